Source: an optimization exercise on an open RTL-to-GDS flow (aim: small area). Production flows keep margins and buffers that such runs may drop. At most, simulation tests tie the RTL to the original design; equivalence was not proved. Runs are listed by start time; runs that overlapped did not see each other's results, and the first one shown may already differ from the original design. Some runs may be left out. An edit can pass the tests and still lose a function that they never use. Function not checked in runs 1, 3 and 6: the RTL went through the layout flow alone.

### design/flow/config.mk
export PLATFORM = sky130hd
export DESIGN_NAME = jpeg_dctq
export DESIGN_NICKNAME = jpeg_dctq
export VERILOG_FILES = /design/flow/design.v
export SDC_FILE = /design/flow/constraint.sdc
export NUM_CORES = 4
export LEC_CHECK = 0
export CAP_MARGIN = 20
export CORE_MARGIN = 2
export CORE_UTILIZATION = 40
export PLACE_DENSITY = 0.6
export SLEW_MARGIN = 20
### design/flow/constraint.sdc
create_clock -name core_clock -period 11.0 [get_ports {clk}]
set_input_delay 2.2000 -clock core_clock [delete_from_list [all_inputs] [get_ports {clk}]]
set_output_delay 2.2000 -clock core_clock [all_outputs]
set_load 0.01 [all_outputs]
### design/flow/run.sh
#!/bin/bash
# synth_recipe.tcl (not shown) runs the flow's synth.tcl, then flattens the netlist and writes it again
# the make line also repeats each setting of config.mk as NAME=value (left out here)
make -C /OpenROAD-flow-scripts/flow DESIGN_CONFIG=/design/flow/config.mk WORK_HOME=/design/flow/orfs CLKGATE_MAP_FILE= SYNTH_SCRIPT=/design/flow/synth_recipe.tcl finish
### design/flow/design.v
module D_ff_64b(in,out,clk,reset);
  input clk, reset;
  input [63:0]in;
  output reg[63:0]out;
  always@(posedge clk)
  begin
    if(~reset)
      out <= 64'b0;
    else
      out <= in;
  end
endmodule
module DCT_first(in,out);
  input [63:0]in;
  output wire [71:0]out;
  wire signed [7:0] in_temp [7:0];
  wire signed [17:0] out_temp [7:0];
  wire signed [9:0] a1,a2,a3,a4,a5,a6,a7,a8;
  wire signed [11:0] b1,b2,b3,b4,b5,b6,b7,a62,a72,a82;
  wire signed [12:0] b31,a63,a73,a83;
  wire signed [13:0] a54,a64,a84,b52,b62,b72;
  wire signed [14:0] c1,c2,b33,b43,a55;
  wire signed [15:0] b34,b44,a56,a66,a76;
  wire signed [16:0] c12,c22,b55,b65,b75;
  wire signed [17:0] c13,b36,b46,c23;
  wire signed [19:0] c15,c25;
  assign in_temp[7] = in[7:0];
  assign in_temp[6] = in[15:8];
  assign in_temp[5] = in[23:16];
  assign in_temp[4] = in[31:24];
  assign in_temp[3] = in[39:32];
  assign in_temp[2] = in[47:40];
  assign in_temp[1] = in[55:48];
  assign in_temp[0] = in[63:56];
  assign a1 = $signed(in_temp[0]) + $signed(in_temp[7]);
  assign a2 = $signed(in_temp[1]) + $signed(in_temp[6]);
  assign a3 = $signed(in_temp[2]) + $signed(in_temp[5]);
  assign a4 = $signed(in_temp[3]) + $signed(in_temp[4]);
  assign a5 = $signed(in_temp[0]) - $signed(in_temp[7]);
  assign a6 = $signed(in_temp[1]) - $signed(in_temp[6]);
  assign a7 = $signed(in_temp[2]) - $signed(in_temp[5]);
  assign a8 = $signed(in_temp[3]) - $signed(in_temp[4]);
  assign b1 = a1 + a4;
  assign b2 = a2 + a3;
  assign b3 = a1 - a4;
  assign b4 = a2 - a3;
  assign b5 = a6 + a7;
  assign b6 = a5 - a8;
  assign b7 = a5 + a8;
  assign c1 = b1 + b2; 
  assign c2 = b1 - b2;
  assign b31 = {b3,1'b0};
  assign b33 = {b3,3'b0};
  assign b34 = {b3,4'b0};
  assign b36 = {b3,6'b0};
  assign b44 = {b4,4'b0};
  assign b43 = {b4,3'b0};
  assign b46 = {b4,6'b0};
  assign b52 = {b5,2'b0};
  assign b55 = {b5,5'b0};
  assign b62 = {b6,2'b0};
  assign b65 = {b6,5'b0};
  assign b72 = {b7,2'b0};
  assign b75 = {b7,5'b0};
  assign a54 = {a5,4'b0};
  assign a56 = {a5,6'b0};
  assign a62 = {a6,2'b0};
  assign a63 = {a6,3'b0};
  assign a64 = {a6,4'b0};
  assign a66 = {a6,6'b0};
  assign a72 = {a7,2'b0};
  assign a73 = {a7,3'b0};
  assign a76 = {a7,6'b0};
  assign a82 = {a8,2'b0};
  assign a83 = {a8,3'b0};
  assign a84 = {a8,4'b0};
  assign c12 = {c1,2'b0};
  assign c13 = {c1,3'b0};
  assign c15 = {c1,5'b0};
  assign c22 = {c2,2'b0};
  assign c23 = {c2,3'b0};
  assign c25 = {c2,5'b0};
  assign out_temp[0]= c1 + c12 + c13 + c15; 
  assign out_temp[2]= b3 + b31 - b33 + b36 + b43 + b44;
  assign out_temp[4]= c2 + c22 + c23 + c25;
  assign out_temp[6]= -b4 -b43 - b46 + b33 + b34;
  assign out_temp[1]= b52 + b55 -a5 + a56 +a6 + a64 + a82 + a83;
  assign out_temp[3]= b62 + b65 +a7 - a76 +a5 + a54 - a62 - a63;
  assign out_temp[5]= b72 + b75 +a6 - a66 +a8 + a84 + a72 + a73;
  assign out_temp[7]= 20'd0;
  round1  rnd1(out_temp[0],out[71:63]),
          rnd2(out_temp[1],out[62:54]),
          rnd3(out_temp[2],out[53:45]),
          rnd4(out_temp[3],out[44:36]),
          rnd5(out_temp[4],out[35:27]),
          rnd6(out_temp[5],out[26:18]),
          rnd7(out_temp[6],out[17:9]),
          rnd8(out_temp[7],out[8:0]);
endmodule
module round1(out_temp,out);
  input [17:0]out_temp;
  output reg[8:0]out;
  always @(out_temp)
  begin
    if(out_temp[17])
      begin
        if(out_temp[8:0] > 9'b100000000)
          out  = out_temp[17:9] + 1'b1;
        else
          out = out_temp[17:9];
      end
    else
      begin
        if(out_temp[8])
          out = out_temp[17:9] + 1'b1;
        else
          out = out_temp[17:9];
      end
  end
endmodule
module TPmem1
#( parameter BW = 9 )
(  input [8*BW-1:0]  i_data,
   input	   i_enable,
   input 	   i_clk,
   input	   i_Reset,
   output reg [8*BW-1:0] o_data
);
reg [4-1:0]  counter ;
reg [8*BW-1:0] array [8-1:0];
reg [8*BW-1:0] data_out;
wire [8*BW-1:0] col [8-1:0];
wire [3-1:0] index = counter[3-1:0] ;
wire [8*BW-1:0] w_data;
always@(posedge i_clk) begin
    if(~i_Reset) begin
    counter <= 4'b0;
    o_data <= {BW{8'b0}};
    end
    else    begin
	o_data <= w_data ;
        if(i_enable) 
        counter <= counter + 4'b1;
        else begin    
            if(counter[3]==1'b1)
	    counter <= counter + 4'b1;
    	    else    
    	    counter <= counter ;
    	    end
    end
end
always@(posedge i_clk) begin
    if(~i_Reset) begin
	array[7] <= {BW{8'b0}};
	array[6] <= {BW{8'b0}};
	array[5] <= {BW{8'b0}};
	array[4] <= {BW{8'b0}};
	array[3] <= {BW{8'b0}};
	array[2] <= {BW{8'b0}};
	array[1] <= {BW{8'b0}};
	array[0] <= {BW{8'b0}};
    end
    else    begin
	if(i_enable) begin
	array[index] <= i_data ;
	end
    end
end
assign col[0] = {{array[0][8*BW-1:7*BW]},{array[1][8*BW-1:7*BW]},{array[2][8*BW-1:7*BW]},{array[3][8*BW-1:7*BW]},{array[4][8*BW-1:7*BW]},{array[5][8*BW-1:7*BW]},{array[6][8*BW-1:7*BW]},{array[7][8*BW-1:7*BW]}} ; 
assign col[1] = {{array[0][7*BW-1:6*BW]},{array[1][7*BW-1:6*BW]},{array[2][7*BW-1:6*BW]},{array[3][7*BW-1:6*BW]},{array[4][7*BW-1:6*BW]},{array[5][7*BW-1:6*BW]},{array[6][7*BW-1:6*BW]},{array[7][7*BW-1:6*BW]}} ; 
assign col[2] = {{array[0][6*BW-1:5*BW]},{array[1][6*BW-1:5*BW]},{array[2][6*BW-1:5*BW]},{array[3][6*BW-1:5*BW]},{array[4][6*BW-1:5*BW]},{array[5][6*BW-1:5*BW]},{array[6][6*BW-1:5*BW]},{array[7][6*BW-1:5*BW]}} ; 
assign col[3] = {{array[0][5*BW-1:4*BW]},{array[1][5*BW-1:4*BW]},{array[2][5*BW-1:4*BW]},{array[3][5*BW-1:4*BW]},{array[4][5*BW-1:4*BW]},{array[5][5*BW-1:4*BW]},{array[6][5*BW-1:4*BW]},{array[7][5*BW-1:4*BW]}} ; 
assign col[4] = {{array[0][4*BW-1:3*BW]},{array[1][4*BW-1:3*BW]},{array[2][4*BW-1:3*BW]},{array[3][4*BW-1:3*BW]},{array[4][4*BW-1:3*BW]},{array[5][4*BW-1:3*BW]},{array[6][4*BW-1:3*BW]},{array[7][4*BW-1:3*BW]}} ; 
assign col[5] = {{array[0][3*BW-1:2*BW]},{array[1][3*BW-1:2*BW]},{array[2][3*BW-1:2*BW]},{array[3][3*BW-1:2*BW]},{array[4][3*BW-1:2*BW]},{array[5][3*BW-1:2*BW]},{array[6][3*BW-1:2*BW]},{array[7][3*BW-1:2*BW]}} ; 
assign col[6] = {{array[0][2*BW-1:1*BW]},{array[1][2*BW-1:1*BW]},{array[2][2*BW-1:1*BW]},{array[3][2*BW-1:1*BW]},{array[4][2*BW-1:1*BW]},{array[5][2*BW-1:1*BW]},{array[6][2*BW-1:1*BW]},{array[7][2*BW-1:1*BW]}} ; 
assign col[7] = 72'b0; 
always@(*) begin
    if(counter[3]==1'b1) begin
    data_out = col[index] ;
    end
    else    begin
    data_out = {BW{8'b0}}; 
    end
end
assign w_data = data_out ; 
endmodule
module DCT_second(in,out,count1);
  input [72-1:0]in;
  input wire [2:0] count1;
  output [80-1:0]out;
  wire signed [9-1:0] in_temp [7:0];
  wire signed [16:0] out_temp [7:0];
  wire signed [9:0] a1,a2,a3,a4,a5,a6,a7,a8;
  wire signed [11:0] b1,b2,b3,b4,b5,b6;
  wire signed [14:0] c1;
	wire signed [9:0]out_temp2,out_temp3,out_temp4;
  assign in_temp[7] = in[8:0];
  assign in_temp[6] = in[17:9];
  assign in_temp[5] = in[26:18];
  assign in_temp[4] = in[35:27];
  assign in_temp[3] = in[44:36];
  assign in_temp[2] = in[53:45];
  assign in_temp[1] = in[62:54];
  assign in_temp[0] = in[71:63];
  assign a1 = $signed(in_temp[0]) + $signed(in_temp[7]);
  assign a2 = $signed(in_temp[1]) + $signed(in_temp[6]);
  assign a3 = $signed(in_temp[2]) + $signed(in_temp[5]);
  assign a4 = $signed(in_temp[3]) + $signed(in_temp[4]);
  assign a5 = $signed(in_temp[0]) - $signed(in_temp[7]);
  assign a6 = $signed(in_temp[1]) - $signed(in_temp[6]);
  assign a7 = $signed(in_temp[2]) - $signed(in_temp[5]);
  assign a8 = $signed(in_temp[3]) - $signed(in_temp[4]);
  assign b1 = a1 + a4;
  assign b2 = a2 + a3;
  assign b3 = a1 - a4;
  assign b4 = a2 - a3;
  assign b5 = a6 + a7;
  assign b6 = a5 - a8;
  assign c1 = b1 + b2; 
  assign out_temp[0] = ({c1,5'b0} + {c1,3'b0} + {c1,2'b0} + c1);
  assign out_temp[2] = {-b3,3'b0} - {-b3,6'b0} + {b4,3'b0} + {b4,4'b0}; 
  assign out_temp[1] =  {b5,5'b0} + {a5,6'b0};
  assign out_temp[3] =  {b6,5'b0} - {a7,6'b0};
  assign out_temp[4] =  20'b0;
  assign out_temp[5] =  20'b0;
  assign out_temp[6] =  20'b0;
  assign out_temp[7] =  20'b0;
  round2  rnd2(out_temp[1],out_temp2),
          rnd3(out_temp[2],out_temp3),
					rnd4(out_temp[3],out_temp4);
  assign out = (count1==3'b010) ? {out_temp[0][16:7],out_temp2,out_temp3,out_temp4,40'b0}:
                                  {out_temp[0][14:5],out_temp2,out_temp3,out_temp4,40'b0};
endmodule
module round2(out_temp,out);
  input [16:0]out_temp;
  output reg[9:0]out;
  always @(out_temp)
  begin
    if(out_temp[16])
      begin
        if(out_temp[4:0] > 5'b10000)
          out  = out_temp[14:5] + 1'b1;
        else
          out = out_temp[14:5];
      end
    else
      begin
        if(out_temp[4])
          out = out_temp[14:5] + 1'b1;
        else
          out = out_temp[14:5];
      end
  end
endmodule
module D_ff_80b(in,out,clk,reset);
  input clk, reset;
  input [79:0]in;
  output reg[79:0]out;
  always@(posedge clk)
  begin
    if(~reset)
      out <= 80'b0;
    else
      out <= in;
  end
endmodule
module Quantization_re(in,out,count,clk,reset);
  input [79:0]in;
  input clk,reset;
  input [2:0]count;
  output wire [63:0]out;
  wire signed [9:0] in_temp [7:0];
  reg signed [17:0] out_temp [7:0];
  assign in_temp[7] = in[9:0];
  assign in_temp[6] = in[19:10];
  assign in_temp[5] = in[29:20];
  assign in_temp[4] = in[39:30];
  assign in_temp[3] = in[49:40];
  assign in_temp[2] = in[59:50];
  assign in_temp[1] = in[69:60];
  assign in_temp[0] = in[79:70];
  parameter signed q11 = 7'h20;
  parameter signed q12 = 7'h0B;
  parameter signed q13 = 7'h0C; 
  parameter signed q14 = 7'h08; 
  parameter signed q15 = 7'h05; 
  parameter signed q16 = 7'h03; 
  parameter signed q17 = 7'h02; 
  parameter signed q18 = 7'h02;
  parameter signed q21 = 7'h0A;
  parameter signed q22 = 7'h0A;
  parameter signed q23 = 7'h09;
  parameter signed q24 = 7'h06;
  parameter signed q25 = 7'h04;
  parameter signed q26 = 7'h02;
  parameter signed q27 = 7'h02;
  parameter signed q28 = 7'h02;
  parameter signed q31 = 7'h09;
  parameter signed q32 = 7'h09;
  parameter signed q33 = 7'h08;
  parameter signed q34 = 7'h05;
  parameter signed q35 = 7'h03;
  parameter signed q36 = 7'h02;
  parameter signed q37 = 7'h01;
  parameter signed q38 = 7'h02;
  parameter signed q41 = 7'h09;
  parameter signed q42 = 7'h07;
  parameter signed q43 = 7'h05;
  parameter signed q44 = 7'h04;
  parameter signed q45 = 7'h02;
  parameter signed q46 = 7'h01;
  parameter signed q47 = 7'h01;
  parameter signed q48 = 7'h02;
  parameter signed q51 = 7'h07;
  parameter signed q52 = 7'h05;
  parameter signed q53 = 7'h03;
  parameter signed q54 = 7'h02;
  parameter signed q55 = 7'h01;
  parameter signed q56 = 7'h01;
  parameter signed q57 = 7'h01;
  parameter signed q58 = 7'h01;
  parameter signed q61 = 7'h05;
  parameter signed q62 = 7'h03;
  parameter signed q63 = 7'h02;
  parameter signed q64 = 7'h02 ;
  parameter signed q65 = 7'h01 ;
  parameter signed q66 = 7'h01 ;
  parameter signed q67 = 7'h01 ;
  parameter signed q68 = 7'h01 ;
  parameter signed q71 = 7'h02;
  parameter signed q72 = 7'h02;
  parameter signed q73 = 7'h01;
  parameter signed q74 = 7'h01;
  parameter signed q75 = 7'h01;
  parameter signed q76 = 7'h01;
  parameter signed q77 = 7'h01;
  parameter signed q78 = 7'h01;
  parameter signed q81 = 7'h01;
  parameter signed q82 = 7'h01;
  parameter signed q83 = 7'h01;
  parameter signed q84 = 7'h01;
  parameter signed q85 = 7'h01;
  parameter signed q86 = 7'h01;
  parameter signed q87 = 7'h01;
  parameter signed q88 = 7'h01;
  round rnd1(out_temp[0],out[63:56]),
        rnd2(out_temp[1],out[55:48]),
        rnd3(out_temp[2],out[47:40]),
        rnd4(out_temp[3],out[39:32]),
        rnd5(out_temp[4],out[31:24]),
        rnd6(out_temp[5],out[23:16]),
        rnd7(out_temp[6],out[15:8]),
        rnd8(out_temp[7],out[7:0]);
  always @(*)
  case(count)
    3'b000: begin out_temp[0] = $signed(in_temp[0]) * $signed(q11);out_temp[1] = $signed(in_temp[1]) * $signed(q21);out_temp[2] = $signed(in_temp[2]) * $signed(q31);out_temp[3] = $signed(in_temp[3]) * $signed(q41);out_temp[4] = $signed(in_temp[4]) * $signed(q51);out_temp[5] = $signed(in_temp[5]) * $signed(q61);out_temp[6] = $signed(in_temp[6]) * $signed(q71);out_temp[7] = $signed(in_temp[7]) * $signed(q81); end
    3'b001: begin out_temp[0] = $signed(in_temp[0]) * $signed(q12);out_temp[1] = $signed(in_temp[1]) * $signed(q22);out_temp[2] = $signed(in_temp[2]) * $signed(q32);out_temp[3] = $signed(in_temp[3]) * $signed(q42);out_temp[4] = $signed(in_temp[4]) * $signed(q52);out_temp[5] = $signed(in_temp[5]) * $signed(q62);out_temp[6] = $signed(in_temp[6]) * $signed(q72);out_temp[7] = $signed(in_temp[7]) * $signed(q82); end
    3'b010: begin out_temp[0] = $signed(in_temp[0]) * $signed(q13);out_temp[1] = $signed(in_temp[1]) * $signed(q23);out_temp[2] = $signed(in_temp[2]) * $signed(q33);out_temp[3] = $signed(in_temp[3]) * $signed(q43);out_temp[4] = $signed(in_temp[4]) * $signed(q53);out_temp[5] = $signed(in_temp[5]) * $signed(q63);out_temp[6] = $signed(in_temp[6]) * $signed(q73);out_temp[7] = $signed(in_temp[7]) * $signed(q83); end
    3'b011: begin out_temp[0] = $signed(in_temp[0]) * $signed(q14);out_temp[1] = $signed(in_temp[1]) * $signed(q24);out_temp[2] = $signed(in_temp[2]) * $signed(q34);out_temp[3] = $signed(in_temp[3]) * $signed(q44);out_temp[4] = $signed(in_temp[4]) * $signed(q54);out_temp[5] = $signed(in_temp[5]) * $signed(q64);out_temp[6] = $signed(in_temp[6]) * $signed(q74);out_temp[7] = $signed(in_temp[7]) * $signed(q84); end
    3'b100: begin out_temp[0] = $signed(in_temp[0]) * $signed(q15);out_temp[1] = $signed(in_temp[1]) * $signed(q25);out_temp[2] = $signed(in_temp[2]) * $signed(q35);out_temp[3] = $signed(in_temp[3]) * $signed(q45);out_temp[4] = $signed(in_temp[4]) * $signed(q55);out_temp[5] = $signed(in_temp[5]) * $signed(q65);out_temp[6] = $signed(in_temp[6]) * $signed(q75);out_temp[7] = $signed(in_temp[7]) * $signed(q85); end
    3'b101: begin out_temp[0] = $signed(in_temp[0]) * $signed(q16);out_temp[1] = $signed(in_temp[1]) * $signed(q26);out_temp[2] = $signed(in_temp[2]) * $signed(q36);out_temp[3] = $signed(in_temp[3]) * $signed(q46);out_temp[4] = $signed(in_temp[4]) * $signed(q56);out_temp[5] = $signed(in_temp[5]) * $signed(q66);out_temp[6] = $signed(in_temp[6]) * $signed(q76);out_temp[7] = $signed(in_temp[7]) * $signed(q86); end
    3'b110: begin out_temp[0] = $signed(in_temp[0]) * $signed(q17);out_temp[1] = $signed(in_temp[1]) * $signed(q27);out_temp[2] = $signed(in_temp[2]) * $signed(q37);out_temp[3] = $signed(in_temp[3]) * $signed(q47);out_temp[4] = $signed(in_temp[4]) * $signed(q57);out_temp[5] = $signed(in_temp[5]) * $signed(q67);out_temp[6] = $signed(in_temp[6]) * $signed(q77);out_temp[7] = $signed(in_temp[7]) * $signed(q87); end
    3'b111: begin out_temp[0] = $signed(in_temp[0]) * $signed(q18);out_temp[1] = $signed(in_temp[1]) * $signed(q28);out_temp[2] = $signed(in_temp[2]) * $signed(q38);out_temp[3] = $signed(in_temp[3]) * $signed(q48);out_temp[4] = $signed(in_temp[4]) * $signed(q58);out_temp[5] = $signed(in_temp[5]) * $signed(q68);out_temp[6] = $signed(in_temp[6]) * $signed(q78);out_temp[7] = $signed(in_temp[7]) * $signed(q88); end
  endcase
endmodule
module round(out_temp,out);
  input [17:0]out_temp;
  output reg[7:0]out;
  always @(out_temp)
  begin
    if(out_temp[17])
      begin
        if(out_temp[6:0] > 7'b1000000)
          out  = out_temp[14:7] + 1'b1;
        else
          out = out_temp[14:7];
      end
    else
      begin
        if(out_temp[6])
          out = out_temp[14:7] + 1'b1;
        else
          out = out_temp[14:7];
      end
  end
endmodule
module ZigZag_TP
#( parameter BW = 8 )
(  input [8*BW-1:0]  i_data,
   input	   i_enable,
   input 	   i_clk,
   input	   i_Reset,
   output reg [8*BW-1:0] o_data
);
  reg [4-1:0]  counter ;
  reg [8*BW-1:0] array [8-1:0];
  reg [8*BW-1:0] data_out;
  wire [8*BW-1:0] col [8-1:0];
  wire [3-1:0] index = counter[3-1:0] ;
  wire [8*BW-1:0] w_data;
  always@(posedge i_clk) 
  begin
      if(~i_Reset) 
      begin
        counter <= 4'b1111;
        o_data <= {BW{8'b0}}; 
      end
      else    
      begin
        o_data <= w_data ;
        if(i_enable) 
          counter <= counter + 4'b1;
        else 
        begin
        if(counter[3]==1'b1)
          counter <= counter + 4'b1;
   	    else    
     	    counter <= counter ;
   	    end
      end
  end
  always@(posedge i_clk) 
  begin
      if(~i_Reset) 
      begin
        array[7] <= {BW{8'b0}};
        array[6] <= {BW{8'b0}};
        array[5] <= {BW{8'b0}};
        array[4] <= {BW{8'b0}};
        array[3] <= {BW{8'b0}};
        array[2] <= {BW{8'b0}};
        array[1] <= {BW{8'b0}};
        array[0] <= {BW{8'b0}};
      end
      else    
      begin
        if(i_enable)
        begin
          array[index] <= i_data ;
        end
      end
  end
	assign col[0] = {{array[0][8*BW-1:7*BW]},{array[1][8*BW-1:7*BW]},{array[0][7*BW-1:6*BW]},{array[0][6*BW-1:5*BW]},{array[1][7*BW-1:6*BW]},{array[2][8*BW-1:7*BW]},{array[3][8*BW-1:7*BW]},{array[2][7*BW-1:6*BW]}} ; 
  assign col[1] = {{array[1][6*BW-1:5*BW]},{array[0][5*BW-1:4*BW]},8'b0,{array[1][5*BW-1:4*BW]},{array[2][6*BW-1:5*BW]},{array[3][7*BW-1:6*BW]},{array[4][8*BW-1:7*BW]},{array[5][8*BW-1:7*BW]}} ; 
  assign col[2] = {{array[4][7*BW-1:6*BW]},{array[3][6*BW-1:5*BW]},{array[2][5*BW-1:4*BW]},40'b0} ; 
  assign col[3] = {{array[3][5*BW-1:4*BW]},{array[4][6*BW-1:5*BW]},{array[5][7*BW-1:6*BW]},{array[6][8*BW-1:7*BW]},{array[7][8*BW-1:7*BW]},{array[6][7*BW-1:6*BW]},{array[5][6*BW-1:5*BW]},{array[4][5*BW-1:4*BW]}} ; 
  assign col[4] = 64'b0;
  assign col[5] = {{array[5][5*BW-1:4*BW]},{array[6][6*BW-1:5*BW]},{array[7][7*BW-1:6*BW]},{array[7][6*BW-1:5*BW]},{array[6][5*BW-1:4*BW]},24'b0} ; 
  assign col[6] = 64'b0; 
  assign col[7] = 64'b0;
  always@(*) 
  begin
    if(counter[3]==1'b1)
    begin
      data_out = col[index] ;
    end
    else
    begin
      data_out = {BW{8'b0}}; 
    end
  end
  assign w_data = data_out ; 
endmodule
module jpeg_dctq (clk, reset, pix_in, coef_out);
  input clk, reset;
  input [63:0] pix_in;
  output [63:0] coef_out;
  wire [3:0]count1;
  wire [71:0]DCT_out1,tp_out1,tp_out2;
  wire [79:0]DCT_out2,DCT_out2_ff;
  wire [63:0]DIN1;
  wire [71:0]DIN2;
  wire [63:0]qt_out,tp_out4,tp_out3,out;
  wire en1,en2;
  D_ff_64b      din(pix_in,DIN1,clk,reset);
  DCT_first     d1(DIN1,DCT_out1);
  TPmem1 TP1(DCT_out1, en1,clk,reset,tp_out1);
  TPmem1 TP2(DCT_out1,~en1,clk,reset,tp_out2);
  DCT_second    d2(DIN2,DCT_out2,count1[2:0]);
  D_ff_80b      df1(DCT_out2,DCT_out2_ff,clk,reset);
  Quantization_re qt2(DCT_out2_ff,qt_out,(count1[2:0]-3'b011),clk,reset);
  ZigZag_TP Zg3(qt_out, en2,clk,reset,tp_out3),
            Zg4(qt_out,~en2,clk,reset,tp_out4);
  counter  cnt1(count1,       clk,reset);
  TPcontrol tp1(count1,en1,en2,clk,reset);
  assign DIN2 = en1 ? tp_out2 : tp_out1;
  assign out = en2 ? tp_out4 : tp_out3;
  assign coef_out = out;
endmodule
module counter(count,clk,reset);
  input clk,reset;
  output reg [3:0]count;
  always @(posedge clk)
  begin
    if(~reset)
      count <= 4'b0;
    else
      count <= count + 1'b1;
  end
endmodule
module TPcontrol(count,en1,en2,clk,reset);
input [3:0]count;
input clk,reset;
output reg en1,en2;
  always @(posedge clk)
  begin
    if(~reset)
      en1 <= 1'b1;
    else if(count[3:0] == 4'b0000)
      en1 <= 1'b1;
    else
      begin
        if(count[2:0] == 3'b000)
          en1 <= ~en1;
      end
  end
  always @(posedge clk)
    if(~reset)
      en2 <= 1'b1;
    else if(count[3:0]==4'b1010)
      en2<=1'b1;
    else if(count[2:0] == 3'b010)
      en2<=(~en2);
endmodule
==> impl_metrics.py, run 1 <==
metrics = {
    "critical_path": {
        "arrival_ns": 10.04,
        "path_max_fanout": 16,
        "crit_end": "TP1.array[0][48]$_SDFFCE_PN0P_",
        "cp-end-kind": "flip-flop",
        "ff2ff_setup_slack_ns": 1.52,
        "cp_slowest_cell": "a31oi_2",
        "required_ns": 11.56,
        "r2r_cells": 32,
        "start_kind": "flip-flop",
        "reg2reg_to": "TP1.array[0][48]$_SDFFCE_PN0P_",
        "crit_type": "reg -> reg",
        "r2r-start": "din.out[25]$_SDFF_PN0_",
        "critPathLaunch": "din.out[25]$_SDFF_PN0_",
        "slowest_delay_ns": 0.91,
    },
    "cells_and_area": {
        "layout_common_cells": "nor2_1, edfxtp_1, ha_1",
        "stdcell_area_um2": 124000,
        "area_growth_pct": 11.9,
        "num-nets-final": 11400,
        "nFillCells": 25400,
        "fin_util_pct": 45.0,
        "final_common_cell": "nor2_1",
        "final_layout_size_suffix_gt1_share_pct": 10.9,
    },
    "logic_synthesis": {
        "synth_cell_types": 117,
        "syn_area_per_cell_um2": 10.9,
        "synth-edff-count": 1504,
        "synth_seq_cells": 1902,
        "synth_area_um2": 111000,
        "synth_ff_type": "edfxtp_1",
        "synth_xor_area_share_pct": 3.82,
        "synth_top_family_by_area": "adder cells",
        "muxShareOfSynthArea_pct": 4.87,
        "syn_inst": 10200,
        "synth_warnings": 14,
        "seq_area_frac_synth_pct": 47.8,
        "async_reset_ff_share_pct": 0,
        "synth_compound_area_share_pct": 11.6,
        "yosys.area_share.simple_pct": 11.8,
        "synth-adder-area-share_pct": 15.5,
    },
    "grt": {
        "grt_start_max_net_pins": 109,
        "grt_use_total_pct": 24.6,
        "grt_pass1_wl_um": 523000,
        "antenna_found_initial": 7,
        "grt_pass1_vias": 80600,
        "gr-total-overflow": 0,
    },
    "sta": {
        "finalHoldViolations": 0,
        "worst_slew_pin_slew_ns": 1.20,
        "fin_skew_ns": 0.109,
        "min_period_ns": 9.48,
        "drv_slew": 0,
        "setup_tns_ns": 0,
        "max_freq_ghz": 0.106,
        "setup_viol": 0,
        "slew_headroom_pct": 18.0,
        "rsz0062_at_grt": "no",
        "fin_crit_sh_pct": 86.1,
    },
    "placed_design": {
        "portBuffers": 129,
        "gp_congestion": 0.919,
        "dp_hpwl_um": 232000,
        "dpl_cell_area_um2": 117000,
    },
    "floorplanning": {
        "initial_core_util_pct": 40.2,
        "rows": 193,
        "die_h_um": 531,
        "dieWidth_um": 531,
        "fp.dieArea_um2": 282000,
        "core_area_um2": 276000,
        "io_pins": 130,
    },
    "routing": {
        "drc": 0,
        "routed_via_density": 5.76,
        "ant_nets": 0,
        "drt-total-wl_um": 352000,
        "drt-initial-drc-count": 9259,
        "wl_per_cell_um": 25.1,
        "via_count": 80700,
        "firstDrtPassIters": 10,
    },
    "clock_network": {
        "cts_setup_buffers": 0,
        "cts_made_buffers": 203,
        "insertion_delay_ns": 0.95,
        "cts-resized-gates": 0,
        "cts_buffer_depth": 4,
        "cts.clk_slew.worst_paths_ns": 0.06,
        "clock-sinks": 1902,
        "hold_buffers": 0,
        "clock-root-buffer": "clkbuf_16",
        "cts_tree": "built",
        "htree_levels": 4,
    },
    "flow_run": {
        "maxCapViolations": 0,
    },
    "min_path": {
        "holdCritPathClass": "reg -> reg",
    },
    "status": {
        "status": "finished clean",
    },
}
[flip-flops by register name (all words and copies together), names as in the netlist, 72 cells and up]
signal,flops
TP2.array,504
Zg3.array,248
TP1.array,504
TP1.o_data,72
Zg4.array,248
TP2.o_data,72
[metal layers]
layer  vias up  track usage, %  share of wire [%]
met5         -               0                  0
met4         0            7.34                3.3
met3       552            3.89                8.9
met2      3819            40.5                 46
met1     40300            33.4                 41
li1      36100               -                  -
[how the worst min path moves through the flow]
| stage | from | endpoint | slack (ns) | cells past startpoint |
|---|---|---|---|---|
| after global routing | TP1.array[0][70]$_SDFFCE_PN0P_ | TP1.o_data[70]$_SDFF_PN0_ | 0.51 | 2 |
| after CTS | Zg4.array[7][55]$_SDFFCE_PN0P_ | Zg4.o_data[47]$_SDFF_PN0_ | 0.49 | 2 |
| after global placement | Zg4.array[4][63]$_SDFFCE_PN0P_ | Zg4.o_data[15]$_SDFF_PN0_ | 0.48 | 2 |
| after floorplan | TP1.array[0][70]$_SDFFCE_PN0P_ | TP1.o_data[70]$_SDFF_PN0_ | 0.45 | 2 |
| final | TP1.array[0][70]$_SDFFCE_PN0P_ | TP1.o_data[70]$_SDFF_PN0_ | 0.49 | 2 |
| after detailed placement | Zg4.array[5][62]$_SDFFCE_PN0P_ | Zg4.o_data[6]$_SDFF_PN0_ | 0.48 | 2 |
[kinds of logic (layout without fill, tap and decap cells)]
| family | Yosys count | count (layout) |
|---|---|---|
| and+or+nand+nor | 3038 | 3038 |
| DFF | 1902 | 1902 |
| AOI/OAI and AO/OA | 1824 | 1824 |
| buffers and inverters | 1331 | 1451 |
| adders and majority gates | 1144 | 1144 |
| muxes | 487 | 487 |
| xor gates and xnor gates | 471 | 471 |
| other | 0 | 2 |
[worst max-delay path, delay by kind of cell (launching register included)]
kind / cells / cell delay [ns]
AO/OA/AOI/OAI: 13 / 3.85
XOR/XNOR: 3 / 1.07
adder cells (fa/ha/maj): 7 / 2.83
buffers and inverters: 5 / 0.37
flip-flops: 1 / 0.39
AND/OR/NAND/NOR: 4 / 0.65
[synthesized netlist by cell type (17+ instances only)]
library cell | count | share of area (%)
buf_1 | 23 | 0.078
nand2_1 | 303 | 1.0
inv_1 | 738 | 2.5
a221oi_1 | 86 | 0.68
mux2_2 | 401 | 4.1
edfxtp_1 | 1504 | 41
o21ai_1 | 17 | 0.077
a222oi_1 | 221 | 2.0
nor2b_1 | 56 | 0.32
o22ai_1 | 20 | 0.11
fa_1 | 394 | 7.1
clkbuf_1 | 509 | 1.7
or3_1 | 35 | 0.20
o21ai_0 | 180 | 0.81
xor2_1 | 163 | 1.3
a21oi_1 | 548 | 2.5
nand2b_1 | 48 | 0.27
nor3_1 | 229 | 1.0
dfxtp_1 | 398 | 7.2
and3_1 | 20 | 0.11
o31ai_1 | 20 | 0.14
nor2_1 | 1999 | 6.8
and2_1 | 91 | 0.51
buf_2 | 49 | 0.22
a31oi_1 | 27 | 0.15
a21o_1 | 95 | 0.64
o21bai_1 | 115 | 0.78
nand3_1 | 90 | 0.41
nor4_1 | 26 | 0.15
ha_1 | 750 | 8.4
nand4_1 | 21 | 0.12
o211ai_1 | 31 | 0.21
xnor2_1 | 296 | 2.3
mux2i_1 | 66 | 0.59
o21a_1 | 60 | 0.41
nor3b_1 | 31 | 0.21
or2_2 | 18 | 0.10
a211oi_1 | 204 | 1.4
[through the flow]
stage / cells / hold WS (ns) / setup WS [ns]
after CTS: 14000 / 0.490 / 1.34
final: 14000 / 0.489 / 1.52
after detailed placement: 13600 / 0.479 / 1.38
after global placement: 13600 / 0.484 / 1.52
after global routing: 14000 / 0.514 / 0.786
after floorplan: 10200 / 0.447 / 2.18
[final cells by class]
| type | count | area [um2] | share of cell area [%] |
|---|---|---|---|
| multi-input cells | 6964 | 54200 | 43.6 |
| flip-flops and latches | 1902 | 53100 | 42.8 |
| clock buffers | 287 | 5710 | 4.60 |
| well taps | 3705 | 4640 | 3.73 |
| repair buffers | 328 | 2900 | 2.33 |
| inverters | 743 | 2790 | 2.24 |
| clock inverters | 93 | 953 | 0.767 |
| diodes | 2 | 5.00 | 0.00403 |
Power of run 1 is left out: the tool's default activity adds up to more than one toggle a clock period on the data nets, which glitch-free logic cannot reach.
==> run 2: changes to the inputs <==
==> design/flow/design.v (replaced) <==
module jpeg_dctq (clk, reset, pix_in, coef_out);
  input clk, reset;
  input [63:0] pix_in;
  output [63:0] coef_out;
  reg [2:0] ph;
  reg [2:0] bc;
  always @(posedge clk)
    if (~reset) begin ph <= 3'd0; bc <= 3'd0; end
    else begin
      ph <= ph + 3'd1;
      if (ph == 3'd7 && bc != 3'd4) bc <= bc + 3'd1;
    end
  wire [55:0] d1;
  dct_row row (.in(pix_in), .out(d1));
  reg [63:0] ln0;
  reg [71:0] ln1;
  reg [79:0] ln2;
  reg [87:0] ln3;
  reg [95:0] ln4;
  reg [103:0] ln5;
  reg [111:0] ln6;
  always @(posedge clk) begin
    ln0 <= {ln0[55:0], d1[55:48]};
    ln1 <= {ln1[63:0], d1[47:40]};
    ln2 <= {ln2[71:0], d1[39:32]};
    ln3 <= {ln3[79:0], d1[31:24]};
    ln4 <= {ln4[87:0], d1[23:16]};
    ln5 <= {ln5[95:0], d1[15:8]};
    ln6 <= {ln6[103:0], d1[7:0]};
  end
  wire b0 = (bc == 3'd1);           
  wire [3:0] lsel = b0 ? {1'b0, ph} + 4'd1 : {1'b0, ph};
  reg [63:0] col;
  always @(*) begin
    case (lsel)
      4'd0: col = {(b0 ? 8'd0 : ln0[63:56]), ln0[55:48], ln0[47:40], ln0[39:32], ln0[31:24], ln0[23:16], ln0[15:8], ln0[7:0]};
      4'd1: col = {(b0 ? ln1[7:0] : ln1[71:64]), ln1[63:56], ln1[55:48], ln1[47:40], ln1[39:32], ln1[31:24], ln1[23:16], ln1[15:8]};
      4'd2: col = {(b0 ? ln2[15:8] : ln2[79:72]), ln2[71:64], ln2[63:56], ln2[55:48], ln2[47:40], ln2[39:32], ln2[31:24], ln2[23:16]};
      4'd3: col = {(b0 ? ln3[23:16] : ln3[87:80]), ln3[79:72], ln3[71:64], ln3[63:56], ln3[55:48], ln3[47:40], ln3[39:32], ln3[31:24]};
      4'd4: col = {(b0 ? ln4[31:24] : ln4[95:88]), ln4[87:80], ln4[79:72], ln4[71:64], ln4[63:56], ln4[55:48], ln4[47:40], ln4[39:32]};
      4'd5: col = {(b0 ? ln5[39:32] : ln5[103:96]), ln5[95:88], ln5[87:80], ln5[79:72], ln5[71:64], ln5[63:56], ln5[55:48], ln5[47:40]};
      4'd6: col = {(b0 ? ln6[47:40] : ln6[111:104]), ln6[103:96], ln6[95:88], ln6[87:80], ln6[79:72], ln6[71:64], ln6[63:56], ln6[55:48]};
      default: col = 64'd0;
    endcase
  end
  wire [39:0] d2;
  dct_col cdct (.in(col), .dc(ph == 3'd0), .out(d2));
  reg [39:0] d2r;
  always @(posedge clk) d2r <= d2;
  wire [2:0] uq = ph - 3'd1;
  reg [5:0] q0;
  reg [5:0] q1;
  reg [5:0] q2;
  reg [5:0] q3;
  always @(*) begin
    case (uq)
      3'd0: begin q0 = 6'd32; q1 = 6'd10; q2 = 6'd9; q3 = 6'd9; end
      3'd1: begin q0 = 6'd11; q1 = 6'd10; q2 = 6'd9; q3 = 6'd7; end
      3'd2: begin q0 = 6'd12; q1 = 6'd9; q2 = 6'd8; q3 = 6'd5; end
      3'd3: begin q0 = 6'd8; q1 = 6'd6; q2 = 6'd5; q3 = 6'd4; end
      3'd4: begin q0 = 6'd5; q1 = 6'd4; q2 = 6'd3; q3 = 6'd2; end
      3'd5: begin q0 = 6'd3; q1 = 6'd2; q2 = 6'd2; q3 = 6'd1; end
      3'd6: begin q0 = 6'd2; q1 = 6'd2; q2 = 6'd1; q3 = 6'd1; end
      default: begin q0 = 6'd0; q1 = 6'd0; q2 = 6'd0; q3 = 6'd0; end
    endcase
  end
  wire [7:0] qo0;
  quant qu0 (.in(d2r[39:30]), .q(q0), .out(qo0));
  wire [7:0] qo1;
  quant qu1 (.in(d2r[29:20]), .q(q1), .out(qo1));
  wire [7:0] qo2;
  quant qu2 (.in(d2r[19:10]), .q(q2), .out(qo2));
  wire [7:0] qo3;
  quant qu3 (.in(d2r[9:0]), .q(q3), .out(qo3));
  reg [87:0] zz0;
  reg [87:0] zz1;
  reg [87:0] zz2;
  reg [95:0] zz3;
  always @(posedge clk) begin
    zz0 <= {zz0[79:0], qo0};
    zz1 <= {zz1[79:0], qo1};
    zz2 <= {zz2[79:0], qo2};
    zz3 <= {zz3[87:0], qo3};
  end
  wire [2:0] r = {~ph[2], ph[1:0]};
  wire ob0 = (bc == 3'd3 && !ph[2]) || (bc == 3'd2 && ph[2]);
  wire obn = !ob0;
  wire e0 = obn && r == 3'd0;
  wire e1 = obn && r == 3'd1;
  wire e2 = (obn && r == 3'd2) || (ob0 && r == 3'd0);
  wire e3 = (obn && r == 3'd3) || (ob0 && r == 3'd1);
  wire e5 = (obn && r == 3'd5) || (ob0 && r == 3'd3);
  assign coef_out[63:56] = ({8{e0}} & zz0[87:80]) | ({8{e1}} & zz2[87:80]) | ({8{e2}} & zz1[71:64]) | ({8{e3}} & zz3[87:80]) | ({8{e5}} & zz3[87:80]);
  assign coef_out[55:48] = ({8{e0}} & zz0[79:72]) | ({8{e1}} & zz3[95:88]) | ({8{e2}} & zz2[79:72]) | ({8{e3}} & zz2[79:72]) | ({8{e5}} & zz2[79:72]);
  assign coef_out[47:40] = ({8{e0}} & zz1[87:80]) | ({8{e2}} & zz3[87:80]) | ({8{e3}} & zz1[71:64]) | ({8{e5}} & zz1[71:64]);
  assign coef_out[39:32] = ({8{e0}} & zz2[87:80]) | ({8{e1}} & zz3[87:80]) | ({8{e3}} & zz0[63:56]) | ({8{e5}} & zz2[71:64]);
  assign coef_out[31:24] = ({8{e0}} & zz1[79:72]) | ({8{e1}} & zz2[79:72]) | ({8{e3}} & zz0[55:48]) | ({8{e5}} & zz3[79:72]);
  assign coef_out[23:16] = ({8{e0}} & zz0[71:64]) | ({8{e1}} & zz1[71:64]) | ({8{e3}} & zz1[63:56]);
  assign coef_out[15:8] = ({8{e0}} & zz0[63:56]) | ({8{e1}} & zz0[63:56]) | ({8{e3}} & zz2[71:64]);
  assign coef_out[7:0] = ({8{e0}} & zz1[71:64]) | ({8{e1}} & zz0[55:48]) | ({8{e3}} & zz3[79:72]);
endmodule
module dct_row (in, out);
  input [63:0] in;
  output [55:0] out;
  wire signed [7:0] p0 = in[63:56], p1 = in[55:48], p2 = in[47:40], p3 = in[39:32],
                    p4 = in[31:24], p5 = in[23:16], p6 = in[15:8],  p7 = in[7:0];
  wire signed [8:0] a1 = p0 + p7, a2 = p1 + p6, a3 = p2 + p5, a4 = p3 + p4;
  wire signed [8:0] a5 = p0 - p7, a6 = p1 - p6, a7 = p2 - p5, a8 = p3 - p4;
  wire signed [9:0] b1 = a1 + a4, b2 = a2 + a3, b3 = a1 - a4, b4 = a2 - a3;
  wire signed [10:0] c1 = b1 + b2, c2 = b1 - b2;
  wire signed [17:0] s0 = 45 * c1;
  wire signed [17:0] s4 = 45 * c2;
  wire signed [17:0] s2 = 59 * b3 + 24 * b4;
  wire signed [17:0] s6 = 24 * b3 - 73 * b4;
  wire signed [17:0] s1 = 63 * a5 + 53 * a6 + 36 * a7 + 12 * a8;
  wire signed [17:0] s3 = 53 * a5 - 12 * a6 - 63 * a7 - 36 * a8;
  wire signed [17:0] s5 = 36 * a5 - 63 * a6 + 12 * a7 + 53 * a8;
  rnd9 r0 (s0, out[55:48]);
  rnd9 r1 (s1, out[47:40]);
  rnd9 r2 (s2, out[39:32]);
  rnd9 r3 (s3, out[31:24]);
  rnd9 r4 (s4, out[23:16]);
  rnd9 r5 (s5, out[15:8]);
  rnd9 r6 (s6, out[7:0]);
endmodule
module rnd9 (s, o);
  input [17:0] s;
  output [7:0] o;
  wire up = s[8] & ((|s[7:0]) | ~s[17]);
  assign o = s[16:9] + {7'd0, up};
endmodule
module dct_col (in, dc, out);
  input [63:0] in;
  input dc;
  output [39:0] out;
  wire signed [7:0] x0 = in[63:56], x1 = in[55:48], x2 = in[47:40], x3 = in[39:32],
                    x4 = in[31:24], x5 = in[23:16], x6 = in[15:8],  x7 = in[7:0];
  wire signed [8:0] a1 = x0 + x7, a2 = x1 + x6, a3 = x2 + x5, a4 = x3 + x4;
  wire signed [8:0] a5 = x0 - x7, a6 = x1 - x6, a7 = x2 - x5, a8 = x3 - x4;
  wire signed [9:0] b1 = a1 + a4, b2 = a2 + a3, b3 = a1 - a4, b4 = a2 - a3;
  wire signed [9:0] b5 = a6 + a7, b6 = a5 - a8;
  wire signed [10:0] c1 = b1 + b2;
  wire signed [16:0] m = 45 * c1;
  wire [16:0] md = m + {c1[10], 15'd0};
  wire [9:0] v0 = dc ? md[16:7] : m[14:5];
  wire [9:0] v1 = b5 + {a5, 1'b0};
  wire [9:0] v3 = b6 - {a7, 1'b0};
  wire signed [16:0] t = 56 * b3 + 24 * b4;
  wire f1 = (b3 > 0);
  wire f2 = b4[9];
  wire [16:0] wv = t + {f1, 15'd0} + {f2, 15'd0} + {f2, 16'd0};
  wire inc2 = wv[16] ? (t[4:3] == 2'b11) : t[4];
  wire [9:0] v2 = t[14:5] + {9'd0, inc2};
  assign out = {v0, v1, v2, v3};
endmodule
module quant (in, q, out);
  input [9:0] in;
  input [5:0] q;
  output [7:0] out;
  wire signed [15:0] p = $signed(in) * $signed({1'b0, q});
  wire [14:0] pr = p[14:0] + 15'd63 + {14'd0, ~in[9]};
  assign out = pr[14:7];
endmodule
==> run 2 against run 1 <==
  * Synthesized area is 41% lower
  * Routed wire length is 53% lower
  * Sequential share of layout area is 17 points lower
  * Register-to-register slack worse by 0.88 ns
  * Critical path type is now in -> reg
  * Largest cell class unchanged
==> impl_metrics.py, run 2 <==
metrics = {
    "status": {
        "status": "finished clean",
    },
    "flow_run": {
        "maxCapViolations": 0,
    },
    "sta": {
        "max_freq_ghz": 0.0950,
        "fin_crit_sh_pct": 95.7,
        "worst_slew_pin_slew_ns": 1.10,
        "fin_skew_ns": 0.0615,
        "rsz0062_at_grt": "yes",
        "slew_headroom_pct": 26.4,
        "setup_viol": 0,
        "finalHoldViolations": 0,
        "setup_tns_ns": 0,
        "min_period_ns": 10.52,
        "drv_slew": 0,
    },
    "critical_path": {
        "path_max_fanout": 5,
        "cp_num_buf_inv": 7,
        "start_kind": "input port",
        "required_ns": 11.51,
        "arrival_ns": 11.03,
        "crit_type": "in -> reg",
        "crit_top_cell": "fa_1",
        "cp_slowest_cell": "fa_1",
        "slowest_delay_ns": 0.54,
        "cp_top_family": "adder cells",
        "cp-end-kind": "flip-flop",
    },
    "clock_network": {
        "cts.clk_slew.worst_paths_ns": 0.06,
        "cts_made_buffers": 94,
        "hold_buffers": 0,
        "clock-sinks": 1022,
        "cts_tree": "built",
        "cts_buffer_depth": 3,
        "insertion_delay_ns": 0.69,
        "clock-root-buffer": "clkbuf_16",
        "htree_levels": 3,
    },
    "placed_design": {
        "gp_congestion": 0.923,
        "dp_cells": 9425,
        "portBuffers": 129,
        "dp_hpwl_um": 139000,
    },
    "grt": {
        "gr-total-overflow": 0,
        "grt_start_max_net_pins": 58,
        "antenna_found_initial": 4,
        "grt_use_total_pct": 19.3,
        "grt_pass1_wl_um": 256000,
        "grt_pass1_vias": 47800,
    },
    "logic_synthesis": {
        "synth_cell_types": 105,
        "seq_area_frac_synth_pct": 31.0,
        "syn_area_per_cell_um2": 10.0,
        "post-synth-top-count-cell": "inv_1",
        "synth_area_um2": 66100,
        "synth_ff_type": "dfxtp_1",
        "synth_common_cells": "inv_1, dfxtp_1, ha_1",
        "syn_inst": 6589,
        "synth-edff-count": 0,
        "async_reset_ff_share_pct": 0,
        "synth_warnings": 1,
        "yosysTopAreaCell": "dfxtp_1",
        "synthTopCellsByArea": "dfxtp_1, ha_1, fa_1",
        "synth_seq_cells": 1022,
        "synth_top_area_share_pct": 31.0,
    },
    "routing": {
        "ant_nets": 0,
        "firstDrtPassIters": 12,
        "via_count": 47200,
        "routed_via_density": 4.90,
        "drt-total-wl_um": 164000,
        "drc": 0,
        "drt-initial-drc-count": 2560,
        "wl_per_cell_um": 17.1,
    },
    "floorplanning": {
        "io_pins": 130,
        "initial_core_util_pct": 40.2,
        "dieWidth_um": 410,
        "rows": 149,
        "die_h_um": 410,
        "fp.dieArea_um2": 168000,
        "core_area_um2": 164000,
    },
    "cells_and_area": {
        "regMostFlops": "ln6",
        "layout_common_cells": "inv_1, dfxtp_1, ha_1",
        "area_growth_pct": 18.6,
        "final_layout_size_suffix_gt1_share_pct": 12.7,
        "fin_util_pct": 47.7,
        "final_common_cell": "inv_1",
        "final_cells": 9621,
        "num-nets-final": 8878,
        "largest_reg_flops": 112,
        "nFillCells": 15300,
        "reg.largest.list": "ln6: 112 flops, ln5: 104 flops",
    },
    "min_path": {
        "holdCritPathClass": "reg -> reg",
    },
}
-- run 2: per-stage QoR --
step	area [um2]	hold slack (ns)	worst slack (ns)
6_report	78400	0.294	0.478
5_1_grt	78400	0.300	-0.0613
4_1_cts	77900	0.290	0.111
3_5_place_dp	74600	0.312	-0.418
3_3_place_gp	74600	0.310	-0.313
2_1_floorplan	66100	0.310	0.150
-- run 2: final timing paths --
check	start	end	slack, ns	cells past startpoint
min reg2reg	zz3[24]$_DFF_P_	zz3[32]$_DFF_P_	0.29	0
max	pix_in[16]	ln3[4]$_DFF_P_	0.48	40
max reg2reg	ph[1]$_SDFF_PN0_	d2r[18]$_DFF_P_	0.64	50
min	zz3[24]$_DFF_P_	zz3[32]$_DFF_P_	0.29	0
-- run 2: area by class of cell --
| type | count | area [um2] | share of cell area (%) |
|---|---|---|---|
| multi-input cells | 4358 | 41500 | 52.9 |
| flip-flops and latches | 1022 | 20500 | 26.1 |
| repair buffers | 788 | 6350 | 8.10 |
| inverters | 1089 | 4090 | 5.22 |
| well taps | 2189 | 2740 | 3.49 |
| clock buffers | 137 | 2720 | 3.47 |
| clock inverters | 35 | 561 | 0.715 |
| diodes | 3 | 7.51 | 0.00958 |
-- run 2: cell families after synthesis --
group                      after synthesis  share of synthesized area (%)
adders and majority gates             1462                           33.5
buffers and inverters                 1209                           6.88
AOI/OAI and AO/OA                     1168                           12.2
and+or+nand+nor                       1124                           8.24
DFF                                   1022                           31.0
xor gates and xnor gates               568                           7.64
muxes                                   35                          0.543
other                                    1                        0.00568
-- run 2: metal layers --
layer	up-vias	track usage, %	share of wire (%)
met2	892	36.3	51
li1	23500	-	-
met4	2	7.49	4.1
met3	220	1.75	3.1
met1	22600	22.4	41
met5	-	0	0.0067
-- run 2: worst register-to-register path, delay by kind of cell, from the launching register on --
family                   cells  cell delay [ns]
buffers and inverters        7             0.79
AO/OA/AOI/OAI               12             2.48
flip-flops                   1             0.36
AND/OR/NAND/NOR             13             1.74
adder cells (fa/ha/maj)     12             3.80
XOR/XNOR                     6             1.19
-- run 2: timing repair --
action                                 CTS  global route
endpoints found under the hold margin    0             0
setup endpoints to repair                0            37
gates resized for setup                  0            70
buffers inserted                         0            21
Power of run 2 is left out for the same reason.
==> run 3: too many edits to list; what changed since run 2 <==
design/flow/design.v: 163 -> 1937 lines; modules unchanged: 1
  dct_row: edited, 24 -> 1222 lines, shown in part
  dct_col: edited, 24 -> 449 lines
  quant: edited, 8 -> 165 lines
  removed: rnd9
==> module dct_row, changes in run 3, first 38 of 1242 lines <==
@@ -2,23 +2,1221 @@
   input [63:0] in;
   output [55:0] out;
-  wire signed [7:0] p0 = in[63:56], p1 = in[55:48], p2 = in[47:40], p3 = in[39:32],
-                    p4 = in[31:24], p5 = in[23:16], p6 = in[15:8],  p7 = in[7:0];
-  wire signed [8:0] a1 = p0 + p7, a2 = p1 + p6, a3 = p2 + p5, a4 = p3 + p4;
-  wire signed [8:0] a5 = p0 - p7, a6 = p1 - p6, a7 = p2 - p5, a8 = p3 - p4;
-  wire signed [9:0] b1 = a1 + a4, b2 = a2 + a3, b3 = a1 - a4, b4 = a2 - a3;
-  wire signed [10:0] c1 = b1 + b2, c2 = b1 - b2;
-  wire signed [17:0] s0 = 45 * c1;
-  wire signed [17:0] s4 = 45 * c2;
-  wire signed [17:0] s2 = 59 * b3 + 24 * b4;
-  wire signed [17:0] s6 = 24 * b3 - 73 * b4;
-  wire signed [17:0] s1 = 63 * a5 + 53 * a6 + 36 * a7 + 12 * a8;
-  wire signed [17:0] s3 = 53 * a5 - 12 * a6 - 63 * a7 - 36 * a8;
-  wire signed [17:0] s5 = 36 * a5 - 63 * a6 + 12 * a7 + 53 * a8;
-  rnd9 r0 (s0, out[55:48]);
-  rnd9 r1 (s1, out[47:40]);
-  rnd9 r2 (s2, out[39:32]);
-  rnd9 r3 (s3, out[31:24]);
-  rnd9 r4 (s4, out[23:16]);
-  rnd9 r5 (s5, out[15:8]);
-  rnd9 r6 (s6, out[7:0]);
+  wire r1 = in[56] ^ in[0];
+  wire r2 = in[56] & in[0];
+  wire r3 = in[57] ^ in[1] ^ r2;
+  wire r4 = (in[57] & in[1]) | (in[57] & r2) | (in[1] & r2);
+  wire r5 = in[58] ^ in[2] ^ r4;
+  wire r6 = (in[58] & in[2]) | (in[58] & r4) | (in[2] & r4);
+  wire r7 = in[59] ^ in[3] ^ r6;
+  wire r8 = (in[59] & in[3]) | (in[59] & r6) | (in[3] & r6);
+  wire r9 = in[60] ^ in[4] ^ r8;
+  wire r10 = (in[60] & in[4]) | (in[60] & r8) | (in[4] & r8);
+  wire r11 = in[61] ^ in[5] ^ r10;
+  wire r12 = (in[61] & in[5]) | (in[61] & r10) | (in[5] & r10);
+  wire r13 = in[62] ^ in[6] ^ r12;
+  wire r14 = (in[62] & in[6]) | (in[62] & r12) | (in[6] & r12);
+  wire r15 = ~in[63] ^ ~in[7] ^ r14;
==> module dct_col as of run 3 <==
module dct_col (in, dc, out);
  input [63:0] in;
  input dc;
  output [39:0] out;
  wire c1 = in[56] ^ in[0];
  wire c2 = in[56] & in[0];
  wire c3 = in[57] ^ in[1] ^ c2;
  wire c4 = (in[57] & in[1]) | (in[57] & c2) | (in[1] & c2);
  wire c5 = in[58] ^ in[2] ^ c4;
  wire c6 = (in[58] & in[2]) | (in[58] & c4) | (in[2] & c4);
  wire c7 = in[59] ^ in[3] ^ c6;
  wire c8 = (in[59] & in[3]) | (in[59] & c6) | (in[3] & c6);
  wire c9 = in[60] ^ in[4] ^ c8;
  wire c10 = (in[60] & in[4]) | (in[60] & c8) | (in[4] & c8);
  wire c11 = in[61] ^ in[5] ^ c10;
  wire c12 = (in[61] & in[5]) | (in[61] & c10) | (in[5] & c10);
  wire c13 = in[62] ^ in[6] ^ c12;
  wire c14 = (in[62] & in[6]) | (in[62] & c12) | (in[6] & c12);
  wire c15 = ~in[63] ^ ~in[7] ^ c14;
  wire c16 = (~in[63] & ~in[7]) | (~in[63] & c14) | (~in[7] & c14);
  wire c17 = in[48] ^ in[8];
  wire c18 = in[48] & in[8];
  wire c19 = in[49] ^ in[9] ^ c18;
  wire c20 = (in[49] & in[9]) | (in[49] & c18) | (in[9] & c18);
  wire c21 = in[50] ^ in[10] ^ c20;
  wire c22 = (in[50] & in[10]) | (in[50] & c20) | (in[10] & c20);
  wire c23 = in[51] ^ in[11] ^ c22;
  wire c24 = (in[51] & in[11]) | (in[51] & c22) | (in[11] & c22);
  wire c25 = in[52] ^ in[12] ^ c24;
  wire c26 = (in[52] & in[12]) | (in[52] & c24) | (in[12] & c24);
  wire c27 = in[53] ^ in[13] ^ c26;
  wire c28 = (in[53] & in[13]) | (in[53] & c26) | (in[13] & c26);
  wire c29 = in[54] ^ in[14] ^ c28;
  wire c30 = (in[54] & in[14]) | (in[54] & c28) | (in[14] & c28);
  wire c31 = ~in[55] ^ ~in[15] ^ c30;
  wire c32 = (~in[55] & ~in[15]) | (~in[55] & c30) | (~in[15] & c30);
  wire c33 = in[40] ^ in[16];
  wire c34 = in[40] & in[16];
  wire c35 = in[41] ^ in[17] ^ c34;
  wire c36 = (in[41] & in[17]) | (in[41] & c34) | (in[17] & c34);
  wire c37 = in[42] ^ in[18] ^ c36;
  wire c38 = (in[42] & in[18]) | (in[42] & c36) | (in[18] & c36);
  wire c39 = in[43] ^ in[19] ^ c38;
  wire c40 = (in[43] & in[19]) | (in[43] & c38) | (in[19] & c38);
  wire c41 = in[44] ^ in[20] ^ c40;
  wire c42 = (in[44] & in[20]) | (in[44] & c40) | (in[20] & c40);
  wire c43 = in[45] ^ in[21] ^ c42;
  wire c44 = (in[45] & in[21]) | (in[45] & c42) | (in[21] & c42);
  wire c45 = in[46] ^ in[22] ^ c44;
  wire c46 = (in[46] & in[22]) | (in[46] & c44) | (in[22] & c44);
  wire c47 = ~in[47] ^ ~in[23] ^ c46;
  wire c48 = (~in[47] & ~in[23]) | (~in[47] & c46) | (~in[23] & c46);
  wire c49 = in[32] ^ in[24];
  wire c50 = in[32] & in[24];
  wire c51 = in[33] ^ in[25] ^ c50;
  wire c52 = (in[33] & in[25]) | (in[33] & c50) | (in[25] & c50);
  wire c53 = in[34] ^ in[26] ^ c52;
  wire c54 = (in[34] & in[26]) | (in[34] & c52) | (in[26] & c52);
  wire c55 = in[35] ^ in[27] ^ c54;
  wire c56 = (in[35] & in[27]) | (in[35] & c54) | (in[27] & c54);
  wire c57 = in[36] ^ in[28] ^ c56;
  wire c58 = (in[36] & in[28]) | (in[36] & c56) | (in[28] & c56);
  wire c59 = in[37] ^ in[29] ^ c58;
  wire c60 = (in[37] & in[29]) | (in[37] & c58) | (in[29] & c58);
  wire c61 = in[38] ^ in[30] ^ c60;
  wire c62 = (in[38] & in[30]) | (in[38] & c60) | (in[30] & c60);
  wire c63 = ~in[39] ^ ~in[31] ^ c62;
  wire c64 = (~in[39] & ~in[31]) | (~in[39] & c62) | (~in[31] & c62);
  wire c65 = ~(in[56] ^ ~in[0]);
  wire c66 = in[56] | ~in[0];
  wire c67 = in[57] ^ ~in[1] ^ c66;
  wire c68 = (in[57] & ~in[1]) | (in[57] & c66) | (~in[1] & c66);
  wire c69 = in[58] ^ ~in[2] ^ c68;
  wire c70 = (in[58] & ~in[2]) | (in[58] & c68) | (~in[2] & c68);
  wire c71 = in[59] ^ ~in[3] ^ c70;
  wire c72 = (in[59] & ~in[3]) | (in[59] & c70) | (~in[3] & c70);
  wire c73 = in[60] ^ ~in[4] ^ c72;
  wire c74 = (in[60] & ~in[4]) | (in[60] & c72) | (~in[4] & c72);
  wire c75 = in[61] ^ ~in[5] ^ c74;
  wire c76 = (in[61] & ~in[5]) | (in[61] & c74) | (~in[5] & c74);
  wire c77 = in[62] ^ ~in[6] ^ c76;
  wire c78 = (in[62] & ~in[6]) | (in[62] & c76) | (~in[6] & c76);
  wire c79 = ~in[63] ^ in[7] ^ c78;
  wire c80 = (~in[63] & in[7]) | (~in[63] & c78) | (in[7] & c78);
  wire c81 = ~(in[48] ^ ~in[8]);
  wire c82 = in[48] | ~in[8];
  wire c83 = in[49] ^ ~in[9] ^ c82;
  wire c84 = (in[49] & ~in[9]) | (in[49] & c82) | (~in[9] & c82);
  wire c85 = in[50] ^ ~in[10] ^ c84;
  wire c86 = (in[50] & ~in[10]) | (in[50] & c84) | (~in[10] & c84);
  wire c87 = in[51] ^ ~in[11] ^ c86;
  wire c88 = (in[51] & ~in[11]) | (in[51] & c86) | (~in[11] & c86);
  wire c89 = in[52] ^ ~in[12] ^ c88;
  wire c90 = (in[52] & ~in[12]) | (in[52] & c88) | (~in[12] & c88);
  wire c91 = in[53] ^ ~in[13] ^ c90;
  wire c92 = (in[53] & ~in[13]) | (in[53] & c90) | (~in[13] & c90);
  wire c93 = in[54] ^ ~in[14] ^ c92;
  wire c94 = (in[54] & ~in[14]) | (in[54] & c92) | (~in[14] & c92);
  wire c95 = ~in[55] ^ in[15] ^ c94;
  wire c96 = (~in[55] & in[15]) | (~in[55] & c94) | (in[15] & c94);
  wire c97 = ~(in[40] ^ ~in[16]);
  wire c98 = in[40] | ~in[16];
  wire c99 = in[41] ^ ~in[17] ^ c98;
  wire c100 = (in[41] & ~in[17]) | (in[41] & c98) | (~in[17] & c98);
  wire c101 = in[42] ^ ~in[18] ^ c100;
  wire c102 = (in[42] & ~in[18]) | (in[42] & c100) | (~in[18] & c100);
  wire c103 = in[43] ^ ~in[19] ^ c102;
  wire c104 = (in[43] & ~in[19]) | (in[43] & c102) | (~in[19] & c102);
  wire c105 = in[44] ^ ~in[20] ^ c104;
  wire c106 = (in[44] & ~in[20]) | (in[44] & c104) | (~in[20] & c104);
  wire c107 = in[45] ^ ~in[21] ^ c106;
  wire c108 = (in[45] & ~in[21]) | (in[45] & c106) | (~in[21] & c106);
  wire c109 = in[46] ^ ~in[22] ^ c108;
  wire c110 = (in[46] & ~in[22]) | (in[46] & c108) | (~in[22] & c108);
  wire c111 = ~in[47] ^ in[23] ^ c110;
  wire c112 = (~in[47] & in[23]) | (~in[47] & c110) | (in[23] & c110);
  wire c113 = ~(in[32] ^ ~in[24]);
  wire c114 = in[32] | ~in[24];
  wire c115 = in[33] ^ ~in[25] ^ c114;
  wire c116 = (in[33] & ~in[25]) | (in[33] & c114) | (~in[25] & c114);
  wire c117 = in[34] ^ ~in[26] ^ c116;
  wire c118 = (in[34] & ~in[26]) | (in[34] & c116) | (~in[26] & c116);
  wire c119 = in[35] ^ ~in[27] ^ c118;
  wire c120 = (in[35] & ~in[27]) | (in[35] & c118) | (~in[27] & c118);
  wire c121 = in[36] ^ ~in[28] ^ c120;
  wire c122 = (in[36] & ~in[28]) | (in[36] & c120) | (~in[28] & c120);
  wire c123 = in[37] ^ ~in[29] ^ c122;
  wire c124 = (in[37] & ~in[29]) | (in[37] & c122) | (~in[29] & c122);
  wire c125 = in[38] ^ ~in[30] ^ c124;
  wire c126 = (in[38] & ~in[30]) | (in[38] & c124) | (~in[30] & c124);
  wire c127 = ~in[39] ^ in[31] ^ c126;
  wire c128 = (~in[39] & in[31]) | (~in[39] & c126) | (in[31] & c126);
  wire c129 = c1 ^ c49;
  wire c130 = c1 & c49;
  wire c131 = c130 ^ c3 ^ c51;
  wire c132 = (c130 & c3) | (c130 & c51) | (c3 & c51);
  wire c133 = c5 ^ c53 ^ c132;
  wire c134 = (c5 & c53) | (c5 & c132) | (c53 & c132);
  wire c135 = c7 ^ c55 ^ c134;
  wire c136 = (c7 & c55) | (c7 & c134) | (c55 & c134);
  wire c137 = c9 ^ c57 ^ c136;
  wire c138 = (c9 & c57) | (c9 & c136) | (c57 & c136);
  wire c139 = c11 ^ c59 ^ c138;
  wire c140 = (c11 & c59) | (c11 & c138) | (c59 & c138);
  wire c141 = c13 ^ c61 ^ c140;
  wire c142 = (c13 & c61) | (c13 & c140) | (c61 & c140);
  wire c143 = c15 ^ c63 ^ c142;
  wire c144 = (c15 & c63) | (c15 & c142) | (c63 & c142);
  wire c145 = c16 ^ c64 ^ c144;
  wire c146 = (c16 & c64) | (c16 & c144) | (c64 & c144);
  wire c147 = c17 ^ c33;
  wire c148 = c17 & c33;
  wire c149 = c148 ^ c19 ^ c35;
  wire c150 = (c148 & c19) | (c148 & c35) | (c19 & c35);
  wire c151 = c21 ^ c37 ^ c150;
  wire c152 = (c21 & c37) | (c21 & c150) | (c37 & c150);
  wire c153 = c23 ^ c39 ^ c152;
  wire c154 = (c23 & c39) | (c23 & c152) | (c39 & c152);
  wire c155 = c25 ^ c41 ^ c154;
  wire c156 = (c25 & c41) | (c25 & c154) | (c41 & c154);
  wire c157 = c27 ^ c43 ^ c156;
  wire c158 = (c27 & c43) | (c27 & c156) | (c43 & c156);
  wire c159 = c29 ^ c45 ^ c158;
  wire c160 = (c29 & c45) | (c29 & c158) | (c45 & c158);
  wire c161 = c31 ^ c47 ^ c160;
  wire c162 = (c31 & c47) | (c31 & c160) | (c47 & c160);
  wire c163 = c32 ^ c48 ^ c162;
  wire c164 = (c32 & c48) | (c32 & c162) | (c48 & c162);
  wire c165 = ~(c1 ^ ~c49);
  wire c166 = c1 | ~c49;
  wire c167 = c166 ^ c3 ^ ~c51;
  wire c168 = (c166 & c3) | (c166 & ~c51) | (c3 & ~c51);
  wire c169 = c5 ^ ~c53 ^ c168;
  wire c170 = (c5 & ~c53) | (c5 & c168) | (~c53 & c168);
  wire c171 = c7 ^ ~c55 ^ c170;
  wire c172 = (c7 & ~c55) | (c7 & c170) | (~c55 & c170);
  wire c173 = c9 ^ ~c57 ^ c172;
  wire c174 = (c9 & ~c57) | (c9 & c172) | (~c57 & c172);
  wire c175 = c11 ^ ~c59 ^ c174;
  wire c176 = (c11 & ~c59) | (c11 & c174) | (~c59 & c174);
  wire c177 = c13 ^ ~c61 ^ c176;
  wire c178 = (c13 & ~c61) | (c13 & c176) | (~c61 & c176);
  wire c179 = c15 ^ ~c63 ^ c178;
  wire c180 = (c15 & ~c63) | (c15 & c178) | (~c63 & c178);
  wire c181 = c16 ^ ~c64 ^ c180;
  wire c182 = (c16 & ~c64) | (c16 & c180) | (~c64 & c180);
  wire c183 = ~(c17 ^ ~c33);
  wire c184 = c17 | ~c33;
  wire c185 = c184 ^ c19 ^ ~c35;
  wire c186 = (c184 & c19) | (c184 & ~c35) | (c19 & ~c35);
  wire c187 = c21 ^ ~c37 ^ c186;
  wire c188 = (c21 & ~c37) | (c21 & c186) | (~c37 & c186);
  wire c189 = c23 ^ ~c39 ^ c188;
  wire c190 = (c23 & ~c39) | (c23 & c188) | (~c39 & c188);
  wire c191 = c25 ^ ~c41 ^ c190;
  wire c192 = (c25 & ~c41) | (c25 & c190) | (~c41 & c190);
  wire c193 = c27 ^ ~c43 ^ c192;
  wire c194 = (c27 & ~c43) | (c27 & c192) | (~c43 & c192);
  wire c195 = c29 ^ ~c45 ^ c194;
  wire c196 = (c29 & ~c45) | (c29 & c194) | (~c45 & c194);
  wire c197 = c31 ^ ~c47 ^ c196;
  wire c198 = (c31 & ~c47) | (c31 & c196) | (~c47 & c196);
  wire c199 = c32 ^ ~c48 ^ c198;
  wire c200 = (c32 & ~c48) | (c32 & c198) | (~c48 & c198);
  wire c201 = c129 ^ c147;
  wire c202 = c129 & c147;
  wire c203 = c202 ^ c131 ^ c149;
  wire c204 = (c202 & c131) | (c202 & c149) | (c131 & c149);
  wire c205 = c133 ^ c151 ^ c204;
  wire c206 = (c133 & c151) | (c133 & c204) | (c151 & c204);
  wire c207 = c135 ^ c153 ^ c206;
  wire c208 = (c135 & c153) | (c135 & c206) | (c153 & c206);
  wire c209 = c137 ^ c155 ^ c208;
  wire c210 = (c137 & c155) | (c137 & c208) | (c155 & c208);
  wire c211 = c139 ^ c157 ^ c210;
  wire c212 = (c139 & c157) | (c139 & c210) | (c157 & c210);
  wire c213 = c141 ^ c159 ^ c212;
  wire c214 = (c141 & c159) | (c141 & c212) | (c159 & c212);
  wire c215 = c143 ^ c161 ^ c214;
  wire c216 = (c143 & c161) | (c143 & c214) | (c161 & c214);
  wire c217 = c145 ^ c163 ^ c216;
  wire c218 = (c145 & c163) | (c145 & c216) | (c163 & c216);
  wire c219 = c146 ^ c164 ^ c218;
  wire c220 = (c146 & c164) | (c146 & c218) | (c164 & c218);
  wire c221 = dc & ~c220;
  wire c222 = c201 ^ c205;
  wire c223 = c201 & c205;
  wire c224 = c201 ^ c203 ^ c223;
  wire c225 = (c201 & c203) | (c201 & c223) | (c203 & c223);
  wire c226 = c207 ^ c224;
  wire c227 = c207 & c224;
  wire c228 = c203 ^ c205 ^ c225;
  wire c229 = (c203 & c205) | (c203 & c225) | (c205 & c225);
  wire c230 = c209 ^ c227 ^ c228;
  wire c231 = (c209 & c227) | (c209 & c228) | (c227 & c228);
  wire c232 = c201 ^ c205 ^ c207;
  wire c233 = (c201 & c205) | (c201 & c207) | (c205 & c207);
  wire c234 = c232 ^ c229 ^ c211;
  wire c235 = (c232 & c229) | (c232 & c211) | (c229 & c211);
  wire c236 = c231 ^ c234;
  wire c237 = c231 & c234;
  wire c238 = c203 ^ c207 ^ c209;
  wire c239 = (c203 & c207) | (c203 & c209) | (c207 & c209);
  wire c240 = c233 ^ c238 ^ c213;
  wire c241 = (c233 & c238) | (c233 & c213) | (c238 & c213);
  wire c242 = c235 ^ c237 ^ c240;
  wire c243 = (c235 & c237) | (c235 & c240) | (c237 & c240);
  wire c244 = c205 ^ c209 ^ c211;
  wire c245 = (c205 & c209) | (c205 & c211) | (c209 & c211);
  wire c246 = c239 ^ c244 ^ c215;
  wire c247 = (c239 & c244) | (c239 & c215) | (c244 & c215);
  wire c248 = c241 ^ c243 ^ c246;
  wire c249 = (c241 & c243) | (c241 & c246) | (c243 & c246);
  wire c250 = c207 ^ c211 ^ c213;
  wire c251 = (c207 & c211) | (c207 & c213) | (c211 & c213);
  wire c252 = c245 ^ c250 ^ c217;
  wire c253 = (c245 & c250) | (c245 & c217) | (c250 & c217);
  wire c254 = c247 ^ c249 ^ c252;
  wire c255 = (c247 & c249) | (c247 & c252) | (c249 & c252);
  wire c256 = c209 ^ c213 ^ c215;
  wire c257 = (c209 & c213) | (c209 & c215) | (c213 & c215);
  wire c258 = c251 ^ c256 ^ c219;
  wire c259 = (c251 & c256) | (c251 & c219) | (c256 & c219);
  wire c260 = c253 ^ c258 ^ c255;
  wire c261 = (c253 & c258) | (c253 & c255) | (c258 & c255);
  wire c262 = ~(c211 ^ c215);
  wire c263 = c211 | c215;
  wire c264 = c262 ^ c217 ^ c257;
  wire c265 = (c262 & c217) | (c262 & c257) | (c217 & c257);
  wire c266 = c220 ^ c264 ^ c259;
  wire c267 = (c220 & c264) | (c220 & c259) | (c264 & c259);
  wire c268 = c266 ^ c261;
  wire c269 = c266 & c261;
  wire c270 = ~(c213 ^ c263);
  wire c271 = c213 | c263;
  wire c272 = c217 ^ c270 ^ c219;
  wire c273 = (c217 & c270) | (c217 & c219) | (c270 & c219);
  wire c274 = c265 ^ c272 ^ c267;
  wire c275 = (c265 & c272) | (c265 & c267) | (c272 & c267);
  wire c276 = c269 ^ c274;
  wire c277 = c269 & c274;
  wire c278 = c215 ^ c271 ^ c220;
  wire c279 = (c215 & c271) | (c215 & c220) | (c271 & c220);
  wire c280 = c219 ^ c273 ^ c278;
  wire c281 = (c219 & c273) | (c219 & c278) | (c273 & c278);
  wire c282 = c280 ^ c275 ^ c277;
  wire c283 = (c280 & c275) | (c280 & c277) | (c275 & c277);
  wire c284 = c217 ^ c220 ^ c279;
  wire c285 = (c217 & c220) | (c217 & c279) | (c220 & c279);
  wire c286 = c281 ^ c284 ^ c283;
  wire c287 = (c281 & c284) | (c281 & c283) | (c284 & c283);
  wire c288 = ~(c219 ^ c285);
  wire c289 = c219 | c285;
  wire c290 = c288 ^ c287;
  wire c291 = c288 & c287;
  wire c292 = c221 ^ c220 ^ c289;
  wire c293 = (c221 & c220) | (c221 & c289) | (c220 & c289);
  wire c294 = c292 ^ c291;
  wire c295 = c292 & c291;
  wire c296 = ~(c293 ^ c295);
  wire c297 = c293 | c295;
  wire c298 = c81 ^ c97;
  wire c299 = c81 & c97;
  wire c300 = c65 ^ c299 ^ c83;
  wire c301 = (c65 & c299) | (c65 & c83) | (c299 & c83);
  wire c302 = c99 ^ c300;
  wire c303 = c99 & c300;
  wire c304 = c67 ^ c85 ^ c101;
  wire c305 = (c67 & c85) | (c67 & c101) | (c85 & c101);
  wire c306 = c301 ^ c303 ^ c304;
  wire c307 = (c301 & c303) | (c301 & c304) | (c303 & c304);
  wire c308 = c69 ^ c87 ^ c103;
  wire c309 = (c69 & c87) | (c69 & c103) | (c87 & c103);
  wire c310 = c305 ^ c307 ^ c308;
  wire c311 = (c305 & c307) | (c305 & c308) | (c307 & c308);
  wire c312 = c71 ^ c89 ^ c105;
  wire c313 = (c71 & c89) | (c71 & c105) | (c89 & c105);
  wire c314 = c309 ^ c311 ^ c312;
  wire c315 = (c309 & c311) | (c309 & c312) | (c311 & c312);
  wire c316 = c73 ^ c91 ^ c107;
  wire c317 = (c73 & c91) | (c73 & c107) | (c91 & c107);
  wire c318 = c313 ^ c315 ^ c316;
  wire c319 = (c313 & c315) | (c313 & c316) | (c315 & c316);
  wire c320 = c75 ^ c93 ^ c109;
  wire c321 = (c75 & c93) | (c75 & c109) | (c93 & c109);
  wire c322 = c317 ^ c319 ^ c320;
  wire c323 = (c317 & c319) | (c317 & c320) | (c319 & c320);
  wire c324 = c77 ^ c95 ^ c111;
  wire c325 = (c77 & c95) | (c77 & c111) | (c95 & c111);
  wire c326 = c321 ^ c323 ^ c324;
  wire c327 = (c321 & c323) | (c321 & c324) | (c323 & c324);
  wire c328 = c96 ^ c112 ^ c79;
  wire c329 = (c96 & c112) | (c96 & c79) | (c112 & c79);
  wire c330 = c325 ^ c328 ^ c327;
  wire c331 = (c325 & c328) | (c325 & c327) | (c328 & c327);
  wire c332 = c80 ^ c329 ^ c331;
  wire c333 = (c80 & c329) | (c80 & c331) | (c329 & c331);
  wire c334 = ~(c65 ^ ~c113);
  wire c335 = c65 | ~c113;
  wire c336 = ~(~c97 ^ c335);
  wire c337 = ~c97 | c335;
  wire c338 = c67 ^ ~c115 ^ c336;
  wire c339 = (c67 & ~c115) | (c67 & c336) | (~c115 & c336);
  wire c340 = ~c99 ^ c337 ^ c69;
  wire c341 = (~c99 & c337) | (~c99 & c69) | (c337 & c69);
  wire c342 = ~c117 ^ c339 ^ c340;
  wire c343 = (~c117 & c339) | (~c117 & c340) | (c339 & c340);
  wire c344 = ~c101 ^ c71 ^ ~c119;
  wire c345 = (~c101 & c71) | (~c101 & ~c119) | (c71 & ~c119);
  wire c346 = c341 ^ c343 ^ c344;
  wire c347 = (c341 & c343) | (c341 & c344) | (c343 & c344);
  wire c348 = ~c103 ^ c73 ^ ~c121;
  wire c349 = (~c103 & c73) | (~c103 & ~c121) | (c73 & ~c121);
  wire c350 = c345 ^ c347 ^ c348;
  wire c351 = (c345 & c347) | (c345 & c348) | (c347 & c348);
  wire c352 = ~c105 ^ c75 ^ ~c123;
  wire c353 = (~c105 & c75) | (~c105 & ~c123) | (c75 & ~c123);
  wire c354 = c349 ^ c351 ^ c352;
  wire c355 = (c349 & c351) | (c349 & c352) | (c351 & c352);
  wire c356 = ~c107 ^ c77 ^ ~c125;
  wire c357 = (~c107 & c77) | (~c107 & ~c125) | (c77 & ~c125);
  wire c358 = c353 ^ c355 ^ c356;
  wire c359 = (c353 & c355) | (c353 & c356) | (c355 & c356);
  wire c360 = ~c109 ^ c79 ^ ~c127;
  wire c361 = (~c109 & c79) | (~c109 & ~c127) | (c79 & ~c127);
  wire c362 = c357 ^ c359 ^ c360;
  wire c363 = (c357 & c359) | (c357 & c360) | (c359 & c360);
  wire c364 = c80 ^ ~c128 ^ ~c111;
  wire c365 = (c80 & ~c128) | (c80 & ~c111) | (~c128 & ~c111);
  wire c366 = c361 ^ c364 ^ c363;
  wire c367 = (c361 & c364) | (c361 & c363) | (c364 & c363);
  wire c368 = ~c112 ^ c365 ^ c367;
  wire c369 = (~c112 & c365) | (~c112 & c367) | (c365 & c367);
  wire c370 = ~(~c165 ^ c183);
  wire c371 = ~c165 | c183;
  wire c372 = c183 ^ c371 ^ ~c167;
  wire c373 = (c183 & c371) | (c183 & ~c167) | (c371 & ~c167);
  wire c374 = c185 ^ c372;
  wire c375 = c185 & c372;
  wire c376 = c185 ^ ~c169 ^ c187;
  wire c377 = (c185 & ~c169) | (c185 & c187) | (~c169 & c187);
  wire c378 = c373 ^ c375 ^ c376;
  wire c379 = (c373 & c375) | (c373 & c376) | (c375 & c376);
  wire c380 = c165 ^ c187 ^ ~c171;
  wire c381 = (c165 & c187) | (c165 & ~c171) | (c187 & ~c171);
  wire c382 = c189 ^ c377 ^ c379;
  wire c383 = (c189 & c377) | (c189 & c379) | (c377 & c379);
  wire c384 = c380 ^ c382;
  wire c385 = c380 & c382;
  wire c386 = c167 ^ c189 ^ ~c173;
  wire c387 = (c167 & c189) | (c167 & ~c173) | (c189 & ~c173);
  wire c388 = c191 ^ c381 ^ c383;
  wire c389 = (c191 & c381) | (c191 & c383) | (c381 & c383);
  wire c390 = c386 ^ c385 ^ c388;
  wire c391 = (c386 & c385) | (c386 & c388) | (c385 & c388);
  wire c392 = c169 ^ c191 ^ ~c175;
  wire c393 = (c169 & c191) | (c169 & ~c175) | (c191 & ~c175);
  wire c394 = c193 ^ c387 ^ c389;
  wire c395 = (c193 & c387) | (c193 & c389) | (c387 & c389);
  wire c396 = c392 ^ c391 ^ c394;
  wire c397 = (c392 & c391) | (c392 & c394) | (c391 & c394);
  wire c398 = c171 ^ c193 ^ ~c177;
  wire c399 = (c171 & c193) | (c171 & ~c177) | (c193 & ~c177);
  wire c400 = c195 ^ c393 ^ c395;
  wire c401 = (c195 & c393) | (c195 & c395) | (c393 & c395);
  wire c402 = c398 ^ c400 ^ c397;
  wire c403 = (c398 & c400) | (c398 & c397) | (c400 & c397);
  wire c404 = c173 ^ c195 ^ ~c179;
  wire c405 = (c173 & c195) | (c173 & ~c179) | (c195 & ~c179);
  wire c406 = c197 ^ c399 ^ c401;
  wire c407 = (c197 & c399) | (c197 & c401) | (c399 & c401);
  wire c408 = c404 ^ c406 ^ c403;
  wire c409 = (c404 & c406) | (c404 & c403) | (c406 & c403);
  wire c410 = c175 ^ c197 ^ ~c181;
  wire c411 = (c175 & c197) | (c175 & ~c181) | (c197 & ~c181);
  wire c412 = c199 ^ c405 ^ c407;
  wire c413 = (c199 & c405) | (c199 & c407) | (c405 & c407);
  wire c414 = c410 ^ c412 ^ c409;
  wire c415 = (c410 & c412) | (c410 & c409) | (c412 & c409);
  wire c416 = c177 ^ ~c182 ^ c200;
  wire c417 = (c177 & ~c182) | (c177 & c200) | (~c182 & c200);
  wire c418 = c199 ^ c411 ^ c416;
  wire c419 = (c199 & c411) | (c199 & c416) | (c411 & c416);
  wire c420 = c418 ^ c413 ^ c415;
  wire c421 = (c418 & c413) | (c418 & c415) | (c413 & c415);
  wire c422 = c179 ^ c200 ^ c417;
  wire c423 = (c179 & c200) | (c179 & c417) | (c200 & c417);
  wire c424 = c419 ^ c422 ^ c421;
  wire c425 = (c419 & c422) | (c419 & c421) | (c422 & c421);
  wire c426 = ~(c181 ^ c423);
  wire c427 = c181 | c423;
  wire c428 = c426 ^ c425;
  wire c429 = c426 & c425;
  wire c430 = c182 ^ c427 ^ c429;
  wire c431 = (c182 & c427) | (c182 & c429) | (c427 & c429);
  wire [16:0] m = {c296, c294, c290, c286, c282, c276, c268, c260, c254, c248, c242, c236, c230, c226, c222, c203, c201};
  wire [9:0] v1 = {c332, c330, c326, c322, c318, c314, c310, c306, c302, c298};
  wire [9:0] v3 = {c368, c366, c362, c358, c354, c350, c346, c342, c338, c334};
  wire [16:0] t = {~c431, c430, c428, c424, c420, c414, c408, c402, c396, c390, c384, c378, c374, c370, 1'b0, 1'b0, 1'b0};
  wire [9:0] b3 = {~c182, c181, c179, c177, c175, c173, c171, c169, c167, c165};
  wire [9:0] b4 = {~c200, c199, c197, c195, c193, c191, c189, c187, c185, c183};
  wire [9:0] v0 = dc ? m[16:7] : m[14:5];
  wire f1 = ~b3[9] & (|b3[8:0]);
  wire f2 = b4[9];
  wire [1:0] hs = t[16:15] + {1'b0, f1} + {f2, f2};
  wire inc2 = hs[1] ? (t[4:3] == 2'b11) : t[4];
  wire [9:0] v2 = t[14:5] + {9'd0, inc2};
  assign out = {v0, v1, v2, v3};
endmodule
==> module quant as of run 3 <==
module quant (in, q, out);
  input [9:0] in;
  input [5:0] q;
  output [7:0] out;
  wire q1 = q[0] & in[0];
  wire q2 = q[0] & in[1];
  wire q3 = q[0] & in[2];
  wire q4 = q[0] & in[3];
  wire q5 = q[0] & in[4];
  wire q6 = q[0] & in[5];
  wire q7 = q[0] & in[6];
  wire q8 = q[0] & in[7];
  wire q9 = q[0] & in[8];
  wire q10 = q[0] & in[9];
  wire q11 = q[1] & in[0];
  wire q12 = q[1] & in[1];
  wire q13 = q[1] & in[2];
  wire q14 = q[1] & in[3];
  wire q15 = q[1] & in[4];
  wire q16 = q[1] & in[5];
  wire q17 = q[1] & in[6];
  wire q18 = q[1] & in[7];
  wire q19 = q[1] & in[8];
  wire q20 = q[1] & in[9];
  wire q21 = q[2] & in[0];
  wire q22 = q[2] & in[1];
  wire q23 = q[2] & in[2];
  wire q24 = q[2] & in[3];
  wire q25 = q[2] & in[4];
  wire q26 = q[2] & in[5];
  wire q27 = q[2] & in[6];
  wire q28 = q[2] & in[7];
  wire q29 = q[2] & in[8];
  wire q30 = q[2] & in[9];
  wire q31 = q[3] & in[0];
  wire q32 = q[3] & in[1];
  wire q33 = q[3] & in[2];
  wire q34 = q[3] & in[3];
  wire q35 = q[3] & in[4];
  wire q36 = q[3] & in[5];
  wire q37 = q[3] & in[6];
  wire q38 = q[3] & in[7];
  wire q39 = q[3] & in[8];
  wire q40 = q[3] & in[9];
  wire q41 = q[5] & in[0];
  wire q42 = q[5] & in[1];
  wire q43 = q[5] & in[2];
  wire q44 = q[5] & in[3];
  wire q45 = q[5] & in[4];
  wire q46 = q[5] & in[5];
  wire q47 = q[5] & in[6];
  wire q48 = q[5] & in[7];
  wire q49 = q[5] & in[8];
  wire q50 = q[5] & in[9];
  wire q51 = ~(~in[9] ^ q1);
  wire q52 = ~in[9] | q1;
  wire q53 = ~(q2 ^ q11);
  wire q54 = q2 | q11;
  wire q55 = q52 ^ q53;
  wire q56 = q52 & q53;
  wire q57 = ~(q3 ^ q12);
  wire q58 = q3 | q12;
  wire q59 = q21 ^ q54 ^ q57;
  wire q60 = (q21 & q54) | (q21 & q57) | (q54 & q57);
  wire q61 = q56 ^ q59;
  wire q62 = q56 & q59;
  wire q63 = ~(q4 ^ q13);
  wire q64 = q4 | q13;
  wire q65 = q22 ^ q31 ^ q58;
  wire q66 = (q22 & q31) | (q22 & q58) | (q31 & q58);
  wire q67 = q63 ^ q60 ^ q65;
  wire q68 = (q63 & q60) | (q63 & q65) | (q60 & q65);
  wire q69 = q62 ^ q67;
  wire q70 = q62 & q67;
  wire q71 = ~(q5 ^ q14);
  wire q72 = q5 | q14;
  wire q73 = q23 ^ q32 ^ q64;
  wire q74 = (q23 & q32) | (q23 & q64) | (q32 & q64);
  wire q75 = q71 ^ q66 ^ q73;
  wire q76 = (q71 & q66) | (q71 & q73) | (q66 & q73);
  wire q77 = q68 ^ q75 ^ q70;
  wire q78 = (q68 & q75) | (q68 & q70) | (q75 & q70);
  wire q79 = ~(q6 ^ q15);
  wire q80 = q6 | q15;
  wire q81 = q24 ^ q33 ^ q41;
  wire q82 = (q24 & q33) | (q24 & q41) | (q33 & q41);
  wire q83 = q72 ^ q79 ^ q81;
  wire q84 = (q72 & q79) | (q72 & q81) | (q79 & q81);
  wire q85 = q74 ^ q83 ^ q76;
  wire q86 = (q74 & q83) | (q74 & q76) | (q83 & q76);
  wire q87 = q85 ^ q78;
  wire q88 = q85 & q78;
  wire q89 = q7 ^ q16 ^ q25;
  wire q90 = (q7 & q16) | (q7 & q25) | (q16 & q25);
  wire q91 = q34 ^ q42 ^ q80;
  wire q92 = (q34 & q42) | (q34 & q80) | (q42 & q80);
  wire q93 = q82 ^ q89 ^ q91;
  wire q94 = (q82 & q89) | (q82 & q91) | (q89 & q91);
  wire q95 = q84 ^ q93 ^ q86;
  wire q96 = (q84 & q93) | (q84 & q86) | (q93 & q86);
  wire q97 = q95 ^ q88;
  wire q98 = q95 & q88;
  wire q99 = q8 ^ q17 ^ q26;
  wire q100 = (q8 & q17) | (q8 & q26) | (q17 & q26);
  wire q101 = q35 ^ q43 ^ q90;
  wire q102 = (q35 & q43) | (q35 & q90) | (q43 & q90);
  wire q103 = q99 ^ q92 ^ q101;
  wire q104 = (q99 & q92) | (q99 & q101) | (q92 & q101);
  wire q105 = q94 ^ q103 ^ q96;
  wire q106 = (q94 & q103) | (q94 & q96) | (q103 & q96);
  wire q107 = q98 ^ q105;
  wire q108 = q98 & q105;
  wire q109 = q9 ^ q18 ^ q27;
  wire q110 = (q9 & q18) | (q9 & q27) | (q18 & q27);
  wire q111 = q36 ^ q44 ^ q100;
  wire q112 = (q36 & q44) | (q36 & q100) | (q44 & q100);
  wire q113 = q109 ^ q102 ^ q111;
  wire q114 = (q109 & q102) | (q109 & q111) | (q102 & q111);
  wire q115 = q104 ^ q113 ^ q106;
  wire q116 = (q104 & q113) | (q104 & q106) | (q113 & q106);
  wire q117 = q108 ^ q115;
  wire q118 = q108 & q115;
  wire q119 = ~(~q10 ^ q19);
  wire q120 = ~q10 | q19;
  wire q121 = q28 ^ q37 ^ q45;
  wire q122 = (q28 & q37) | (q28 & q45) | (q37 & q45);
  wire q123 = q119 ^ q110 ^ q121;
  wire q124 = (q119 & q110) | (q119 & q121) | (q110 & q121);
  wire q125 = q112 ^ q123 ^ q114;
  wire q126 = (q112 & q123) | (q112 & q114) | (q123 & q114);
  wire q127 = q125 ^ q116 ^ q118;
  wire q128 = (q125 & q116) | (q125 & q118) | (q116 & q118);
  wire q129 = ~q20 ^ q29 ^ q38;
  wire q130 = (~q20 & q29) | (~q20 & q38) | (q29 & q38);
  wire q131 = q46 ^ q120 ^ q122;
  wire q132 = (q46 & q120) | (q46 & q122) | (q120 & q122);
  wire q133 = q129 ^ q124 ^ q131;
  wire q134 = (q129 & q124) | (q129 & q131) | (q124 & q131);
  wire q135 = q133 ^ q126 ^ q128;
  wire q136 = (q133 & q126) | (q133 & q128) | (q126 & q128);
  wire q137 = ~q30 ^ q39 ^ q47;
  wire q138 = (~q30 & q39) | (~q30 & q47) | (q39 & q47);
  wire q139 = q130 ^ q137 ^ q132;
  wire q140 = (q130 & q137) | (q130 & q132) | (q137 & q132);
  wire q141 = q134 ^ q139 ^ q136;
  wire q142 = (q134 & q139) | (q134 & q136) | (q139 & q136);
  wire q143 = ~q40 ^ q48 ^ q138;
  wire q144 = (~q40 & q48) | (~q40 & q138) | (q48 & q138);
  wire q145 = q143 ^ q140 ^ q142;
  wire q146 = (q143 & q140) | (q143 & q142) | (q140 & q142);
  wire q147 = ~(q49 ^ q144);
  wire q148 = q49 | q144;
  wire q149 = q147 ^ q146;
  wire q150 = q147 & q146;
  wire q151 = ~q50 ^ q148 ^ q150;
  wire q152 = (~q50 & q148) | (~q50 & q150) | (q148 & q150);
  assign out[0] = q107;
  assign out[1] = q117;
  assign out[2] = q127;
  assign out[3] = q135;
  assign out[4] = q141;
  assign out[5] = q145;
  assign out[6] = q149;
  assign out[7] = q151;
endmodule
==> run 3 against run 2 <==
  * Die area decreased by 26%
  * Still clean on timing, DRC and antenna
  * Non-clock buffer count down 319
  * Cell area is 26% lower
  * Routed wire length shrank 27%
  * Fmax shrank 1.9%
==> impl_metrics.py, run 3 <==
metrics = {
    "status": {
        "status": "finished clean",
    },
    "sta": {
        "setup_viol": 0,
        "min_period_ns": 10.73,
        "slew_headroom_pct": 31.8,
        "finalHoldViolations": 0,
        "fin_crit_sh_pct": 97.5,
        "max_freq_ghz": 0.0932,
        "fin_skew_ns": 0.0396,
        "worst_slew_pin_slew_ns": 1.02,
        "drv_slew": 0,
        "finalWorstSetupSlack_ns": 0.272,
    },
    "routing": {
        "routed_via_density": 4.74,
        "drt-total-wl_um": 121000,
        "firstDrtPassIters": 10,
        "wl_per_cell_um": 19.1,
        "via_count": 29900,
        "drt-initial-drc-count": 2261,
        "ant_nets": 0,
        "drc": 0,
    },
    "logic_synthesis": {
        "synth_warnings": 1,
        "synth_cell_types": 77,
        "synth_seq_cells": 1022,
        "post-synth-top-count-cell": "dfxtp_1",
        "synth_ff_type": "dfxtp_1",
        "synthTopCellsByArea": "dfxtp_1, fa_1, inv_1",
        "synth-edff-count": 0,
        "synth_top_area_share_pct": 42.1,
        "synth_area_um2": 48600,
        "yosysTopAreaCell": "dfxtp_1",
        "async_reset_ff_share_pct": 0,
        "syn_area_per_cell_um2": 11.7,
        "synth_common_cells": "dfxtp_1, inv_1, fa_1",
        "syn_inst": 4159,
        "seq_area_frac_synth_pct": 42.1,
    },
    "clock_network": {
        "cts.clk_slew.worst_paths_ns": 0.06,
        "clock-root-buffer": "clkbuf_16",
        "htree_levels": 3,
        "insertion_delay_ns": 0.68,
        "cts_made_buffers": 98,
        "cts_buffer_depth": 3,
        "clock-sinks": 1022,
        "hold_buffers": 0,
        "cts_tree": "built",
    },
    "critical_path": {
        "start_kind": "input port",
        "arrival_ns": 11.28,
        "cp-end-kind": "flip-flop",
        "reg2reg_to": "d2r[18]$_DFF_P_",
        "r2r_cells": 39,
        "crit_type": "in -> reg",
        "required_ns": 11.55,
        "slowest_delay_ns": 0.56,
        "path_max_fanout": 3,
        "r2r-start": "bc[1]$_SDFFE_PN0P_",
        "crit_top_cell": "fa_2",
        "ff2ff_setup_slack_ns": 0.40,
        "cp_slowest_cell": "fa_2",
    },
    "floorplanning": {
        "fp.dieArea_um2": 124000,
        "core_area_um2": 120000,
        "die_h_um": 352,
        "io_pins": 130,
        "initial_core_util_pct": 40.4,
        "dieWidth_um": 352,
        "rows": 127,
    },
    "min_path": {
        "hold_depth": 0,
        "min_from": "zz2[25]$_DFF_P_",
        "holdCritPathClass": "reg -> reg",
        "holdPathEnd": "zz2[33]$_DFF_P_",
    },
    "cells_and_area": {
        "num-nets-final": 5615,
        "final_layout_size_suffix_gt1_share_pct": 15.0,
        "final_common_cell": "dfxtp_1",
        "layout_common_cells": "dfxtp_1, inv_1, fa_1",
        "regMostFlops": "ln6",
        "reg.largest.list": "ln6: 112 flops, ln5: 104 flops",
        "area_growth_pct": 19.5,
        "largest_reg_flops": 112,
        "n_antenna_cell": 0,
    },
    "grt": {
        "antenna_found_initial": 0,
        "grt_pass1_vias": 32200,
        "grt_start_max_net_pins": 58,
        "gr-total-overflow": 0,
        "grt_use_total_pct": 19.6,
        "grt_pass1_wl_um": 187000,
    },
    "flow_run": {
        "maxCapViolations": 0,
    },
    "placed_design": {
        "gp_congestion": 0.957,
        "pre_cts_slack_ns": -0.955,
        "dp_hpwl_um": 96900,
        "portBuffers": 129,
    },
}
run 3: repair_timing:
action	4_1_cts	5_1_grt
pin swaps	28	70
setup endpoints to repair	11	27
gates cloned	0	1
resized for setup	34	122
buffers inserted	6	19
run 3: critical path: cells and delay by family:
| kind | cells | cell delay [ns] |
|---|---|---|
| and+or+nand+nor | 2 | 0.66 |
| adders and majority gates | 24 | 7.22 |
| xor gates and xnor gates | 1 | 0.13 |
| buffers and inverters | 8 | 0.93 |
| AOI/OAI and AO/OA | 1 | 0.14 |
run 3: per-layer routing:
metal | GRT usage (%) | part of all wire, % | vias to the layer above
met2 | 34.5 | 50 | 898
met1 | 24.6 | 42 | 14900
met5 | 0 | 0 | -
li1 | - | - | 13800
met3 | 2.24 | 4.8 | 227
met4 | 7.28 | 3.8 | 0
run 3: cell families (layout without fill, tap and decap cells):
| group | Yosys count | in the layout | share of synthesized area, % |
|---|---|---|---|
| compound gates | 409 | 409 | 6.25 |
| xor+xnor | 56 | 56 | 1.14 |
| fa+ha+maj | 947 | 947 | 34.9 |
| buf+inv | 1015 | 1543 | 8.08 |
| flops | 1022 | 1022 | 42.1 |
| mux | 64 | 65 | 1.44 |
| simple gates | 646 | 646 | 6.00 |
run 3: cell type report:
class / count / area [um2]
tap: 1612 / 2020
sequential: 1022 / 20500
clock buffer: 131 / 2750
multi-input combinational: 2123 / 24700
timing repair buffer: 469 / 4010
fill: 10900 / 62100
clock inverter: 49 / 754
inverter: 894 / 3370
run 3: stage by stage:
step                instance area (um2)  setup TNS (ns)  hold WS (ns)  util, %  instances
floorplan                         48600               0         0.310        -       4159
CTS                               57500               0         0.288     47.9       6280
detailed placement                53900          -16.30         0.312     44.9       6094
finish                            58000               0         0.295     48.3       6300
global placement                  53900          -11.60         0.309     44.9       6094
global route                      58000         -0.0882         0.300     48.3       6300
run 3: how the worst max path moves through the flow:
stage / startpoint / endpoint / slack, ns / depth (start not counted)
6_report: pix_in[25] / ln5[7]$_DFF_P_ / 0.27 / 36
5_1_grt: bc[1]$_SDFFE_PN0P_ / d2r[16]$_DFF_P_ / -0.03 / 46
4_1_cts: pix_in[32] / ln5[7]$_DFF_P_ / 0.003 / 38
3_5_place_dp: pix_in[24] / ln2[7]$_DFF_P_ / -0.96 / 38
3_3_place_gp: pix_in[24] / ln2[7]$_DFF_P_ / -0.85 / 38
2_1_floorplan: pix_in[16] / ln2[7]$_DFF_P_ / 0.004 / 37
Power of run 3 is left out for the same reason.
## Run 4: large edit since run 3, in outline
design/flow/design.v: 1937 -> 2008 lines; modules unchanged: 0
  jpeg_dctq: edited, 101 -> 163 lines, not shown
  dct_row: edited, 1222 -> 1220 lines, shown in part
  dct_col: edited, 449 -> 448 lines
  quant: edited, 165 -> 165 lines
  fa: new, 6 lines
  ha: new, 6 lines
==> module dct_row as of run 4, first 58 of 1220 lines <==
module dct_row (in, out);
  input [63:0] in;
  output [55:0] out;
  wire r1s, r1c;
  ha r1u (in[56], in[0], r1s, r1c);
  wire r2s, r2c;
  fa r2u (in[57], in[1], r1c, r2s, r2c);
  wire r3s, r3c;
  fa r3u (in[58], in[2], r2c, r3s, r3c);
  wire r4s, r4c;
  fa r4u (in[59], in[3], r3c, r4s, r4c);
  wire r5s, r5c;
  fa r5u (in[60], in[4], r4c, r5s, r5c);
  wire r6s, r6c;
  fa r6u (in[61], in[5], r5c, r6s, r6c);
  wire r7s, r7c;
  fa r7u (in[62], in[6], r6c, r7s, r7c);
  wire r8s, r8c;
  fa r8u (in[63], in[7], ~r7c, r8s, r8c);
  wire r9s, r9c;
  ha r9u (in[48], in[8], r9s, r9c);
  wire r10s, r10c;
  fa r10u (in[49], in[9], r9c, r10s, r10c);
  wire r11s, r11c;
  fa r11u (in[50], in[10], r10c, r11s, r11c);
  wire r12s, r12c;
  fa r12u (in[51], in[11], r11c, r12s, r12c);
  wire r13s, r13c;
  fa r13u (in[52], in[12], r12c, r13s, r13c);
  wire r14s, r14c;
  fa r14u (in[53], in[13], r13c, r14s, r14c);
  wire r15s, r15c;
  fa r15u (in[54], in[14], r14c, r15s, r15c);
  wire r16s, r16c;
  fa r16u (in[55], in[15], ~r15c, r16s, r16c);
  wire r17s, r17c;
  ha r17u (in[40], in[16], r17s, r17c);
  wire r18s, r18c;
  fa r18u (in[41], in[17], r17c, r18s, r18c);
  wire r19s, r19c;
  fa r19u (in[42], in[18], r18c, r19s, r19c);
  wire r20s, r20c;
  fa r20u (in[43], in[19], r19c, r20s, r20c);
  wire r21s, r21c;
  fa r21u (in[44], in[20], r20c, r21s, r21c);
  wire r22s, r22c;
  fa r22u (in[45], in[21], r21c, r22s, r22c);
  wire r23s, r23c;
  fa r23u (in[46], in[22], r22c, r23s, r23c);
  wire r24s, r24c;
  fa r24u (in[47], in[23], ~r23c, r24s, r24c);
  wire r25s, r25c;
  ha r25u (in[32], in[24], r25s, r25c);
  wire r26s, r26c;
  fa r26u (in[33], in[25], r25c, r26s, r26c);
  wire r27s, r27c;
  fa r27u (in[34], in[26], r26c, r27s, r27c);
  wire r28s, r28c;
==> module dct_col as of run 4 <==
module dct_col (in, dc, out);
  input [63:0] in;
  input dc;
  output [39:0] out;
  wire c1s, c1c;
  ha c1u (in[56], in[0], c1s, c1c);
  wire c2s, c2c;
  fa c2u (in[57], in[1], c1c, c2s, c2c);
  wire c3s, c3c;
  fa c3u (in[58], in[2], c2c, c3s, c3c);
  wire c4s, c4c;
  fa c4u (in[59], in[3], c3c, c4s, c4c);
  wire c5s, c5c;
  fa c5u (in[60], in[4], c4c, c5s, c5c);
  wire c6s, c6c;
  fa c6u (in[61], in[5], c5c, c6s, c6c);
  wire c7s, c7c;
  fa c7u (in[62], in[6], c6c, c7s, c7c);
  wire c8s, c8c;
  fa c8u (in[63], in[7], ~c7c, c8s, c8c);
  wire c9s, c9c;
  ha c9u (in[48], in[8], c9s, c9c);
  wire c10s, c10c;
  fa c10u (in[49], in[9], c9c, c10s, c10c);
  wire c11s, c11c;
  fa c11u (in[50], in[10], c10c, c11s, c11c);
  wire c12s, c12c;
  fa c12u (in[51], in[11], c11c, c12s, c12c);
  wire c13s, c13c;
  fa c13u (in[52], in[12], c12c, c13s, c13c);
  wire c14s, c14c;
  fa c14u (in[53], in[13], c13c, c14s, c14c);
  wire c15s, c15c;
  fa c15u (in[54], in[14], c14c, c15s, c15c);
  wire c16s, c16c;
  fa c16u (in[55], in[15], ~c15c, c16s, c16c);
  wire c17s, c17c;
  ha c17u (in[40], in[16], c17s, c17c);
  wire c18s, c18c;
  fa c18u (in[41], in[17], c17c, c18s, c18c);
  wire c19s, c19c;
  fa c19u (in[42], in[18], c18c, c19s, c19c);
  wire c20s, c20c;
  fa c20u (in[43], in[19], c19c, c20s, c20c);
  wire c21s, c21c;
  fa c21u (in[44], in[20], c20c, c21s, c21c);
  wire c22s, c22c;
  fa c22u (in[45], in[21], c21c, c22s, c22c);
  wire c23s, c23c;
  fa c23u (in[46], in[22], c22c, c23s, c23c);
  wire c24s, c24c;
  fa c24u (in[47], in[23], ~c23c, c24s, c24c);
  wire c25s, c25c;
  ha c25u (in[32], in[24], c25s, c25c);
  wire c26s, c26c;
  fa c26u (in[33], in[25], c25c, c26s, c26c);
  wire c27s, c27c;
  fa c27u (in[34], in[26], c26c, c27s, c27c);
  wire c28s, c28c;
  fa c28u (in[35], in[27], c27c, c28s, c28c);
  wire c29s, c29c;
  fa c29u (in[36], in[28], c28c, c29s, c29c);
  wire c30s, c30c;
  fa c30u (in[37], in[29], c29c, c30s, c30c);
  wire c31s, c31c;
  fa c31u (in[38], in[30], c30c, c31s, c31c);
  wire c32s, c32c;
  fa c32u (in[39], in[31], ~c31c, c32s, c32c);
  wire c33 = in[56] ^ in[0];
  wire c34 = in[56] | ~in[0];
  wire c35s, c35c;
  fa c35u (in[57], ~in[1], c34, c35s, c35c);
  wire c36s, c36c;
  fa c36u (in[58], ~in[2], c35c, c36s, c36c);
  wire c37s, c37c;
  fa c37u (in[59], ~in[3], c36c, c37s, c37c);
  wire c38s, c38c;
  fa c38u (in[60], ~in[4], c37c, c38s, c38c);
  wire c39s, c39c;
  fa c39u (in[61], ~in[5], c38c, c39s, c39c);
  wire c40s, c40c;
  fa c40u (in[62], ~in[6], c39c, c40s, c40c);
  wire c41s, c41c;
  fa c41u (~in[63], in[7], c40c, c41s, c41c);
  wire c42 = in[48] ^ in[8];
  wire c43 = in[48] | ~in[8];
  wire c44s, c44c;
  fa c44u (in[49], ~in[9], c43, c44s, c44c);
  wire c45s, c45c;
  fa c45u (in[50], ~in[10], c44c, c45s, c45c);
  wire c46s, c46c;
  fa c46u (in[51], ~in[11], c45c, c46s, c46c);
  wire c47s, c47c;
  fa c47u (in[52], ~in[12], c46c, c47s, c47c);
  wire c48s, c48c;
  fa c48u (in[53], ~in[13], c47c, c48s, c48c);
  wire c49s, c49c;
  fa c49u (in[54], ~in[14], c48c, c49s, c49c);
  wire c50s, c50c;
  fa c50u (~in[55], in[15], c49c, c50s, c50c);
  wire c51 = in[40] ^ in[16];
  wire c52 = in[40] | ~in[16];
  wire c53s, c53c;
  fa c53u (in[41], ~in[17], c52, c53s, c53c);
  wire c54s, c54c;
  fa c54u (in[42], ~in[18], c53c, c54s, c54c);
  wire c55s, c55c;
  fa c55u (in[43], ~in[19], c54c, c55s, c55c);
  wire c56s, c56c;
  fa c56u (in[44], ~in[20], c55c, c56s, c56c);
  wire c57s, c57c;
  fa c57u (in[45], ~in[21], c56c, c57s, c57c);
  wire c58s, c58c;
  fa c58u (in[46], ~in[22], c57c, c58s, c58c);
  wire c59s, c59c;
  fa c59u (~in[47], in[23], c58c, c59s, c59c);
  wire c60 = in[32] ^ in[24];
  wire c61 = in[32] | ~in[24];
  wire c62s, c62c;
  fa c62u (in[33], ~in[25], c61, c62s, c62c);
  wire c63s, c63c;
  fa c63u (in[34], ~in[26], c62c, c63s, c63c);
  wire c64s, c64c;
  fa c64u (in[35], ~in[27], c63c, c64s, c64c);
  wire c65s, c65c;
  fa c65u (in[36], ~in[28], c64c, c65s, c65c);
  wire c66s, c66c;
  fa c66u (in[37], ~in[29], c65c, c66s, c66c);
  wire c67s, c67c;
  fa c67u (in[38], ~in[30], c66c, c67s, c67c);
  wire c68s, c68c;
  fa c68u (~in[39], in[31], c67c, c68s, c68c);
  wire c69s, c69c;
  ha c69u (c1s, c25s, c69s, c69c);
  wire c70s, c70c;
  fa c70u (c69c, c2s, c26s, c70s, c70c);
  wire c71s, c71c;
  fa c71u (c3s, c27s, c70c, c71s, c71c);
  wire c72s, c72c;
  fa c72u (c4s, c28s, c71c, c72s, c72c);
  wire c73s, c73c;
  fa c73u (c5s, c29s, c72c, c73s, c73c);
  wire c74s, c74c;
  fa c74u (c6s, c30s, c73c, c74s, c74c);
  wire c75s, c75c;
  fa c75u (c7s, c31s, c74c, c75s, c75c);
  wire c76s, c76c;
  fa c76u (c8s, c32s, ~c75c, c76s, c76c);
  wire c77s, c77c;
  fa c77u (c8c, c32c, c76c, c77s, c77c);
  wire c78s, c78c;
  ha c78u (c9s, c17s, c78s, c78c);
  wire c79s, c79c;
  fa c79u (c78c, c10s, c18s, c79s, c79c);
  wire c80s, c80c;
  fa c80u (c11s, c19s, c79c, c80s, c80c);
  wire c81s, c81c;
  fa c81u (c12s, c20s, c80c, c81s, c81c);
  wire c82s, c82c;
  fa c82u (c13s, c21s, c81c, c82s, c82c);
  wire c83s, c83c;
  fa c83u (c14s, c22s, c82c, c83s, c83c);
  wire c84s, c84c;
  fa c84u (c15s, c23s, c83c, c84s, c84c);
  wire c85s, c85c;
  fa c85u (c16s, c24s, ~c84c, c85s, c85c);
  wire c86s, c86c;
  fa c86u (c16c, c24c, c85c, c86s, c86c);
  wire c87 = c1s ^ c25s;
  wire c88 = c1s | ~c25s;
  wire c89s, c89c;
  fa c89u (c88, c2s, ~c26s, c89s, c89c);
  wire c90s, c90c;
  fa c90u (c3s, ~c27s, c89c, c90s, c90c);
  wire c91s, c91c;
  fa c91u (c4s, ~c28s, c90c, c91s, c91c);
  wire c92s, c92c;
  fa c92u (c5s, ~c29s, c91c, c92s, c92c);
  wire c93s, c93c;
  fa c93u (c6s, ~c30s, c92c, c93s, c93c);
  wire c94s, c94c;
  fa c94u (c7s, ~c31s, c93c, c94s, c94c);
  wire c95s, c95c;
  fa c95u (~c8s, c32s, c94c, c95s, c95c);
  wire c96s, c96c;
  fa c96u (~c8c, c32c, c95c, c96s, c96c);
  wire c97 = c9s ^ c17s;
  wire c98 = c9s | ~c17s;
  wire c99s, c99c;
  fa c99u (c98, c10s, ~c18s, c99s, c99c);
  wire c100s, c100c;
  fa c100u (c11s, ~c19s, c99c, c100s, c100c);
  wire c101s, c101c;
  fa c101u (c12s, ~c20s, c100c, c101s, c101c);
  wire c102s, c102c;
  fa c102u (c13s, ~c21s, c101c, c102s, c102c);
  wire c103s, c103c;
  fa c103u (c14s, ~c22s, c102c, c103s, c103c);
  wire c104s, c104c;
  fa c104u (c15s, ~c23s, c103c, c104s, c104c);
  wire c105s, c105c;
  fa c105u (~c16s, c24s, c104c, c105s, c105c);
  wire c106s, c106c;
  fa c106u (~c16c, c24c, c105c, c106s, c106c);
  wire c107s, c107c;
  ha c107u (c69s, c78s, c107s, c107c);
  wire c108s, c108c;
  fa c108u (c107c, c70s, c79s, c108s, c108c);
  wire c109s, c109c;
  fa c109u (c71s, c80s, c108c, c109s, c109c);
  wire c110s, c110c;
  fa c110u (c72s, c81s, c109c, c110s, c110c);
  wire c111s, c111c;
  fa c111u (c73s, c82s, c110c, c111s, c111c);
  wire c112s, c112c;
  fa c112u (c74s, c83s, c111c, c112s, c112c);
  wire c113s, c113c;
  fa c113u (c75s, c84s, c112c, c113s, c113c);
  wire c114s, c114c;
  fa c114u (c76s, c85s, ~c113c, c114s, c114c);
  wire c115s, c115c;
  fa c115u (c77s, c86s, c114c, c115s, c115c);
  wire c116s, c116c;
  fa c116u (c77c, c86c, c115c, c116s, c116c);
  wire c117 = dc & c116c;
  wire c118s, c118c;
  ha c118u (c107s, c109s, c118s, c118c);
  wire c119s, c119c;
  fa c119u (c107s, c108s, c118c, c119s, c119c);
  wire c120s, c120c;
  ha c120u (c110s, c119s, c120s, c120c);
  wire c121s, c121c;
  fa c121u (c108s, c109s, c119c, c121s, c121c);
  wire c122s, c122c;
  fa c122u (c111s, c120c, c121s, c122s, c122c);
  wire c123s, c123c;
  fa c123u (c107s, c109s, c110s, c123s, c123c);
  wire c124s, c124c;
  fa c124u (c123s, c121c, c112s, c124s, c124c);
  wire c125s, c125c;
  ha c125u (c122c, c124s, c125s, c125c);
  wire c126s, c126c;
  fa c126u (c108s, c110s, c111s, c126s, c126c);
  wire c127s, c127c;
  fa c127u (c123c, c126s, c113s, c127s, c127c);
  wire c128s, c128c;
  fa c128u (c124c, c125c, c127s, c128s, c128c);
  wire c129s, c129c;
  fa c129u (c109s, c111s, c112s, c129s, c129c);
  wire c130s, c130c;
  fa c130u (c126c, c129s, c127c, c130s, c130c);
  wire c131s, c131c;
  fa c131u (~c114s, c128c, c130s, c131s, c131c);
  wire c132s, c132c;
  fa c132u (c110s, c112s, c113s, c132s, c132c);
  wire c133s, c133c;
  fa c133u (c129c, c132s, c130c, c133s, c133c);
  wire c134s, c134c;
  fa c134u (~c115s, c131c, c133s, c134s, c134c);
  wire c135s, c135c;
  fa c135u (c111s, c113s, c132c, c135s, c135c);
  wire c136s, c136c;
  fa c136u (c114s, ~c135s, c116s, c136s, c136c);
  wire c137s, c137c;
  fa c137u (c133c, ~c136s, c134c, c137s, c137c);
  wire c138 = c112s ^ c114s;
  wire c139 = c112s | ~c114s;
  wire c140s, c140c;
  fa c140u (c138, ~c115s, c135c, c140s, c140c);
  wire c141s, c141c;
  fa c141u (c116c, ~c140s, c136c, c141s, c141c);
  wire c142 = c141s ^ c137c;
  wire c143 = ~c141s & c137c;
  wire c144 = c113s ^ c139;
  wire c145 = c113s | c139;
  wire c146s, c146c;
  fa c146u (c115s, c144, c116s, c146s, c146c);
  wire c147s, c147c;
  fa c147u (~c140c, c146s, c141c, c147s, c147c);
  wire c148 = c143 ^ c147s;
  wire c149 = c143 & ~c147s;
  wire c150s, c150c;
  fa c150u (c114s, c116c, c116s, c150s, c150c);
  wire c151s, c151c;
  fa c151u (~c145, c146c, c150s, c151s, c151c);
  wire c152s, c152c;
  fa c152u (c151s, c147c, ~c149, c152s, c152c);
  wire c153s, c153c;
  fa c153u (c115s, c116c, c150c, c153s, c153c);
  wire c154s, c154c;
  fa c154u (c151c, c153s, c152c, c154s, c154c);
  wire c155s, c155c;
  ha c155u (c116s, c153c, c155s, c155c);
  wire c156 = c155s ^ c154c;
  wire c157 = c155s | c154c;
  wire c158s, c158c;
  fa c158u (~c117, c116c, c155c, c158s, c158c);
  wire c159 = c158s ^ c157;
  wire c160 = c158s | c157;
  wire c161 = c158c ^ c160;
  wire c162s, c162c;
  ha c162u (c42, c51, c162s, c162c);
  wire c163s, c163c;
  fa c163u (c33, c162c, c44s, c163s, c163c);
  wire c164s, c164c;
  ha c164u (c53s, c163s, c164s, c164c);
  wire c165s, c165c;
  fa c165u (c35s, c45s, c54s, c165s, c165c);
  wire c166s, c166c;
  fa c166u (c163c, c164c, c165s, c166s, c166c);
  wire c167s, c167c;
  fa c167u (c36s, c46s, c55s, c167s, c167c);
  wire c168s, c168c;
  fa c168u (c165c, c166c, c167s, c168s, c168c);
  wire c169s, c169c;
  fa c169u (c37s, c47s, c56s, c169s, c169c);
  wire c170s, c170c;
  fa c170u (c167c, c168c, c169s, c170s, c170c);
  wire c171s, c171c;
  fa c171u (c38s, c48s, c57s, c171s, c171c);
  wire c172s, c172c;
  fa c172u (c169c, c170c, c171s, c172s, c172c);
  wire c173s, c173c;
  fa c173u (c39s, c49s, c58s, c173s, c173c);
  wire c174s, c174c;
  fa c174u (c171c, c172c, c173s, c174s, c174c);
  wire c175s, c175c;
  fa c175u (c40s, c50s, c59s, c175s, c175c);
  wire c176s, c176c;
  fa c176u (c173c, c174c, c175s, c176s, c176c);
  wire c177s, c177c;
  fa c177u (c50c, c59c, c41s, c177s, c177c);
  wire c178s, c178c;
  fa c178u (c175c, c177s, c176c, c178s, c178c);
  wire c179 = c41c ^ c177c;
  wire c180 = c179 ^ c178c;
  wire c181 = c33 ^ c60;
  wire c182 = c33 | ~c60;
  wire c183 = c51 ^ c182;
  wire c184 = ~c51 | c182;
  wire c185s, c185c;
  fa c185u (c35s, ~c62s, c183, c185s, c185c);
  wire c186s, c186c;
  fa c186u (~c53s, c184, c36s, c186s, c186c);
  wire c187s, c187c;
  fa c187u (~c63s, c185c, c186s, c187s, c187c);
  wire c188s, c188c;
  fa c188u (c54s, ~c37s, c64s, c188s, c188c);
  wire c189s, c189c;
  fa c189u (c186c, c187c, ~c188s, c189s, c189c);
  wire c190s, c190c;
  fa c190u (c55s, c65s, c188c, c190s, c190c);
  wire c191s, c191c;
  fa c191u (c38s, c189c, ~c190s, c191s, c191c);
  wire c192s, c192c;
  fa c192u (c56s, c66s, c190c, c192s, c192c);
  wire c193s, c193c;
  fa c193u (c39s, c191c, ~c192s, c193s, c193c);
  wire c194s, c194c;
  fa c194u (c57s, c67s, c192c, c194s, c194c);
  wire c195s, c195c;
  fa c195u (c40s, c193c, ~c194s, c195s, c195c);
  wire c196s, c196c;
  fa c196u (c58s, c68s, c194c, c196s, c196c);
  wire c197s, c197c;
  fa c197u (c41s, c195c, ~c196s, c197s, c197c);
  wire c198s, c198c;
  fa c198u (~c41c, c68c, c59s, c198s, c198c);
  wire c199s, c199c;
  fa c199u (c196c, c198s, ~c197c, c199s, c199c);
  wire c200 = c59c ^ c198c;
  wire c201 = c200 ^ c199c;
  wire c202 = c87 ^ c97;
  wire c203 = ~c87 | c97;
  wire c204s, c204c;
  fa c204u (c97, c203, c99s, c204s, c204c);
  wire c205 = c89s ^ c204s;
  wire c206 = ~c89s & c204s;
  wire c207s, c207c;
  fa c207u (c99s, c100s, c204c, c207s, c207c);
  wire c208s, c208c;
  fa c208u (~c90s, c206, c207s, c208s, c208c);
  wire c209s, c209c;
  fa c209u (c87, c100s, c101s, c209s, c209c);
  wire c210s, c210c;
  fa c210u (c207c, c208c, c209s, c210s, c210c);
  wire c211 = c91s ^ c210s;
  wire c212 = ~c91s & c210s;
  wire c213s, c213c;
  fa c213u (c89s, c101s, c102s, c213s, c213c);
  wire c214s, c214c;
  fa c214u (c209c, c210c, c213s, c214s, c214c);
  wire c215s, c215c;
  fa c215u (~c92s, c212, c214s, c215s, c215c);
  wire c216s, c216c;
  fa c216u (c90s, c102s, c103s, c216s, c216c);
  wire c217s, c217c;
  fa c217u (c213c, c214c, c216s, c217s, c217c);
  wire c218s, c218c;
  fa c218u (~c93s, c215c, c217s, c218s, c218c);
  wire c219s, c219c;
  fa c219u (c91s, c103s, c104s, c219s, c219c);
  wire c220s, c220c;
  fa c220u (c216c, c217c, c219s, c220s, c220c);
  wire c221s, c221c;
  fa c221u (~c94s, c220s, c218c, c221s, c221c);
  wire c222s, c222c;
  fa c222u (c92s, c104s, c105s, c222s, c222c);
  wire c223s, c223c;
  fa c223u (c219c, c220c, c222s, c223s, c223c);
  wire c224s, c224c;
  fa c224u (~c95s, c223s, c221c, c224s, c224c);
  wire c225s, c225c;
  fa c225u (c93s, c105s, c106s, c225s, c225c);
  wire c226s, c226c;
  fa c226u (c222c, c223c, c225s, c226s, c226c);
  wire c227s, c227c;
  fa c227u (~c96s, c226s, c224c, c227s, c227c);
  wire c228s, c228c;
  fa c228u (c94s, c106c, c106s, c228s, c228c);
  wire c229s, c229c;
  fa c229u (~c96c, c225c, c228s, c229s, c229c);
  wire c230s, c230c;
  fa c230u (c226c, c229s, c227c, c230s, c230c);
  wire c231s, c231c;
  fa c231u (c95s, c106c, c228c, c231s, c231c);
  wire c232s, c232c;
  fa c232u (c231s, c229c, c230c, c232s, c232c);
  wire c233 = c96s ^ c231c;
  wire c234 = c96s | c231c;
  wire c235 = c233 ^ c232c;
  wire c236 = ~c233 & c232c;
  wire c237s, c237c;
  fa c237u (c96c, c234, c236, c237s, c237c);
  wire [16:0] m = {~c161, c159, c156, ~c154s, ~c152s, ~c148, ~c142, c137s, c134s, c131s, c128s, c125s, c122s, c120s, c118s, c108s, c107s};
  wire [9:0] v1 = {c180, c178s, c176s, c174s, c172s, c170s, c168s, c166s, c164s, c162s};
  wire [9:0] v3 = {~c201, ~c199s, c197s, c195s, c193s, c191s, c189s, c187s, c185s, c181};
  wire [16:0] t = {~c237c, c237s, ~c235, c232s, c230s, c227s, c224s, c221s, c218s, c215s, ~c211, c208s, ~c205, c202, 1'b0, 1'b0, 1'b0};
  wire [9:0] b3 = {~c96c, c96s, c95s, c94s, c93s, c92s, c91s, c90s, c89s, c87};
  wire [9:0] b4 = {~c106c, c106s, c105s, c104s, c103s, c102s, c101s, c100s, c99s, c97};
  wire [9:0] v0 = dc ? m[16:7] : m[14:5];
  wire f1 = ~b3[9] & (|b3[8:0]);
  wire f2 = b4[9];
  wire [1:0] hs = t[16:15] + {1'b0, f1} + {f2, f2};
  wire inc2 = hs[1] ? (t[4:3] == 2'b11) : t[4];
  wire [9:0] v2 = t[14:5] + {9'd0, inc2};
  assign out = {v0, v1, v2, v3};
endmodule
==> module quant as of run 4 <==
module quant (in, q, out);
  input [9:0] in;
  input [5:0] q;
  output [7:0] out;
  wire q1 = q[0] & in[0];
  wire q2 = q[0] & in[1];
  wire q3 = q[0] & in[2];
  wire q4 = q[0] & in[3];
  wire q5 = q[0] & in[4];
  wire q6 = q[0] & in[5];
  wire q7 = q[0] & in[6];
  wire q8 = q[0] & in[7];
  wire q9 = q[0] & in[8];
  wire q10 = q[0] & in[9];
  wire q11 = q[1] & in[0];
  wire q12 = q[1] & in[1];
  wire q13 = q[1] & in[2];
  wire q14 = q[1] & in[3];
  wire q15 = q[1] & in[4];
  wire q16 = q[1] & in[5];
  wire q17 = q[1] & in[6];
  wire q18 = q[1] & in[7];
  wire q19 = q[1] & in[8];
  wire q20 = q[1] & in[9];
  wire q21 = q[2] & in[0];
  wire q22 = q[2] & in[1];
  wire q23 = q[2] & in[2];
  wire q24 = q[2] & in[3];
  wire q25 = q[2] & in[4];
  wire q26 = q[2] & in[5];
  wire q27 = q[2] & in[6];
  wire q28 = q[2] & in[7];
  wire q29 = q[2] & in[8];
  wire q30 = q[2] & in[9];
  wire q31 = q[3] & in[0];
  wire q32 = q[3] & in[1];
  wire q33 = q[3] & in[2];
  wire q34 = q[3] & in[3];
  wire q35 = q[3] & in[4];
  wire q36 = q[3] & in[5];
  wire q37 = q[3] & in[6];
  wire q38 = q[3] & in[7];
  wire q39 = q[3] & in[8];
  wire q40 = q[3] & in[9];
  wire q41 = q[5] & in[0];
  wire q42 = q[5] & in[1];
  wire q43 = q[5] & in[2];
  wire q44 = q[5] & in[3];
  wire q45 = q[5] & in[4];
  wire q46 = q[5] & in[5];
  wire q47 = q[5] & in[6];
  wire q48 = q[5] & in[7];
  wire q49 = q[5] & in[8];
  wire q50 = q[5] & in[9];
  wire q51 = in[9] ^ q1;
  wire q52 = ~in[9] | q1;
  wire q53 = q2 ^ q11;
  wire q54 = q2 | q11;
  wire q55 = q52 ^ q53;
  wire q56 = q52 & ~q53;
  wire q57 = q3 ^ q12;
  wire q58 = q3 | q12;
  wire q59s, q59c;
  fa q59u (q21, q54, ~q57, q59s, q59c);
  wire q60s, q60c;
  ha q60u (q56, q59s, q60s, q60c);
  wire q61 = q4 ^ q13;
  wire q62 = q4 | q13;
  wire q63s, q63c;
  fa q63u (q22, q31, q58, q63s, q63c);
  wire q64s, q64c;
  fa q64u (~q61, q59c, q63s, q64s, q64c);
  wire q65s, q65c;
  ha q65u (q60c, q64s, q65s, q65c);
  wire q66 = q5 ^ q14;
  wire q67 = q5 | q14;
  wire q68s, q68c;
  fa q68u (q23, q32, q62, q68s, q68c);
  wire q69s, q69c;
  fa q69u (~q66, q63c, q68s, q69s, q69c);
  wire q70s, q70c;
  fa q70u (q64c, q69s, q65c, q70s, q70c);
  wire q71 = q6 ^ q15;
  wire q72 = q6 | q15;
  wire q73s, q73c;
  fa q73u (q24, q33, q41, q73s, q73c);
  wire q74s, q74c;
  fa q74u (q67, q73s, q68c, q74s, q74c);
  wire q75s, q75c;
  fa q75u (~q71, q69c, q74s, q75s, q75c);
  wire q76s, q76c;
  ha q76u (q75s, q70c, q76s, q76c);
  wire q77s, q77c;
  fa q77u (q7, q16, q25, q77s, q77c);
  wire q78s, q78c;
  fa q78u (q34, q42, q72, q78s, q78c);
  wire q79s, q79c;
  fa q79u (q73c, q77s, q78s, q79s, q79c);
  wire q80s, q80c;
  fa q80u (q74c, q79s, q75c, q80s, q80c);
  wire q81s, q81c;
  ha q81u (q80s, q76c, q81s, q81c);
  wire q82s, q82c;
  fa q82u (q8, q17, q26, q82s, q82c);
  wire q83s, q83c;
  fa q83u (q35, q43, q77c, q83s, q83c);
  wire q84s, q84c;
  fa q84u (q82s, q78c, q83s, q84s, q84c);
  wire q85s, q85c;
  fa q85u (q79c, q84s, q80c, q85s, q85c);
  wire q86s, q86c;
  ha q86u (q81c, q85s, q86s, q86c);
  wire q87s, q87c;
  fa q87u (q9, q18, q27, q87s, q87c);
  wire q88s, q88c;
  fa q88u (q36, q44, q82c, q88s, q88c);
  wire q89s, q89c;
  fa q89u (q87s, q83c, q88s, q89s, q89c);
  wire q90s, q90c;
  fa q90u (q84c, q89s, q85c, q90s, q90c);
  wire q91s, q91c;
  ha q91u (q86c, q90s, q91s, q91c);
  wire q92 = q19 ^ q28;
  wire q93 = q19 | q28;
  wire q94s, q94c;
  fa q94u (~q10, q37, q45, q94s, q94c);
  wire q95s, q95c;
  fa q95u (~q92, q87c, q94s, q95s, q95c);
  wire q96s, q96c;
  fa q96u (q88c, q95s, q89c, q96s, q96c);
  wire q97s, q97c;
  fa q97u (q96s, q90c, q91c, q97s, q97c);
  wire q98s, q98c;
  fa q98u (q29, q38, q46, q98s, q98c);
  wire q99s, q99c;
  fa q99u (q93, q94c, q98s, q99s, q99c);
  wire q100s, q100c;
  fa q100u (~q20, q95c, q99s, q100s, q100c);
  wire q101s, q101c;
  fa q101u (q100s, q96c, q97c, q101s, q101c);
  wire q102s, q102c;
  fa q102u (~q30, q39, q47, q102s, q102c);
  wire q103s, q103c;
  fa q103u (q98c, q102s, q99c, q103s, q103c);
  wire q104s, q104c;
  fa q104u (q100c, q103s, q101c, q104s, q104c);
  wire q105s, q105c;
  fa q105u (~q40, q48, q102c, q105s, q105c);
  wire q106s, q106c;
  fa q106u (q105s, q103c, q104c, q106s, q106c);
  wire q107 = q49 ^ q105c;
  wire q108 = q49 | q105c;
  wire q109 = q107 ^ q106c;
  wire q110 = ~q107 & q106c;
  wire q111 = q50 ^ q108;
  wire q112 = q111 ^ q110;
  assign out[0] = q86s;
  assign out[1] = q91s;
  assign out[2] = q97s;
  assign out[3] = q101s;
  assign out[4] = q104s;
  assign out[5] = q106s;
  assign out[6] = ~q109;
  assign out[7] = ~q112;
endmodule
==> module fa as of run 4 <==
module fa (a, b, c, s, co);
  input a, b, c;
  output s, co;
  assign s = a ^ b ^ c;
  assign co = (a & b) | (a & c) | (b & c);
endmodule
==> module ha as of run 4 <==
module ha (a, b, s, co);
  input a, b;
  output s, co;
  assign s = a ^ b;
  assign co = a & b;
endmodule
--- a/design/flow/config.mk
+++ b/design/flow/config.mk
@@ -9,4 +9,7 @@
 export CORE_MARGIN = 2
 export CORE_UTILIZATION = 40
+export GPL_TIMING_DRIVEN = 0
 export PLACE_DENSITY = 0.6
 export SLEW_MARGIN = 20
+export SYNTH_HIERARCHICAL = 1
+export SYNTH_MINIMUM_KEEP_SIZE = 0
==> run 4 against run 3 <==
  * Non-clock buffer count is 174 lower
  * Highest routed layer unchanged
  * Cell area is 7.5% lower
  * Worst hold slack better by 0.024 ns
  * Clock skew is 0.0055 ns higher
  * Routed wire length is 13% lower
  * Register-to-register slack worse by 0.04 ns
  * Largest cell class unchanged
  * Via count is 15% lower
  * Final cell count is 15% lower
==> impl_metrics.py, run 4 <==
metrics = {
    "status": {
        "status": "finished clean",
    },
    "critical_path": {
        "crit_top_cell": "fa_1",
        "cp-end-kind": "flip-flop",
        "crit_type": "reg -> reg",
        "path_max_fanout": 10,
        "cp_slowest_cell": "fa_2",
        "critPathLaunch": "sel[2]$_SDFF_PN0_",
        "reg2reg_to": "d2r[18]$_DFF_P_",
        "ff2ff_setup_slack_ns": 0.36,
        "arrival_ns": 11.22,
        "slowest_delay_ns": 0.59,
        "required_ns": 11.58,
        "start_kind": "flip-flop",
        "r2r-start": "sel[2]$_SDFF_PN0_",
        "r2r_cells": 32,
    },
    "cells_and_area": {
        "regMostFlops": "ln6",
        "reg.largest.list": "ln6: 112 flops, ln5: 104 flops, ln4: 96 flops",
        "area_growth_pct": 14.8,
        "final_common_cell": "dfxtp_1",
        "final_cells": 5329,
        "final_layout_size_suffix_gt1_share_pct": 10.2,
        "layout_common_cells": "dfxtp_1, fa_1, inv_1",
        "num-nets-final": 4771,
        "largest_reg_flops": 112,
    },
    "floorplanning": {
        "die_h_um": 346,
        "rows": 125,
        "core_area_um2": 116000,
        "io_pins": 130,
        "initial_core_util_pct": 40.3,
        "dieWidth_um": 346,
        "fp.dieArea_um2": 120000,
    },
    "clock_network": {
        "cts_made_buffers": 98,
        "cts_buffer_depth": 3,
        "cts_tree": "built",
        "htree_levels": 3,
        "hold_buffers": 0,
        "insertion_delay_ns": 0.73,
        "clock-root-buffer": "clkbuf_16",
        "cts.clk_slew.worst_paths_ns": 0.06,
        "clock-sinks": 1032,
    },
    "sta": {
        "worst_slew_pin_slew_ns": 1.02,
        "min_period_ns": 10.64,
        "drv_slew": 0,
        "hold-worst-slack_ns": 0.319,
        "setup_viol": 0,
        "max_freq_ghz": 0.0940,
        "setup_tns_ns": 0,
        "slew_headroom_pct": 31.9,
        "fin_skew_ns": 0.0451,
        "fin_crit_sh_pct": 96.7,
        "finalHoldViolations": 0,
    },
    "placed_design": {
        "gp_congestion": 0.867,
        "portBuffers": 129,
        "dp_cells": 5147,
        "dp_hpwl_um": 84700,
    },
    "grt": {
        "grt_start_max_net_pins": 22,
        "grt_pass1_vias": 27800,
        "antenna_found_initial": 4,
        "grt_pass1_wl_um": 163000,
        "gr-total-overflow": 0,
        "grt_use_total_pct": 18.1,
    },
    "routing": {
        "ant_nets": 0,
        "wl_per_cell_um": 19.7,
        "firstDrtPassIters": 8,
        "drc": 0,
        "routed_via_density": 4.75,
        "drt-total-wl_um": 105000,
        "drt-initial-drc-count": 1799,
        "via_count": 25300,
    },
    "min_path": {
        "holdCritPathClass": "reg -> reg",
        "min_from": "ln5[43]$_DFF_P_",
        "holdPathEnd": "ln5[51]$_DFF_P_",
        "hold_depth": 0,
    },
    "logic_synthesis": {
        "syn_inst": 3468,
        "syn_area_per_cell_um2": 13.5,
        "synth_area_um2": 46800,
        "synth_warnings": 7,
    },
    "flow_run": {
        "maxCapViolations": 0,
    },
}
==> run 4: cell types whose count changed in the layout (fill, tap and decap cells not counted), sizes merged, moves of 67 or more <==
cell	change
inv	-423
nand2	-225
buf	-213
a22oi	+100
a21oi	-84
and2	+67
==> run 4: final cells by class <==
type	instances	area (um2)
sequential	1032	20700
antenna	1	2.50
inverter	472	1770
tap	1524	1910
timing repair buffer	136	1340
buffer	159	1060
multi-input combinational	1823	23600
clock buffer	133	2770
fill	10400	62300
clock inverter	49	617
==> run 4: critical path: cells and delay by family (launching register included) <==
family / cells / cell delay (ns)
flip-flops: 1 / 0.50
AND/OR/NAND/NOR: 5 / 0.71
multiplexers: 1 / 0.30
XOR/XNOR: 1 / 0.13
adder cells (fa/ha/maj): 20 / 7.76
buffers and inverters: 2 / 0.69
AO/OA/AOI/OAI: 3 / 0.37
==> run 4: repair_timing <==
item / CTS / global route
resized for setup: 75 / 71
setup endpoints to repair: 14 / 5
pin swaps: 0 / 10
setup buffers: 0 / 7
==> run 4: worst max-delay path by stage <==
stage                           end
floorplan           d2r[18]$_DFF_P_
global placement    d2r[18]$_DFF_P_
detailed placement  d2r[18]$_DFF_P_
CTS                 d2r[18]$_DFF_P_
global route        d2r[18]$_DFF_P_
finish              d2r[18]$_DFF_P_
==> run 4: per-stage QoR <==
| step | utilization (%) | instance area [um2] | setup slack, ns |
|---|---|---|---|
| floorplan | - | 46900 | 0.969 |
| global placement | 43.2 | 50100 | -1.18 |
| detailed placement | 43.2 | 50100 | -1.28 |
| CTS | 46.2 | 53600 | 0.0158 |
| global route | 46.3 | 53700 | -0.0251 |
| finish | 46.3 | 53700 | 0.359 |
==> run 4: layer usage <==
layer | GRT usage [%] | up-vias | wire [um] | share of wire, %
li1 | - | 11600 | - | -
met1 | 21.6 | 12800 | 42200 | 40
met2 | 32.8 | 703 | 54500 | 52
met3 | 2.71 | 156 | 4890 | 4.7
met4 | 6.65 | 0 | 3560 | 3.4
met5 | 0 | - | 0 | 0
Power of run 4 is left out for the same reason.
==> run 5: changes to the inputs <==
--- a/design/flow/config.mk
+++ b/design/flow/config.mk
@@ -9,5 +9,4 @@
 export CORE_MARGIN = 2
 export CORE_UTILIZATION = 40
-export GPL_TIMING_DRIVEN = 0
 export PLACE_DENSITY = 0.6
 export SLEW_MARGIN = 20
==> run 5 against run 4 <==
  * Final cell count is 3.0% lower
  * First-iteration DRC count is 14% lower
  * Clock skew is 0.013 ns lower
  * Worst hold slack worse by 0.0094 ns
  * Register-to-register slack better by 0.27 ns
==> impl_metrics.py, run 5 <==
metrics = {
    "routing": {
        "drc": 0,
        "ant_nets": 0,
        "wl_per_cell_um": 18.8,
        "drt-initial-drc-count": 1556,
        "routed_via_density": 4.74,
        "firstDrtPassIters": 8,
        "via_count": 24500,
        "drt-total-wl_um": 97200,
    },
    "clock_network": {
        "cts_setup_buffers": 0,
        "clock-sinks": 1032,
        "hold_buffers": 0,
        "cts_tree": "built",
        "cts.clk_slew.worst_paths_ns": 0.06,
        "htree_levels": 3,
        "insertion_delay_ns": 0.68,
        "clock-root-buffer": "clkbuf_16",
        "cts-resized-gates": 0,
        "cts_made_buffers": 96,
        "cts_buffer_depth": 3,
    },
    "critical_path": {
        "required_ns": 11.57,
        "crit_type": "reg -> reg",
        "slowest_delay_ns": 0.90,
        "ff2ff_setup_slack_ns": 0.63,
        "start_kind": "flip-flop",
        "cp_slowest_cell": "dfxtp_2",
        "crit_top_cell": "fa_1",
        "r2r_cells": 31,
        "cp.depth": 31,
        "cp_top_family": "adder cells",
        "path_max_fanout": 36,
        "arrival_ns": 10.94,
        "cp-end-kind": "flip-flop",
        "cp_num_buf_inv": 1,
        "reg2reg_to": "d2r[18]$_DFF_P_",
        "r2r-start": "sel[1]$_SDFF_PN0_",
    },
    "grt": {
        "grt_use_total_pct": 16.7,
        "gr-total-overflow": 0,
        "grt_pass1_wl_um": 155000,
        "grt_start_max_net_pins": 47,
        "antenna_found_initial": 1,
        "grt_pass1_vias": 27200,
    },
    "cells_and_area": {
        "final_common_cell": "dfxtp_1",
        "layout_common_cells": "dfxtp_1, fa_1, inv_1",
        "num-nets-final": 4623,
        "regMostFlops": "ln6",
        "area_growth_pct": 12.4,
        "stdcell_area_um2": 52600,
        "reg.largest.list": "ln6: 112 flops, ln5: 104 flops, ln4: 96 flops",
        "final_layout_size_suffix_gt1_share_pct": 6.31,
        "n_antenna_cell": 0,
        "largest_reg_flops": 112,
    },
    "logic_synthesis": {
        "synth_area_um2": 46800,
        "synth_warnings": 7,
        "syn_area_per_cell_um2": 13.5,
        "syn_inst": 3468,
    },
    "floorplanning": {
        "initial_core_util_pct": 40.3,
        "rows": 125,
        "core_area_um2": 116000,
        "io_pins": 130,
        "die_h_um": 346,
        "fp.dieArea_um2": 120000,
        "dieWidth_um": 346,
    },
    "min_path": {
        "holdPathEnd": "zz0[13]$_DFF_P_",
        "min_from": "zz0[5]$_DFF_P_",
        "hold_depth": 0,
        "holdCritPathClass": "reg -> reg",
    },
    "sta": {
        "setup_viol": 0,
        "slew_headroom_pct": 32.3,
        "finalHoldViolations": 0,
        "min_period_ns": 10.37,
        "setup_tns_ns": 0,
        "fin_crit_sh_pct": 94.3,
        "rsz0062_at_grt": "no",
        "max_freq_ghz": 0.0964,
        "fin_skew_ns": 0.0325,
        "worst_slew_pin_slew_ns": 1.02,
        "drv_slew": 0,
    },
    "placed_design": {
        "dpl_cell_area_um2": 49300,
        "gp_congestion": 0.878,
        "portBuffers": 129,
        "dp_hpwl_um": 76200,
    },
    "flow_run": {
        "maxCapViolations": 0,
    },
    "status": {
        "status": "finished clean",
    },
}
[run 5: layout make-up]
| type | instances | area, um2 |
|---|---|---|
| Clock buffer | 133 | 2690 |
| Fill cell | 10500 | 63400 |
| Multi-Input combinational cell | 1823 | 23500 |
| Inverter | 472 | 1770 |
| Clock inverter | 38 | 594 |
| Sequential cell | 1032 | 20700 |
| Timing Repair Buffer | 149 | 1460 |
| Tap cell | 1524 | 1910 |
[run 5: stage by stage]
stage	worst slack [ns]	instances	hold slack (ns)	util, %
finish	0.629	5171	0.309	45.3
global route	0.175	5171	0.309	45.3
CTS	0.621	5170	0.305	45.3
detailed placement	0.669	4999	0.312	42.5
global placement	0.812	4999	0.310	42.5
floorplan	0.969	3494	0.310	-
[run 5: how the worst max path moves through the flow]
stage                     slack [ns]         startpoint               to
after CTS                       0.62  sel[1]$_SDFF_PN0_  d2r[18]$_DFF_P_
after floorplan                 0.97  sel[4]$_SDFF_PN0_  d2r[18]$_DFF_P_
after global routing            0.18  sel[1]$_SDFF_PN0_  d2r[18]$_DFF_P_
after global placement          0.81  sel[3]$_SDFF_PN0_  d2r[18]$_DFF_P_
final                           0.63  sel[1]$_SDFF_PN0_  d2r[18]$_DFF_P_
after detailed placement        0.67  sel[3]$_SDFF_PN0_  d2r[18]$_DFF_P_
[run 5: layer usage]
metal / wire length, um / vias to the layer above / GRT usage [%]
met5: 0 / - / 0
met4: 2820 / 0 / 5.00
met3: 4000 / 135 / 2.73
met2: 49000 / 512 / 29.5
met1: 41400 / 12600 / 21.0
li1: - / 11300 / -
Power of run 5 is left out for the same reason.
==> run 6: changes to the inputs <==
--- a/design/flow/design.v
+++ b/design/flow/design.v
@@ -111,34 +111,48 @@
   always @(posedge clk) d2r <= d2;
   wire [2:0] uq = ph - 3'd1;
-  reg [5:0] q0;
-  reg [5:0] q1;
-  reg [5:0] q2;
-  reg [5:0] q3;
-  always @(*) begin
-    case (uq)
-      3'd0: begin q0 = 6'd32; q1 = 6'd10; q2 = 6'd9; q3 = 6'd9; end
-      3'd1: begin q0 = 6'd11; q1 = 6'd10; q2 = 6'd9; q3 = 6'd7; end
-      3'd2: begin q0 = 6'd12; q1 = 6'd9; q2 = 6'd8; q3 = 6'd5; end
-      3'd3: begin q0 = 6'd8; q1 = 6'd6; q2 = 6'd5; q3 = 6'd4; end
-      3'd4: begin q0 = 6'd5; q1 = 6'd4; q2 = 6'd3; q3 = 6'd2; end
-      3'd5: begin q0 = 6'd3; q1 = 6'd2; q2 = 6'd2; q3 = 6'd1; end
-      3'd6: begin q0 = 6'd2; q1 = 6'd2; q2 = 6'd1; q3 = 6'd1; end
-      default: begin q0 = 6'd0; q1 = 6'd0; q2 = 6'd0; q3 = 6'd0; end
-    endcase
-  end
+  wire dcq = (uq == 3'd0);    
+  wire [7:0] qs0;
+  assign qs0[0] = uq == 3'd5 || uq == 3'd6;
+  assign qs0[1] = uq == 3'd4;
+  assign qs0[2] = uq == 3'd1 || uq == 3'd2 || uq == 3'd3;
+  assign qs0[3] = uq == 3'd0;
+  assign qs0[4] = uq == 3'd4 || uq == 3'd5;
+  assign qs0[5] = uq == 3'd1;
+  assign qs0[6] = uq == 3'd2;
+  assign qs0[7] = uq == 3'd1;
   wire [7:0] qo0;
-  quant qu0 (.in(d2r[39:30]), .q(q0), .out(qo0));
+  quant0 qu0 (.in(d2r[39:30]), .sel(qs0), .off(dcq), .out(qo0));
+  wire [4:0] qs1;
+  assign qs1[0] = uq == 3'd5 || uq == 3'd6;
+  assign qs1[1] = uq == 3'd3 || uq == 3'd4;
+  assign qs1[2] = uq == 3'd0 || uq == 3'd1 || uq == 3'd2;
+  assign qs1[3] = uq == 3'd2;
+  assign qs1[4] = uq == 3'd0 || uq == 3'd1 || uq == 3'd3;
   wire [7:0] qo1;
-  quant qu1 (.in(d2r[29:20]), .q(q1), .out(qo1));
+  quant1 qu1 (.in(d2r[29:20]), .sel(qs1), .off(1'b0), .out(qo1));
+  wire [4:0] qs2;
+  assign qs2[0] = uq == 3'd6;
+  assign qs2[1] = uq == 3'd4 || uq == 3'd5;
+  assign qs2[2] = uq == 3'd3;
+  assign qs2[3] = uq == 3'd0 || uq == 3'd1 || uq == 3'd2;
+  assign qs2[4] = uq == 3'd0 || uq == 3'd1 || uq == 3'd3 || uq == 3'd4;
   wire [7:0] qo2;
-  quant qu2 (.in(d2r[19:10]), .q(q2), .out(qo2));
+  quant2 qu2 (.in(d2r[19:10]), .sel(qs2), .off(1'b0), .out(qo2));
+  wire [6:0] qs3;
+  assign qs3[0] = uq == 3'd5 || uq == 3'd6;
+  assign qs3[1] = uq == 3'd4;
+  assign qs3[2] = uq == 3'd1 || uq == 3'd2 || uq == 3'd3;
+  assign qs3[3] = uq == 3'd0;
+  assign qs3[4] = uq == 3'd0 || uq == 3'd2;
+  assign qs3[5] = uq == 3'd1;
+  assign qs3[6] = uq == 3'd1;
   wire [7:0] qo3;
-  quant qu3 (.in(d2r[9:0]), .q(q3), .out(qo3));
-  reg [79:0] zz0;
+  quant3 qu3 (.in(d2r[9:0]), .sel(qs3), .off(1'b0), .out(qo3));
+  reg [69:0] zz0;
   reg [69:0] zz1;
   reg [69:0] zz2;
   reg [76:0] zz3;
   always @(posedge clk) begin
-    zz0 <= {zz0[71:0], qo0[7:0]};
+    zz0 <= {zz0[62:0], qo0[6:0]};
     zz1 <= {zz1[62:0], qo1[6:0]};
     zz2 <= {zz2[62:0], qo2[6:0]};
@@ -146,4 +160,5 @@
   end
   wire [2:0] r = ph - 3'd3;
+  wire [7:0] dcv = {{1'b0, zz0[69:68]} - 3'd1, zz0[67:63]};
   wire ob0 = (bc == 3'd4 && ph < 3'd3) || (bc == 3'd3 && ph >= 3'd3);
   wire obn = !ob0;
@@ -153,12 +168,12 @@
   wire e3 = (obn && r == 3'd3) || (ob0 && r == 3'd1);
   wire e5 = (obn && r == 3'd5) || (ob0 && r == 3'd3);
-  assign coef_out[63:56] = ({8{e0}} & zz0[79:72]) | ({8{e1}} & {zz2[69], zz2[69:63]}) | ({8{e2}} & {zz1[55], zz1[55:49]}) | ({8{e3}} & {zz3[69], zz3[69:63]}) | ({8{e5}} & {zz3[69], zz3[69:63]});
-  assign coef_out[55:48] = ({8{e0}} & zz0[71:64]) | ({8{e1}} & {zz3[76], zz3[76:70]}) | ({8{e2}} & {zz2[62], zz2[62:56]}) | ({8{e3}} & {zz2[62], zz2[62:56]}) | ({8{e5}} & {zz2[62], zz2[62:56]});
+  assign coef_out[63:56] = ({8{e0}} & dcv) | ({8{e1}} & {zz2[69], zz2[69:63]}) | ({8{e2}} & {zz1[55], zz1[55:49]}) | ({8{e3}} & {zz3[69], zz3[69:63]}) | ({8{e5}} & {zz3[69], zz3[69:63]});
+  assign coef_out[55:48] = ({8{e0}} & {zz0[62], zz0[62:56]}) | ({8{e1}} & {zz3[76], zz3[76:70]}) | ({8{e2}} & {zz2[62], zz2[62:56]}) | ({8{e3}} & {zz2[62], zz2[62:56]}) | ({8{e5}} & {zz2[62], zz2[62:56]});
   assign coef_out[47:40] = ({8{e0}} & {zz1[69], zz1[69:63]}) | ({8{e2}} & {zz3[69], zz3[69:63]}) | ({8{e3}} & {zz1[55], zz1[55:49]}) | ({8{e5}} & {zz1[55], zz1[55:49]});
-  assign coef_out[39:32] = ({8{e0}} & {zz2[69], zz2[69:63]}) | ({8{e1}} & {zz3[69], zz3[69:63]}) | ({8{e3}} & zz0[55:48]) | ({8{e5}} & {zz2[55], zz2[55:49]});
-  assign coef_out[31:24] = ({8{e0}} & {zz1[62], zz1[62:56]}) | ({8{e1}} & {zz2[62], zz2[62:56]}) | ({8{e3}} & zz0[47:40]) | ({8{e5}} & {zz3[62], zz3[62:56]});
-  assign coef_out[23:16] = ({8{e0}} & zz0[63:56]) | ({8{e1}} & {zz1[55], zz1[55:49]}) | ({8{e3}} & {zz1[48], zz1[48:42]});
-  assign coef_out[15:8] = ({8{e0}} & zz0[55:48]) | ({8{e1}} & zz0[55:48]) | ({8{e3}} & {zz2[55], zz2[55:49]});
-  assign coef_out[7:0] = ({8{e0}} & {zz1[55], zz1[55:49]}) | ({8{e1}} & zz0[47:40]) | ({8{e3}} & {zz3[62], zz3[62:56]});
+  assign coef_out[39:32] = ({8{e0}} & {zz2[69], zz2[69:63]}) | ({8{e1}} & {zz3[69], zz3[69:63]}) | ({8{e3}} & {zz0[48], zz0[48:42]}) | ({8{e5}} & {zz2[55], zz2[55:49]});
+  assign coef_out[31:24] = ({8{e0}} & {zz1[62], zz1[62:56]}) | ({8{e1}} & {zz2[62], zz2[62:56]}) | ({8{e3}} & {zz0[41], zz0[41:35]}) | ({8{e5}} & {zz3[62], zz3[62:56]});
+  assign coef_out[23:16] = ({8{e0}} & {zz0[55], zz0[55:49]}) | ({8{e1}} & {zz1[55], zz1[55:49]}) | ({8{e3}} & {zz1[48], zz1[48:42]});
+  assign coef_out[15:8] = ({8{e0}} & {zz0[48], zz0[48:42]}) | ({8{e1}} & {zz0[48], zz0[48:42]}) | ({8{e3}} & {zz2[55], zz2[55:49]});
+  assign coef_out[7:0] = ({8{e0}} & {zz1[55], zz1[55:49]}) | ({8{e1}} & {zz0[41], zz0[41:35]}) | ({8{e3}} & {zz3[62], zz3[62:56]});
 endmodule
 module dct_row (in, out);
@@ -1830,168 +1845,460 @@
   assign out = {v0, v1, v2, v3};
 endmodule
-module quant (in, q, out);
+module quant0 (in, sel, off, out);
+  input [9:0] in;
+  input [7:0] sel;
+  input off;
+  output [7:0] out;
+  wire q0_1 = (sel[0] & in[0]);
+  wire q0_2 = (sel[0] & in[1]) | (sel[1] & in[0]);
+  wire q0_3 = (sel[0] & in[2]) | (sel[1] & in[1]) | (sel[2] & in[0]);
+  wire q0_4 = (sel[0] & in[3]) | (sel[1] & in[2]) | (sel[2] & in[1]);
+  wire q0_5 = (sel[0] & in[4]) | (sel[1] & in[3]) | (sel[2] & in[2]) | (sel[3] & in[0]);
+  wire q0_6 = (sel[0] & in[5]) | (sel[1] & in[4]) | (sel[2] & in[3]) | (sel[3] & in[1]);
+  wire q0_7 = (sel[0] & in[6]) | (sel[1] & in[5]) | (sel[2] & in[4]) | (sel[3] & in[2]);
+  wire q0_8 = (sel[0] & in[7]) | (sel[1] & in[6]) | (sel[2] & in[5]) | (sel[3] & in[3]);
+  wire q0_9 = (sel[0] & in[8]) | (sel[1] & in[7]) | (sel[2] & in[6]) | (sel[3] & in[4]);
+  wire q0_10 = (sel[1] & in[8]) | (sel[2] & in[7]) | (sel[3] & in[5]);
+  wire q0_11 = (sel[2] & in[8]) | (sel[3] & in[6]);
+  wire q0_12 = (sel[3] & in[7]);
+  wire q0_13 = (sel[3] & in[8]);
+  wire q0_14 = sel[0] & in[9];
+  wire q0_15 = sel[1] & in[9];
+  wire q0_16 = sel[2] & in[9];
+  wire q0_17 = sel[3] & in[9];
+  wire q0_18 = (sel[4] & in[0]);
+  wire q0_19 = (sel[4] & in[1]) | (sel[5] & in[0]);
+  wire q0_20 = (sel[4] & in[2]) | (sel[5] & in[1]) | (sel[6] & in[0]);
+  wire q0_21 = (sel[4] & in[3]) | (sel[5] & in[2]) | (sel[6] & in[1]);
+  wire q0_22 = (sel[4] & in[4]) | (sel[5] & in[3]) | (sel[6] & in[2]);
+  wire q0_23 = (sel[4] & in[5]) | (sel[5] & in[4]) | (sel[6] & in[3]);
+  wire q0_24 = (sel[4] & in[6]) | (sel[5] & in[5]) | (sel[6] & in[4]);
+  wire q0_25 = (sel[4] & in[7]) | (sel[5] & in[6]) | (sel[6] & in[5]);
+  wire q0_26 = (sel[4] & in[8]) | (sel[5] & in[7]) | (sel[6] & in[6]);
+  wire q0_27 = (sel[5] & in[8]) | (sel[6] & in[7]);
+  wire q0_28 = (sel[6] & in[8]);
+  wire q0_29 = sel[4] & in[9];
+  wire q0_30 = sel[5] & in[9];
+  wire q0_31 = sel[6] & in[9];
+  wire q0_32 = (sel[7] & in[0]);
+  wire q0_33 = (sel[7] & in[1]);
+  wire q0_34 = (sel[7] & in[2]);
+  wire q0_35 = (sel[7] & in[3]);
+  wire q0_36 = (sel[7] & in[4]);
+  wire q0_37 = (sel[7] & in[5]);
+  wire q0_38 = (sel[7] & in[6]);
+  wire q0_39 = (sel[7] & in[7]);
+  wire q0_40 = (sel[7] & in[8]);
+  wire q0_41 = sel[7] & in[9];
+  wire q0_42 = q0_18 ^ q0_32;
+  wire q0_43 = q0_18 | q0_32;
+  wire q0_44 = in[9] ^ q0_42;
+  wire q0_45 = in[9] | q0_42;
+  wire q0_46 = q0_1 ^ q0_19;
+  wire q0_47 = q0_1 | q0_19;
+  wire q0_48s, q0_48c;
+  fa q0_48u (q0_33, q0_43, ~q0_46, q0_48s, q0_48c);
+  wire q0_49 = q0_45 ^ q0_48s;
+  wire q0_50 = ~q0_45 & q0_48s;
+  wire q0_51 = q0_2 ^ q0_20;
+  wire q0_52 = q0_2 | q0_20;
+  wire q0_53s, q0_53c;
+  fa q0_53u (q0_34, q0_47, ~q0_51, q0_53s, q0_53c);
+  wire q0_54s, q0_54c;
+  fa q0_54u (q0_48c, q0_53s, q0_50, q0_54s, q0_54c);
+  wire q0_55 = q0_3 ^ q0_21;
+  wire q0_56 = q0_3 | q0_21;
+  wire q0_57s, q0_57c;
+  fa q0_57u (q0_35, q0_52, ~q0_55, q0_57s, q0_57c);
+  wire q0_58s, q0_58c;
+  fa q0_58u (q0_53c, q0_57s, q0_54c, q0_58s, q0_58c);
+  wire q0_59 = q0_4 ^ q0_22;
+  wire q0_60 = q0_4 | q0_22;
+  wire q0_61s, q0_61c;
+  fa q0_61u (q0_36, q0_56, ~q0_59, q0_61s, q0_61c);
+  wire q0_62s, q0_62c;
+  fa q0_62u (q0_57c, q0_61s, q0_58c, q0_62s, q0_62c);
+  wire q0_63 = q0_5 ^ q0_23;
+  wire q0_64 = q0_5 | q0_23;
+  wire q0_65s, q0_65c;
+  fa q0_65u (q0_37, q0_60, ~q0_63, q0_65s, q0_65c);
+  wire q0_66s, q0_66c;
+  fa q0_66u (q0_61c, q0_65s, q0_62c, q0_66s, q0_66c);
+  wire q0_67s, q0_67c;
+  fa q0_67u (q0_6, q0_24, q0_38, q0_67s, q0_67c);
+  wire q0_68s, q0_68c;
+  fa q0_68u (q0_64, q0_67s, q0_65c, q0_68s, q0_68c);
+  wire q0_69s, q0_69c;
+  ha q0_69u (q0_68s, q0_66c, q0_69s, q0_69c);
+  wire q0_70s, q0_70c;
+  fa q0_70u (q0_7, q0_25, q0_39, q0_70s, q0_70c);
+  wire q0_71s, q0_71c;
+  fa q0_71u (q0_67c, q0_70s, q0_68c, q0_71s, q0_71c);
+  wire q0_72s, q0_72c;
+  ha q0_72u (q0_71s, q0_69c, q0_72s, q0_72c);
+  wire q0_73s, q0_73c;
+  fa q0_73u (q0_8, q0_26, q0_40, q0_73s, q0_73c);
+  wire q0_74s, q0_74c;
+  fa q0_74u (q0_70c, q0_73s, q0_71c, q0_74s, q0_74c);
+  wire q0_75s, q0_75c;
+  ha q0_75u (q0_74s, q0_72c, q0_75s, q0_75c);
+  wire q0_76s, q0_76c;
+  fa q0_76u (q0_29, q0_41, ~q0_9, q0_76s, q0_76c);
+  wire q0_77s, q0_77c;
+  fa q0_77u (q0_27, q0_73c, ~q0_76s, q0_77s, q0_77c);
+  wire q0_78s, q0_78c;
+  fa q0_78u (q0_77s, q0_74c, q0_75c, q0_78s, q0_78c);
+  wire q0_79s, q0_79c;
+  ha q0_79u (q0_14, q0_30, q0_79s, q0_79c);
+  wire q0_80s, q0_80c;
+  fa q0_80u (q0_10, q0_28, ~q0_79s, q0_80s, q0_80c);
+  wire q0_81s, q0_81c;
+  fa q0_81u (~q0_76c, q0_80s, q0_77c, q0_81s, q0_81c);
+  wire q0_82s, q0_82c;
+  ha q0_82u (q0_81s, q0_78c, q0_82s, q0_82c);
+  wire q0_83s, q0_83c;
+  fa q0_83u (q0_15, q0_31, q0_79c, q0_83s, q0_83c);
+  wire q0_84s, q0_84c;
+  fa q0_84u (q0_11, q0_80c, ~q0_83s, q0_84s, q0_84c);
+  wire q0_85s, q0_85c;
+  fa q0_85u (q0_84s, q0_81c, q0_82c, q0_85s, q0_85c);
+  wire q0_86 = off ^ q0_12;
+  wire q0_87 = off | q0_12;
+  wire q0_88s, q0_88c;
+  fa q0_88u (q0_16, q0_86, q0_83c, q0_88s, q0_88c);
+  wire q0_89s, q0_89c;
+  fa q0_89u (q0_84c, ~q0_88s, q0_85c, q0_89s, q0_89c);
+  wire q0_90s, q0_90c;
+  fa q0_90u (q0_13, q0_87, ~q0_88c, q0_90s, q0_90c);
+  wire q0_91s, q0_91c;
+  ha q0_91u (q0_90s, q0_89c, q0_91s, q0_91c);
+  wire q0_92 = q0_17 ^ q0_90c;
+  wire q0_93 = q0_92 ^ q0_91c;
+  assign out[0] = q0_72s;
+  assign out[1] = q0_75s;
+  assign out[2] = q0_78s;
+  assign out[3] = q0_82s;
+  assign out[4] = q0_85s;
+  assign out[5] = q0_89s;
+  assign out[6] = q0_91s;
+  assign out[7] = ~q0_93;
+endmodule
+module quant1 (in, sel, off, out);
+  input [9:0] in;
+  input [4:0] sel;
+  input off;
+  output [7:0] out;
+  wire q1_1 = (sel[0] & in[0]);
+  wire q1_2 = (sel[0] & in[1]) | (sel[1] & in[0]);
+  wire q1_3 = (sel[0] & in[2]) | (sel[1] & in[1]) | (sel[2] & in[0]);
+  wire q1_4 = (sel[0] & in[3]) | (sel[1] & in[2]) | (sel[2] & in[1]);
+  wire q1_5 = (sel[0] & in[4]) | (sel[1] & in[3]) | (sel[2] & in[2]);
+  wire q1_6 = (sel[0] & in[5]) | (sel[1] & in[4]) | (sel[2] & in[3]);
+  wire q1_7 = (sel[0] & in[6]) | (sel[1] & in[5]) | (sel[2] & in[4]);
+  wire q1_8 = (sel[0] & in[7]) | (sel[1] & in[6]) | (sel[2] & in[5]);
+  wire q1_9 = (sel[0] & in[8]) | (sel[1] & in[7]) | (sel[2] & in[6]);
+  wire q1_10 = (sel[1] & in[8]) | (sel[2] & in[7]);
+  wire q1_11 = (sel[2] & in[8]);
+  wire q1_12 = sel[0] & in[9];
+  wire q1_13 = sel[1] & in[9];
+  wire q1_14 = sel[2] & in[9];
+  wire q1_15 = (sel[3] & in[0]);
+  wire q1_16 = (sel[3] & in[1]) | (sel[4] & in[0]);
+  wire q1_17 = (sel[3] & in[2]) | (sel[4] & in[1]);
+  wire q1_18 = (sel[3] & in[3]) | (sel[4] & in[2]);
+  wire q1_19 = (sel[3] & in[4]) | (sel[4] & in[3]);
+  wire q1_20 = (sel[3] & in[5]) | (sel[4] & in[4]);
+  wire q1_21 = (sel[3] & in[6]) | (sel[4] & in[5]);
+  wire q1_22 = (sel[3] & in[7]) | (sel[4] & in[6]);
+  wire q1_23 = (sel[3] & in[8]) | (sel[4] & in[7]);
+  wire q1_24 = (sel[4] & in[8]);
+  wire q1_25 = sel[3] & in[9];
+  wire q1_26 = sel[4] & in[9];
+  wire q1_27 = in[9] ^ q1_15;
+  wire q1_28 = ~in[9] | q1_15;
+  wire q1_29 = q1_1 ^ q1_16;
+  wire q1_30 = q1_1 | q1_16;
+  wire q1_31 = q1_28 ^ q1_29;
+  wire q1_32 = q1_28 & ~q1_29;
+  wire q1_33 = q1_2 ^ q1_17;
+  wire q1_34 = q1_2 | q1_17;
+  wire q1_35s, q1_35c;
+  fa q1_35u (q1_30, ~q1_33, q1_32, q1_35s, q1_35c);
+  wire q1_36 = q1_3 ^ q1_18;
+  wire q1_37 = q1_3 | q1_18;
+  wire q1_38s, q1_38c;
+  fa q1_38u (q1_34, ~q1_36, q1_35c, q1_38s, q1_38c);
+  wire q1_39 = q1_4 ^ q1_19;
+  wire q1_40 = q1_4 | q1_19;
+  wire q1_41s, q1_41c;
+  fa q1_41u (q1_37, ~q1_39, q1_38c, q1_41s, q1_41c);
+  wire q1_42 = q1_5 ^ q1_20;
+  wire q1_43 = q1_5 | q1_20;
+  wire q1_44s, q1_44c;
+  fa q1_44u (q1_40, ~q1_42, q1_41c, q1_44s, q1_44c);
+  wire q1_45s, q1_45c;
+  fa q1_45u (q1_6, q1_21, q1_43, q1_45s, q1_45c);
+  wire q1_46s, q1_46c;
+  ha q1_46u (q1_45s, q1_44c, q1_46s, q1_46c);
+  wire q1_47s, q1_47c;
+  fa q1_47u (q1_7, q1_22, q1_45c, q1_47s, q1_47c);
+  wire q1_48s, q1_48c;
+  ha q1_48u (q1_47s, q1_46c, q1_48s, q1_48c);
+  wire q1_49s, q1_49c;
+  fa q1_49u (q1_8, q1_23, q1_47c, q1_49s, q1_49c);
+  wire q1_50s, q1_50c;
+  ha q1_50u (q1_49s, q1_48c, q1_50s, q1_50c);
+  wire q1_51 = q1_9 ^ q1_24;
+  wire q1_52 = q1_9 | q1_24;
+  wire q1_53s, q1_53c;
+  fa q1_53u (q1_25, q1_51, ~q1_49c, q1_53s, q1_53c);
+  wire q1_54 = q1_53s ^ q1_50c;
+  wire q1_55 = ~q1_53s & q1_50c;
+  wire q1_56s, q1_56c;
+  ha q1_56u (q1_12, q1_26, q1_56s, q1_56c);
+  wire q1_57s, q1_57c;
+  fa q1_57u (q1_10, ~q1_56s, q1_52, q1_57s, q1_57c);
+  wire q1_58s, q1_58c;
+  fa q1_58u (q1_57s, ~q1_53c, q1_55, q1_58s, q1_58c);
+  wire q1_59s, q1_59c;
+  ha q1_59u (q1_13, q1_56c, q1_59s, q1_59c);
+  wire q1_60s, q1_60c;
+  fa q1_60u (q1_11, ~q1_59s, q1_57c, q1_60s, q1_60c);
+  wire q1_61s, q1_61c;
+  ha q1_61u (q1_60s, q1_58c, q1_61s, q1_61c);
+  wire q1_62s, q1_62c;
+  ha q1_62u (q1_14, q1_59c, q1_62s, q1_62c);
+  wire q1_63s, q1_63c;
+  fa q1_63u (~q1_62s, q1_60c, q1_61c, q1_63s, q1_63c);
+  wire q1_64 = q1_62c ^ q1_63c;
+  wire q1_65 = ~q1_62c & q1_63c;
+  assign out[0] = q1_48s;
+  assign out[1] = q1_50s;
+  assign out[2] = ~q1_54;
+  assign out[3] = q1_58s;
+  assign out[4] = q1_61s;
+  assign out[5] = q1_63s;
+  assign out[6] = ~q1_64;
+  assign out[7] = ~q1_65;
+endmodule
+module quant2 (in, sel, off, out);
+  input [9:0] in;
+  input [4:0] sel;
+  input off;
+  output [7:0] out;
+  wire q2_1 = (sel[0] & in[0]);
+  wire q2_2 = (sel[0] & in[1]) | (sel[1] & in[0]);
+  wire q2_3 = (sel[0] & in[2]) | (sel[1] & in[1]) | (sel[2] & in[0]);
+  wire q2_4 = (sel[0] & in[3]) | (sel[1] & in[2]) | (sel[2] & in[1]) | (sel[3] & in[0]);
+  wire q2_5 = (sel[0] & in[4]) | (sel[1] & in[3]) | (sel[2] & in[2]) | (sel[3] & in[1]);
+  wire q2_6 = (sel[0] & in[5]) | (sel[1] & in[4]) | (sel[2] & in[3]) | (sel[3] & in[2]);
+  wire q2_7 = (sel[0] & in[6]) | (sel[1] & in[5]) | (sel[2] & in[4]) | (sel[3] & in[3]);
+  wire q2_8 = (sel[0] & in[7]) | (sel[1] & in[6]) | (sel[2] & in[5]) | (sel[3] & in[4]);
+  wire q2_9 = (sel[0] & in[8]) | (sel[1] & in[7]) | (sel[2] & in[6]) | (sel[3] & in[5]);
+  wire q2_10 = (sel[1] & in[8]) | (sel[2] & in[7]) | (sel[3] & in[6]);
+  wire q2_11 = (sel[2] & in[8]) | (sel[3] & in[7]);
+  wire q2_12 = (sel[3] & in[8]);
+  wire q2_13 = sel[0] & in[9];
+  wire q2_14 = sel[1] & in[9];
+  wire q2_15 = sel[2] & in[9];
+  wire q2_16 = sel[3] & in[9];
+  wire q2_17 = (sel[4] & in[0]);
+  wire q2_18 = (sel[4] & in[1]);
+  wire q2_19 = (sel[4] & in[2]);
+  wire q2_20 = (sel[4] & in[3]);
+  wire q2_21 = (sel[4] & in[4]);
+  wire q2_22 = (sel[4] & in[5]);
+  wire q2_23 = (sel[4] & in[6]);
+  wire q2_24 = (sel[4] & in[7]);
+  wire q2_25 = (sel[4] & in[8]);
+  wire q2_26 = sel[4] & in[9];
+  wire q2_27 = q2_1 ^ q2_17;
+  wire q2_28 = q2_1 | q2_17;
+  wire q2_29 = in[9] ^ q2_27;
+  wire q2_30 = in[9] | q2_27;
+  wire q2_31 = q2_2 ^ q2_18;
+  wire q2_32 = q2_2 | q2_18;
+  wire q2_33s, q2_33c;
+  fa q2_33u (~q2_28, q2_31, q2_30, q2_33s, q2_33c);
+  wire q2_34 = q2_3 ^ q2_19;
+  wire q2_35 = q2_3 | q2_19;
+  wire q2_36s, q2_36c;
+  fa q2_36u (~q2_32, q2_34, q2_33c, q2_36s, q2_36c);
+  wire q2_37 = q2_4 ^ q2_20;
+  wire q2_38 = q2_4 | q2_20;
+  wire q2_39s, q2_39c;
+  fa q2_39u (~q2_35, q2_37, q2_36c, q2_39s, q2_39c);
+  wire q2_40 = q2_5 ^ q2_21;
+  wire q2_41 = q2_5 | q2_21;
+  wire q2_42s, q2_42c;
+  fa q2_42u (~q2_38, q2_40, q2_39c, q2_42s, q2_42c);
+  wire q2_43 = q2_6 ^ q2_22;
+  wire q2_44 = q2_6 | q2_22;
+  wire q2_45s, q2_45c;
+  fa q2_45u (~q2_41, q2_43, q2_42c, q2_45s, q2_45c);
+  wire q2_46s, q2_46c;
+  fa q2_46u (q2_7, q2_23, q2_44, q2_46s, q2_46c);
+  wire q2_47 = q2_46s ^ q2_45c;
+  wire q2_48 = q2_46s & ~q2_45c;
+  wire q2_49s, q2_49c;
+  fa q2_49u (q2_8, q2_24, q2_46c, q2_49s, q2_49c);
+  wire q2_50s, q2_50c;
+  ha q2_50u (q2_49s, q2_48, q2_50s, q2_50c);
+  wire q2_51s, q2_51c;
+  fa q2_51u (q2_9, q2_25, q2_49c, q2_51s, q2_51c);
+  wire q2_52s, q2_52c;
+  ha q2_52u (q2_51s, q2_50c, q2_52s, q2_52c);
+  wire q2_53s, q2_53c;
+  fa q2_53u (q2_13, q2_26, ~q2_10, q2_53s, q2_53c);
+  wire q2_54s, q2_54c;
+  fa q2_54u (~q2_53s, q2_51c, q2_52c, q2_54s, q2_54c);
+  wire q2_55s, q2_55c;
+  fa q2_55u (q2_14, ~q2_11, q2_53c, q2_55s, q2_55c);
+  wire q2_56 = q2_55s ^ q2_54c;
+  wire q2_57 = ~q2_55s & q2_54c;
+  wire q2_58s, q2_58c;
+  fa q2_58u (q2_15, ~q2_12, q2_55c, q2_58s, q2_58c);
+  wire q2_59 = q2_58s ^ q2_57;
+  wire q2_60 = ~q2_58s & q2_57;
+  wire q2_61s, q2_61c;
+  fa q2_61u (q2_16, q2_58c, ~q2_60, q2_61s, q2_61c);
+  assign out[0] = q2_50s;
+  assign out[1] = q2_52s;
+  assign out[2] = q2_54s;
+  assign out[3] = ~q2_56;
+  assign out[4] = ~q2_59;
+  assign out[5] = ~q2_61s;
+  assign out[6] = q2_61c;
+  assign out[7] = q2_61c;
+endmodule
+module quant3 (in, sel, off, out);
   input [9:0] in;
-  input [5:0] q;
+  input [6:0] sel;
+  input off;
   output [7:0] out;
-  wire q1 = q[0] & in[0];
-  wire q2 = q[0] & in[1];
-  wire q3 = q[0] & in[2];
-  wire q4 = q[0] & in[3];
-  wire q5 = q[0] & in[4];
-  wire q6 = q[0] & in[5];
-  wire q7 = q[0] & in[6];
-  wire q8 = q[0] & in[7];
-  wire q9 = q[0] & in[8];
-  wire q10 = q[0] & in[9];
-  wire q11 = q[1] & in[0];
-  wire q12 = q[1] & in[1];
-  wire q13 = q[1] & in[2];
-  wire q14 = q[1] & in[3];
-  wire q15 = q[1] & in[4];
-  wire q16 = q[1] & in[5];
-  wire q17 = q[1] & in[6];
-  wire q18 = q[1] & in[7];
-  wire q19 = q[1] & in[8];
-  wire q20 = q[1] & in[9];
-  wire q21 = q[2] & in[0];
-  wire q22 = q[2] & in[1];
-  wire q23 = q[2] & in[2];
-  wire q24 = q[2] & in[3];
-  wire q25 = q[2] & in[4];
-  wire q26 = q[2] & in[5];
-  wire q27 = q[2] & in[6];
-  wire q28 = q[2] & in[7];
-  wire q29 = q[2] & in[8];
-  wire q30 = q[2] & in[9];
-  wire q31 = q[3] & in[0];
-  wire q32 = q[3] & in[1];
-  wire q33 = q[3] & in[2];
-  wire q34 = q[3] & in[3];
-  wire q35 = q[3] & in[4];
-  wire q36 = q[3] & in[5];
-  wire q37 = q[3] & in[6];
-  wire q38 = q[3] & in[7];
-  wire q39 = q[3] & in[8];
-  wire q40 = q[3] & in[9];
-  wire q41 = q[5] & in[0];
-  wire q42 = q[5] & in[1];
-  wire q43 = q[5] & in[2];
-  wire q44 = q[5] & in[3];
-  wire q45 = q[5] & in[4];
-  wire q46 = q[5] & in[5];
-  wire q47 = q[5] & in[6];
-  wire q48 = q[5] & in[7];
-  wire q49 = q[5] & in[8];
-  wire q50 = q[5] & in[9];
-  wire q51 = in[9] ^ q1;
-  wire q52 = ~in[9] | q1;
-  wire q53 = q2 ^ q11;
-  wire q54 = q2 | q11;
-  wire q55 = q52 ^ q53;
-  wire q56 = q52 & ~q53;
-  wire q57 = q3 ^ q12;
-  wire q58 = q3 | q12;
-  wire q59s, q59c;
-  fa q59u (q21, q54, ~q57, q59s, q59c);
-  wire q60s, q60c;
-  ha q60u (q56, q59s, q60s, q60c);
-  wire q61 = q4 ^ q13;
-  wire q62 = q4 | q13;
-  wire q63s, q63c;
-  fa q63u (q22, q31, q58, q63s, q63c);
-  wire q64s, q64c;
-  fa q64u (~q61, q59c, q63s, q64s, q64c);
-  wire q65s, q65c;
-  ha q65u (q60c, q64s, q65s, q65c);
-  wire q66 = q5 ^ q14;
-  wire q67 = q5 | q14;
-  wire q68s, q68c;
-  fa q68u (q23, q32, q62, q68s, q68c);
-  wire q69s, q69c;
-  fa q69u (~q66, q63c, q68s, q69s, q69c);
-  wire q70s, q70c;
-  fa q70u (q64c, q69s, q65c, q70s, q70c);
-  wire q71 = q6 ^ q15;
-  wire q72 = q6 | q15;
-  wire q73s, q73c;
-  fa q73u (q24, q33, q41, q73s, q73c);
-  wire q74s, q74c;
-  fa q74u (q67, q73s, q68c, q74s, q74c);
-  wire q75s, q75c;
-  fa q75u (~q71, q69c, q74s, q75s, q75c);
-  wire q76s, q76c;
-  ha q76u (q75s, q70c, q76s, q76c);
-  wire q77s, q77c;
-  fa q77u (q7, q16, q25, q77s, q77c);
-  wire q78s, q78c;
-  fa q78u (q34, q42, q72, q78s, q78c);
-  wire q79s, q79c;
-  fa q79u (q73c, q77s, q78s, q79s, q79c);
-  wire q80s, q80c;
-  fa q80u (q74c, q79s, q75c, q80s, q80c);
-  wire q81s, q81c;
-  ha q81u (q80s, q76c, q81s, q81c);
-  wire q82s, q82c;
-  fa q82u (q8, q17, q26, q82s, q82c);
-  wire q83s, q83c;
-  fa q83u (q35, q43, q77c, q83s, q83c);
-  wire q84s, q84c;
-  fa q84u (q82s, q78c, q83s, q84s, q84c);
-  wire q85s, q85c;
-  fa q85u (q79c, q84s, q80c, q85s, q85c);
-  wire q86s, q86c;
-  ha q86u (q81c, q85s, q86s, q86c);
-  wire q87s, q87c;
-  fa q87u (q9, q18, q27, q87s, q87c);
-  wire q88s, q88c;
-  fa q88u (q36, q44, q82c, q88s, q88c);
-  wire q89s, q89c;
-  fa q89u (q87s, q83c, q88s, q89s, q89c);
-  wire q90s, q90c;
-  fa q90u (q84c, q89s, q85c, q90s, q90c);
-  wire q91s, q91c;
-  ha q91u (q86c, q90s, q91s, q91c);
-  wire q92 = q19 ^ q28;
-  wire q93 = q19 | q28;
-  wire q94s, q94c;
-  fa q94u (~q10, q37, q45, q94s, q94c);
-  wire q95s, q95c;
-  fa q95u (~q92, q87c, q94s, q95s, q95c);
-  wire q96s, q96c;
-  fa q96u (q88c, q95s, q89c, q96s, q96c);
-  wire q97s, q97c;
-  fa q97u (q96s, q90c, q91c, q97s, q97c);
-  wire q98s, q98c;
-  fa q98u (q29, q38, q46, q98s, q98c);
-  wire q99s, q99c;
-  fa q99u (q93, q94c, q98s, q99s, q99c);
-  wire q100s, q100c;
-  fa q100u (~q20, q95c, q99s, q100s, q100c);
-  wire q101s, q101c;
-  fa q101u (q100s, q96c, q97c, q101s, q101c);
-  wire q102s, q102c;
-  fa q102u (~q30, q39, q47, q102s, q102c);
-  wire q103s, q103c;
-  fa q103u (q98c, q102s, q99c, q103s, q103c);
-  wire q104s, q104c;
-  fa q104u (q100c, q103s, q101c, q104s, q104c);
-  wire q105s, q105c;
-  fa q105u (~q40, q48, q102c, q105s, q105c);
-  wire q106s, q106c;
-  fa q106u (q105s, q103c, q104c, q106s, q106c);
-  wire q107 = q49 ^ q105c;
-  wire q108 = q49 | q105c;
-  wire q109 = q107 ^ q106c;
-  wire q110 = ~q107 & q106c;
-  wire q111 = q50 ^ q108;
-  wire q112 = q111 ^ q110;
-  assign out[0] = q86s;
-  assign out[1] = q91s;
-  assign out[2] = q97s;
-  assign out[3] = q101s;
-  assign out[4] = q104s;
-  assign out[5] = q106s;
-  assign out[6] = ~q109;
-  assign out[7] = ~q112;
+  wire q3_1 = (sel[0] & in[0]);
+  wire q3_2 = (sel[0] & in[1]) | (sel[1] & in[0]);
+  wire q3_3 = (sel[0] & in[2]) | (sel[1] & in[1]) | (sel[2] & in[0]);
+  wire q3_4 = (sel[0] & in[3]) | (sel[1] & in[2]) | (sel[2] & in[1]) | (sel[3] & in[0]);
+  wire q3_5 = (sel[0] & in[4]) | (sel[1] & in[3]) | (sel[2] & in[2]) | (sel[3] & in[1]);
+  wire q3_6 = (sel[0] & in[5]) | (sel[1] & in[4]) | (sel[2] & in[3]) | (sel[3] & in[2]);
+  wire q3_7 = (sel[0] & in[6]) | (sel[1] & in[5]) | (sel[2] & in[4]) | (sel[3] & in[3]);
+  wire q3_8 = (sel[0] & in[7]) | (sel[1] & in[6]) | (sel[2] & in[5]) | (sel[3] & in[4]);
+  wire q3_9 = (sel[0] & in[8]) | (sel[1] & in[7]) | (sel[2] & in[6]) | (sel[3] & in[5]);
+  wire q3_10 = (sel[1] & in[8]) | (sel[2] & in[7]) | (sel[3] & in[6]);
+  wire q3_11 = (sel[2] & in[8]) | (sel[3] & in[7]);
+  wire q3_12 = (sel[3] & in[8]);
+  wire q3_13 = sel[0] & in[9];
+  wire q3_14 = sel[1] & in[9];
+  wire q3_15 = sel[2] & in[9];
+  wire q3_16 = sel[3] & in[9];
+  wire q3_17 = (sel[4] & in[0]);
+  wire q3_18 = (sel[4] & in[1]) | (sel[5] & in[0]);
+  wire q3_19 = (sel[4] & in[2]) | (sel[5] & in[1]);
+  wire q3_20 = (sel[4] & in[3]) | (sel[5] & in[2]);
+  wire q3_21 = (sel[4] & in[4]) | (sel[5] & in[3]);
+  wire q3_22 = (sel[4] & in[5]) | (sel[5] & in[4]);
+  wire q3_23 = (sel[4] & in[6]) | (sel[5] & in[5]);
+  wire q3_24 = (sel[4] & in[7]) | (sel[5] & in[6]);
+  wire q3_25 = (sel[4] & in[8]) | (sel[5] & in[7]);
+  wire q3_26 = (sel[5] & in[8]);
+  wire q3_27 = sel[4] & in[9];
+  wire q3_28 = sel[5] & in[9];
+  wire q3_29 = (sel[6] & in[0]);
+  wire q3_30 = (sel[6] & in[1]);
+  wire q3_31 = (sel[6] & in[2]);
+  wire q3_32 = (sel[6] & in[3]);
+  wire q3_33 = (sel[6] & in[4]);
+  wire q3_34 = (sel[6] & in[5]);
+  wire q3_35 = (sel[6] & in[6]);
+  wire q3_36 = (sel[6] & in[7]);
+  wire q3_37 = (sel[6] & in[8]);
+  wire q3_38 = sel[6] & in[9];
+  wire q3_39 = q3_1 ^ q3_17;
+  wire q3_40 = q3_1 | q3_17;
+  wire q3_41s, q3_41c;
+  fa q3_41u (in[9], ~q3_29, q3_39, q3_41s, q3_41c);
+  wire q3_42 = q3_2 ^ q3_18;
+  wire q3_43 = q3_2 | q3_18;
+  wire q3_44s, q3_44c;
+  fa q3_44u (q3_30, q3_40, ~q3_42, q3_44s, q3_44c);
+  wire q3_45 = q3_41c ^ q3_44s;
+  wire q3_46 = ~q3_41c & q3_44s;
+  wire q3_47 = q3_3 ^ q3_19;
+  wire q3_48 = q3_3 | q3_19;
+  wire q3_49s, q3_49c;
+  fa q3_49u (q3_31, q3_43, ~q3_47, q3_49s, q3_49c);
+  wire q3_50s, q3_50c;
+  fa q3_50u (q3_44c, q3_49s, q3_46, q3_50s, q3_50c);
+  wire q3_51 = q3_4 ^ q3_20;
+  wire q3_52 = q3_4 | q3_20;
+  wire q3_53s, q3_53c;
+  fa q3_53u (q3_32, q3_48, ~q3_51, q3_53s, q3_53c);
+  wire q3_54s, q3_54c;
+  fa q3_54u (q3_49c, q3_53s, q3_50c, q3_54s, q3_54c);
+  wire q3_55 = q3_5 ^ q3_21;
+  wire q3_56 = q3_5 | q3_21;
+  wire q3_57s, q3_57c;
+  fa q3_57u (q3_33, q3_52, ~q3_55, q3_57s, q3_57c);
+  wire q3_58s, q3_58c;
+  fa q3_58u (q3_53c, q3_57s, q3_54c, q3_58s, q3_58c);
+  wire q3_59 = q3_6 ^ q3_22;
+  wire q3_60 = q3_6 | q3_22;
+  wire q3_61s, q3_61c;
+  fa q3_61u (q3_34, q3_56, ~q3_59, q3_61s, q3_61c);
+  wire q3_62s, q3_62c;
+  fa q3_62u (q3_57c, q3_61s, q3_58c, q3_62s, q3_62c);
+  wire q3_63s, q3_63c;
+  fa q3_63u (q3_7, q3_23, q3_35, q3_63s, q3_63c);
+  wire q3_64s, q3_64c;
+  fa q3_64u (q3_60, q3_63s, q3_61c, q3_64s, q3_64c);
+  wire q3_65s, q3_65c;
+  ha q3_65u (q3_64s, q3_62c, q3_65s, q3_65c);
+  wire q3_66s, q3_66c;
+  fa q3_66u (q3_8, q3_24, q3_36, q3_66s, q3_66c);
+  wire q3_67s, q3_67c;
+  fa q3_67u (q3_63c, q3_66s, q3_64c, q3_67s, q3_67c);
+  wire q3_68s, q3_68c;
+  ha q3_68u (q3_67s, q3_65c, q3_68s, q3_68c);
+  wire q3_69s, q3_69c;
+  fa q3_69u (q3_9, q3_25, q3_37, q3_69s, q3_69c);
+  wire q3_70s, q3_70c;
+  fa q3_70u (q3_66c, q3_69s, q3_67c, q3_70s, q3_70c);
+  wire q3_71s, q3_71c;
+  ha q3_71u (q3_70s, q3_68c, q3_71s, q3_71c);
+  wire q3_72s, q3_72c;
+  ha q3_72u (q3_13, q3_27, q3_72s, q3_72c);
+  wire q3_73s, q3_73c;
+  fa q3_73u (~q3_38, q3_10, q3_26, q3_73s, q3_73c);
+  wire q3_74s, q3_74c;
+  fa q3_74u (~q3_72s, q3_69c, q3_73s, q3_74s, q3_74c);
+  wire q3_75s, q3_75c;
+  fa q3_75u (q3_74s, q3_70c, q3_71c, q3_75s, q3_75c);
+  wire q3_76s, q3_76c;
+  fa q3_76u (q3_14, q3_28, q3_72c, q3_76s, q3_76c);
+  wire q3_77s, q3_77c;
+  fa q3_77u (q3_11, q3_73c, ~q3_76s, q3_77s, q3_77c);
+  wire q3_78s, q3_78c;
+  fa q3_78u (q3_74c, q3_77s, q3_75c, q3_78s, q3_78c);
+  wire q3_79 = q3_15 ^ q3_12;
+  wire q3_80 = ~q3_15 | q3_12;
+  wire q3_81s, q3_81c;
+  fa q3_81u (q3_79, ~q3_76c, q3_77c, q3_81s, q3_81c);
+  wire q3_82s, q3_82c;
+  ha q3_82u (q3_81s, q3_78c, q3_82s, q3_82c);
+  wire q3_83 = q3_16 ^ q3_80;
+  wire q3_84 = ~q3_16 | q3_80;
+  wire q3_85s, q3_85c;
+  fa q3_85u (q3_83, q3_81c, q3_82c, q3_85s, q3_85c);
+  wire q3_86s, q3_86c;
+  ha q3_86u (q3_84, q3_85c, q3_86s, q3_86c);
+  assign out[0] = q3_68s;
+  assign out[1] = q3_71s;
+  assign out[2] = q3_75s;
+  assign out[3] = q3_78s;
+  assign out[4] = q3_82s;
+  assign out[5] = q3_85s;
+  assign out[6] = q3_86s;
+  assign out[7] = ~q3_86c;
 endmodule
 module fa (a, b, c, s, co);
--- a/design/flow/config.mk
+++ b/design/flow/config.mk
@@ -9,4 +9,6 @@
 export CORE_MARGIN = 2
 export CORE_UTILIZATION = 40
+export CTS_BUF_LIST = sky130_fd_sc_hd__clkbuf_8
+export CTS_CLUSTER_SIZE = 24
 export PLACE_DENSITY = 0.6
 export SLEW_MARGIN = 20
==> run 6 against run 5 <==
  * Still clean on timing, DRC and antenna
  * Cell area decreased by 2.9%
  * Clock skew increased by 0.011 ns
  * Register-to-register slack improved by 0.09 ns
  * Clock-buffer cell count increased by 41
  * Flip-flop and latch count decreased by 10
  * Synthesized area decreased by 2.3%
  * Fmax increased by 0.83%
  * Critical path type unchanged
==> impl_metrics.py, run 6 <==
metrics = {
    "grt": {
        "grt_pass1_vias": 27500,
        "gr-total-overflow": 0,
        "grt_start_max_net_pins": 64,
        "antenna_found_initial": 2,
        "grt_pass1_wl_um": 152000,
        "grt_use_total_pct": 16.8,
    },
    "sta": {
        "fin_crit_sh_pct": 93.5,
        "worst_slew_pin_slew_ns": 1.05,
        "min_period_ns": 10.28,
        "max_freq_ghz": 0.0972,
        "drv_slew": 0,
        "setup_tns_ns": 0,
        "finalHoldViolations": 0,
        "slew_headroom_pct": 29.8,
        "fin_skew_ns": 0.0432,
        "rsz0062_at_grt": "no",
        "setup_viol": 0,
    },
    "floorplanning": {
        "dieWidth_um": 342,
        "fp.dieArea_um2": 117000,
        "core_area_um2": 114000,
        "rows": 124,
        "initial_core_util_pct": 40.2,
        "io_pins": 130,
        "die_h_um": 342,
    },
    "cells_and_area": {
        "final_common_cell": "dfxtp_1",
        "largest_reg_flops": 112,
        "area_growth_pct": 11.8,
        "final_layout_size_suffix_gt1_share_pct": 8.04,
        "num-nets-final": 4513,
        "regMostFlops": "ln6",
        "layout_common_cells": "dfxtp_1, fa_1, inv_1",
        "reg.largest.list": "ln6: 112 flops, ln5: 104 flops, ln4: 96 flops",
    },
    "logic_synthesis": {
        "syn_area_per_cell_um2": 13.4,
        "synth_warnings": 7,
        "syn_inst": 3414,
        "synth_area_um2": 45700,
    },
    "routing": {
        "ant_nets": 0,
        "drt-initial-drc-count": 1863,
        "via_count": 24900,
        "drt-total-wl_um": 95900,
        "drc": 0,
        "firstDrtPassIters": 6,
        "routed_via_density": 4.85,
        "wl_per_cell_um": 18.6,
    },
    "clock_network": {
        "htree_levels": 4,
        "insertion_delay_ns": 0.83,
        "cts.clk_slew.worst_paths_ns": 0.06,
        "cts_made_buffers": 153,
        "cts_tree": "built",
        "clock-root-buffer": "clkbuf_8",
        "cts-resized-gates": 0,
        "cts_setup_buffers": 0,
        "cts_buffer_depth": 3,
        "clock-sinks": 1022,
        "hold_buffers": 0,
    },
    "status": {
        "status": "finished clean",
    },
    "critical_path": {
        "crit_top_cell": "fa_1",
        "path_max_fanout": 27,
        "r2r_cells": 31,
        "slowest_delay_ns": 0.59,
        "start_kind": "flip-flop",
        "required_ns": 11.69,
        "cp-end-kind": "flip-flop",
        "crit_type": "reg -> reg",
        "arrival_ns": 10.98,
        "cp_slowest_cell": "fa_1",
    },
    "placed_design": {
        "dp_hpwl_um": 73900,
        "gp_congestion": 0.857,
        "portBuffers": 129,
    },
    "min_path": {
        "hold_depth": 0,
        "holdCritPathClass": "reg -> reg",
    },
    "flow_run": {
        "maxCapViolations": 0,
    },
}
## run 6: critical path: cells and delay by family (launching register included)
kind	cells	cell delay [ns]
fa+ha+maj	20	7.87
simple gates	5	0.66
compound gates	3	0.62
flops	1	0.50
mux	1	0.30
xor+xnor	1	0.13
buf+inv	1	0.07
## run 6: area by class of cell
cell class,count,area (um2)
multi-input cells,1711,22300
repair buffers,152,1460
flip-flops and latches,1022,20500
clock inverters,90,788
well taps,1512,1890
clock buffers,174,2390
fillers,10400,62800
inverters,485,1820
diodes,2,5.00
## run 6: final timing paths
path                          start  slack [ns]               to
setup / recovery  sel[5]$_SDFF_PN0_        0.72  d2r[18]$_DFF_P_
hold / removal      zz0[24]$_DFF_P_        0.31  zz0[31]$_DFF_P_
setup reg to reg  sel[5]$_SDFF_PN0_        0.72  d2r[18]$_DFF_P_
hold reg to reg     zz0[24]$_DFF_P_        0.31  zz0[31]$_DFF_P_
## run 6: routing by layer
layer  global-route usage [%]  wire [um]  up-vias
li1                         -          -    11400
met1                     20.8      40400    12700
met2                     29.7      48500      702
met3                     2.96       4610      155
met4                     5.54       2390        0
met5                        0          0        -
## run 6: per-stage QoR
| step | area (um2) | cells | util [%] | hold WS (ns) | worst slack (ns) |
|---|---|---|---|---|---|
| 2_1_floorplan | 45700 | 3414 | - | 0.310 | 0.999 |
| 3_3_place_gp | 47900 | 4882 | 42.1 | 0.310 | 0.855 |
| 3_5_place_dp | 47900 | 4882 | 42.1 | 0.312 | 0.729 |
| 4_1_cts | 51100 | 5146 | 44.9 | 0.312 | 0.699 |
| 5_1_grt | 51100 | 5147 | 44.9 | 0.308 | 0.224 |
| 6_report | 51100 | 5148 | 44.9 | 0.310 | 0.715 |
Power of run 6 is left out for the same reason.
==> run 7: changes to the inputs <==
--- a/design/flow/design.v
+++ b/design/flow/design.v
@@ -474,926 +474,890 @@
   wire r155s, r155c;
   fa r155u (r41c, r68c, r154c, r155s, r155c);
-  wire r156 = r107s ^ r116c;
-  wire r157 = r107s | ~r116c;
-  wire r158 = r108s ^ r157;
-  wire r159 = r108s | r157;
-  wire r160 = r107s ^ r109s;
-  wire r161 = r107s | r109s;
-  wire r162 = r160 ^ r159;
-  wire r163 = ~r160 & r159;
-  wire r164 = r107s ^ r108s;
-  wire r165 = r107s | r108s;
-  wire r166s, r166c;
-  fa r166u (~r164, r161, r110s, r166s, r166c);
-  wire r167s, r167c;
-  ha r167u (r166s, r163, r167s, r167c);
-  wire r168 = r108s ^ r165;
-  wire r169 = r108s | r165;
-  wire r170s, r170c;
-  fa r170u (r109s, r111s, r166c, r170s, r170c);
-  wire r171s, r171c;
-  fa r171u (~r168, r170s, r167c, r171s, r171c);
-  wire r172 = r107s ^ r109s;
-  wire r173 = r107s | r109s;
-  wire r174s, r174c;
-  fa r174u (r169, ~r172, r110s, r174s, r174c);
-  wire r175s, r175c;
-  fa r175u (r174s, r112s, r170c, r175s, r175c);
-  wire r176s, r176c;
-  ha r176u (r175s, r171c, r176s, r176c);
-  wire r177 = r108s ^ r173;
-  wire r178 = r108s | r173;
+  wire r156s, r156c;
+  ha r156u (r107s, r108s, r156s, r156c);
+  wire r157s, r157c;
+  fa r157u (r108s, r156c, r109s, r157s, r157c);
+  wire r158s, r158c;
+  fa r158u (r109s, r110s, r157c, r158s, r158c);
+  wire r159s, r159c;
+  fa r159u (r110s, r111s, r158c, r159s, r159c);
+  wire r160s, r160c;
+  fa r160u (r111s, r112s, r159c, r160s, r160c);
+  wire r161s, r161c;
+  fa r161u (r112s, r113s, r160c, r161s, r161c);
+  wire r162s, r162c;
+  fa r162u (r113s, ~r114s, r161c, r162s, r162c);
+  wire r163s, r163c;
+  fa r163u (r114s, r115s, ~r162c, r163s, r163c);
+  wire r164s, r164c;
+  fa r164u (r115s, r116s, r163c, r164s, r164c);
+  wire r165s, r165c;
+  ha r165u (r116c, r116s, r165s, r165c);
+  wire r166 = r165s ^ r164c;
+  wire r167 = r165s | r164c;
+  wire r168s, r168c;
+  fa r168u (r116c, r165c, r167, r168s, r168c);
+  wire r169 = r107s ^ r116c;
+  wire r170 = r107s | r116c;
+  wire r171 = r156s ^ r170;
+  wire r172 = r156s | r170;
+  wire r173 = r157s ^ r172;
+  wire r174 = r157s | r172;
+  wire r175 = r158s ^ r174;
+  wire r176 = r158s | r174;
+  wire r177s, r177c;
+  fa r177u (~r107s, r159s, r176, r177s, r177c);
+  wire r178s, r178c;
+  fa r178u (~r156s, r160s, r177c, r178s, r178c);
   wire r179s, r179c;
-  fa r179u (r110s, r111s, r174c, r179s, r179c);
+  fa r179u (~r157s, r161s, r178c, r179s, r179c);
   wire r180s, r180c;
-  fa r180u (r179s, r113s, r175c, r180s, r180c);
-  wire r181s, r181c;
-  fa r181u (~r177, r180s, r176c, r181s, r181c);
-  wire r182 = r109s ^ r178;
-  wire r183 = r109s | r178;
-  wire r184s, r184c;
-  fa r184u (r111s, r112s, r179c, r184s, r184c);
+  fa r180u (~r158s, r162s, r179c, r180s, r180c);
+  wire r181 = r159s ^ r163s;
+  wire r182 = r159s | r163s;
+  wire r183 = r181 ^ r180c;
+  wire r184 = r181 | r180c;
   wire r185s, r185c;
-  fa r185u (r182, ~r184s, r114s, r185s, r185c);
-  wire r186s, r186c;
-  fa r186u (r180c, ~r185s, r181c, r186s, r186c);
-  wire r187s, r187c;
-  fa r187u (r110s, r183, r112s, r187s, r187c);
+  fa r185u (r160s, r182, r164s, r185s, r185c);
+  wire r186 = r185s ^ r184;
+  wire r187 = r185s & ~r184;
   wire r188s, r188c;
-  fa r188u (r113s, r184c, r187s, r188s, r188c);
+  fa r188u (r161s, ~r166, r185c, r188s, r188c);
   wire r189s, r189c;
-  fa r189u (~r188s, r115s, r185c, r189s, r189c);
-  wire r190 = r189s ^ r186c;
-  wire r191 = ~r189s & r186c;
-  wire r192s, r192c;
-  fa r192u (r111s, r113s, r187c, r192s, r192c);
-  wire r193s, r193c;
-  fa r193u (~r114s, r192s, r188c, r193s, r193c);
+  ha r189u (r188s, r187, r189s, r189c);
+  wire r190s, r190c;
+  fa r190u (r162s, r168s, r188c, r190s, r190c);
+  wire r191s, r191c;
+  ha r191u (r190s, r189c, r191s, r191c);
+  wire r192 = r163s ^ r168c;
+  wire r193 = ~r163s | r168c;
   wire r194s, r194c;
-  fa r194u (~r193s, r116s, r189c, r194s, r194c);
-  wire r195 = r194s ^ r191;
-  wire r196 = ~r194s & r191;
-  wire r197 = r112s ^ r192c;
-  wire r198 = r112s | r192c;
-  wire r199s, r199c;
-  fa r199u (r114s, r197, r115s, r199s, r199c);
-  wire r200s, r200c;
-  fa r200u (~r193c, r116c, r199s, r200s, r200c);
-  wire r201s, r201c;
-  fa r201u (r194c, r200s, ~r196, r201s, r201c);
-  wire r202 = r113s ^ r198;
-  wire r203 = r113s | r198;
+  fa r194u (r192, r190c, r191c, r194s, r194c);
+  wire r195 = r164s ^ r193;
+  wire r196 = ~r164s | r193;
+  wire r197s, r197c;
+  ha r197u (r195, r194c, r197s, r197c);
+  wire r198 = r166 ^ r196;
+  wire r199 = r166 | r196;
+  wire r200 = r198 ^ r197c;
+  wire r201 = ~r198 & r197c;
+  wire r202 = r168s ^ r199;
+  wire r203 = ~r168s | r199;
   wire r204s, r204c;
-  fa r204u (r115s, r202, r116s, r204s, r204c);
-  wire r205s, r205c;
-  fa r205u (r199c, r204s, r200c, r205s, r205c);
-  wire r206 = r205s ^ r201c;
-  wire r207 = r205s | r201c;
+  ha r204u (r202, r201, r204s, r204c);
+  wire r205 = r168c ^ r203;
+  wire r206 = r205 ^ r204c;
+  wire r207s, r207c;
+  ha r207u (r117, r119s, r207s, r207c);
   wire r208s, r208c;
-  fa r208u (r114s, r116c, r116s, r208s, r208c);
+  fa r208u (r119s, r207c, r120s, r208s, r208c);
   wire r209s, r209c;
-  fa r209u (~r203, r204c, r208s, r209s, r209c);
+  fa r209u (r120s, r121s, r208c, r209s, r209c);
   wire r210s, r210c;
-  fa r210u (r205c, r209s, r207, r210s, r210c);
+  fa r210u (r121s, r122s, r209c, r210s, r210c);
   wire r211s, r211c;
-  fa r211u (r115s, r116c, r208c, r211s, r211c);
+  fa r211u (r122s, r123s, r210c, r211s, r211c);
   wire r212s, r212c;
-  fa r212u (r209c, r211s, r210c, r212s, r212c);
+  fa r212u (r123s, r124s, r211c, r212s, r212c);
   wire r213s, r213c;
-  ha r213u (r116s, r211c, r213s, r213c);
-  wire r214 = r213s ^ r212c;
-  wire r215 = r213s | r212c;
-  wire r216s, r216c;
-  fa r216u (r116c, r213c, r215, r216s, r216c);
-  wire r217 = r117 ^ r127c;
-  wire r218 = r117 | r127c;
-  wire r219 = r119s ^ r218;
-  wire r220 = r119s | r218;
-  wire r221 = r117 ^ r120s;
-  wire r222 = r117 | r120s;
-  wire r223 = r221 ^ r220;
-  wire r224 = ~r221 & r220;
-  wire r225 = r117 ^ r119s;
-  wire r226 = r117 | r119s;
-  wire r227s, r227c;
-  fa r227u (~r225, r222, r121s, r227s, r227c);
-  wire r228s, r228c;
-  ha r228u (r227s, r224, r228s, r228c);
-  wire r229 = r119s ^ r226;
-  wire r230 = r119s | r226;
+  fa r213u (r124s, r125s, r212c, r213s, r213c);
+  wire r214s, r214c;
+  fa r214u (r125s, r126s, r213c, r214s, r214c);
+  wire r215s, r215c;
+  fa r215u (r126s, r127s, r214c, r215s, r215c);
+  wire r216 = r127c ^ r127s;
+  wire r217 = r127c | r127s;
+  wire r218 = r216 ^ r215c;
+  wire r219 = ~r216 & r215c;
+  wire r220s, r220c;
+  fa r220u (r127c, r217, r219, r220s, r220c);
+  wire r221 = r117 ^ r127c;
+  wire r222 = ~r117 & r127c;
+  wire r223 = r207s ^ r222;
+  wire r224 = ~r207s & r222;
+  wire r225 = r208s ^ r224;
+  wire r226 = ~r208s & r224;
+  wire r227 = r209s ^ r226;
+  wire r228 = ~r209s & r226;
+  wire r229s, r229c;
+  fa r229u (r117, ~r210s, r228, r229s, r229c);
+  wire r230s, r230c;
+  fa r230u (r207s, ~r211s, r229c, r230s, r230c);
   wire r231s, r231c;
-  fa r231u (r120s, r122s, r227c, r231s, r231c);
+  fa r231u (r208s, ~r212s, r230c, r231s, r231c);
   wire r232s, r232c;
-  fa r232u (~r229, r231s, r228c, r232s, r232c);
-  wire r233 = r117 ^ r120s;
-  wire r234 = r117 | r120s;
+  fa r232u (r209s, ~r213s, r231c, r232s, r232c);
+  wire r233 = r210s ^ r214s;
+  wire r234 = r210s | ~r214s;
   wire r235s, r235c;
-  fa r235u (r230, ~r233, r121s, r235s, r235c);
+  ha r235u (r233, r232c, r235s, r235c);
   wire r236s, r236c;
-  fa r236u (r235s, r123s, r231c, r236s, r236c);
+  fa r236u (r211s, r234, ~r215s, r236s, r236c);
   wire r237s, r237c;
-  ha r237u (r236s, r232c, r237s, r237c);
-  wire r238 = r119s ^ r234;
-  wire r239 = r119s | r234;
+  ha r237u (r236s, r235c, r237s, r237c);
+  wire r238s, r238c;
+  fa r238u (r212s, r218, r236c, r238s, r238c);
+  wire r239s, r239c;
+  ha r239u (r238s, r237c, r239s, r239c);
   wire r240s, r240c;
-  fa r240u (r121s, r122s, r235c, r240s, r240c);
+  fa r240u (r213s, ~r220s, r238c, r240s, r240c);
   wire r241s, r241c;
-  fa r241u (r240s, r124s, r236c, r241s, r241c);
-  wire r242s, r242c;
-  fa r242u (~r238, r241s, r237c, r242s, r242c);
-  wire r243 = r120s ^ r239;
-  wire r244 = r120s | r239;
-  wire r245s, r245c;
-  fa r245u (r122s, r123s, r240c, r245s, r245c);
-  wire r246s, r246c;
-  fa r246u (r245s, r125s, r241c, r246s, r246c);
-  wire r247s, r247c;
-  fa r247u (~r243, r246s, r242c, r247s, r247c);
-  wire r248s, r248c;
-  fa r248u (r121s, r244, r123s, r248s, r248c);
-  wire r249s, r249c;
-  fa r249u (r124s, r245c, r248s, r249s, r249c);
-  wire r250s, r250c;
-  fa r250u (r249s, r126s, r246c, r250s, r250c);
+  ha r241u (r240s, r239c, r241s, r241c);
+  wire r242 = r214s ^ r220c;
+  wire r243 = r214s | ~r220c;
+  wire r244s, r244c;
+  fa r244u (r242, r240c, r241c, r244s, r244c);
+  wire r245 = r215s ^ r243;
+  wire r246 = r215s | r243;
+  wire r247 = r245 ^ r244c;
+  wire r248 = ~r245 & r244c;
+  wire r249 = r218 ^ r246;
+  wire r250 = ~r218 | r246;
   wire r251s, r251c;
-  ha r251u (r250s, r247c, r251s, r251c);
-  wire r252s, r252c;
-  fa r252u (r122s, r124s, r248c, r252s, r252c);
-  wire r253s, r253c;
-  fa r253u (r125s, r252s, r249c, r253s, r253c);
-  wire r254s, r254c;
-  fa r254u (r253s, r127s, r250c, r254s, r254c);
-  wire r255s, r255c;
-  ha r255u (r254s, r251c, r255s, r255c);
-  wire r256 = r123s ^ r125s;
-  wire r257 = r123s | r125s;
-  wire r258s, r258c;
-  fa r258u (r252c, r126s, r253c, r258s, r258c);
-  wire r259s, r259c;
-  fa r259u (~r256, r127c, r258s, r259s, r259c);
+  ha r251u (r249, r248, r251s, r251c);
+  wire r252 = r220s ^ r250;
+  wire r253 = r220s | r250;
+  wire r254 = r252 ^ r251c;
+  wire r255 = ~r252 & r251c;
+  wire r256 = r220c ^ r253;
+  wire r257 = r256 ^ r255;
+  wire r258 = r87 ^ r89s;
+  wire r259 = r87 | r89s;
   wire r260s, r260c;
-  fa r260u (r254c, r259s, r255c, r260s, r260c);
-  wire r261 = r124s ^ r257;
-  wire r262 = r124s | r257;
+  ha r260u (r87, r259, r260s, r260c);
+  wire r261 = r90s ^ r260s;
+  wire r262 = r90s | r260s;
   wire r263s, r263c;
-  fa r263u (r126s, r127s, r258c, r263s, r263c);
+  fa r263u (~r97, r89s, r260c, r263s, r263c);
   wire r264s, r264c;
-  fa r264u (~r261, r259c, r263s, r264s, r264c);
+  fa r264u (r262, r91s, r263s, r264s, r264c);
   wire r265s, r265c;
-  ha r265u (r264s, r260c, r265s, r265c);
+  fa r265u (r97, r99s, ~r90s, r265s, r265c);
   wire r266s, r266c;
-  fa r266u (r125s, r262, r127c, r266s, r266c);
-  wire r267s, r267c;
-  fa r267u (r127s, r266s, r263c, r267s, r267c);
-  wire r268s, r268c;
-  fa r268u (r264c, r267s, r265c, r268s, r268c);
+  fa r266u (r263c, r92s, r264c, r266s, r266c);
+  wire r267 = r265s ^ r266s;
+  wire r268 = r265s & ~r266s;
   wire r269s, r269c;
-  fa r269u (r126s, r127c, r266c, r269s, r269c);
+  fa r269u (r99s, r100s, r265c, r269s, r269c);
   wire r270s, r270c;
-  fa r270u (r269s, r267c, r268c, r270s, r270c);
-  wire r271 = r127s ^ r269c;
-  wire r272 = r127s | r269c;
-  wire r273 = r271 ^ r270c;
-  wire r274 = ~r271 & r270c;
-  wire r275s, r275c;
-  fa r275u (r127c, r272, r274, r275s, r275c);
-  wire r276 = r87 ^ r89s;
-  wire r277 = r87 | r89s;
+  fa r270u (r91s, r93s, r266c, r270s, r270c);
+  wire r271s, r271c;
+  fa r271u (r269s, r268, ~r270s, r271s, r271c);
+  wire r272s, r272c;
+  fa r272u (r87, r100s, r101s, r272s, r272c);
+  wire r273s, r273c;
+  fa r273u (~r92s, r269c, r272s, r273s, r273c);
+  wire r274s, r274c;
+  fa r274u (~r273s, r94s, r270c, r274s, r274c);
+  wire r275 = r271c ^ r274s;
+  wire r276 = r271c & ~r274s;
+  wire r277s, r277c;
+  fa r277u (r89s, r101s, r102s, r277s, r277c);
   wire r278s, r278c;
-  ha r278u (r87, r277, r278s, r278c);
-  wire r279 = r90s ^ r278s;
-  wire r280 = r90s | r278s;
+  fa r278u (r272c, r273c, r277s, r278s, r278c);
+  wire r279s, r279c;
+  fa r279u (r93s, r95s, r274c, r279s, r279c);
+  wire r280s, r280c;
+  fa r280u (r278s, r276, ~r279s, r280s, r280c);
   wire r281s, r281c;
-  fa r281u (~r97, r89s, r278c, r281s, r281c);
+  fa r281u (r90s, r102s, r103s, r281s, r281c);
   wire r282s, r282c;
-  fa r282u (r280, r91s, r281s, r282s, r282c);
+  fa r282u (r277c, r278c, r281s, r282s, r282c);
   wire r283s, r283c;
-  fa r283u (r97, r99s, ~r90s, r283s, r283c);
+  fa r283u (r94s, r96s, r279c, r283s, r283c);
   wire r284s, r284c;
-  fa r284u (r281c, r92s, r282c, r284s, r284c);
-  wire r285 = r283s ^ r284s;
-  wire r286 = r283s & ~r284s;
+  fa r284u (r282s, r280c, ~r283s, r284s, r284c);
+  wire r285 = r91s ^ r103s;
+  wire r286 = r91s | r103s;
   wire r287s, r287c;
-  fa r287u (r99s, r100s, r283c, r287s, r287c);
+  fa r287u (~r285, r104s, r281c, r287s, r287c);
   wire r288s, r288c;
-  fa r288u (r91s, r93s, r284c, r288s, r288c);
+  fa r288u (~r95s, r282c, r287s, r288s, r288c);
   wire r289s, r289c;
-  fa r289u (r287s, r286, ~r288s, r289s, r289c);
-  wire r290s, r290c;
-  fa r290u (r87, r100s, r101s, r290s, r290c);
-  wire r291s, r291c;
-  fa r291u (~r92s, r287c, r290s, r291s, r291c);
-  wire r292s, r292c;
-  fa r292u (~r291s, r94s, r288c, r292s, r292c);
-  wire r293 = r289c ^ r292s;
-  wire r294 = r289c & ~r292s;
+  fa r289u (r96c, ~r288s, r283c, r289s, r289c);
+  wire r290 = r284c ^ r289s;
+  wire r291 = r284c & ~r289s;
+  wire r292 = r92s ^ r286;
+  wire r293 = r92s | r286;
+  wire r294s, r294c;
+  fa r294u (r104s, r105s, r287c, r294s, r294c);
   wire r295s, r295c;
-  fa r295u (r89s, r101s, r102s, r295s, r295c);
+  fa r295u (r292, r96s, ~r288c, r295s, r295c);
   wire r296s, r296c;
-  fa r296u (r290c, r291c, r295s, r296s, r296c);
-  wire r297s, r297c;
-  fa r297u (r93s, r95s, r292c, r297s, r297c);
-  wire r298s, r298c;
-  fa r298u (r296s, r294, ~r297s, r298s, r298c);
+  fa r296u (~r294s, r295s, r289c, r296s, r296c);
+  wire r297 = r291 ^ r296s;
+  wire r298 = r291 & ~r296s;
   wire r299s, r299c;
-  fa r299u (r90s, r102s, r103s, r299s, r299c);
+  fa r299u (r93s, r293, r105s, r299s, r299c);
   wire r300s, r300c;
-  fa r300u (r295c, r296c, r299s, r300s, r300c);
+  fa r300u (r106s, r294c, r299s, r300s, r300c);
   wire r301s, r301c;
-  fa r301u (r94s, r96s, r297c, r301s, r301c);
+  fa r301u (r96c, r295c, ~r300s, r301s, r301c);
   wire r302s, r302c;
-  fa r302u (r300s, r298c, ~r301s, r302s, r302c);
-  wire r303 = r91s ^ r103s;
-  wire r304 = r91s | r103s;
+  fa r302u (r301s, r296c, ~r298, r302s, r302c);
+  wire r303s, r303c;
+  fa r303u (r94s, r106c, r106s, r303s, r303c);
+  wire r304s, r304c;
+  fa r304u (r299c, r300c, r303s, r304s, r304c);
   wire r305s, r305c;
-  fa r305u (~r303, r104s, r299c, r305s, r305c);
+  fa r305u (r301c, ~r304s, r302c, r305s, r305c);
   wire r306s, r306c;
-  fa r306u (~r95s, r300c, r305s, r306s, r306c);
+  fa r306u (r95s, r106c, r303c, r306s, r306c);
   wire r307s, r307c;
-  fa r307u (r96c, ~r306s, r301c, r307s, r307c);
-  wire r308 = r302c ^ r307s;
-  wire r309 = r302c & ~r307s;
-  wire r310 = r92s ^ r304;
-  wire r311 = r92s | r304;
+  fa r307u (r306s, r304c, ~r305c, r307s, r307c);
+  wire r308 = r96s ^ r306c;
+  wire r309 = r96s | r306c;
+  wire r310 = r308 ^ r307c;
+  wire r311 = ~r308 & r307c;
   wire r312s, r312c;
-  fa r312u (r104s, r105s, r305c, r312s, r312c);
-  wire r313s, r313c;
-  fa r313u (r310, r96s, ~r306c, r313s, r313c);
-  wire r314s, r314c;
-  fa r314u (~r312s, r313s, r307c, r314s, r314c);
-  wire r315 = r309 ^ r314s;
-  wire r316 = r309 & ~r314s;
-  wire r317s, r317c;
-  fa r317u (r93s, r311, r105s, r317s, r317c);
-  wire r318s, r318c;
-  fa r318u (r106s, r312c, r317s, r318s, r318c);
-  wire r319s, r319c;
-  fa r319u (r96c, r313c, ~r318s, r319s, r319c);
-  wire r320s, r320c;
-  fa r320u (r319s, r314c, ~r316, r320s, r320c);
-  wire r321s, r321c;
-  fa r321u (r94s, r106c, r106s, r321s, r321c);
+  fa r312u (r96c, r309, r311, r312s, r312c);
+  wire r313 = r284s & ((|{r87, r258, r261, ~r264s, ~r267, r271s, ~r275, r280s}) | r312c);
+  wire r314 = r313 ^ r290;
+  wire r315 = r313 & ~r290;
+  wire r316 = r315 ^ r297;
+  wire r317 = r315 & ~r297;
+  wire r318 = r317 ^ r302s;
+  wire r319 = r317 & ~r302s;
+  wire r320 = r319 ^ r305s;
+  wire r321 = r319 & ~r305s;
   wire r322s, r322c;
-  fa r322u (r317c, r318c, r321s, r322s, r322c);
-  wire r323s, r323c;
-  fa r323u (r319c, ~r322s, r320c, r323s, r323c);
-  wire r324s, r324c;
-  fa r324u (r95s, r106c, r321c, r324s, r324c);
+  ha r322u (r321, r307s, r322s, r322c);
+  wire r323 = r310 ^ r322c;
+  wire r324 = ~r310 & r322c;
   wire r325s, r325c;
-  fa r325u (r324s, r322c, ~r323c, r325s, r325c);
-  wire r326 = r96s ^ r324c;
-  wire r327 = r96s | r324c;
-  wire r328 = r326 ^ r325c;
-  wire r329 = ~r326 & r325c;
-  wire r330s, r330c;
-  fa r330u (r96c, r327, r329, r330s, r330c);
-  wire r331 = r302s & ((|{r87, r276, r279, ~r282s, ~r285, r289s, ~r293, r298s}) | r330c);
-  wire r332 = r331 ^ r308;
-  wire r333 = r331 & ~r308;
-  wire r334 = r333 ^ r315;
-  wire r335 = r333 & ~r315;
-  wire r336 = r335 ^ r320s;
-  wire r337 = r335 & ~r320s;
-  wire r338 = r337 ^ r323s;
-  wire r339 = r337 & ~r323s;
+  ha r325u (r324, r312s, r325s, r325c);
+  wire r326 = r312c ^ r325c;
+  wire r327 = r97 ^ r99s;
+  wire r328 = r97 | r99s;
+  wire r329 = r328 ^ r100s;
+  wire r330 = r328 | r100s;
+  wire r331 = r87 ^ r97;
+  wire r332 = r87 | ~r97;
+  wire r333s, r333c;
+  fa r333u (~r331, r330, r101s, r333s, r333c);
+  wire r334s, r334c;
+  fa r334u (r87, r332, r89s, r334s, r334c);
+  wire r335s, r335c;
+  fa r335u (r99s, r102s, r333c, r335s, r335c);
+  wire r336 = r334s ^ r335s;
+  wire r337 = r334s & ~r335s;
+  wire r338s, r338c;
+  fa r338u (r89s, r90s, r334c, r338s, r338c);
+  wire r339s, r339c;
+  fa r339u (r100s, r103s, r335c, r339s, r339c);
   wire r340s, r340c;
-  ha r340u (r339, r325s, r340s, r340c);
-  wire r341 = r328 ^ r340c;
-  wire r342 = ~r328 & r340c;
+  fa r340u (r338s, r337, ~r339s, r340s, r340c);
+  wire r341 = r97 ^ r90s;
+  wire r342 = ~r97 | r90s;
   wire r343s, r343c;
-  ha r343u (r342, r330s, r343s, r343c);
-  wire r344 = r330c ^ r343c;
-  wire r345 = r97 ^ r99s;
-  wire r346 = r97 | r99s;
-  wire r347 = r346 ^ r100s;
-  wire r348 = r346 | r100s;
-  wire r349 = r87 ^ r97;
-  wire r350 = r87 | ~r97;
+  fa r343u (r341, r91s, r338c, r343s, r343c);
+  wire r344s, r344c;
+  fa r344u (r101s, r104s, r339c, r344s, r344c);
+  wire r345s, r345c;
+  fa r345u (r343s, r340c, ~r344s, r345s, r345c);
+  wire r346s, r346c;
+  fa r346u (~r99s, r342, r91s, r346s, r346c);
+  wire r347s, r347c;
+  fa r347u (r92s, r343c, r346s, r347s, r347c);
+  wire r348s, r348c;
+  fa r348u (r102s, r105s, r344c, r348s, r348c);
+  wire r349s, r349c;
+  fa r349u (r347s, r345c, ~r348s, r349s, r349c);
+  wire r350s, r350c;
+  fa r350u (~r100s, r92s, r346c, r350s, r350c);
   wire r351s, r351c;
-  fa r351u (~r349, r348, r101s, r351s, r351c);
+  fa r351u (r93s, r347c, r350s, r351s, r351c);
   wire r352s, r352c;
-  fa r352u (r87, r350, r89s, r352s, r352c);
+  fa r352u (r103s, r106s, r348c, r352s, r352c);
   wire r353s, r353c;
-  fa r353u (r99s, r102s, r351c, r353s, r353c);
-  wire r354 = r352s ^ r353s;
-  wire r355 = r352s & ~r353s;
+  fa r353u (r351s, r349c, ~r352s, r353s, r353c);
+  wire r354 = r93s ^ r350c;
+  wire r355 = r93s | r350c;
   wire r356s, r356c;
-  fa r356u (r89s, r90s, r352c, r356s, r356c);
+  fa r356u (r101s, r354, r104s, r356s, r356c);
   wire r357s, r357c;
-  fa r357u (r100s, r103s, r353c, r357s, r357c);
+  fa r357u (r94s, r351c, ~r356s, r357s, r357c);
   wire r358s, r358c;
-  fa r358u (r356s, r355, ~r357s, r358s, r358c);
-  wire r359 = r97 ^ r90s;
-  wire r360 = ~r97 | r90s;
-  wire r361s, r361c;
-  fa r361u (r359, r91s, r356c, r361s, r361c);
-  wire r362s, r362c;
-  fa r362u (r101s, r104s, r357c, r362s, r362c);
+  fa r358u (r106c, ~r357s, r352c, r358s, r358c);
+  wire r359 = r358s ^ r353c;
+  wire r360 = ~r358s & r353c;
+  wire r361 = r102s ^ r355;
+  wire r362 = ~r102s | r355;
   wire r363s, r363c;
-  fa r363u (r361s, r358c, ~r362s, r363s, r363c);
+  fa r363u (r94s, r361, r95s, r363s, r363c);
   wire r364s, r364c;
-  fa r364u (~r99s, r360, r91s, r364s, r364c);
+  fa r364u (r105s, r356c, ~r357c, r364s, r364c);
   wire r365s, r365c;
-  fa r365u (r92s, r361c, r364s, r365s, r365c);
-  wire r366s, r366c;
-  fa r366u (r102s, r105s, r362c, r366s, r366c);
-  wire r367s, r367c;
-  fa r367u (r365s, r363c, ~r366s, r367s, r367c);
-  wire r368s, r368c;
-  fa r368u (~r100s, r92s, r364c, r368s, r368c);
-  wire r369s, r369c;
-  fa r369u (r93s, r365c, r368s, r369s, r369c);
+  fa r365u (~r363s, r364s, r358c, r365s, r365c);
+  wire r366 = r360 ^ r365s;
+  wire r367 = r360 & ~r365s;
+  wire r368 = r103s ^ r362;
+  wire r369 = ~r103s | r362;
   wire r370s, r370c;
-  fa r370u (r103s, r106s, r366c, r370s, r370c);
+  fa r370u (r368, r95s, r96s, r370s, r370c);
   wire r371s, r371c;
-  fa r371u (r369s, r367c, ~r370s, r371s, r371c);
-  wire r372 = r93s ^ r368c;
-  wire r373 = r93s | r368c;
-  wire r374s, r374c;
-  fa r374u (r101s, r372, r104s, r374s, r374c);
-  wire r375s, r375c;
-  fa r375u (r94s, r369c, ~r374s, r375s, r375c);
-  wire r376s, r376c;
-  fa r376u (r106c, ~r375s, r370c, r376s, r376c);
-  wire r377 = r376s ^ r371c;
-  wire r378 = ~r376s & r371c;
-  wire r379 = r102s ^ r373;
-  wire r380 = ~r102s | r373;
-  wire r381s, r381c;
-  fa r381u (r94s, r379, r95s, r381s, r381c);
-  wire r382s, r382c;
-  fa r382u (r105s, r374c, ~r375c, r382s, r382c);
-  wire r383s, r383c;
-  fa r383u (~r381s, r382s, r376c, r383s, r383c);
-  wire r384 = r378 ^ r383s;
-  wire r385 = r378 & ~r383s;
-  wire r386 = r103s ^ r380;
-  wire r387 = ~r103s | r380;
+  fa r371u (r106s, ~r363c, r364c, r371s, r371c);
+  wire r372s, r372c;
+  fa r372u (~r370s, r371s, r365c, r372s, r372c);
+  wire r373 = r367 ^ r372s;
+  wire r374 = r367 & ~r372s;
+  wire r375 = r104s ^ r369;
+  wire r376 = ~r104s | r369;
+  wire r377s, r377c;
+  fa r377u (r375, r96c, r96s, r377s, r377c);
+  wire r378s, r378c;
+  fa r378u (~r106c, r370c, r377s, r378s, r378c);
+  wire r379s, r379c;
+  fa r379u (r371c, ~r378s, r372c, r379s, r379c);
+  wire r380 = r374 ^ r379s;
+  wire r381 = r374 & ~r379s;
+  wire r382 = r105s ^ r376;
+  wire r383 = ~r105s | r376;
+  wire r384s, r384c;
+  fa r384u (r96c, r382, r377c, r384s, r384c);
+  wire r385s, r385c;
+  fa r385u (r384s, r378c, ~r379c, r385s, r385c);
+  wire r386s, r386c;
+  ha r386u (r381, r385s, r386s, r386c);
+  wire r387s, r387c;
+  fa r387u (r383, ~r106s, r384c, r387s, r387c);
   wire r388s, r388c;
-  fa r388u (r386, r95s, r96s, r388s, r388c);
+  fa r388u (r387s, r385c, r386c, r388s, r388c);
   wire r389s, r389c;
-  fa r389u (r106s, ~r381c, r382c, r389s, r389c);
-  wire r390s, r390c;
-  fa r390u (~r388s, r389s, r383c, r390s, r390c);
-  wire r391 = r385 ^ r390s;
-  wire r392 = r385 & ~r390s;
-  wire r393 = r104s ^ r387;
-  wire r394 = ~r104s | r387;
-  wire r395s, r395c;
-  fa r395u (r393, r96c, r96s, r395s, r395c);
-  wire r396s, r396c;
-  fa r396u (~r106c, r388c, r395s, r396s, r396c);
-  wire r397s, r397c;
-  fa r397u (r389c, ~r396s, r390c, r397s, r397c);
-  wire r398 = r392 ^ r397s;
-  wire r399 = r392 & ~r397s;
-  wire r400 = r105s ^ r394;
-  wire r401 = ~r105s | r394;
-  wire r402s, r402c;
-  fa r402u (r96c, r400, r395c, r402s, r402c);
-  wire r403s, r403c;
-  fa r403u (r402s, r396c, ~r397c, r403s, r403c);
-  wire r404s, r404c;
-  ha r404u (r399, r403s, r404s, r404c);
+  fa r389u (~r106c, r387c, r388c, r389s, r389c);
+  wire r390 = r353s & ((|{r97, r327, r329, ~r333s, ~r336, r340s, r345s, r349s}) | r389c);
+  wire r391 = r390 ^ r359;
+  wire r392 = r390 & ~r359;
+  wire r393 = r392 ^ r366;
+  wire r394 = r392 & ~r366;
+  wire r395 = r394 ^ r373;
+  wire r396 = r394 & ~r373;
+  wire r397 = r396 ^ r380;
+  wire r398 = r396 & ~r380;
+  wire r399s, r399c;
+  ha r399u (r398, r386s, r399s, r399c);
+  wire r400s, r400c;
+  ha r400u (r399c, r388s, r400s, r400c);
+  wire r401s, r401c;
+  ha r401u (r400c, r389s, r401s, r401c);
+  wire r402 = r389c ^ r401c;
+  wire r403 = r33 ^ r42;
+  wire r404 = ~r33 | r42;
   wire r405s, r405c;
-  fa r405u (r401, ~r106s, r402c, r405s, r405c);
+  fa r405u (r404, ~r35s, r44s, r405s, r405c);
   wire r406s, r406c;
-  fa r406u (r405s, r403c, r404c, r406s, r406c);
+  fa r406u (r60, r128s, r45s, r406s, r406c);
   wire r407s, r407c;
-  fa r407u (~r106c, r405c, r406c, r407s, r407c);
-  wire r408 = r371s & ((|{r97, r345, r347, ~r351s, ~r354, r358s, r363s, r367s}) | r407c);
-  wire r409 = r408 ^ r377;
-  wire r410 = r408 & ~r377;
-  wire r411 = r410 ^ r384;
-  wire r412 = r410 & ~r384;
-  wire r413 = r412 ^ r391;
-  wire r414 = r412 & ~r391;
-  wire r415 = r414 ^ r398;
-  wire r416 = r414 & ~r398;
+  fa r407u (~r36s, r405c, r406s, r407s, r407c);
+  wire r408s, r408c;
+  fa r408u (r60, r62s, r129s, r408s, r408c);
+  wire r409s, r409c;
+  fa r409u (~r37s, r46s, r406c, r409s, r409c);
+  wire r410s, r410c;
+  fa r410u (r408s, r407c, r409s, r410s, r410c);
+  wire r411s, r411c;
+  fa r411u (r42, r62s, r63s, r411s, r411c);
+  wire r412s, r412c;
+  fa r412u (r130s, r408c, r411s, r412s, r412c);
+  wire r413s, r413c;
+  fa r413u (~r38s, r47s, r409c, r413s, r413c);
+  wire r414s, r414c;
+  fa r414u (r412s, r410c, r413s, r414s, r414c);
+  wire r415s, r415c;
+  fa r415u (r128s, r44s, r63s, r415s, r415c);
+  wire r416s, r416c;
+  fa r416u (r64s, r411c, r415s, r416s, r416c);
   wire r417s, r417c;
-  ha r417u (r416, r404s, r417s, r417c);
+  fa r417u (r131s, r412c, r416s, r417s, r417c);
   wire r418s, r418c;
-  ha r418u (r417c, r406s, r418s, r418c);
+  fa r418u (~r39s, r48s, r413c, r418s, r418c);
   wire r419s, r419c;
-  ha r419u (r418c, r407s, r419s, r419c);
-  wire r420 = r407c ^ r419c;
-  wire r421 = r33 ^ r42;
-  wire r422 = ~r33 | r42;
+  fa r419u (r417s, r414c, r418s, r419s, r419c);
+  wire r420s, r420c;
+  fa r420u (r33, r45s, r129s, r420s, r420c);
+  wire r421s, r421c;
+  fa r421u (r64s, r415c, r420s, r421s, r421c);
+  wire r422s, r422c;
+  fa r422u (r65s, r416c, r421s, r422s, r422c);
   wire r423s, r423c;
-  fa r423u (r422, ~r35s, r44s, r423s, r423c);
+  fa r423u (r132s, r417c, r49s, r423s, r423c);
   wire r424s, r424c;
-  fa r424u (r60, r128s, r45s, r424s, r424c);
+  fa r424u (~r40s, r418c, r422s, r424s, r424c);
   wire r425s, r425c;
-  fa r425u (~r36s, r423c, r424s, r425s, r425c);
+  fa r425u (r419c, r423s, r424s, r425s, r425c);
   wire r426s, r426c;
-  fa r426u (r60, r62s, r129s, r426s, r426c);
+  fa r426u (r35s, r46s, r130s, r426s, r426c);
   wire r427s, r427c;
-  fa r427u (~r37s, r46s, r424c, r427s, r427c);
+  fa r427u (r420c, r65s, r421c, r427s, r427c);
   wire r428s, r428c;
-  fa r428u (r426s, r425c, r427s, r428s, r428c);
+  fa r428u (r426s, r66s, r422c, r428s, r428c);
   wire r429s, r429c;
-  fa r429u (r42, r62s, r63s, r429s, r429c);
+  fa r429u (r427s, r133s, r50s, r429s, r429c);
   wire r430s, r430c;
-  fa r430u (r130s, r426c, r429s, r430s, r430c);
+  fa r430u (r423c, r424c, r428s, r430s, r430c);
   wire r431s, r431c;
-  fa r431u (~r38s, r47s, r427c, r431s, r431c);
-  wire r432s, r432c;
-  fa r432u (r430s, r428c, r431s, r432s, r432c);
-  wire r433s, r433c;
-  fa r433u (r128s, r44s, r63s, r433s, r433c);
+  fa r431u (r429s, r425c, r430s, r431s, r431c);
+  wire r432 = r41s ^ r431s;
+  wire r433 = ~r41s & r431s;
   wire r434s, r434c;
-  fa r434u (r64s, r429c, r433s, r434s, r434c);
+  fa r434u (r36s, r47s, r131s, r434s, r434c);
   wire r435s, r435c;
-  fa r435u (r131s, r430c, r434s, r435s, r435c);
+  fa r435u (r426c, r66s, r427c, r435s, r435c);
   wire r436s, r436c;
-  fa r436u (~r39s, r48s, r431c, r436s, r436c);
+  fa r436u (r434s, r67s, r50c, r436s, r436c);
   wire r437s, r437c;
-  fa r437u (r435s, r432c, r436s, r437s, r437c);
+  fa r437u (~r41c, r428c, r435s, r437s, r437c);
   wire r438s, r438c;
-  fa r438u (r33, r45s, r129s, r438s, r438c);
+  fa r438u (r134s, r429c, r436s, r438s, r438c);
   wire r439s, r439c;
-  fa r439u (r64s, r433c, r438s, r439s, r439c);
+  fa r439u (r430c, r437s, r438s, r439s, r439c);
   wire r440s, r440c;
-  fa r440u (r65s, r434c, r439s, r440s, r440c);
-  wire r441s, r441c;
-  fa r441u (r132s, r435c, r49s, r441s, r441c);
-  wire r442s, r442c;
-  fa r442u (~r40s, r436c, r440s, r442s, r442c);
+  fa r440u (r431c, r433, r439s, r440s, r440c);
+  wire r441 = r37s ^ r48s;
+  wire r442 = r37s | r48s;
   wire r443s, r443c;
-  fa r443u (r437c, r441s, r442s, r443s, r443c);
+  fa r443u (r132s, r434c, r67s, r443s, r443c);
   wire r444s, r444c;
-  fa r444u (r35s, r46s, r130s, r444s, r444c);
+  fa r444u (r435c, r68s, r443s, r444s, r444c);
   wire r445s, r445c;
-  fa r445u (r438c, r65s, r439c, r445s, r445c);
+  fa r445u (~r441, r436c, r437c, r445s, r445c);
   wire r446s, r446c;
-  fa r446u (r444s, r66s, r440c, r446s, r446c);
+  fa r446u (r135s, r444s, r438c, r446s, r446c);
   wire r447s, r447c;
-  fa r447u (r445s, r133s, r50s, r447s, r447c);
+  fa r447u (r445s, r439c, r446s, r447s, r447c);
   wire r448s, r448c;
-  fa r448u (r441c, r442c, r446s, r448s, r448c);
+  ha r448u (r447s, r440c, r448s, r448c);
   wire r449s, r449c;
-  fa r449u (r447s, r443c, r448s, r449s, r449c);
-  wire r450 = r41s ^ r449s;
-  wire r451 = ~r41s & r449s;
+  fa r449u (r38s, r442, r49s, r449s, r449c);
+  wire r450s, r450c;
+  fa r450u (r133s, r68c, r68s, r450s, r450c);
+  wire r451s, r451c;
+  fa r451u (r443c, r449s, r444c, r451s, r451c);
   wire r452s, r452c;
-  fa r452u (r36s, r47s, r131s, r452s, r452c);
+  fa r452u (r450s, r445c, r136s, r452s, r452c);
   wire r453s, r453c;
-  fa r453u (r444c, r66s, r445c, r453s, r453c);
+  fa r453u (r451s, r446c, r452s, r453s, r453c);
   wire r454s, r454c;
-  fa r454u (r452s, r67s, r50c, r454s, r454c);
-  wire r455s, r455c;
-  fa r455u (~r41c, r446c, r453s, r455s, r455c);
-  wire r456s, r456c;
-  fa r456u (r134s, r447c, r454s, r456s, r456c);
+  fa r454u (r447c, r453s, r448c, r454s, r454c);
+  wire r455 = r39s ^ r68c;
+  wire r456 = r39s | r68c;
   wire r457s, r457c;
-  fa r457u (r448c, r455s, r456s, r457s, r457c);
+  fa r457u (r50s, r449c, r134s, r457s, r457c);
   wire r458s, r458c;
-  fa r458u (r449c, r451, r457s, r458s, r458c);
-  wire r459 = r37s ^ r48s;
-  wire r460 = r37s | r48s;
+  fa r458u (~r455, r450c, r457s, r458s, r458c);
+  wire r459s, r459c;
+  fa r459u (r136c, r451c, r458s, r459s, r459c);
+  wire r460s, r460c;
+  fa r460u (r452c, r459s, r453c, r460s, r460c);
   wire r461s, r461c;
-  fa r461u (r132s, r452c, r67s, r461s, r461c);
-  wire r462s, r462c;
-  fa r462u (r453c, r68s, r461s, r462s, r462c);
-  wire r463s, r463c;
-  fa r463u (~r459, r454c, r455c, r463s, r463c);
+  ha r461u (r460s, r454c, r461s, r461c);
+  wire r462 = r40s ^ r50c;
+  wire r463 = r40s | r50c;
   wire r464s, r464c;
-  fa r464u (r135s, r462s, r456c, r464s, r464c);
+  fa r464u (r456, r135s, r457c, r464s, r464c);
   wire r465s, r465c;
-  fa r465u (r463s, r457c, r464s, r465s, r465c);
+  fa r465u (~r462, r458c, r464s, r465s, r465c);
   wire r466s, r466c;
-  ha r466u (r465s, r458c, r466s, r466c);
+  fa r466u (r459c, r465s, r460c, r466s, r466c);
   wire r467s, r467c;
-  fa r467u (r38s, r460, r49s, r467s, r467c);
+  ha r467u (r461c, r466s, r467s, r467c);
   wire r468s, r468c;
-  fa r468u (r133s, r68c, r68s, r468s, r468c);
+  fa r468u (r41s, r463, r136s, r468s, r468c);
   wire r469s, r469c;
-  fa r469u (r461c, r467s, r462c, r469s, r469c);
+  fa r469u (r464c, r465c, r468s, r469s, r469c);
   wire r470s, r470c;
-  fa r470u (r468s, r463c, r136s, r470s, r470c);
-  wire r471s, r471c;
-  fa r471u (r469s, r464c, r470s, r471s, r471c);
-  wire r472s, r472c;
-  fa r472u (r465c, r471s, r466c, r472s, r472c);
-  wire r473 = r39s ^ r68c;
-  wire r474 = r39s | r68c;
+  fa r470u (r469s, r466c, r467c, r470s, r470c);
+  wire r471 = r41c ^ r136c;
+  wire r472 = r41c | r136c;
+  wire r473s, r473c;
+  fa r473u (~r471, r468c, r469c, r473s, r473c);
+  wire r474s, r474c;
+  ha r474u (r473s, r470c, r474s, r474c);
   wire r475s, r475c;
-  fa r475u (r50s, r467c, r134s, r475s, r475c);
-  wire r476s, r476c;
-  fa r476u (~r473, r468c, r475s, r476s, r476c);
+  fa r475u (r472, r473c, r474c, r475s, r475c);
+  wire r476 = r440s & ((|{r403, r405s, r407s, r410s, r414s, r419s, r425s, ~r432}) | r475c);
   wire r477s, r477c;
-  fa r477u (r136c, r469c, r476s, r477s, r477c);
+  ha r477u (r476, r448s, r477s, r477c);
   wire r478s, r478c;
-  fa r478u (r470c, r477s, r471c, r478s, r478c);
+  ha r478u (r477c, r454s, r478s, r478c);
   wire r479s, r479c;
-  ha r479u (r478s, r472c, r479s, r479c);
-  wire r480 = r40s ^ r50c;
-  wire r481 = r40s | r50c;
+  ha r479u (r461s, r478c, r479s, r479c);
+  wire r480s, r480c;
+  ha r480u (r479c, r467s, r480s, r480c);
+  wire r481s, r481c;
+  ha r481u (r480c, r470s, r481s, r481c);
   wire r482s, r482c;
-  fa r482u (r474, r135s, r475c, r482s, r482c);
+  ha r482u (r474s, r481c, r482s, r482c);
   wire r483s, r483c;
-  fa r483u (~r480, r476c, r482s, r483s, r483c);
-  wire r484s, r484c;
-  fa r484u (r477c, r483s, r478c, r484s, r484c);
+  ha r483u (r482c, r475s, r483s, r483c);
+  wire r484 = r475c ^ r483c;
   wire r485s, r485c;
-  ha r485u (r479c, r484s, r485s, r485c);
+  ha r485u (r51, r33, r485s, r485c);
   wire r486s, r486c;
-  fa r486u (r41s, r481, r136s, r486s, r486c);
-  wire r487s, r487c;
-  fa r487u (r482c, r483c, r486s, r487s, r487c);
-  wire r488s, r488c;
-  fa r488u (r487s, r484c, r485c, r488s, r488c);
-  wire r489 = r41c ^ r136c;
-  wire r490 = r41c | r136c;
+  fa r486u (r485c, r53s, r35s, r486s, r486c);
+  wire r487 = r42 ^ r137;
+  wire r488 = ~r42 | r137;
+  wire r489s, r489c;
+  fa r489u (r487, r54s, r36s, r489s, r489c);
+  wire r490s, r490c;
+  ha r490u (r486c, r489s, r490s, r490c);
   wire r491s, r491c;
-  fa r491u (~r489, r486c, r487c, r491s, r491c);
+  ha r491u (r42, r44s, r491s, r491c);
   wire r492s, r492c;
-  ha r492u (r491s, r488c, r492s, r492c);
+  fa r492u (r488, ~r491s, r139s, r492s, r492c);
   wire r493s, r493c;
-  fa r493u (r490, r491c, r492c, r493s, r493c);
-  wire r494 = r458s & ((|{r421, r423s, r425s, r428s, r432s, r437s, r443s, ~r450}) | r493c);
+  fa r493u (r55s, r37s, r489c, r493s, r493c);
+  wire r494s, r494c;
+  fa r494u (r492s, r490c, r493s, r494s, r494c);
   wire r495s, r495c;
-  ha r495u (r494, r466s, r495s, r495c);
+  fa r495u (~r33, r44s, r491c, r495s, r495c);
   wire r496s, r496c;
-  ha r496u (r495c, r472s, r496s, r496c);
+  fa r496u (r45s, r495s, ~r140s, r496s, r496c);
   wire r497s, r497c;
-  ha r497u (r479s, r496c, r497s, r497c);
+  fa r497u (r492c, r56s, r38s, r497s, r497c);
   wire r498s, r498c;
-  ha r498u (r497c, r485s, r498s, r498c);
-  wire r499s, r499c;
-  ha r499u (r498c, r488s, r499s, r499c);
-  wire r500s, r500c;
-  ha r500u (r492s, r499c, r500s, r500c);
+  fa r498u (r493c, r494c, r497s, r498s, r498c);
+  wire r499 = r496s ^ r498s;
+  wire r500 = ~r496s & r498s;
   wire r501s, r501c;
-  ha r501u (r500c, r493s, r501s, r501c);
-  wire r502 = r493c ^ r501c;
+  fa r501u (r137, r35s, ~r45s, r501s, r501c);
+  wire r502s, r502c;
+  fa r502u (r495c, r46s, ~r501s, r502s, r502c);
   wire r503s, r503c;
-  ha r503u (r51, r33, r503s, r503c);
+  fa r503u (~r141s, r496c, r502s, r503s, r503c);
   wire r504s, r504c;
-  fa r504u (r503c, r53s, r35s, r504s, r504c);
-  wire r505 = r42 ^ r137;
-  wire r506 = ~r42 | r137;
-  wire r507s, r507c;
-  fa r507u (r505, r54s, r36s, r507s, r507c);
-  wire r508s, r508c;
-  ha r508u (r504c, r507s, r508s, r508c);
+  fa r504u (r57s, r39s, r497c, r504s, r504c);
+  wire r505s, r505c;
+  fa r505u (~r503s, r498c, r504s, r505s, r505c);
+  wire r506s, r506c;
+  ha r506u (r500, r505s, r506s, r506c);
+  wire r507 = r36s ^ r139s;
+  wire r508 = r36s | r139s;
   wire r509s, r509c;
-  ha r509u (r42, r44s, r509s, r509c);
+  fa r509u (r51, r46s, r507, r509s, r509c);
   wire r510s, r510c;
-  fa r510u (r506, ~r509s, r139s, r510s, r510c);
+  fa r510u (r47s, r502c, r509s, r510s, r510c);
   wire r511s, r511c;
-  fa r511u (r55s, r37s, r507c, r511s, r511c);
+  fa r511u (r501c, r142s, ~r503c, r511s, r511c);
   wire r512s, r512c;
-  fa r512u (r510s, r508c, r511s, r512s, r512c);
+  fa r512u (r58s, r40s, r504c, r512s, r512c);
   wire r513s, r513c;
-  fa r513u (~r33, r44s, r509c, r513s, r513c);
+  fa r513u (r511s, r505c, r512s, r513s, r513c);
   wire r514s, r514c;
-  fa r514u (r45s, r513s, ~r140s, r514s, r514c);
+  fa r514u (~r510s, r506c, r513s, r514s, r514c);
   wire r515s, r515c;
-  fa r515u (r510c, r56s, r38s, r515s, r515c);
+  fa r515u (r508, r37s, r140s, r515s, r515c);
   wire r516s, r516c;
-  fa r516u (r511c, r512c, r515s, r516s, r516c);
-  wire r517 = r514s ^ r516s;
-  wire r518 = ~r514s & r516s;
+  fa r516u (r53s, r47s, r509c, r516s, r516c);
+  wire r517s, r517c;
+  fa r517u (r48s, r510c, r516s, r517s, r517c);
+  wire r518s, r518c;
+  fa r518u (r515s, r143s, r511c, r518s, r518c);
   wire r519s, r519c;
-  fa r519u (r137, r35s, ~r45s, r519s, r519c);
+  fa r519u (r59s, r41s, r512c, r519s, r519c);
   wire r520s, r520c;
-  fa r520u (r513c, r46s, ~r519s, r520s, r520c);
+  fa r520u (r518s, r513c, r519s, r520s, r520c);
   wire r521s, r521c;
-  fa r521u (~r141s, r514c, r520s, r521s, r521c);
+  fa r521u (~r517s, r514c, r520s, r521s, r521c);
   wire r522s, r522c;
-  fa r522u (r57s, r39s, r515c, r522s, r522c);
+  fa r522u (r38s, r141s, r515c, r522s, r522c);
   wire r523s, r523c;
-  fa r523u (~r521s, r516c, r522s, r523s, r523c);
+  fa r523u (r54s, r48s, r516c, r523s, r523c);
   wire r524s, r524c;
-  ha r524u (r518, r523s, r524s, r524c);
-  wire r525 = r36s ^ r139s;
-  wire r526 = r36s | r139s;
+  fa r524u (r49s, r517c, r523s, r524s, r524c);
+  wire r525s, r525c;
+  fa r525u (r522s, r59c, r41c, r525s, r525c);
+  wire r526s, r526c;
+  fa r526u (r144s, r518c, ~r524s, r526s, r526c);
   wire r527s, r527c;
-  fa r527u (r51, r46s, r525, r527s, r527c);
+  fa r527u (r519c, r525s, r526s, r527s, r527c);
   wire r528s, r528c;
-  fa r528u (r47s, r520c, r527s, r528s, r528c);
-  wire r529s, r529c;
-  fa r529u (r519c, r142s, ~r521c, r529s, r529c);
-  wire r530s, r530c;
-  fa r530u (r58s, r40s, r522c, r530s, r530c);
+  fa r528u (r520c, r527s, r521c, r528s, r528c);
+  wire r529 = r39s ^ r142s;
+  wire r530 = r39s | r142s;
   wire r531s, r531c;
-  fa r531u (r529s, r523c, r530s, r531s, r531c);
+  fa r531u (r55s, r49s, r523c, r531s, r531c);
   wire r532s, r532c;
-  fa r532u (~r528s, r524c, r531s, r532s, r532c);
+  fa r532u (r529, r50s, r524c, r532s, r532c);
   wire r533s, r533c;
-  fa r533u (r526, r37s, r140s, r533s, r533c);
+  fa r533u (r522c, ~r531s, r525c, r533s, r533c);
   wire r534s, r534c;
-  fa r534u (r53s, r47s, r527c, r534s, r534c);
+  fa r534u (r145s, r526c, ~r532s, r534s, r534c);
   wire r535s, r535c;
-  fa r535u (r48s, r528c, r534s, r535s, r535c);
+  fa r535u (r533s, r534s, r527c, r535s, r535c);
   wire r536s, r536c;
-  fa r536u (r533s, r143s, r529c, r536s, r536c);
+  ha r536u (r535s, r528c, r536s, r536c);
   wire r537s, r537c;
-  fa r537u (r59s, r41s, r530c, r537s, r537c);
+  fa r537u (r530, r40s, r143s, r537s, r537c);
   wire r538s, r538c;
-  fa r538u (r536s, r531c, r537s, r538s, r538c);
+  fa r538u (r56s, r50c, r50s, r538s, r538c);
   wire r539s, r539c;
-  fa r539u (~r535s, r532c, r538s, r539s, r539c);
+  fa r539u (r531c, r532c, r538s, r539s, r539c);
   wire r540s, r540c;
-  fa r540u (r38s, r141s, r533c, r540s, r540c);
+  fa r540u (r537s, r533c, r146s, r540s, r540c);
   wire r541s, r541c;
-  fa r541u (r54s, r48s, r534c, r541s, r541c);
+  fa r541u (r534c, r540s, r535c, r541s, r541c);
   wire r542s, r542c;
-  fa r542u (r49s, r535c, r541s, r542s, r542c);
+  fa r542u (~r539s, r536c, r541s, r542s, r542c);
   wire r543s, r543c;
-  fa r543u (r540s, r59c, r41c, r543s, r543c);
+  ha r543u (r57s, r50c, r543s, r543c);
   wire r544s, r544c;
-  fa r544u (r144s, r536c, ~r542s, r544s, r544c);
+  fa r544u (r41s, r144s, r537c, r544s, r544c);
   wire r545s, r545c;
-  fa r545u (r537c, r543s, r544s, r545s, r545c);
+  fa r545u (r543s, r538c, ~r544s, r545s, r545c);
   wire r546s, r546c;
-  fa r546u (r538c, r545s, r539c, r546s, r546c);
-  wire r547 = r39s ^ r142s;
-  wire r548 = r39s | r142s;
-  wire r549s, r549c;
-  fa r549u (r55s, r49s, r541c, r549s, r549c);
-  wire r550s, r550c;
-  fa r550u (r547, r50s, r542c, r550s, r550c);
+  fa r546u (~r146c, r539c, r545s, r546s, r546c);
+  wire r547s, r547c;
+  fa r547u (r540c, ~r546s, r541c, r547s, r547c);
+  wire r548s, r548c;
+  ha r548u (r542c, r547s, r548s, r548c);
+  wire r549 = r58s ^ r41c;
+  wire r550 = ~r58s | r41c;
   wire r551s, r551c;
-  fa r551u (r540c, ~r549s, r543c, r551s, r551c);
+  fa r551u (r549, r145s, r544c, r551s, r551c);
   wire r552s, r552c;
-  fa r552u (r145s, r544c, ~r550s, r552s, r552c);
+  fa r552u (r543c, r545c, ~r551s, r552s, r552c);
   wire r553s, r553c;
-  fa r553u (r551s, r552s, r545c, r553s, r553c);
-  wire r554s, r554c;
-  ha r554u (r553s, r546c, r554s, r554c);
-  wire r555s, r555c;
-  fa r555u (r548, r40s, r143s, r555s, r555c);
+  fa r553u (r546c, r552s, ~r547c, r553s, r553c);
+  wire r554 = r548c ^ r553s;
+  wire r555 = r548c & ~r553s;
   wire r556s, r556c;
-  fa r556u (r56s, r50c, r50s, r556s, r556c);
+  fa r556u (r550, r146s, r551c, r556s, r556c);
   wire r557s, r557c;
-  fa r557u (r549c, r550c, r556s, r557s, r557c);
+  fa r557u (r59s, r552c, ~r556s, r557s, r557c);
   wire r558s, r558c;
-  fa r558u (r555s, r551c, r146s, r558s, r558c);
-  wire r559s, r559c;
-  fa r559u (r552c, r558s, r553c, r559s, r559c);
-  wire r560s, r560c;
-  fa r560u (~r557s, r554c, r559s, r560s, r560c);
+  fa r558u (r557s, r553c, ~r555, r558s, r558c);
+  wire r559 = r59c ^ r146c;
+  wire r560 = ~r59c | r146c;
   wire r561s, r561c;
-  ha r561u (r57s, r50c, r561s, r561c);
-  wire r562s, r562c;
-  fa r562u (r41s, r144s, r555c, r562s, r562c);
-  wire r563s, r563c;
-  fa r563u (r561s, r556c, ~r562s, r563s, r563c);
+  fa r561u (r559, r556c, ~r557c, r561s, r561c);
+  wire r562 = r561s ^ r558c;
+  wire r563 = r561s & ~r558c;
   wire r564s, r564c;
-  fa r564u (~r146c, r557c, r563s, r564s, r564c);
-  wire r565s, r565c;
-  fa r565u (r558c, ~r564s, r559c, r565s, r565c);
+  fa r564u (r560, r561c, r563, r564s, r564c);
+  wire r565 = r528s & ((|{r485s, r486s, r490s, r494s, ~r499, r506s, r514s, r521s}) | r564c);
   wire r566s, r566c;
-  ha r566u (r560c, r565s, r566s, r566c);
-  wire r567 = r58s ^ r41c;
-  wire r568 = ~r58s | r41c;
-  wire r569s, r569c;
-  fa r569u (r567, r145s, r562c, r569s, r569c);
-  wire r570s, r570c;
-  fa r570u (r561c, r563c, ~r569s, r570s, r570c);
-  wire r571s, r571c;
-  fa r571u (r564c, r570s, ~r565c, r571s, r571c);
-  wire r572 = r566c ^ r571s;
-  wire r573 = r566c & ~r571s;
-  wire r574s, r574c;
-  fa r574u (r568, r146s, r569c, r574s, r574c);
+  ha r566u (r565, r536s, r566s, r566c);
+  wire r567s, r567c;
+  ha r567u (r566c, r542s, r567s, r567c);
+  wire r568s, r568c;
+  ha r568u (r548s, r567c, r568s, r568c);
+  wire r569 = r568c ^ r554;
+  wire r570 = r568c & ~r554;
+  wire r571 = r570 ^ r558s;
+  wire r572 = r570 & ~r558s;
+  wire r573 = r562 ^ r572;
+  wire r574 = ~r562 & r572;
   wire r575s, r575c;
-  fa r575u (r59s, r570c, ~r574s, r575s, r575c);
-  wire r576s, r576c;
-  fa r576u (r575s, r571c, ~r573, r576s, r576c);
-  wire r577 = r59c ^ r146c;
-  wire r578 = ~r59c | r146c;
+  ha r575u (r574, r564s, r575s, r575c);
+  wire r576 = r564c ^ r575c;
+  wire r577s, r577c;
+  ha r577u (r42, r60, r577s, r577c);
+  wire r578s, r578c;
+  fa r578u (r577c, r44s, r62s, r578s, r578c);
   wire r579s, r579c;
-  fa r579u (r577, r574c, ~r575c, r579s, r579c);
-  wire r580 = r579s ^ r576c;
-  wire r581 = r579s & ~r576c;
+  fa r579u (r51, r147s, r45s, r579s, r579c);
+  wire r580s, r580c;
+  fa r580u (r63s, r578c, r579s, r580s, r580c);
+  wire r581s, r581c;
+  fa r581u (r51, r53s, r148s, r581s, r581c);
   wire r582s, r582c;
-  fa r582u (r578, r579c, r581, r582s, r582c);
-  wire r583 = r546s & ((|{r503s, r504s, r508s, r512s, ~r517, r524s, r532s, r539s}) | r582c);
+  fa r582u (r46s, r64s, r579c, r582s, r582c);
+  wire r583s, r583c;
+  fa r583u (r581s, r580c, r582s, r583s, r583c);
   wire r584s, r584c;
-  ha r584u (r583, r554s, r584s, r584c);
+  fa r584u (r60, r53s, r54s, r584s, r584c);
   wire r585s, r585c;
-  ha r585u (r584c, r560s, r585s, r585c);
+  fa r585u (r149s, r581c, r584s, r585s, r585c);
   wire r586s, r586c;
-  ha r586u (r566s, r585c, r586s, r586c);
-  wire r587 = r586c ^ r572;
-  wire r588 = r586c & ~r572;
-  wire r589 = r588 ^ r576s;
-  wire r590 = r588 & ~r576s;
-  wire r591 = r580 ^ r590;
-  wire r592 = ~r580 & r590;
-  wire r593s, r593c;
-  ha r593u (r592, r582s, r593s, r593c);
-  wire r594 = r582c ^ r593c;
+  fa r586u (r47s, r65s, r582c, r586s, r586c);
+  wire r587s, r587c;
+  fa r587u (r585s, r583c, r586s, r587s, r587c);
+  wire r588s, r588c;
+  fa r588u (r147s, r62s, r54s, r588s, r588c);
+  wire r589s, r589c;
+  fa r589u (r55s, r584c, r588s, r589s, r589c);
+  wire r590s, r590c;
+  fa r590u (r150s, r585c, r589s, r590s, r590c);
+  wire r591s, r591c;
+  fa r591u (r48s, r66s, r586c, r591s, r591c);
+  wire r592s, r592c;
+  fa r592u (r590s, r587c, r591s, r592s, r592c);
+  wire r593 = r63s ^ r148s;
+  wire r594 = r63s | r148s;
   wire r595s, r595c;
-  ha r595u (r42, r60, r595s, r595c);
+  fa r595u (~r42, r55s, r588c, r595s, r595c);
   wire r596s, r596c;
-  fa r596u (r595c, r44s, r62s, r596s, r596c);
+  fa r596u (r56s, r589c, r595s, r596s, r596c);
   wire r597s, r597c;
-  fa r597u (r51, r147s, r45s, r597s, r597c);
+  fa r597u (r151s, r590c, r596s, r597s, r597c);
   wire r598s, r598c;
-  fa r598u (r63s, r596c, r597s, r598s, r598c);
+  fa r598u (r49s, r67s, r591c, r598s, r598c);
   wire r599s, r599c;
-  fa r599u (r51, r53s, r148s, r599s, r599c);
-  wire r600s, r600c;
-  fa r600u (r46s, r64s, r597c, r600s, r600c);
-  wire r601s, r601c;
-  fa r601u (r599s, r598c, r600s, r601s, r601c);
+  fa r599u (r597s, r592c, r598s, r599s, r599c);
+  wire r600 = r593 ^ r599s;
+  wire r601 = ~r593 & r599s;
   wire r602s, r602c;
-  fa r602u (r60, r53s, r54s, r602s, r602c);
+  fa r602u (r594, r64s, r149s, r602s, r602c);
   wire r603s, r603c;
-  fa r603u (r149s, r599c, r602s, r603s, r603c);
+  fa r603u (~r44s, r56s, r595c, r603s, r603c);
   wire r604s, r604c;
-  fa r604u (r47s, r65s, r600c, r604s, r604c);
+  fa r604u (r602s, r57s, r596c, r604s, r604c);
   wire r605s, r605c;
-  fa r605u (r603s, r601c, r604s, r605s, r605c);
+  fa r605u (r603s, r152s, r597c, r605s, r605c);
   wire r606s, r606c;
-  fa r606u (r147s, r62s, r54s, r606s, r606c);
+  fa r606u (r604s, r50s, r68s, r606s, r606c);
   wire r607s, r607c;
-  fa r607u (r55s, r602c, r606s, r607s, r607c);
+  fa r607u (r598c, r605s, r599c, r607s, r607c);
   wire r608s, r608c;
-  fa r608u (r150s, r603c, r607s, r608s, r608c);
+  fa r608u (r606s, r601, r607s, r608s, r608c);
   wire r609s, r609c;
-  fa r609u (r48s, r66s, r604c, r609s, r609c);
+  fa r609u (r65s, r150s, r602c, r609s, r609c);
   wire r610s, r610c;
-  fa r610u (r608s, r605c, r609s, r610s, r610c);
-  wire r611 = r63s ^ r148s;
-  wire r612 = r63s | r148s;
+  fa r610u (~r45s, r57s, r603c, r610s, r610c);
+  wire r611s, r611c;
+  fa r611u (r609s, r58s, r604c, r611s, r611c);
+  wire r612s, r612c;
+  fa r612u (r610s, r50c, r68c, r612s, r612c);
   wire r613s, r613c;
-  fa r613u (~r42, r55s, r606c, r613s, r613c);
+  fa r613u (r153s, r605c, r611s, r613s, r613c);
   wire r614s, r614c;
-  fa r614u (r56s, r607c, r613s, r614s, r614c);
+  fa r614u (r606c, r612s, r613s, r614s, r614c);
   wire r615s, r615c;
-  fa r615u (r151s, r608c, r614s, r615s, r615c);
-  wire r616s, r616c;
-  fa r616u (r49s, r67s, r609c, r616s, r616c);
-  wire r617s, r617c;
-  fa r617u (r615s, r610c, r616s, r617s, r617c);
-  wire r618 = r611 ^ r617s;
-  wire r619 = ~r611 & r617s;
+  fa r615u (r607c, r614s, r608c, r615s, r615c);
+  wire r616 = r66s ^ r151s;
+  wire r617 = r66s | r151s;
+  wire r618s, r618c;
+  fa r618u (r609c, r58s, r610c, r618s, r618c);
+  wire r619s, r619c;
+  fa r619u (r46s, r616, ~r59s, r619s, r619c);
   wire r620s, r620c;
-  fa r620u (r612, r64s, r149s, r620s, r620c);
+  fa r620u (r611c, r618s, r612c, r620s, r620c);
   wire r621s, r621c;
-  fa r621u (~r44s, r56s, r613c, r621s, r621c);
+  fa r621u (r154s, ~r619s, r613c, r621s, r621c);
   wire r622s, r622c;
-  fa r622u (r620s, r57s, r614c, r622s, r622c);
+  fa r622u (r620s, r621s, r614c, r622s, r622c);
   wire r623s, r623c;
-  fa r623u (r621s, r152s, r615c, r623s, r623c);
+  ha r623u (r622s, r615c, r623s, r623c);
   wire r624s, r624c;
-  fa r624u (r622s, r50s, r68s, r624s, r624c);
+  fa r624u (r617, r67s, r152s, r624s, r624c);
   wire r625s, r625c;
-  fa r625u (r616c, r623s, r617c, r625s, r625c);
+  fa r625u (r59c, r59s, r618c, r625s, r625c);
   wire r626s, r626c;
-  fa r626u (r624s, r619, r625s, r626s, r626c);
+  fa r626u (r47s, ~r624s, r619c, r626s, r626c);
   wire r627s, r627c;
-  fa r627u (r65s, r150s, r620c, r627s, r627c);
+  fa r627u (r625s, r620c, r155s, r627s, r627c);
   wire r628s, r628c;
-  fa r628u (~r45s, r57s, r621c, r628s, r628c);
+  fa r628u (r621c, r627s, r622c, r628s, r628c);
   wire r629s, r629c;
-  fa r629u (r627s, r58s, r622c, r629s, r629c);
-  wire r630s, r630c;
-  fa r630u (r628s, r50c, r68c, r630s, r630c);
-  wire r631s, r631c;
-  fa r631u (r153s, r623c, r629s, r631s, r631c);
+  fa r629u (~r626s, r623c, r628s, r629s, r629c);
+  wire r630 = r59c ^ r68s;
+  wire r631 = r59c | r68s;
   wire r632s, r632c;
-  fa r632u (r624c, r630s, r631s, r632s, r632c);
+  fa r632u (~r48s, r153s, r624c, r632s, r632c);
   wire r633s, r633c;
-  fa r633u (r625c, r632s, r626c, r633s, r633c);
-  wire r634 = r66s ^ r151s;
-  wire r635 = r66s | r151s;
+  fa r633u (~r630, r625c, r632s, r633s, r633c);
+  wire r634s, r634c;
+  fa r634u (r155c, ~r626c, r633s, r634s, r634c);
+  wire r635s, r635c;
+  fa r635u (r627c, r634s, r628c, r635s, r635c);
   wire r636s, r636c;
-  fa r636u (r627c, r58s, r628c, r636s, r636c);
-  wire r637s, r637c;
-  fa r637u (r46s, r634, ~r59s, r637s, r637c);
-  wire r638s, r638c;
-  fa r638u (r629c, r636s, r630c, r638s, r638c);
+  ha r636u (r629c, r635s, r636s, r636c);
+  wire r637 = r49s ^ r68c;
+  wire r638 = ~r49s | r68c;
   wire r639s, r639c;
-  fa r639u (r154s, ~r637s, r631c, r639s, r639c);
+  fa r639u (r637, r631, r154s, r639s, r639c);
   wire r640s, r640c;
-  fa r640u (r638s, r639s, r632c, r640s, r640c);
+  fa r640u (r632c, r633c, r639s, r640s, r640c);
   wire r641s, r641c;
-  ha r641u (r640s, r633c, r641s, r641c);
+  fa r641u (r634c, r640s, r635c, r641s, r641c);
   wire r642s, r642c;
-  fa r642u (r635, r67s, r152s, r642s, r642c);
+  ha r642u (r636c, r641s, r642s, r642c);
   wire r643s, r643c;
-  fa r643u (r59c, r59s, r636c, r643s, r643c);
+  fa r643u (r638, r155s, r639c, r643s, r643c);
   wire r644s, r644c;
-  fa r644u (r47s, ~r642s, r637c, r644s, r644c);
+  fa r644u (~r50s, r640c, r643s, r644s, r644c);
   wire r645s, r645c;
-  fa r645u (r643s, r638c, r155s, r645s, r645c);
-  wire r646s, r646c;
-  fa r646u (r639c, r645s, r640c, r646s, r646c);
-  wire r647s, r647c;
-  fa r647u (~r644s, r641c, r646s, r647s, r647c);
-  wire r648 = r59c ^ r68s;
-  wire r649 = r59c | r68s;
+  fa r645u (r644s, r641c, r642c, r645s, r645c);
+  wire r646 = r50c ^ r155c;
+  wire r647 = ~r50c | r155c;
+  wire r648s, r648c;
+  fa r648u (r646, r643c, r644c, r648s, r648c);
+  wire r649s, r649c;
+  ha r649u (r648s, r645c, r649s, r649c);
   wire r650s, r650c;
-  fa r650u (~r48s, r153s, r642c, r650s, r650c);
-  wire r651s, r651c;
-  fa r651u (~r648, r643c, r650s, r651s, r651c);
+  fa r650u (r647, r648c, r649c, r650s, r650c);
+  wire r651 = r615s & ((|{r577s, r578s, r580s, r583s, r587s, r592s, ~r600, r608s}) | r650c);
   wire r652s, r652c;
-  fa r652u (r155c, ~r644c, r651s, r652s, r652c);
+  ha r652u (r651, r623s, r652s, r652c);
   wire r653s, r653c;
-  fa r653u (r645c, r652s, r646c, r653s, r653c);
+  ha r653u (r652c, r629s, r653s, r653c);
   wire r654s, r654c;
-  ha r654u (r647c, r653s, r654s, r654c);
-  wire r655 = r49s ^ r68c;
-  wire r656 = ~r49s | r68c;
+  ha r654u (r636s, r653c, r654s, r654c);
+  wire r655s, r655c;
+  ha r655u (r654c, r642s, r655s, r655c);
+  wire r656s, r656c;
+  ha r656u (r655c, r645s, r656s, r656c);
   wire r657s, r657c;
-  fa r657u (r655, r649, r154s, r657s, r657c);
+  ha r657u (r649s, r656c, r657s, r657c);
   wire r658s, r658c;
-  fa r658u (r650c, r651c, r657s, r658s, r658c);
-  wire r659s, r659c;
-  fa r659u (r652c, r658s, r653c, r659s, r659c);
-  wire r660s, r660c;
-  ha r660u (r654c, r659s, r660s, r660c);
-  wire r661s, r661c;
-  fa r661u (r656, r155s, r657c, r661s, r661c);
-  wire r662s, r662c;
-  fa r662u (~r50s, r658c, r661s, r662s, r662c);
-  wire r663s, r663c;
-  fa r663u (r662s, r659c, r660c, r663s, r663c);
-  wire r664 = r50c ^ r155c;
-  wire r665 = ~r50c | r155c;
-  wire r666s, r666c;
-  fa r666u (r664, r661c, r662c, r666s, r666c);
-  wire r667s, r667c;
-  ha r667u (r666s, r663c, r667s, r667c);
-  wire r668s, r668c;
-  fa r668u (r665, r666c, r667c, r668s, r668c);
-  wire r669 = r633s & ((|{r595s, r596s, r598s, r601s, r605s, r610s, ~r618, r626s}) | r668c);
-  wire r670s, r670c;
-  ha r670u (r669, r641s, r670s, r670c);
-  wire r671s, r671c;
-  ha r671u (r670c, r647s, r671s, r671c);
-  wire r672s, r672c;
-  ha r672u (r654s, r671c, r672s, r672c);
-  wire r673s, r673c;
-  ha r673u (r672c, r660s, r673s, r673c);
-  wire r674s, r674c;
-  ha r674u (r673c, r663s, r674s, r674c);
-  wire r675s, r675c;
-  ha r675u (r667s, r674c, r675s, r675c);
-  wire r676s, r676c;
-  ha r676u (r675c, r668s, r676s, r676c);
-  wire r677 = r668c ^ r676c;
-  assign out[48] = ~r195;
-  assign out[49] = ~r201s;
-  assign out[50] = r206;
-  assign out[51] = ~r210s;
-  assign out[52] = ~r212s;
-  assign out[53] = r214;
-  assign out[54] = ~r216s;
-  assign out[55] = r216c;
-  assign out[40] = r495s;
-  assign out[41] = r496s;
-  assign out[42] = r497s;
-  assign out[43] = r498s;
-  assign out[44] = r499s;
-  assign out[45] = r500s;
-  assign out[46] = r501s;
-  assign out[47] = ~r502;
-  assign out[32] = ~r332;
-  assign out[33] = ~r334;
-  assign out[34] = ~r336;
-  assign out[35] = ~r338;
-  assign out[36] = r340s;
-  assign out[37] = ~r341;
-  assign out[38] = r343s;
-  assign out[39] = ~r344;
-  assign out[24] = r584s;
-  assign out[25] = r585s;
-  assign out[26] = r586s;
-  assign out[27] = ~r587;
-  assign out[28] = ~r589;
-  assign out[29] = ~r591;
-  assign out[30] = r593s;
-  assign out[31] = ~r594;
-  assign out[16] = r255s;
-  assign out[17] = r260s;
-  assign out[18] = r265s;
-  assign out[19] = r268s;
-  assign out[20] = r270s;
-  assign out[21] = ~r273;
-  assign out[22] = r275s;
-  assign out[23] = ~r275c;
-  assign out[8] = r670s;
-  assign out[9] = r671s;
-  assign out[10] = r672s;
-  assign out[11] = r673s;
-  assign out[12] = r674s;
-  assign out[13] = r675s;
-  assign out[14] = r676s;
-  assign out[15] = ~r677;
-  assign out[0] = ~r409;
-  assign out[1] = ~r411;
-  assign out[2] = ~r413;
-  assign out[3] = ~r415;
-  assign out[4] = r417s;
-  assign out[5] = r418s;
-  assign out[6] = r419s;
-  assign out[7] = ~r420;
+  ha r658u (r657c, r650s, r658s, r658c);
+  wire r659 = r650c ^ r658c;
+  assign out[48] = ~r186;
+  assign out[49] = r189s;
+  assign out[50] = r191s;
+  assign out[51] = r194s;
+  assign out[52] = r197s;
+  assign out[53] = ~r200;
+  assign out[54] = r204s;
+  assign out[55] = ~r206;
+  assign out[40] = r477s;
+  assign out[41] = r478s;
+  assign out[42] = r479s;
+  assign out[43] = r480s;
+  assign out[44] = r481s;
+  assign out[45] = r482s;
+  assign out[46] = r483s;
+  assign out[47] = ~r484;
+  assign out[32] = ~r314;
+  assign out[33] = ~r316;
+  assign out[34] = ~r318;
+  assign out[35] = ~r320;
+  assign out[36] = r322s;
+  assign out[37] = ~r323;
+  assign out[38] = r325s;
+  assign out[39] = ~r326;
+  assign out[24] = r566s;
+  assign out[25] = r567s;
+  assign out[26] = r568s;
+  assign out[27] = ~r569;
+  assign out[28] = ~r571;
+  assign out[29] = ~r573;
+  assign out[30] = r575s;
+  assign out[31] = ~r576;
+  assign out[16] = r237s;
+  assign out[17] = r239s;
+  assign out[18] = r241s;
+  assign out[19] = r244s;
+  assign out[20] = ~r247;
+  assign out[21] = r251s;
+  assign out[22] = ~r254;
+  assign out[23] = r257;
+  assign out[8] = r652s;
+  assign out[9] = r653s;
+  assign out[10] = r654s;
+  assign out[11] = r655s;
+  assign out[12] = r656s;
+  assign out[13] = r657s;
+  assign out[14] = r658s;
+  assign out[15] = ~r659;
+  assign out[0] = ~r391;
+  assign out[1] = ~r393;
+  assign out[2] = ~r395;
+  assign out[3] = ~r397;
+  assign out[4] = r399s;
+  assign out[5] = r400s;
+  assign out[6] = r401s;
+  assign out[7] = ~r402;
 endmodule
 module dct_col (in, dc, out);
@@ -1623,216 +1587,205 @@
   wire c117 = dc & c116c;
   wire c118s, c118c;
-  ha c118u (c107s, c109s, c118s, c118c);
+  ha c118u (c107s, c108s, c118s, c118c);
   wire c119s, c119c;
-  fa c119u (c107s, c108s, c118c, c119s, c119c);
+  fa c119u (c108s, c118c, c109s, c119s, c119c);
   wire c120s, c120c;
-  ha c120u (c110s, c119s, c120s, c120c);
+  fa c120u (c109s, c110s, c119c, c120s, c120c);
   wire c121s, c121c;
-  fa c121u (c108s, c109s, c119c, c121s, c121c);
+  fa c121u (c110s, c111s, c120c, c121s, c121c);
   wire c122s, c122c;
-  fa c122u (c111s, c120c, c121s, c122s, c122c);
+  fa c122u (c111s, c112s, c121c, c122s, c122c);
   wire c123s, c123c;
-  fa c123u (c107s, c109s, c110s, c123s, c123c);
+  fa c123u (c112s, c113s, c122c, c123s, c123c);
   wire c124s, c124c;
-  fa c124u (c123s, c121c, c112s, c124s, c124c);
+  fa c124u (c113s, ~c114s, c123c, c124s, c124c);
   wire c125s, c125c;
-  ha c125u (c122c, c124s, c125s, c125c);
+  fa c125u (c114s, c115s, ~c124c, c125s, c125c);
   wire c126s, c126c;
-  fa c126u (c108s, c110s, c111s, c126s, c126c);
+  fa c126u (c115s, c116s, c125c, c126s, c126c);
   wire c127s, c127c;
-  fa c127u (c123c, c126s, c113s, c127s, c127c);
-  wire c128s, c128c;
-  fa c128u (c124c, c125c, c127s, c128s, c128c);
-  wire c129s, c129c;
-  fa c129u (c109s, c111s, c112s, c129s, c129c);
+  ha c127u (c116c, c116s, c127s, c127c);
+  wire c128 = c127s ^ c126c;
+  wire c129 = c127s | c126c;
   wire c130s, c130c;
-  fa c130u (c126c, c129s, c127c, c130s, c130c);
-  wire c131s, c131c;
-  fa c131u (~c114s, c128c, c130s, c131s, c131c);
-  wire c132s, c132c;
-  fa c132u (c110s, c112s, c113s, c132s, c132c);
-  wire c133s, c133c;
-  fa c133u (c129c, c132s, c130c, c133s, c133c);
-  wire c134s, c134c;
-  fa c134u (~c115s, c131c, c133s, c134s, c134c);
-  wire c135s, c135c;
-  fa c135u (c111s, c113s, c132c, c135s, c135c);
-  wire c136s, c136c;
-  fa c136u (c114s, ~c135s, c116s, c136s, c136c);
+  fa c130u (c116c, c127c, c129, c130s, c130c);
+  wire c131 = c107s ^ c118s;
+  wire c132 = c107s | c118s;
+  wire c133 = c132 ^ c119s;
+  wire c134 = c132 | c119s;
+  wire c135 = c134 ^ c120s;
+  wire c136 = c134 | c120s;
   wire c137s, c137c;
-  fa c137u (c133c, ~c136s, c134c, c137s, c137c);
-  wire c138 = c112s ^ c114s;
-  wire c139 = c112s | ~c114s;
+  fa c137u (~c107s, c136, c121s, c137s, c137c);
+  wire c138s, c138c;
+  fa c138u (~c118s, c122s, c137c, c138s, c138c);
+  wire c139s, c139c;
+  fa c139u (~c119s, c123s, c138c, c139s, c139c);
   wire c140s, c140c;
-  fa c140u (c138, ~c115s, c135c, c140s, c140c);
+  fa c140u (~c120s, c124s, c139c, c140s, c140c);
   wire c141s, c141c;
-  fa c141u (c116c, ~c140s, c136c, c141s, c141c);
-  wire c142 = c141s ^ c137c;
-  wire c143 = ~c141s & c137c;
-  wire c144 = c113s ^ c139;
-  wire c145 = c113s | c139;
-  wire c146s, c146c;
-  fa c146u (c115s, c144, c116s, c146s, c146c);
+  fa c141u (c121s, c125s, ~c140c, c141s, c141c);
+  wire c142s, c142c;
+  fa c142u (c122s, c126s, c141c, c142s, c142c);
+  wire c143s, c143c;
+  fa c143u (c123s, ~c128, c142c, c143s, c143c);
+  wire c144s, c144c;
+  fa c144u (c124s, c130s, c143c, c144s, c144c);
+  wire c145 = c125s ^ c130c;
+  wire c146 = ~c125s | c130c;
   wire c147s, c147c;
-  fa c147u (~c140c, c146s, c141c, c147s, c147c);
-  wire c148 = c143 ^ c147s;
-  wire c149 = c143 & ~c147s;
+  ha c147u (c145, c144c, c147s, c147c);
+  wire c148 = c126s ^ c146;
+  wire c149 = ~c126s | c146;
   wire c150s, c150c;
-  fa c150u (c114s, c116c, c116s, c150s, c150c);
-  wire c151s, c151c;
-  fa c151u (~c145, c146c, c150s, c151s, c151c);
-  wire c152s, c152c;
-  fa c152u (c151s, c147c, ~c149, c152s, c152c);
-  wire c153s, c153c;
-  fa c153u (c115s, c116c, c150c, c153s, c153c);
-  wire c154s, c154c;
-  fa c154u (c151c, c153s, c152c, c154s, c154c);
-  wire c155s, c155c;
-  ha c155u (c116s, c153c, c155s, c155c);
-  wire c156 = c155s ^ c154c;
-  wire c157 = c155s | c154c;
-  wire c158s, c158c;
-  fa c158u (~c117, c116c, c155c, c158s, c158c);
-  wire c159 = c158s ^ c157;
-  wire c160 = c158s | c157;
-  wire c161 = c158c ^ c160;
+  ha c150u (c148, c147c, c150s, c150c);
+  wire c151 = c128 ^ c149;
+  wire c152 = c128 | c149;
+  wire c153 = c151 ^ c150c;
+  wire c154 = ~c151 & c150c;
+  wire c155 = c117 ^ c130s;
+  wire c156 = c117 | ~c130s;
+  wire c157s, c157c;
+  fa c157u (c155, c152, c154, c157s, c157c);
+  wire c158 = c130c ^ c156;
+  wire c159 = c158 ^ c157c;
+  wire c160s, c160c;
+  ha c160u (c42, c51, c160s, c160c);
+  wire c161s, c161c;
+  fa c161u (c33, c160c, c44s, c161s, c161c);
   wire c162s, c162c;
-  ha c162u (c42, c51, c162s, c162c);
+  ha c162u (c53s, c161s, c162s, c162c);
   wire c163s, c163c;
-  fa c163u (c33, c162c, c44s, c163s, c163c);
+  fa c163u (c35s, c45s, c54s, c163s, c163c);
   wire c164s, c164c;
-  ha c164u (c53s, c163s, c164s, c164c);
+  fa c164u (c161c, c162c, c163s, c164s, c164c);
   wire c165s, c165c;
-  fa c165u (c35s, c45s, c54s, c165s, c165c);
+  fa c165u (c36s, c46s, c55s, c165s, c165c);
   wire c166s, c166c;
   fa c166u (c163c, c164c, c165s, c166s, c166c);
   wire c167s, c167c;
-  fa c167u (c36s, c46s, c55s, c167s, c167c);
+  fa c167u (c37s, c47s, c56s, c167s, c167c);
   wire c168s, c168c;
   fa c168u (c165c, c166c, c167s, c168s, c168c);
   wire c169s, c169c;
-  fa c169u (c37s, c47s, c56s, c169s, c169c);
+  fa c169u (c38s, c48s, c57s, c169s, c169c);
   wire c170s, c170c;
   fa c170u (c167c, c168c, c169s, c170s, c170c);
   wire c171s, c171c;
-  fa c171u (c38s, c48s, c57s, c171s, c171c);
+  fa c171u (c39s, c49s, c58s, c171s, c171c);
   wire c172s, c172c;
   fa c172u (c169c, c170c, c171s, c172s, c172c);
   wire c173s, c173c;
-  fa c173u (c39s, c49s, c58s, c173s, c173c);
+  fa c173u (c40s, c50s, c59s, c173s, c173c);
   wire c174s, c174c;
   fa c174u (c171c, c172c, c173s, c174s, c174c);
   wire c175s, c175c;
-  fa c175u (c40s, c50s, c59s, c175s, c175c);
+  fa c175u (c50c, c59c, c41s, c175s, c175c);
   wire c176s, c176c;
-  fa c176u (c173c, c174c, c175s, c176s, c176c);
-  wire c177s, c177c;
-  fa c177u (c50c, c59c, c41s, c177s, c177c);
-  wire c178s, c178c;
-  fa c178u (c175c, c177s, c176c, c178s, c178c);
-  wire c179 = c41c ^ c177c;
-  wire c180 = c179 ^ c178c;
-  wire c181 = c33 ^ c60;
-  wire c182 = c33 | ~c60;
-  wire c183 = c51 ^ c182;
-  wire c184 = ~c51 | c182;
+  fa c176u (c173c, c175s, c174c, c176s, c176c);
+  wire c177 = c41c ^ c175c;
+  wire c178 = c177 ^ c176c;
+  wire c179 = c33 ^ c60;
+  wire c180 = c33 | ~c60;
+  wire c181 = c51 ^ c180;
+  wire c182 = ~c51 | c180;
+  wire c183s, c183c;
+  fa c183u (c35s, ~c62s, c181, c183s, c183c);
+  wire c184s, c184c;
+  fa c184u (~c53s, c182, c36s, c184s, c184c);
   wire c185s, c185c;
-  fa c185u (c35s, ~c62s, c183, c185s, c185c);
+  fa c185u (~c63s, c183c, c184s, c185s, c185c);
   wire c186s, c186c;
-  fa c186u (~c53s, c184, c36s, c186s, c186c);
+  fa c186u (c54s, ~c37s, c64s, c186s, c186c);
   wire c187s, c187c;
-  fa c187u (~c63s, c185c, c186s, c187s, c187c);
+  fa c187u (c184c, c185c, ~c186s, c187s, c187c);
   wire c188s, c188c;
-  fa c188u (c54s, ~c37s, c64s, c188s, c188c);
+  fa c188u (c55s, c65s, c186c, c188s, c188c);
   wire c189s, c189c;
-  fa c189u (c186c, c187c, ~c188s, c189s, c189c);
+  fa c189u (c38s, c187c, ~c188s, c189s, c189c);
   wire c190s, c190c;
-  fa c190u (c55s, c65s, c188c, c190s, c190c);
+  fa c190u (c56s, c66s, c188c, c190s, c190c);
   wire c191s, c191c;
-  fa c191u (c38s, c189c, ~c190s, c191s, c191c);
+  fa c191u (c39s, c189c, ~c190s, c191s, c191c);
   wire c192s, c192c;
-  fa c192u (c56s, c66s, c190c, c192s, c192c);
+  fa c192u (c57s, c67s, c190c, c192s, c192c);
   wire c193s, c193c;
-  fa c193u (c39s, c191c, ~c192s, c193s, c193c);
+  fa c193u (c40s, c191c, ~c192s, c193s, c193c);
   wire c194s, c194c;
-  fa c194u (c57s, c67s, c192c, c194s, c194c);
+  fa c194u (c58s, c68s, c192c, c194s, c194c);
   wire c195s, c195c;
-  fa c195u (c40s, c193c, ~c194s, c195s, c195c);
+  fa c195u (c41s, c193c, ~c194s, c195s, c195c);
   wire c196s, c196c;
-  fa c196u (c58s, c68s, c194c, c196s, c196c);
+  fa c196u (~c41c, c68c, c59s, c196s, c196c);
   wire c197s, c197c;
-  fa c197u (c41s, c195c, ~c196s, c197s, c197c);
-  wire c198s, c198c;
-  fa c198u (~c41c, c68c, c59s, c198s, c198c);
-  wire c199s, c199c;
-  fa c199u (c196c, c198s, ~c197c, c199s, c199c);
-  wire c200 = c59c ^ c198c;
-  wire c201 = c200 ^ c199c;
-  wire c202 = c87 ^ c97;
-  wire c203 = ~c87 | c97;
-  wire c204s, c204c;
-  fa c204u (c97, c203, c99s, c204s, c204c);
-  wire c205 = c89s ^ c204s;
-  wire c206 = ~c89s & c204s;
+  fa c197u (c194c, c196s, ~c195c, c197s, c197c);
+  wire c198 = c59c ^ c196c;
+  wire c199 = c198 ^ c197c;
+  wire c200 = c87 ^ c97;
+  wire c201 = ~c87 | c97;
+  wire c202s, c202c;
+  fa c202u (c97, c201, c99s, c202s, c202c);
+  wire c203 = c89s ^ c202s;
+  wire c204 = ~c89s & c202s;
+  wire c205s, c205c;
+  fa c205u (c99s, c100s, c202c, c205s, c205c);
+  wire c206s, c206c;
+  fa c206u (~c90s, c204, c205s, c206s, c206c);
   wire c207s, c207c;
-  fa c207u (c99s, c100s, c204c, c207s, c207c);
+  fa c207u (c87, c100s, c101s, c207s, c207c);
   wire c208s, c208c;
-  fa c208u (~c90s, c206, c207s, c208s, c208c);
-  wire c209s, c209c;
-  fa c209u (c87, c100s, c101s, c209s, c209c);
-  wire c210s, c210c;
-  fa c210u (c207c, c208c, c209s, c210s, c210c);
-  wire c211 = c91s ^ c210s;
-  wire c212 = ~c91s & c210s;
+  fa c208u (c205c, c206c, c207s, c208s, c208c);
+  wire c209 = c91s ^ c208s;
+  wire c210 = ~c91s & c208s;
+  wire c211s, c211c;
+  fa c211u (c89s, c101s, c102s, c211s, c211c);
+  wire c212s, c212c;
+  fa c212u (c207c, c208c, c211s, c212s, c212c);
   wire c213s, c213c;
-  fa c213u (c89s, c101s, c102s, c213s, c213c);
+  fa c213u (~c92s, c210, c212s, c213s, c213c);
   wire c214s, c214c;
-  fa c214u (c209c, c210c, c213s, c214s, c214c);
+  fa c214u (c90s, c102s, c103s, c214s, c214c);
   wire c215s, c215c;
-  fa c215u (~c92s, c212, c214s, c215s, c215c);
+  fa c215u (c211c, c212c, c214s, c215s, c215c);
   wire c216s, c216c;
-  fa c216u (c90s, c102s, c103s, c216s, c216c);
+  fa c216u (~c93s, c213c, c215s, c216s, c216c);
   wire c217s, c217c;
-  fa c217u (c213c, c214c, c216s, c217s, c217c);
+  fa c217u (c91s, c103s, c104s, c217s, c217c);
   wire c218s, c218c;
-  fa c218u (~c93s, c215c, c217s, c218s, c218c);
+  fa c218u (c214c, c215c, c217s, c218s, c218c);
   wire c219s, c219c;
-  fa c219u (c91s, c103s, c104s, c219s, c219c);
+  fa c219u (~c94s, c218s, c216c, c219s, c219c);
   wire c220s, c220c;
-  fa c220u (c216c, c217c, c219s, c220s, c220c);
+  fa c220u (c92s, c104s, c105s, c220s, c220c);
   wire c221s, c221c;
-  fa c221u (~c94s, c220s, c218c, c221s, c221c);
+  fa c221u (c217c, c218c, c220s, c221s, c221c);
   wire c222s, c222c;
-  fa c222u (c92s, c104s, c105s, c222s, c222c);
+  fa c222u (~c95s, c221s, c219c, c222s, c222c);
   wire c223s, c223c;
-  fa c223u (c219c, c220c, c222s, c223s, c223c);
+  fa c223u (c93s, c105s, c106s, c223s, c223c);
   wire c224s, c224c;
-  fa c224u (~c95s, c223s, c221c, c224s, c224c);
+  fa c224u (c220c, c221c, c223s, c224s, c224c);
   wire c225s, c225c;
-  fa c225u (c93s, c105s, c106s, c225s, c225c);
+  fa c225u (~c96s, c224s, c222c, c225s, c225c);
   wire c226s, c226c;
-  fa c226u (c222c, c223c, c225s, c226s, c226c);
+  fa c226u (c94s, c106c, c106s, c226s, c226c);
   wire c227s, c227c;
-  fa c227u (~c96s, c226s, c224c, c227s, c227c);
+  fa c227u (~c96c, c223c, c226s, c227s, c227c);
   wire c228s, c228c;
-  fa c228u (c94s, c106c, c106s, c228s, c228c);
+  fa c228u (c224c, c227s, c225c, c228s, c228c);
   wire c229s, c229c;
-  fa c229u (~c96c, c225c, c228s, c229s, c229c);
+  fa c229u (c95s, c106c, c226c, c229s, c229c);
   wire c230s, c230c;
-  fa c230u (c226c, c229s, c227c, c230s, c230c);
-  wire c231s, c231c;
-  fa c231u (c95s, c106c, c228c, c231s, c231c);
-  wire c232s, c232c;
-  fa c232u (c231s, c229c, c230c, c232s, c232c);
-  wire c233 = c96s ^ c231c;
-  wire c234 = c96s | c231c;
-  wire c235 = c233 ^ c232c;
-  wire c236 = ~c233 & c232c;
-  wire c237s, c237c;
-  fa c237u (c96c, c234, c236, c237s, c237c);
-  wire [16:0] m = {~c161, c159, c156, ~c154s, ~c152s, ~c148, ~c142, c137s, c134s, c131s, c128s, c125s, c122s, c120s, c118s, c108s, c107s};
-  wire [9:0] v1 = {c180, c178s, c176s, c174s, c172s, c170s, c168s, c166s, c164s, c162s};
-  wire [9:0] v3 = {~c201, ~c199s, c197s, c195s, c193s, c191s, c189s, c187s, c185s, c181};
-  wire [16:0] t = {~c237c, c237s, ~c235, c232s, c230s, c227s, c224s, c221s, c218s, c215s, ~c211, c208s, ~c205, c202, 1'b0, 1'b0, 1'b0};
+  fa c230u (c229s, c227c, c228c, c230s, c230c);
+  wire c231 = c96s ^ c229c;
+  wire c232 = c96s | c229c;
+  wire c233 = c231 ^ c230c;
+  wire c234 = ~c231 & c230c;
+  wire c235s, c235c;
+  fa c235u (c96c, c232, c234, c235s, c235c);
+  wire [16:0] m = {~c159, c157s, ~c153, c150s, c147s, c144s, c143s, c142s, c141s, ~c140s, ~c139s, ~c138s, ~c137s, c135, c133, c131, c107s};
+  wire [9:0] v1 = {c178, c176s, c174s, c172s, c170s, c168s, c166s, c164s, c162s, c160s};
+  wire [9:0] v3 = {~c199, ~c197s, c195s, c193s, c191s, c189s, c187s, c185s, c183s, c179};
+  wire [16:0] t = {~c235c, c235s, ~c233, c230s, c228s, c225s, c222s, c219s, c216s, c213s, ~c209, c206s, ~c203, c200, 1'b0, 1'b0, 1'b0};
   wire [9:0] b3 = {~c96c, c96s, c95s, c94s, c93s, c92s, c91s, c90s, c89s, c87};
   wire [9:0] b4 = {~c106c, c106s, c105s, c104s, c103s, c102s, c101s, c100s, c99s, c97};
--- a/design/flow/config.mk
+++ b/design/flow/config.mk
@@ -9,6 +9,7 @@
 export CORE_MARGIN = 2
 export CORE_UTILIZATION = 40
-export CTS_BUF_LIST = sky130_fd_sc_hd__clkbuf_8
-export CTS_CLUSTER_SIZE = 24
+export CTS_BUF_LIST = sky130_fd_sc_hd__clkbuf_16
+export CTS_CLUSTER_DIAMETER = 120
+export CTS_CLUSTER_SIZE = 32
 export PLACE_DENSITY = 0.6
 export SLEW_MARGIN = 20
==> run 7 against run 6 <==
  * Synthesized cell count down 0.97%
  * Fmax grew 0.81%
  * Critical endpoint is now ln6[7]$_DFF_P_
  * Worst setup slack improved by 0.082 ns
  * Flip-flop and latch count stayed put
  * Core utilization decreased by 1.6 points
  * Worst hold slack better by 0.0058 ns
==> impl_metrics.py, run 7 <==
metrics = {
    "critical_path": {
        "arrival_ns": 10.71,
        "crit_type": "reg -> reg",
        "cp-end-kind": "flip-flop",
        "crit_top_cell": "fa_1",
        "path_max_fanout": 5,
        "slowest_delay_ns": 0.62,
        "cp_slowest_cell": "fa_1",
        "required_ns": 11.51,
        "start_kind": "flip-flop",
    },
    "cells_and_area": {
        "final_common_cell": "dfxtp_1",
        "fin_util_pct": 43.3,
        "final_layout_size_suffix_gt1_share_pct": 3.75,
        "reg.largest.list": "ln6: 112 flops, ln5: 104 flops, ln4: 96 flops",
        "num-nets-final": 4341,
        "stdcell_area_um2": 48600,
        "regMostFlops": "ln6",
        "layout_common_cells": "dfxtp_1, fa_1, inv_1",
        "area_growth_pct": 7.50,
        "largest_reg_flops": 112,
    },
    "routing": {
        "drt-initial-drc-count": 1944,
        "wl_per_cell_um": 18.8,
        "ant_nets": 0,
        "drt-total-wl_um": 91800,
        "via_count": 23600,
        "routed_via_density": 4.83,
        "firstDrtPassIters": 9,
        "drc": 0,
    },
    "sta": {
        "drv_slew": 0,
        "fin_crit_sh_pct": 92.8,
        "min_period_ns": 10.20,
        "setup_viol": 0,
        "worst_slew_pin_slew_ns": 1.05,
        "max_freq_ghz": 0.0980,
        "slew_headroom_pct": 30.1,
        "finalWorstSetupSlack_ns": 0.797,
        "finalHoldViolations": 0,
        "rsz0062_at_grt": "no",
        "fin_skew_ns": 0.0346,
        "setup_tns_ns": 0,
    },
    "status": {
        "status": "finished clean",
    },
    "placed_design": {
        "portBuffers": 129,
        "gp_congestion": 0.879,
        "dpl_cell_area_um2": 47400,
        "dp_hpwl_um": 72200,
        "pre_cts_slack_ns": 0.776,
    },
    "floorplanning": {
        "initial_core_util_pct": 40.3,
        "fp.dieArea_um2": 116000,
        "core_area_um2": 112000,
        "die_h_um": 340,
        "rows": 123,
        "dieWidth_um": 340,
        "io_pins": 130,
    },
    "grt": {
        "gr-total-overflow": 0,
        "grt_pass1_vias": 25700,
        "antenna_found_initial": 1,
        "grt_start_max_net_pins": 65,
        "grt_use_total_pct": 16.3,
        "grt_pass1_wl_um": 147000,
    },
    "clock_network": {
        "cts.clk_slew.worst_paths_ns": 0.11,
        "cts-resized-gates": 0,
        "clock-sinks": 1022,
        "clock-root-buffer": "clkbuf_16",
        "htree_levels": 2,
        "hold_buffers": 0,
        "insertion_delay_ns": 0.63,
        "cts_made_buffers": 40,
        "cts_setup_buffers": 0,
        "cts_tree": "built",
        "cts_buffer_depth": 3,
    },
    "logic_synthesis": {
        "syn_area_per_cell_um2": 13.4,
        "syn_inst": 3381,
        "synth_warnings": 7,
        "synth_area_um2": 45200,
    },
    "min_path": {
        "holdCritPathClass": "reg -> reg",
    },
    "flow_run": {
        "maxCapViolations": 0,
    },
}
==> run 7: final timing paths <==
kind                   startpoint              end  slack, ns  cells after the start
setup reg to reg  din[48]$_DFF_P_   ln6[7]$_DFF_P_       0.80                     30
hold / removal    ln6[25]$_DFF_P_  ln6[33]$_DFF_P_       0.32                      0
setup / recovery  din[48]$_DFF_P_   ln6[7]$_DFF_P_       0.80                     30
hold reg to reg   ln6[25]$_DFF_P_  ln6[33]$_DFF_P_       0.32                      0
==> run 7: cell type report <==
type	count	area, um2
sequential	1022	20500
tap	1500	1880
clock buffer	41	1030
clock inverter	10	159
inverter	472	1770
antenna	2	5.00
fill	10200	63600
timing repair buffer	157	1500
multi-input combinational	1689	21700
==> run 7: metrics by stage <==
stage                     cells  hold slack [ns]
after detailed placement   4840            0.312
after floorplan            3381            0.310
after global placement     4840            0.310
after global routing       4891            0.318
final                      4893            0.316
after CTS                  4891            0.319
==> run 7: metal layers <==
metal	part of all wire (%)	GRT usage [%]	vias up	routed length, um
met5	0	0	-	0
met4	2.9	4.66	0	2630
met3	4.1	1.89	101	3790
met2	51	29.0	529	46600
met1	42	20.8	12000	38800
li1	-	-	11000	-
==> run 7: critical path, delay by kind of cell (launching register included) <==
kind,cells,cell delay [ns]
adders and majority gates,26,9.09
DFF,1,0.34
buffers and inverters,1,0.07
and+or+nand+nor,1,0.35
xor gates and xnor gates,1,0.12
AOI/OAI and AO/OA,1,0.14
Power of run 7 is left out for the same reason.
==> run 8: changes to the inputs <==
--- a/design/flow/design.v
+++ b/design/flow/design.v
@@ -6,9 +6,9 @@
   reg [2:0] bc;
   wire [2:0] nph = ph + 3'd1;
-  wire [2:0] nbc = (ph == 3'd7 && bc != 3'd5) ? bc + 3'd1 : bc;
+  wire [2:0] nbc = (ph == 3'd7 && bc != 3'd4) ? bc + 3'd1 : bc;
   always @(posedge clk)
-    if (~reset) begin ph <= 3'd7; bc <= 3'd0; end
+    if (~reset) begin ph <= 3'd0; bc <= 3'd0; end
     else begin ph <= nph; bc <= nbc; end
-  wire nb0 = (nbc == 3'd2);
+  wire nb0 = (nbc == 3'd1);
   wire [3:0] nl = nb0 ? {1'b0, nph} + 4'd1 : {1'b0, nph};
   reg [6:0] sel;
@@ -21,8 +21,6 @@
       dc <= (nph == 3'd0);
     end
-  reg [63:0] din;
-  always @(posedge clk) din <= pix_in;
   wire [55:0] d1;
-  dct_row row (.in(din), .out(d1));
+  dct_row row (.in(pix_in), .out(d1));
   reg [63:0] ln0;
   reg [71:0] ln1;
@@ -149,17 +147,17 @@
   wire [7:0] qo3;
   quant3 qu3 (.in(d2r[9:0]), .sel(qs3), .off(1'b0), .out(qo3));
-  reg [69:0] zz0;
-  reg [69:0] zz1;
-  reg [69:0] zz2;
-  reg [76:0] zz3;
+  reg [76:0] zz0;
+  reg [76:0] zz1;
+  reg [76:0] zz2;
+  reg [83:0] zz3;
   always @(posedge clk) begin
-    zz0 <= {zz0[62:0], qo0[6:0]};
-    zz1 <= {zz1[62:0], qo1[6:0]};
-    zz2 <= {zz2[62:0], qo2[6:0]};
-    zz3 <= {zz3[69:0], qo3[6:0]};
+    zz0 <= {zz0[69:0], qo0[6:0]};
+    zz1 <= {zz1[69:0], qo1[6:0]};
+    zz2 <= {zz2[69:0], qo2[6:0]};
+    zz3 <= {zz3[76:0], qo3[6:0]};
   end
-  wire [2:0] r = ph - 3'd3;
-  wire [7:0] dcv = {{1'b0, zz0[69:68]} - 3'd1, zz0[67:63]};
-  wire ob0 = (bc == 3'd4 && ph < 3'd3) || (bc == 3'd3 && ph >= 3'd3);
+  wire [2:0] r = ph - 3'd4;
+  wire [7:0] dcv = {{1'b0, zz0[76:75]} - 3'd1, zz0[74:70]};
+  wire ob0 = (bc == 3'd3 && ph < 3'd4) || (bc == 3'd2 && ph >= 3'd4);
   wire obn = !ob0;
   wire e0 = obn && r == 3'd0;
@@ -168,12 +166,12 @@
   wire e3 = (obn && r == 3'd3) || (ob0 && r == 3'd1);
   wire e5 = (obn && r == 3'd5) || (ob0 && r == 3'd3);
-  assign coef_out[63:56] = ({8{e0}} & dcv) | ({8{e1}} & {zz2[69], zz2[69:63]}) | ({8{e2}} & {zz1[55], zz1[55:49]}) | ({8{e3}} & {zz3[69], zz3[69:63]}) | ({8{e5}} & {zz3[69], zz3[69:63]});
-  assign coef_out[55:48] = ({8{e0}} & {zz0[62], zz0[62:56]}) | ({8{e1}} & {zz3[76], zz3[76:70]}) | ({8{e2}} & {zz2[62], zz2[62:56]}) | ({8{e3}} & {zz2[62], zz2[62:56]}) | ({8{e5}} & {zz2[62], zz2[62:56]});
-  assign coef_out[47:40] = ({8{e0}} & {zz1[69], zz1[69:63]}) | ({8{e2}} & {zz3[69], zz3[69:63]}) | ({8{e3}} & {zz1[55], zz1[55:49]}) | ({8{e5}} & {zz1[55], zz1[55:49]});
-  assign coef_out[39:32] = ({8{e0}} & {zz2[69], zz2[69:63]}) | ({8{e1}} & {zz3[69], zz3[69:63]}) | ({8{e3}} & {zz0[48], zz0[48:42]}) | ({8{e5}} & {zz2[55], zz2[55:49]});
-  assign coef_out[31:24] = ({8{e0}} & {zz1[62], zz1[62:56]}) | ({8{e1}} & {zz2[62], zz2[62:56]}) | ({8{e3}} & {zz0[41], zz0[41:35]}) | ({8{e5}} & {zz3[62], zz3[62:56]});
-  assign coef_out[23:16] = ({8{e0}} & {zz0[55], zz0[55:49]}) | ({8{e1}} & {zz1[55], zz1[55:49]}) | ({8{e3}} & {zz1[48], zz1[48:42]});
-  assign coef_out[15:8] = ({8{e0}} & {zz0[48], zz0[48:42]}) | ({8{e1}} & {zz0[48], zz0[48:42]}) | ({8{e3}} & {zz2[55], zz2[55:49]});
-  assign coef_out[7:0] = ({8{e0}} & {zz1[55], zz1[55:49]}) | ({8{e1}} & {zz0[41], zz0[41:35]}) | ({8{e3}} & {zz3[62], zz3[62:56]});
+  assign coef_out[63:56] = ({8{e0}} & dcv) | ({8{e1}} & {zz2[76], zz2[76:70]}) | ({8{e2}} & {zz1[62], zz1[62:56]}) | ({8{e3}} & {zz3[76], zz3[76:70]}) | ({8{e5}} & {zz3[76], zz3[76:70]});
+  assign coef_out[55:48] = ({8{e0}} & {zz0[69], zz0[69:63]}) | ({8{e1}} & {zz3[83], zz3[83:77]}) | ({8{e2}} & {zz2[69], zz2[69:63]}) | ({8{e3}} & {zz2[69], zz2[69:63]}) | ({8{e5}} & {zz2[69], zz2[69:63]});
+  assign coef_out[47:40] = ({8{e0}} & {zz1[76], zz1[76:70]}) | ({8{e2}} & {zz3[76], zz3[76:70]}) | ({8{e3}} & {zz1[62], zz1[62:56]}) | ({8{e5}} & {zz1[62], zz1[62:56]});
+  assign coef_out[39:32] = ({8{e0}} & {zz2[76], zz2[76:70]}) | ({8{e1}} & {zz3[76], zz3[76:70]}) | ({8{e3}} & {zz0[55], zz0[55:49]}) | ({8{e5}} & {zz2[62], zz2[62:56]});
+  assign coef_out[31:24] = ({8{e0}} & {zz1[69], zz1[69:63]}) | ({8{e1}} & {zz2[69], zz2[69:63]}) | ({8{e3}} & {zz0[48], zz0[48:42]}) | ({8{e5}} & {zz3[69], zz3[69:63]});
+  assign coef_out[23:16] = ({8{e0}} & {zz0[62], zz0[62:56]}) | ({8{e1}} & {zz1[62], zz1[62:56]}) | ({8{e3}} & {zz1[55], zz1[55:49]});
+  assign coef_out[15:8] = ({8{e0}} & {zz0[55], zz0[55:49]}) | ({8{e1}} & {zz0[55], zz0[55:49]}) | ({8{e3}} & {zz2[62], zz2[62:56]});
+  assign coef_out[7:0] = ({8{e0}} & {zz1[62], zz1[62:56]}) | ({8{e1}} & {zz0[48], zz0[48:42]}) | ({8{e3}} & {zz3[69], zz3[69:63]});
 endmodule
 module dct_row (in, out);
@@ -713,595 +711,625 @@
   fa r312u (r96c, r309, r311, r312s, r312c);
   wire r313 = r284s & ((|{r87, r258, r261, ~r264s, ~r267, r271s, ~r275, r280s}) | r312c);
-  wire r314 = r313 ^ r290;
-  wire r315 = r313 & ~r290;
-  wire r316 = r315 ^ r297;
-  wire r317 = r315 & ~r297;
-  wire r318 = r317 ^ r302s;
-  wire r319 = r317 & ~r302s;
-  wire r320 = r319 ^ r305s;
-  wire r321 = r319 & ~r305s;
-  wire r322s, r322c;
-  ha r322u (r321, r307s, r322s, r322c);
-  wire r323 = r310 ^ r322c;
-  wire r324 = ~r310 & r322c;
-  wire r325s, r325c;
-  ha r325u (r324, r312s, r325s, r325c);
-  wire r326 = r312c ^ r325c;
-  wire r327 = r97 ^ r99s;
-  wire r328 = r97 | r99s;
-  wire r329 = r328 ^ r100s;
-  wire r330 = r328 | r100s;
-  wire r331 = r87 ^ r97;
-  wire r332 = r87 | ~r97;
-  wire r333s, r333c;
-  fa r333u (~r331, r330, r101s, r333s, r333c);
-  wire r334s, r334c;
-  fa r334u (r87, r332, r89s, r334s, r334c);
-  wire r335s, r335c;
-  fa r335u (r99s, r102s, r333c, r335s, r335c);
-  wire r336 = r334s ^ r335s;
-  wire r337 = r334s & ~r335s;
-  wire r338s, r338c;
-  fa r338u (r89s, r90s, r334c, r338s, r338c);
-  wire r339s, r339c;
-  fa r339u (r100s, r103s, r335c, r339s, r339c);
+  wire r314 = r290 ^ r297;
+  wire r315 = r290 | r297;
+  wire r316 = r315 ^ r302s;
+  wire r317 = r315 | r302s;
+  wire r318 = r317 ^ r305s;
+  wire r319 = r317 | r305s;
+  wire r320 = r319 ^ r307s;
+  wire r321 = ~r319 & r307s;
+  wire r322 = r310 ^ r321;
+  wire r323 = ~r310 & r321;
+  wire r324s, r324c;
+  ha r324u (r323, r312s, r324s, r324c);
+  wire r325 = r312c ^ r324c;
+  wire r326 = r313 ? r290 : ~r290;
+  wire r327 = r313 ? r314 : ~r297;
+  wire r328 = r313 ? r316 : ~r302s;
+  wire r329 = r313 ? r318 : ~r305s;
+  wire r330 = r313 ? ~r320 : r307s;
+  wire r331 = r313 ? ~r322 : ~r310;
+  wire r332 = r313 ? r324s : r312s;
+  wire r333 = r313 ? ~r325 : ~r312c;
+  wire r334 = r97 ^ r99s;
+  wire r335 = r97 | r99s;
+  wire r336 = r335 ^ r100s;
+  wire r337 = r335 | r100s;
+  wire r338 = r87 ^ r97;
+  wire r339 = r87 | ~r97;
   wire r340s, r340c;
-  fa r340u (r338s, r337, ~r339s, r340s, r340c);
-  wire r341 = r97 ^ r90s;
-  wire r342 = ~r97 | r90s;
-  wire r343s, r343c;
-  fa r343u (r341, r91s, r338c, r343s, r343c);
-  wire r344s, r344c;
-  fa r344u (r101s, r104s, r339c, r344s, r344c);
+  fa r340u (~r338, r337, r101s, r340s, r340c);
+  wire r341s, r341c;
+  fa r341u (r87, r339, r89s, r341s, r341c);
+  wire r342s, r342c;
+  fa r342u (r99s, r102s, r340c, r342s, r342c);
+  wire r343 = r341s ^ r342s;
+  wire r344 = r341s & ~r342s;
   wire r345s, r345c;
-  fa r345u (r343s, r340c, ~r344s, r345s, r345c);
+  fa r345u (r89s, r90s, r341c, r345s, r345c);
   wire r346s, r346c;
-  fa r346u (~r99s, r342, r91s, r346s, r346c);
+  fa r346u (r100s, r103s, r342c, r346s, r346c);
   wire r347s, r347c;
-  fa r347u (r92s, r343c, r346s, r347s, r347c);
-  wire r348s, r348c;
-  fa r348u (r102s, r105s, r344c, r348s, r348c);
-  wire r349s, r349c;
-  fa r349u (r347s, r345c, ~r348s, r349s, r349c);
+  fa r347u (r345s, r344, ~r346s, r347s, r347c);
+  wire r348 = r97 ^ r90s;
+  wire r349 = ~r97 | r90s;
   wire r350s, r350c;
-  fa r350u (~r100s, r92s, r346c, r350s, r350c);
+  fa r350u (r348, r91s, r345c, r350s, r350c);
   wire r351s, r351c;
-  fa r351u (r93s, r347c, r350s, r351s, r351c);
+  fa r351u (r101s, r104s, r346c, r351s, r351c);
   wire r352s, r352c;
-  fa r352u (r103s, r106s, r348c, r352s, r352c);
+  fa r352u (r350s, r347c, ~r351s, r352s, r352c);
   wire r353s, r353c;
-  fa r353u (r351s, r349c, ~r352s, r353s, r353c);
-  wire r354 = r93s ^ r350c;
-  wire r355 = r93s | r350c;
+  fa r353u (~r99s, r349, r91s, r353s, r353c);
+  wire r354s, r354c;
+  fa r354u (r92s, r350c, r353s, r354s, r354c);
+  wire r355s, r355c;
+  fa r355u (r102s, r105s, r351c, r355s, r355c);
   wire r356s, r356c;
-  fa r356u (r101s, r354, r104s, r356s, r356c);
+  fa r356u (r354s, r352c, ~r355s, r356s, r356c);
   wire r357s, r357c;
-  fa r357u (r94s, r351c, ~r356s, r357s, r357c);
+  fa r357u (~r100s, r92s, r353c, r357s, r357c);
   wire r358s, r358c;
-  fa r358u (r106c, ~r357s, r352c, r358s, r358c);
-  wire r359 = r358s ^ r353c;
-  wire r360 = ~r358s & r353c;
-  wire r361 = r102s ^ r355;
-  wire r362 = ~r102s | r355;
+  fa r358u (r93s, r354c, r357s, r358s, r358c);
+  wire r359s, r359c;
+  fa r359u (r103s, r106s, r355c, r359s, r359c);
+  wire r360s, r360c;
+  fa r360u (r358s, r356c, ~r359s, r360s, r360c);
+  wire r361 = r93s ^ r357c;
+  wire r362 = r93s | r357c;
   wire r363s, r363c;
-  fa r363u (r94s, r361, r95s, r363s, r363c);
+  fa r363u (r101s, r361, r104s, r363s, r363c);
   wire r364s, r364c;
-  fa r364u (r105s, r356c, ~r357c, r364s, r364c);
+  fa r364u (r94s, r358c, ~r363s, r364s, r364c);
   wire r365s, r365c;
-  fa r365u (~r363s, r364s, r358c, r365s, r365c);
-  wire r366 = r360 ^ r365s;
-  wire r367 = r360 & ~r365s;
-  wire r368 = r103s ^ r362;
-  wire r369 = ~r103s | r362;
+  fa r365u (r106c, ~r364s, r359c, r365s, r365c);
+  wire r366 = r365s ^ r360c;
+  wire r367 = ~r365s & r360c;
+  wire r368 = r102s ^ r362;
+  wire r369 = ~r102s | r362;
   wire r370s, r370c;
-  fa r370u (r368, r95s, r96s, r370s, r370c);
+  fa r370u (r94s, r368, r95s, r370s, r370c);
   wire r371s, r371c;
-  fa r371u (r106s, ~r363c, r364c, r371s, r371c);
+  fa r371u (r105s, r363c, ~r364c, r371s, r371c);
   wire r372s, r372c;
   fa r372u (~r370s, r371s, r365c, r372s, r372c);
   wire r373 = r367 ^ r372s;
   wire r374 = r367 & ~r372s;
-  wire r375 = r104s ^ r369;
-  wire r376 = ~r104s | r369;
+  wire r375 = r103s ^ r369;
+  wire r376 = ~r103s | r369;
   wire r377s, r377c;
-  fa r377u (r375, r96c, r96s, r377s, r377c);
+  fa r377u (r375, r95s, r96s, r377s, r377c);
   wire r378s, r378c;
-  fa r378u (~r106c, r370c, r377s, r378s, r378c);
+  fa r378u (r106s, ~r370c, r371c, r378s, r378c);
   wire r379s, r379c;
-  fa r379u (r371c, ~r378s, r372c, r379s, r379c);
+  fa r379u (~r377s, r378s, r372c, r379s, r379c);
   wire r380 = r374 ^ r379s;
   wire r381 = r374 & ~r379s;
-  wire r382 = r105s ^ r376;
-  wire r383 = ~r105s | r376;
+  wire r382 = r104s ^ r376;
+  wire r383 = ~r104s | r376;
   wire r384s, r384c;
-  fa r384u (r96c, r382, r377c, r384s, r384c);
+  fa r384u (r382, r96c, r96s, r384s, r384c);
   wire r385s, r385c;
-  fa r385u (r384s, r378c, ~r379c, r385s, r385c);
+  fa r385u (~r106c, r377c, r384s, r385s, r385c);
   wire r386s, r386c;
-  ha r386u (r381, r385s, r386s, r386c);
-  wire r387s, r387c;
-  fa r387u (r383, ~r106s, r384c, r387s, r387c);
-  wire r388s, r388c;
-  fa r388u (r387s, r385c, r386c, r388s, r388c);
-  wire r389s, r389c;
-  fa r389u (~r106c, r387c, r388c, r389s, r389c);
-  wire r390 = r353s & ((|{r97, r327, r329, ~r333s, ~r336, r340s, r345s, r349s}) | r389c);
-  wire r391 = r390 ^ r359;
-  wire r392 = r390 & ~r359;
-  wire r393 = r392 ^ r366;
-  wire r394 = r392 & ~r366;
-  wire r395 = r394 ^ r373;
-  wire r396 = r394 & ~r373;
-  wire r397 = r396 ^ r380;
-  wire r398 = r396 & ~r380;
-  wire r399s, r399c;
-  ha r399u (r398, r386s, r399s, r399c);
-  wire r400s, r400c;
-  ha r400u (r399c, r388s, r400s, r400c);
-  wire r401s, r401c;
-  ha r401u (r400c, r389s, r401s, r401c);
-  wire r402 = r389c ^ r401c;
-  wire r403 = r33 ^ r42;
-  wire r404 = ~r33 | r42;
-  wire r405s, r405c;
-  fa r405u (r404, ~r35s, r44s, r405s, r405c);
+  fa r386u (r378c, ~r385s, r379c, r386s, r386c);
+  wire r387 = r381 ^ r386s;
+  wire r388 = r381 & ~r386s;
+  wire r389 = r105s ^ r383;
+  wire r390 = ~r105s | r383;
+  wire r391s, r391c;
+  fa r391u (r96c, r389, r384c, r391s, r391c);
+  wire r392s, r392c;
+  fa r392u (r391s, r385c, ~r386c, r392s, r392c);
+  wire r393s, r393c;
+  ha r393u (r388, r392s, r393s, r393c);
+  wire r394s, r394c;
+  fa r394u (r390, ~r106s, r391c, r394s, r394c);
+  wire r395s, r395c;
+  fa r395u (r394s, r392c, r393c, r395s, r395c);
+  wire r396s, r396c;
+  fa r396u (~r106c, r394c, r395c, r396s, r396c);
+  wire r397 = r360s & ((|{r97, r334, r336, ~r340s, ~r343, r347s, r352s, r356s}) | r396c);
+  wire r398 = r366 ^ r373;
+  wire r399 = r366 | r373;
+  wire r400 = r399 ^ r380;
+  wire r401 = r399 | r380;
+  wire r402 = r401 ^ r387;
+  wire r403 = r401 | r387;
+  wire r404 = r403 ^ r393s;
+  wire r405 = ~r403 & r393s;
   wire r406s, r406c;
-  fa r406u (r60, r128s, r45s, r406s, r406c);
+  ha r406u (r405, r395s, r406s, r406c);
   wire r407s, r407c;
-  fa r407u (~r36s, r405c, r406s, r407s, r407c);
-  wire r408s, r408c;
-  fa r408u (r60, r62s, r129s, r408s, r408c);
-  wire r409s, r409c;
-  fa r409u (~r37s, r46s, r406c, r409s, r409c);
-  wire r410s, r410c;
-  fa r410u (r408s, r407c, r409s, r410s, r410c);
-  wire r411s, r411c;
-  fa r411u (r42, r62s, r63s, r411s, r411c);
-  wire r412s, r412c;
-  fa r412u (r130s, r408c, r411s, r412s, r412c);
-  wire r413s, r413c;
-  fa r413u (~r38s, r47s, r409c, r413s, r413c);
-  wire r414s, r414c;
-  fa r414u (r412s, r410c, r413s, r414s, r414c);
-  wire r415s, r415c;
-  fa r415u (r128s, r44s, r63s, r415s, r415c);
-  wire r416s, r416c;
-  fa r416u (r64s, r411c, r415s, r416s, r416c);
-  wire r417s, r417c;
-  fa r417u (r131s, r412c, r416s, r417s, r417c);
-  wire r418s, r418c;
-  fa r418u (~r39s, r48s, r413c, r418s, r418c);
+  ha r407u (r406c, r396s, r407s, r407c);
+  wire r408 = r396c ^ r407c;
+  wire r409 = r397 ? r366 : ~r366;
+  wire r410 = r397 ? r398 : ~r373;
+  wire r411 = r397 ? r400 : ~r380;
+  wire r412 = r397 ? r402 : ~r387;
+  wire r413 = r397 ? ~r404 : r393s;
+  wire r414 = r397 ? r406s : r395s;
+  wire r415 = r397 ? r407s : r396s;
+  wire r416 = r397 ? ~r408 : ~r396c;
+  wire r417 = r33 ^ r42;
+  wire r418 = ~r33 | r42;
   wire r419s, r419c;
-  fa r419u (r417s, r414c, r418s, r419s, r419c);
+  fa r419u (r418, ~r35s, r44s, r419s, r419c);
   wire r420s, r420c;
-  fa r420u (r33, r45s, r129s, r420s, r420c);
+  fa r420u (r60, r128s, r45s, r420s, r420c);
   wire r421s, r421c;
-  fa r421u (r64s, r415c, r420s, r421s, r421c);
+  fa r421u (~r36s, r419c, r420s, r421s, r421c);
   wire r422s, r422c;
-  fa r422u (r65s, r416c, r421s, r422s, r422c);
+  fa r422u (r60, r62s, r129s, r422s, r422c);
   wire r423s, r423c;
-  fa r423u (r132s, r417c, r49s, r423s, r423c);
+  fa r423u (~r37s, r46s, r420c, r423s, r423c);
   wire r424s, r424c;
-  fa r424u (~r40s, r418c, r422s, r424s, r424c);
+  fa r424u (r422s, r421c, r423s, r424s, r424c);
   wire r425s, r425c;
-  fa r425u (r419c, r423s, r424s, r425s, r425c);
+  fa r425u (r42, r62s, r63s, r425s, r425c);
   wire r426s, r426c;
-  fa r426u (r35s, r46s, r130s, r426s, r426c);
+  fa r426u (r130s, r422c, r425s, r426s, r426c);
   wire r427s, r427c;
-  fa r427u (r420c, r65s, r421c, r427s, r427c);
+  fa r427u (~r38s, r47s, r423c, r427s, r427c);
   wire r428s, r428c;
-  fa r428u (r426s, r66s, r422c, r428s, r428c);
+  fa r428u (r426s, r424c, r427s, r428s, r428c);
   wire r429s, r429c;
-  fa r429u (r427s, r133s, r50s, r429s, r429c);
+  fa r429u (r128s, r44s, r63s, r429s, r429c);
   wire r430s, r430c;
-  fa r430u (r423c, r424c, r428s, r430s, r430c);
+  fa r430u (r64s, r425c, r429s, r430s, r430c);
   wire r431s, r431c;
-  fa r431u (r429s, r425c, r430s, r431s, r431c);
-  wire r432 = r41s ^ r431s;
-  wire r433 = ~r41s & r431s;
+  fa r431u (r131s, r426c, r430s, r431s, r431c);
+  wire r432s, r432c;
+  fa r432u (~r39s, r48s, r427c, r432s, r432c);
+  wire r433s, r433c;
+  fa r433u (r431s, r428c, r432s, r433s, r433c);
   wire r434s, r434c;
-  fa r434u (r36s, r47s, r131s, r434s, r434c);
+  fa r434u (r33, r45s, r129s, r434s, r434c);
   wire r435s, r435c;
-  fa r435u (r426c, r66s, r427c, r435s, r435c);
+  fa r435u (r64s, r429c, r434s, r435s, r435c);
   wire r436s, r436c;
-  fa r436u (r434s, r67s, r50c, r436s, r436c);
+  fa r436u (r65s, r430c, r435s, r436s, r436c);
   wire r437s, r437c;
-  fa r437u (~r41c, r428c, r435s, r437s, r437c);
+  fa r437u (r132s, r431c, r49s, r437s, r437c);
   wire r438s, r438c;
-  fa r438u (r134s, r429c, r436s, r438s, r438c);
+  fa r438u (~r40s, r432c, r436s, r438s, r438c);
   wire r439s, r439c;
-  fa r439u (r430c, r437s, r438s, r439s, r439c);
+  fa r439u (r433c, r437s, r438s, r439s, r439c);
   wire r440s, r440c;
-  fa r440u (r431c, r433, r439s, r440s, r440c);
-  wire r441 = r37s ^ r48s;
-  wire r442 = r37s | r48s;
+  fa r440u (r35s, r46s, r130s, r440s, r440c);
+  wire r441s, r441c;
+  fa r441u (r434c, r65s, r435c, r441s, r441c);
+  wire r442s, r442c;
+  fa r442u (r440s, r66s, r436c, r442s, r442c);
   wire r443s, r443c;
-  fa r443u (r132s, r434c, r67s, r443s, r443c);
+  fa r443u (r441s, r133s, r50s, r443s, r443c);
   wire r444s, r444c;
-  fa r444u (r435c, r68s, r443s, r444s, r444c);
+  fa r444u (r437c, r438c, r442s, r444s, r444c);
   wire r445s, r445c;
-  fa r445u (~r441, r436c, r437c, r445s, r445c);
-  wire r446s, r446c;
-  fa r446u (r135s, r444s, r438c, r446s, r446c);
-  wire r447s, r447c;
-  fa r447u (r445s, r439c, r446s, r447s, r447c);
+  fa r445u (r443s, r439c, r444s, r445s, r445c);
+  wire r446 = r41s ^ r445s;
+  wire r447 = ~r41s & r445s;
   wire r448s, r448c;
-  ha r448u (r447s, r440c, r448s, r448c);
+  fa r448u (r36s, r47s, r131s, r448s, r448c);
   wire r449s, r449c;
-  fa r449u (r38s, r442, r49s, r449s, r449c);
+  fa r449u (r440c, r66s, r441c, r449s, r449c);
   wire r450s, r450c;
-  fa r450u (r133s, r68c, r68s, r450s, r450c);
+  fa r450u (r448s, r67s, r50c, r450s, r450c);
   wire r451s, r451c;
-  fa r451u (r443c, r449s, r444c, r451s, r451c);
+  fa r451u (~r41c, r442c, r449s, r451s, r451c);
   wire r452s, r452c;
-  fa r452u (r450s, r445c, r136s, r452s, r452c);
+  fa r452u (r134s, r443c, r450s, r452s, r452c);
   wire r453s, r453c;
-  fa r453u (r451s, r446c, r452s, r453s, r453c);
+  fa r453u (r444c, r451s, r452s, r453s, r453c);
   wire r454s, r454c;
-  fa r454u (r447c, r453s, r448c, r454s, r454c);
-  wire r455 = r39s ^ r68c;
-  wire r456 = r39s | r68c;
+  fa r454u (r445c, r447, r453s, r454s, r454c);
+  wire r455 = r37s ^ r48s;
+  wire r456 = r37s | r48s;
   wire r457s, r457c;
-  fa r457u (r50s, r449c, r134s, r457s, r457c);
+  fa r457u (r132s, r448c, r67s, r457s, r457c);
   wire r458s, r458c;
-  fa r458u (~r455, r450c, r457s, r458s, r458c);
+  fa r458u (r449c, r68s, r457s, r458s, r458c);
   wire r459s, r459c;
-  fa r459u (r136c, r451c, r458s, r459s, r459c);
+  fa r459u (~r455, r450c, r451c, r459s, r459c);
   wire r460s, r460c;
-  fa r460u (r452c, r459s, r453c, r460s, r460c);
+  fa r460u (r135s, r458s, r452c, r460s, r460c);
   wire r461s, r461c;
-  ha r461u (r460s, r454c, r461s, r461c);
-  wire r462 = r40s ^ r50c;
-  wire r463 = r40s | r50c;
+  fa r461u (r459s, r453c, r460s, r461s, r461c);
+  wire r462s, r462c;
+  ha r462u (r461s, r454c, r462s, r462c);
+  wire r463s, r463c;
+  fa r463u (r38s, r456, r49s, r463s, r463c);
   wire r464s, r464c;
-  fa r464u (r456, r135s, r457c, r464s, r464c);
+  fa r464u (r133s, r68c, r68s, r464s, r464c);
   wire r465s, r465c;
-  fa r465u (~r462, r458c, r464s, r465s, r465c);
+  fa r465u (r457c, r463s, r458c, r465s, r465c);
   wire r466s, r466c;
-  fa r466u (r459c, r465s, r460c, r466s, r466c);
+  fa r466u (r464s, r459c, r136s, r466s, r466c);
   wire r467s, r467c;
-  ha r467u (r461c, r466s, r467s, r467c);
+  fa r467u (r465s, r460c, r466s, r467s, r467c);
   wire r468s, r468c;
-  fa r468u (r41s, r463, r136s, r468s, r468c);
-  wire r469s, r469c;
-  fa r469u (r464c, r465c, r468s, r469s, r469c);
-  wire r470s, r470c;
-  fa r470u (r469s, r466c, r467c, r470s, r470c);
-  wire r471 = r41c ^ r136c;
-  wire r472 = r41c | r136c;
+  fa r468u (r461c, r467s, r462c, r468s, r468c);
+  wire r469 = r39s ^ r68c;
+  wire r470 = r39s | r68c;
+  wire r471s, r471c;
+  fa r471u (r50s, r463c, r134s, r471s, r471c);
+  wire r472s, r472c;
+  fa r472u (~r469, r464c, r471s, r472s, r472c);
   wire r473s, r473c;
-  fa r473u (~r471, r468c, r469c, r473s, r473c);
+  fa r473u (r136c, r465c, r472s, r473s, r473c);
   wire r474s, r474c;
-  ha r474u (r473s, r470c, r474s, r474c);
+  fa r474u (r466c, r473s, r467c, r474s, r474c);
   wire r475s, r475c;
-  fa r475u (r472, r473c, r474c, r475s, r475c);
-  wire r476 = r440s & ((|{r403, r405s, r407s, r410s, r414s, r419s, r425s, ~r432}) | r475c);
-  wire r477s, r477c;
-  ha r477u (r476, r448s, r477s, r477c);
+  ha r475u (r474s, r468c, r475s, r475c);
+  wire r476 = r40s ^ r50c;
+  wire r477 = r40s | r50c;
   wire r478s, r478c;
-  ha r478u (r477c, r454s, r478s, r478c);
+  fa r478u (r470, r135s, r471c, r478s, r478c);
   wire r479s, r479c;
-  ha r479u (r461s, r478c, r479s, r479c);
+  fa r479u (~r476, r472c, r478s, r479s, r479c);
   wire r480s, r480c;
-  ha r480u (r479c, r467s, r480s, r480c);
+  fa r480u (r473c, r479s, r474c, r480s, r480c);
   wire r481s, r481c;
-  ha r481u (r480c, r470s, r481s, r481c);
+  ha r481u (r475c, r480s, r481s, r481c);
   wire r482s, r482c;
-  ha r482u (r474s, r481c, r482s, r482c);
+  fa r482u (r41s, r477, r136s, r482s, r482c);
   wire r483s, r483c;
-  ha r483u (r482c, r475s, r483s, r483c);
-  wire r484 = r475c ^ r483c;
-  wire r485s, r485c;
-  ha r485u (r51, r33, r485s, r485c);
-  wire r486s, r486c;
-  fa r486u (r485c, r53s, r35s, r486s, r486c);
-  wire r487 = r42 ^ r137;
-  wire r488 = ~r42 | r137;
+  fa r483u (r478c, r479c, r482s, r483s, r483c);
+  wire r484s, r484c;
+  fa r484u (r483s, r480c, r481c, r484s, r484c);
+  wire r485 = r41c ^ r136c;
+  wire r486 = r41c | r136c;
+  wire r487s, r487c;
+  fa r487u (~r485, r482c, r483c, r487s, r487c);
+  wire r488s, r488c;
+  ha r488u (r487s, r484c, r488s, r488c);
   wire r489s, r489c;
-  fa r489u (r487, r54s, r36s, r489s, r489c);
-  wire r490s, r490c;
-  ha r490u (r486c, r489s, r490s, r490c);
+  fa r489u (r486, r487c, r488c, r489s, r489c);
+  wire r490 = r454s & ((|{r417, r419s, r421s, r424s, r428s, r433s, r439s, ~r446}) | r489c);
   wire r491s, r491c;
-  ha r491u (r42, r44s, r491s, r491c);
+  ha r491u (r462s, r468s, r491s, r491c);
   wire r492s, r492c;
-  fa r492u (r488, ~r491s, r139s, r492s, r492c);
+  ha r492u (r475s, r491c, r492s, r492c);
   wire r493s, r493c;
-  fa r493u (r55s, r37s, r489c, r493s, r493c);
+  ha r493u (r492c, r481s, r493s, r493c);
   wire r494s, r494c;
-  fa r494u (r492s, r490c, r493s, r494s, r494c);
+  ha r494u (r493c, r484s, r494s, r494c);
   wire r495s, r495c;
-  fa r495u (~r33, r44s, r491c, r495s, r495c);
+  ha r495u (r488s, r494c, r495s, r495c);
   wire r496s, r496c;
-  fa r496u (r45s, r495s, ~r140s, r496s, r496c);
-  wire r497s, r497c;
-  fa r497u (r492c, r56s, r38s, r497s, r497c);
-  wire r498s, r498c;
-  fa r498u (r493c, r494c, r497s, r498s, r498c);
-  wire r499 = r496s ^ r498s;
-  wire r500 = ~r496s & r498s;
-  wire r501s, r501c;
-  fa r501u (r137, r35s, ~r45s, r501s, r501c);
-  wire r502s, r502c;
-  fa r502u (r495c, r46s, ~r501s, r502s, r502c);
-  wire r503s, r503c;
-  fa r503u (~r141s, r496c, r502s, r503s, r503c);
-  wire r504s, r504c;
-  fa r504u (r57s, r39s, r497c, r504s, r504c);
-  wire r505s, r505c;
-  fa r505u (~r503s, r498c, r504s, r505s, r505c);
+  ha r496u (r495c, r489s, r496s, r496c);
+  wire r497 = r489c ^ r496c;
+  wire r498 = r490 ? ~r462s : r462s;
+  wire r499 = r490 ? r491s : r468s;
+  wire r500 = r490 ? r492s : r475s;
+  wire r501 = r490 ? r493s : r481s;
+  wire r502 = r490 ? r494s : r484s;
+  wire r503 = r490 ? r495s : r488s;
+  wire r504 = r490 ? r496s : r489s;
+  wire r505 = r490 ? ~r497 : ~r489c;
   wire r506s, r506c;
-  ha r506u (r500, r505s, r506s, r506c);
-  wire r507 = r36s ^ r139s;
-  wire r508 = r36s | r139s;
-  wire r509s, r509c;
-  fa r509u (r51, r46s, r507, r509s, r509c);
+  ha r506u (r51, r33, r506s, r506c);
+  wire r507s, r507c;
+  fa r507u (r506c, r53s, r35s, r507s, r507c);
+  wire r508 = r42 ^ r137;
+  wire r509 = ~r42 | r137;
   wire r510s, r510c;
-  fa r510u (r47s, r502c, r509s, r510s, r510c);
+  fa r510u (r508, r54s, r36s, r510s, r510c);
   wire r511s, r511c;
-  fa r511u (r501c, r142s, ~r503c, r511s, r511c);
+  ha r511u (r507c, r510s, r511s, r511c);
   wire r512s, r512c;
-  fa r512u (r58s, r40s, r504c, r512s, r512c);
+  ha r512u (r42, r44s, r512s, r512c);
   wire r513s, r513c;
-  fa r513u (r511s, r505c, r512s, r513s, r513c);
+  fa r513u (r509, ~r512s, r139s, r513s, r513c);
   wire r514s, r514c;
-  fa r514u (~r510s, r506c, r513s, r514s, r514c);
+  fa r514u (r55s, r37s, r510c, r514s, r514c);
   wire r515s, r515c;
-  fa r515u (r508, r37s, r140s, r515s, r515c);
+  fa r515u (r513s, r511c, r514s, r515s, r515c);
   wire r516s, r516c;
-  fa r516u (r53s, r47s, r509c, r516s, r516c);
+  fa r516u (~r33, r44s, r512c, r516s, r516c);
   wire r517s, r517c;
-  fa r517u (r48s, r510c, r516s, r517s, r517c);
+  fa r517u (r45s, r516s, ~r140s, r517s, r517c);
   wire r518s, r518c;
-  fa r518u (r515s, r143s, r511c, r518s, r518c);
+  fa r518u (r513c, r56s, r38s, r518s, r518c);
   wire r519s, r519c;
-  fa r519u (r59s, r41s, r512c, r519s, r519c);
-  wire r520s, r520c;
-  fa r520u (r518s, r513c, r519s, r520s, r520c);
-  wire r521s, r521c;
-  fa r521u (~r517s, r514c, r520s, r521s, r521c);
+  fa r519u (r514c, r515c, r518s, r519s, r519c);
+  wire r520 = r517s ^ r519s;
+  wire r521 = ~r517s & r519s;
   wire r522s, r522c;
-  fa r522u (r38s, r141s, r515c, r522s, r522c);
+  fa r522u (r137, r35s, ~r45s, r522s, r522c);
   wire r523s, r523c;
-  fa r523u (r54s, r48s, r516c, r523s, r523c);
+  fa r523u (r516c, r46s, ~r522s, r523s, r523c);
   wire r524s, r524c;
-  fa r524u (r49s, r517c, r523s, r524s, r524c);
+  fa r524u (~r141s, r517c, r523s, r524s, r524c);
   wire r525s, r525c;
-  fa r525u (r522s, r59c, r41c, r525s, r525c);
+  fa r525u (r57s, r39s, r518c, r525s, r525c);
   wire r526s, r526c;
-  fa r526u (r144s, r518c, ~r524s, r526s, r526c);
+  fa r526u (~r524s, r519c, r525s, r526s, r526c);
   wire r527s, r527c;
-  fa r527u (r519c, r525s, r526s, r527s, r527c);
-  wire r528s, r528c;
-  fa r528u (r520c, r527s, r521c, r528s, r528c);
-  wire r529 = r39s ^ r142s;
-  wire r530 = r39s | r142s;
+  ha r527u (r521, r526s, r527s, r527c);
+  wire r528 = r36s ^ r139s;
+  wire r529 = r36s | r139s;
+  wire r530s, r530c;
+  fa r530u (r51, r46s, r528, r530s, r530c);
   wire r531s, r531c;
-  fa r531u (r55s, r49s, r523c, r531s, r531c);
+  fa r531u (r47s, r523c, r530s, r531s, r531c);
   wire r532s, r532c;
-  fa r532u (r529, r50s, r524c, r532s, r532c);
+  fa r532u (r522c, r142s, ~r524c, r532s, r532c);
   wire r533s, r533c;
-  fa r533u (r522c, ~r531s, r525c, r533s, r533c);
+  fa r533u (r58s, r40s, r525c, r533s, r533c);
   wire r534s, r534c;
-  fa r534u (r145s, r526c, ~r532s, r534s, r534c);
+  fa r534u (r532s, r526c, r533s, r534s, r534c);
   wire r535s, r535c;
-  fa r535u (r533s, r534s, r527c, r535s, r535c);
+  fa r535u (~r531s, r527c, r534s, r535s, r535c);
   wire r536s, r536c;
-  ha r536u (r535s, r528c, r536s, r536c);
+  fa r536u (r529, r37s, r140s, r536s, r536c);
   wire r537s, r537c;
-  fa r537u (r530, r40s, r143s, r537s, r537c);
+  fa r537u (r53s, r47s, r530c, r537s, r537c);
   wire r538s, r538c;
-  fa r538u (r56s, r50c, r50s, r538s, r538c);
+  fa r538u (r48s, r531c, r537s, r538s, r538c);
   wire r539s, r539c;
-  fa r539u (r531c, r532c, r538s, r539s, r539c);
+  fa r539u (r536s, r143s, r532c, r539s, r539c);
   wire r540s, r540c;
-  fa r540u (r537s, r533c, r146s, r540s, r540c);
+  fa r540u (r59s, r41s, r533c, r540s, r540c);
   wire r541s, r541c;
-  fa r541u (r534c, r540s, r535c, r541s, r541c);
+  fa r541u (r539s, r534c, r540s, r541s, r541c);
   wire r542s, r542c;
-  fa r542u (~r539s, r536c, r541s, r542s, r542c);
+  fa r542u (~r538s, r535c, r541s, r542s, r542c);
   wire r543s, r543c;
-  ha r543u (r57s, r50c, r543s, r543c);
+  fa r543u (r38s, r141s, r536c, r543s, r543c);
   wire r544s, r544c;
-  fa r544u (r41s, r144s, r537c, r544s, r544c);
+  fa r544u (r54s, r48s, r537c, r544s, r544c);
   wire r545s, r545c;
-  fa r545u (r543s, r538c, ~r544s, r545s, r545c);
+  fa r545u (r49s, r538c, r544s, r545s, r545c);
   wire r546s, r546c;
-  fa r546u (~r146c, r539c, r545s, r546s, r546c);
+  fa r546u (r543s, r59c, r41c, r546s, r546c);
   wire r547s, r547c;
-  fa r547u (r540c, ~r546s, r541c, r547s, r547c);
+  fa r547u (r144s, r539c, ~r545s, r547s, r547c);
   wire r548s, r548c;
-  ha r548u (r542c, r547s, r548s, r548c);
-  wire r549 = r58s ^ r41c;
-  wire r550 = ~r58s | r41c;
-  wire r551s, r551c;
-  fa r551u (r549, r145s, r544c, r551s, r551c);
+  fa r548u (r540c, r546s, r547s, r548s, r548c);
+  wire r549s, r549c;
+  fa r549u (r541c, r548s, r542c, r549s, r549c);
+  wire r550 = r39s ^ r142s;
+  wire r551 = r39s | r142s;
   wire r552s, r552c;
-  fa r552u (r543c, r545c, ~r551s, r552s, r552c);
+  fa r552u (r55s, r49s, r544c, r552s, r552c);
   wire r553s, r553c;
-  fa r553u (r546c, r552s, ~r547c, r553s, r553c);
-  wire r554 = r548c ^ r553s;
-  wire r555 = r548c & ~r553s;
+  fa r553u (r550, r50s, r545c, r553s, r553c);
+  wire r554s, r554c;
+  fa r554u (r543c, ~r552s, r546c, r554s, r554c);
+  wire r555s, r555c;
+  fa r555u (r145s, r547c, ~r553s, r555s, r555c);
   wire r556s, r556c;
-  fa r556u (r550, r146s, r551c, r556s, r556c);
+  fa r556u (r554s, r555s, r548c, r556s, r556c);
   wire r557s, r557c;
-  fa r557u (r59s, r552c, ~r556s, r557s, r557c);
+  ha r557u (r556s, r549c, r557s, r557c);
   wire r558s, r558c;
-  fa r558u (r557s, r553c, ~r555, r558s, r558c);
-  wire r559 = r59c ^ r146c;
-  wire r560 = ~r59c | r146c;
+  fa r558u (r551, r40s, r143s, r558s, r558c);
+  wire r559s, r559c;
+  fa r559u (r56s, r50c, r50s, r559s, r559c);
+  wire r560s, r560c;
+  fa r560u (r552c, r553c, r559s, r560s, r560c);
   wire r561s, r561c;
-  fa r561u (r559, r556c, ~r557c, r561s, r561c);
-  wire r562 = r561s ^ r558c;
-  wire r563 = r561s & ~r558c;
+  fa r561u (r558s, r554c, r146s, r561s, r561c);
+  wire r562s, r562c;
+  fa r562u (r555c, r561s, r556c, r562s, r562c);
+  wire r563s, r563c;
+  fa r563u (~r560s, r557c, r562s, r563s, r563c);
   wire r564s, r564c;
-  fa r564u (r560, r561c, r563, r564s, r564c);
-  wire r565 = r528s & ((|{r485s, r486s, r490s, r494s, ~r499, r506s, r514s, r521s}) | r564c);
+  ha r564u (r57s, r50c, r564s, r564c);
+  wire r565s, r565c;
+  fa r565u (r41s, r144s, r558c, r565s, r565c);
   wire r566s, r566c;
-  ha r566u (r565, r536s, r566s, r566c);
+  fa r566u (r564s, r559c, ~r565s, r566s, r566c);
   wire r567s, r567c;
-  ha r567u (r566c, r542s, r567s, r567c);
+  fa r567u (~r146c, r560c, r566s, r567s, r567c);
   wire r568s, r568c;
-  ha r568u (r548s, r567c, r568s, r568c);
-  wire r569 = r568c ^ r554;
-  wire r570 = r568c & ~r554;
-  wire r571 = r570 ^ r558s;
-  wire r572 = r570 & ~r558s;
-  wire r573 = r562 ^ r572;
-  wire r574 = ~r562 & r572;
-  wire r575s, r575c;
-  ha r575u (r574, r564s, r575s, r575c);
-  wire r576 = r564c ^ r575c;
+  fa r568u (r561c, ~r567s, r562c, r568s, r568c);
+  wire r569s, r569c;
+  ha r569u (r563c, r568s, r569s, r569c);
+  wire r570 = r58s ^ r41c;
+  wire r571 = ~r58s | r41c;
+  wire r572s, r572c;
+  fa r572u (r570, r145s, r565c, r572s, r572c);
+  wire r573s, r573c;
+  fa r573u (r564c, r566c, ~r572s, r573s, r573c);
+  wire r574s, r574c;
+  fa r574u (r567c, r573s, ~r568c, r574s, r574c);
+  wire r575 = r569c ^ r574s;
+  wire r576 = r569c & ~r574s;
   wire r577s, r577c;
-  ha r577u (r42, r60, r577s, r577c);
+  fa r577u (r571, r146s, r572c, r577s, r577c);
   wire r578s, r578c;
-  fa r578u (r577c, r44s, r62s, r578s, r578c);
+  fa r578u (r59s, r573c, ~r577s, r578s, r578c);
   wire r579s, r579c;
-  fa r579u (r51, r147s, r45s, r579s, r579c);
-  wire r580s, r580c;
-  fa r580u (r63s, r578c, r579s, r580s, r580c);
-  wire r581s, r581c;
-  fa r581u (r51, r53s, r148s, r581s, r581c);
+  fa r579u (r578s, r574c, ~r576, r579s, r579c);
+  wire r580 = r59c ^ r146c;
+  wire r581 = ~r59c | r146c;
   wire r582s, r582c;
-  fa r582u (r46s, r64s, r579c, r582s, r582c);
-  wire r583s, r583c;
-  fa r583u (r581s, r580c, r582s, r583s, r583c);
-  wire r584s, r584c;
-  fa r584u (r60, r53s, r54s, r584s, r584c);
+  fa r582u (r580, r577c, ~r578c, r582s, r582c);
+  wire r583 = r582s ^ r579c;
+  wire r584 = r582s & ~r579c;
   wire r585s, r585c;
-  fa r585u (r149s, r581c, r584s, r585s, r585c);
-  wire r586s, r586c;
-  fa r586u (r47s, r65s, r582c, r586s, r586c);
+  fa r585u (r581, r582c, r584, r585s, r585c);
+  wire r586 = r549s & ((|{r506s, r507s, r511s, r515s, ~r520, r527s, r535s, r542s}) | r585c);
   wire r587s, r587c;
-  fa r587u (r585s, r583c, r586s, r587s, r587c);
+  ha r587u (r557s, r563s, r587s, r587c);
   wire r588s, r588c;
-  fa r588u (r147s, r62s, r54s, r588s, r588c);
-  wire r589s, r589c;
-  fa r589u (r55s, r584c, r588s, r589s, r589c);
-  wire r590s, r590c;
-  fa r590u (r150s, r585c, r589s, r590s, r590c);
-  wire r591s, r591c;
-  fa r591u (r48s, r66s, r586c, r591s, r591c);
-  wire r592s, r592c;
-  fa r592u (r590s, r587c, r591s, r592s, r592c);
-  wire r593 = r63s ^ r148s;
-  wire r594 = r63s | r148s;
+  ha r588u (r569s, r587c, r588s, r588c);
+  wire r589 = r588c ^ r575;
+  wire r590 = r588c & ~r575;
+  wire r591 = r590 ^ r579s;
+  wire r592 = r590 & ~r579s;
+  wire r593 = r583 ^ r592;
+  wire r594 = ~r583 & r592;
   wire r595s, r595c;
-  fa r595u (~r42, r55s, r588c, r595s, r595c);
-  wire r596s, r596c;
-  fa r596u (r56s, r589c, r595s, r596s, r596c);
-  wire r597s, r597c;
-  fa r597u (r151s, r590c, r596s, r597s, r597c);
-  wire r598s, r598c;
-  fa r598u (r49s, r67s, r591c, r598s, r598c);
-  wire r599s, r599c;
-  fa r599u (r597s, r592c, r598s, r599s, r599c);
-  wire r600 = r593 ^ r599s;
-  wire r601 = ~r593 & r599s;
-  wire r602s, r602c;
-  fa r602u (r594, r64s, r149s, r602s, r602c);
-  wire r603s, r603c;
-  fa r603u (~r44s, r56s, r595c, r603s, r603c);
-  wire r604s, r604c;
-  fa r604u (r602s, r57s, r596c, r604s, r604c);
+  ha r595u (r594, r585s, r595s, r595c);
+  wire r596 = r585c ^ r595c;
+  wire r597 = r586 ? ~r557s : r557s;
+  wire r598 = r586 ? r587s : r563s;
+  wire r599 = r586 ? r588s : r569s;
+  wire r600 = r586 ? ~r589 : ~r575;
+  wire r601 = r586 ? ~r591 : ~r579s;
+  wire r602 = r586 ? ~r593 : ~r583;
+  wire r603 = r586 ? r595s : r585s;
+  wire r604 = r586 ? ~r596 : ~r585c;
   wire r605s, r605c;
-  fa r605u (r603s, r152s, r597c, r605s, r605c);
+  ha r605u (r42, r60, r605s, r605c);
   wire r606s, r606c;
-  fa r606u (r604s, r50s, r68s, r606s, r606c);
+  fa r606u (r605c, r44s, r62s, r606s, r606c);
   wire r607s, r607c;
-  fa r607u (r598c, r605s, r599c, r607s, r607c);
+  fa r607u (r51, r147s, r45s, r607s, r607c);
   wire r608s, r608c;
-  fa r608u (r606s, r601, r607s, r608s, r608c);
+  fa r608u (r63s, r606c, r607s, r608s, r608c);
   wire r609s, r609c;
-  fa r609u (r65s, r150s, r602c, r609s, r609c);
+  fa r609u (r51, r53s, r148s, r609s, r609c);
   wire r610s, r610c;
-  fa r610u (~r45s, r57s, r603c, r610s, r610c);
+  fa r610u (r46s, r64s, r607c, r610s, r610c);
   wire r611s, r611c;
-  fa r611u (r609s, r58s, r604c, r611s, r611c);
+  fa r611u (r609s, r608c, r610s, r611s, r611c);
   wire r612s, r612c;
-  fa r612u (r610s, r50c, r68c, r612s, r612c);
+  fa r612u (r60, r53s, r54s, r612s, r612c);
   wire r613s, r613c;
-  fa r613u (r153s, r605c, r611s, r613s, r613c);
+  fa r613u (r149s, r609c, r612s, r613s, r613c);
   wire r614s, r614c;
-  fa r614u (r606c, r612s, r613s, r614s, r614c);
+  fa r614u (r47s, r65s, r610c, r614s, r614c);
   wire r615s, r615c;
-  fa r615u (r607c, r614s, r608c, r615s, r615c);
-  wire r616 = r66s ^ r151s;
-  wire r617 = r66s | r151s;
+  fa r615u (r613s, r611c, r614s, r615s, r615c);
+  wire r616s, r616c;
+  fa r616u (r147s, r62s, r54s, r616s, r616c);
+  wire r617s, r617c;
+  fa r617u (r55s, r612c, r616s, r617s, r617c);
   wire r618s, r618c;
-  fa r618u (r609c, r58s, r610c, r618s, r618c);
+  fa r618u (r150s, r613c, r617s, r618s, r618c);
   wire r619s, r619c;
-  fa r619u (r46s, r616, ~r59s, r619s, r619c);
+  fa r619u (r48s, r66s, r614c, r619s, r619c);
   wire r620s, r620c;
-  fa r620u (r611c, r618s, r612c, r620s, r620c);
-  wire r621s, r621c;
-  fa r621u (r154s, ~r619s, r613c, r621s, r621c);
-  wire r622s, r622c;
-  fa r622u (r620s, r621s, r614c, r622s, r622c);
+  fa r620u (r618s, r615c, r619s, r620s, r620c);
+  wire r621 = r63s ^ r148s;
+  wire r622 = r63s | r148s;
   wire r623s, r623c;
-  ha r623u (r622s, r615c, r623s, r623c);
+  fa r623u (~r42, r55s, r616c, r623s, r623c);
   wire r624s, r624c;
-  fa r624u (r617, r67s, r152s, r624s, r624c);
+  fa r624u (r56s, r617c, r623s, r624s, r624c);
   wire r625s, r625c;
-  fa r625u (r59c, r59s, r618c, r625s, r625c);
+  fa r625u (r151s, r618c, r624s, r625s, r625c);
   wire r626s, r626c;
-  fa r626u (r47s, ~r624s, r619c, r626s, r626c);
+  fa r626u (r49s, r67s, r619c, r626s, r626c);
   wire r627s, r627c;
-  fa r627u (r625s, r620c, r155s, r627s, r627c);
-  wire r628s, r628c;
-  fa r628u (r621c, r627s, r622c, r628s, r628c);
-  wire r629s, r629c;
-  fa r629u (~r626s, r623c, r628s, r629s, r629c);
-  wire r630 = r59c ^ r68s;
-  wire r631 = r59c | r68s;
+  fa r627u (r625s, r620c, r626s, r627s, r627c);
+  wire r628 = r621 ^ r627s;
+  wire r629 = ~r621 & r627s;
+  wire r630s, r630c;
+  fa r630u (r622, r64s, r149s, r630s, r630c);
+  wire r631s, r631c;
+  fa r631u (~r44s, r56s, r623c, r631s, r631c);
   wire r632s, r632c;
-  fa r632u (~r48s, r153s, r624c, r632s, r632c);
+  fa r632u (r630s, r57s, r624c, r632s, r632c);
   wire r633s, r633c;
-  fa r633u (~r630, r625c, r632s, r633s, r633c);
+  fa r633u (r631s, r152s, r625c, r633s, r633c);
   wire r634s, r634c;
-  fa r634u (r155c, ~r626c, r633s, r634s, r634c);
+  fa r634u (r632s, r50s, r68s, r634s, r634c);
   wire r635s, r635c;
-  fa r635u (r627c, r634s, r628c, r635s, r635c);
+  fa r635u (r626c, r633s, r627c, r635s, r635c);
   wire r636s, r636c;
-  ha r636u (r629c, r635s, r636s, r636c);
-  wire r637 = r49s ^ r68c;
-  wire r638 = ~r49s | r68c;
+  fa r636u (r634s, r629, r635s, r636s, r636c);
+  wire r637s, r637c;
+  fa r637u (r65s, r150s, r630c, r637s, r637c);
+  wire r638s, r638c;
+  fa r638u (~r45s, r57s, r631c, r638s, r638c);
   wire r639s, r639c;
-  fa r639u (r637, r631, r154s, r639s, r639c);
+  fa r639u (r637s, r58s, r632c, r639s, r639c);
   wire r640s, r640c;
-  fa r640u (r632c, r633c, r639s, r640s, r640c);
+  fa r640u (r638s, r50c, r68c, r640s, r640c);
   wire r641s, r641c;
-  fa r641u (r634c, r640s, r635c, r641s, r641c);
+  fa r641u (r153s, r633c, r639s, r641s, r641c);
   wire r642s, r642c;
-  ha r642u (r636c, r641s, r642s, r642c);
+  fa r642u (r634c, r640s, r641s, r642s, r642c);
   wire r643s, r643c;
-  fa r643u (r638, r155s, r639c, r643s, r643c);
-  wire r644s, r644c;
-  fa r644u (~r50s, r640c, r643s, r644s, r644c);
-  wire r645s, r645c;
-  fa r645u (r644s, r641c, r642c, r645s, r645c);
-  wire r646 = r50c ^ r155c;
-  wire r647 = ~r50c | r155c;
+  fa r643u (r635c, r642s, r636c, r643s, r643c);
+  wire r644 = r66s ^ r151s;
+  wire r645 = r66s | r151s;
+  wire r646s, r646c;
+  fa r646u (r637c, r58s, r638c, r646s, r646c);
+  wire r647s, r647c;
+  fa r647u (r46s, r644, ~r59s, r647s, r647c);
   wire r648s, r648c;
-  fa r648u (r646, r643c, r644c, r648s, r648c);
+  fa r648u (r639c, r646s, r640c, r648s, r648c);
   wire r649s, r649c;
-  ha r649u (r648s, r645c, r649s, r649c);
+  fa r649u (r154s, ~r647s, r641c, r649s, r649c);
   wire r650s, r650c;
-  fa r650u (r647, r648c, r649c, r650s, r650c);
-  wire r651 = r615s & ((|{r577s, r578s, r580s, r583s, r587s, r592s, ~r600, r608s}) | r650c);
+  fa r650u (r648s, r649s, r642c, r650s, r650c);
+  wire r651s, r651c;
+  ha r651u (r650s, r643c, r651s, r651c);
   wire r652s, r652c;
-  ha r652u (r651, r623s, r652s, r652c);
+  fa r652u (r645, r67s, r152s, r652s, r652c);
   wire r653s, r653c;
-  ha r653u (r652c, r629s, r653s, r653c);
+  fa r653u (r59c, r59s, r646c, r653s, r653c);
   wire r654s, r654c;
-  ha r654u (r636s, r653c, r654s, r654c);
+  fa r654u (r47s, ~r652s, r647c, r654s, r654c);
   wire r655s, r655c;
-  ha r655u (r654c, r642s, r655s, r655c);
+  fa r655u (r653s, r648c, r155s, r655s, r655c);
   wire r656s, r656c;
-  ha r656u (r655c, r645s, r656s, r656c);
+  fa r656u (r649c, r655s, r650c, r656s, r656c);
   wire r657s, r657c;
-  ha r657u (r649s, r656c, r657s, r657c);
-  wire r658s, r658c;
-  ha r658u (r657c, r650s, r658s, r658c);
-  wire r659 = r650c ^ r658c;
+  fa r657u (~r654s, r651c, r656s, r657s, r657c);
+  wire r658 = r59c ^ r68s;
+  wire r659 = r59c | r68s;
+  wire r660s, r660c;
+  fa r660u (~r48s, r153s, r652c, r660s, r660c);
+  wire r661s, r661c;
+  fa r661u (~r658, r653c, r660s, r661s, r661c);
+  wire r662s, r662c;
+  fa r662u (r155c, ~r654c, r661s, r662s, r662c);
+  wire r663s, r663c;
+  fa r663u (r655c, r662s, r656c, r663s, r663c);
+  wire r664s, r664c;
+  ha r664u (r657c, r663s, r664s, r664c);
+  wire r665 = r49s ^ r68c;
+  wire r666 = ~r49s | r68c;
+  wire r667s, r667c;
+  fa r667u (r665, r659, r154s, r667s, r667c);
+  wire r668s, r668c;
+  fa r668u (r660c, r661c, r667s, r668s, r668c);
+  wire r669s, r669c;
+  fa r669u (r662c, r668s, r663c, r669s, r669c);
+  wire r670s, r670c;
+  ha r670u (r664c, r669s, r670s, r670c);
+  wire r671s, r671c;
+  fa r671u (r666, r155s, r667c, r671s, r671c);
+  wire r672s, r672c;
+  fa r672u (~r50s, r668c, r671s, r672s, r672c);
+  wire r673s, r673c;
+  fa r673u (r672s, r669c, r670c, r673s, r673c);
+  wire r674 = r50c ^ r155c;
+  wire r675 = ~r50c | r155c;
+  wire r676s, r676c;
+  fa r676u (r674, r671c, r672c, r676s, r676c);
+  wire r677s, r677c;
+  ha r677u (r676s, r673c, r677s, r677c);
+  wire r678s, r678c;
+  fa r678u (r675, r676c, r677c, r678s, r678c);
+  wire r679 = r643s & ((|{r605s, r606s, r608s, r611s, r615s, r620s, ~r628, r636s}) | r678c);
+  wire r680s, r680c;
+  ha r680u (r651s, r657s, r680s, r680c);
+  wire r681s, r681c;
+  ha r681u (r664s, r680c, r681s, r681c);
+  wire r682s, r682c;
+  ha r682u (r681c, r670s, r682s, r682c);
+  wire r683s, r683c;
+  ha r683u (r682c, r673s, r683s, r683c);
+  wire r684s, r684c;
+  ha r684u (r677s, r683c, r684s, r684c);
+  wire r685s, r685c;
+  ha r685u (r684c, r678s, r685s, r685c);
+  wire r686 = r678c ^ r685c;
+  wire r687 = r679 ? ~r651s : r651s;
+  wire r688 = r679 ? r680s : r657s;
+  wire r689 = r679 ? r681s : r664s;
+  wire r690 = r679 ? r682s : r670s;
+  wire r691 = r679 ? r683s : r673s;
+  wire r692 = r679 ? r684s : r677s;
+  wire r693 = r679 ? r685s : r678s;
+  wire r694 = r679 ? ~r686 : ~r678c;
   assign out[48] = ~r186;
   assign out[49] = r189s;
@@ -1312,28 +1340,28 @@
   assign out[54] = r204s;
   assign out[55] = ~r206;
-  assign out[40] = r477s;
-  assign out[41] = r478s;
-  assign out[42] = r479s;
-  assign out[43] = r480s;
-  assign out[44] = r481s;
-  assign out[45] = r482s;
-  assign out[46] = r483s;
-  assign out[47] = ~r484;
-  assign out[32] = ~r314;
-  assign out[33] = ~r316;
-  assign out[34] = ~r318;
-  assign out[35] = ~r320;
-  assign out[36] = r322s;
-  assign out[37] = ~r323;
-  assign out[38] = r325s;
-  assign out[39] = ~r326;
-  assign out[24] = r566s;
-  assign out[25] = r567s;
-  assign out[26] = r568s;
-  assign out[27] = ~r569;
-  assign out[28] = ~r571;
-  assign out[29] = ~r573;
-  assign out[30] = r575s;
-  assign out[31] = ~r576;
+  assign out[40] = r498;
+  assign out[41] = r499;
+  assign out[42] = r500;
+  assign out[43] = r501;
+  assign out[44] = r502;
+  assign out[45] = r503;
+  assign out[46] = r504;
+  assign out[47] = r505;
+  assign out[32] = r326;
+  assign out[33] = r327;
+  assign out[34] = r328;
+  assign out[35] = r329;
+  assign out[36] = r330;
+  assign out[37] = r331;
+  assign out[38] = r332;
+  assign out[39] = r333;
+  assign out[24] = r597;
+  assign out[25] = r598;
+  assign out[26] = r599;
+  assign out[27] = r600;
+  assign out[28] = r601;
+  assign out[29] = r602;
+  assign out[30] = r603;
+  assign out[31] = r604;
   assign out[16] = r237s;
   assign out[17] = r239s;
@@ -1344,20 +1372,20 @@
   assign out[22] = ~r254;
   assign out[23] = r257;
-  assign out[8] = r652s;
-  assign out[9] = r653s;
-  assign out[10] = r654s;
-  assign out[11] = r655s;
-  assign out[12] = r656s;
-  assign out[13] = r657s;
-  assign out[14] = r658s;
-  assign out[15] = ~r659;
-  assign out[0] = ~r391;
-  assign out[1] = ~r393;
-  assign out[2] = ~r395;
-  assign out[3] = ~r397;
-  assign out[4] = r399s;
-  assign out[5] = r400s;
-  assign out[6] = r401s;
-  assign out[7] = ~r402;
+  assign out[8] = r687;
+  assign out[9] = r688;
+  assign out[10] = r689;
+  assign out[11] = r690;
+  assign out[12] = r691;
+  assign out[13] = r692;
+  assign out[14] = r693;
+  assign out[15] = r694;
+  assign out[0] = r409;
+  assign out[1] = r410;
+  assign out[2] = r411;
+  assign out[3] = r412;
+  assign out[4] = r413;
+  assign out[5] = r414;
+  assign out[6] = r415;
+  assign out[7] = r416;
 endmodule
 module dct_col (in, dc, out);
--- a/design/flow/config.mk
+++ b/design/flow/config.mk
@@ -8,9 +8,9 @@
 export CAP_MARGIN = 20
 export CORE_MARGIN = 2
-export CORE_UTILIZATION = 40
+export CORE_UTILIZATION = 60
 export CTS_BUF_LIST = sky130_fd_sc_hd__clkbuf_16
 export CTS_CLUSTER_DIAMETER = 120
 export CTS_CLUSTER_SIZE = 32
-export PLACE_DENSITY = 0.6
+export PLACE_DENSITY = 0.75
 export SLEW_MARGIN = 20
 export SYNTH_HIERARCHICAL = 1
==> run 8 against run 7 <==
  * Die area decreased by 34%
  * Final cell count down 9.0%
  * Clock skew is 0.012 ns lower
  * Critical endpoint is now ln4[7]$_DFF_P_
  * Flip-flop and latch count decreased by 36
  * Cell area is 0.69% lower
  * Core utilization is 22 points higher
  * Worst setup slack worse by 0.57 ns
  * Sequential share of layout area fell by 1.2 points
  * Register-to-register slack worse by 0.19 ns
==> impl_metrics.py, run 8 <==
metrics = {
    "critical_path": {
        "r2r_cells": 30,
        "slowest_delay_ns": 0.56,
        "crit_top_cell": "fa_1",
        "cp_slowest_cell": "fa_2",
        "ff2ff_setup_slack_ns": 0.61,
        "start_kind": "input port",
        "arrival_ns": 11.26,
        "crit_type": "in -> reg",
        "path_max_fanout": 2,
        "r2r-start": "sel[3]$_SDFF_PN0_",
        "reg2reg_to": "d2r[18]$_DFF_P_",
        "cp-end-kind": "flip-flop",
        "critPathLaunch": "pix_in[32]",
        "required_ns": 11.48,
    },
    "cells_and_area": {
        "fin_util_pct": 65.1,
        "regMostFlops": "ln6",
        "multi_input_area_um2": 21900,
        "nFillCells": 5487,
        "seq_area_um2": 19800,
        "num-nets-final": 4432,
        "layout_common_cells": "dfxtp_1, fa_1, inv_1",
        "final_common_cell": "dfxtp_1",
        "largest_reg_flops": 112,
        "final_layout_size_suffix_gt1_share_pct": 8.75,
        "stdcell_area_um2": 48200,
        "reg.largest.list": "ln6: 112 flops, ln5: 104 flops, ln4: 96 flops",
        "area_growth_pct": 7.83,
    },
    "grt": {
        "grt_use_total_pct": 25.2,
        "grt_start_max_net_pins": 52,
        "grt_pass1_vias": 27400,
        "antenna_found_initial": 2,
        "gr-total-overflow": 0,
        "grt_pass1_wl_um": 150000,
    },
    "clock_network": {
        "cts_buffer_depth": 3,
        "clock-root-buffer": "clkbuf_16",
        "cts_made_buffers": 37,
        "cts_tree": "built",
        "hold_buffers": 0,
        "cts.clk_slew.worst_paths_ns": 0.11,
        "htree_levels": 2,
        "insertion_delay_ns": 0.60,
        "clock-sinks": 986,
    },
    "floorplanning": {
        "initial_core_util_pct": 60.4,
        "core_area_um2": 74100,
        "rows": 100,
        "die_h_um": 277,
        "fp.dieArea_um2": 76700,
        "dieWidth_um": 277,
        "io_pins": 130,
    },
    "routing": {
        "drc": 0,
        "wl_per_cell_um": 21.1,
        "routed_via_density": 5.53,
        "wl_met1_um": 37200,
        "wl_met3_um": 3920,
        "firstDrtPassIters": 9,
        "met2_length_um": 49200,
        "drt-total-wl_um": 93800,
        "ant_nets": 0,
        "top_layer_used": "met4",
        "via_count": 24600,
        "drt-initial-drc-count": 1991,
    },
    "logic_synthesis": {
        "syn_area_per_cell_um2": 13.3,
        "syn_inst": 3362,
        "synth_area_um2": 44700,
        "synth_warnings": 7,
    },
    "flow_run": {
        "maxCapViolations": 0,
    },
    "placed_design": {
        "dp_hpwl_um": 75900,
        "gp_congestion": 0.977,
        "portBuffers": 129,
        "dpl_cell_area_um2": 47100,
    },
    "sta": {
        "min_period_ns": 10.78,
        "setup_viol": 0,
        "worst_slew_pin_slew_ns": 0.940,
        "finalHoldViolations": 0,
        "drv_slew": 0,
        "fin_skew_ns": 0.0226,
        "max_freq_ghz": 0.0928,
        "rsz0062_at_grt": "no",
        "fin_crit_sh_pct": 98.0,
        "slew_headroom_pct": 37.2,
        "setup_tns_ns": 0,
    },
    "min_path": {
        "min_from": "ln4[7]$_DFF_P_",
        "hold_depth": 0,
        "holdCritPathClass": "reg -> reg",
        "holdPathEnd": "ln4[15]$_DFF_P_",
    },
    "status": {
        "status": "finished clean",
    },
}
==> run 8: how the worst max path moves through the flow <==
stage	end	depth (start not counted)
after global routing	ln4[7]$_DFF_P_	30
final	ln4[7]$_DFF_P_	30
after detailed placement	ln2[3]$_DFF_P_	28
after global placement	ln4[7]$_DFF_P_	31
after CTS	ln6[1]$_DFF_P_	25
after floorplan	ln6[1]$_DFF_P_	26
==> run 8: per-layer routing <==
| layer | vias up | GRT usage, % |
|---|---|---|
| met4 | 0 | 8.78 |
| met2 | 700 | 46.0 |
| met1 | 12700 | 31.4 |
| met5 | - | 0 |
| li1 | 11100 | - |
| met3 | 125 | 2.26 |
==> run 8: layout make-up <==
type,count,share of cell area (%)
Multi-Input combinational cell,1668,45.3
Sequential cell,986,41.0
Timing Repair Buffer,287,5.24
Inverter,500,3.89
Tap cell,969,2.51
Clock buffer,37,1.92
Clock inverter,6,0.127
Antenna cell,1,0.00519
==> run 8: through the flow <==
stage / instances / setup slack, ns / hold slack (ns)
after CTS: 4449 / 0.214 / 0.334
after global routing: 4453 / 0.0119 / 0.338
after detailed placement: 4406 / -0.434 / 0.312
after floorplan: 3362 / 0.129 / 0.310
final: 4454 / 0.224 / 0.330
after global placement: 4406 / -0.255 / 0.309
==> run 8: timing repair <==
action,CTS,global route
setup buffers,0,4
setup endpoints to repair,0,17
gates resized for setup,0,26
==> run 8: critical path: cells and delay by family <==
kind / cells / cell delay (ns)
xor+xnor: 1 / 0.12
buf+inv: 3 / 0.64
fa+ha+maj: 24 / 8.16
simple gates: 2 / 0.15
Power of run 8 is left out for the same reason.
==> run 9: changes to the inputs <==
==> design/flow/design.v: back to that of run 7 <==
==> run 9 against run 8 <==
  * Synthesized area up 1.0%
  * Register-to-register slack improved by 0.11 ns
  * Synthesized cell count is 0.57% higher
  * Via count fell by 0.70%
  * Die area grew 1.0%
  * Global-route usage shrank 0.12 points
  * Clock skew increased by 0.013 ns
  * Sequential share of layout area up 1.9 points
  * Largest cell class unchanged
  * First-iteration DRC count is 19% higher
==> impl_metrics.py, run 9 <==
metrics = {
    "routing": {
        "drc": 0,
        "drt-total-wl_um": 93800,
        "via_count": 24500,
        "firstDrtPassIters": 9,
        "ant_nets": 0,
        "wl_per_cell_um": 21.6,
        "routed_via_density": 5.63,
        "drt-initial-drc-count": 2375,
    },
    "clock_network": {
        "hold_buffers": 0,
        "htree_levels": 2,
        "cts_buffer_depth": 3,
        "clock-root-buffer": "clkbuf_16",
        "clock-sinks": 1022,
        "cts_made_buffers": 39,
        "insertion_delay_ns": 0.62,
        "cts-resized-gates": 0,
        "cts.clk_slew.worst_paths_ns": 0.12,
        "cts_setup_buffers": 0,
        "cts_tree": "built",
    },
    "floorplanning": {
        "dieWidth_um": 278,
        "core_area_um2": 74400,
        "fp.dieArea_um2": 77500,
        "die_h_um": 278,
        "rows": 100,
        "initial_core_util_pct": 60.7,
        "io_pins": 130,
    },
    "min_path": {
        "hold_depth": 0,
        "holdPathEnd": "zz2[11]$_DFF_P_",
        "holdCritPathClass": "reg -> reg",
        "min_from": "zz2[4]$_DFF_P_",
    },
    "critical_path": {
        "cp-end-kind": "flip-flop",
        "cp_slowest_cell": "fa_1",
        "start_kind": "flip-flop",
        "slowest_delay_ns": 0.58,
        "crit_top_cell": "fa_1",
        "required_ns": 11.52,
        "r2r-start": "sel[3]$_SDFF_PN0_",
        "path_max_fanout": 32,
        "cp_top_family": "adder cells",
        "arrival_ns": 10.80,
        "crit_type": "reg -> reg",
        "cp_num_buf_inv": 1,
        "r2r_cells": 31,
        "ff2ff_setup_slack_ns": 0.72,
        "reg2reg_to": "d2r[18]$_DFF_P_",
    },
    "sta": {
        "max_freq_ghz": 0.0973,
        "fin_crit_sh_pct": 93.4,
        "drv_slew": 0,
        "fin_skew_ns": 0.0355,
        "rsz0062_at_grt": "no",
        "hold-worst-slack_ns": 0.324,
        "setup_tns_ns": 0,
        "min_period_ns": 10.28,
        "slew_headroom_pct": 29.7,
        "setup_viol": 0,
        "finalHoldViolations": 0,
        "worst_slew_pin_slew_ns": 1.05,
    },
    "cells_and_area": {
        "seq_area_um2": 20500,
        "final_common_cell": "dfxtp_1",
        "nFillCells": 5497,
        "reg.largest.list": "ln6: 112 flops, ln5: 104 flops, ln4: 96 flops",
        "n_antenna_cell": 0,
        "largest_reg_flops": 112,
        "regMostFlops": "ln6",
        "multi_input_area_um2": 21700,
        "area_growth_pct": 5.68,
        "num-nets-final": 4331,
        "layout_common_cells": "dfxtp_1, fa_1, inv_1",
        "final_layout_size_suffix_gt1_share_pct": 3.35,
    },
    "grt": {
        "grt_pass1_wl_um": 150000,
        "grt_start_max_net_pins": 64,
        "grt_use_total_pct": 25.1,
        "grt_use_met3_pct": 2.35,
        "grt_pass1_vias": 27000,
        "busiest_layer": "met2",
        "met1_usage_pct": 31.7,
        "gr-total-overflow": 0,
        "antenna_found_initial": 0,
        "met2_usage_pct": 45.7,
    },
    "placed_design": {
        "gp_congestion": 0.928,
        "dp_hpwl_um": 74500,
        "portBuffers": 129,
    },
    "logic_synthesis": {
        "syn_area_per_cell_um2": 13.4,
        "synth_area_um2": 45200,
        "syn_inst": 3381,
        "synth_warnings": 7,
    },
    "status": {
        "status": "finished clean",
    },
    "flow_run": {
        "maxCapViolations": 0,
    },
}
==> run 9: layer usage <==
| metal | share of wire, % | vias to the layer above | wire length [um] |
|---|---|---|---|
| met5 | 0 | - | 0 |
| met4 | 3.1 | 0 | 2940 |
| met3 | 4.4 | 133 | 4140 |
| met2 | 53 | 742 | 49300 |
| met1 | 40 | 12600 | 37500 |
| li1 | - | 11000 | - |
==> run 9: worst max path at each step <==
stage / slack, ns / startpoint / cells after the start / endpoint
detailed placement: 0.68 / din[32]$_DFF_P_ / 33 / ln6[7]$_DFF_P_
floorplan: 1.01 / sel[3]$_SDFF_PN0_ / 34 / d2r[18]$_DFF_P_
CTS: 0.66 / din[32]$_DFF_P_ / 33 / ln6[7]$_DFF_P_
global placement: 0.91 / sel[3]$_SDFF_PN0_ / 31 / d2r[18]$_DFF_P_
global route: 0.23 / din[32]$_DFF_P_ / 33 / ln6[7]$_DFF_P_
finish: 0.72 / sel[3]$_SDFF_PN0_ / 31 / d2r[18]$_DFF_P_
==> run 9: area by class of cell <==
cell class | instances | share of cell area (%)
clock buffer | 41 | 2.15
clock inverter | 5 | 0.165
inverter | 472 | 3.71
multi-input combinational | 1689 | 45.5
sequential | 1022 | 42.9
tap | 969 | 2.54
timing repair buffer | 148 | 3.00
==> run 9: through the flow <==
stage / cells / util [%] / area, um2 / worst slack (ns)
after floorplan: 3381 / - / 45200 / 1.01
after global placement: 4300 / 62.6 / 46600 / 0.908
after detailed placement: 4300 / 62.6 / 46600 / 0.677
after CTS: 4346 / 64.1 / 47700 / 0.663
after global routing: 4346 / 64.1 / 47700 / 0.227
final: 4346 / 64.1 / 47700 / 0.724
Power of run 9 is left out for the same reason.

[afterwards: timing with drivers on the ports]
In the flow no input, the clock included, has a driving cell. The finished layouts below were timed again as built, in two steps. Step 1 sets driving cells, clkbuf_16 on the clock port and buf_2 on the other inputs (assumed; they add their load-dependent delay and slew). Step 2, shift: input delay + t, output delay - t, t = (earliest + latest rising clock arrival at the registers) / 2. This alone moves slack from input paths to output paths. Slacks: no drivers / after step 1 / after step 2; pairs: no drivers / after step 1.
run	t (ns)	setup WS [ns]	worst setup path after step 2	cell pins on the clock port's net
run 1	0.991	1.525 / 1.525 / 1.525	register to register	1
run 2	0.730	0.478 / 0.523 / -0.207	input to register	1
run 3	0.726	0.272 / 0.316 / -0.409	input to register	1
run 4	0.776	0.359 / 0.359 / 0.359	register to register	1
run 5	0.727	0.629 / 0.629 / 0.629	register to register	1
run 6	0.873	0.715 / 0.715 / 0.715	register to register	1
run 7	0.686	0.797 / 0.797 / 0.797	register to register	1
run 8	0.649	0.224 / 0.265 / -0.383	input to register	1
run 9	0.656	0.724 / 0.724 / 0.724	register to register	1
Met with ideal ports but missed after step 2: setup timing in run 2, run 3 and run 8. For run 2, which loses most, drivers alone change the setup slack by +0.045 ns; drivers and shift together by -0.685 ns.
